Context: an optimization exercise on an open-source flow, tuned for small area, a short achievable clock period and few clock cycles per item. The choices shown serve that exercise and are no tape-out recipe. Where RTL was checked, it was by simulation tests only, not by an equivalence proof against the original. Runs are listed by start time; runs that overlapped did not see each other's results, and the first one shown may already differ from the original design. The series may have gaps, and a smaller design here may also do less where the tests do not look. The RTL of runs 7, 9, 11, 12, 17 and 19 was laid out without a check of its function. Power and IR drop assume default switching activity.

[flow/run.sh]
#!/bin/bash
# synth_recipe.tcl (not shown) runs the flow's synth.tcl, then flattens the netlist and writes it again
# the make line also repeats each setting of config.mk as NAME=value (left out here)
make -C /OpenROAD-flow-scripts/flow DESIGN_CONFIG=/design/flow/config.mk WORK_HOME=/design/flow/orfs CLKGATE_MAP_FILE= SYNTH_SCRIPT=/design/flow/synth_recipe.tcl finish
[flow/config.mk]
export PLATFORM = sky130hd
export DESIGN_NAME = RFILE
export DESIGN_NICKNAME = RFILE
export VERILOG_FILES = /design/flow/design.v
export SDC_FILE = /design/flow/constraint.sdc
export NUM_CORES = 8
export LEC_CHECK = 0
export CAP_MARGIN = 20
export CORE_MARGIN = 2
export CORE_UTILIZATION = 40
export SLEW_MARGIN = 20
[flow/constraint.sdc]
create_clock -name core_clock -period 115.0 [get_ports {clk}]
set_input_delay 23.0000 -clock core_clock [delete_from_list [all_inputs] [get_ports {clk}]]
set_output_delay 23.0000 -clock core_clock [all_outputs]
set_load 0.01 [all_outputs]
[flow/design.v]
`timescale 1ns/10ps
module RFILE(clk, rst, A_x, A_y, B_x, B_y, C_x, C_y, rssiA, rssiB, rssiC, valueA, valueB, valueC, expA, expB, expC, busy, out_valid, xt, yt);
input           clk;
input           rst;
input  [7:0]    A_x;
input  [7:0]    A_y; 
input  [7:0]    B_x; 
input  [7:0]    B_y; 
input  [7:0]    C_x; 
input  [7:0]    C_y;
input  [19:0]   rssiA;
input  [19:0]   rssiB;
input  [19:0]   rssiC;
input  [15:0]   valueA;
input  [15:0]   valueB;
input  [15:0]   valueC;
output [11:0]   expA;
output [11:0]   expB;
output [11:0]   expC;
output          busy;
output          out_valid;
output [7:0]    xt;
output [7:0]    yt;
reg [1:0] cs,ns;
reg [3:0] cs_p,ns_p;  
reg done,busy;
reg out_valid;
reg pow_a,pow_b,pow_c;
reg [31:0] d_a,d_b,d_c;
reg signed [15:0] X_0,X_1,Y_0,Y_1,C_0,C_1;
reg signed [31:0] delt_x,delt_y,delt;
reg [7:0] xt,yt;
reg [7:0] d_ar,d_br,d_cr;
reg [7:0] cnt_pow_a,cnt_pow_b,cnt_pow_c;
reg [11:0] expA;
reg [11:0] expB;
reg [11:0] expC;
parameter IDLE = 2'd0;
parameter RECV = 2'd3;
parameter PROCESS = 2'd1;
parameter OUT = 2'd2;
parameter P_IDLE = 4'd0;
parameter P_RSSI_2S = 4'd1;
parameter P_DISTANCE_0 = 4'd2;
parameter P_DISTANCE_1 = 4'd3;
parameter P_DISTANCE_2 = 4'd4;
parameter P_DISTANCE_3 = 4'd5;
parameter P_DISTANCE_4 = 4'd6;
parameter P_COMPUTE_0 = 4'd7;
parameter P_COMPUTE_1 = 4'd8;
parameter P_COMPUTE_2 = 4'd9;
parameter P_COMPUTE_3 = 4'd10;
parameter P_COMPUTE_4 = 4'd11;
parameter P_POW = 4'd12;
parameter P_DONE = 4'd15;
always@(posedge clk or posedge rst) begin
    if(rst) begin
        cs <= IDLE;
        cs_p <= P_IDLE;
    end 
    else begin
        cs <= ns;
        cs_p <= ns_p;
    end
end
always@(*) begin
    case(cs)
    IDLE: ns = RECV;
    RECV: ns = PROCESS;
    PROCESS: begin
        if(done == 1'd1) ns = OUT;
        else ns = PROCESS;
    end
    OUT: ns = RECV;
    default: ns = IDLE; 
    endcase
end
always@(*) begin
    if(cs == PROCESS || cs == RECV) begin
        case(cs_p)
        P_IDLE: ns_p = P_RSSI_2S;
        P_RSSI_2S: ns_p = P_DISTANCE_0;
        P_DISTANCE_0: ns_p = P_DISTANCE_1;
        P_DISTANCE_1: begin
            ns_p = P_DISTANCE_2;
        end
        P_DISTANCE_2: begin
            ns_p = P_POW;
        end
        P_POW: begin
            if(pow_a == 1'd1 && pow_b == 1'd1 && pow_c == 1'd1) ns_p = P_DISTANCE_3;
            else ns_p = P_POW;
        end
        P_DISTANCE_3: begin
            ns_p = P_DISTANCE_4;
        end
        P_DISTANCE_4: begin
            ns_p = P_COMPUTE_0;
        end
        P_COMPUTE_0: begin
            ns_p = P_COMPUTE_1;
        end
        P_COMPUTE_1: begin
            ns_p = P_COMPUTE_2;
        end
        P_COMPUTE_2: begin
            ns_p = P_COMPUTE_3;
        end
        P_COMPUTE_3: begin
            ns_p = P_COMPUTE_4;
        end
        P_COMPUTE_4: begin
            ns_p = P_DONE;
        end
        P_DONE: begin
            ns_p = P_DONE;
        end
        default: ns_p = P_IDLE;
        endcase 
    end
    else ns_p = P_IDLE;
end
always@(posedge clk or posedge rst) begin
    if(rst) begin
        d_a <= 48'd0;
        d_b <= 48'd0;
        d_c <= 48'd0; 
        pow_a <= 1'd0;
        pow_b <= 1'd0;
        pow_c <= 1'd0;
        xt <= 8'd0;
        yt <= 8'd0;
        X_0 <= 17'd0;
        X_1 <= 17'd0;
        Y_0 <= 17'd0;
        Y_1 <= 17'd0;
        C_0 <= 17'd0;
        C_1 <= 17'd0;
        delt_x <= 33'd0;
        delt_y <= 33'd0;
        delt <= 33'd0;
        cnt_pow_a <= 8'd0;
        cnt_pow_b <= 8'd0;
        cnt_pow_c <= 8'd0;
        expA <= 12'd0;
        expB <= 12'd0;
        expC <= 12'd0;
    end
    else if(cs_p == IDLE) begin
        pow_a <= 1'd0;
        pow_b <= 1'd0;
        pow_c <= 1'd0;
    end
    else if(cs_p == P_RSSI_2S) begin
        d_a[19:0] <= ~(rssiA-20'h1);
        d_b[19:0] <= ~(rssiB-20'h1);
        d_c[19:0] <= ~(rssiC-20'h1);
    end
    else if(cs_p == P_DISTANCE_0) begin
        d_a <= ((d_a[19:0]-{8'd59,12'd0})>>1);
        d_b <= ((d_b[19:0]-{8'd59,12'd0})>>1);
        d_c <= ((d_c[19:0]-{8'd59,12'd0})>>1);
    end
    else if(cs_p == P_DISTANCE_1) begin
        d_a <= d_a / 4'd10;
        d_b <= d_b / 4'd10;
        d_c <= d_c / 4'd10;
    end
    else if(cs_p == P_DISTANCE_2) begin
        d_ar <= d_a[19:12];
        d_br <= d_b[19:12];
        d_cr <= d_c[19:12];
        d_a <= 32'd1;
        d_b <= 32'd1;
        d_c <= 32'd1;
        cnt_pow_a <= 8'd0;
        cnt_pow_b <= 8'd0;
        cnt_pow_c <= 8'd0;
        expA <= d_a[11:0];
        expB <= d_b[11:0];
        expC <= d_c[11:0];
    end
    else if(cs_p == P_POW) begin
        if(cnt_pow_a < d_ar) begin
            d_a <= d_a*4'd10;
            cnt_pow_a <= cnt_pow_a + 8'd1;
        end
        else pow_a <= 1'd1;
        if(cnt_pow_b < d_br) begin
            d_b <= d_b*4'd10;
            cnt_pow_b <= cnt_pow_b + 8'd1;
        end
        else pow_b <= 1'd1;
        if(cnt_pow_c < d_cr) begin
            d_c <= d_c*4'd10;
            cnt_pow_c <= cnt_pow_c + 8'd1;
        end
        else pow_c <= 1'd1;
    end
    else if(cs_p == P_DISTANCE_3) begin
        pow_a <= 1'd0;
        pow_b <= 1'd0;
        pow_c <= 1'd0;
        d_a <= (d_a * valueA)>>12;
        d_b <= (d_b * valueB)>>12;
        d_c <= (d_c * valueC)>>12;
    end
    else if(cs_p == P_DISTANCE_4) begin
        d_a <= d_a*d_a;
        d_b <= d_b*d_b;
        d_c <= d_c*d_c;
    end
    else if(cs_p == P_COMPUTE_0) begin
        C_0 <= (d_a - d_b) - A_x*A_x + B_x*B_x - A_y*A_y + B_y*B_y;
    end
    else if(cs_p == P_COMPUTE_1) begin
        C_1 <= (d_b - d_c) - B_x*B_x + C_x*C_x - B_y*B_y + C_y*C_y;
    end
    else if(cs_p == P_COMPUTE_2) begin
        X_0 <= (B_x - A_x)<<1;
        X_1 <= (C_x - B_x)<<1;
        Y_0 <= (B_y - A_y)<<1;
        Y_1 <= (C_y - B_y)<<1;
    end
    else if(cs_p == P_COMPUTE_3) begin
        delt <= X_0*Y_1 - X_1*Y_0;
        delt_x <= C_0*Y_1 - Y_0*C_1;
        delt_y <= X_0*C_1 - X_1*C_0;
    end
    else if(cs_p == P_COMPUTE_4) begin
    end
    else if(cs_p == P_DONE) begin
         xt <= delt_x / delt;
         yt <= delt_y / delt;
    end
end
always@(posedge clk or posedge rst) begin
    if(rst) busy <= 1'd0;
    else if(ns == RECV || ns == PROCESS) busy <= 1'd1;
    else if(ns == OUT) busy <= 1'd0;
end
always@(posedge clk or posedge rst) begin
    if(rst) out_valid <= 1'd0;
    else if(ns == OUT) out_valid <= 1'd1;
    else out_valid <= 1'd0;
end
always@(posedge clk or posedge rst) begin
    if(rst) done <= 1'd0;
    else if(ns_p == P_DONE) done <= 1'd1;
    else done <= 1'd0;
end
endmodule
==> results of run 1 <==
## routing by layer
layer | up-vias | global-route usage (%) | part of all wire, %
met2 | 4737 | 41.7 | 48
met4 | 10 | 9.78 | 4.8
met3 | 1070 | 2.67 | 5.6
met5 | - | 0 | 0.011
met1 | 83691 | 31.8 | 42
li1 | 77359 | - | -
## logic make-up (layout without fill, tap and decap cells)
family / count (synthesis) / in the layout / share of synthesized area (%)
simple gates: 6754 / 6755 / 15.4
fa+ha+maj: 6058 / 6058 / 49.8
buf+inv: 5367 / 5038 / 9.90
compound gates: 4020 / 4024 / 13.2
xor+xnor: 1003 / 1003 / 4.29
mux: 516 / 516 / 2.85
flops: 368 / 368 / 4.54
other cells: 0 / 18 / 0
## flip-flops by register name (all words and copies together), names as in the netlist, 16 cells and up
register	count
delt_y	31
delt_x	31
d_c	32
C_0	16
d_a	32
C_1	16
delt	30
d_b	32
## worst max-delay path by stage
stage             slack [ns]    end     from  cells past startpoint
floorplan               0.12  xt[6]  delt[2]                    565
global placement        3.78  yt[7]  delt[2]                    537
## per-stage QoR
stage	cells	hold WS [ns]	setup slack [ns]	instance area, um^2	util, %
final	30537	0.472	6.37	219000	42.7
after global placement	30340	0.460	3.78	215000	42.0
after floorplan	24086	0.428	0.117	206000	-
after global routing	30523	0.504	-0.173	219000	42.7
after CTS	30443	0.482	1.11	217000	42.4
after detailed placement	30340	0.464	1.65	215000	42.0
## layout by cell type, fill, tap and decap left out, types with 169 or more instances in the layout
cell and instances:
a21o_1 256, a21oi_1 754, and2_1 897, buf_4 407, clkdlybuf4s50_1 210, dfrtp_1 285, fa_1 3548, ha_1 2498
inv_1 4259, mux2_2 411, nand2_1 2651, nand2b_1 199, nand3_1 169, nor2_1 1186, nor3_1 964, o21a_1 833
o21ai_0 747, o31ai_1 389, xnor2_1 735, xor2_1 243
## layout make-up
type	count	area, um^2	area share (%)
clock buffer	69	1520	0.695
clock inverter	34	493	0.226
timing repair inverter	1	5.00	0.00229
antenna	18	45.0	0.0206
inverter	4291	16100	7.38
multi-input combinational	18356	177000	81.0
sequential	368	9400	4.30
timing repair buffer	643	5540	2.54
tap	6757	8450	3.87
## what timing repair did
item,4_1_cts,5_1_grt
setup buffers,0,68
hold buffers,0,0
endpoints found under the hold margin,0,0
gates resized for setup,0,130
endpoints found under the setup margin,0,16
==> results.sh, run 1 <==
export IMPL_status="complete, no violations"
export IMPL_async_flop_share_pct=93.5
export IMPL_synth_edf_count=24
export IMPL_final_fill_count=50828
export IMPL_grt_pass1_wl_um=996000
export IMPL_grt_total_usage_pct=24.5
export IMPL_critical_path_top_delay_family="compound AO/OA/AOI/OAI gates"
export IMPL_vias=166867
export IMPL_start_util_pct=40.1
export IMPL_synth_common_cells="inv_1, fa_1, nand2_1, ha_1, nor2_1"
export IMPL_netlist_area_leader_share_pct=34.6
export IMPL_fmax_ghz=0.00921
export IMPL_postRouteAntennaNets=0
export IMPL_crit_cells=532
export IMPL_syn_avg_cell_area_um2=8.53
export IMPL_yosysSeqAreaShare_pct=4.54
export IMPL_h_tree_depth=2
export IMPL_clockBufferDepth=3
export IMPL_first_pass_iters=8
export IMPL_crit_type="flop to flop"
export IMPL_hp_class="flop to flop"
export IMPL_worst_path_most_repeated_cell="o21a_1"
export IMPL_yosysMostFrequentCell="inv_1"
export IMPL_netlist_area_um2=206000
export IMPL_drc=0
export IMPL_clk_latency_ns=0.85
export IMPL_worstHoldPathCells=2
export IMPL_yosys_register_bits=368
export IMPL_ff2ff_setup_slack_ns=6.37
export IMPL_cts_root_buf="clkbuf_16"
export IMPL_timing_rr_end="xt[6]"
export IMPL_synth_area_leader_cell="fa_1"
export IMPL_grt_pass1_vias=171117
export IMPL_synth_main_ff_cell="dfrtp_1"
export IMPL_slew_violations=0
export IMPL_hold_start="yt[1]"
export IMPL_setup_viol=0
export IMPL_synthTopCellsByArea="fa_1, ha_1, inv_1"
export IMPL_worstMarginPinSlew_ns=1.32
export IMPL_min_to="yt[1]"
export IMPL_cts_sinks=368
export IMPL_cp_num_buf_inv=20
export IMPL_grt_max_degree=110
export IMPL_die_h_um=721
export IMPL_dieArea_um2=520000
export IMPL_fin_nets=29920
export IMPL_grt_ovfl_total=0
export IMPL_fin_skew_ns=0.153
export IMPL_clk_pin_slew_worst_paths_ns=0.06
export IMPL_vias_per_cell=5.46
export IMPL_postRouteWirelength_um=637000
export IMPL_slew_headroom_pct=11.1
export IMPL_r2r_start="delt[2]"
export IMPL_port_buffers=211
export IMPL_antenna_found_initial=30
export IMPL_reg2reg_depth=532
export IMPL_gp_congestion=0.945
export IMPL_drive_gt1_share_pct=5.74
export IMPL_yosys_warnings=1
export IMPL_fin_crit_ns=108.63
export IMPL_critPathCapture="xt[6]"
export IMPL_drt_iter0_drc=11410
export IMPL_cts_tree="done"
export IMPL_end_kind="flop"
export IMPL_final_setup_tns_ns=0
export IMPL_layout_area_overhead_vs_synth_pct=6.34
export IMPL_maxCapViolations=0
export IMPL_slowest_delay_ns=0.61
export IMPL_finalHoldViolations=0
export IMPL_cp_arrival_ns=109.33
export IMPL_rows=263
export IMPL_worst_path_max_fanout=37
export IMPL_hpwl_um=508000
export IMPL_die_w_um=721
export IMPL_synth_nets=30290
export IMPL_required_ns=115.70
export IMPL_core_area_um2=512000
export IMPL_cp_slowest_cell="or4_4"
export IMPL_startpoint="delt[2]"
export IMPL_io_pin_count=212
export IMPL_wl_per_cell_um=20.9
export IMPL_synth_cell_type_count=146
export IMPL_period_share_pct=94.5
export IMPL_syn_inst=24086
export IMPL_start_kind="flop"
export IMPL_cts_buffers=55
Testbench counts, summed over its fixed seeds: cycles 8,717, items 512.
Power of run 1 is not shown: the default activity estimate is doubtful for this run.
==> inputs of run 2 (changes only) <==
==> flow/design.v (replaced) <==
`timescale 1ns/10ps
module RFILE(clk, rst, A_x, A_y, B_x, B_y, C_x, C_y, rssiA, rssiB, rssiC,
             valueA, valueB, valueC, expA, expB, expC, busy, out_valid, xt, yt);
input           clk;
input           rst;
input  [7:0]    A_x, A_y, B_x, B_y, C_x, C_y;
input  [19:0]   rssiA, rssiB, rssiC;
input  [15:0]   valueA, valueB, valueC;
output reg [11:0] expA, expB, expC;
output          busy;
output reg      out_valid;
output reg [7:0] xt, yt;
reg  [4:0] t;           
reg  [2:0] k;           
wire       fin = (t >= 5'd13) && (t[2:0] - 3'd5 == k);
always @(posedge clk or posedge rst) begin
    if (rst) begin
        t <= 5'd0;
        out_valid <= 1'b0;
    end else begin
        t <= fin ? 5'd0 : t + 5'd1;
        out_valid <= fin;
    end
end
assign busy = ~out_valid;
function [13:0] f_exp(input [19:0] u);
    reg [19:0] z; reg [2:0] r; reg [3:0] s; reg [16:0] q; integer j;
    begin
        z = 20'd806912 - u;
        r = 3'd0;
        for (j = 18; j >= 2; j = j - 1) begin
            s = {r, z[j]};
            q[j-2] = (s >= 4'd5);
            r = q[j-2] ? s - 4'd5 : s[2:0];
        end
        f_exp = q[13:0];
    end
endfunction
reg  [19:0] rs;
reg  [1:0]  iA, iB, iC;
wire [13:0] e = f_exp(rs);
always @(posedge clk) begin
    rs <= (t == 5'd0) ? rssiA : (t == 5'd1) ? rssiB : rssiC;
    if (t == 5'd1) {iA, expA} <= e;
    if (t == 5'd2) {iB, expB} <= e;
    if (t == 5'd3) {iC, expC} <= e;
end
function [13:0] f_d(input [15:0] v, input [1:0] i);
    reg [25:0] a, b, c, p; reg ci;
    begin
        case (i)
            2'd0: begin a = v;            b = 26'd0;         c = 26'd0;        end
            2'd1: begin a = {v, 3'd0};    b = {v, 1'd0};     c = 26'd0;        end
            2'd2: begin a = {v, 6'd0};    b = {v, 5'd0};     c = {v, 2'd0};    end
            default: begin a = {v, 10'd0}; b = ~{5'd0, v, 5'd0}; c = {v, 3'd0}; end
        endcase
        ci = (i == 2'd3);
        p = a + b + c + ci;
        f_d = p[25:12];
    end
endfunction
reg  [15:0] vr;
reg  [7:0]  cx, cy;
wire [1:0]  isel = (t == 5'd4) ? iA : (t == 5'd5) ? iB : iC;
wire [13:0] dd = f_d(vr, isel);
wire [15:0] w = dd * dd - cx * cx - cy * cy;
always @(posedge clk) begin
    vr <= (t == 5'd3) ? valueA : (t == 5'd4) ? valueB : valueC;
    {cx, cy} <= (t == 5'd3) ? {A_x, A_y} : (t == 5'd4) ? {B_x, B_y} : {C_x, C_y};
end
wire signed [8:0] x0 = {1'b0, B_x} - {1'b0, A_x};
wire signed [8:0] x1 = {1'b0, C_x} - {1'b0, B_x};
wire signed [8:0] y0 = {1'b0, B_y} - {1'b0, A_y};
wire signed [8:0] y1 = {1'b0, C_y} - {1'b0, B_y};
reg  [15:0] c0, c1;
reg  [16:0] cd;
wire [15:0] c1n = c1 - ((t == 5'd6) ? w : 16'd0);
wire [16:0] cdn = {c0[15], c0} - {c1n[15], c1n};
always @(posedge clk) begin
    if (t == 5'd0) begin
        c0 <= {{7{x0[8]}}, x0};
        c1 <= {{7{x1[8]}}, x1};
    end else if (t == 5'd4) c0 <= w;
    else if (t == 5'd5) c0 <= c0 - w;
    if (t == 5'd5) c1 <= w;
    else if (t == 5'd6) c1 <= c1n;
    if (t == 5'd1 || t == 5'd6) cd <= cdn;
end
reg  [17:0] g;
reg         sgnd;
reg         negx, negy;
wire [18:0] rxq, ryq;
wire [17:0] fxq, fyq;
wire [17:0] dlt = {rxq[8:0], fxq[17:9]};      
wire [16:0] adl = dlt[17] ? 17'd0 - dlt[16:0] : dlt[16:0];
always @(posedge clk) begin
    if (t == 5'd5) begin
        sgnd <= dlt[17];
        g <= {adl, 1'b0};
        k <= 3'd0;
    end else if (t >= 5'd6 && t <= 5'd8) begin
        if (g[17:12] == 6'd0) begin g <= {g[11:0], 6'd0}; k <= k + 3'd2; end
        else if (g[17:15] == 3'd0) begin g <= {g[14:0], 3'd0}; k <= k + 3'd1; end
    end
    if (t == 5'd10) begin negx <= rxq[18]; negy <= ryq[18]; end
end
wire ldx  = (t == 5'd1) || (t == 5'd6);
wire mulx = (t >= 5'd2 && t <= 5'd4) || (t >= 5'd7 && t <= 5'd9);
wire ldy  = (t == 5'd6);
wire muly = (t >= 5'd7 && t <= 5'd9);
wire msb  = (t == 5'd4) || (t == 5'd9);
wire div  = (t >= 5'd10);
wire fe   = (t <= 5'd12);
wire ginv = sgnd & (t >= 5'd7);
lane lx(.clk(clk), .ld(ldx), .mul(mulx), .div(div), .msb(msb), .fe(fe), .ginv(ginv),
        .ldv({y1, y0}), .u(c0), .v(c1), .w(cd), .polw(1'b0), .g(g), .r(rxq), .f(fxq));
lane ly(.clk(clk), .ld(ldy), .mul(muly), .div(div), .msb(msb), .fe(fe), .ginv(ginv),
        .ldv({x0, x1}), .u(c1), .v(c0), .w(cd), .polw(1'b1), .g(g), .r(ryq), .f(fyq));
wire [18:0] ng = 19'd0 - {1'b0, g};
wire nzx = rxq[18] ? (rxq != ng) : (rxq != 19'd0);
wire nzy = ryq[18] ? (ryq != ng) : (ryq != 19'd0);
always @(posedge clk) begin
    xt <= fxq[7:0] + {7'd0, negx & nzx};
    yt <= fyq[7:0] + {7'd0, negy & nzy};
end
endmodule
module lane(clk, ld, mul, div, msb, fe, ginv, ldv, u, v, w, polw, g, r, f);
input clk, ld, mul, div, msb, fe, ginv, polw;
input [17:0] ldv;
input [15:0] u, v;
input [16:0] w;
input [17:0] g;
output reg [18:0] r;
output reg [17:0] f;
reg [18:0] rr [0:3];
reg [19:0] x, y, s;
reg        ci, ab, bb, inv;
reg [16:0] sel;
reg [2:0]  ob;
integer j;
always @* begin
    rr[0] = r;
    for (j = 0; j < 3; j = j + 1) begin
        if (mul) begin
            ab = f[9 + j];
            bb = f[j];
            sel = (ab & ~bb) ? {u[15], u} : (~ab & bb) ? {v[15], v} : (ab & bb) ? w : 17'd0;
            inv = ((~ab & bb) | (ab & bb & polw)) ^ (msb && j == 2) ^ ginv;
            x = {rr[j][18], rr[j]};
            y = {{3{sel[16]}}, sel} ^ {20{inv}};
            ci = inv;
        end else begin
            x = {rr[j], fe & f[17 - j]};
            inv = ~rr[j][18];
            y = {2'b00, g} ^ {20{inv}};
            ci = inv;
        end
        s = x + y + {19'd0, ci};
        if (mul) begin
            ob[j] = s[0];
            rr[j + 1] = s[19:1];
        end else begin
            ob[j] = ~s[19];
            rr[j + 1] = s[18:0];
        end
    end
end
always @(posedge clk) begin
    if (ld) begin
        r <= 19'd0;
        f <= ldv;
    end else if (mul) begin
        r <= rr[3];
        f <= {ob[2], ob[1], ob[0], f[17:12], 3'd0, f[8:3]};
    end else if (div) begin
        r <= rr[3];
        f <= {f[14:0], ob[0], ob[1], ob[2]};
    end
end
endmodule
==> run 2 against run 1 <==
Still clean. Sequential share of layout area grew 12 points. Non-clock buffer count down 377. Sequential cell count shrank 107. Global-route usage down 1.5 points. Routed wire length down 83%. Die area shrank 82%. Critical endpoint is now c0[15]. Largest cell class unchanged.
==> results.sh, run 2 <==
export IMPL_status="complete, no violations"
export IMPL_hold_buffers=0
export IMPL_period_share_pct=22.2
export IMPL_synth_area_leader_cell="edfxtp_1"
export IMPL_dieArea_um2=95400
export IMPL_cts_tree="done"
export IMPL_cts_root_buf="clkbuf_16"
export IMPL_wl_per_cell_um=18.1
export IMPL_final_setup_tns_ns=0
export IMPL_postRouteAntennaNets=0
export IMPL_layout_area_overhead_vs_synth_pct=12.0
export IMPL_syn_inst=4761
export IMPL_clk_latency_ns=0.59
export IMPL_finalHoldViolations=0
export IMPL_yosysMostFrequentCell="nand2_1"
export IMPL_fin_nets=5500
export IMPL_post_cts_buffers=0
export IMPL_netlist_area_leader_share_pct=11.9
export IMPL_hpwl_um=86600
export IMPL_place_inst=6006
export IMPL_fmax_ghz=0.0393
export IMPL_drt_iter0_drc=2455
export IMPL_start_kind="input pin"
export IMPL_yosysSeqAreaShare_pct=18.1
export IMPL_rows=111
export IMPL_first_pass_iters=5
export IMPL_start_util_pct=40.5
export IMPL_postRouteWirelength_um=110000
export IMPL_netlist_area_um2=37200
export IMPL_grt_total_usage_pct=23.0
export IMPL_reg_largest_list="lx.r: 19 flops, ly.r: 19 flops, rs: 19 flops"
export IMPL_clk_pin_slew_worst_paths_ns=0.06
export IMPL_synthTopCellsByArea="edfxtp_1, fa_1, ha_1"
export IMPL_core_area_um2=91900
export IMPL_design_area_um2=41600
export IMPL_die_h_um=309
export IMPL_grt_pass1_wl_um=174000
export IMPL_grt_pass1_vias=31482
export IMPL_layout_common_cells="nand2_1, inv_1, a21oi_1, ha_1"
export IMPL_drive_gt1_share_pct=3.91
export IMPL_worstHoldPathCells=1
export IMPL_synth_nets=5458
export IMPL_final_cells=6076
export IMPL_grt_ovfl_total=0
export IMPL_setup_viol=0
export IMPL_synth_cell_type_count=95
export IMPL_end_kind="flop"
export IMPL_required_ns=115.28
export IMPL_worstMarginPinSlew_ns=1.08
export IMPL_dpl_cell_area_um2=40400
export IMPL_async_flop_share_pct=2.30
export IMPL_clockBufferDepth=3
export IMPL_yosys_warnings=3
export IMPL_grt_max_degree=97
export IMPL_vias=32382
export IMPL_worst_path_max_fanout=8
export IMPL_rsz0062_at_grt="no"
export IMPL_slew_headroom_pct=28.1
export IMPL_cts_buffers=37
export IMPL_synth_edf_count=147
export IMPL_final_common_cell="nand2_1"
export IMPL_cts_resized=0
export IMPL_port_buffers=208
export IMPL_gp_congestion=0.906
export IMPL_hp_class="flop to flop"
export IMPL_cp_arrival_ns=25.76
export IMPL_synth_common_cells="nand2_1, inv_1, a21oi_1, nor2_1, ha_1"
export IMPL_antenna_found_initial=1
export IMPL_cts_sinks=261
export IMPL_vias_per_cell=5.33
export IMPL_synth_main_ff_cell="edfxtp_1"
export IMPL_yosys_register_bits=261
export IMPL_dp_worst_setup_slack_ns=88.91
export IMPL_drc=0
export IMPL_fin_skew_ns=0.0427
export IMPL_die_w_um=309
export IMPL_fin_crit_ns=25.48
export IMPL_syn_avg_cell_area_um2=7.81
export IMPL_maxCapViolations=0
export IMPL_h_tree_depth=2
export IMPL_setup_ws_ns=89.52
export IMPL_reg2reg_depth=73
export IMPL_slew_violations=0
export IMPL_io_pin_count=212
export IMPL_crit_type="input pin to flop"
run 2: cell families after synthesis:
logic type,count (synthesis),synth area share [%]
buf+inv,706,7.16
xor+xnor,530,12.5
flops,261,18.1
compound gates,1140,18.7
mux,154,4.26
simple gates,1430,17.0
fa+ha+maj,539,22.4
other cells,1,0.0101
run 2: path summary, 6_finish.rpt:
check                              from   endpoint  slack [ns]
worst max-delay path             B_x[0]     c0[15]       89.52
worst min-delay path            ly.f[7]      yt[7]        0.52
worst max register to register    rs[3]    expC[0]       97.37
worst min register to register  ly.f[7]      yt[7]        0.52
max in group asynchronous           rst  out_valid       92.16
min in group asynchronous           rst       t[0]       22.65
run 2: worst max-delay path, stage by stage:
cell,delay (ns)
clkdlybuf4s50_1,0.50
inv_1,0.06
ha_1,0.21
fa_1,0.41
nor2b_1,0.12
o21ai_0,0.08
nand2b_1,0.11
a21o_1,0.12
a21o_1,0.13
and2_1,0.12
o21ai_0,0.11
a21oi_1,0.68
a21oi_1,0.09
run 2: through the flow:
stage | hold WS [ns] | util [%]
final | 0.517 | 45.3
after global routing | 0.547 | 45.3
after CTS | 0.518 | 45.3
after detailed placement | 0.510 | 43.9
after global placement | 0.488 | 43.9
after floorplan | 0.406 | -
run 2: metal layers:
layer | wire length (um) | GRT usage (%) | vias to the layer above | part of all wire (%)
li1 | - | - | 16102 | -
met1 | 47800 | 29.8 | 15338 | 43
met2 | 53600 | 40.3 | 776 | 49
met3 | 5310 | 2.17 | 166 | 4.8
met4 | 3380 | 7.19 | 0 | 3.1
met5 | 0 | 0 | - | 0
run 2: cell type report:
class	instances	area [um^2]
diodes	1	2.50
clock buffers	52	1050
clock inverters	16	208
fillers	9272	50300
inverters	443	1660
multi-input cells	3794	27900
flip-flops and latches	261	6730
well taps	1243	1560
repair buffers	266	2530
Testbench counts for the RTL of run 2, summed over its fixed seeds: cycles 8,201, items 512.
Power of run 2 is not shown: default switching activity piles up to over one toggle a cycle in this logic, so the estimate is an artifact.
==> inputs of run 3 (changes only) <==
==> flow/design.v (replaced) <==
`timescale 1ns/10ps
module RFILE(clk, rst, A_x, A_y, B_x, B_y, C_x, C_y, rssiA, rssiB, rssiC,
             valueA, valueB, valueC, expA, expB, expC, busy, out_valid, xt, yt);
input           clk;
input           rst;
input  [7:0]    A_x, A_y, B_x, B_y, C_x, C_y;
input  [19:0]   rssiA, rssiB, rssiC;
input  [15:0]   valueA, valueB, valueC;
output reg [11:0] expA, expB, expC;
output          busy;
output reg      out_valid;
output reg [7:0] xt, yt;
reg  [4:0] t;
reg  [2:0] k;             
reg  [4:0] endx, endy;    
reg  [4:0] tfin;
wire       fx = (t == 5'd7);
wire       fy = (t == 5'd8);
wire [4:0] endxn = 5'd6 + {3'd0, fsx} + {2'd0, k};
wire [4:0] endyn = 5'd7 + {3'd0, fsy} + {2'd0, k};
wire [4:0] endxv = fx ? endxn : endx;
wire [4:0] finn = (endxv > endyn) ? endxv : endyn;
wire       lastx = fx ? (endxn == 5'd7) : (t == endx);
wire       lasty = (t == (fy ? endyn : endy));
wire       fin = fy ? (finn == 5'd8) : ((t > 5'd8) && (t == tfin));
wire       fex = (t <= endx - {2'd0, k});
wire       fey = (t <= endy - {2'd0, k});
always @(posedge clk or posedge rst) begin
    if (rst) begin
        t <= 5'd0;
        out_valid <= 1'b0;
    end else begin
        t <= fin ? 5'd0 : t + 5'd1;
        out_valid <= fin;
    end
end
assign busy = ~out_valid;
always @(posedge clk) begin
    if (fx) endx <= endxn;
    if (fy) begin endy <= endyn; tfin <= finn; end
end
function [13:0] f_exp(input [19:0] u);
    reg [19:0] z; reg [2:0] r, rn; reg [16:0] q; integer j; reg b;
    begin
        z = 20'd806912 - u;
        r = 3'd0;
        for (j = 18; j >= 2; j = j - 1) begin
            b = z[j];
            case (r)
                3'd0: begin q[j-2] = 1'b0; rn = {2'b00, b}; end
                3'd1: begin q[j-2] = 1'b0; rn = {2'b01, b}; end
                3'd2: begin q[j-2] = b;    rn = b ? 3'd0 : 3'd4; end
                3'd3: begin q[j-2] = 1'b1; rn = b ? 3'd2 : 3'd1; end
                default: begin q[j-2] = 1'b1; rn = b ? 3'd4 : 3'd3; end
            endcase
            r = rn;
        end
        f_exp = q[13:0];
    end
endfunction
reg  [19:0] rs;
reg  [1:0]  iA, iB, iC;
wire [13:0] e = f_exp(rs);
always @(posedge clk) begin
    rs <= (t == 5'd0) ? rssiA : (t == 5'd1) ? rssiB : rssiC;
    if (t == 5'd1) {iA, expA} <= e;
    if (t == 5'd2) {iB, expB} <= e;
    if (t == 5'd3) {iC, expC} <= e;
end
reg  [15:0] vr;
reg  [7:0]  cx, cy;
wire [1:0]  isel = (t == 5'd4) ? iA : (t == 5'd5) ? iB : iC;
wire du_i0 = (isel == 2'd0), du_i1 = (isel == 2'd1), du_i2 = (isel == 2'd2), du_i3 = (isel == 2'd3);
wire du_0 = (du_i0 & vr[0]);
wire du_1 = (du_i0 & vr[1]);
wire du_2 = (du_i1 & vr[0]);
wire du_3 = (du_i0 & vr[2]);
wire du_4 = (du_i1 & vr[1]);
wire du_5 = (du_i2 & vr[0]);
wire du_6 = (du_i0 & vr[3]) | (du_i1 & vr[0]);
wire du_7 = (du_i1 & vr[2]);
wire du_8 = (du_i2 & vr[1]) | (du_i3 & vr[0]);
wire du_9 = (du_i0 & vr[4]) | (du_i1 & vr[1]);
wire du_10 = (du_i1 & vr[3]);
wire du_11 = (du_i2 & vr[2]) | (du_i3 & vr[1]);
wire du_12 = (du_i0 & vr[5]) | (du_i1 & vr[2]);
wire du_13 = (du_i1 & vr[4]) | (du_i2 & vr[0]) | (du_i3 & ~vr[0]);
wire du_14 = (du_i2 & vr[3]) | (du_i3 & vr[2]);
wire du_15 = (du_i0 & vr[6]) | (du_i1 & vr[3]) | (du_i2 & vr[0]);
wire du_16 = (du_i1 & vr[5]) | (du_i2 & vr[1]) | (du_i3 & ~vr[1]);
wire du_17 = (du_i2 & vr[4]) | (du_i3 & vr[3]);
wire du_18 = (du_i0 & vr[7]) | (du_i1 & vr[4]) | (du_i2 & vr[1]);
wire du_19 = (du_i1 & vr[6]) | (du_i2 & vr[2]) | (du_i3 & ~vr[2]);
wire du_20 = (du_i2 & vr[5]) | (du_i3 & vr[4]);
wire du_21 = (du_i0 & vr[8]) | (du_i1 & vr[5]) | (du_i2 & vr[2]);
wire du_22 = (du_i1 & vr[7]) | (du_i2 & vr[3]) | (du_i3 & ~vr[3]);
wire du_23 = (du_i2 & vr[6]) | (du_i3 & vr[5]);
wire du_24 = (du_i0 & vr[9]) | (du_i1 & vr[6]) | (du_i2 & vr[3]);
wire du_25 = (du_i1 & vr[8]) | (du_i2 & vr[4]) | (du_i3 & ~vr[4]);
wire du_26 = (du_i2 & vr[7]) | (du_i3 & vr[6]);
wire du_27 = (du_i0 & vr[10]) | (du_i1 & vr[7]) | (du_i2 & vr[4]) | (du_i3 & vr[0]);
wire du_28 = (du_i1 & vr[9]) | (du_i2 & vr[5]) | (du_i3 & ~vr[5]);
wire du_29 = (du_i2 & vr[8]) | (du_i3 & vr[7]);
wire du_30 = (du_i0 & vr[11]) | (du_i1 & vr[8]) | (du_i2 & vr[5]) | (du_i3 & vr[1]);
wire du_31 = (du_i1 & vr[10]) | (du_i2 & vr[6]) | (du_i3 & ~vr[6]);
wire du_32 = (du_i2 & vr[9]) | (du_i3 & vr[8]);
wire du_33 = (du_i0 & vr[12]) | (du_i1 & vr[9]) | (du_i2 & vr[6]) | (du_i3 & vr[2]);
wire du_34 = (du_i1 & vr[11]) | (du_i2 & vr[7]) | (du_i3 & ~vr[7]);
wire du_35 = (du_i2 & vr[10]) | (du_i3 & vr[9]);
wire du_36 = (du_i0 & vr[13]) | (du_i1 & vr[10]) | (du_i2 & vr[7]) | (du_i3 & vr[3]);
wire du_37 = (du_i1 & vr[12]) | (du_i2 & vr[8]) | (du_i3 & ~vr[8]);
wire du_38 = (du_i2 & vr[11]) | (du_i3 & vr[10]);
wire du_39 = (du_i0 & vr[14]) | (du_i1 & vr[11]) | (du_i2 & vr[8]) | (du_i3 & vr[4]);
wire du_40 = (du_i1 & vr[13]) | (du_i2 & vr[9]) | (du_i3 & ~vr[9]);
wire du_41 = (du_i2 & vr[12]) | (du_i3 & vr[11]);
wire du_42 = (du_i0 & vr[15]) | (du_i1 & vr[12]) | (du_i2 & vr[9]) | (du_i3 & vr[5]);
wire du_43 = (du_i1 & vr[14]) | (du_i2 & vr[10]) | (du_i3 & ~vr[10]);
wire du_44 = (du_i2 & vr[13]) | (du_i3 & vr[12]);
wire du_45 = (du_i1 & vr[13]) | (du_i2 & vr[10]) | (du_i3 & vr[6]);
wire du_46 = (du_i1 & vr[15]) | (du_i2 & vr[11]) | (du_i3 & ~vr[11]);
wire du_47 = (du_i2 & vr[14]) | (du_i3 & vr[13]);
wire du_48 = (du_i1 & vr[14]) | (du_i2 & vr[11]) | (du_i3 & vr[7]);
wire du_49 = (du_i2 & vr[12]) | (du_i3 & ~vr[12]);
wire du_50 = (du_i2 & vr[15]) | (du_i3 & vr[14]);
wire du_51 = (du_i1 & vr[15]) | (du_i2 & vr[12]) | (du_i3 & vr[8]);
wire du_52 = (du_i2 & vr[13]) | (du_i3 & ~vr[13]);
wire du_53 = (du_i3 & vr[15]);
wire du_54 = (du_i2 & vr[13]) | (du_i3 & vr[9]);
wire du_55 = (du_i2 & vr[14]) | (du_i3 & ~vr[14]);
wire du_56 = (du_i2 & vr[14]) | (du_i3 & vr[10]);
wire du_57 = (du_i2 & vr[15]) | (du_i3 & ~vr[15]);
wire du_58 = (du_i2 & vr[15]) | (du_i3 & vr[11]);
wire du_59 = du_i3;
wire du_60 = (du_i3 & vr[12]);
wire du_61 = du_i3;
wire du_62 = (du_i3 & vr[13]);
wire du_63 = du_i3;
wire du_64 = (du_i3 & vr[14]);
wire du_65 = du_i3;
wire du_66 = (du_i3 & vr[15]);
wire du_67 = du_i3;
wire du_68 = du_i3;
wire du_69 = du_12 ^ du_13;
wire du_70 = du_12 & du_13;
wire du_71 = du_15 ^ du_16;
wire du_72 = du_15 & du_16;
wire du_73 = du_18 ^ du_19;
wire du_74 = du_18 & du_19;
wire du_75 = du_21 ^ du_22;
wire du_76 = du_21 & du_22;
wire du_77 = du_24 ^ du_25;
wire du_78 = du_24 & du_25;
wire du_79 = du_27 ^ du_28;
wire du_80 = du_27 & du_28;
wire du_81 = du_30 ^ du_31;
wire du_82 = du_30 & du_31;
wire du_83 = du_33 ^ du_34;
wire du_84 = du_33 & du_34;
wire du_85 = du_36 ^ du_37;
wire du_86 = du_36 & du_37;
wire du_87 = du_39 ^ du_40;
wire du_88 = du_39 & du_40;
wire du_89 = du_42 ^ du_43;
wire du_90 = du_42 & du_43;
wire du_91 = du_45 ^ du_46;
wire du_92 = du_45 & du_46;
wire du_93 = du_48 ^ du_49;
wire du_94 = du_48 & du_49;
wire du_95 = du_51 ^ du_52;
wire du_96 = du_51 & du_52;
wire du_97 = du_3 ^ du_4;
wire du_98 = du_3 & du_4;
wire du_99 = du_6 ^ du_7 ^ du_8;
wire du_100 = (du_6 & du_7) | (du_6 & du_8) | (du_7 & du_8);
wire du_101 = du_9 ^ du_10 ^ du_11;
wire du_102 = (du_9 & du_10) | (du_9 & du_11) | (du_10 & du_11);
wire du_103 = du_14 ^ du_68 ^ du_69;
wire du_104 = (du_14 & du_68) | (du_14 & du_69) | (du_68 & du_69);
wire du_105 = du_17 ^ du_70 ^ du_71;
wire du_106 = (du_17 & du_70) | (du_17 & du_71) | (du_70 & du_71);
wire du_107 = du_20 ^ du_72 ^ du_73;
wire du_108 = (du_20 & du_72) | (du_20 & du_73) | (du_72 & du_73);
wire du_109 = du_23 ^ du_74 ^ du_75;
wire du_110 = (du_23 & du_74) | (du_23 & du_75) | (du_74 & du_75);
wire du_111 = du_26 ^ du_76 ^ du_77;
wire du_112 = (du_26 & du_76) | (du_26 & du_77) | (du_76 & du_77);
wire du_113 = du_29 ^ du_78 ^ du_79;
wire du_114 = (du_29 & du_78) | (du_29 & du_79) | (du_78 & du_79);
wire du_115 = du_32 ^ du_80 ^ du_81;
wire du_116 = (du_32 & du_80) | (du_32 & du_81) | (du_80 & du_81);
wire du_117 = du_35 ^ du_82 ^ du_83;
wire du_118 = (du_35 & du_82) | (du_35 & du_83) | (du_82 & du_83);
wire du_119 = du_38 ^ du_84 ^ du_85;
wire du_120 = (du_38 & du_84) | (du_38 & du_85) | (du_84 & du_85);
wire du_121 = du_41 ^ du_86 ^ du_87;
wire du_122 = (du_41 & du_86) | (du_41 & du_87) | (du_86 & du_87);
wire du_123 = du_44 ^ du_88 ^ du_89;
wire du_124 = (du_44 & du_88) | (du_44 & du_89) | (du_88 & du_89);
wire du_125 = du_47 ^ du_90 ^ du_91;
wire du_126 = (du_47 & du_90) | (du_47 & du_91) | (du_90 & du_91);
wire du_127 = du_50 ^ du_92 ^ du_93;
wire du_128 = (du_50 & du_92) | (du_50 & du_93) | (du_92 & du_93);
wire du_129 = du_53 ^ du_94 ^ du_95;
wire du_130 = (du_53 & du_94) | (du_53 & du_95) | (du_94 & du_95);
wire du_131 = du_54 ^ du_55 ^ du_96;
wire du_132 = (du_54 & du_55) | (du_54 & du_96) | (du_55 & du_96);
wire du_133 = du_56 ^ du_57;
wire du_134 = du_56 & du_57;
wire du_135 = du_58 ^ du_59;
wire du_136 = du_58 & du_59;
wire du_137 = du_60 ^ du_61;
wire du_138 = du_60 & du_61;
wire du_139 = du_62 ^ du_63;
wire du_140 = du_62 & du_63;
wire du_141 = du_64 ^ du_65;
wire du_142 = du_64 & du_65;
wire du_143 = du_66 ^ du_67;
wire du_144 = du_66 & du_67;
wire du_145 = du_0;
wire du_146 = du_1 ^ du_2;
wire du_147 = du_1 & du_2;
wire du_148 = du_5 ^ du_97 ^ du_147;
wire du_149 = (du_5 & du_97) | (du_5 & du_147) | (du_97 & du_147);
wire du_150 = du_98 ^ du_99 ^ du_149;
wire du_151 = (du_98 & du_99) | (du_98 & du_149) | (du_99 & du_149);
wire du_152 = du_100 ^ du_101 ^ du_151;
wire du_153 = (du_100 & du_101) | (du_100 & du_151) | (du_101 & du_151);
wire du_154 = du_102 ^ du_103 ^ du_153;
wire du_155 = (du_102 & du_103) | (du_102 & du_153) | (du_103 & du_153);
wire du_156 = du_104 ^ du_105 ^ du_155;
wire du_157 = (du_104 & du_105) | (du_104 & du_155) | (du_105 & du_155);
wire du_158 = du_106 ^ du_107 ^ du_157;
wire du_159 = (du_106 & du_107) | (du_106 & du_157) | (du_107 & du_157);
wire du_160 = du_108 ^ du_109 ^ du_159;
wire du_161 = (du_108 & du_109) | (du_108 & du_159) | (du_109 & du_159);
wire du_162 = du_110 ^ du_111 ^ du_161;
wire du_163 = (du_110 & du_111) | (du_110 & du_161) | (du_111 & du_161);
wire du_164 = du_112 ^ du_113 ^ du_163;
wire du_165 = (du_112 & du_113) | (du_112 & du_163) | (du_113 & du_163);
wire du_166 = du_114 ^ du_115 ^ du_165;
wire du_167 = (du_114 & du_115) | (du_114 & du_165) | (du_115 & du_165);
wire du_168 = du_116 ^ du_117 ^ du_167;
wire du_169 = (du_116 & du_117) | (du_116 & du_167) | (du_117 & du_167);
wire du_170 = du_118 ^ du_119 ^ du_169;
wire du_171 = (du_118 & du_119) | (du_118 & du_169) | (du_119 & du_169);
wire du_172 = du_120 ^ du_121 ^ du_171;
wire du_173 = (du_120 & du_121) | (du_120 & du_171) | (du_121 & du_171);
wire du_174 = du_122 ^ du_123 ^ du_173;
wire du_175 = (du_122 & du_123) | (du_122 & du_173) | (du_123 & du_173);
wire du_176 = du_124 ^ du_125 ^ du_175;
wire du_177 = (du_124 & du_125) | (du_124 & du_175) | (du_125 & du_175);
wire du_178 = du_126 ^ du_127 ^ du_177;
wire du_179 = (du_126 & du_127) | (du_126 & du_177) | (du_127 & du_177);
wire du_180 = du_128 ^ du_129 ^ du_179;
wire du_181 = (du_128 & du_129) | (du_128 & du_179) | (du_129 & du_179);
wire du_182 = du_130 ^ du_131 ^ du_181;
wire du_183 = (du_130 & du_131) | (du_130 & du_181) | (du_131 & du_181);
wire du_184 = du_132 ^ du_133 ^ du_183;
wire du_185 = (du_132 & du_133) | (du_132 & du_183) | (du_133 & du_183);
wire du_186 = du_134 ^ du_135 ^ du_185;
wire du_187 = (du_134 & du_135) | (du_134 & du_185) | (du_135 & du_185);
wire du_188 = du_136 ^ du_137 ^ du_187;
wire du_189 = (du_136 & du_137) | (du_136 & du_187) | (du_137 & du_187);
wire du_190 = du_138 ^ du_139 ^ du_189;
wire du_191 = (du_138 & du_139) | (du_138 & du_189) | (du_139 & du_189);
wire du_192 = du_140 ^ du_141 ^ du_191;
wire du_193 = (du_140 & du_141) | (du_140 & du_191) | (du_141 & du_191);
wire du_194 = du_142 ^ du_143 ^ du_193;
wire du_195 = (du_142 & du_143) | (du_142 & du_193) | (du_143 & du_193);
wire [25:0] du_sum = {du_194, du_192, du_190, du_188, du_186, du_184, du_182, du_180, du_178, du_176, du_174, du_172, du_170, du_168, du_166, du_164, du_162, du_160, du_158, du_156, du_154, du_152, du_150, du_148, du_146, du_145};
wire [13:0] dd = du_sum[25:12];
wire sq_0 = dd[0];
wire sq_1 = dd[0] & dd[1];
wire sq_2 = dd[0] & dd[2];
wire sq_3 = dd[0] & dd[3];
wire sq_4 = dd[0] & dd[4];
wire sq_5 = dd[0] & dd[5];
wire sq_6 = dd[0] & dd[6];
wire sq_7 = dd[0] & dd[7];
wire sq_8 = dd[0] & dd[8];
wire sq_9 = dd[0] & dd[9];
wire sq_10 = dd[0] & dd[10];
wire sq_11 = dd[0] & dd[11];
wire sq_12 = dd[0] & dd[12];
wire sq_13 = dd[0] & dd[13];
wire sq_14 = dd[1];
wire sq_15 = dd[1] & dd[2];
wire sq_16 = dd[1] & dd[3];
wire sq_17 = dd[1] & dd[4];
wire sq_18 = dd[1] & dd[5];
wire sq_19 = dd[1] & dd[6];
wire sq_20 = dd[1] & dd[7];
wire sq_21 = dd[1] & dd[8];
wire sq_22 = dd[1] & dd[9];
wire sq_23 = dd[1] & dd[10];
wire sq_24 = dd[1] & dd[11];
wire sq_25 = dd[1] & dd[12];
wire sq_26 = dd[1] & dd[13];
wire sq_27 = dd[2];
wire sq_28 = dd[2] & dd[3];
wire sq_29 = dd[2] & dd[4];
wire sq_30 = dd[2] & dd[5];
wire sq_31 = dd[2] & dd[6];
wire sq_32 = dd[2] & dd[7];
wire sq_33 = dd[2] & dd[8];
wire sq_34 = dd[2] & dd[9];
wire sq_35 = dd[2] & dd[10];
wire sq_36 = dd[2] & dd[11];
wire sq_37 = dd[2] & dd[12];
wire sq_38 = dd[3];
wire sq_39 = dd[3] & dd[4];
wire sq_40 = dd[3] & dd[5];
wire sq_41 = dd[3] & dd[6];
wire sq_42 = dd[3] & dd[7];
wire sq_43 = dd[3] & dd[8];
wire sq_44 = dd[3] & dd[9];
wire sq_45 = dd[3] & dd[10];
wire sq_46 = dd[3] & dd[11];
wire sq_47 = dd[4];
wire sq_48 = dd[4] & dd[5];
wire sq_49 = dd[4] & dd[6];
wire sq_50 = dd[4] & dd[7];
wire sq_51 = dd[4] & dd[8];
wire sq_52 = dd[4] & dd[9];
wire sq_53 = dd[4] & dd[10];
wire sq_54 = dd[5];
wire sq_55 = dd[5] & dd[6];
wire sq_56 = dd[5] & dd[7];
wire sq_57 = dd[5] & dd[8];
wire sq_58 = dd[5] & dd[9];
wire sq_59 = dd[6];
wire sq_60 = dd[6] & dd[7];
wire sq_61 = dd[6] & dd[8];
wire sq_62 = dd[7];
wire sq_63 = ~cx[0];
wire sq_64 = ~(cx[0] & cx[1]);
wire sq_65 = ~(cx[0] & cx[2]);
wire sq_66 = ~(cx[0] & cx[3]);
wire sq_67 = ~(cx[0] & cx[4]);
wire sq_68 = ~(cx[0] & cx[5]);
wire sq_69 = ~(cx[0] & cx[6]);
wire sq_70 = ~(cx[0] & cx[7]);
wire sq_71 = ~cx[1];
wire sq_72 = ~(cx[1] & cx[2]);
wire sq_73 = ~(cx[1] & cx[3]);
wire sq_74 = ~(cx[1] & cx[4]);
wire sq_75 = ~(cx[1] & cx[5]);
wire sq_76 = ~(cx[1] & cx[6]);
wire sq_77 = ~(cx[1] & cx[7]);
wire sq_78 = ~cx[2];
wire sq_79 = ~(cx[2] & cx[3]);
wire sq_80 = ~(cx[2] & cx[4]);
wire sq_81 = ~(cx[2] & cx[5]);
wire sq_82 = ~(cx[2] & cx[6]);
wire sq_83 = ~(cx[2] & cx[7]);
wire sq_84 = ~cx[3];
wire sq_85 = ~(cx[3] & cx[4]);
wire sq_86 = ~(cx[3] & cx[5]);
wire sq_87 = ~(cx[3] & cx[6]);
wire sq_88 = ~(cx[3] & cx[7]);
wire sq_89 = ~cx[4];
wire sq_90 = ~(cx[4] & cx[5]);
wire sq_91 = ~(cx[4] & cx[6]);
wire sq_92 = ~(cx[4] & cx[7]);
wire sq_93 = ~cx[5];
wire sq_94 = ~(cx[5] & cx[6]);
wire sq_95 = ~(cx[5] & cx[7]);
wire sq_96 = ~cx[6];
wire sq_97 = ~(cx[6] & cx[7]);
wire sq_98 = ~cx[7];
wire sq_99 = ~cy[0];
wire sq_100 = ~(cy[0] & cy[1]);
wire sq_101 = ~(cy[0] & cy[2]);
wire sq_102 = ~(cy[0] & cy[3]);
wire sq_103 = ~(cy[0] & cy[4]);
wire sq_104 = ~(cy[0] & cy[5]);
wire sq_105 = ~(cy[0] & cy[6]);
wire sq_106 = ~(cy[0] & cy[7]);
wire sq_107 = ~cy[1];
wire sq_108 = ~(cy[1] & cy[2]);
wire sq_109 = ~(cy[1] & cy[3]);
wire sq_110 = ~(cy[1] & cy[4]);
wire sq_111 = ~(cy[1] & cy[5]);
wire sq_112 = ~(cy[1] & cy[6]);
wire sq_113 = ~(cy[1] & cy[7]);
wire sq_114 = ~cy[2];
wire sq_115 = ~(cy[2] & cy[3]);
wire sq_116 = ~(cy[2] & cy[4]);
wire sq_117 = ~(cy[2] & cy[5]);
wire sq_118 = ~(cy[2] & cy[6]);
wire sq_119 = ~(cy[2] & cy[7]);
wire sq_120 = ~cy[3];
wire sq_121 = ~(cy[3] & cy[4]);
wire sq_122 = ~(cy[3] & cy[5]);
wire sq_123 = ~(cy[3] & cy[6]);
wire sq_124 = ~(cy[3] & cy[7]);
wire sq_125 = ~cy[4];
wire sq_126 = ~(cy[4] & cy[5]);
wire sq_127 = ~(cy[4] & cy[6]);
wire sq_128 = ~(cy[4] & cy[7]);
wire sq_129 = ~cy[5];
wire sq_130 = ~(cy[5] & cy[6]);
wire sq_131 = ~(cy[5] & cy[7]);
wire sq_132 = ~cy[6];
wire sq_133 = ~(cy[6] & cy[7]);
wire sq_134 = ~cy[7];
wire sq_135 = sq_7 ^ sq_19 ^ sq_30;
wire sq_136 = (sq_7 & sq_19) | (sq_7 & sq_30) | (sq_19 & sq_30);
wire sq_137 = sq_39 ^ sq_47;
wire sq_138 = sq_39 & sq_47;
wire sq_139 = sq_9 ^ sq_21;
wire sq_140 = sq_9 & sq_21;
wire sq_141 = sq_3 ^ sq_15;
wire sq_142 = sq_3 & sq_15;
wire sq_143 = sq_5 ^ sq_17 ^ sq_28;
wire sq_144 = (sq_5 & sq_17) | (sq_5 & sq_28) | (sq_17 & sq_28);
wire sq_145 = sq_38 ^ sq_68 ^ sq_74;
wire sq_146 = (sq_38 & sq_68) | (sq_38 & sq_74) | (sq_68 & sq_74);
wire sq_147 = sq_6 ^ sq_18 ^ sq_29;
wire sq_148 = (sq_6 & sq_18) | (sq_6 & sq_29) | (sq_18 & sq_29);
wire sq_149 = sq_69 ^ sq_75;
wire sq_150 = sq_69 & sq_75;
wire sq_151 = sq_70 ^ sq_76 ^ sq_81;
wire sq_152 = (sq_70 & sq_76) | (sq_70 & sq_81) | (sq_76 & sq_81);
wire sq_153 = sq_85 ^ sq_89 ^ sq_106;
wire sq_154 = (sq_85 & sq_89) | (sq_85 & sq_106) | (sq_89 & sq_106);
wire sq_155 = sq_112 ^ sq_117 ^ sq_121;
wire sq_156 = (sq_112 & sq_117) | (sq_112 & sq_121) | (sq_117 & sq_121);
wire sq_157 = sq_8 ^ sq_20 ^ sq_31;
wire sq_158 = (sq_8 & sq_20) | (sq_8 & sq_31) | (sq_20 & sq_31);
wire sq_159 = sq_40 ^ sq_77 ^ sq_82;
wire sq_160 = (sq_40 & sq_77) | (sq_40 & sq_82) | (sq_77 & sq_82);
wire sq_161 = sq_86 ^ sq_113 ^ sq_118;
wire sq_162 = (sq_86 & sq_113) | (sq_86 & sq_118) | (sq_113 & sq_118);
wire sq_163 = sq_122 ^ 1'b1;
wire sq_164 = sq_122 & 1'b1;
wire sq_165 = sq_32 ^ sq_41 ^ sq_48;
wire sq_166 = (sq_32 & sq_41) | (sq_32 & sq_48) | (sq_41 & sq_48);
wire sq_167 = sq_54 ^ sq_83 ^ sq_87;
wire sq_168 = (sq_54 & sq_83) | (sq_54 & sq_87) | (sq_83 & sq_87);
wire sq_169 = sq_90 ^ sq_93 ^ sq_119;
wire sq_170 = (sq_90 & sq_93) | (sq_90 & sq_119) | (sq_93 & sq_119);
wire sq_171 = sq_123 ^ sq_126 ^ sq_129;
wire sq_172 = (sq_123 & sq_126) | (sq_123 & sq_129) | (sq_126 & sq_129);
wire sq_173 = sq_10 ^ sq_22 ^ sq_33;
wire sq_174 = (sq_10 & sq_22) | (sq_10 & sq_33) | (sq_22 & sq_33);
wire sq_175 = sq_42 ^ sq_49 ^ sq_88;
wire sq_176 = (sq_42 & sq_49) | (sq_42 & sq_88) | (sq_49 & sq_88);
wire sq_177 = sq_91 ^ sq_124;
wire sq_178 = sq_91 & sq_124;
wire sq_179 = sq_11 ^ sq_23 ^ sq_34;
wire sq_180 = (sq_11 & sq_23) | (sq_11 & sq_34) | (sq_23 & sq_34);
wire sq_181 = sq_43 ^ sq_50 ^ sq_55;
wire sq_182 = (sq_43 & sq_50) | (sq_43 & sq_55) | (sq_50 & sq_55);
wire sq_183 = sq_59 ^ sq_92 ^ sq_94;
wire sq_184 = (sq_59 & sq_92) | (sq_59 & sq_94) | (sq_92 & sq_94);
wire sq_185 = sq_96 ^ sq_128;
wire sq_186 = sq_96 & sq_128;
wire sq_187 = sq_12 ^ sq_24 ^ sq_35;
wire sq_188 = (sq_12 & sq_24) | (sq_12 & sq_35) | (sq_24 & sq_35);
wire sq_189 = sq_44 ^ sq_51;
wire sq_190 = sq_44 & sq_51;
wire sq_191 = sq_13 ^ sq_25 ^ sq_36;
wire sq_192 = (sq_13 & sq_25) | (sq_13 & sq_36) | (sq_25 & sq_36);
wire sq_193 = sq_45 ^ sq_52 ^ sq_57;
wire sq_194 = (sq_45 & sq_52) | (sq_45 & sq_57) | (sq_52 & sq_57);
wire sq_195 = sq_60 ^ sq_62;
wire sq_196 = sq_60 & sq_62;
wire sq_197 = sq_1 ^ sq_14;
wire sq_198 = sq_1 & sq_14;
wire sq_199 = sq_27 ^ sq_66 ^ sq_72;
wire sq_200 = (sq_27 & sq_66) | (sq_27 & sq_72) | (sq_66 & sq_72);
wire sq_201 = sq_78 ^ sq_102;
wire sq_202 = sq_78 & sq_102;
wire sq_203 = sq_4 ^ sq_16 ^ sq_67;
wire sq_204 = (sq_4 & sq_16) | (sq_4 & sq_67) | (sq_16 & sq_67);
wire sq_205 = sq_73 ^ sq_103 ^ sq_109;
wire sq_206 = (sq_73 & sq_103) | (sq_73 & sq_109) | (sq_103 & sq_109);
wire sq_207 = sq_79 ^ sq_84 ^ sq_104;
wire sq_208 = (sq_79 & sq_84) | (sq_79 & sq_104) | (sq_84 & sq_104);
wire sq_209 = sq_110 ^ sq_115 ^ sq_120;
wire sq_210 = (sq_110 & sq_115) | (sq_110 & sq_120) | (sq_115 & sq_120);
wire sq_211 = 1'b1 ^ sq_143;
wire sq_212 = 1'b1 & sq_143;
wire sq_213 = sq_80 ^ sq_105 ^ sq_111;
wire sq_214 = (sq_80 & sq_105) | (sq_80 & sq_111) | (sq_105 & sq_111);
wire sq_215 = sq_116 ^ 1'b1 ^ sq_144;
wire sq_216 = (sq_116 & 1'b1) | (sq_116 & sq_144) | (1'b1 & sq_144);
wire sq_217 = sq_146 ^ sq_147 ^ sq_149;
wire sq_218 = (sq_146 & sq_147) | (sq_146 & sq_149) | (sq_147 & sq_149);
wire sq_219 = sq_125 ^ 1'b1 ^ sq_135;
wire sq_220 = (sq_125 & 1'b1) | (sq_125 & sq_135) | (1'b1 & sq_135);
wire sq_221 = sq_137 ^ sq_148 ^ sq_150;
wire sq_222 = (sq_137 & sq_148) | (sq_137 & sq_150) | (sq_148 & sq_150);
wire sq_223 = sq_151 ^ sq_153 ^ sq_155;
wire sq_224 = (sq_151 & sq_153) | (sq_151 & sq_155) | (sq_153 & sq_155);
wire sq_225 = sq_136 ^ sq_138 ^ sq_152;
wire sq_226 = (sq_136 & sq_138) | (sq_136 & sq_152) | (sq_138 & sq_152);
wire sq_227 = sq_154 ^ sq_156 ^ sq_157;
wire sq_228 = (sq_154 & sq_156) | (sq_154 & sq_157) | (sq_156 & sq_157);
wire sq_229 = sq_159 ^ sq_161 ^ sq_163;
wire sq_230 = (sq_159 & sq_161) | (sq_159 & sq_163) | (sq_161 & sq_163);
wire sq_231 = sq_139 ^ sq_158 ^ sq_160;
wire sq_232 = (sq_139 & sq_158) | (sq_139 & sq_160) | (sq_158 & sq_160);
wire sq_233 = sq_162 ^ sq_164 ^ sq_165;
wire sq_234 = (sq_162 & sq_164) | (sq_162 & sq_165) | (sq_164 & sq_165);
wire sq_235 = sq_167 ^ sq_169 ^ sq_171;
wire sq_236 = (sq_167 & sq_169) | (sq_167 & sq_171) | (sq_169 & sq_171);
wire sq_237 = sq_127 ^ sq_140 ^ sq_166;
wire sq_238 = (sq_127 & sq_140) | (sq_127 & sq_166) | (sq_140 & sq_166);
wire sq_239 = sq_168 ^ sq_170 ^ sq_172;
wire sq_240 = (sq_168 & sq_170) | (sq_168 & sq_172) | (sq_170 & sq_172);
wire sq_241 = sq_173 ^ sq_175 ^ sq_177;
wire sq_242 = (sq_173 & sq_175) | (sq_173 & sq_177) | (sq_175 & sq_177);
wire sq_243 = sq_130 ^ sq_132 ^ sq_174;
wire sq_244 = (sq_130 & sq_132) | (sq_130 & sq_174) | (sq_132 & sq_174);
wire sq_245 = sq_176 ^ sq_178 ^ sq_179;
wire sq_246 = (sq_176 & sq_178) | (sq_176 & sq_179) | (sq_178 & sq_179);
wire sq_247 = sq_181 ^ sq_183 ^ sq_185;
wire sq_248 = (sq_181 & sq_183) | (sq_181 & sq_185) | (sq_183 & sq_185);
wire sq_249 = sq_56 ^ sq_95 ^ sq_131;
wire sq_250 = (sq_56 & sq_95) | (sq_56 & sq_131) | (sq_95 & sq_131);
wire sq_251 = sq_180 ^ sq_182 ^ sq_184;
wire sq_252 = (sq_180 & sq_182) | (sq_180 & sq_184) | (sq_182 & sq_184);
wire sq_253 = sq_186 ^ sq_187 ^ sq_189;
wire sq_254 = (sq_186 & sq_187) | (sq_186 & sq_189) | (sq_187 & sq_189);
wire sq_255 = sq_97 ^ sq_98 ^ sq_133;
wire sq_256 = (sq_97 & sq_98) | (sq_97 & sq_133) | (sq_98 & sq_133);
wire sq_257 = sq_134 ^ sq_188 ^ sq_190;
wire sq_258 = (sq_134 & sq_188) | (sq_134 & sq_190) | (sq_188 & sq_190);
wire sq_259 = sq_191 ^ sq_193 ^ sq_195;
wire sq_260 = (sq_191 & sq_193) | (sq_191 & sq_195) | (sq_193 & sq_195);
wire sq_261 = sq_26 ^ sq_37 ^ sq_46;
wire sq_262 = (sq_26 & sq_37) | (sq_26 & sq_46) | (sq_37 & sq_46);
wire sq_263 = sq_53 ^ sq_58 ^ sq_61;
wire sq_264 = (sq_53 & sq_58) | (sq_53 & sq_61) | (sq_58 & sq_61);
wire sq_265 = sq_192 ^ sq_194 ^ sq_196;
wire sq_266 = (sq_192 & sq_194) | (sq_192 & sq_196) | (sq_194 & sq_196);
wire sq_267 = sq_64 ^ sq_71 ^ sq_100;
wire sq_268 = (sq_64 & sq_71) | (sq_64 & sq_100) | (sq_71 & sq_100);
wire sq_269 = sq_2 ^ sq_65 ^ sq_101;
wire sq_270 = (sq_2 & sq_65) | (sq_2 & sq_101) | (sq_65 & sq_101);
wire sq_271 = sq_108 ^ sq_114 ^ 1'b1;
wire sq_272 = (sq_108 & sq_114) | (sq_108 & 1'b1) | (sq_114 & 1'b1);
wire sq_273 = sq_141 ^ sq_199;
wire sq_274 = sq_141 & sq_199;
wire sq_275 = 1'b1 ^ sq_142 ^ sq_200;
wire sq_276 = (1'b1 & sq_142) | (1'b1 & sq_200) | (sq_142 & sq_200);
wire sq_277 = sq_202 ^ sq_203 ^ sq_205;
wire sq_278 = (sq_202 & sq_203) | (sq_202 & sq_205) | (sq_203 & sq_205);
wire sq_279 = sq_145 ^ sq_204 ^ sq_206;
wire sq_280 = (sq_145 & sq_204) | (sq_145 & sq_206) | (sq_204 & sq_206);
wire sq_281 = sq_207 ^ sq_209 ^ sq_211;
wire sq_282 = (sq_207 & sq_209) | (sq_207 & sq_211) | (sq_209 & sq_211);
wire sq_283 = sq_208 ^ sq_210 ^ sq_212;
wire sq_284 = (sq_208 & sq_210) | (sq_208 & sq_212) | (sq_210 & sq_212);
wire sq_285 = sq_213 ^ sq_215 ^ sq_217;
wire sq_286 = (sq_213 & sq_215) | (sq_213 & sq_217) | (sq_215 & sq_217);
wire sq_287 = sq_214 ^ sq_216 ^ sq_218;
wire sq_288 = (sq_214 & sq_216) | (sq_214 & sq_218) | (sq_216 & sq_218);
wire sq_289 = sq_219 ^ sq_221 ^ sq_223;
wire sq_290 = (sq_219 & sq_221) | (sq_219 & sq_223) | (sq_221 & sq_223);
wire sq_291 = sq_220 ^ sq_222 ^ sq_224;
wire sq_292 = (sq_220 & sq_222) | (sq_220 & sq_224) | (sq_222 & sq_224);
wire sq_293 = sq_225 ^ sq_227 ^ sq_229;
wire sq_294 = (sq_225 & sq_227) | (sq_225 & sq_229) | (sq_227 & sq_229);
wire sq_295 = sq_226 ^ sq_228 ^ sq_230;
wire sq_296 = (sq_226 & sq_228) | (sq_226 & sq_230) | (sq_228 & sq_230);
wire sq_297 = sq_231 ^ sq_233 ^ sq_235;
wire sq_298 = (sq_231 & sq_233) | (sq_231 & sq_235) | (sq_233 & sq_235);
wire sq_299 = sq_232 ^ sq_234 ^ sq_236;
wire sq_300 = (sq_232 & sq_234) | (sq_232 & sq_236) | (sq_234 & sq_236);
wire sq_301 = sq_237 ^ sq_239 ^ sq_241;
wire sq_302 = (sq_237 & sq_239) | (sq_237 & sq_241) | (sq_239 & sq_241);
wire sq_303 = sq_238 ^ sq_240 ^ sq_242;
wire sq_304 = (sq_238 & sq_240) | (sq_238 & sq_242) | (sq_240 & sq_242);
wire sq_305 = sq_243 ^ sq_245 ^ sq_247;
wire sq_306 = (sq_243 & sq_245) | (sq_243 & sq_247) | (sq_245 & sq_247);
wire sq_307 = sq_244 ^ sq_246 ^ sq_248;
wire sq_308 = (sq_244 & sq_246) | (sq_244 & sq_248) | (sq_246 & sq_248);
wire sq_309 = sq_249 ^ sq_251 ^ sq_253;
wire sq_310 = (sq_249 & sq_251) | (sq_249 & sq_253) | (sq_251 & sq_253);
wire sq_311 = sq_250 ^ sq_252 ^ sq_254;
wire sq_312 = (sq_250 & sq_252) | (sq_250 & sq_254) | (sq_252 & sq_254);
wire sq_313 = sq_255 ^ sq_257 ^ sq_259;
wire sq_314 = (sq_255 & sq_257) | (sq_255 & sq_259) | (sq_257 & sq_259);
wire sq_315 = sq_256 ^ sq_258 ^ sq_260;
wire sq_316 = (sq_256 & sq_258) | (sq_256 & sq_260) | (sq_258 & sq_260);
wire sq_317 = sq_261 ^ sq_263 ^ sq_265;
wire sq_318 = (sq_261 & sq_263) | (sq_261 & sq_265) | (sq_263 & sq_265);
wire sq_319 = sq_107 ^ 1'b1;
wire sq_320 = sq_107 & 1'b1;
wire sq_321 = 1'b1 ^ sq_198 ^ sq_268;
wire sq_322 = (1'b1 & sq_198) | (1'b1 & sq_268) | (sq_198 & sq_268);
wire sq_323 = sq_201 ^ sq_270 ^ sq_271;
wire sq_324 = (sq_201 & sq_270) | (sq_201 & sq_271) | (sq_270 & sq_271);
wire sq_325 = sq_272 ^ sq_274 ^ sq_275;
wire sq_326 = (sq_272 & sq_274) | (sq_272 & sq_275) | (sq_274 & sq_275);
wire sq_327 = sq_276 ^ sq_278 ^ sq_279;
wire sq_328 = (sq_276 & sq_278) | (sq_276 & sq_279) | (sq_278 & sq_279);
wire sq_329 = sq_280 ^ sq_282 ^ sq_283;
wire sq_330 = (sq_280 & sq_282) | (sq_280 & sq_283) | (sq_282 & sq_283);
wire sq_331 = sq_284 ^ sq_286 ^ sq_287;
wire sq_332 = (sq_284 & sq_286) | (sq_284 & sq_287) | (sq_286 & sq_287);
wire sq_333 = sq_288 ^ sq_290 ^ sq_291;
wire sq_334 = (sq_288 & sq_290) | (sq_288 & sq_291) | (sq_290 & sq_291);
wire sq_335 = sq_292 ^ sq_294 ^ sq_295;
wire sq_336 = (sq_292 & sq_294) | (sq_292 & sq_295) | (sq_294 & sq_295);
wire sq_337 = sq_296 ^ sq_298 ^ sq_299;
wire sq_338 = (sq_296 & sq_298) | (sq_296 & sq_299) | (sq_298 & sq_299);
wire sq_339 = sq_300 ^ sq_302 ^ sq_303;
wire sq_340 = (sq_300 & sq_302) | (sq_300 & sq_303) | (sq_302 & sq_303);
wire sq_341 = sq_304 ^ sq_306 ^ sq_307;
wire sq_342 = (sq_304 & sq_306) | (sq_304 & sq_307) | (sq_306 & sq_307);
wire sq_343 = sq_308 ^ sq_310 ^ sq_311;
wire sq_344 = (sq_308 & sq_310) | (sq_308 & sq_311) | (sq_310 & sq_311);
wire sq_345 = sq_312 ^ sq_314 ^ sq_315;
wire sq_346 = (sq_312 & sq_314) | (sq_312 & sq_315) | (sq_314 & sq_315);
wire sq_347 = sq_0 ^ sq_63;
wire sq_348 = sq_0 & sq_63;
wire sq_349 = sq_197 ^ sq_267;
wire sq_350 = sq_197 & sq_267;
wire sq_351 = sq_269 ^ sq_320 ^ sq_321;
wire sq_352 = (sq_269 & sq_320) | (sq_269 & sq_321) | (sq_320 & sq_321);
wire sq_353 = sq_273 ^ sq_322 ^ sq_323;
wire sq_354 = (sq_273 & sq_322) | (sq_273 & sq_323) | (sq_322 & sq_323);
wire sq_355 = sq_277 ^ sq_324 ^ sq_325;
wire sq_356 = (sq_277 & sq_324) | (sq_277 & sq_325) | (sq_324 & sq_325);
wire sq_357 = sq_281 ^ sq_326 ^ sq_327;
wire sq_358 = (sq_281 & sq_326) | (sq_281 & sq_327) | (sq_326 & sq_327);
wire sq_359 = sq_285 ^ sq_328 ^ sq_329;
wire sq_360 = (sq_285 & sq_328) | (sq_285 & sq_329) | (sq_328 & sq_329);
wire sq_361 = sq_289 ^ sq_330 ^ sq_331;
wire sq_362 = (sq_289 & sq_330) | (sq_289 & sq_331) | (sq_330 & sq_331);
wire sq_363 = sq_293 ^ sq_332 ^ sq_333;
wire sq_364 = (sq_293 & sq_332) | (sq_293 & sq_333) | (sq_332 & sq_333);
wire sq_365 = sq_297 ^ sq_334 ^ sq_335;
wire sq_366 = (sq_297 & sq_334) | (sq_297 & sq_335) | (sq_334 & sq_335);
wire sq_367 = sq_301 ^ sq_336 ^ sq_337;
wire sq_368 = (sq_301 & sq_336) | (sq_301 & sq_337) | (sq_336 & sq_337);
wire sq_369 = sq_305 ^ sq_338 ^ sq_339;
wire sq_370 = (sq_305 & sq_338) | (sq_305 & sq_339) | (sq_338 & sq_339);
wire sq_371 = sq_309 ^ sq_340 ^ sq_341;
wire sq_372 = (sq_309 & sq_340) | (sq_309 & sq_341) | (sq_340 & sq_341);
wire sq_373 = sq_313 ^ sq_342 ^ sq_343;
wire sq_374 = (sq_313 & sq_342) | (sq_313 & sq_343) | (sq_342 & sq_343);
wire sq_375 = sq_317 ^ sq_344 ^ sq_345;
wire sq_376 = (sq_317 & sq_344) | (sq_317 & sq_345) | (sq_344 & sq_345);
wire sq_377 = sq_99 ^ sq_347;
wire sq_378 = sq_99 & sq_347;
wire sq_379 = 1'b1 ^ sq_348 ^ sq_378;
wire sq_380 = (1'b1 & sq_348) | (1'b1 & sq_378) | (sq_348 & sq_378);
wire sq_381 = sq_319 ^ sq_349 ^ sq_380;
wire sq_382 = (sq_319 & sq_349) | (sq_319 & sq_380) | (sq_349 & sq_380);
wire sq_383 = sq_350 ^ sq_351 ^ sq_382;
wire sq_384 = (sq_350 & sq_351) | (sq_350 & sq_382) | (sq_351 & sq_382);
wire sq_385 = sq_352 ^ sq_353 ^ sq_384;
wire sq_386 = (sq_352 & sq_353) | (sq_352 & sq_384) | (sq_353 & sq_384);
wire sq_387 = sq_354 ^ sq_355 ^ sq_386;
wire sq_388 = (sq_354 & sq_355) | (sq_354 & sq_386) | (sq_355 & sq_386);
wire sq_389 = sq_356 ^ sq_357 ^ sq_388;
wire sq_390 = (sq_356 & sq_357) | (sq_356 & sq_388) | (sq_357 & sq_388);
wire sq_391 = sq_358 ^ sq_359 ^ sq_390;
wire sq_392 = (sq_358 & sq_359) | (sq_358 & sq_390) | (sq_359 & sq_390);
wire sq_393 = sq_360 ^ sq_361 ^ sq_392;
wire sq_394 = (sq_360 & sq_361) | (sq_360 & sq_392) | (sq_361 & sq_392);
wire sq_395 = sq_362 ^ sq_363 ^ sq_394;
wire sq_396 = (sq_362 & sq_363) | (sq_362 & sq_394) | (sq_363 & sq_394);
wire sq_397 = sq_364 ^ sq_365 ^ sq_396;
wire sq_398 = (sq_364 & sq_365) | (sq_364 & sq_396) | (sq_365 & sq_396);
wire sq_399 = sq_366 ^ sq_367 ^ sq_398;
wire sq_400 = (sq_366 & sq_367) | (sq_366 & sq_398) | (sq_367 & sq_398);
wire sq_401 = sq_368 ^ sq_369 ^ sq_400;
wire sq_402 = (sq_368 & sq_369) | (sq_368 & sq_400) | (sq_369 & sq_400);
wire sq_403 = sq_370 ^ sq_371 ^ sq_402;
wire sq_404 = (sq_370 & sq_371) | (sq_370 & sq_402) | (sq_371 & sq_402);
wire sq_405 = sq_372 ^ sq_373 ^ sq_404;
wire sq_406 = (sq_372 & sq_373) | (sq_372 & sq_404) | (sq_373 & sq_404);
wire sq_407 = sq_374 ^ sq_375 ^ sq_406;
wire sq_408 = (sq_374 & sq_375) | (sq_374 & sq_406) | (sq_375 & sq_406);
wire [15:0] sq_sum = {sq_407, sq_405, sq_403, sq_401, sq_399, sq_397, sq_395, sq_393, sq_391, sq_389, sq_387, sq_385, sq_383, sq_381, sq_379, sq_377};
wire [15:0] w = sq_sum;
always @(posedge clk) begin
    vr <= (t == 5'd3) ? valueA : (t == 5'd4) ? valueB : valueC;
    {cx, cy} <= (t == 5'd3) ? {A_x, A_y} : (t == 5'd4) ? {B_x, B_y} : {C_x, C_y};
end
reg  [15:0] c0, c1;
always @(posedge clk) begin
    if (t == 5'd4) c0 <= w;
    else if (t == 5'd5) c0 <= c0 - w;
    if (t == 5'd5) c1 <= w;
    else if (t == 5'd6) c1 <= c1 - w;
end
wire signed [8:0] x0 = {1'b0, B_x} - {1'b0, A_x};
wire signed [8:0] x1 = {1'b0, C_x} - {1'b0, B_x};
wire signed [8:0] y0 = {1'b0, B_y} - {1'b0, A_y};
wire signed [8:0] y1 = {1'b0, C_y} - {1'b0, B_y};
wire [15:0] na = (t == 5'd7) ? c0 : (t == 5'd8) ? c1 : {{7{fxr[17]}}, fxr[17:9]};
wire [15:0] nb = (t == 5'd7) ? c1 : (t == 5'd8) ? c0 : {{7{fxr[8]}}, fxr[8:0]};
wire [8:0]  pp = fx ? fxr[17:9] : fyr[17:9];
wire [8:0]  qv = fx ? fxr[8:0] : fyr[8:0];
wire [9:0]  np = {pp[8], pp};
wire [9:0]  nq = 10'd0 - {qv[8], qv};
wire [9:0]  npq = {pp[8], pp} - {qv[8], qv};
wire nu_sp0 = (na[0] & ~nb[0]), nu_sq0 = (~na[0] & nb[0]), nu_sb0 = (na[0] & nb[0]);
wire nu_0 = ((nu_sp0 & np[0]) | (nu_sq0 & nq[0]) | (nu_sb0 & npq[0]));
wire nu_1 = ((nu_sp0 & np[1]) | (nu_sq0 & nq[1]) | (nu_sb0 & npq[1]));
wire nu_2 = ((nu_sp0 & np[2]) | (nu_sq0 & nq[2]) | (nu_sb0 & npq[2]));
wire nu_3 = ((nu_sp0 & np[3]) | (nu_sq0 & nq[3]) | (nu_sb0 & npq[3]));
wire nu_4 = ((nu_sp0 & np[4]) | (nu_sq0 & nq[4]) | (nu_sb0 & npq[4]));
wire nu_5 = ((nu_sp0 & np[5]) | (nu_sq0 & nq[5]) | (nu_sb0 & npq[5]));
wire nu_6 = ((nu_sp0 & np[6]) | (nu_sq0 & nq[6]) | (nu_sb0 & npq[6]));
wire nu_7 = ((nu_sp0 & np[7]) | (nu_sq0 & nq[7]) | (nu_sb0 & npq[7]));
wire nu_8 = ((nu_sp0 & np[8]) | (nu_sq0 & nq[8]) | (nu_sb0 & npq[8]));
wire nu_9 = ~((nu_sp0 & np[9]) | (nu_sq0 & nq[9]) | (nu_sb0 & npq[9]));
wire nu_sp1 = (na[1] & ~nb[1]), nu_sq1 = (~na[1] & nb[1]), nu_sb1 = (na[1] & nb[1]);
wire nu_10 = ((nu_sp1 & np[0]) | (nu_sq1 & nq[0]) | (nu_sb1 & npq[0]));
wire nu_11 = ((nu_sp1 & np[1]) | (nu_sq1 & nq[1]) | (nu_sb1 & npq[1]));
wire nu_12 = ((nu_sp1 & np[2]) | (nu_sq1 & nq[2]) | (nu_sb1 & npq[2]));
wire nu_13 = ((nu_sp1 & np[3]) | (nu_sq1 & nq[3]) | (nu_sb1 & npq[3]));
wire nu_14 = ((nu_sp1 & np[4]) | (nu_sq1 & nq[4]) | (nu_sb1 & npq[4]));
wire nu_15 = ((nu_sp1 & np[5]) | (nu_sq1 & nq[5]) | (nu_sb1 & npq[5]));
wire nu_16 = ((nu_sp1 & np[6]) | (nu_sq1 & nq[6]) | (nu_sb1 & npq[6]));
wire nu_17 = ((nu_sp1 & np[7]) | (nu_sq1 & nq[7]) | (nu_sb1 & npq[7]));
wire nu_18 = ((nu_sp1 & np[8]) | (nu_sq1 & nq[8]) | (nu_sb1 & npq[8]));
wire nu_19 = ~((nu_sp1 & np[9]) | (nu_sq1 & nq[9]) | (nu_sb1 & npq[9]));
wire nu_sp2 = (na[2] & ~nb[2]), nu_sq2 = (~na[2] & nb[2]), nu_sb2 = (na[2] & nb[2]);
wire nu_20 = ((nu_sp2 & np[0]) | (nu_sq2 & nq[0]) | (nu_sb2 & npq[0]));
wire nu_21 = ((nu_sp2 & np[1]) | (nu_sq2 & nq[1]) | (nu_sb2 & npq[1]));
wire nu_22 = ((nu_sp2 & np[2]) | (nu_sq2 & nq[2]) | (nu_sb2 & npq[2]));
wire nu_23 = ((nu_sp2 & np[3]) | (nu_sq2 & nq[3]) | (nu_sb2 & npq[3]));
wire nu_24 = ((nu_sp2 & np[4]) | (nu_sq2 & nq[4]) | (nu_sb2 & npq[4]));
wire nu_25 = ((nu_sp2 & np[5]) | (nu_sq2 & nq[5]) | (nu_sb2 & npq[5]));
wire nu_26 = ((nu_sp2 & np[6]) | (nu_sq2 & nq[6]) | (nu_sb2 & npq[6]));
wire nu_27 = ((nu_sp2 & np[7]) | (nu_sq2 & nq[7]) | (nu_sb2 & npq[7]));
wire nu_28 = ((nu_sp2 & np[8]) | (nu_sq2 & nq[8]) | (nu_sb2 & npq[8]));
wire nu_29 = ~((nu_sp2 & np[9]) | (nu_sq2 & nq[9]) | (nu_sb2 & npq[9]));
wire nu_sp3 = (na[3] & ~nb[3]), nu_sq3 = (~na[3] & nb[3]), nu_sb3 = (na[3] & nb[3]);
wire nu_30 = ((nu_sp3 & np[0]) | (nu_sq3 & nq[0]) | (nu_sb3 & npq[0]));
wire nu_31 = ((nu_sp3 & np[1]) | (nu_sq3 & nq[1]) | (nu_sb3 & npq[1]));
wire nu_32 = ((nu_sp3 & np[2]) | (nu_sq3 & nq[2]) | (nu_sb3 & npq[2]));
wire nu_33 = ((nu_sp3 & np[3]) | (nu_sq3 & nq[3]) | (nu_sb3 & npq[3]));
wire nu_34 = ((nu_sp3 & np[4]) | (nu_sq3 & nq[4]) | (nu_sb3 & npq[4]));
wire nu_35 = ((nu_sp3 & np[5]) | (nu_sq3 & nq[5]) | (nu_sb3 & npq[5]));
wire nu_36 = ((nu_sp3 & np[6]) | (nu_sq3 & nq[6]) | (nu_sb3 & npq[6]));
wire nu_37 = ((nu_sp3 & np[7]) | (nu_sq3 & nq[7]) | (nu_sb3 & npq[7]));
wire nu_38 = ((nu_sp3 & np[8]) | (nu_sq3 & nq[8]) | (nu_sb3 & npq[8]));
wire nu_39 = ~((nu_sp3 & np[9]) | (nu_sq3 & nq[9]) | (nu_sb3 & npq[9]));
wire nu_sp4 = (na[4] & ~nb[4]), nu_sq4 = (~na[4] & nb[4]), nu_sb4 = (na[4] & nb[4]);
wire nu_40 = ((nu_sp4 & np[0]) | (nu_sq4 & nq[0]) | (nu_sb4 & npq[0]));
wire nu_41 = ((nu_sp4 & np[1]) | (nu_sq4 & nq[1]) | (nu_sb4 & npq[1]));
wire nu_42 = ((nu_sp4 & np[2]) | (nu_sq4 & nq[2]) | (nu_sb4 & npq[2]));
wire nu_43 = ((nu_sp4 & np[3]) | (nu_sq4 & nq[3]) | (nu_sb4 & npq[3]));
wire nu_44 = ((nu_sp4 & np[4]) | (nu_sq4 & nq[4]) | (nu_sb4 & npq[4]));
wire nu_45 = ((nu_sp4 & np[5]) | (nu_sq4 & nq[5]) | (nu_sb4 & npq[5]));
wire nu_46 = ((nu_sp4 & np[6]) | (nu_sq4 & nq[6]) | (nu_sb4 & npq[6]));
wire nu_47 = ((nu_sp4 & np[7]) | (nu_sq4 & nq[7]) | (nu_sb4 & npq[7]));
wire nu_48 = ((nu_sp4 & np[8]) | (nu_sq4 & nq[8]) | (nu_sb4 & npq[8]));
wire nu_49 = ~((nu_sp4 & np[9]) | (nu_sq4 & nq[9]) | (nu_sb4 & npq[9]));
wire nu_sp5 = (na[5] & ~nb[5]), nu_sq5 = (~na[5] & nb[5]), nu_sb5 = (na[5] & nb[5]);
wire nu_50 = ((nu_sp5 & np[0]) | (nu_sq5 & nq[0]) | (nu_sb5 & npq[0]));
wire nu_51 = ((nu_sp5 & np[1]) | (nu_sq5 & nq[1]) | (nu_sb5 & npq[1]));
wire nu_52 = ((nu_sp5 & np[2]) | (nu_sq5 & nq[2]) | (nu_sb5 & npq[2]));
wire nu_53 = ((nu_sp5 & np[3]) | (nu_sq5 & nq[3]) | (nu_sb5 & npq[3]));
wire nu_54 = ((nu_sp5 & np[4]) | (nu_sq5 & nq[4]) | (nu_sb5 & npq[4]));
wire nu_55 = ((nu_sp5 & np[5]) | (nu_sq5 & nq[5]) | (nu_sb5 & npq[5]));
wire nu_56 = ((nu_sp5 & np[6]) | (nu_sq5 & nq[6]) | (nu_sb5 & npq[6]));
wire nu_57 = ((nu_sp5 & np[7]) | (nu_sq5 & nq[7]) | (nu_sb5 & npq[7]));
wire nu_58 = ((nu_sp5 & np[8]) | (nu_sq5 & nq[8]) | (nu_sb5 & npq[8]));
wire nu_59 = ~((nu_sp5 & np[9]) | (nu_sq5 & nq[9]) | (nu_sb5 & npq[9]));
wire nu_sp6 = (na[6] & ~nb[6]), nu_sq6 = (~na[6] & nb[6]), nu_sb6 = (na[6] & nb[6]);
wire nu_60 = ((nu_sp6 & np[0]) | (nu_sq6 & nq[0]) | (nu_sb6 & npq[0]));
wire nu_61 = ((nu_sp6 & np[1]) | (nu_sq6 & nq[1]) | (nu_sb6 & npq[1]));
wire nu_62 = ((nu_sp6 & np[2]) | (nu_sq6 & nq[2]) | (nu_sb6 & npq[2]));
wire nu_63 = ((nu_sp6 & np[3]) | (nu_sq6 & nq[3]) | (nu_sb6 & npq[3]));
wire nu_64 = ((nu_sp6 & np[4]) | (nu_sq6 & nq[4]) | (nu_sb6 & npq[4]));
wire nu_65 = ((nu_sp6 & np[5]) | (nu_sq6 & nq[5]) | (nu_sb6 & npq[5]));
wire nu_66 = ((nu_sp6 & np[6]) | (nu_sq6 & nq[6]) | (nu_sb6 & npq[6]));
wire nu_67 = ((nu_sp6 & np[7]) | (nu_sq6 & nq[7]) | (nu_sb6 & npq[7]));
wire nu_68 = ((nu_sp6 & np[8]) | (nu_sq6 & nq[8]) | (nu_sb6 & npq[8]));
wire nu_69 = ~((nu_sp6 & np[9]) | (nu_sq6 & nq[9]) | (nu_sb6 & npq[9]));
wire nu_sp7 = (na[7] & ~nb[7]), nu_sq7 = (~na[7] & nb[7]), nu_sb7 = (na[7] & nb[7]);
wire nu_70 = ((nu_sp7 & np[0]) | (nu_sq7 & nq[0]) | (nu_sb7 & npq[0]));
wire nu_71 = ((nu_sp7 & np[1]) | (nu_sq7 & nq[1]) | (nu_sb7 & npq[1]));
wire nu_72 = ((nu_sp7 & np[2]) | (nu_sq7 & nq[2]) | (nu_sb7 & npq[2]));
wire nu_73 = ((nu_sp7 & np[3]) | (nu_sq7 & nq[3]) | (nu_sb7 & npq[3]));
wire nu_74 = ((nu_sp7 & np[4]) | (nu_sq7 & nq[4]) | (nu_sb7 & npq[4]));
wire nu_75 = ((nu_sp7 & np[5]) | (nu_sq7 & nq[5]) | (nu_sb7 & npq[5]));
wire nu_76 = ((nu_sp7 & np[6]) | (nu_sq7 & nq[6]) | (nu_sb7 & npq[6]));
wire nu_77 = ((nu_sp7 & np[7]) | (nu_sq7 & nq[7]) | (nu_sb7 & npq[7]));
wire nu_78 = ((nu_sp7 & np[8]) | (nu_sq7 & nq[8]) | (nu_sb7 & npq[8]));
wire nu_79 = ~((nu_sp7 & np[9]) | (nu_sq7 & nq[9]) | (nu_sb7 & npq[9]));
wire nu_sp8 = (na[8] & ~nb[8]), nu_sq8 = (~na[8] & nb[8]), nu_sb8 = (na[8] & nb[8]);
wire nu_80 = ((nu_sp8 & np[0]) | (nu_sq8 & nq[0]) | (nu_sb8 & npq[0]));
wire nu_81 = ((nu_sp8 & np[1]) | (nu_sq8 & nq[1]) | (nu_sb8 & npq[1]));
wire nu_82 = ((nu_sp8 & np[2]) | (nu_sq8 & nq[2]) | (nu_sb8 & npq[2]));
wire nu_83 = ((nu_sp8 & np[3]) | (nu_sq8 & nq[3]) | (nu_sb8 & npq[3]));
wire nu_84 = ((nu_sp8 & np[4]) | (nu_sq8 & nq[4]) | (nu_sb8 & npq[4]));
wire nu_85 = ((nu_sp8 & np[5]) | (nu_sq8 & nq[5]) | (nu_sb8 & npq[5]));
wire nu_86 = ((nu_sp8 & np[6]) | (nu_sq8 & nq[6]) | (nu_sb8 & npq[6]));
wire nu_87 = ((nu_sp8 & np[7]) | (nu_sq8 & nq[7]) | (nu_sb8 & npq[7]));
wire nu_88 = ((nu_sp8 & np[8]) | (nu_sq8 & nq[8]) | (nu_sb8 & npq[8]));
wire nu_89 = ~((nu_sp8 & np[9]) | (nu_sq8 & nq[9]) | (nu_sb8 & npq[9]));
wire nu_sp9 = (na[9] & ~nb[9]), nu_sq9 = (~na[9] & nb[9]), nu_sb9 = (na[9] & nb[9]);
wire nu_90 = ((nu_sp9 & np[0]) | (nu_sq9 & nq[0]) | (nu_sb9 & npq[0]));
wire nu_91 = ((nu_sp9 & np[1]) | (nu_sq9 & nq[1]) | (nu_sb9 & npq[1]));
wire nu_92 = ((nu_sp9 & np[2]) | (nu_sq9 & nq[2]) | (nu_sb9 & npq[2]));
wire nu_93 = ((nu_sp9 & np[3]) | (nu_sq9 & nq[3]) | (nu_sb9 & npq[3]));
wire nu_94 = ((nu_sp9 & np[4]) | (nu_sq9 & nq[4]) | (nu_sb9 & npq[4]));
wire nu_95 = ((nu_sp9 & np[5]) | (nu_sq9 & nq[5]) | (nu_sb9 & npq[5]));
wire nu_96 = ((nu_sp9 & np[6]) | (nu_sq9 & nq[6]) | (nu_sb9 & npq[6]));
wire nu_97 = ((nu_sp9 & np[7]) | (nu_sq9 & nq[7]) | (nu_sb9 & npq[7]));
wire nu_98 = ((nu_sp9 & np[8]) | (nu_sq9 & nq[8]) | (nu_sb9 & npq[8]));
wire nu_99 = ~((nu_sp9 & np[9]) | (nu_sq9 & nq[9]) | (nu_sb9 & npq[9]));
wire nu_sp10 = (na[10] & ~nb[10]), nu_sq10 = (~na[10] & nb[10]), nu_sb10 = (na[10] & nb[10]);
wire nu_100 = ((nu_sp10 & np[0]) | (nu_sq10 & nq[0]) | (nu_sb10 & npq[0]));
wire nu_101 = ((nu_sp10 & np[1]) | (nu_sq10 & nq[1]) | (nu_sb10 & npq[1]));
wire nu_102 = ((nu_sp10 & np[2]) | (nu_sq10 & nq[2]) | (nu_sb10 & npq[2]));
wire nu_103 = ((nu_sp10 & np[3]) | (nu_sq10 & nq[3]) | (nu_sb10 & npq[3]));
wire nu_104 = ((nu_sp10 & np[4]) | (nu_sq10 & nq[4]) | (nu_sb10 & npq[4]));
wire nu_105 = ((nu_sp10 & np[5]) | (nu_sq10 & nq[5]) | (nu_sb10 & npq[5]));
wire nu_106 = ((nu_sp10 & np[6]) | (nu_sq10 & nq[6]) | (nu_sb10 & npq[6]));
wire nu_107 = ((nu_sp10 & np[7]) | (nu_sq10 & nq[7]) | (nu_sb10 & npq[7]));
wire nu_108 = ((nu_sp10 & np[8]) | (nu_sq10 & nq[8]) | (nu_sb10 & npq[8]));
wire nu_109 = ~((nu_sp10 & np[9]) | (nu_sq10 & nq[9]) | (nu_sb10 & npq[9]));
wire nu_sp11 = (na[11] & ~nb[11]), nu_sq11 = (~na[11] & nb[11]), nu_sb11 = (na[11] & nb[11]);
wire nu_110 = ((nu_sp11 & np[0]) | (nu_sq11 & nq[0]) | (nu_sb11 & npq[0]));
wire nu_111 = ((nu_sp11 & np[1]) | (nu_sq11 & nq[1]) | (nu_sb11 & npq[1]));
wire nu_112 = ((nu_sp11 & np[2]) | (nu_sq11 & nq[2]) | (nu_sb11 & npq[2]));
wire nu_113 = ((nu_sp11 & np[3]) | (nu_sq11 & nq[3]) | (nu_sb11 & npq[3]));
wire nu_114 = ((nu_sp11 & np[4]) | (nu_sq11 & nq[4]) | (nu_sb11 & npq[4]));
wire nu_115 = ((nu_sp11 & np[5]) | (nu_sq11 & nq[5]) | (nu_sb11 & npq[5]));
wire nu_116 = ((nu_sp11 & np[6]) | (nu_sq11 & nq[6]) | (nu_sb11 & npq[6]));
wire nu_117 = ((nu_sp11 & np[7]) | (nu_sq11 & nq[7]) | (nu_sb11 & npq[7]));
wire nu_118 = ((nu_sp11 & np[8]) | (nu_sq11 & nq[8]) | (nu_sb11 & npq[8]));
wire nu_119 = ~((nu_sp11 & np[9]) | (nu_sq11 & nq[9]) | (nu_sb11 & npq[9]));
wire nu_sp12 = (na[12] & ~nb[12]), nu_sq12 = (~na[12] & nb[12]), nu_sb12 = (na[12] & nb[12]);
wire nu_120 = ((nu_sp12 & np[0]) | (nu_sq12 & nq[0]) | (nu_sb12 & npq[0]));
wire nu_121 = ((nu_sp12 & np[1]) | (nu_sq12 & nq[1]) | (nu_sb12 & npq[1]));
wire nu_122 = ((nu_sp12 & np[2]) | (nu_sq12 & nq[2]) | (nu_sb12 & npq[2]));
wire nu_123 = ((nu_sp12 & np[3]) | (nu_sq12 & nq[3]) | (nu_sb12 & npq[3]));
wire nu_124 = ((nu_sp12 & np[4]) | (nu_sq12 & nq[4]) | (nu_sb12 & npq[4]));
wire nu_125 = ((nu_sp12 & np[5]) | (nu_sq12 & nq[5]) | (nu_sb12 & npq[5]));
wire nu_126 = ((nu_sp12 & np[6]) | (nu_sq12 & nq[6]) | (nu_sb12 & npq[6]));
wire nu_127 = ((nu_sp12 & np[7]) | (nu_sq12 & nq[7]) | (nu_sb12 & npq[7]));
wire nu_128 = ((nu_sp12 & np[8]) | (nu_sq12 & nq[8]) | (nu_sb12 & npq[8]));
wire nu_129 = ~((nu_sp12 & np[9]) | (nu_sq12 & nq[9]) | (nu_sb12 & npq[9]));
wire nu_sp13 = (na[13] & ~nb[13]), nu_sq13 = (~na[13] & nb[13]), nu_sb13 = (na[13] & nb[13]);
wire nu_130 = ((nu_sp13 & np[0]) | (nu_sq13 & nq[0]) | (nu_sb13 & npq[0]));
wire nu_131 = ((nu_sp13 & np[1]) | (nu_sq13 & nq[1]) | (nu_sb13 & npq[1]));
wire nu_132 = ((nu_sp13 & np[2]) | (nu_sq13 & nq[2]) | (nu_sb13 & npq[2]));
wire nu_133 = ((nu_sp13 & np[3]) | (nu_sq13 & nq[3]) | (nu_sb13 & npq[3]));
wire nu_134 = ((nu_sp13 & np[4]) | (nu_sq13 & nq[4]) | (nu_sb13 & npq[4]));
wire nu_135 = ((nu_sp13 & np[5]) | (nu_sq13 & nq[5]) | (nu_sb13 & npq[5]));
wire nu_136 = ((nu_sp13 & np[6]) | (nu_sq13 & nq[6]) | (nu_sb13 & npq[6]));
wire nu_137 = ((nu_sp13 & np[7]) | (nu_sq13 & nq[7]) | (nu_sb13 & npq[7]));
wire nu_138 = ((nu_sp13 & np[8]) | (nu_sq13 & nq[8]) | (nu_sb13 & npq[8]));
wire nu_139 = ~((nu_sp13 & np[9]) | (nu_sq13 & nq[9]) | (nu_sb13 & npq[9]));
wire nu_sp14 = (na[14] & ~nb[14]), nu_sq14 = (~na[14] & nb[14]), nu_sb14 = (na[14] & nb[14]);
wire nu_140 = ((nu_sp14 & np[0]) | (nu_sq14 & nq[0]) | (nu_sb14 & npq[0]));
wire nu_141 = ((nu_sp14 & np[1]) | (nu_sq14 & nq[1]) | (nu_sb14 & npq[1]));
wire nu_142 = ((nu_sp14 & np[2]) | (nu_sq14 & nq[2]) | (nu_sb14 & npq[2]));
wire nu_143 = ((nu_sp14 & np[3]) | (nu_sq14 & nq[3]) | (nu_sb14 & npq[3]));
wire nu_144 = ((nu_sp14 & np[4]) | (nu_sq14 & nq[4]) | (nu_sb14 & npq[4]));
wire nu_145 = ((nu_sp14 & np[5]) | (nu_sq14 & nq[5]) | (nu_sb14 & npq[5]));
wire nu_146 = ((nu_sp14 & np[6]) | (nu_sq14 & nq[6]) | (nu_sb14 & npq[6]));
wire nu_147 = ((nu_sp14 & np[7]) | (nu_sq14 & nq[7]) | (nu_sb14 & npq[7]));
wire nu_148 = ((nu_sp14 & np[8]) | (nu_sq14 & nq[8]) | (nu_sb14 & npq[8]));
wire nu_149 = ~((nu_sp14 & np[9]) | (nu_sq14 & nq[9]) | (nu_sb14 & npq[9]));
wire nu_sp15 = (na[15] & ~nb[15]), nu_sq15 = (~na[15] & nb[15]), nu_sb15 = (na[15] & nb[15]);
wire nu_150 = ~((nu_sp15 & np[0]) | (nu_sq15 & nq[0]) | (nu_sb15 & npq[0]));
wire nu_151 = ~((nu_sp15 & np[1]) | (nu_sq15 & nq[1]) | (nu_sb15 & npq[1]));
wire nu_152 = ~((nu_sp15 & np[2]) | (nu_sq15 & nq[2]) | (nu_sb15 & npq[2]));
wire nu_153 = ~((nu_sp15 & np[3]) | (nu_sq15 & nq[3]) | (nu_sb15 & npq[3]));
wire nu_154 = ~((nu_sp15 & np[4]) | (nu_sq15 & nq[4]) | (nu_sb15 & npq[4]));
wire nu_155 = ~((nu_sp15 & np[5]) | (nu_sq15 & nq[5]) | (nu_sb15 & npq[5]));
wire nu_156 = ~((nu_sp15 & np[6]) | (nu_sq15 & nq[6]) | (nu_sb15 & npq[6]));
wire nu_157 = ~((nu_sp15 & np[7]) | (nu_sq15 & nq[7]) | (nu_sb15 & npq[7]));
wire nu_158 = ~((nu_sp15 & np[8]) | (nu_sq15 & nq[8]) | (nu_sb15 & npq[8]));
wire nu_159 = ((nu_sp15 & np[9]) | (nu_sq15 & nq[9]) | (nu_sb15 & npq[9]));
wire nu_160 = nu_9 ^ nu_18 ^ nu_27;
wire nu_161 = (nu_9 & nu_18) | (nu_9 & nu_27) | (nu_18 & nu_27);
wire nu_162 = nu_19 ^ nu_28 ^ nu_37;
wire nu_163 = (nu_19 & nu_28) | (nu_19 & nu_37) | (nu_28 & nu_37);
wire nu_164 = nu_29 ^ nu_38 ^ nu_47;
wire nu_165 = (nu_29 & nu_38) | (nu_29 & nu_47) | (nu_38 & nu_47);
wire nu_166 = nu_39 ^ nu_48 ^ nu_57;
wire nu_167 = (nu_39 & nu_48) | (nu_39 & nu_57) | (nu_48 & nu_57);
wire nu_168 = nu_49 ^ nu_58 ^ nu_67;
wire nu_169 = (nu_49 & nu_58) | (nu_49 & nu_67) | (nu_58 & nu_67);
wire nu_170 = nu_59 ^ nu_68 ^ nu_77;
wire nu_171 = (nu_59 & nu_68) | (nu_59 & nu_77) | (nu_68 & nu_77);
wire nu_172 = nu_69 ^ nu_78 ^ nu_87;
wire nu_173 = (nu_69 & nu_78) | (nu_69 & nu_87) | (nu_78 & nu_87);
wire nu_174 = nu_96 ^ nu_105;
wire nu_175 = nu_96 & nu_105;
wire nu_176 = nu_79 ^ nu_88 ^ nu_97;
wire nu_177 = (nu_79 & nu_88) | (nu_79 & nu_97) | (nu_88 & nu_97);
wire nu_178 = nu_6 ^ nu_15;
wire nu_179 = nu_6 & nu_15;
wire nu_180 = nu_7 ^ nu_16 ^ nu_25;
wire nu_181 = (nu_7 & nu_16) | (nu_7 & nu_25) | (nu_16 & nu_25);
wire nu_182 = nu_34 ^ nu_43;
wire nu_183 = nu_34 & nu_43;
wire nu_184 = nu_8 ^ nu_17 ^ nu_26;
wire nu_185 = (nu_8 & nu_17) | (nu_8 & nu_26) | (nu_17 & nu_26);
wire nu_186 = nu_35 ^ nu_44 ^ nu_53;
wire nu_187 = (nu_35 & nu_44) | (nu_35 & nu_53) | (nu_44 & nu_53);
wire nu_188 = nu_62 ^ nu_71;
wire nu_189 = nu_62 & nu_71;
wire nu_190 = nu_36 ^ nu_45 ^ nu_54;
wire nu_191 = (nu_36 & nu_45) | (nu_36 & nu_54) | (nu_45 & nu_54);
wire nu_192 = nu_63 ^ nu_72 ^ nu_81;
wire nu_193 = (nu_63 & nu_72) | (nu_63 & nu_81) | (nu_72 & nu_81);
wire nu_194 = nu_90 ^ 1'b1 ^ nu_160;
wire nu_195 = (nu_90 & 1'b1) | (nu_90 & nu_160) | (1'b1 & nu_160);
wire nu_196 = nu_46 ^ nu_55 ^ nu_64;
wire nu_197 = (nu_46 & nu_55) | (nu_46 & nu_64) | (nu_55 & nu_64);
wire nu_198 = nu_73 ^ nu_82 ^ nu_91;
wire nu_199 = (nu_73 & nu_82) | (nu_73 & nu_91) | (nu_82 & nu_91);
wire nu_200 = nu_100 ^ nu_161 ^ nu_162;
wire nu_201 = (nu_100 & nu_161) | (nu_100 & nu_162) | (nu_161 & nu_162);
wire nu_202 = nu_56 ^ nu_65 ^ nu_74;
wire nu_203 = (nu_56 & nu_65) | (nu_56 & nu_74) | (nu_65 & nu_74);
wire nu_204 = nu_83 ^ nu_92 ^ nu_101;
wire nu_205 = (nu_83 & nu_92) | (nu_83 & nu_101) | (nu_92 & nu_101);
wire nu_206 = nu_110 ^ nu_163 ^ nu_164;
wire nu_207 = (nu_110 & nu_163) | (nu_110 & nu_164) | (nu_163 & nu_164);
wire nu_208 = nu_66 ^ nu_75 ^ nu_84;
wire nu_209 = (nu_66 & nu_75) | (nu_66 & nu_84) | (nu_75 & nu_84);
wire nu_210 = nu_93 ^ nu_102 ^ nu_111;
wire nu_211 = (nu_93 & nu_102) | (nu_93 & nu_111) | (nu_102 & nu_111);
wire nu_212 = nu_120 ^ nu_165 ^ nu_166;
wire nu_213 = (nu_120 & nu_165) | (nu_120 & nu_166) | (nu_165 & nu_166);
wire nu_214 = nu_76 ^ nu_85 ^ nu_94;
wire nu_215 = (nu_76 & nu_85) | (nu_76 & nu_94) | (nu_85 & nu_94);
wire nu_216 = nu_103 ^ nu_112 ^ nu_121;
wire nu_217 = (nu_103 & nu_112) | (nu_103 & nu_121) | (nu_112 & nu_121);
wire nu_218 = nu_130 ^ nu_167 ^ nu_168;
wire nu_219 = (nu_130 & nu_167) | (nu_130 & nu_168) | (nu_167 & nu_168);
wire nu_220 = nu_86 ^ nu_95 ^ nu_104;
wire nu_221 = (nu_86 & nu_95) | (nu_86 & nu_104) | (nu_95 & nu_104);
wire nu_222 = nu_113 ^ nu_122 ^ nu_131;
wire nu_223 = (nu_113 & nu_122) | (nu_113 & nu_131) | (nu_122 & nu_131);
wire nu_224 = nu_140 ^ nu_169 ^ nu_170;
wire nu_225 = (nu_140 & nu_169) | (nu_140 & nu_170) | (nu_169 & nu_170);
wire nu_226 = nu_114 ^ nu_123 ^ nu_132;
wire nu_227 = (nu_114 & nu_123) | (nu_114 & nu_132) | (nu_123 & nu_132);
wire nu_228 = nu_141 ^ nu_150 ^ 1'b1;
wire nu_229 = (nu_141 & nu_150) | (nu_141 & 1'b1) | (nu_150 & 1'b1);
wire nu_230 = nu_171 ^ nu_172 ^ nu_174;
wire nu_231 = (nu_171 & nu_172) | (nu_171 & nu_174) | (nu_172 & nu_174);
wire nu_232 = nu_106 ^ nu_115 ^ nu_124;
wire nu_233 = (nu_106 & nu_115) | (nu_106 & nu_124) | (nu_115 & nu_124);
wire nu_234 = nu_133 ^ nu_142 ^ nu_151;
wire nu_235 = (nu_133 & nu_142) | (nu_133 & nu_151) | (nu_142 & nu_151);
wire nu_236 = nu_173 ^ nu_175 ^ nu_176;
wire nu_237 = (nu_173 & nu_175) | (nu_173 & nu_176) | (nu_175 & nu_176);
wire nu_238 = nu_89 ^ nu_98 ^ nu_107;
wire nu_239 = (nu_89 & nu_98) | (nu_89 & nu_107) | (nu_98 & nu_107);
wire nu_240 = nu_116 ^ nu_125 ^ nu_134;
wire nu_241 = (nu_116 & nu_125) | (nu_116 & nu_134) | (nu_125 & nu_134);
wire nu_242 = nu_143 ^ nu_152 ^ nu_177;
wire nu_243 = (nu_143 & nu_152) | (nu_143 & nu_177) | (nu_152 & nu_177);
wire nu_244 = nu_99 ^ nu_108 ^ nu_117;
wire nu_245 = (nu_99 & nu_108) | (nu_99 & nu_117) | (nu_108 & nu_117);
wire nu_246 = nu_126 ^ nu_135 ^ nu_144;
wire nu_247 = (nu_126 & nu_135) | (nu_126 & nu_144) | (nu_135 & nu_144);
wire nu_248 = nu_109 ^ nu_118 ^ nu_127;
wire nu_249 = (nu_109 & nu_118) | (nu_109 & nu_127) | (nu_118 & nu_127);
wire nu_250 = nu_4 ^ nu_13;
wire nu_251 = nu_4 & nu_13;
wire nu_252 = nu_5 ^ nu_14 ^ nu_23;
wire nu_253 = (nu_5 & nu_14) | (nu_5 & nu_23) | (nu_14 & nu_23);
wire nu_254 = nu_32 ^ nu_41;
wire nu_255 = nu_32 & nu_41;
wire nu_256 = nu_24 ^ nu_33 ^ nu_42;
wire nu_257 = (nu_24 & nu_33) | (nu_24 & nu_42) | (nu_33 & nu_42);
wire nu_258 = nu_51 ^ nu_60 ^ nu_178;
wire nu_259 = (nu_51 & nu_60) | (nu_51 & nu_178) | (nu_60 & nu_178);
wire nu_260 = nu_52 ^ nu_61 ^ nu_70;
wire nu_261 = (nu_52 & nu_61) | (nu_52 & nu_70) | (nu_61 & nu_70);
wire nu_262 = nu_179 ^ nu_180 ^ nu_182;
wire nu_263 = (nu_179 & nu_180) | (nu_179 & nu_182) | (nu_180 & nu_182);
wire nu_264 = nu_80 ^ nu_181 ^ nu_183;
wire nu_265 = (nu_80 & nu_181) | (nu_80 & nu_183) | (nu_181 & nu_183);
wire nu_266 = nu_184 ^ nu_186 ^ nu_188;
wire nu_267 = (nu_184 & nu_186) | (nu_184 & nu_188) | (nu_186 & nu_188);
wire nu_268 = nu_185 ^ nu_187 ^ nu_189;
wire nu_269 = (nu_185 & nu_187) | (nu_185 & nu_189) | (nu_187 & nu_189);
wire nu_270 = nu_190 ^ nu_192 ^ nu_194;
wire nu_271 = (nu_190 & nu_192) | (nu_190 & nu_194) | (nu_192 & nu_194);
wire nu_272 = nu_191 ^ nu_193 ^ nu_195;
wire nu_273 = (nu_191 & nu_193) | (nu_191 & nu_195) | (nu_193 & nu_195);
wire nu_274 = nu_196 ^ nu_198 ^ nu_200;
wire nu_275 = (nu_196 & nu_198) | (nu_196 & nu_200) | (nu_198 & nu_200);
wire nu_276 = nu_197 ^ nu_199 ^ nu_201;
wire nu_277 = (nu_197 & nu_199) | (nu_197 & nu_201) | (nu_199 & nu_201);
wire nu_278 = nu_202 ^ nu_204 ^ nu_206;
wire nu_279 = (nu_202 & nu_204) | (nu_202 & nu_206) | (nu_204 & nu_206);
wire nu_280 = nu_203 ^ nu_205 ^ nu_207;
wire nu_281 = (nu_203 & nu_205) | (nu_203 & nu_207) | (nu_205 & nu_207);
wire nu_282 = nu_208 ^ nu_210 ^ nu_212;
wire nu_283 = (nu_208 & nu_210) | (nu_208 & nu_212) | (nu_210 & nu_212);
wire nu_284 = nu_209 ^ nu_211 ^ nu_213;
wire nu_285 = (nu_209 & nu_211) | (nu_209 & nu_213) | (nu_211 & nu_213);
wire nu_286 = nu_214 ^ nu_216 ^ nu_218;
wire nu_287 = (nu_214 & nu_216) | (nu_214 & nu_218) | (nu_216 & nu_218);
wire nu_288 = nu_215 ^ nu_217 ^ nu_219;
wire nu_289 = (nu_215 & nu_217) | (nu_215 & nu_219) | (nu_217 & nu_219);
wire nu_290 = nu_220 ^ nu_222 ^ nu_224;
wire nu_291 = (nu_220 & nu_222) | (nu_220 & nu_224) | (nu_222 & nu_224);
wire nu_292 = nu_221 ^ nu_223 ^ nu_225;
wire nu_293 = (nu_221 & nu_223) | (nu_221 & nu_225) | (nu_223 & nu_225);
wire nu_294 = nu_226 ^ nu_228 ^ nu_230;
wire nu_295 = (nu_226 & nu_228) | (nu_226 & nu_230) | (nu_228 & nu_230);
wire nu_296 = nu_227 ^ nu_229 ^ nu_231;
wire nu_297 = (nu_227 & nu_229) | (nu_227 & nu_231) | (nu_229 & nu_231);
wire nu_298 = nu_232 ^ nu_234 ^ nu_236;
wire nu_299 = (nu_232 & nu_234) | (nu_232 & nu_236) | (nu_234 & nu_236);
wire nu_300 = nu_233 ^ nu_235 ^ nu_237;
wire nu_301 = (nu_233 & nu_235) | (nu_233 & nu_237) | (nu_235 & nu_237);
wire nu_302 = nu_238 ^ nu_240 ^ nu_242;
wire nu_303 = (nu_238 & nu_240) | (nu_238 & nu_242) | (nu_240 & nu_242);
wire nu_304 = nu_153 ^ nu_239 ^ nu_241;
wire nu_305 = (nu_153 & nu_239) | (nu_153 & nu_241) | (nu_239 & nu_241);
wire nu_306 = nu_243 ^ nu_244 ^ nu_246;
wire nu_307 = (nu_243 & nu_244) | (nu_243 & nu_246) | (nu_244 & nu_246);
wire nu_308 = nu_136 ^ nu_145 ^ nu_154;
wire nu_309 = (nu_136 & nu_145) | (nu_136 & nu_154) | (nu_145 & nu_154);
wire nu_310 = nu_245 ^ nu_247 ^ nu_248;
wire nu_311 = (nu_245 & nu_247) | (nu_245 & nu_248) | (nu_247 & nu_248);
wire nu_312 = nu_119 ^ nu_128 ^ nu_137;
wire nu_313 = (nu_119 & nu_128) | (nu_119 & nu_137) | (nu_128 & nu_137);
wire nu_314 = nu_146 ^ nu_155 ^ nu_249;
wire nu_315 = (nu_146 & nu_155) | (nu_146 & nu_249) | (nu_155 & nu_249);
wire nu_316 = nu_129 ^ nu_138 ^ nu_147;
wire nu_317 = (nu_129 & nu_138) | (nu_129 & nu_147) | (nu_138 & nu_147);
wire nu_318 = nu_3 ^ nu_12;
wire nu_319 = nu_3 & nu_12;
wire nu_320 = nu_22 ^ nu_31 ^ nu_40;
wire nu_321 = (nu_22 & nu_31) | (nu_22 & nu_40) | (nu_31 & nu_40);
wire nu_322 = nu_50 ^ nu_251 ^ nu_252;
wire nu_323 = (nu_50 & nu_251) | (nu_50 & nu_252) | (nu_251 & nu_252);
wire nu_324 = nu_253 ^ nu_255 ^ nu_256;
wire nu_325 = (nu_253 & nu_255) | (nu_253 & nu_256) | (nu_255 & nu_256);
wire nu_326 = nu_257 ^ nu_259 ^ nu_260;
wire nu_327 = (nu_257 & nu_259) | (nu_257 & nu_260) | (nu_259 & nu_260);
wire nu_328 = nu_261 ^ nu_263 ^ nu_264;
wire nu_329 = (nu_261 & nu_263) | (nu_261 & nu_264) | (nu_263 & nu_264);
wire nu_330 = nu_265 ^ nu_267 ^ nu_268;
wire nu_331 = (nu_265 & nu_267) | (nu_265 & nu_268) | (nu_267 & nu_268);
wire nu_332 = nu_269 ^ nu_271 ^ nu_272;
wire nu_333 = (nu_269 & nu_271) | (nu_269 & nu_272) | (nu_271 & nu_272);
wire nu_334 = nu_273 ^ nu_275 ^ nu_276;
wire nu_335 = (nu_273 & nu_275) | (nu_273 & nu_276) | (nu_275 & nu_276);
wire nu_336 = nu_277 ^ nu_279 ^ nu_280;
wire nu_337 = (nu_277 & nu_279) | (nu_277 & nu_280) | (nu_279 & nu_280);
wire nu_338 = nu_281 ^ nu_283 ^ nu_284;
wire nu_339 = (nu_281 & nu_283) | (nu_281 & nu_284) | (nu_283 & nu_284);
wire nu_340 = nu_285 ^ nu_287 ^ nu_288;
wire nu_341 = (nu_285 & nu_287) | (nu_285 & nu_288) | (nu_287 & nu_288);
wire nu_342 = nu_289 ^ nu_291 ^ nu_292;
wire nu_343 = (nu_289 & nu_291) | (nu_289 & nu_292) | (nu_291 & nu_292);
wire nu_344 = nu_293 ^ nu_295 ^ nu_296;
wire nu_345 = (nu_293 & nu_295) | (nu_293 & nu_296) | (nu_295 & nu_296);
wire nu_346 = nu_297 ^ nu_299 ^ nu_300;
wire nu_347 = (nu_297 & nu_299) | (nu_297 & nu_300) | (nu_299 & nu_300);
wire nu_348 = nu_301 ^ nu_303 ^ nu_304;
wire nu_349 = (nu_301 & nu_303) | (nu_301 & nu_304) | (nu_303 & nu_304);
wire nu_350 = nu_305 ^ nu_307 ^ nu_308;
wire nu_351 = (nu_305 & nu_307) | (nu_305 & nu_308) | (nu_307 & nu_308);
wire nu_352 = nu_309 ^ nu_311 ^ nu_312;
wire nu_353 = (nu_309 & nu_311) | (nu_309 & nu_312) | (nu_311 & nu_312);
wire nu_354 = nu_156 ^ nu_313 ^ nu_315;
wire nu_355 = (nu_156 & nu_313) | (nu_156 & nu_315) | (nu_313 & nu_315);
wire nu_356 = nu_139 ^ nu_148 ^ nu_157;
wire nu_357 = (nu_139 & nu_148) | (nu_139 & nu_157) | (nu_148 & nu_157);
wire nu_358 = nu_2 ^ nu_11;
wire nu_359 = nu_2 & nu_11;
wire nu_360 = nu_21 ^ nu_30 ^ nu_318;
wire nu_361 = (nu_21 & nu_30) | (nu_21 & nu_318) | (nu_30 & nu_318);
wire nu_362 = nu_250 ^ nu_319 ^ nu_320;
wire nu_363 = (nu_250 & nu_319) | (nu_250 & nu_320) | (nu_319 & nu_320);
wire nu_364 = nu_254 ^ nu_321 ^ nu_322;
wire nu_365 = (nu_254 & nu_321) | (nu_254 & nu_322) | (nu_321 & nu_322);
wire nu_366 = nu_258 ^ nu_323 ^ nu_324;
wire nu_367 = (nu_258 & nu_323) | (nu_258 & nu_324) | (nu_323 & nu_324);
wire nu_368 = nu_262 ^ nu_325 ^ nu_326;
wire nu_369 = (nu_262 & nu_325) | (nu_262 & nu_326) | (nu_325 & nu_326);
wire nu_370 = nu_266 ^ nu_327 ^ nu_328;
wire nu_371 = (nu_266 & nu_327) | (nu_266 & nu_328) | (nu_327 & nu_328);
wire nu_372 = nu_270 ^ nu_329 ^ nu_330;
wire nu_373 = (nu_270 & nu_329) | (nu_270 & nu_330) | (nu_329 & nu_330);
wire nu_374 = nu_274 ^ nu_331 ^ nu_332;
wire nu_375 = (nu_274 & nu_331) | (nu_274 & nu_332) | (nu_331 & nu_332);
wire nu_376 = nu_278 ^ nu_333 ^ nu_334;
wire nu_377 = (nu_278 & nu_333) | (nu_278 & nu_334) | (nu_333 & nu_334);
wire nu_378 = nu_282 ^ nu_335 ^ nu_336;
wire nu_379 = (nu_282 & nu_335) | (nu_282 & nu_336) | (nu_335 & nu_336);
wire nu_380 = nu_286 ^ nu_337 ^ nu_338;
wire nu_381 = (nu_286 & nu_337) | (nu_286 & nu_338) | (nu_337 & nu_338);
wire nu_382 = nu_290 ^ nu_339 ^ nu_340;
wire nu_383 = (nu_290 & nu_339) | (nu_290 & nu_340) | (nu_339 & nu_340);
wire nu_384 = nu_294 ^ nu_341 ^ nu_342;
wire nu_385 = (nu_294 & nu_341) | (nu_294 & nu_342) | (nu_341 & nu_342);
wire nu_386 = nu_298 ^ nu_343 ^ nu_344;
wire nu_387 = (nu_298 & nu_343) | (nu_298 & nu_344) | (nu_343 & nu_344);
wire nu_388 = nu_302 ^ nu_345 ^ nu_346;
wire nu_389 = (nu_302 & nu_345) | (nu_302 & nu_346) | (nu_345 & nu_346);
wire nu_390 = nu_306 ^ nu_347 ^ nu_348;
wire nu_391 = (nu_306 & nu_347) | (nu_306 & nu_348) | (nu_347 & nu_348);
wire nu_392 = nu_310 ^ nu_349 ^ nu_350;
wire nu_393 = (nu_310 & nu_349) | (nu_310 & nu_350) | (nu_349 & nu_350);
wire nu_394 = nu_314 ^ nu_351 ^ nu_352;
wire nu_395 = (nu_314 & nu_351) | (nu_314 & nu_352) | (nu_351 & nu_352);
wire nu_396 = nu_316 ^ nu_353 ^ nu_354;
wire nu_397 = (nu_316 & nu_353) | (nu_316 & nu_354) | (nu_353 & nu_354);
wire nu_398 = nu_317 ^ nu_355 ^ nu_356;
wire nu_399 = (nu_317 & nu_355) | (nu_317 & nu_356) | (nu_355 & nu_356);
wire nu_400 = nu_149 ^ nu_158 ^ nu_357;
wire nu_401 = (nu_149 & nu_158) | (nu_149 & nu_357) | (nu_158 & nu_357);
wire [24:0] nu_sum = {nu_159, nu_399, nu_397, nu_395, nu_393, nu_391, nu_389, nu_387, nu_385, nu_383, nu_381, nu_379, nu_377, nu_375, nu_373, nu_371, nu_369, nu_367, nu_365, nu_363, nu_361, nu_359, nu_20, nu_1, nu_0} + {nu_401, nu_400, nu_398, nu_396, nu_394, nu_392, nu_390, nu_388, nu_386, nu_384, nu_382, nu_380, nu_378, nu_376, nu_374, nu_372, nu_370, nu_368, nu_366, nu_364, nu_362, nu_360, nu_358, nu_10, 1'b0};
reg  [17:0] g;
reg         sgnd;
wire [17:0] dl = nu_sum[17:0];
wire [16:0] adl = dl[17] ? 17'd0 - dl[16:0] : dl[16:0];
wire gb17 = g[17], gb16 = ~g[17] & g[16], gb15 = ~g[17] & ~g[16];
wire [18:0] negg = 19'd0 - {1'b0, g};
always @(posedge clk) begin
    if (t == 5'd1) begin
        sgnd <= dl[17];
        g <= {adl, 1'b0};
        k <= 3'd0;
    end else if (t >= 5'd2 && t <= 5'd6 && g[17:15] == 3'd0) begin
        g <= {g[14:0], 3'd0};
        k <= k + 3'd1;
    end
end
wire [24:0] nx = nu_sum;
wire f3x = (gb17 & (&nx[24:20] | ~|nx[24:20])) | (gb16 & (&nx[24:19] | ~|nx[24:19])) | (gb15 & (&nx[24:18] | ~|nx[24:18]));
wire f6x = (gb17 & (&nx[24:23] | ~|nx[24:23])) | (gb16 & (&nx[24:22] | ~|nx[24:22])) | (gb15 & (&nx[24:21] | ~|nx[24:21]));
wire [1:0] fsx = f3x ? 2'd1 : f6x ? 2'd2 : 2'd3;    
wire [18:0] rix = f3x ? {nx[24], nx[20:3]} : f6x ? {nx[24], nx[23:6]} : {{3{nx[24]}}, nx[24:9]};
wire [2:0] fix = f3x ? nx[2:0] : f6x ? nx[5:3] : nx[8:6];
wire [17:0] ffx = f3x ? {18{nx[24]}} : f6x ? {nx[2:0], {15{nx[24]}}} : {nx[5:0], {12{nx[24]}}};
reg  [18:0] rx;
reg  [17:0] fxr;
reg         negx;
reg  [18:0] rrx [0:3];
reg  [2:0]  qx;
reg  [19:0] xsx, ysx, ssx;
reg         fbx, ivx;
integer jx;
always @* begin
    rrx[0] = fx ? rix : rx;
    for (jx = 0; jx < 3; jx = jx + 1) begin
        fbx = fx ? fix[2 - jx] : (fex & fxr[17 - jx]);
        xsx = {rrx[jx], fbx};
        ivx = ~rrx[jx][18];
        ysx = {2'b00, g} ^ {20{ivx}};
        ssx = xsx + ysx + {19'd0, ivx};
        qx[2 - jx] = ~ssx[19];
        rrx[jx + 1] = ssx[18:0];
    end
end
wire        ngx = fx ? nx[24] : negx;
wire [7:0]  qqx = fx ? {{5{nx[24]}}, qx} : {fxr[4:0], qx};
wire        nzx = rrx[3][18] ? (rrx[3] != negg) : (rrx[3] != 19'd0);
wire [7:0]  resx = (qqx ^ {8{sgnd}}) + {7'd0, sgnd ^ (ngx & nzx)};
always @(posedge clk) begin
    rx <= rrx[3];
    if (fx) negx <= nx[24];
end
wire [24:0] ny = nu_sum;
wire f3y = (gb17 & (&ny[24:20] | ~|ny[24:20])) | (gb16 & (&ny[24:19] | ~|ny[24:19])) | (gb15 & (&ny[24:18] | ~|ny[24:18]));
wire f6y = (gb17 & (&ny[24:23] | ~|ny[24:23])) | (gb16 & (&ny[24:22] | ~|ny[24:22])) | (gb15 & (&ny[24:21] | ~|ny[24:21]));
wire [1:0] fsy = f3y ? 2'd1 : f6y ? 2'd2 : 2'd3;    
wire [18:0] riy = f3y ? {ny[24], ny[20:3]} : f6y ? {ny[24], ny[23:6]} : {{3{ny[24]}}, ny[24:9]};
wire [2:0] fiy = f3y ? ny[2:0] : f6y ? ny[5:3] : ny[8:6];
wire [17:0] ffy = f3y ? {18{ny[24]}} : f6y ? {ny[2:0], {15{ny[24]}}} : {ny[5:0], {12{ny[24]}}};
reg  [18:0] ry;
reg  [17:0] fyr;
reg         negy;
reg  [18:0] rry [0:3];
reg  [2:0]  qy;
reg  [19:0] xsy, ysy, ssy;
reg         fby, ivy;
integer jy;
always @* begin
    rry[0] = fy ? riy : ry;
    for (jy = 0; jy < 3; jy = jy + 1) begin
        fby = fy ? fiy[2 - jy] : (fey & fyr[17 - jy]);
        xsy = {rry[jy], fby};
        ivy = ~rry[jy][18];
        ysy = {2'b00, g} ^ {20{ivy}};
        ssy = xsy + ysy + {19'd0, ivy};
        qy[2 - jy] = ~ssy[19];
        rry[jy + 1] = ssy[18:0];
    end
end
wire        ngy = fy ? ny[24] : negy;
wire [7:0]  qqy = fy ? {{5{ny[24]}}, qy} : {fyr[4:0], qy};
wire        nzy = rry[3][18] ? (rry[3] != negg) : (rry[3] != 19'd0);
wire [7:0]  resy = (qqy ^ {8{sgnd}}) + {7'd0, sgnd ^ (ngy & nzy)};
always @(posedge clk) begin
    ry <= rry[3];
    if (fy) negy <= ny[24];
end
always @(posedge clk) begin
    if (t == 5'd0) begin
        fxr <= {y1, y0};
        fyr <= {x0, x1};
    end else begin
        if (fx) fxr <= {ffx[17:3], qx};
        else if (t > 5'd7) fxr <= {fxr[14:0], qx};
        if (fy) fyr <= {ffy[17:3], qy};
        else if (t > 5'd8) fyr <= {fyr[14:0], qy};
    end
    if (lastx) xt <= resx;
    if (lasty) yt <= resy;
end
endmodule
==> run 3 against run 2 <==
Clock skew grew 0.0010 ns. Maximum frequency shrank 1.2%. Count of clock-buffer cells in the layout decreased by 7. Sequential cell count decreased by 2. Global-route usage increased by 2.3 points. Utilization shrank 0.21 points. Sequential share of layout area shrank 0.77 points.
==> results.sh, run 3 <==
export IMPL_syn_inst=4841
export IMPL_period_share_pct=22.4
export IMPL_wl_per_cell_um=20.8
export IMPL_hp_class="flop to flop"
export IMPL_design_area_um2=43600
export IMPL_io_pin_count=212
export IMPL_final_common_cell="nand2_1"
export IMPL_slowest_delay_ns=0.84
export IMPL_cts_resized=0
export IMPL_busiest_layer="met2"
export IMPL_cp_arrival_ns=26.09
export IMPL_fin_nets=5597
export IMPL_cts_root_buf="clkbuf_16"
export IMPL_place_inst=6143
export IMPL_fin_skew_ns=0.0437
export IMPL_grt_max_degree=98
export IMPL_netlist_area_um2=39000
export IMPL_setup_viol=0
export IMPL_final_fill_count=9810
export IMPL_die_w_um=316
export IMPL_synthTopCellsByArea="fa_1, edfxtp_1, ha_1"
export IMPL_yosys_register_bits=259
export IMPL_postRouteAntennaNets=0
export IMPL_grt_pass1_vias=34392
export IMPL_h_tree_depth=2
export IMPL_synth_nets=5534
export IMPL_grt_total_usage_pct=25.3
export IMPL_finalHoldViolations=0
export IMPL_cts_sinks=259
export IMPL_synth_common_cells="nand2_1, inv_1, o21ai_0, nor2_1, ha_1"
export IMPL_slew_violations=0
export IMPL_hpwl_um=102000
export IMPL_layout_common_cells="nand2_1, inv_1, o21ai_0, nor2_1, ha_1"
export IMPL_required_ns=115.30
export IMPL_met1_usage_pct=34.6
export IMPL_drive_gt1_share_pct=5.07
export IMPL_dieArea_um2=100000
export IMPL_grt_ovfl_total=0
export IMPL_worst_path_max_fanout=80
export IMPL_synth_cell_type_count=118
export IMPL_reg_largest_list="rs: 19 flops, rx: 19 flops, ry: 19 flops"
export IMPL_rsz0062_at_grt="no"
export IMPL_fin_crit_ns=25.79
export IMPL_start_kind="flop"
export IMPL_rows=114
export IMPL_clk_latency_ns=0.58
export IMPL_antenna_found_initial=1
export IMPL_grt_pass1_wl_um=200000
export IMPL_drc=0
export IMPL_post_cts_buffers=0
export IMPL_grtUsageMet2_pct=41.6
export IMPL_yosysMostFrequentCell="nand2_1"
export IMPL_fmax_ghz=0.0388
export IMPL_port_buffers=208
export IMPL_synth_main_ff_cell="edfxtp_1"
export IMPL_first_pass_iters=13
export IMPL_core_area_um2=96700
export IMPL_clockBufferDepth=3
export IMPL_syn_avg_cell_area_um2=8.07
export IMPL_seq_area_um2=6710
export IMPL_crit_type="flop to flop"
export IMPL_cts_buffers=35
export IMPL_slew_headroom_pct=23.0
export IMPL_gp_congestion=0.958
export IMPL_cp_slowest_cell="xor2_2"
export IMPL_synth_area_leader_cell="fa_1"
export IMPL_clk_pin_slew_worst_paths_ns=0.06
export IMPL_vias_per_cell=5.84
export IMPL_dpl_cell_area_um2=42400
export IMPL_layout_area_overhead_vs_synth_pct=11.7
export IMPL_hold_buffers=0
export IMPL_start_util_pct=40.4
export IMPL_vias=36262
export IMPL_postRouteWirelength_um=129000
export IMPL_multi_input_area_um2=29900
export IMPL_grt_util_met3_pct=3.54
export IMPL_final_setup_tns_ns=0
export IMPL_end_kind="flop"
export IMPL_maxCapViolations=0
export IMPL_cts_tree="done"
export IMPL_async_flop_share_pct=2.32
export IMPL_yosysSeqAreaShare_pct=17.2
export IMPL_drt_iter0_drc=3453
export IMPL_yosys_warnings=3
export IMPL_netlist_area_leader_share_pct=13.0
export IMPL_status="complete, no violations"
export IMPL_worstMarginPinSlew_ns=1.15
export IMPL_synth_edf_count=149
export IMPL_final_cells=6207
export IMPL_die_h_um=316
==> run 3: layout make-up <==
cell class	instances	share of cell area (%)
diodes	1	0.00574
clock buffers	45	2.26
clock inverters	18	0.508
inverters	447	3.85
multi-input cells	3896	68.6
flip-flops and latches	259	15.4
well taps	1276	3.66
repair buffers	265	5.76
==> run 3: final timing paths <==
kind	from	slack (ns)	to	cells after the start
hold reg to reg	endy[2]	0.53	endy[2]	2
min in group asynchronous	rst	22.72	t[2]	2
max in group asynchronous	rst	92.09	t[1]	2
setup / recovery	t[1]	89.21	xt[6]	92
hold / removal	endy[2]	0.53	endy[2]	2
setup reg to reg	t[1]	89.21	xt[6]	92
==> run 3: critical path: cells and delay by family (launching register included) <==
kind	cells	cell delay [ns]
AND/OR/NAND/NOR	25	4.99
adder cells (fa/ha/maj)	15	6.10
XOR/XNOR	7	2.49
buffers and inverters	8	1.99
AO/OA/AOI/OAI	36	9.06
flip-flops	1	0.63
multiplexers	1	0.15
==> run 3: metrics by stage <==
| stage | util, % | worst slack (ns) | hold WS [ns] |
|---|---|---|---|
| floorplan | - | 90.19 | 0.455 |
| detailed placement | 43.8 | 89.18 | 0.519 |
| global placement | 43.8 | 89.21 | 0.502 |
| CTS | 45.1 | 89.57 | 0.528 |
| global route | 45.1 | 87.89 | 0.565 |
| finish | 45.1 | 89.21 | 0.529 |
==> run 3: cell families after synthesis <==
kind of cell             Yosys count  share of synthesized area (%)
buffers and inverters            686                           6.63
AND/OR/NAND/NOR                 1482                           18.4
adder cells (fa/ha/maj)          541                           22.2
flip-flops                       259                           17.2
AO/OA/AOI/OAI                   1343                           23.2
multiplexers                      85                           2.22
XOR/XNOR                         445                           10.3
==> run 3: metal layers <==
metal	up-vias	routed length, um
met3	228	9820
met2	1397	59500
met5	-	0
met1	17377	56100
met4	0	3890
li1	17260	-
Testbench counts for the RTL of run 3, summed over its fixed seeds: cycles 5,694, items 512.
Power of run 3 is left out for the same reason.
## Run 4: large edit since run 3, in outline
flow/design.v: 1223 -> 2230 lines; modules unchanged: 0
  RFILE: edited, 1222 -> 2229 lines, shown in part
==> module RFILE, changes in run 4, first 39 of 2046 lines <==
@@ -14,13 +14,11 @@
 reg  [4:0] endx, endy;    
 reg  [4:0] tfin;
-wire       fx = (t == 5'd7);
-wire       fy = (t == 5'd8);
+wire       first = (t == 5'd7);
 wire [4:0] endxn = 5'd6 + {3'd0, fsx} + {2'd0, k};
-wire [4:0] endyn = 5'd7 + {3'd0, fsy} + {2'd0, k};
-wire [4:0] endxv = fx ? endxn : endx;
-wire [4:0] finn = (endxv > endyn) ? endxv : endyn;
-wire       lastx = fx ? (endxn == 5'd7) : (t == endx);
-wire       lasty = (t == (fy ? endyn : endy));
-wire       fin = fy ? (finn == 5'd8) : ((t > 5'd8) && (t == tfin));
+wire [4:0] endyn = 5'd6 + {3'd0, fsy} + {2'd0, k};
+wire [4:0] finn = (endxn > endyn) ? endxn : endyn;
+wire       lastx = first ? (endxn == 5'd7) : (t == endx);
+wire       lasty = first ? (endyn == 5'd7) : (t == endy);
+wire       fin = first ? (finn == 5'd7) : ((t > 5'd7) && (t == tfin));
 wire       fex = (t <= endx - {2'd0, k});
 wire       fey = (t <= endy - {2'd0, k});
@@ -36,6 +34,5 @@
 assign busy = ~out_valid;
 always @(posedge clk) begin
-    if (fx) endx <= endxn;
-    if (fy) begin endy <= endyn; tfin <= finn; end
+    if (first) begin endx <= endxn; endy <= endyn; tfin <= finn; end
 end
 function [13:0] f_exp(input [19:0] u);
@@ -695,447 +692,886 @@
 wire signed [8:0] y0 = {1'b0, B_y} - {1'b0, A_y};
 wire signed [8:0] y1 = {1'b0, C_y} - {1'b0, B_y};
-wire [15:0] na = (t == 5'd7) ? c0 : (t == 5'd8) ? c1 : {{7{fxr[17]}}, fxr[17:9]};
-wire [15:0] nb = (t == 5'd7) ? c1 : (t == 5'd8) ? c0 : {{7{fxr[8]}}, fxr[8:0]};
-wire [8:0]  pp = fx ? fxr[17:9] : fyr[17:9];
-wire [8:0]  qv = fx ? fxr[8:0] : fyr[8:0];
-wire [9:0]  np = {pp[8], pp};
-wire [9:0]  nq = 10'd0 - {qv[8], qv};
-wire [9:0]  npq = {pp[8], pp} - {qv[8], qv};
-wire nu_sp0 = (na[0] & ~nb[0]), nu_sq0 = (~na[0] & nb[0]), nu_sb0 = (na[0] & nb[0]);
--- a/flow/config.mk
+++ b/flow/config.mk
@@ -6,4 +6,5 @@
 export NUM_CORES = 8
 export LEC_CHECK = 0
+export ABC_AREA = 1
 export CAP_MARGIN = 20
 export CORE_MARGIN = 2
==> run 4 against run 3 <==
Register-to-register slack better by 1.4 ns. Maximum frequency up 1.3%. First-iteration DRC count down 6.6%. Die area up 3.9%. Routed wire length up 2.0%. Via count up 2.4%. Critical path type is now input pin to flop. Largest cell class unchanged.
==> results.sh, run 4 <==
export IMPL_status="complete, no violations"
export IMPL_reg2reg_depth=122
export IMPL_hold_buffers=0
export IMPL_netlist_area_um2=40600
export IMPL_synthTopCellsByArea="fa_1, edfxtp_1, inv_1"
export IMPL_fin_nets=6594
export IMPL_io_pin_count=212
export IMPL_fin_crit_ns=25.45
export IMPL_dieArea_um2=104000
export IMPL_timing_rr_end="xt[7]"
export IMPL_cts_root_buf="clkbuf_16"
export IMPL_maxCapViolations=0
export IMPL_r2r_start="t[4]"
export IMPL_cp_slowest_cell="clkdlybuf4s50_1"
export IMPL_final_fill_count=10341
export IMPL_ff2ff_setup_slack_ns=90.61
export IMPL_fmax_ghz=0.0393
export IMPL_hp_class="flop to flop"
export IMPL_yosys_register_bits=259
export IMPL_synth_area_leader_cell="fa_1"
export IMPL_postRouteAntennaNets=0
export IMPL_clk_latency_ns=0.58
export IMPL_final_common_cell="inv_1"
export IMPL_cts_tree="done"
export IMPL_yosysMostFrequentCell="inv_1"
export IMPL_cp_num_buf_inv=2
export IMPL_synth_cell_type_count=71
export IMPL_gp_congestion=0.960
export IMPL_vias_per_cell=5.21
export IMPL_worstMarginPinSlew_ns=1.11
export IMPL_hold_start="negy"
export IMPL_grt_pass1_wl_um=204000
export IMPL_async_flop_share_pct=2.32
export IMPL_synth_main_ff_cell="edfxtp_1"
export IMPL_clk_pin_slew_worst_paths_ns=0.06
export IMPL_yosys_warnings=1
export IMPL_h_tree_depth=2
export IMPL_min_to="negy"
export IMPL_final_setup_tns_ns=0
export IMPL_worst_path_most_repeated_cell="nor2_1"
export IMPL_slew_headroom_pct=25.4
export IMPL_finalHoldViolations=0
export IMPL_drive_gt1_share_pct=5.17
export IMPL_reg_largest_list="rs: 19 flops, rx: 19 flops, ry: 19 flops"
export IMPL_rows=116
export IMPL_hpwl_um=106000
export IMPL_slew_violations=0
export IMPL_vias=37118
export IMPL_drc=0
export IMPL_post_cts_buffers=0
export IMPL_layout_common_cells="inv_1, nand2_1, nor2_1, fa_1, ha_1"
export IMPL_start_kind="input pin"
export IMPL_port_buffers=208
export IMPL_cp_arrival_ns=25.73
export IMPL_worst_path_max_fanout=3
export IMPL_grt_max_degree=80
export IMPL_cts_buffers=36
export IMPL_synth_nets=6468
export IMPL_critical_path_top_delay_family="simple AND/OR/NAND/NOR gates"
export IMPL_grt_total_usage_pct=25.3
export IMPL_fin_skew_ns=0.0279
export IMPL_syn_avg_cell_area_um2=7.24
export IMPL_first_pass_iters=8
export IMPL_drt_iter0_drc=3225
export IMPL_postRouteWirelength_um=132000
export IMPL_layout_area_overhead_vs_synth_pct=11.9
export IMPL_synth_edf_count=159
export IMPL_clockBufferDepth=3
export IMPL_end_kind="flop"
export IMPL_period_share_pct=22.1
export IMPL_wl_per_cell_um=18.5
export IMPL_crit_type="input pin to flop"
export IMPL_slowest_delay_ns=0.63
export IMPL_die_w_um=323
export IMPL_required_ns=115.28
export IMPL_cts_resized=0
export IMPL_worstHoldPathCells=2
export IMPL_die_h_um=323
export IMPL_grt_pass1_vias=35868
export IMPL_grt_ovfl_total=0
export IMPL_netlist_area_leader_share_pct=18.8
export IMPL_yosysSeqAreaShare_pct=16.8
export IMPL_cts_sinks=259
export IMPL_start_util_pct=40.5
export IMPL_core_area_um2=100000
export IMPL_syn_inst=5607
export IMPL_setup_viol=0
export IMPL_rsz0062_at_grt="no"
export IMPL_synth_common_cells="inv_1, nand2_1, nor2_1, fa_1, ha_1"
export IMPL_antenna_found_initial=3
export IMPL_cp_cell_sequence="clkdlybuf4s50_1 > inv_1 > ha_1 > nand3b_1 > and2_1 > or2_2 > nand2_1 > a21oi_1 > nor2_1 > nor2_1 > nor2_1 > nor2_1 > xnor2_1 > nand2_1 > o221ai_1"
-- run 4: cell types whose count changed after synthesis, sizes merged, moves of 65 or more --
cell | previous run | this run
a21o | 121 | 16
and2 | 85 | 8
fa | 254 | 381
inv | 442 | 1129
mux2i | 75 | 2
nand2 | 528 | 1164
nand2b | 80 | 0
nand3 | 85 | 207
nor2 | 314 | 543
nor2b | 89 | 0
o22ai | 17 | 82
xnor2 | 269 | 78
xor2 | 172 | 239
-- run 4: logic make-up after synthesis --
kind of cell / share of synthesized area, %
AOI/OAI and AO/OA: 13.7
xor gates and xnor gates: 6.93
adders and majority gates: 28.7
buffers and inverters: 12.4
muxes: 0.0493
DFF: 16.8
and+or+nand+nor: 21.5
-- run 4: area by class of cell --
| cell class | count | area [um^2] | area share, % |
|---|---|---|---|
| Inverter | 1146 | 4300 | 9.48 |
| Antenna cell | 1 | 2.50 | 0.00551 |
| Multi-Input combinational cell | 4023 | 28800 | 63.5 |
| Timing Repair Buffer | 267 | 2530 | 5.58 |
| Clock inverter | 23 | 253 | 0.557 |
| Clock buffer | 43 | 968 | 2.13 |
| Sequential cell | 259 | 6810 | 15.0 |
| Tap cell | 1357 | 1700 | 3.74 |
-- run 4: per-stage QoR --
stage          cell area, um^2  util, %  std cells  setup WS [ns]  hold slack, ns
6_report                 45400     45.3       7119          89.55           0.509
5_1_grt                  45400     45.3       7118          88.54           0.524
4_1_cts                  45400     45.3       7118          89.66           0.501
3_5_place_dp             44200     44.0       7052          89.07           0.483
3_3_place_gp             44200     44.0       7051          89.09           0.478
2_1_floorplan            40600        -       5607          90.13           0.443
-- run 4: per-layer routing --
layer / global-route usage (%) / vias to the layer above / part of all wire (%)
met4: 7.85 / 4 / 3.2
met3: 3.18 / 194 / 6.6
met2: 41.9 / 1249 / 46
li1: - / 18029 / -
met5: 0 / - / 0.020
met1: 34.4 / 17642 / 44
-- run 4: worst max-delay path by stage --
stage / end / slack, ns / cells after the start / from
after global routing: xt[7] / 88.54 / 119 / t[4]
after detailed placement: fx[16] / 89.07 / 15 / B_y[1]
after CTS: fx[16] / 89.66 / 15 / B_y[1]
final: fx[16] / 89.55 / 15 / B_y[1]
after global placement: fx[16] / 89.09 / 15 / B_y[1]
after floorplan: fx[8] / 90.13 / 10 / B_y[0]
-- run 4: worst min-delay path: stages, from the launching register on --
cell,delay (ns)
dfxtp_1,0.31
nand2_1,0.05
nand2_1,0.11
Testbench counts for the RTL of run 4, summed over its fixed seeds: cycles 5,198, items 512.
Power of run 4 is left out for the same reason.
==> inputs of run 5 (changes only) <==
--- a/flow/design.v
+++ b/flow/design.v
@@ -12,22 +12,27 @@
 output reg [7:0] xt, yt;
 reg  [4:0] t;
+reg  [8:0] ph;            
 reg  [2:0] k;             
-reg  [4:0] endx, endy;    
-reg  [4:0] tfin;
-wire       first = (t == 5'd7);
-wire [4:0] endxn = 5'd6 + {3'd0, fsx} + {2'd0, k};
-wire [4:0] endyn = 5'd6 + {3'd0, fsy} + {2'd0, k};
-wire [4:0] finn = (endxn > endyn) ? endxn : endyn;
-wire       lastx = first ? (endxn == 5'd7) : (t == endx);
-wire       lasty = first ? (endyn == 5'd7) : (t == endy);
-wire       fin = first ? (finn == 5'd7) : ((t > 5'd7) && (t == tfin));
-wire       fex = (t <= endx - {2'd0, k});
-wire       fey = (t <= endy - {2'd0, k});
+reg        knz;           
+reg  [2:0] cx_, cy_;      
+wire       first = ph[7];
+wire [2:0] nxn = {1'b0, fsx} + k;      
+wire [2:0] nyn = {1'b0, fsy} + k;
+wire [2:0] cxn = first ? nxn : (cx_ == 3'd0) ? 3'd0 : cx_ - 3'd1;
+wire [2:0] cyn = first ? nyn : (cy_ == 3'd0) ? 3'd0 : cy_ - 3'd1;
+wire       lastx = (cxn == 3'd1);
+wire       lasty = (cyn == 3'd1);
+wire       fin = ph[8] && (cxn <= 3'd1) && (cyn <= 3'd1);
+reg  [1:0] fcx, fcy;      
+wire       fex = (fcx != 2'd0);
+wire       fey = (fcy != 2'd0);
 always @(posedge clk or posedge rst) begin
     if (rst) begin
         t <= 5'd0;
+        ph <= 9'd1;
         out_valid <= 1'b0;
     end else begin
-        t <= fin ? 5'd0 : t + 5'd1;
+        t <= fin ? 5'd0 : (t == 5'd8) ? t : t + 5'd1;
+        ph <= fin ? 9'd1 : {ph[8] | ph[7], ph[6:0], 1'b0};
         out_valid <= fin;
     end
@@ -35,5 +40,11 @@
 assign busy = ~out_valid;
 always @(posedge clk) begin
-    if (first) begin endx <= endxn; endy <= endyn; tfin <= finn; end
+    cx_ <= cxn;
+    cy_ <= cyn;
+    if (first) begin fcx <= fsx - 2'd1; fcy <= fsy - 2'd1; end
+    else begin
+        if (fcx != 2'd0) fcx <= fcx - 2'd1;
+        if (fcy != 2'd0) fcy <= fcy - 2'd1;
+    end
 end
 function [13:0] f_exp(input [19:0] u);
@@ -60,12 +71,12 @@
 wire [13:0] e = f_exp(rs);
 always @(posedge clk) begin
-    rs <= (t == 5'd0) ? rssiA : (t == 5'd1) ? rssiB : rssiC;
-    if (t == 5'd1) {iA, expA} <= e;
-    if (t == 5'd2) {iB, expB} <= e;
-    if (t == 5'd3) {iC, expC} <= e;
+    rs <= ph[0] ? rssiA : ph[1] ? rssiB : rssiC;
+    if (ph[1]) {iA, expA} <= e;
+    if (ph[2]) {iB, expB} <= e;
+    if (ph[3]) {iC, expC} <= e;
 end
 reg  [15:0] vr;
 reg  [7:0]  cx, cy;
-wire [1:0]  isel = (t == 5'd4) ? iA : (t == 5'd5) ? iB : iC;
+wire [1:0]  isel = ph[4] ? iA : ph[5] ? iB : iC;
 wire du_i0 = (isel == 2'd0), du_i1 = (isel == 2'd1), du_i2 = (isel == 2'd2), du_i3 = (isel == 2'd3);
 wire du_0 = (du_i0 & vr[0]);
@@ -679,25 +690,27 @@
 wire [15:0] w = sq_sum;
 always @(posedge clk) begin
-    vr <= (t == 5'd3) ? valueA : (t == 5'd4) ? valueB : valueC;
-    {cx, cy} <= (t == 5'd3) ? {A_x, A_y} : (t == 5'd4) ? {B_x, B_y} : {C_x, C_y};
+    vr <= ph[3] ? valueA : ph[4] ? valueB : valueC;
+    {cx, cy} <= ph[3] ? {A_x, A_y} : ph[4] ? {B_x, B_y} : {C_x, C_y};
 end
 reg  [15:0] c0, c1;
 always @(posedge clk) begin
-    if (t == 5'd4) c0 <= w;
-    else if (t == 5'd5) c0 <= c0 - w;
-    if (t == 5'd5) c1 <= w;
-    else if (t == 5'd6) c1 <= c1 - w;
+    if (ph[0]) c0 <= {A_x, B_x};
+    else if (ph[4]) c0 <= w;
+    else if (ph[5]) c0 <= c0 - w;
+    if (ph[0]) c1 <= {C_x, A_y};
+    else if (ph[5]) c1 <= w;
+    else if (ph[6]) c1 <= c1 - w;
 end
-wire signed [8:0] x0 = {1'b0, B_x} - {1'b0, A_x};
-wire signed [8:0] x1 = {1'b0, C_x} - {1'b0, B_x};
-wire signed [8:0] y0 = {1'b0, B_y} - {1'b0, A_y};
-wire signed [8:0] y1 = {1'b0, C_y} - {1'b0, B_y};
-wire [15:0] ma = (t == 5'd6) ? c0 : (t == 5'd7) ? c1 : (t == 5'd1) ? {{7{fx[17]}}, fx[17:9]} : {{7{fx[8]}}, fx[8:0]};
-wire [8:0]  mpx0 = (t == 5'd1) ? fy[17:9] : (t == 5'd2) ? fy[8:0] : (t == 5'd6) ? fx[17:9] : fx[8:0];
-wire        mnx = (t == 5'd2) || (t == 5'd7);
+wire signed [8:0] x0 = {1'b0, c0[7:0]} - {1'b0, c0[15:8]};
+wire signed [8:0] x1 = {1'b0, c1[15:8]} - {1'b0, c0[7:0]};
+wire signed [8:0] y0 = {1'b0, g[15:8]} - {1'b0, c1[7:0]};
+wire signed [8:0] y1 = {1'b0, g[7:0]} - {1'b0, g[15:8]};
+wire [15:0] ma = ph[6] ? c0 : first ? c1 : ph[2] ? {{7{fx[17]}}, fx[17:9]} : {{7{fx[8]}}, fx[8:0]};
+wire [8:0]  mpx0 = ph[2] ? fy[17:9] : ph[3] ? fy[8:0] : ph[6] ? fx[17:9] : fx[8:0];
+wire        mnx = ph[3] || first;
 wire [8:0]  mpx = mnx ? 9'd0 - mpx0 : mpx0;
-wire [8:0]  mpy = (t == 5'd6) ? 9'd0 - fy[8:0] : fy[17:9];
-wire [24:0] madx = (t == 5'd2) ? {{6{rx[18]}}, rx} : (t == 5'd7) ? {rx[18], rx, fx[17:13]} : 25'd0;
-wire [24:0] mady = (t == 5'd7) ? {ry[18], ry, fy[4:0]} : 25'd0;
+wire [8:0]  mpy = ph[6] ? 9'd0 - fy[8:0] : fy[17:9];
+wire [24:0] madx = ph[3] ? {{6{rx[18]}}, rx} : first ? {rx[18], rx, fx[17:13]} : 25'd0;
+wire [24:0] mady = first ? {ry[18], ry, fy[4:0]} : 25'd0;
 wire mx_0 = (ma[0] & mpx[0]);
 wire mx_1 = (ma[0] & mpx[1]);
@@ -1562,28 +1575,30 @@
 wire [17:0] dl = mxo[17:0];
 wire [16:0] adl = dl[17] ? 17'd0 - dl[16:0] : dl[16:0];
-wire gb17 = g[17], gb16 = ~g[17] & g[16], gb15 = ~g[17] & ~g[16];
+wire gb17 = g[17], gb16 = ~g[17] & g[16], gb15 = ~g[17] & ~g[16] & g[15], gb14 = ~g[17] & ~g[16] & ~g[15];
 wire [18:0] negg = 19'd0 - {1'b0, g};
 always @(posedge clk) begin
-    if (t == 5'd2) begin
+    if (ph[0]) g <= {2'b00, B_y, C_y};
+    else if (ph[3]) begin
         sgnd <= dl[17];
         g <= {adl, 1'b0};
         k <= 3'd0;
-    end else if (t >= 5'd3 && t <= 5'd6) begin
-        if (g[17:12] == 6'd0) begin g <= {g[11:0], 6'd0}; k <= k + 3'd2; end
-        else if (g[17:15] == 3'd0) begin g <= {g[14:0], 3'd0}; k <= k + 3'd1; end
+        knz <= 1'b0;
+    end else if (ph[4] | ph[5] | ph[6]) begin
+        if (g[17:10] == 8'd0) begin g <= {g[9:0], 8'd0}; k <= k + 3'd2; knz <= 1'b1; end
+        else if (g[17:14] == 4'd0) begin g <= {g[13:0], 4'd0}; k <= k + 3'd1; knz <= 1'b1; end
     end
 end
 wire [24:0] nx = mxo;
-wire f3x = (gb17 & (&nx[24:20] | ~|nx[24:20])) | (gb16 & (&nx[24:19] | ~|nx[24:19])) | (gb15 & (&nx[24:18] | ~|nx[24:18]));
-wire f6x = (gb17 & (&nx[24:23] | ~|nx[24:23])) | (gb16 & (&nx[24:22] | ~|nx[24:22])) | (gb15 & (&nx[24:21] | ~|nx[24:21]));
-wire [1:0] fsx = f3x ? 2'd1 : f6x ? 2'd2 : 2'd3;    
-wire [18:0] rix = f3x ? {nx[24], nx[20:3]} : f6x ? {nx[24], nx[23:6]} : {{3{nx[24]}}, nx[24:9]};
-wire [2:0] fix = f3x ? nx[2:0] : f6x ? nx[5:3] : nx[8:6];
-wire [17:0] ffx = f3x ? {18{nx[24]}} : f6x ? {nx[2:0], {15{nx[24]}}} : {nx[5:0], {12{nx[24]}}};
+wire f4x = knz & ((gb17 & (&nx[24:21] | ~|nx[24:21])) | (gb16 & (&nx[24:20] | ~|nx[24:20])) | (gb15 & (&nx[24:19] | ~|nx[24:19])) | (gb14 & (&nx[24:18] | ~|nx[24:18])));
+wire f8x = (gb17) | (gb16 & (&nx[24] | ~|nx[24])) | (gb15 & (&nx[24:23] | ~|nx[24:23])) | (gb14 & (&nx[24:22] | ~|nx[24:22]));
+wire [1:0] fsx = f4x ? 2'd1 : f8x ? 2'd2 : 2'd3;    
+wire [18:0] rix = f4x ? {nx[24], nx[21:4]} : f8x ? {{2{nx[24]}}, nx[24:8]} : {{6{nx[24]}}, nx[24:12]};
+wire [3:0] fix = f4x ? nx[3:0] : f8x ? nx[7:4] : nx[11:8];
+wire [17:0] ffx = f4x ? 18'd0 : f8x ? {nx[3:0], 14'd0} : {nx[7:0], 10'd0};
 reg  [18:0] rx;
 reg  [17:0] fx;
 reg         negx;
 wire [18:0] rrx0 = first ? rix : rx;
-wire fbx0 = first ? fix[2] : (fex & fx[17]);
+wire fbx0 = first ? fix[3] : (fex & fx[17]);
 wire ivx0 = ~rrx0[18];
 wire [19:0] xax0 = {rrx0, fbx0};
@@ -1684,5 +1699,5 @@
 wire [18:0] rrx1 = {ax0_s18, ax0_s17, ax0_s16, ax0_s15, ax0_s14, ax0_s13, ax0_s12, ax0_s11, ax0_s10, ax0_s9, ax0_s8, ax0_s7, ax0_s6, ax0_s5, ax0_s4, ax0_s3, ax0_s2, ax0_s1, ax0_s0};
 wire qx0 = ~ax0_s19;
-wire fbx1 = first ? fix[1] : (fex & fx[16]);
+wire fbx1 = first ? fix[2] : (fex & fx[16]);
 wire ivx1 = ~rrx1[18];
 wire [19:0] xax1 = {rrx1, fbx1};
@@ -1783,5 +1798,5 @@
 wire [18:0] rrx2 = {ax1_s18, ax1_s17, ax1_s16, ax1_s15, ax1_s14, ax1_s13, ax1_s12, ax1_s11, ax1_s10, ax1_s9, ax1_s8, ax1_s7, ax1_s6, ax1_s5, ax1_s4, ax1_s3, ax1_s2, ax1_s1, ax1_s0};
 wire qx1 = ~ax1_s19;
-wire fbx2 = first ? fix[0] : (fex & fx[15]);
+wire fbx2 = first ? fix[1] : (fex & fx[15]);
 wire ivx2 = ~rrx2[18];
 wire [19:0] xax2 = {rrx2, fbx2};
@@ -1882,24 +1897,122 @@
 wire [18:0] rrx3 = {ax2_s18, ax2_s17, ax2_s16, ax2_s15, ax2_s14, ax2_s13, ax2_s12, ax2_s11, ax2_s10, ax2_s9, ax2_s8, ax2_s7, ax2_s6, ax2_s5, ax2_s4, ax2_s3, ax2_s2, ax2_s1, ax2_s0};
 wire qx2 = ~ax2_s19;
-wire [2:0] qx = {qx0, qx1, qx2};
-wire        ngx = first ? nx[24] : negx;
-wire [7:0]  qqx = first ? {{5{nx[24]}}, qx} : {fx[4:0], qx};
-wire        nzx = rrx3[18] ? (rrx3 != negg) : (rrx3 != 19'd0);
-wire [7:0]  resx = (qqx ^ {8{sgnd}}) + {7'd0, sgnd ^ (ngx & nzx)};
+wire fbx3 = first ? fix[0] : (fex & fx[14]);
+wire ivx3 = ~rrx3[18];
+wire [19:0] xax3 = {rrx3, fbx3};
+wire [19:0] yax3 = {2'b00, g} ^ {20{ivx3}};
+wire ax3_g0 = xax3[0] & yax3[0]; wire ax3_p0 = xax3[0] ^ yax3[0];
+wire ax3_g1 = xax3[1] & yax3[1]; wire ax3_p1 = xax3[1] ^ yax3[1];
+wire ax3_g2 = xax3[2] & yax3[2]; wire ax3_p2 = xax3[2] ^ yax3[2];
+wire ax3_g3 = xax3[3] & yax3[3]; wire ax3_p3 = xax3[3] ^ yax3[3];
+wire ax3_g4 = xax3[4] & yax3[4]; wire ax3_p4 = xax3[4] ^ yax3[4];
+wire ax3_g5 = xax3[5] & yax3[5]; wire ax3_p5 = xax3[5] ^ yax3[5];
+wire ax3_g6 = xax3[6] & yax3[6]; wire ax3_p6 = xax3[6] ^ yax3[6];
+wire ax3_g7 = xax3[7] & yax3[7]; wire ax3_p7 = xax3[7] ^ yax3[7];
+wire ax3_g8 = xax3[8] & yax3[8]; wire ax3_p8 = xax3[8] ^ yax3[8];
+wire ax3_g9 = xax3[9] & yax3[9]; wire ax3_p9 = xax3[9] ^ yax3[9];
+wire ax3_g10 = xax3[10] & yax3[10]; wire ax3_p10 = xax3[10] ^ yax3[10];
+wire ax3_g11 = xax3[11] & yax3[11]; wire ax3_p11 = xax3[11] ^ yax3[11];
+wire ax3_g12 = xax3[12] & yax3[12]; wire ax3_p12 = xax3[12] ^ yax3[12];
+wire ax3_g13 = xax3[13] & yax3[13]; wire ax3_p13 = xax3[13] ^ yax3[13];
+wire ax3_g14 = xax3[14] & yax3[14]; wire ax3_p14 = xax3[14] ^ yax3[14];
+wire ax3_g15 = xax3[15] & yax3[15]; wire ax3_p15 = xax3[15] ^ yax3[15];
+wire ax3_g16 = xax3[16] & yax3[16]; wire ax3_p16 = xax3[16] ^ yax3[16];
+wire ax3_g17 = xax3[17] & yax3[17]; wire ax3_p17 = xax3[17] ^ yax3[17];
+wire ax3_g18 = xax3[18] & yax3[18]; wire ax3_p18 = xax3[18] ^ yax3[18];
+wire ax3_g19 = xax3[19] & yax3[19]; wire ax3_p19 = xax3[19] ^ yax3[19];
+wire ax3_G0 = ax3_g1 | (ax3_p1 & ax3_g0); wire ax3_P0 = ax3_p1 & ax3_p0;
+wire ax3_G1 = ax3_g3 | (ax3_p3 & ax3_g2); wire ax3_P1 = ax3_p3 & ax3_p2;
+wire ax3_G2 = ax3_g5 | (ax3_p5 & ax3_g4); wire ax3_P2 = ax3_p5 & ax3_p4;
+wire ax3_G3 = ax3_g7 | (ax3_p7 & ax3_g6); wire ax3_P3 = ax3_p7 & ax3_p6;
+wire ax3_G4 = ax3_g9 | (ax3_p9 & ax3_g8); wire ax3_P4 = ax3_p9 & ax3_p8;
+wire ax3_G5 = ax3_g11 | (ax3_p11 & ax3_g10); wire ax3_P5 = ax3_p11 & ax3_p10;
+wire ax3_G6 = ax3_g13 | (ax3_p13 & ax3_g12); wire ax3_P6 = ax3_p13 & ax3_p12;
+wire ax3_G7 = ax3_g15 | (ax3_p15 & ax3_g14); wire ax3_P7 = ax3_p15 & ax3_p14;
+wire ax3_G8 = ax3_g17 | (ax3_p17 & ax3_g16); wire ax3_P8 = ax3_p17 & ax3_p16;
+wire ax3_G9 = ax3_g19 | (ax3_p19 & ax3_g18); wire ax3_P9 = ax3_p19 & ax3_p18;
+wire ax3_G10 = ax3_G1 | (ax3_P1 & ax3_G0); wire ax3_P10 = ax3_P1 & ax3_P0;
+wire ax3_G11 = ax3_G3 | (ax3_P3 & ax3_G2); wire ax3_P11 = ax3_P3 & ax3_P2;
+wire ax3_G12 = ax3_G5 | (ax3_P5 & ax3_G4); wire ax3_P12 = ax3_P5 & ax3_P4;
+wire ax3_G13 = ax3_G7 | (ax3_P7 & ax3_G6); wire ax3_P13 = ax3_P7 & ax3_P6;
+wire ax3_G14 = ax3_G9 | (ax3_P9 & ax3_G8); wire ax3_P14 = ax3_P9 & ax3_P8;
+wire ax3_G15 = ax3_G11 | (ax3_P11 & ax3_G10); wire ax3_P15 = ax3_P11 & ax3_P10;
+wire ax3_G16 = ax3_G13 | (ax3_P13 & ax3_G12); wire ax3_P16 = ax3_P13 & ax3_P12;
+wire ax3_G17 = ax3_G16 | (ax3_P16 & ax3_G15); wire ax3_P17 = ax3_P16 & ax3_P15;
+wire ax3_G18 = ax3_g2 | (ax3_p2 & ax3_G0); wire ax3_P18 = ax3_p2 & ax3_P0;
+wire ax3_G19 = ax3_g4 | (ax3_p4 & ax3_G10); wire ax3_P19 = ax3_p4 & ax3_P10;
+wire ax3_G20 = ax3_G2 | (ax3_P2 & ax3_G10); wire ax3_P20 = ax3_P2 & ax3_P10;
+wire ax3_G21 = ax3_g6 | (ax3_p6 & ax3_G20); wire ax3_P21 = ax3_p6 & ax3_P20;
+wire ax3_G22 = ax3_g8 | (ax3_p8 & ax3_G15); wire ax3_P22 = ax3_p8 & ax3_P15;
+wire ax3_G23 = ax3_G4 | (ax3_P4 & ax3_G15); wire ax3_P23 = ax3_P4 & ax3_P15;
+wire ax3_G24 = ax3_g10 | (ax3_p10 & ax3_G23); wire ax3_P24 = ax3_p10 & ax3_P23;
+wire ax3_G25 = ax3_G12 | (ax3_P12 & ax3_G15); wire ax3_P25 = ax3_P12 & ax3_P15;
+wire ax3_G26 = ax3_g12 | (ax3_p12 & ax3_G25); wire ax3_P26 = ax3_p12 & ax3_P25;
+wire ax3_G27 = ax3_G6 | (ax3_P6 & ax3_G25); wire ax3_P27 = ax3_P6 & ax3_P25;
+wire ax3_G28 = ax3_g14 | (ax3_p14 & ax3_G27); wire ax3_P28 = ax3_p14 & ax3_P27;
+wire ax3_G29 = ax3_g16 | (ax3_p16 & ax3_G17); wire ax3_P29 = ax3_p16 & ax3_P17;
+wire ax3_G30 = ax3_G8 | (ax3_P8 & ax3_G17); wire ax3_P30 = ax3_P8 & ax3_P17;
+wire ax3_G31 = ax3_g18 | (ax3_p18 & ax3_G30); wire ax3_P31 = ax3_p18 & ax3_P30;
+wire ax3_G32 = ax3_G14 | (ax3_P14 & ax3_G17); wire ax3_P32 = ax3_P14 & ax3_P17;
+wire ax3_c1 = ax3_g0 | (ax3_p0 & ivx3);
+wire ax3_c2 = ax3_G0 | (ax3_P0 & ivx3);
+wire ax3_c3 = ax3_G18 | (ax3_P18 & ivx3);
+wire ax3_c4 = ax3_G10 | (ax3_P10 & ivx3);
+wire ax3_c5 = ax3_G19 | (ax3_P19 & ivx3);
+wire ax3_c6 = ax3_G20 | (ax3_P20 & ivx3);
+wire ax3_c7 = ax3_G21 | (ax3_P21 & ivx3);
+wire ax3_c8 = ax3_G15 | (ax3_P15 & ivx3);
+wire ax3_c9 = ax3_G22 | (ax3_P22 & ivx3);
+wire ax3_c10 = ax3_G23 | (ax3_P23 & ivx3);
+wire ax3_c11 = ax3_G24 | (ax3_P24 & ivx3);
+wire ax3_c12 = ax3_G25 | (ax3_P25 & ivx3);
+wire ax3_c13 = ax3_G26 | (ax3_P26 & ivx3);
+wire ax3_c14 = ax3_G27 | (ax3_P27 & ivx3);
+wire ax3_c15 = ax3_G28 | (ax3_P28 & ivx3);
+wire ax3_c16 = ax3_G17 | (ax3_P17 & ivx3);
+wire ax3_c17 = ax3_G29 | (ax3_P29 & ivx3);
+wire ax3_c18 = ax3_G30 | (ax3_P30 & ivx3);
+wire ax3_c19 = ax3_G31 | (ax3_P31 & ivx3);
+wire ax3_c20 = ax3_G32 | (ax3_P32 & ivx3);
+wire ax3_s0 = ax3_p0 ^ ivx3;
+wire ax3_s1 = ax3_p1 ^ ax3_c1;
+wire ax3_s2 = ax3_p2 ^ ax3_c2;
+wire ax3_s3 = ax3_p3 ^ ax3_c3;
+wire ax3_s4 = ax3_p4 ^ ax3_c4;
+wire ax3_s5 = ax3_p5 ^ ax3_c5;
+wire ax3_s6 = ax3_p6 ^ ax3_c6;
+wire ax3_s7 = ax3_p7 ^ ax3_c7;
+wire ax3_s8 = ax3_p8 ^ ax3_c8;
+wire ax3_s9 = ax3_p9 ^ ax3_c9;
+wire ax3_s10 = ax3_p10 ^ ax3_c10;
+wire ax3_s11 = ax3_p11 ^ ax3_c11;
+wire ax3_s12 = ax3_p12 ^ ax3_c12;
+wire ax3_s13 = ax3_p13 ^ ax3_c13;
+wire ax3_s14 = ax3_p14 ^ ax3_c14;
+wire ax3_s15 = ax3_p15 ^ ax3_c15;
+wire ax3_s16 = ax3_p16 ^ ax3_c16;
+wire ax3_s17 = ax3_p17 ^ ax3_c17;
+wire ax3_s18 = ax3_p18 ^ ax3_c18;
+wire ax3_s19 = ax3_p19 ^ ax3_c19;
+wire [18:0] rrx4 = {ax3_s18, ax3_s17, ax3_s16, ax3_s15, ax3_s14, ax3_s13, ax3_s12, ax3_s11, ax3_s10, ax3_s9, ax3_s8, ax3_s7, ax3_s6, ax3_s5, ax3_s4, ax3_s3, ax3_s2, ax3_s1, ax3_s0};
+wire qx3 = ~ax3_s19;
+wire [3:0] qx = {qx0, qx1, qx2, qx3};
+wire [7:0]  qqx = {fx[3:0], qx};
+wire        nzx = rrx4[18] ? (rrx4 != negg) : (rrx4 != 19'd0);
+wire [7:0]  resx = (qqx ^ {8{sgnd}}) + {7'd0, sgnd ^ (negx & nzx)};
 always @(posedge clk) begin
     if (first) negx <= nx[24];
 end
 wire [24:0] ny = myo;
-wire f3y = (gb17 & (&ny[24:20] | ~|ny[24:20])) | (gb16 & (&ny[24:19] | ~|ny[24:19])) | (gb15 & (&ny[24:18] | ~|ny[24:18]));
-wire f6y = (gb17 & (&ny[24:23] | ~|ny[24:23])) | (gb16 & (&ny[24:22] | ~|ny[24:22])) | (gb15 & (&ny[24:21] | ~|ny[24:21]));
-wire [1:0] fsy = f3y ? 2'd1 : f6y ? 2'd2 : 2'd3;    
-wire [18:0] riy = f3y ? {ny[24], ny[20:3]} : f6y ? {ny[24], ny[23:6]} : {{3{ny[24]}}, ny[24:9]};
-wire [2:0] fiy = f3y ? ny[2:0] : f6y ? ny[5:3] : ny[8:6];
-wire [17:0] ffy = f3y ? {18{ny[24]}} : f6y ? {ny[2:0], {15{ny[24]}}} : {ny[5:0], {12{ny[24]}}};
+wire f4y = knz & ((gb17 & (&ny[24:21] | ~|ny[24:21])) | (gb16 & (&ny[24:20] | ~|ny[24:20])) | (gb15 & (&ny[24:19] | ~|ny[24:19])) | (gb14 & (&ny[24:18] | ~|ny[24:18])));
+wire f8y = (gb17) | (gb16 & (&ny[24] | ~|ny[24])) | (gb15 & (&ny[24:23] | ~|ny[24:23])) | (gb14 & (&ny[24:22] | ~|ny[24:22]));
+wire [1:0] fsy = f4y ? 2'd1 : f8y ? 2'd2 : 2'd3;    
+wire [18:0] riy = f4y ? {ny[24], ny[21:4]} : f8y ? {{2{ny[24]}}, ny[24:8]} : {{6{ny[24]}}, ny[24:12]};
+wire [3:0] fiy = f4y ? ny[3:0] : f8y ? ny[7:4] : ny[11:8];
+wire [17:0] ffy = f4y ? 18'd0 : f8y ? {ny[3:0], 14'd0} : {ny[7:0], 10'd0};
 reg  [18:0] ry;
 reg  [17:0] fy;
 reg         negy;
 wire [18:0] rry0 = first ? riy : ry;
-wire fby0 = first ? fiy[2] : (fey & fy[17]);
+wire fby0 = first ? fiy[3] : (fey & fy[17]);
 wire ivy0 = ~rry0[18];
 wire [19:0] xay0 = {rry0, fby0};
@@ -2000,5 +2113,5 @@
 wire [18:0] rry1 = {ay0_s18, ay0_s17, ay0_s16, ay0_s15, ay0_s14, ay0_s13, ay0_s12, ay0_s11, ay0_s10, ay0_s9, ay0_s8, ay0_s7, ay0_s6, ay0_s5, ay0_s4, ay0_s3, ay0_s2, ay0_s1, ay0_s0};
 wire qy0 = ~ay0_s19;
-wire fby1 = first ? fiy[1] : (fey & fy[16]);
+wire fby1 = first ? fiy[2] : (fey & fy[16]);
 wire ivy1 = ~rry1[18];
 wire [19:0] xay1 = {rry1, fby1};
@@ -2099,5 +2212,5 @@
 wire [18:0] rry2 = {ay1_s18, ay1_s17, ay1_s16, ay1_s15, ay1_s14, ay1_s13, ay1_s12, ay1_s11, ay1_s10, ay1_s9, ay1_s8, ay1_s7, ay1_s6, ay1_s5, ay1_s4, ay1_s3, ay1_s2, ay1_s1, ay1_s0};
 wire qy1 = ~ay1_s19;
-wire fby2 = first ? fiy[0] : (fey & fy[15]);
+wire fby2 = first ? fiy[1] : (fey & fy[15]);
 wire ivy2 = ~rry2[18];
 wire [19:0] xay2 = {rry2, fby2};
@@ -2198,33 +2311,131 @@
 wire [18:0] rry3 = {ay2_s18, ay2_s17, ay2_s16, ay2_s15, ay2_s14, ay2_s13, ay2_s12, ay2_s11, ay2_s10, ay2_s9, ay2_s8, ay2_s7, ay2_s6, ay2_s5, ay2_s4, ay2_s3, ay2_s2, ay2_s1, ay2_s0};
 wire qy2 = ~ay2_s19;
-wire [2:0] qy = {qy0, qy1, qy2};
-wire        ngy = first ? ny[24] : negy;
-wire [7:0]  qqy = first ? {{5{ny[24]}}, qy} : {fy[4:0], qy};
-wire        nzy = rry3[18] ? (rry3 != negg) : (rry3 != 19'd0);
-wire [7:0]  resy = (qqy ^ {8{sgnd}}) + {7'd0, sgnd ^ (ngy & nzy)};
+wire fby3 = first ? fiy[0] : (fey & fy[14]);
+wire ivy3 = ~rry3[18];
+wire [19:0] xay3 = {rry3, fby3};
+wire [19:0] yay3 = {2'b00, g} ^ {20{ivy3}};
+wire ay3_g0 = xay3[0] & yay3[0]; wire ay3_p0 = xay3[0] ^ yay3[0];
+wire ay3_g1 = xay3[1] & yay3[1]; wire ay3_p1 = xay3[1] ^ yay3[1];
+wire ay3_g2 = xay3[2] & yay3[2]; wire ay3_p2 = xay3[2] ^ yay3[2];
+wire ay3_g3 = xay3[3] & yay3[3]; wire ay3_p3 = xay3[3] ^ yay3[3];
+wire ay3_g4 = xay3[4] & yay3[4]; wire ay3_p4 = xay3[4] ^ yay3[4];
+wire ay3_g5 = xay3[5] & yay3[5]; wire ay3_p5 = xay3[5] ^ yay3[5];
+wire ay3_g6 = xay3[6] & yay3[6]; wire ay3_p6 = xay3[6] ^ yay3[6];
+wire ay3_g7 = xay3[7] & yay3[7]; wire ay3_p7 = xay3[7] ^ yay3[7];
+wire ay3_g8 = xay3[8] & yay3[8]; wire ay3_p8 = xay3[8] ^ yay3[8];
+wire ay3_g9 = xay3[9] & yay3[9]; wire ay3_p9 = xay3[9] ^ yay3[9];
+wire ay3_g10 = xay3[10] & yay3[10]; wire ay3_p10 = xay3[10] ^ yay3[10];
+wire ay3_g11 = xay3[11] & yay3[11]; wire ay3_p11 = xay3[11] ^ yay3[11];
+wire ay3_g12 = xay3[12] & yay3[12]; wire ay3_p12 = xay3[12] ^ yay3[12];
+wire ay3_g13 = xay3[13] & yay3[13]; wire ay3_p13 = xay3[13] ^ yay3[13];
+wire ay3_g14 = xay3[14] & yay3[14]; wire ay3_p14 = xay3[14] ^ yay3[14];
+wire ay3_g15 = xay3[15] & yay3[15]; wire ay3_p15 = xay3[15] ^ yay3[15];
+wire ay3_g16 = xay3[16] & yay3[16]; wire ay3_p16 = xay3[16] ^ yay3[16];
+wire ay3_g17 = xay3[17] & yay3[17]; wire ay3_p17 = xay3[17] ^ yay3[17];
+wire ay3_g18 = xay3[18] & yay3[18]; wire ay3_p18 = xay3[18] ^ yay3[18];
+wire ay3_g19 = xay3[19] & yay3[19]; wire ay3_p19 = xay3[19] ^ yay3[19];
+wire ay3_G0 = ay3_g1 | (ay3_p1 & ay3_g0); wire ay3_P0 = ay3_p1 & ay3_p0;
+wire ay3_G1 = ay3_g3 | (ay3_p3 & ay3_g2); wire ay3_P1 = ay3_p3 & ay3_p2;
+wire ay3_G2 = ay3_g5 | (ay3_p5 & ay3_g4); wire ay3_P2 = ay3_p5 & ay3_p4;
+wire ay3_G3 = ay3_g7 | (ay3_p7 & ay3_g6); wire ay3_P3 = ay3_p7 & ay3_p6;
+wire ay3_G4 = ay3_g9 | (ay3_p9 & ay3_g8); wire ay3_P4 = ay3_p9 & ay3_p8;
+wire ay3_G5 = ay3_g11 | (ay3_p11 & ay3_g10); wire ay3_P5 = ay3_p11 & ay3_p10;
+wire ay3_G6 = ay3_g13 | (ay3_p13 & ay3_g12); wire ay3_P6 = ay3_p13 & ay3_p12;
+wire ay3_G7 = ay3_g15 | (ay3_p15 & ay3_g14); wire ay3_P7 = ay3_p15 & ay3_p14;
+wire ay3_G8 = ay3_g17 | (ay3_p17 & ay3_g16); wire ay3_P8 = ay3_p17 & ay3_p16;
+wire ay3_G9 = ay3_g19 | (ay3_p19 & ay3_g18); wire ay3_P9 = ay3_p19 & ay3_p18;
+wire ay3_G10 = ay3_G1 | (ay3_P1 & ay3_G0); wire ay3_P10 = ay3_P1 & ay3_P0;
+wire ay3_G11 = ay3_G3 | (ay3_P3 & ay3_G2); wire ay3_P11 = ay3_P3 & ay3_P2;
+wire ay3_G12 = ay3_G5 | (ay3_P5 & ay3_G4); wire ay3_P12 = ay3_P5 & ay3_P4;
+wire ay3_G13 = ay3_G7 | (ay3_P7 & ay3_G6); wire ay3_P13 = ay3_P7 & ay3_P6;
+wire ay3_G14 = ay3_G9 | (ay3_P9 & ay3_G8); wire ay3_P14 = ay3_P9 & ay3_P8;
+wire ay3_G15 = ay3_G11 | (ay3_P11 & ay3_G10); wire ay3_P15 = ay3_P11 & ay3_P10;
+wire ay3_G16 = ay3_G13 | (ay3_P13 & ay3_G12); wire ay3_P16 = ay3_P13 & ay3_P12;
+wire ay3_G17 = ay3_G16 | (ay3_P16 & ay3_G15); wire ay3_P17 = ay3_P16 & ay3_P15;
+wire ay3_G18 = ay3_g2 | (ay3_p2 & ay3_G0); wire ay3_P18 = ay3_p2 & ay3_P0;
+wire ay3_G19 = ay3_g4 | (ay3_p4 & ay3_G10); wire ay3_P19 = ay3_p4 & ay3_P10;
+wire ay3_G20 = ay3_G2 | (ay3_P2 & ay3_G10); wire ay3_P20 = ay3_P2 & ay3_P10;
+wire ay3_G21 = ay3_g6 | (ay3_p6 & ay3_G20); wire ay3_P21 = ay3_p6 & ay3_P20;
+wire ay3_G22 = ay3_g8 | (ay3_p8 & ay3_G15); wire ay3_P22 = ay3_p8 & ay3_P15;
+wire ay3_G23 = ay3_G4 | (ay3_P4 & ay3_G15); wire ay3_P23 = ay3_P4 & ay3_P15;
+wire ay3_G24 = ay3_g10 | (ay3_p10 & ay3_G23); wire ay3_P24 = ay3_p10 & ay3_P23;
+wire ay3_G25 = ay3_G12 | (ay3_P12 & ay3_G15); wire ay3_P25 = ay3_P12 & ay3_P15;
+wire ay3_G26 = ay3_g12 | (ay3_p12 & ay3_G25); wire ay3_P26 = ay3_p12 & ay3_P25;
+wire ay3_G27 = ay3_G6 | (ay3_P6 & ay3_G25); wire ay3_P27 = ay3_P6 & ay3_P25;
+wire ay3_G28 = ay3_g14 | (ay3_p14 & ay3_G27); wire ay3_P28 = ay3_p14 & ay3_P27;
+wire ay3_G29 = ay3_g16 | (ay3_p16 & ay3_G17); wire ay3_P29 = ay3_p16 & ay3_P17;
+wire ay3_G30 = ay3_G8 | (ay3_P8 & ay3_G17); wire ay3_P30 = ay3_P8 & ay3_P17;
+wire ay3_G31 = ay3_g18 | (ay3_p18 & ay3_G30); wire ay3_P31 = ay3_p18 & ay3_P30;
+wire ay3_G32 = ay3_G14 | (ay3_P14 & ay3_G17); wire ay3_P32 = ay3_P14 & ay3_P17;
+wire ay3_c1 = ay3_g0 | (ay3_p0 & ivy3);
+wire ay3_c2 = ay3_G0 | (ay3_P0 & ivy3);
+wire ay3_c3 = ay3_G18 | (ay3_P18 & ivy3);
+wire ay3_c4 = ay3_G10 | (ay3_P10 & ivy3);
+wire ay3_c5 = ay3_G19 | (ay3_P19 & ivy3);
+wire ay3_c6 = ay3_G20 | (ay3_P20 & ivy3);
+wire ay3_c7 = ay3_G21 | (ay3_P21 & ivy3);
+wire ay3_c8 = ay3_G15 | (ay3_P15 & ivy3);
+wire ay3_c9 = ay3_G22 | (ay3_P22 & ivy3);
+wire ay3_c10 = ay3_G23 | (ay3_P23 & ivy3);
+wire ay3_c11 = ay3_G24 | (ay3_P24 & ivy3);
+wire ay3_c12 = ay3_G25 | (ay3_P25 & ivy3);
+wire ay3_c13 = ay3_G26 | (ay3_P26 & ivy3);
+wire ay3_c14 = ay3_G27 | (ay3_P27 & ivy3);
+wire ay3_c15 = ay3_G28 | (ay3_P28 & ivy3);
+wire ay3_c16 = ay3_G17 | (ay3_P17 & ivy3);
+wire ay3_c17 = ay3_G29 | (ay3_P29 & ivy3);
+wire ay3_c18 = ay3_G30 | (ay3_P30 & ivy3);
+wire ay3_c19 = ay3_G31 | (ay3_P31 & ivy3);
+wire ay3_c20 = ay3_G32 | (ay3_P32 & ivy3);
+wire ay3_s0 = ay3_p0 ^ ivy3;
+wire ay3_s1 = ay3_p1 ^ ay3_c1;
+wire ay3_s2 = ay3_p2 ^ ay3_c2;
+wire ay3_s3 = ay3_p3 ^ ay3_c3;
+wire ay3_s4 = ay3_p4 ^ ay3_c4;
+wire ay3_s5 = ay3_p5 ^ ay3_c5;
+wire ay3_s6 = ay3_p6 ^ ay3_c6;
+wire ay3_s7 = ay3_p7 ^ ay3_c7;
+wire ay3_s8 = ay3_p8 ^ ay3_c8;
+wire ay3_s9 = ay3_p9 ^ ay3_c9;
+wire ay3_s10 = ay3_p10 ^ ay3_c10;
+wire ay3_s11 = ay3_p11 ^ ay3_c11;
+wire ay3_s12 = ay3_p12 ^ ay3_c12;
+wire ay3_s13 = ay3_p13 ^ ay3_c13;
+wire ay3_s14 = ay3_p14 ^ ay3_c14;
+wire ay3_s15 = ay3_p15 ^ ay3_c15;
+wire ay3_s16 = ay3_p16 ^ ay3_c16;
+wire ay3_s17 = ay3_p17 ^ ay3_c17;
+wire ay3_s18 = ay3_p18 ^ ay3_c18;
+wire ay3_s19 = ay3_p19 ^ ay3_c19;
+wire [18:0] rry4 = {ay3_s18, ay3_s17, ay3_s16, ay3_s15, ay3_s14, ay3_s13, ay3_s12, ay3_s11, ay3_s10, ay3_s9, ay3_s8, ay3_s7, ay3_s6, ay3_s5, ay3_s4, ay3_s3, ay3_s2, ay3_s1, ay3_s0};
+wire qy3 = ~ay3_s19;
+wire [3:0] qy = {qy0, qy1, qy2, qy3};
+wire [7:0]  qqy = {fy[3:0], qy};
+wire        nzy = rry4[18] ? (rry4 != negg) : (rry4 != 19'd0);
+wire [7:0]  resy = (qqy ^ {8{sgnd}}) + {7'd0, sgnd ^ (negy & nzy)};
 always @(posedge clk) begin
     if (first) negy <= ny[24];
 end
 always @(posedge clk) begin
-    if (t == 5'd1) rx <= mxo[18:0];
-    else if (t == 5'd6) rx <= mxo[23:5];
-    else rx <= rrx3;
-    if (t == 5'd6) ry <= myo[23:5];
-    else ry <= rry3;
-    if (t == 5'd0) begin
+    if (ph[2]) rx <= mxo[18:0];
+    else if (ph[6]) rx <= mxo[23:5];
+    else rx <= rrx4;
+    if (ph[6]) ry <= myo[23:5];
+    else ry <= rry4;
+    if (ph[1]) begin
         fx <= {y1, y0};
         fy <= {x0, x1};
-    end else if (t == 5'd6) begin
+    end else if (ph[6]) begin
         fx <= {mxo[4:0], fx[12:0]};
         fy <= {fy[17:5], myo[4:0]};
     end else if (first) begin
-        fx <= {ffx[17:3], qx};
-        fy <= {ffy[17:3], qy};
-    end else if (t > 5'd7) begin
-        fx <= {fx[14:0], qx};
-        fy <= {fy[14:0], qy};
+        fx <= {ffx[17:4], qx};
+        fy <= {ffy[17:4], qy};
+    end else if (ph[8]) begin
+        fx <= {fx[13:0], qx};
+        fy <= {fy[13:0], qy};
     end
-    if (lastx) xt <= resx;
-    if (lasty) yt <= resy;
+    if (ph[8] & lastx) xt <= resx;
+    if (ph[8] & lasty) yt <= resy;
 end
 endmodule
==> run 5 against run 4 <==
Still clean. Via count up 7.4%. Area after synthesis up 4.0%. Clock skew is 0.010 ns higher. Largest cell class unchanged.
==> results.sh, run 5 <==
export IMPL_start_util_pct=40.2
export IMPL_hp_class="flop to flop"
export IMPL_die_w_um=329
export IMPL_period_share_pct=21.3
export IMPL_power_per_cell_area_nw_per_um2=25.8
export IMPL_worst_path_max_fanout=2
export IMPL_worstMarginPinSlew_ns=1.19
export IMPL_cp_cell_sequence="inv_1 > clkdlybuf4s50_1"
export IMPL_yosys_warnings=1
export IMPL_grt_ovfl_total=0
export IMPL_first_pass_iters=6
export IMPL_postRouteWirelength_um=147000
export IMPL_finalHoldViolations=0
export IMPL_vias_per_cell=5.34
export IMPL_grt_pass1_vias=37811
export IMPL_synth_edf_count=153
export IMPL_syn_avg_cell_area_um2=7.13
export IMPL_p_leak_nw=23.6
export IMPL_vdd_ir_drop_max_mv=0.0888
export IMPL_synth_common_cells="nand2_1, inv_1, nor2_1, a21oi_1, fa_1"
export IMPL_dieArea_um2=108000
export IMPL_yosysSeqAreaShare_pct=16.1
export IMPL_hpwl_um=117000
export IMPL_die_h_um=329
export IMPL_final_common_cell="nand2_1"
export IMPL_seq_area_um2=6800
export IMPL_async_flop_share_pct=3.85
export IMPL_fin_skew_ns=0.0382
export IMPL_p_comb_share_pct=77.0
export IMPL_synth_main_ff_cell="edfxtp_1"
export IMPL_io_pin_count=212
export IMPL_layout_area_overhead_vs_synth_pct=11.5
export IMPL_drc=0
export IMPL_clockBufferDepth=3
export IMPL_maxCapViolations=0
export IMPL_cp_arrival_ns=1.51
export IMPL_clk_pin_slew_worst_paths_ns=0.06
export IMPL_rows=119
export IMPL_utilization_pct=44.8
export IMPL_swShare_pct=49.9
export IMPL_m1WireLength_um=64900
export IMPL_yosysMostFrequentCell="nand2_1"
export IMPL_cts_buffers=36
export IMPL_reg_largest_list="rs: 19 flops, rx: 19 flops, ry: 19 flops"
export IMPL_end_kind="output port"
export IMPL_fmax_ghz=0.0408
export IMPL_slew_violations=0
export IMPL_power_net_switching_w=0.000606
export IMPL_highest_layer="met5"
export IMPL_netlist_area_leader_share_pct=18.0
export IMPL_port_buffers=208
export IMPL_crit_type="flop to output port"
export IMPL_core_area_um2=105000
export IMPL_cp_num_buf_inv=2
export IMPL_slew_headroom_pct=20.0
export IMPL_grt_pass1_wl_um=222000
export IMPL_status="complete, no violations"
export IMPL_cts_root_buf="clkbuf_16"
export IMPL_wl_per_cell_um=19.7
export IMPL_netlist_area_um2=42200
export IMPL_final_setup_tns_ns=0
export IMPL_layout_common_cells="nand2_1, inv_1, nor2_1, a21oi_1, fa_1"
export IMPL_start_kind="flop"
export IMPL_rsz0062_at_grt="no"
export IMPL_gp_congestion=0.998
export IMPL_drt_iter0_drc=3715
export IMPL_yosys_register_bits=260
export IMPL_synth_area_leader_cell="fa_1"
export IMPL_grt_max_degree=86
export IMPL_cts_resized=0
export IMPL_met3_length_um=14000
export IMPL_h_tree_depth=2
export IMPL_critical_path_top_delay_family="buffers and inverters"
export IMPL_cts_sinks=260
export IMPL_antenna_found_initial=11
export IMPL_dp_worst_setup_slack_ns=90.89
export IMPL_cp_slowest_cell="clkdlybuf4s50_1"
export IMPL_post_cts_buffers=0
export IMPL_setup_viol=0
export IMPL_p_int_w=0.000609
export IMPL_fin_nets=6911
export IMPL_synth_nets=6787
export IMPL_grt_total_usage_pct=26.8
export IMPL_postRouteAntennaNets=0
export IMPL_power_frac_seq_pct=13.6
export IMPL_synth_cell_type_count=63
export IMPL_required_ns=92.00
export IMPL_synthTopCellsByArea="fa_1, edfxtp_1, nand2_1"
export IMPL_cts_tree="done"
export IMPL_multi_input_area_um2=30300
export IMPL_setup_ws_ns=90.49
export IMPL_drive_gt1_share_pct=4.37
export IMPL_fin_crit_ns=24.51
export IMPL_clk_latency_ns=0.58
export IMPL_hold_buffers=0
export IMPL_dr_wl_met2_um=63400
export IMPL_syn_inst=5919
export IMPL_clkPwrFrac_pct=9.4
export IMPL_vias=39860
export IMPL_slowest_delay_ns=0.52
export IMPL_final_fill_count=10842
## run 5: cell types whose count changed after synthesis, sizes merged, moves of 13 or more
cell / delta
xnor2: +13
o211ai: +37
inv: +33
nand3: +17
a31oi: -22
a21oi: +118
nor2: -19
buf: +14
o221ai: -19
xor2: +70
nand2: +30
a22oi: +24
o21ai: +30
o22ai: -36
## run 5: worst reg2reg max path, delay by kind of cell (launching register included)
| family | cells | cell delay (ns) |
|---|---|---|
| buffers and inverters | 16 | 2.87 |
| DFF | 1 | 0.49 |
| AOI/OAI and AO/OA | 31 | 6.46 |
| and+or+nand+nor | 54 | 7.20 |
| xor gates and xnor gates | 5 | 2.19 |
| adders and majority gates | 13 | 4.84 |
## run 5: path summary, 6_finish.rpt
check | depth (start not counted) | slack [ns] | endpoint | startpoint
max in group asynchronous | 2 | 91.88 | ph[7] | rst
hold reg to reg | 2 | 0.51 | cy_[1] | cy_[2]
min in group asynchronous | 2 | 22.75 | ph[3] | rst
hold / removal | 2 | 0.51 | cy_[1] | cy_[2]
setup reg to reg | 119 | 90.70 | xt[7] | ph[6]
setup / recovery | 2 | 90.49 | busy | out_valid
## run 5: cells by family after synthesis
| kind of cell | share of synthesized area, % |
|---|---|
| and+or+nand+nor | 20.8 |
| buffers and inverters | 12.3 |
| AOI/OAI and AO/OA | 14.6 |
| adders and majority gates | 27.8 |
| xor gates and xnor gates | 8.44 |
| DFF | 16.1 |
## run 5: through the flow
| step | cells | total power, W | cell area (um^2) | hold WS (ns) |
|---|---|---|---|---|
| floorplan | 5919 | 0.000887 | 42200 | 0.469 |
| global placement | 7395 | 0.00107 | 45900 | 0.488 |
| finish | 7463 | 0.00122 | 47100 | 0.512 |
| CTS | 7460 | 0.00121 | 47000 | 0.510 |
| global route | 7463 | 0.00135 | 47100 | 0.541 |
| detailed placement | 7395 | 0.00109 | 45900 | 0.500 |
## run 5: area by class of cell
cell class              instances  share of cell area, %
multi-input cells            4278                   64.3
inverters                    1184                   9.45
flip-flops and latches        260                   14.5
well taps                    1391                   3.70
clock buffers                  47                   2.07
clock inverters                18                  0.378
diodes                          2                 0.0106
repair buffers                283                   5.64
## run 5: power by group through the flow
stage / Clock, W / Combinational [W] / Sequential [W]
after floorplan: 0 / 0.000722 / 0.000166
after global placement: 0 / 0.000906 / 0.000167
after detailed placement: 0 / 0.000922 / 0.000167
after CTS: 0.000116 / 0.000930 / 0.000165
after global routing: 0.000119 / 0.00107 / 0.000165
final: 0.000114 / 0.000936 / 0.000165
## run 5: metal layers
metal	vias to the layer above	GRT usage, %
met5	-	0
met4	16	8.05
met3	300	4.79
met2	1654	41.0
met1	18871	38.2
li1	19019	-
Testbench counts for the RTL of run 5, summed over its fixed seeds: cycles 4,791, items 512.
==> inputs of run 6 (changes only) <==
==> flow/flow/run.sh (new file) <==
#!/bin/bash
# Standard layout (standard.sh) with two changes:
#  - synthesis script flow/syn.tcl (the standard flow's script, Yosys synth -noabc),
#  - port buffers are sky130_fd_sc_hd__buf_1 (every port still gets one).
set -euo pipefail
HERE=$(pwd)
sed -e "s#SYNTH_SCRIPT=[^ ]*#SYNTH_SCRIPT=$HERE/flow/syn.tcl#" \
    -e "s#make -C #make BUFFER_PORTS_ARGS='-buffer_cell sky130_fd_sc_hd__buf_1' -C #" \
    standard.sh > flow_standard.sh
grep -q "flow/syn.tcl" flow_standard.sh
grep -q "BUFFER_PORTS_ARGS" flow_standard.sh
bash flow_standard.sh finish > make.log 2>&1
==> flow/flow/syn.tcl (new file) <==
# The standard flow's synthesis script (synth_recipe.tcl) with one change: Yosys's generic
# synth runs without its early "abc -fast" pass (-noabc). That pass rewrites
# the XOR/majority logic so that extract_fa builds full adders with inverted
# pins and leaves inverters between them. Registers are unchanged.
proc synth {args} { yosys synth -nofsm -noshare -noabc {*}$args }
source $::env(SCRIPTS_DIR)/synth.tcl
# left out here: clear keep_hierarchy, flatten, clean up, hide names made inside functions, write 1_2_yosys.v
==> flow/standard.sh (new file) <==
#!/bin/bash
# synth_recipe.tcl (not shown) runs the flow's synth.tcl, then flattens the netlist and writes it again
# the make line also repeats each setting of config.mk as NAME=value (left out here)
make -C /OpenROAD-flow-scripts/flow DESIGN_CONFIG=/design/flow/config.mk WORK_HOME=/design/flow/orfs CLKGATE_MAP_FILE= SYNTH_SCRIPT=/design/flow/synth_recipe.tcl "${@:-finish}"
removed: flow/run.sh
==> run 6 against run 5 <==
Area after synthesis down 3.0%. Combinational power grew 4.6%. Clock power is 11% lower. Highest routed layer unchanged. Power grew 2.6%. Setup slack worse by 0.45 ns. Maximum frequency fell by 1.8%. Synthesized cell count down 6.7%. Via count is 4.3% lower. First-iteration DRC count is 6.3% lower. Utilization fell by 1.2 points. Routed wire length decreased by 1.6%.
==> results.sh, run 6 <==
export IMPL_drt_iter0_drc=3480
export IMPL_core_area_um2=102000
export IMPL_syn_avg_cell_area_um2=7.42
export IMPL_synth_cell_type_count=69
export IMPL_grt_max_degree=86
export IMPL_io_pin_count=212
export IMPL_cts_resized=0
export IMPL_dp_worst_setup_slack_ns=90.45
export IMPL_synth_main_ff_cell="edfxtp_1"
export IMPL_power_per_cell_area_nw_per_um2=28.1
export IMPL_postRouteAntennaNets=0
export IMPL_cts_sinks=260
export IMPL_fin_nets=6532
export IMPL_final_common_cell="nand2_1"
export IMPL_cts_tree="done"
export IMPL_netlist_area_um2=41000
export IMPL_antenna_cells=0
export IMPL_post_cts_buffers=0
export IMPL_clk_latency_ns=0.65
export IMPL_setup_viol=0
export IMPL_clk_pin_slew_worst_paths_ns=0.06
export IMPL_p_leak_nw=21.8
export IMPL_netlist_area_leader_share_pct=19.2
export IMPL_start_util_pct=40.3
export IMPL_drive_gt1_share_pct=4.70
export IMPL_gp_congestion=0.995
export IMPL_fin_skew_ns=0.0577
export IMPL_cp_slowest_cell="dfrtp_4"
export IMPL_vdd_ir_drop_max_mv=0.0701
export IMPL_cts_root_buf="clkbuf_16"
export IMPL_layout_area_overhead_vs_synth_pct=8.19
export IMPL_grt_ovfl_total=0
export IMPL_design_area_um2=44300
export IMPL_die_w_um=324
export IMPL_fmax_ghz=0.0401
export IMPL_worst_path_most_repeated_cell="nand2_1"
export IMPL_yosys_area_share_simple_pct=21.1
export IMPL_fin_crit_ns=24.96
export IMPL_final_fill_count=10606
export IMPL_slew_headroom_pct=24.8
export IMPL_die_h_um=324
export IMPL_critical_path_top_delay_family="compound AO/OA/AOI/OAI gates"
export IMPL_grt_total_usage_pct=27.3
export IMPL_vias=38145
export IMPL_grt_pass1_vias=36935
export IMPL_finalHoldViolations=0
export IMPL_reg_largest_list="rs: 19 flops, rx: 19 flops, ry: 19 flops"
export IMPL_drc=0
export IMPL_total_power_w=0.00125
export IMPL_status="complete, no violations"
export IMPL_synth_area_leader_cell="fa_1"
export IMPL_clockBufferDepth=3
export IMPL_hold_buffers=0
export IMPL_cp_num_buf_inv=13
export IMPL_synthTopCellsByArea="fa_1, edfxtp_1, ha_1"
export IMPL_hp_class="flop to flop"
export IMPL_worst_path_max_fanout=50
export IMPL_setup_ws_ns=90.04
export IMPL_rsz0062_at_grt="no"
export IMPL_yosys_register_bits=260
export IMPL_vias_per_cell=5.42
export IMPL_start_kind="flop"
export IMPL_wl_per_cell_um=20.6
export IMPL_ff2ff_setup_slack_ns=90.04
export IMPL_yosysSeqAreaShare_pct=16.6
export IMPL_yosys_warnings=1
export IMPL_maxCapViolations=0
export IMPL_grt_pass1_wl_um=219000
export IMPL_hpwl_um=117000
export IMPL_port_buffers=208
export IMPL_synthMuxAreaShare_pct=0.0244
export IMPL_synth_common_cells="nand2_1, inv_1, nor2_1, fa_1, a21oi_1"
export IMPL_synth_top_family_by_area="adder cells"
export IMPL_yosys_area_share_adder_pct=29.7
export IMPL_cp_arrival_ns=25.34
export IMPL_h_tree_depth=1
export IMPL_yosysMostFrequentCell="nand2_1"
export IMPL_slowest_delay_ns=0.80
export IMPL_synth_compound_area_share_pct=14.8
export IMPL_multi_input_area_um2=30400
export IMPL_syn_inst=5523
export IMPL_async_flop_share_pct=3.85
export IMPL_required_ns=115.37
export IMPL_dieArea_um2=105000
export IMPL_crit_type="flop to flop"
export IMPL_synth_edf_count=153
export IMPL_postRouteWirelength_um=145000
export IMPL_period_share_pct=21.7
export IMPL_antenna_found_initial=5
export IMPL_end_kind="flop"
export IMPL_cts_buffers=31
export IMPL_seq_area_um2=6800
export IMPL_slew_violations=0
export IMPL_final_setup_tns_ns=0
export IMPL_worstMarginPinSlew_ns=1.13
export IMPL_layout_common_cells="nand2_1, inv_1, nor2_1, fa_1, a21oi_1"
export IMPL_dpl_cell_area_um2=43300
export IMPL_synth_nets=6416
export IMPL_rows=117
export IMPL_first_pass_iters=7
export IMPL_synth_xor_area_share_pct=8.55
==> run 6: changes by cell type after synthesis, sizes merged, moves of 18 or more <==
cell and change:
xor2 +45, o21ai -23, a21oi -22, nand2 -63
inv -364, nor3 -21, nor2 +91, xnor2 -51
clkbuf +18
==> run 6: per-layer routing <==
layer / track usage (%) / wire, um / part of all wire, % / vias up
met5: 0 / 8 / 0.0055 / -
met4: 9.59 / 5580 / 3.9 / 2
met3: 4.08 / 10400 / 7.2 / 309
met1: 35.6 / 60600 / 42 / 18311
li1: - / - / - / 18134
met2: 46.0 / 68300 / 47 / 1389
==> run 6: cells by family after synthesis <==
group	Yosys count
buf+inv	1008
fa+ha+maj	735
xor+xnor	395
mux	1
compound gates	1032
simple gates	2092
flops	260
==> run 6: final cells by class <==
cell class / count / area share [%]
multi-input combinational: 4255 / 68.6
clock buffer: 40 / 1.94
timing repair buffer: 284 / 3.05
clock inverter: 18 / 0.339
tap: 1368 / 3.86
sequential: 260 / 15.3
inverter: 807 / 6.84
==> run 6: worst paths after layout <==
kind / endpoint / cells after the start / start
hold reg to reg: cx_[1] / 4 / cx_[2]
max in group asynchronous: ph[3] / 2 / rst
setup reg to reg: xt[6] / 112 / ph[3]
setup / recovery: xt[6] / 112 / ph[3]
hold / removal: cx_[1] / 4 / cx_[2]
min in group asynchronous: ph[6] / 2 / rst
==> run 6: stage by stage <==
stage | instances | hold WS, ns | utilization [%]
2_1_floorplan | 5523 | 0.520 | -
3_3_place_gp | 6974 | 0.555 | 42.6
3_5_place_dp | 6974 | 0.568 | 42.6
4_1_cts | 7032 | 0.583 | 43.6
5_1_grt | 7032 | 0.647 | 43.6
6_report | 7032 | 0.589 | 43.6
==> run 6: tightest hold or removal path, cell delays in order, from the launching register on <==
cell and delay, ns:
dfxtp_1 0.31, inv_1 0.05, nand2_1 0.07, a31oi_1 0.09, inv_1 0.04
==> run 6: power by group <==
group          total [W]  internal [W]  leakage (nW)  switching (W)
Combinational   0.000979      0.000392          18.9       0.000587
Clock           0.000101     0.0000556         0.503      0.0000451
Sequential      0.000167      0.000165          2.33     0.00000190
Total            0.00125      0.000613          21.8       0.000634
==> inputs of run 7 (changes only) <==
--- a/flow/design.v
+++ b/flow/design.v
@@ -15,16 +15,10 @@
 reg  [2:0] k;             
 reg        knz;           
-reg  [2:0] cx_, cy_;      
+reg  [2:0] cnt;           
 wire       first = ph[7];
-wire [2:0] nxn = {1'b0, fsx} + k;      
-wire [2:0] nyn = {1'b0, fsy} + k;
-wire [2:0] cxn = first ? nxn : (cx_ == 3'd0) ? 3'd0 : cx_ - 3'd1;
-wire [2:0] cyn = first ? nyn : (cy_ == 3'd0) ? 3'd0 : cy_ - 3'd1;
-wire       lastx = (cxn == 3'd1);
-wire       lasty = (cyn == 3'd1);
-wire       fin = ph[8] && (cxn <= 3'd1) && (cyn <= 3'd1);
-reg  [1:0] fcx, fcy;      
-wire       fex = (fcx != 2'd0);
-wire       fey = (fcy != 2'd0);
+wire [2:0] cn = first ? ({1'b0, fs} + k) : cnt - 3'd1;
+wire       fin = ph[8] && (cn == 3'd1);
+reg  [1:0] fc;            
+wire       fe = (fc != 2'd0);
 always @(posedge clk or posedge rst) begin
     if (rst) begin
@@ -40,11 +34,7 @@
 assign busy = ~out_valid;
 always @(posedge clk) begin
-    cx_ <= cxn;
-    cy_ <= cyn;
-    if (first) begin fcx <= fsx - 2'd1; fcy <= fsy - 2'd1; end
-    else begin
-        if (fcx != 2'd0) fcx <= fcx - 2'd1;
-        if (fcy != 2'd0) fcy <= fcy - 2'd1;
-    end
+    cnt <= cn;
+    if (first) fc <= fs - 2'd1;
+    else if (fc != 2'd0) fc <= fc - 2'd1;
 end
 function [13:0] f_exp(input [19:0] u);
@@ -703,13 +693,12 @@
 end
 wire signed [8:0] x0 = {1'b0, c0[7:0]} - {1'b0, c0[15:8]};
-wire signed [8:0] x1 = {1'b0, c1[15:8]} - {1'b0, c0[7:0]};
-wire signed [8:0] y0 = {1'b0, g[15:8]} - {1'b0, c1[7:0]};
+wire signed [8:0] nx1 = {1'b0, c0[7:0]} - {1'b0, c1[15:8]};    
+wire signed [8:0] ny0 = {1'b0, c1[7:0]} - {1'b0, g[15:8]};     
 wire signed [8:0] y1 = {1'b0, g[7:0]} - {1'b0, g[15:8]};
 wire [15:0] ma = ph[6] ? c0 : first ? c1 : ph[2] ? {{7{fx[17]}}, fx[17:9]} : {{7{fx[8]}}, fx[8:0]};
-wire [8:0]  mpx0 = ph[2] ? fy[17:9] : ph[3] ? fy[8:0] : ph[6] ? fx[17:9] : fx[8:0];
-wire        mnx = ph[3] || first;
-wire [8:0]  mpx = mnx ? 9'd0 - mpx0 : mpx0;
-wire [8:0]  mpy = ph[6] ? 9'd0 - fy[8:0] : fy[17:9];
-wire [24:0] madx = ph[3] ? {{6{rx[18]}}, rx} : first ? {rx[18], rx, fx[17:13]} : 25'd0;
+wire [8:0]  mpx = ph[2] ? fy[17:9] : ph[3] ? fy[8:0] : ph[6] ? fx[17:9] : fx[8:0];
+wire [8:0]  mpy = ph[6] ? fy[8:0] : fy[17:9];
+wire        mcx = ph[3];
+wire [24:0] madx = ph[3] ? ~{{6{rx[18]}}, rx} : first ? {rx[18], rx, fx[17:13]} : 25'd0;
 wire [24:0] mady = first ? {ry[18], ry, fy[4:0]} : 25'd0;
 wire mx_0 = (ma[0] & mpx[0]);
@@ -882,263 +871,266 @@
 wire mx_167 = madx[23];
 wire mx_168 = ~madx[24];
-wire mx_169 = mx_8 ^ mx_16 ^ mx_24;
-wire mx_170 = (mx_8 & mx_16) | (mx_8 & mx_24) | (mx_16 & mx_24);
-wire mx_171 = mx_17 ^ mx_25 ^ mx_33;
-wire mx_172 = (mx_17 & mx_25) | (mx_17 & mx_33) | (mx_25 & mx_33);
-wire mx_173 = mx_26 ^ mx_34 ^ mx_42;
-wire mx_174 = (mx_26 & mx_34) | (mx_26 & mx_42) | (mx_34 & mx_42);
-wire mx_175 = mx_35 ^ mx_43 ^ mx_51;
-wire mx_176 = (mx_35 & mx_43) | (mx_35 & mx_51) | (mx_43 & mx_51);
-wire mx_177 = mx_44 ^ mx_52 ^ mx_60;
-wire mx_178 = (mx_44 & mx_52) | (mx_44 & mx_60) | (mx_52 & mx_60);
-wire mx_179 = mx_53 ^ mx_61 ^ mx_69;
-wire mx_180 = (mx_53 & mx_61) | (mx_53 & mx_69) | (mx_61 & mx_69);
-wire mx_181 = mx_62 ^ mx_70 ^ mx_78;
-wire mx_182 = (mx_62 & mx_70) | (mx_62 & mx_78) | (mx_70 & mx_78);
-wire mx_183 = mx_71 ^ mx_79 ^ mx_87;
-wire mx_184 = (mx_71 & mx_79) | (mx_71 & mx_87) | (mx_79 & mx_87);
-wire mx_185 = mx_95 ^ mx_103;
-wire mx_186 = mx_95 & mx_103;
-wire mx_187 = mx_80 ^ mx_88 ^ mx_96;
-wire mx_188 = (mx_80 & mx_88) | (mx_80 & mx_96) | (mx_88 & mx_96);
-wire mx_189 = mx_5 ^ mx_13;
-wire mx_190 = mx_5 & mx_13;
-wire mx_191 = mx_6 ^ mx_14 ^ mx_22;
-wire mx_192 = (mx_6 & mx_14) | (mx_6 & mx_22) | (mx_14 & mx_22);
-wire mx_193 = mx_30 ^ mx_38;
-wire mx_194 = mx_30 & mx_38;
-wire mx_195 = mx_7 ^ mx_15 ^ mx_23;
-wire mx_196 = (mx_7 & mx_15) | (mx_7 & mx_23) | (mx_15 & mx_23);
-wire mx_197 = mx_31 ^ mx_39 ^ mx_47;
-wire mx_198 = (mx_31 & mx_39) | (mx_31 & mx_47) | (mx_39 & mx_47);
-wire mx_199 = mx_55 ^ mx_63;
-wire mx_200 = mx_55 & mx_63;
-wire mx_201 = mx_32 ^ mx_40 ^ mx_48;
-wire mx_202 = (mx_32 & mx_40) | (mx_32 & mx_48) | (mx_40 & mx_48);
-wire mx_203 = mx_56 ^ mx_64 ^ mx_72;
-wire mx_204 = (mx_56 & mx_64) | (mx_56 & mx_72) | (mx_64 & mx_72);
-wire mx_205 = mx_152 ^ 1'b1 ^ mx_169;
-wire mx_206 = (mx_152 & 1'b1) | (mx_152 & mx_169) | (1'b1 & mx_169);
-wire mx_207 = mx_41 ^ mx_49 ^ mx_57;
-wire mx_208 = (mx_41 & mx_49) | (mx_41 & mx_57) | (mx_49 & mx_57);
-wire mx_209 = mx_65 ^ mx_73 ^ mx_81;
-wire mx_210 = (mx_65 & mx_73) | (mx_65 & mx_81) | (mx_73 & mx_81);
-wire mx_211 = mx_153 ^ mx_170 ^ mx_171;
-wire mx_212 = (mx_153 & mx_170) | (mx_153 & mx_171) | (mx_170 & mx_171);
-wire mx_213 = mx_50 ^ mx_58 ^ mx_66;
-wire mx_214 = (mx_50 & mx_58) | (mx_50 & mx_66) | (mx_58 & mx_66);
-wire mx_215 = mx_74 ^ mx_82 ^ mx_90;
-wire mx_216 = (mx_74 & mx_82) | (mx_74 & mx_90) | (mx_82 & mx_90);
-wire mx_217 = mx_154 ^ mx_172 ^ mx_173;
-wire mx_218 = (mx_154 & mx_172) | (mx_154 & mx_173) | (mx_172 & mx_173);
-wire mx_219 = mx_59 ^ mx_67 ^ mx_75;
-wire mx_220 = (mx_59 & mx_67) | (mx_59 & mx_75) | (mx_67 & mx_75);
-wire mx_221 = mx_83 ^ mx_91 ^ mx_99;
-wire mx_222 = (mx_83 & mx_91) | (mx_83 & mx_99) | (mx_91 & mx_99);
-wire mx_223 = mx_155 ^ mx_174 ^ mx_175;
-wire mx_224 = (mx_155 & mx_174) | (mx_155 & mx_175) | (mx_174 & mx_175);
-wire mx_225 = mx_68 ^ mx_76 ^ mx_84;
-wire mx_226 = (mx_68 & mx_76) | (mx_68 & mx_84) | (mx_76 & mx_84);
-wire mx_227 = mx_92 ^ mx_100 ^ mx_108;
-wire mx_228 = (mx_92 & mx_100) | (mx_92 & mx_108) | (mx_100 & mx_108);
-wire mx_229 = mx_156 ^ mx_176 ^ mx_177;
-wire mx_230 = (mx_156 & mx_176) | (mx_156 & mx_177) | (mx_176 & mx_177);
-wire mx_231 = mx_77 ^ mx_85 ^ mx_93;
-wire mx_232 = (mx_77 & mx_85) | (mx_77 & mx_93) | (mx_85 & mx_93);
-wire mx_233 = mx_101 ^ mx_109 ^ mx_117;
-wire mx_234 = (mx_101 & mx_109) | (mx_101 & mx_117) | (mx_109 & mx_117);
-wire mx_235 = mx_157 ^ mx_178 ^ mx_179;
-wire mx_236 = (mx_157 & mx_178) | (mx_157 & mx_179) | (mx_178 & mx_179);
-wire mx_237 = mx_86 ^ mx_94 ^ mx_102;
-wire mx_238 = (mx_86 & mx_94) | (mx_86 & mx_102) | (mx_94 & mx_102);
-wire mx_239 = mx_110 ^ mx_118 ^ mx_126;
-wire mx_240 = (mx_110 & mx_118) | (mx_110 & mx_126) | (mx_118 & mx_126);
-wire mx_241 = mx_158 ^ mx_180 ^ mx_181;
-wire mx_242 = (mx_158 & mx_180) | (mx_158 & mx_181) | (mx_180 & mx_181);
-wire mx_243 = mx_111 ^ mx_119 ^ mx_127;
-wire mx_244 = (mx_111 & mx_119) | (mx_111 & mx_127) | (mx_119 & mx_127);
-wire mx_245 = mx_135 ^ mx_159 ^ 1'b1;
-wire mx_246 = (mx_135 & mx_159) | (mx_135 & 1'b1) | (mx_159 & 1'b1);
-wire mx_247 = mx_182 ^ mx_183 ^ mx_185;
-wire mx_248 = (mx_182 & mx_183) | (mx_182 & mx_185) | (mx_183 & mx_185);
-wire mx_249 = mx_104 ^ mx_112 ^ mx_120;
-wire mx_250 = (mx_104 & mx_112) | (mx_104 & mx_120) | (mx_112 & mx_120);
-wire mx_251 = mx_128 ^ mx_136 ^ mx_160;
-wire mx_252 = (mx_128 & mx_136) | (mx_128 & mx_160) | (mx_136 & mx_160);
-wire mx_253 = mx_184 ^ mx_186 ^ mx_187;
-wire mx_254 = (mx_184 & mx_186) | (mx_184 & mx_187) | (mx_186 & mx_187);
-wire mx_255 = mx_89 ^ mx_97 ^ mx_105;
-wire mx_256 = (mx_89 & mx_97) | (mx_89 & mx_105) | (mx_97 & mx_105);
-wire mx_257 = mx_113 ^ mx_121 ^ mx_129;
-wire mx_258 = (mx_113 & mx_121) | (mx_113 & mx_129) | (mx_121 & mx_129);
-wire mx_259 = mx_137 ^ mx_161 ^ mx_188;
-wire mx_260 = (mx_137 & mx_161) | (mx_137 & mx_188) | (mx_161 & mx_188);
-wire mx_261 = mx_98 ^ mx_106 ^ mx_114;
-wire mx_262 = (mx_98 & mx_106) | (mx_98 & mx_114) | (mx_106 & mx_114);
-wire mx_263 = mx_122 ^ mx_130 ^ mx_138;
-wire mx_264 = (mx_122 & mx_130) | (mx_122 & mx_138) | (mx_130 & mx_138);
-wire mx_265 = mx_107 ^ mx_115 ^ mx_123;
-wire mx_266 = (mx_107 & mx_115) | (mx_107 & mx_123) | (mx_115 & mx_123);
-wire mx_267 = mx_3 ^ mx_11;
-wire mx_268 = mx_3 & mx_11;
-wire mx_269 = mx_4 ^ mx_12 ^ mx_20;
-wire mx_270 = (mx_4 & mx_12) | (mx_4 & mx_20) | (mx_12 & mx_20);
-wire mx_271 = mx_28 ^ mx_36;
-wire mx_272 = mx_28 & mx_36;
-wire mx_273 = mx_21 ^ mx_29 ^ mx_37;
-wire mx_274 = (mx_21 & mx_29) | (mx_21 & mx_37) | (mx_29 & mx_37);
-wire mx_275 = mx_45 ^ mx_149 ^ mx_189;
-wire mx_276 = (mx_45 & mx_149) | (mx_45 & mx_189) | (mx_149 & mx_189);
-wire mx_277 = mx_46 ^ mx_54 ^ mx_150;
-wire mx_278 = (mx_46 & mx_54) | (mx_46 & mx_150) | (mx_54 & mx_150);
-wire mx_279 = mx_190 ^ mx_191 ^ mx_193;
-wire mx_280 = (mx_190 & mx_191) | (mx_190 & mx_193) | (mx_191 & mx_193);
-wire mx_281 = mx_151 ^ mx_192 ^ mx_194;
-wire mx_282 = (mx_151 & mx_192) | (mx_151 & mx_194) | (mx_192 & mx_194);
-wire mx_283 = mx_195 ^ mx_197 ^ mx_199;
-wire mx_284 = (mx_195 & mx_197) | (mx_195 & mx_199) | (mx_197 & mx_199);
-wire mx_285 = mx_196 ^ mx_198 ^ mx_200;
-wire mx_286 = (mx_196 & mx_198) | (mx_196 & mx_200) | (mx_198 & mx_200);
-wire mx_287 = mx_201 ^ mx_203 ^ mx_205;
-wire mx_288 = (mx_201 & mx_203) | (mx_201 & mx_205) | (mx_203 & mx_205);
-wire mx_289 = mx_202 ^ mx_204 ^ mx_206;
-wire mx_290 = (mx_202 & mx_204) | (mx_202 & mx_206) | (mx_204 & mx_206);
-wire mx_291 = mx_207 ^ mx_209 ^ mx_211;
-wire mx_292 = (mx_207 & mx_209) | (mx_207 & mx_211) | (mx_209 & mx_211);
-wire mx_293 = mx_208 ^ mx_210 ^ mx_212;
-wire mx_294 = (mx_208 & mx_210) | (mx_208 & mx_212) | (mx_210 & mx_212);
-wire mx_295 = mx_213 ^ mx_215 ^ mx_217;
-wire mx_296 = (mx_213 & mx_215) | (mx_213 & mx_217) | (mx_215 & mx_217);
-wire mx_297 = mx_214 ^ mx_216 ^ mx_218;
-wire mx_298 = (mx_214 & mx_216) | (mx_214 & mx_218) | (mx_216 & mx_218);
-wire mx_299 = mx_219 ^ mx_221 ^ mx_223;
-wire mx_300 = (mx_219 & mx_221) | (mx_219 & mx_223) | (mx_221 & mx_223);
-wire mx_301 = mx_220 ^ mx_222 ^ mx_224;
-wire mx_302 = (mx_220 & mx_222) | (mx_220 & mx_224) | (mx_222 & mx_224);
-wire mx_303 = mx_225 ^ mx_227 ^ mx_229;
-wire mx_304 = (mx_225 & mx_227) | (mx_225 & mx_229) | (mx_227 & mx_229);
-wire mx_305 = mx_226 ^ mx_228 ^ mx_230;
-wire mx_306 = (mx_226 & mx_228) | (mx_226 & mx_230) | (mx_228 & mx_230);
-wire mx_307 = mx_231 ^ mx_233 ^ mx_235;
-wire mx_308 = (mx_231 & mx_233) | (mx_231 & mx_235) | (mx_233 & mx_235);
-wire mx_309 = mx_232 ^ mx_234 ^ mx_236;
-wire mx_310 = (mx_232 & mx_234) | (mx_232 & mx_236) | (mx_234 & mx_236);
-wire mx_311 = mx_237 ^ mx_239 ^ mx_241;
-wire mx_312 = (mx_237 & mx_239) | (mx_237 & mx_241) | (mx_239 & mx_241);
-wire mx_313 = mx_238 ^ mx_240 ^ mx_242;
-wire mx_314 = (mx_238 & mx_240) | (mx_238 & mx_242) | (mx_240 & mx_242);
-wire mx_315 = mx_243 ^ mx_245 ^ mx_247;
-wire mx_316 = (mx_243 & mx_245) | (mx_243 & mx_247) | (mx_245 & mx_247);
-wire mx_317 = mx_244 ^ mx_246 ^ mx_248;
-wire mx_318 = (mx_244 & mx_246) | (mx_244 & mx_248) | (mx_246 & mx_248);
-wire mx_319 = mx_249 ^ mx_251 ^ mx_253;
-wire mx_320 = (mx_249 & mx_251) | (mx_249 & mx_253) | (mx_251 & mx_253);
-wire mx_321 = mx_250 ^ mx_252 ^ mx_254;
-wire mx_322 = (mx_250 & mx_252) | (mx_250 & mx_254) | (mx_252 & mx_254);
-wire mx_323 = mx_255 ^ mx_257 ^ mx_259;
-wire mx_324 = (mx_255 & mx_257) | (mx_255 & mx_259) | (mx_257 & mx_259);
-wire mx_325 = mx_162 ^ mx_256 ^ mx_258;
-wire mx_326 = (mx_162 & mx_256) | (mx_162 & mx_258) | (mx_256 & mx_258);
-wire mx_327 = mx_260 ^ mx_261 ^ mx_263;
-wire mx_328 = (mx_260 & mx_261) | (mx_260 & mx_263) | (mx_261 & mx_263);
-wire mx_329 = mx_131 ^ mx_139 ^ mx_163;
-wire mx_330 = (mx_131 & mx_139) | (mx_131 & mx_163) | (mx_139 & mx_163);
-wire mx_331 = mx_262 ^ mx_264 ^ mx_265;
-wire mx_332 = (mx_262 & mx_264) | (mx_262 & mx_265) | (mx_264 & mx_265);
-wire mx_333 = mx_116 ^ mx_124 ^ mx_132;
-wire mx_334 = (mx_116 & mx_124) | (mx_116 & mx_132) | (mx_124 & mx_132);
-wire mx_335 = mx_140 ^ mx_164 ^ mx_266;
-wire mx_336 = (mx_140 & mx_164) | (mx_140 & mx_266) | (mx_164 & mx_266);
-wire mx_337 = mx_125 ^ mx_133 ^ mx_141;
-wire mx_338 = (mx_125 & mx_133) | (mx_125 & mx_141) | (mx_133 & mx_141);
-wire mx_339 = mx_2 ^ mx_10;
-wire mx_340 = mx_2 & mx_10;
-wire mx_341 = mx_19 ^ mx_27 ^ mx_147;
-wire mx_342 = (mx_19 & mx_27) | (mx_19 & mx_147) | (mx_27 & mx_147);
-wire mx_343 = mx_148 ^ mx_268 ^ mx_269;
-wire mx_344 = (mx_148 & mx_268) | (mx_148 & mx_269) | (mx_268 & mx_269);
-wire mx_345 = mx_270 ^ mx_272 ^ mx_273;
-wire mx_346 = (mx_270 & mx_272) | (mx_270 & mx_273) | (mx_272 & mx_273);
-wire mx_347 = mx_274 ^ mx_276 ^ mx_277;
-wire mx_348 = (mx_274 & mx_276) | (mx_274 & mx_277) | (mx_276 & mx_277);
-wire mx_349 = mx_278 ^ mx_280 ^ mx_281;
-wire mx_350 = (mx_278 & mx_280) | (mx_278 & mx_281) | (mx_280 & mx_281);
-wire mx_351 = mx_282 ^ mx_284 ^ mx_285;
-wire mx_352 = (mx_282 & mx_284) | (mx_282 & mx_285) | (mx_284 & mx_285);
-wire mx_353 = mx_286 ^ mx_288 ^ mx_289;
-wire mx_354 = (mx_286 & mx_288) | (mx_286 & mx_289) | (mx_288 & mx_289);
-wire mx_355 = mx_290 ^ mx_292 ^ mx_293;
-wire mx_356 = (mx_290 & mx_292) | (mx_290 & mx_293) | (mx_292 & mx_293);
-wire mx_357 = mx_294 ^ mx_296 ^ mx_297;
-wire mx_358 = (mx_294 & mx_296) | (mx_294 & mx_297) | (mx_296 & mx_297);
-wire mx_359 = mx_298 ^ mx_300 ^ mx_301;
-wire mx_360 = (mx_298 & mx_300) | (mx_298 & mx_301) | (mx_300 & mx_301);
-wire mx_361 = mx_302 ^ mx_304 ^ mx_305;
-wire mx_362 = (mx_302 & mx_304) | (mx_302 & mx_305) | (mx_304 & mx_305);
-wire mx_363 = mx_306 ^ mx_308 ^ mx_309;
-wire mx_364 = (mx_306 & mx_308) | (mx_306 & mx_309) | (mx_308 & mx_309);
-wire mx_365 = mx_310 ^ mx_312 ^ mx_313;
-wire mx_366 = (mx_310 & mx_312) | (mx_310 & mx_313) | (mx_312 & mx_313);
-wire mx_367 = mx_314 ^ mx_316 ^ mx_317;
-wire mx_368 = (mx_314 & mx_316) | (mx_314 & mx_317) | (mx_316 & mx_317);
-wire mx_369 = mx_318 ^ mx_320 ^ mx_321;
-wire mx_370 = (mx_318 & mx_320) | (mx_318 & mx_321) | (mx_320 & mx_321);
-wire mx_371 = mx_322 ^ mx_324 ^ mx_325;
-wire mx_372 = (mx_322 & mx_324) | (mx_322 & mx_325) | (mx_324 & mx_325);
-wire mx_373 = mx_326 ^ mx_328 ^ mx_329;
-wire mx_374 = (mx_326 & mx_328) | (mx_326 & mx_329) | (mx_328 & mx_329);
-wire mx_375 = mx_330 ^ mx_332 ^ mx_333;
-wire mx_376 = (mx_330 & mx_332) | (mx_330 & mx_333) | (mx_332 & mx_333);
-wire mx_377 = mx_165 ^ mx_334 ^ mx_336;
-wire mx_378 = (mx_165 & mx_334) | (mx_165 & mx_336) | (mx_334 & mx_336);
-wire mx_379 = mx_134 ^ mx_142 ^ mx_166;
-wire mx_380 = (mx_134 & mx_142) | (mx_134 & mx_166) | (mx_142 & mx_166);
-wire mx_381 = mx_1 ^ mx_9;
-wire mx_382 = mx_1 & mx_9;
-wire mx_383 = mx_18 ^ mx_146 ^ mx_339;
-wire mx_384 = (mx_18 & mx_146) | (mx_18 & mx_339) | (mx_146 & mx_339);
-wire mx_385 = mx_267 ^ mx_340 ^ mx_341;
-wire mx_386 = (mx_267 & mx_340) | (mx_267 & mx_341) | (mx_340 & mx_341);
-wire mx_387 = mx_271 ^ mx_342 ^ mx_343;
-wire mx_388 = (mx_271 & mx_342) | (mx_271 & mx_343) | (mx_342 & mx_343);
-wire mx_389 = mx_275 ^ mx_344 ^ mx_345;
-wire mx_390 = (mx_275 & mx_344) | (mx_275 & mx_345) | (mx_344 & mx_345);
-wire mx_391 = mx_279 ^ mx_346 ^ mx_347;
-wire mx_392 = (mx_279 & mx_346) | (mx_279 & mx_347) | (mx_346 & mx_347);
-wire mx_393 = mx_283 ^ mx_348 ^ mx_349;
-wire mx_394 = (mx_283 & mx_348) | (mx_283 & mx_349) | (mx_348 & mx_349);
-wire mx_395 = mx_287 ^ mx_350 ^ mx_351;
-wire mx_396 = (mx_287 & mx_350) | (mx_287 & mx_351) | (mx_350 & mx_351);
-wire mx_397 = mx_291 ^ mx_352 ^ mx_353;
-wire mx_398 = (mx_291 & mx_352) | (mx_291 & mx_353) | (mx_352 & mx_353);
-wire mx_399 = mx_295 ^ mx_354 ^ mx_355;
-wire mx_400 = (mx_295 & mx_354) | (mx_295 & mx_355) | (mx_354 & mx_355);
-wire mx_401 = mx_299 ^ mx_356 ^ mx_357;
-wire mx_402 = (mx_299 & mx_356) | (mx_299 & mx_357) | (mx_356 & mx_357);
-wire mx_403 = mx_303 ^ mx_358 ^ mx_359;
-wire mx_404 = (mx_303 & mx_358) | (mx_303 & mx_359) | (mx_358 & mx_359);
-wire mx_405 = mx_307 ^ mx_360 ^ mx_361;
-wire mx_406 = (mx_307 & mx_360) | (mx_307 & mx_361) | (mx_360 & mx_361);
-wire mx_407 = mx_311 ^ mx_362 ^ mx_363;
-wire mx_408 = (mx_311 & mx_362) | (mx_311 & mx_363) | (mx_362 & mx_363);
-wire mx_409 = mx_315 ^ mx_364 ^ mx_365;
-wire mx_410 = (mx_315 & mx_364) | (mx_315 & mx_365) | (mx_364 & mx_365);
-wire mx_411 = mx_319 ^ mx_366 ^ mx_367;
-wire mx_412 = (mx_319 & mx_366) | (mx_319 & mx_367) | (mx_366 & mx_367);
-wire mx_413 = mx_323 ^ mx_368 ^ mx_369;
-wire mx_414 = (mx_323 & mx_368) | (mx_323 & mx_369) | (mx_368 & mx_369);
-wire mx_415 = mx_327 ^ mx_370 ^ mx_371;
-wire mx_416 = (mx_327 & mx_370) | (mx_327 & mx_371) | (mx_370 & mx_371);
-wire mx_417 = mx_331 ^ mx_372 ^ mx_373;
-wire mx_418 = (mx_331 & mx_372) | (mx_331 & mx_373) | (mx_372 & mx_373);
-wire mx_419 = mx_335 ^ mx_374 ^ mx_375;
-wire mx_420 = (mx_335 & mx_374) | (mx_335 & mx_375) | (mx_374 & mx_375);
-wire mx_421 = mx_337 ^ mx_376 ^ mx_377;
-wire mx_422 = (mx_337 & mx_376) | (mx_337 & mx_377) | (mx_376 & mx_377);
-wire mx_423 = mx_338 ^ mx_378 ^ mx_379;
-wire mx_424 = (mx_338 & mx_378) | (mx_338 & mx_379) | (mx_378 & mx_379);
-wire mx_425 = mx_143 ^ mx_167 ^ mx_380;
-wire mx_426 = (mx_143 & mx_167) | (mx_143 & mx_380) | (mx_167 & mx_380);
-wire [24:0] mx_sum = {mx_168, mx_424, mx_422, mx_420, mx_418, mx_416, mx_414, mx_412, mx_410, mx_408, mx_406, mx_404, mx_402, mx_400, mx_398, mx_396, mx_394, mx_392, mx_390, mx_388, mx_386, mx_384, mx_382, mx_145, mx_0} + {mx_426, mx_425, mx_423, mx_421, mx_419, mx_417, mx_415, mx_413, mx_411, mx_409, mx_407, mx_405, mx_403, mx_401, mx_399, mx_397, mx_395, mx_393, mx_391, mx_389, mx_387, mx_385, mx_383, mx_381, mx_144};
+wire mx_169 = mcx;
+wire mx_170 = mx_8 ^ mx_16 ^ mx_24;
+wire mx_171 = (mx_8 & mx_16) | (mx_8 & mx_24) | (mx_16 & mx_24);
+wire mx_172 = mx_17 ^ mx_25 ^ mx_33;
+wire mx_173 = (mx_17 & mx_25) | (mx_17 & mx_33) | (mx_25 & mx_33);
+wire mx_174 = mx_26 ^ mx_34 ^ mx_42;
+wire mx_175 = (mx_26 & mx_34) | (mx_26 & mx_42) | (mx_34 & mx_42);
+wire mx_176 = mx_35 ^ mx_43 ^ mx_51;
+wire mx_177 = (mx_35 & mx_43) | (mx_35 & mx_51) | (mx_43 & mx_51);
+wire mx_178 = mx_44 ^ mx_52 ^ mx_60;
+wire mx_179 = (mx_44 & mx_52) | (mx_44 & mx_60) | (mx_52 & mx_60);
+wire mx_180 = mx_53 ^ mx_61 ^ mx_69;
+wire mx_181 = (mx_53 & mx_61) | (mx_53 & mx_69) | (mx_61 & mx_69);
+wire mx_182 = mx_62 ^ mx_70 ^ mx_78;
+wire mx_183 = (mx_62 & mx_70) | (mx_62 & mx_78) | (mx_70 & mx_78);
+wire mx_184 = mx_71 ^ mx_79 ^ mx_87;
+wire mx_185 = (mx_71 & mx_79) | (mx_71 & mx_87) | (mx_79 & mx_87);
+wire mx_186 = mx_95 ^ mx_103;
+wire mx_187 = mx_95 & mx_103;
+wire mx_188 = mx_80 ^ mx_88 ^ mx_96;
+wire mx_189 = (mx_80 & mx_88) | (mx_80 & mx_96) | (mx_88 & mx_96);
+wire mx_190 = mx_5 ^ mx_13;
+wire mx_191 = mx_5 & mx_13;
+wire mx_192 = mx_6 ^ mx_14 ^ mx_22;
+wire mx_193 = (mx_6 & mx_14) | (mx_6 & mx_22) | (mx_14 & mx_22);
+wire mx_194 = mx_30 ^ mx_38;
+wire mx_195 = mx_30 & mx_38;
+wire mx_196 = mx_7 ^ mx_15 ^ mx_23;
+wire mx_197 = (mx_7 & mx_15) | (mx_7 & mx_23) | (mx_15 & mx_23);
+wire mx_198 = mx_31 ^ mx_39 ^ mx_47;
+wire mx_199 = (mx_31 & mx_39) | (mx_31 & mx_47) | (mx_39 & mx_47);
+wire mx_200 = mx_55 ^ mx_63;
+wire mx_201 = mx_55 & mx_63;
+wire mx_202 = mx_32 ^ mx_40 ^ mx_48;
+wire mx_203 = (mx_32 & mx_40) | (mx_32 & mx_48) | (mx_40 & mx_48);
+wire mx_204 = mx_56 ^ mx_64 ^ mx_72;
+wire mx_205 = (mx_56 & mx_64) | (mx_56 & mx_72) | (mx_64 & mx_72);
+wire mx_206 = mx_152 ^ 1'b1 ^ mx_170;
+wire mx_207 = (mx_152 & 1'b1) | (mx_152 & mx_170) | (1'b1 & mx_170);
+wire mx_208 = mx_41 ^ mx_49 ^ mx_57;
+wire mx_209 = (mx_41 & mx_49) | (mx_41 & mx_57) | (mx_49 & mx_57);
+wire mx_210 = mx_65 ^ mx_73 ^ mx_81;
+wire mx_211 = (mx_65 & mx_73) | (mx_65 & mx_81) | (mx_73 & mx_81);
+wire mx_212 = mx_153 ^ mx_171 ^ mx_172;
+wire mx_213 = (mx_153 & mx_171) | (mx_153 & mx_172) | (mx_171 & mx_172);
+wire mx_214 = mx_50 ^ mx_58 ^ mx_66;
+wire mx_215 = (mx_50 & mx_58) | (mx_50 & mx_66) | (mx_58 & mx_66);
+wire mx_216 = mx_74 ^ mx_82 ^ mx_90;
+wire mx_217 = (mx_74 & mx_82) | (mx_74 & mx_90) | (mx_82 & mx_90);
+wire mx_218 = mx_154 ^ mx_173 ^ mx_174;
+wire mx_219 = (mx_154 & mx_173) | (mx_154 & mx_174) | (mx_173 & mx_174);
+wire mx_220 = mx_59 ^ mx_67 ^ mx_75;
+wire mx_221 = (mx_59 & mx_67) | (mx_59 & mx_75) | (mx_67 & mx_75);
+wire mx_222 = mx_83 ^ mx_91 ^ mx_99;
+wire mx_223 = (mx_83 & mx_91) | (mx_83 & mx_99) | (mx_91 & mx_99);
+wire mx_224 = mx_155 ^ mx_175 ^ mx_176;
+wire mx_225 = (mx_155 & mx_175) | (mx_155 & mx_176) | (mx_175 & mx_176);
+wire mx_226 = mx_68 ^ mx_76 ^ mx_84;
+wire mx_227 = (mx_68 & mx_76) | (mx_68 & mx_84) | (mx_76 & mx_84);
+wire mx_228 = mx_92 ^ mx_100 ^ mx_108;
+wire mx_229 = (mx_92 & mx_100) | (mx_92 & mx_108) | (mx_100 & mx_108);
+wire mx_230 = mx_156 ^ mx_177 ^ mx_178;
+wire mx_231 = (mx_156 & mx_177) | (mx_156 & mx_178) | (mx_177 & mx_178);
+wire mx_232 = mx_77 ^ mx_85 ^ mx_93;
+wire mx_233 = (mx_77 & mx_85) | (mx_77 & mx_93) | (mx_85 & mx_93);
+wire mx_234 = mx_101 ^ mx_109 ^ mx_117;
+wire mx_235 = (mx_101 & mx_109) | (mx_101 & mx_117) | (mx_109 & mx_117);
+wire mx_236 = mx_157 ^ mx_179 ^ mx_180;
+wire mx_237 = (mx_157 & mx_179) | (mx_157 & mx_180) | (mx_179 & mx_180);
+wire mx_238 = mx_86 ^ mx_94 ^ mx_102;
+wire mx_239 = (mx_86 & mx_94) | (mx_86 & mx_102) | (mx_94 & mx_102);
+wire mx_240 = mx_110 ^ mx_118 ^ mx_126;
+wire mx_241 = (mx_110 & mx_118) | (mx_110 & mx_126) | (mx_118 & mx_126);
+wire mx_242 = mx_158 ^ mx_181 ^ mx_182;
+wire mx_243 = (mx_158 & mx_181) | (mx_158 & mx_182) | (mx_181 & mx_182);
+wire mx_244 = mx_111 ^ mx_119 ^ mx_127;
+wire mx_245 = (mx_111 & mx_119) | (mx_111 & mx_127) | (mx_119 & mx_127);
+wire mx_246 = mx_135 ^ mx_159 ^ 1'b1;
+wire mx_247 = (mx_135 & mx_159) | (mx_135 & 1'b1) | (mx_159 & 1'b1);
+wire mx_248 = mx_183 ^ mx_184 ^ mx_186;
+wire mx_249 = (mx_183 & mx_184) | (mx_183 & mx_186) | (mx_184 & mx_186);
+wire mx_250 = mx_104 ^ mx_112 ^ mx_120;
+wire mx_251 = (mx_104 & mx_112) | (mx_104 & mx_120) | (mx_112 & mx_120);
+wire mx_252 = mx_128 ^ mx_136 ^ mx_160;
+wire mx_253 = (mx_128 & mx_136) | (mx_128 & mx_160) | (mx_136 & mx_160);
+wire mx_254 = mx_185 ^ mx_187 ^ mx_188;
+wire mx_255 = (mx_185 & mx_187) | (mx_185 & mx_188) | (mx_187 & mx_188);
+wire mx_256 = mx_89 ^ mx_97 ^ mx_105;
+wire mx_257 = (mx_89 & mx_97) | (mx_89 & mx_105) | (mx_97 & mx_105);
+wire mx_258 = mx_113 ^ mx_121 ^ mx_129;
+wire mx_259 = (mx_113 & mx_121) | (mx_113 & mx_129) | (mx_121 & mx_129);
+wire mx_260 = mx_137 ^ mx_161 ^ mx_189;
+wire mx_261 = (mx_137 & mx_161) | (mx_137 & mx_189) | (mx_161 & mx_189);
+wire mx_262 = mx_98 ^ mx_106 ^ mx_114;
+wire mx_263 = (mx_98 & mx_106) | (mx_98 & mx_114) | (mx_106 & mx_114);
+wire mx_264 = mx_122 ^ mx_130 ^ mx_138;
+wire mx_265 = (mx_122 & mx_130) | (mx_122 & mx_138) | (mx_130 & mx_138);
+wire mx_266 = mx_107 ^ mx_115 ^ mx_123;
+wire mx_267 = (mx_107 & mx_115) | (mx_107 & mx_123) | (mx_115 & mx_123);
+wire mx_268 = mx_3 ^ mx_11;
+wire mx_269 = mx_3 & mx_11;
+wire mx_270 = mx_4 ^ mx_12 ^ mx_20;
+wire mx_271 = (mx_4 & mx_12) | (mx_4 & mx_20) | (mx_12 & mx_20);
+wire mx_272 = mx_28 ^ mx_36;
+wire mx_273 = mx_28 & mx_36;
+wire mx_274 = mx_21 ^ mx_29 ^ mx_37;
+wire mx_275 = (mx_21 & mx_29) | (mx_21 & mx_37) | (mx_29 & mx_37);
+wire mx_276 = mx_45 ^ mx_149 ^ mx_190;
+wire mx_277 = (mx_45 & mx_149) | (mx_45 & mx_190) | (mx_149 & mx_190);
+wire mx_278 = mx_46 ^ mx_54 ^ mx_150;
+wire mx_279 = (mx_46 & mx_54) | (mx_46 & mx_150) | (mx_54 & mx_150);
+wire mx_280 = mx_191 ^ mx_192 ^ mx_194;
+wire mx_281 = (mx_191 & mx_192) | (mx_191 & mx_194) | (mx_192 & mx_194);
+wire mx_282 = mx_151 ^ mx_193 ^ mx_195;
+wire mx_283 = (mx_151 & mx_193) | (mx_151 & mx_195) | (mx_193 & mx_195);
+wire mx_284 = mx_196 ^ mx_198 ^ mx_200;
+wire mx_285 = (mx_196 & mx_198) | (mx_196 & mx_200) | (mx_198 & mx_200);
+wire mx_286 = mx_197 ^ mx_199 ^ mx_201;
+wire mx_287 = (mx_197 & mx_199) | (mx_197 & mx_201) | (mx_199 & mx_201);
+wire mx_288 = mx_202 ^ mx_204 ^ mx_206;
+wire mx_289 = (mx_202 & mx_204) | (mx_202 & mx_206) | (mx_204 & mx_206);
+wire mx_290 = mx_203 ^ mx_205 ^ mx_207;
+wire mx_291 = (mx_203 & mx_205) | (mx_203 & mx_207) | (mx_205 & mx_207);
+wire mx_292 = mx_208 ^ mx_210 ^ mx_212;
+wire mx_293 = (mx_208 & mx_210) | (mx_208 & mx_212) | (mx_210 & mx_212);
+wire mx_294 = mx_209 ^ mx_211 ^ mx_213;
+wire mx_295 = (mx_209 & mx_211) | (mx_209 & mx_213) | (mx_211 & mx_213);
+wire mx_296 = mx_214 ^ mx_216 ^ mx_218;
+wire mx_297 = (mx_214 & mx_216) | (mx_214 & mx_218) | (mx_216 & mx_218);
+wire mx_298 = mx_215 ^ mx_217 ^ mx_219;
+wire mx_299 = (mx_215 & mx_217) | (mx_215 & mx_219) | (mx_217 & mx_219);
+wire mx_300 = mx_220 ^ mx_222 ^ mx_224;
+wire mx_301 = (mx_220 & mx_222) | (mx_220 & mx_224) | (mx_222 & mx_224);
+wire mx_302 = mx_221 ^ mx_223 ^ mx_225;
+wire mx_303 = (mx_221 & mx_223) | (mx_221 & mx_225) | (mx_223 & mx_225);
+wire mx_304 = mx_226 ^ mx_228 ^ mx_230;
+wire mx_305 = (mx_226 & mx_228) | (mx_226 & mx_230) | (mx_228 & mx_230);
+wire mx_306 = mx_227 ^ mx_229 ^ mx_231;
+wire mx_307 = (mx_227 & mx_229) | (mx_227 & mx_231) | (mx_229 & mx_231);
+wire mx_308 = mx_232 ^ mx_234 ^ mx_236;
+wire mx_309 = (mx_232 & mx_234) | (mx_232 & mx_236) | (mx_234 & mx_236);
+wire mx_310 = mx_233 ^ mx_235 ^ mx_237;
+wire mx_311 = (mx_233 & mx_235) | (mx_233 & mx_237) | (mx_235 & mx_237);
+wire mx_312 = mx_238 ^ mx_240 ^ mx_242;
+wire mx_313 = (mx_238 & mx_240) | (mx_238 & mx_242) | (mx_240 & mx_242);
+wire mx_314 = mx_239 ^ mx_241 ^ mx_243;
+wire mx_315 = (mx_239 & mx_241) | (mx_239 & mx_243) | (mx_241 & mx_243);
+wire mx_316 = mx_244 ^ mx_246 ^ mx_248;
+wire mx_317 = (mx_244 & mx_246) | (mx_244 & mx_248) | (mx_246 & mx_248);
+wire mx_318 = mx_245 ^ mx_247 ^ mx_249;
+wire mx_319 = (mx_245 & mx_247) | (mx_245 & mx_249) | (mx_247 & mx_249);
+wire mx_320 = mx_250 ^ mx_252 ^ mx_254;
+wire mx_321 = (mx_250 & mx_252) | (mx_250 & mx_254) | (mx_252 & mx_254);
+wire mx_322 = mx_251 ^ mx_253 ^ mx_255;
+wire mx_323 = (mx_251 & mx_253) | (mx_251 & mx_255) | (mx_253 & mx_255);
+wire mx_324 = mx_256 ^ mx_258 ^ mx_260;
+wire mx_325 = (mx_256 & mx_258) | (mx_256 & mx_260) | (mx_258 & mx_260);
+wire mx_326 = mx_162 ^ mx_257 ^ mx_259;
+wire mx_327 = (mx_162 & mx_257) | (mx_162 & mx_259) | (mx_257 & mx_259);
+wire mx_328 = mx_261 ^ mx_262 ^ mx_264;
+wire mx_329 = (mx_261 & mx_262) | (mx_261 & mx_264) | (mx_262 & mx_264);
+wire mx_330 = mx_131 ^ mx_139 ^ mx_163;
+wire mx_331 = (mx_131 & mx_139) | (mx_131 & mx_163) | (mx_139 & mx_163);
+wire mx_332 = mx_263 ^ mx_265 ^ mx_266;
+wire mx_333 = (mx_263 & mx_265) | (mx_263 & mx_266) | (mx_265 & mx_266);
+wire mx_334 = mx_116 ^ mx_124 ^ mx_132;
+wire mx_335 = (mx_116 & mx_124) | (mx_116 & mx_132) | (mx_124 & mx_132);
+wire mx_336 = mx_140 ^ mx_164 ^ mx_267;
+wire mx_337 = (mx_140 & mx_164) | (mx_140 & mx_267) | (mx_164 & mx_267);
+wire mx_338 = mx_125 ^ mx_133 ^ mx_141;
+wire mx_339 = (mx_125 & mx_133) | (mx_125 & mx_141) | (mx_133 & mx_141);
+wire mx_340 = mx_2 ^ mx_10;
+wire mx_341 = mx_2 & mx_10;
+wire mx_342 = mx_19 ^ mx_27 ^ mx_147;
+wire mx_343 = (mx_19 & mx_27) | (mx_19 & mx_147) | (mx_27 & mx_147);
+wire mx_344 = mx_148 ^ mx_269 ^ mx_270;
+wire mx_345 = (mx_148 & mx_269) | (mx_148 & mx_270) | (mx_269 & mx_270);
+wire mx_346 = mx_271 ^ mx_273 ^ mx_274;
+wire mx_347 = (mx_271 & mx_273) | (mx_271 & mx_274) | (mx_273 & mx_274);
+wire mx_348 = mx_275 ^ mx_277 ^ mx_278;
+wire mx_349 = (mx_275 & mx_277) | (mx_275 & mx_278) | (mx_277 & mx_278);
+wire mx_350 = mx_279 ^ mx_281 ^ mx_282;
+wire mx_351 = (mx_279 & mx_281) | (mx_279 & mx_282) | (mx_281 & mx_282);
+wire mx_352 = mx_283 ^ mx_285 ^ mx_286;
+wire mx_353 = (mx_283 & mx_285) | (mx_283 & mx_286) | (mx_285 & mx_286);
+wire mx_354 = mx_287 ^ mx_289 ^ mx_290;
+wire mx_355 = (mx_287 & mx_289) | (mx_287 & mx_290) | (mx_289 & mx_290);
+wire mx_356 = mx_291 ^ mx_293 ^ mx_294;
+wire mx_357 = (mx_291 & mx_293) | (mx_291 & mx_294) | (mx_293 & mx_294);
+wire mx_358 = mx_295 ^ mx_297 ^ mx_298;
+wire mx_359 = (mx_295 & mx_297) | (mx_295 & mx_298) | (mx_297 & mx_298);
+wire mx_360 = mx_299 ^ mx_301 ^ mx_302;
+wire mx_361 = (mx_299 & mx_301) | (mx_299 & mx_302) | (mx_301 & mx_302);
+wire mx_362 = mx_303 ^ mx_305 ^ mx_306;
+wire mx_363 = (mx_303 & mx_305) | (mx_303 & mx_306) | (mx_305 & mx_306);
+wire mx_364 = mx_307 ^ mx_309 ^ mx_310;
+wire mx_365 = (mx_307 & mx_309) | (mx_307 & mx_310) | (mx_309 & mx_310);
+wire mx_366 = mx_311 ^ mx_313 ^ mx_314;
+wire mx_367 = (mx_311 & mx_313) | (mx_311 & mx_314) | (mx_313 & mx_314);
+wire mx_368 = mx_315 ^ mx_317 ^ mx_318;
+wire mx_369 = (mx_315 & mx_317) | (mx_315 & mx_318) | (mx_317 & mx_318);
+wire mx_370 = mx_319 ^ mx_321 ^ mx_322;
+wire mx_371 = (mx_319 & mx_321) | (mx_319 & mx_322) | (mx_321 & mx_322);
+wire mx_372 = mx_323 ^ mx_325 ^ mx_326;
+wire mx_373 = (mx_323 & mx_325) | (mx_323 & mx_326) | (mx_325 & mx_326);
+wire mx_374 = mx_327 ^ mx_329 ^ mx_330;
+wire mx_375 = (mx_327 & mx_329) | (mx_327 & mx_330) | (mx_329 & mx_330);
+wire mx_376 = mx_331 ^ mx_333 ^ mx_334;
+wire mx_377 = (mx_331 & mx_333) | (mx_331 & mx_334) | (mx_333 & mx_334);
+wire mx_378 = mx_165 ^ mx_335 ^ mx_337;
+wire mx_379 = (mx_165 & mx_335) | (mx_165 & mx_337) | (mx_335 & mx_337);
+wire mx_380 = mx_134 ^ mx_142 ^ mx_166;
+wire mx_381 = (mx_134 & mx_142) | (mx_134 & mx_166) | (mx_142 & mx_166);
+wire mx_382 = mx_0 ^ mx_144;
+wire mx_383 = mx_0 & mx_144;
+wire mx_384 = mx_1 ^ mx_9 ^ mx_145;
+wire mx_385 = (mx_1 & mx_9) | (mx_1 & mx_145) | (mx_9 & mx_145);
+wire mx_386 = mx_18 ^ mx_146 ^ mx_340;
+wire mx_387 = (mx_18 & mx_146) | (mx_18 & mx_340) | (mx_146 & mx_340);
+wire mx_388 = mx_268 ^ mx_341 ^ mx_342;
+wire mx_389 = (mx_268 & mx_341) | (mx_268 & mx_342) | (mx_341 & mx_342);
+wire mx_390 = mx_272 ^ mx_343 ^ mx_344;
+wire mx_391 = (mx_272 & mx_343) | (mx_272 & mx_344) | (mx_343 & mx_344);
+wire mx_392 = mx_276 ^ mx_345 ^ mx_346;
+wire mx_393 = (mx_276 & mx_345) | (mx_276 & mx_346) | (mx_345 & mx_346);
+wire mx_394 = mx_280 ^ mx_347 ^ mx_348;
+wire mx_395 = (mx_280 & mx_347) | (mx_280 & mx_348) | (mx_347 & mx_348);
+wire mx_396 = mx_284 ^ mx_349 ^ mx_350;
+wire mx_397 = (mx_284 & mx_349) | (mx_284 & mx_350) | (mx_349 & mx_350);
+wire mx_398 = mx_288 ^ mx_351 ^ mx_352;
+wire mx_399 = (mx_288 & mx_351) | (mx_288 & mx_352) | (mx_351 & mx_352);
+wire mx_400 = mx_292 ^ mx_353 ^ mx_354;
+wire mx_401 = (mx_292 & mx_353) | (mx_292 & mx_354) | (mx_353 & mx_354);
+wire mx_402 = mx_296 ^ mx_355 ^ mx_356;
+wire mx_403 = (mx_296 & mx_355) | (mx_296 & mx_356) | (mx_355 & mx_356);
+wire mx_404 = mx_300 ^ mx_357 ^ mx_358;
+wire mx_405 = (mx_300 & mx_357) | (mx_300 & mx_358) | (mx_357 & mx_358);
+wire mx_406 = mx_304 ^ mx_359 ^ mx_360;
+wire mx_407 = (mx_304 & mx_359) | (mx_304 & mx_360) | (mx_359 & mx_360);
+wire mx_408 = mx_308 ^ mx_361 ^ mx_362;
+wire mx_409 = (mx_308 & mx_361) | (mx_308 & mx_362) | (mx_361 & mx_362);
+wire mx_410 = mx_312 ^ mx_363 ^ mx_364;
+wire mx_411 = (mx_312 & mx_363) | (mx_312 & mx_364) | (mx_363 & mx_364);
+wire mx_412 = mx_316 ^ mx_365 ^ mx_366;
+wire mx_413 = (mx_316 & mx_365) | (mx_316 & mx_366) | (mx_365 & mx_366);
+wire mx_414 = mx_320 ^ mx_367 ^ mx_368;
+wire mx_415 = (mx_320 & mx_367) | (mx_320 & mx_368) | (mx_367 & mx_368);
+wire mx_416 = mx_324 ^ mx_369 ^ mx_370;
+wire mx_417 = (mx_324 & mx_369) | (mx_324 & mx_370) | (mx_369 & mx_370);
+wire mx_418 = mx_328 ^ mx_371 ^ mx_372;
+wire mx_419 = (mx_328 & mx_371) | (mx_328 & mx_372) | (mx_371 & mx_372);
+wire mx_420 = mx_332 ^ mx_373 ^ mx_374;
+wire mx_421 = (mx_332 & mx_373) | (mx_332 & mx_374) | (mx_373 & mx_374);
+wire mx_422 = mx_336 ^ mx_375 ^ mx_376;
+wire mx_423 = (mx_336 & mx_375) | (mx_336 & mx_376) | (mx_375 & mx_376);
+wire mx_424 = mx_338 ^ mx_377 ^ mx_378;
+wire mx_425 = (mx_338 & mx_377) | (mx_338 & mx_378) | (mx_377 & mx_378);
+wire mx_426 = mx_339 ^ mx_379 ^ mx_380;
+wire mx_427 = (mx_339 & mx_379) | (mx_339 & mx_380) | (mx_379 & mx_380);
+wire mx_428 = mx_143 ^ mx_167 ^ mx_381;
+wire mx_429 = (mx_143 & mx_167) | (mx_143 & mx_381) | (mx_167 & mx_381);
+wire [24:0] mx_sum = {mx_168, mx_427, mx_425, mx_423, mx_421, mx_419, mx_417, mx_415, mx_413, mx_411, mx_409, mx_407, mx_405, mx_403, mx_401, mx_399, mx_397, mx_395, mx_393, mx_391, mx_389, mx_387, mx_385, mx_383, mx_169} + {mx_429, mx_428, mx_426, mx_424, mx_422, mx_420, mx_418, mx_416, mx_414, mx_412, mx_410, mx_408, mx_406, mx_404, mx_402, mx_400, mx_398, mx_396, mx_394, mx_392, mx_390, mx_388, mx_386, mx_384, mx_382};
 wire my_0 = (ma[0] & mpy[0]);
 wire my_1 = (ma[0] & mpy[1]);
@@ -1573,5 +1565,5 @@
 reg  [17:0] g;
 reg         sgnd;
-wire [17:0] dl = mxo[17:0];
+wire [17:0] dl = mxo[17:0];        
 wire [16:0] adl = dl[17] ? 17'd0 - dl[16:0] : dl[16:0];
 wire gb17 = g[17], gb16 = ~g[17] & g[16], gb15 = ~g[17] & ~g[16] & g[15], gb14 = ~g[17] & ~g[16] & ~g[15];
@@ -1580,5 +1572,5 @@
     if (ph[0]) g <= {2'b00, B_y, C_y};
     else if (ph[3]) begin
-        sgnd <= dl[17];
+        sgnd <= ~dl[17];
         g <= {adl, 1'b0};
         k <= 3'd0;
@@ -1591,14 +1583,19 @@
 wire [24:0] nx = mxo;
 wire f4x = knz & ((gb17 & (&nx[24:21] | ~|nx[24:21])) | (gb16 & (&nx[24:20] | ~|nx[24:20])) | (gb15 & (&nx[24:19] | ~|nx[24:19])) | (gb14 & (&nx[24:18] | ~|nx[24:18])));
-wire f8x = (gb17) | (gb16 & (&nx[24] | ~|nx[24])) | (gb15 & (&nx[24:23] | ~|nx[24:23])) | (gb14 & (&nx[24:22] | ~|nx[24:22]));
-wire [1:0] fsx = f4x ? 2'd1 : f8x ? 2'd2 : 2'd3;    
-wire [18:0] rix = f4x ? {nx[24], nx[21:4]} : f8x ? {{2{nx[24]}}, nx[24:8]} : {{6{nx[24]}}, nx[24:12]};
-wire [3:0] fix = f4x ? nx[3:0] : f8x ? nx[7:4] : nx[11:8];
-wire [17:0] ffx = f4x ? 18'd0 : f8x ? {nx[3:0], 14'd0} : {nx[7:0], 10'd0};
+wire f8x = (gb17) | (gb16) | (gb15 & (&nx[24:23] | ~|nx[24:23])) | (gb14 & (&nx[24:22] | ~|nx[24:22]));
+wire [24:0] ny = myo;
+wire f4y = knz & ((gb17 & (&ny[24:21] | ~|ny[24:21])) | (gb16 & (&ny[24:20] | ~|ny[24:20])) | (gb15 & (&ny[24:19] | ~|ny[24:19])) | (gb14 & (&ny[24:18] | ~|ny[24:18])));
+wire f8y = (gb17) | (gb16) | (gb15 & (&ny[24:23] | ~|ny[24:23])) | (gb14 & (&ny[24:22] | ~|ny[24:22]));
+wire f4 = f4x & f4y;
+wire f8 = f8x & f8y;
+wire [1:0] fs = f4 ? 2'd1 : f8 ? 2'd2 : 2'd3;    
+wire [18:0] rix = f4 ? {nx[24], nx[21:4]} : f8 ? {{2{nx[24]}}, nx[24:8]} : {{6{nx[24]}}, nx[24:12]};
+wire [3:0] fix = f4 ? nx[3:0] : f8 ? nx[7:4] : nx[11:8];
+wire [17:0] ffx = f4 ? 18'd0 : f8 ? {nx[3:0], 14'd0} : {nx[7:0], 10'd0};
 reg  [18:0] rx;
 reg  [17:0] fx;
 reg         negx;
 wire [18:0] rrx0 = first ? rix : rx;
-wire fbx0 = first ? fix[3] : (fex & fx[17]);
+wire fbx0 = first ? fix[3] : (fe & fx[17]);
 wire ivx0 = ~rrx0[18];
 wire [19:0] xax0 = {rrx0, fbx0};
@@ -1699,5 +1696,5 @@
 wire [18:0] rrx1 = {ax0_s18, ax0_s17, ax0_s16, ax0_s15, ax0_s14, ax0_s13, ax0_s12, ax0_s11, ax0_s10, ax0_s9, ax0_s8, ax0_s7, ax0_s6, ax0_s5, ax0_s4, ax0_s3, ax0_s2, ax0_s1, ax0_s0};
 wire qx0 = ~ax0_s19;
-wire fbx1 = first ? fix[2] : (fex & fx[16]);
+wire fbx1 = first ? fix[2] : (fe & fx[16]);
 wire ivx1 = ~rrx1[18];
 wire [19:0] xax1 = {rrx1, fbx1};
@@ -1798,5 +1795,5 @@
 wire [18:0] rrx2 = {ax1_s18, ax1_s17, ax1_s16, ax1_s15, ax1_s14, ax1_s13, ax1_s12, ax1_s11, ax1_s10, ax1_s9, ax1_s8, ax1_s7, ax1_s6, ax1_s5, ax1_s4, ax1_s3, ax1_s2, ax1_s1, ax1_s0};
 wire qx1 = ~ax1_s19;
-wire fbx2 = first ? fix[1] : (fex & fx[15]);
+wire fbx2 = first ? fix[1] : (fe & fx[15]);
 wire ivx2 = ~rrx2[18];
 wire [19:0] xax2 = {rrx2, fbx2};
@@ -1897,5 +1894,5 @@
 wire [18:0] rrx3 = {ax2_s18, ax2_s17, ax2_s16, ax2_s15, ax2_s14, ax2_s13, ax2_s12, ax2_s11, ax2_s10, ax2_s9, ax2_s8, ax2_s7, ax2_s6, ax2_s5, ax2_s4, ax2_s3, ax2_s2, ax2_s1, ax2_s0};
 wire qx2 = ~ax2_s19;
-wire fbx3 = first ? fix[0] : (fex & fx[14]);
+wire fbx3 = first ? fix[0] : (fe & fx[14]);
 wire ivx3 = ~rrx3[18];
 wire [19:0] xax3 = {rrx3, fbx3};
@@ -1999,20 +1996,18 @@
 wire [7:0]  qqx = {fx[3:0], qx};
 wire        nzx = rrx4[18] ? (rrx4 != negg) : (rrx4 != 19'd0);
-wire [7:0]  resx = (qqx ^ {8{sgnd}}) + {7'd0, sgnd ^ (negx & nzx)};
+wire [7:0]  bqx = qqx ^ {8{sgnd}};
+wire [7:0]  bix = bqx + 8'd1;
+wire [7:0]  resx = (sgnd ^ (negx & nzx)) ? bix : bqx;
 always @(posedge clk) begin
     if (first) negx <= nx[24];
 end
-wire [24:0] ny = myo;
-wire f4y = knz & ((gb17 & (&ny[24:21] | ~|ny[24:21])) | (gb16 & (&ny[24:20] | ~|ny[24:20])) | (gb15 & (&ny[24:19] | ~|ny[24:19])) | (gb14 & (&ny[24:18] | ~|ny[24:18])));
-wire f8y = (gb17) | (gb16 & (&ny[24] | ~|ny[24])) | (gb15 & (&ny[24:23] | ~|ny[24:23])) | (gb14 & (&ny[24:22] | ~|ny[24:22]));
-wire [1:0] fsy = f4y ? 2'd1 : f8y ? 2'd2 : 2'd3;    
-wire [18:0] riy = f4y ? {ny[24], ny[21:4]} : f8y ? {{2{ny[24]}}, ny[24:8]} : {{6{ny[24]}}, ny[24:12]};
-wire [3:0] fiy = f4y ? ny[3:0] : f8y ? ny[7:4] : ny[11:8];
-wire [17:0] ffy = f4y ? 18'd0 : f8y ? {ny[3:0], 14'd0} : {ny[7:0], 10'd0};
+wire [18:0] riy = f4 ? {ny[24], ny[21:4]} : f8 ? {{2{ny[24]}}, ny[24:8]} : {{6{ny[24]}}, ny[24:12]};
+wire [3:0] fiy = f4 ? ny[3:0] : f8 ? ny[7:4] : ny[11:8];
+wire [17:0] ffy = f4 ? 18'd0 : f8 ? {ny[3:0], 14'd0} : {ny[7:0], 10'd0};
 reg  [18:0] ry;
 reg  [17:0] fy;
 reg         negy;
 wire [18:0] rry0 = first ? riy : ry;
-wire fby0 = first ? fiy[3] : (fey & fy[17]);
+wire fby0 = first ? fiy[3] : (fe & fy[17]);
 wire ivy0 = ~rry0[18];
 wire [19:0] xay0 = {rry0, fby0};
@@ -2113,5 +2108,5 @@
 wire [18:0] rry1 = {ay0_s18, ay0_s17, ay0_s16, ay0_s15, ay0_s14, ay0_s13, ay0_s12, ay0_s11, ay0_s10, ay0_s9, ay0_s8, ay0_s7, ay0_s6, ay0_s5, ay0_s4, ay0_s3, ay0_s2, ay0_s1, ay0_s0};
 wire qy0 = ~ay0_s19;
-wire fby1 = first ? fiy[2] : (fey & fy[16]);
+wire fby1 = first ? fiy[2] : (fe & fy[16]);
 wire ivy1 = ~rry1[18];
 wire [19:0] xay1 = {rry1, fby1};
@@ -2212,5 +2207,5 @@
 wire [18:0] rry2 = {ay1_s18, ay1_s17, ay1_s16, ay1_s15, ay1_s14, ay1_s13, ay1_s12, ay1_s11, ay1_s10, ay1_s9, ay1_s8, ay1_s7, ay1_s6, ay1_s5, ay1_s4, ay1_s3, ay1_s2, ay1_s1, ay1_s0};
 wire qy1 = ~ay1_s19;
-wire fby2 = first ? fiy[1] : (fey & fy[15]);
+wire fby2 = first ? fiy[1] : (fe & fy[15]);
 wire ivy2 = ~rry2[18];
 wire [19:0] xay2 = {rry2, fby2};
@@ -2311,5 +2306,5 @@
 wire [18:0] rry3 = {ay2_s18, ay2_s17, ay2_s16, ay2_s15, ay2_s14, ay2_s13, ay2_s12, ay2_s11, ay2_s10, ay2_s9, ay2_s8, ay2_s7, ay2_s6, ay2_s5, ay2_s4, ay2_s3, ay2_s2, ay2_s1, ay2_s0};
 wire qy2 = ~ay2_s19;
-wire fby3 = first ? fiy[0] : (fey & fy[14]);
+wire fby3 = first ? fiy[0] : (fe & fy[14]);
 wire ivy3 = ~rry3[18];
 wire [19:0] xay3 = {rry3, fby3};
@@ -2413,5 +2408,7 @@
 wire [7:0]  qqy = {fy[3:0], qy};
 wire        nzy = rry4[18] ? (rry4 != negg) : (rry4 != 19'd0);
-wire [7:0]  resy = (qqy ^ {8{sgnd}}) + {7'd0, sgnd ^ (negy & nzy)};
+wire [7:0]  bqy = qqy ^ {8{sgnd}};
+wire [7:0]  biy = bqy + 8'd1;
+wire [7:0]  resy = (sgnd ^ (negy & nzy)) ? biy : bqy;
 always @(posedge clk) begin
     if (first) negy <= ny[24];
@@ -2424,6 +2421,6 @@
     else ry <= rry4;
     if (ph[1]) begin
-        fx <= {y1, y0};
-        fy <= {x0, x1};
+        fx <= {y1, ny0};
+        fy <= {x0, nx1};
     end else if (ph[6]) begin
         fx <= {mxo[4:0], fx[12:0]};
@@ -2436,6 +2433,6 @@
         fy <= {fy[13:0], qy};
     end
-    if (ph[8] & lastx) xt <= resx;
-    if (ph[8] & lasty) yt <= resy;
+    xt <= resx;
+    yt <= resy;
 end
 endmodule
==> run 7 against run 6 <==
Power up 0.53%. Non-clock buffer count is 2 lower. Die area down 0.47%. Area after synthesis shrank 0.47%. Final cell count shrank 0.31%. Global-route usage fell by 0.39 points. Sequential share of layout area shrank 0.61 points. First-iteration DRC count grew 4.2%. Worst hold slack got worse by 0.049 ns. Still clean. Largest power group unchanged. Combinational power barely moved. Routed wire length is 2.0% lower. Highest routed layer is now met4.
==> results.sh, run 7 <==
export IMPL_gp_congestion=0.982
export IMPL_grt_max_degree=79
export IMPL_finalHoldViolations=0
export IMPL_start_kind="flop"
export IMPL_final_fill_count=10385
export IMPL_r2r_start="ph[6]"
export IMPL_rsz0062_at_grt="no"
export IMPL_reg_largest_list="rs: 19 flops, rx: 19 flops, ry: 19 flops"
export IMPL_post_cts_buffers=0
export IMPL_hold_start="cnt[0]"
export IMPL_hold_buffers=0
export IMPL_h_tree_depth=2
export IMPL_multi_input_area_um2=30400
export IMPL_cts_resized=0
export IMPL_layout_area_overhead_vs_synth_pct=8.55
export IMPL_worstMarginPinSlew_ns=0.990
export IMPL_fmax_ghz=0.0414
export IMPL_postRouteWirelength_um=142000
export IMPL_hp_class="flop to flop"
export IMPL_synth_edf_count=135
export IMPL_clk_pin_slew_worst_paths_ns=0.06
export IMPL_netlist_area_um2=40800
export IMPL_dieArea_um2=104000
export IMPL_crit_type="flop to output port"
export IMPL_drive_gt1_share_pct=6.31
export IMPL_cts_root_buf="clkbuf_16"
export IMPL_syn_avg_cell_area_um2=7.42
export IMPL_hpwl_um=113000
export IMPL_layout_common_cells="nand2_1, inv_1, nor2_1, fa_1"
export IMPL_port_buffers=208
export IMPL_vias=38011
export IMPL_grt_pass1_wl_um=216000
export IMPL_clockBufferDepth=3
export IMPL_netlist_area_leader_share_pct=19.3
export IMPL_drt_iter0_drc=3625
export IMPL_grt_pass1_vias=36136
export IMPL_worst_path_max_fanout=2
export IMPL_cts_tree="done"
export IMPL_maxCapViolations=0
export IMPL_vias_per_cell=5.42
export IMPL_final_setup_tns_ns=0
export IMPL_yosysSeqAreaShare_pct=16.0
export IMPL_fin_nets=6499
export IMPL_io_pin_count=212
export IMPL_clk_latency_ns=0.58
export IMPL_final_common_cell="nand2_1"
export IMPL_drc=0
export IMPL_die_h_um=323
export IMPL_syn_inst=5492
export IMPL_startpoint="out_valid"
export IMPL_vdd_ir_drop_max_mv=0.0714
export IMPL_fin_skew_ns=0.0339
export IMPL_synth_nets=6378
export IMPL_required_ns=92.00
export IMPL_die_w_um=323
export IMPL_slew_violations=0
export IMPL_grt_ovfl_total=0
export IMPL_yosys_register_bits=255
export IMPL_first_pass_iters=9
export IMPL_cp_arrival_ns=1.18
export IMPL_synth_main_ff_cell="edfxtp_1"
export IMPL_synthTopCellsByArea="fa_1, ha_1, edfxtp_1"
export IMPL_synth_area_leader_cell="fa_1"
export IMPL_power_per_cell_area_nw_per_um2=28.3
export IMPL_async_flop_share_pct=3.92
export IMPL_cts_sinks=255
export IMPL_end_kind="output port"
export IMPL_period_share_pct=21.0
export IMPL_p_leak_nw=21.9
export IMPL_start_util_pct=40.2
export IMPL_design_area_um2=44200
export IMPL_fin_crit_ns=24.18
export IMPL_dpl_cell_area_um2=43100
export IMPL_rows=117
export IMPL_core_area_um2=101000
export IMPL_synth_cell_type_count=77
export IMPL_postRouteAntennaNets=0
export IMPL_seq_area_um2=6520
export IMPL_slew_headroom_pct=33.3
export IMPL_yosysMostFrequentCell="nand2_1"
export IMPL_antenna_found_initial=1
export IMPL_synth_common_cells="nand2_1, inv_1, nor2_1, fa_1"
export IMPL_wl_per_cell_um=20.2
export IMPL_setup_viol=0
export IMPL_grt_total_usage_pct=26.9
export IMPL_yosys_warnings=1
export IMPL_cts_buffers=35
export IMPL_status="complete, no violations"
-- run 7: cell types whose count changed after synthesis, sizes merged, moves of 10 or more --
cell,previous run,this run
nor2,615,599
dfxtp,97,110
nand3,221,245
a21oi,357,339
o211ai,78,88
o22ai,44,59
edfxtp,153,135
a21o,33,23
nand4,27,45
xor2,354,336
-- run 7: cells by family (layout without fill, tap and decap cells) --
logic type	Yosys count	in the layout	share of synthesized area, %
buffers and inverters	1009	1157	9.39
adder cells (fa/ha/maj)	728	728	29.6
multiplexers	5	5	0.123
XOR/XNOR	374	374	8.10
other	0	2	0
AO/OA/AOI/OAI	1022	1022	14.8
AND/OR/NAND/NOR	2099	2099	22.0
flip-flops	255	255	16.0
-- run 7: layout make-up --
cell class	instances	share of cell area (%)
diodes	2	0.0113
clock buffers	43	2.14
clock inverters	21	0.512
inverters	811	6.91
multi-input cells	4228	68.8
flip-flops and latches	255	14.7
well taps	1368	3.87
repair buffers	282	3.02
-- run 7: path summary, 6_finish.rpt --
path,endpoint,slack [ns],depth (start not counted)
max reg2reg,yt[5],91.40,112
min in group asynchronous,ph[4],22.44,2
min,cnt[0],0.54,3
max,busy,90.82,2
max in group asynchronous,ph[7],92.12,2
min reg2reg,cnt[0],0.54,3
-- run 7: per-layer routing --
metal | share of wire (%) | wire length, um | track usage, %
met4 | 4.2 | 6030 | 10.3
met1 | 42 | 58900 | 35.9
met2 | 46 | 65400 | 43.8
met3 | 8.2 | 11600 | 4.18
met5 | 0 | 0 | 0
-- run 7: critical path: stages, from the launching register on --
cell and delay (ns):
dfrtp_1 0.40, inv_1 0.06, buf_1 0.15
-- run 7: through the flow --
step / util (%) / worst slack (ns) / power [W] / cells / hold slack, ns
3_5_place_dp: 42.5 / 91.27 / 0.00113 / 6944 / 0.527
4_1_cts: 43.6 / 90.78 / 0.00125 / 7008 / 0.542
2_1_floorplan: - / 91.51 / 0.000900 / 5492 / 0.476
5_1_grt: 43.6 / 89.26 / 0.00139 / 7008 / 0.566
3_3_place_gp: 42.5 / 91.29 / 0.00110 / 6944 / 0.525
6_report: 43.6 / 90.82 / 0.00125 / 7010 / 0.540
-- run 7: power breakdown --
part / total (W) / switching, W / internal (W)
Sequential: 0.000160 / 0.00000183 / 0.000158
Clock: 0.000113 / 0.0000470 / 0.0000664
Combinational: 0.000980 / 0.000587 / 0.000393
Total: 0.00125 / 0.000636 / 0.000617
==> inputs of run 8 (changes only) <==
--- a/flow/design.v
+++ b/flow/design.v
@@ -11,5 +11,4 @@
 output reg      out_valid;
 output reg [7:0] xt, yt;
-reg  [4:0] t;
 reg  [8:0] ph;            
 reg  [2:0] k;             
@@ -23,9 +22,7 @@
 always @(posedge clk or posedge rst) begin
     if (rst) begin
-        t <= 5'd0;
         ph <= 9'd1;
         out_valid <= 1'b0;
     end else begin
-        t <= fin ? 5'd0 : (t == 5'd8) ? t : t + 5'd1;
         ph <= fin ? 9'd1 : {ph[8] | ph[7], ph[6:0], 1'b0};
         out_valid <= fin;
@@ -687,8 +684,8 @@
     if (ph[0]) c0 <= {A_x, B_x};
     else if (ph[4]) c0 <= w;
-    else if (ph[5]) c0 <= c0 - w;
+    else c0 <= c0 - w;
     if (ph[0]) c1 <= {C_x, A_y};
     else if (ph[5]) c1 <= w;
-    else if (ph[6]) c1 <= c1 - w;
+    else c1 <= c1 - w;
 end
 wire signed [8:0] x0 = {1'b0, c0[7:0]} - {1'b0, c0[15:8]};
==> run 8 against run 7 <==
Still clean. Register-to-register slack lost 1.2 ns. Combinational power is essentially flat. First-iteration DRC count shrank 1.5%. Clock skew shrank 0.011 ns. Synthesized cell count shrank 0.11%. Largest power group unchanged.
==> results.sh, run 8 <==
export IMPL_status="complete, no violations"
export IMPL_synth_edf_count=103
export IMPL_drive_gt1_share_pct=4.59
export IMPL_grt_max_degree=78
export IMPL_yosysSeqAreaShare_pct=15.5
export IMPL_async_flop_share_pct=3.92
export IMPL_p_leak_nw=21.5
export IMPL_total_power_w=0.00126
export IMPL_final_fill_count=10149
export IMPL_vias=37611
export IMPL_post_cts_buffers=0
export IMPL_maxCapViolations=0
export IMPL_worstMarginPinSlew_ns=1.11
export IMPL_hp_class="flop to flop"
export IMPL_syn_avg_cell_area_um2=7.29
export IMPL_final_common_cell="nand2_1"
export IMPL_wl_per_cell_um=20.0
export IMPL_cts_resized=0
export IMPL_slew_violations=0
export IMPL_crit_type="flop to flop"
export IMPL_power_per_cell_area_nw_per_um2=29.1
export IMPL_met3_length_um=10300
export IMPL_start_util_pct=40.5
export IMPL_highest_layer="met4"
export IMPL_cp_arrival_ns=25.27
export IMPL_synth_cell_type_count=68
export IMPL_io_pin_count=212
export IMPL_p_comb_share_pct=80.3
export IMPL_first_pass_iters=6
export IMPL_layout_common_cells="nand2_1, inv_1, nor2_1, fa_1, a21oi_1"
export IMPL_die_w_um=320
export IMPL_fin_skew_ns=0.0226
export IMPL_m1WireLength_um=59100
export IMPL_clk_pin_slew_worst_paths_ns=0.06
export IMPL_rows=115
export IMPL_synth_common_cells="nand2_1, inv_1, nor2_1, fa_1, a21oi_1"
export IMPL_drc=0
export IMPL_hold_buffers=0
export IMPL_clk_latency_ns=0.55
export IMPL_reg_largest_list="rs: 19 flops, rx: 19 flops, ry: 19 flops"
export IMPL_gp_congestion=0.978
export IMPL_cts_root_buf="clkbuf_16"
export IMPL_worst_path_max_fanout=73
export IMPL_cts_sinks=255
export IMPL_cts_buffers=34
export IMPL_antenna_found_initial=1
export IMPL_period_share_pct=21.6
export IMPL_layout_area_overhead_vs_synth_pct=8.24
export IMPL_p_int_w=0.000621
export IMPL_postRouteAntennaNets=0
export IMPL_yosysMostFrequentCell="nand2_1"
export IMPL_clkPwrFrac_pct=9.0
export IMPL_power_frac_seq_pct=10.6
export IMPL_dr_wl_met2_um=62500
export IMPL_yosys_warnings=1
export IMPL_netlist_area_leader_share_pct=19.7
export IMPL_grt_ovfl_total=0
export IMPL_rsz0062_at_grt="no"
export IMPL_slew_headroom_pct=25.2
export IMPL_dpl_cell_area_um2=42100
export IMPL_synth_main_ff_cell="dfxtp_1"
export IMPL_dieArea_um2=103000
export IMPL_grt_total_usage_pct=26.5
export IMPL_swShare_pct=50.8
export IMPL_utilization_pct=43.9
export IMPL_h_tree_depth=2
export IMPL_fin_nets=6480
export IMPL_start_kind="flop"
export IMPL_slowest_delay_ns=0.70
export IMPL_finalHoldViolations=0
export IMPL_worst_path_most_repeated_cell="nor2_1"
export IMPL_dp_worst_setup_slack_ns=90.83
export IMPL_postRouteWirelength_um=138000
export IMPL_cp_slowest_cell="buf_4"
export IMPL_netlist_area_um2=40000
export IMPL_design_area_um2=43300
export IMPL_vdd_ir_drop_max_mv=0.0887
export IMPL_fin_crit_ns=24.85
export IMPL_synth_nets=6372
export IMPL_port_buffers=208
export IMPL_syn_inst=5486
export IMPL_setup_ws_ns=90.15
export IMPL_clockBufferDepth=3
export IMPL_synth_area_leader_cell="fa_1"
export IMPL_synthTopCellsByArea="fa_1, ha_1, nand2_1"
export IMPL_setup_viol=0
export IMPL_die_h_um=320
export IMPL_drt_iter0_drc=3572
export IMPL_power_net_switching_w=0.000640
export IMPL_end_kind="flop"
export IMPL_final_setup_tns_ns=0
export IMPL_cts_tree="done"
export IMPL_grt_pass1_wl_um=211000
export IMPL_fmax_ghz=0.0402
export IMPL_required_ns=115.42
export IMPL_vias_per_cell=5.44
export IMPL_core_area_um2=98700
export IMPL_yosys_register_bits=255
export IMPL_hpwl_um=111000
export IMPL_grt_pass1_vias=35792
run 8: cell types whose count changed after synthesis, sizes merged, moves of 6 or more:
cell    before  now
a211oi      16   24
edfxtp     135  103
o21ai      340  365
a21oi      339  346
inv        805  792
xnor2       38   44
nand4       45   36
o221ai      17   26
nor2       599  626
dfxtp      110  142
o211ai      88   31
run 8: area by class of cell:
| cell class | count | area, um^2 | share of cell area, % |
|---|---|---|---|
| diodes | 1 | 2.50 | 0.00578 |
| clock buffers | 50 | 1000 | 2.32 |
| clock inverters | 12 | 184 | 0.425 |
| inverters | 796 | 2990 | 6.91 |
| multi-input cells | 4234 | 30000 | 69.4 |
| flip-flops and latches | 255 | 6200 | 14.3 |
| well taps | 1287 | 1610 | 3.72 |
| repair buffers | 273 | 1270 | 2.93 |
run 8: layer usage:
metal / track usage [%] / vias up
met5: 0 / -
met2: 42.3 / 1477
li1: - / 17974
met1: 36.3 / 17910
met3: 3.45 / 250
met4: 10.4 / 0
run 8: cells by family after synthesis:
logic type	Yosys count	synth area share, %
AOI/OAI and AO/OA	1017	14.8
xor gates and xnor gates	381	8.39
adders and majority gates	728	30.2
buffers and inverters	997	9.51
DFF	255	15.5
and+or+nand+nor	2108	21.7
run 8: through the flow:
stage / hold slack, ns / instances
floorplan: 0.443 / 5486
global placement: 0.483 / 6845
detailed placement: 0.485 / 6845
CTS: 0.493 / 6907
global route: 0.510 / 6908
finish: 0.491 / 6908
run 8: power groups by stage:
| stage | clock, W | combinational (W) | sequential, W |
|---|---|---|---|
| after CTS | 0.000116 | 0.00101 | 0.000134 |
| after detailed placement | 0 | 0.00101 | 0.000136 |
| final | 0.000114 | 0.00101 | 0.000134 |
| after floorplan | 0 | 0.000809 | 0.000130 |
| after global placement | 0 | 0.000983 | 0.000136 |
| after global routing | 0.000119 | 0.00118 | 0.000135 |
run 8: worst paths after layout:
check	depth (start not counted)	start	to	slack, ns
max	108	ph[6]	xt[2]	90.15
min	1	cnt[0]	cnt[0]	0.49
max reg2reg	108	ph[6]	xt[2]	90.15
min reg2reg	1	cnt[0]	cnt[0]	0.49
max in group asynchronous	2	rst	ph[3]	92.22
min in group asynchronous	2	rst	out_valid	22.42
run 8: critical path: cells and delay by family (launching register included):
kind / cells / cell delay [ns]
buffers and inverters: 8 / 2.48
AOI/OAI and AO/OA: 43 / 8.84
DFF: 1 / 0.66
and+or+nand+nor: 42 / 6.91
adders and majority gates: 10 / 3.98
xor gates and xnor gates: 5 / 1.76
Testbench counts for the RTL of run 8, summed over its fixed seeds: cycles 4,791, items 512.
==> inputs of run 9 (changes only) <==
--- a/flow/design.v
+++ b/flow/design.v
@@ -8,5 +8,5 @@
 input  [15:0]   valueA, valueB, valueC;
 output reg [11:0] expA, expB, expC;
-output          busy;
+output reg      busy;
 output reg      out_valid;
 output reg [7:0] xt, yt;
@@ -24,10 +24,11 @@
         ph <= 9'd1;
         out_valid <= 1'b0;
+        busy <= 1'b1;
     end else begin
         ph <= fin ? 9'd1 : {ph[8] | ph[7], ph[6:0], 1'b0};
         out_valid <= fin;
+        busy <= ~fin;
     end
 end
-assign busy = ~out_valid;
 always @(posedge clk) begin
     cnt <= cn;
@@ -54,14 +55,14 @@
     end
 endfunction
-reg  [19:0] rs;
+reg  [19:0] rs;            
 reg  [1:0]  iA, iB, iC;
 wire [13:0] e = f_exp(rs);
 always @(posedge clk) begin
-    rs <= ph[0] ? rssiA : ph[1] ? rssiB : rssiC;
+    rs <= ph[0] ? rssiA : ph[1] ? rssiB : ph[2] ? rssiC : ph[3] ? {4'd0, valueA} : ph[4] ? {4'd0, valueB} : {4'd0, valueC};
     if (ph[1]) {iA, expA} <= e;
     if (ph[2]) {iB, expB} <= e;
     if (ph[3]) {iC, expC} <= e;
 end
-reg  [15:0] vr;
+wire [15:0] vr = rs[15:0];
 reg  [7:0]  cx, cy;
 wire [1:0]  isel = ph[4] ? iA : ph[5] ? iB : iC;
@@ -677,5 +678,4 @@
 wire [15:0] w = sq_sum;
 always @(posedge clk) begin
-    vr <= ph[3] ? valueA : ph[4] ? valueB : valueC;
     {cx, cy} <= ph[3] ? {A_x, A_y} : ph[4] ? {B_x, B_y} : {C_x, C_y};
 end
--- a/flow/flow/run.sh
+++ b/flow/flow/run.sh
@@ -1,8 +1,10 @@
 #!/bin/bash
 # Standard layout (standard.sh) with two changes:
-#  - synthesis script flow/syn.tcl (the standard flow's script, Yosys synth -noabc),
+#  - synthesis script flow/syn.tcl (the standard flow's script with Yosys synth -noabc and
+#    the final ABC mapping done by flow/abc_map.script),
 #  - port buffers are sky130_fd_sc_hd__buf_1 (every port still gets one).
 set -euo pipefail
 HERE=$(pwd)
+export FLOW_ABC_SCRIPT=$HERE/flow/abc_map.script
 sed -e "s#SYNTH_SCRIPT=[^ ]*#SYNTH_SCRIPT=$HERE/flow/syn.tcl#" \
     -e "s#make -C #make BUFFER_PORTS_ARGS='-buffer_cell sky130_fd_sc_hd__buf_1' -C #" \
==> flow/flow/abc_map.script (new file) <==
strash
dch -f
map -D 18000
topo
stime -c
buffer -c
upsize -c
dnsize -c
==> flow/flow/syn.tcl (replaced) <==
# The standard flow's synthesis script (synth_recipe.tcl) with two changes to the
# combinational mapping only; registers are unchanged:
#  - Yosys's generic synth runs without its early "abc -fast" pass (-noabc).
#    That pass rewrites XOR/majority logic so that extract_fa builds full
#    adders with inverted pins and leaves inverters between them.
#  - The final ABC mapping uses flow/abc_map.script (delay-targeted mapping
#    with area recovery, then the usual buffering and sizing) in place of the
#    ORFS script, whose delay target of 115 ps makes it map for speed only.
proc synth {args} { yosys synth -nofsm -noshare -noabc {*}$args }
proc abc {args} {
  set i [lsearch -exact $args -script]
  if {$i >= 0 && [info exists ::env(FLOW_ABC_SCRIPT)]} {
    lset args [expr {$i + 1}] $::env(FLOW_ABC_SCRIPT)
  }
  puts "abc mapping script: [lindex $args [expr {$i + 1}]]"
  yosys abc {*}$args
}
source $::env(SCRIPTS_DIR)/synth.tcl
# left out here: clear keep_hierarchy, flatten, clean up, hide names made inside functions, write 1_2_yosys.v
==> run 9 against run 8 <==
Clock skew increased by 0.017 ns. Sequential cell count decreased by 15. Power decreased by 6.1%. Via count decreased by 6.5%. Utilization decreased by 0.29 points. Critical endpoint is now busy.
==> results.sh, run 9 <==
export IMPL_status="complete, no violations"
export IMPL_min_to="cnt[0]"
export IMPL_final_common_cell="nor2_1"
export IMPL_netlist_area_leader_share_pct=20.7
export IMPL_post_cts_buffers=0
export IMPL_yosysMostFrequentCell="nor2_1"
export IMPL_synth_cell_type_count=73
export IMPL_postRouteWirelength_um=135000
export IMPL_layout_area_overhead_vs_synth_pct=8.37
export IMPL_fin_nets=5975
export IMPL_synthTopCellsByArea="fa_1, ha_1, xor2_1"
export IMPL_critical_path_top_delay_family="flip-flops"
export IMPL_cts_buffers=31
export IMPL_grt_total_usage_pct=27.4
export IMPL_period_share_pct=21.1
export IMPL_io_pin_count=212
export IMPL_timing_rr_end="yt[6]"
export IMPL_maxCapViolations=0
export IMPL_rows=113
export IMPL_cp_num_buf_inv=1
export IMPL_p_leak_nw=19.4
export IMPL_vdd_ir_drop_max_mv=0.0904
export IMPL_ff2ff_setup_slack_ns=91.26
export IMPL_vias_per_cell=5.51
export IMPL_rsz0062_at_grt="no"
export IMPL_synth_common_cells="nor2_1, inv_1, nand2_1, fa_1, xor2_1"
export IMPL_cp_cell_sequence="buf_1"
export IMPL_worstHoldPathCells=1
export IMPL_hpwl_um=108000
export IMPL_hp_class="flop to flop"
export IMPL_finalHoldViolations=0
export IMPL_port_buffers=208
export IMPL_worst_hold_slack_ns=0.485
export IMPL_cts_resized=0
export IMPL_synth_edf_count=103
export IMPL_yosys_register_bits=240
export IMPL_slew_headroom_pct=25.3
export IMPL_netlist_area_um2=38000
export IMPL_cp_arrival_ns=1.29
export IMPL_reg2reg_depth=112
export IMPL_grt_ovfl_total=0
export IMPL_cp_slowest_cell="dfstp_2"
export IMPL_synth_main_ff_cell="dfxtp_1"
export IMPL_slowest_delay_ns=0.51
export IMPL_setup_viol=0
export IMPL_clk_latency_ns=0.64
export IMPL_drt_iter0_drc=3087
export IMPL_p_int_w=0.000578
export IMPL_slew_violations=0
export IMPL_fmax_ghz=0.0412
export IMPL_cts_sinks=240
export IMPL_die_w_um=312
export IMPL_vias=35154
export IMPL_syn_avg_cell_area_um2=7.63
export IMPL_r2r_start="ph[6]"
export IMPL_reg_largest_list="rs: 19 flops, rx: 19 flops, ry: 19 flops"
export IMPL_synth_nets=5867
export IMPL_final_setup_tns_ns=0
export IMPL_syn_inst=4981
export IMPL_first_pass_iters=6
export IMPL_worstMarginPinSlew_ns=1.11
export IMPL_clockBufferDepth=3
export IMPL_gp_congestion=0.984
export IMPL_start_kind="flop"
export IMPL_core_area_um2=94600
export IMPL_cts_root_buf="clkbuf_16"
export IMPL_antenna_found_initial=2
export IMPL_h_tree_depth=1
export IMPL_synth_area_leader_cell="fa_1"
export IMPL_layout_common_cells="nor2_1, inv_1, nand2_1, fa_1, xor2_1"
export IMPL_postRouteAntennaNets=0
export IMPL_end_kind="output port"
export IMPL_fin_crit_ns=24.29
export IMPL_swShare_pct=51.2
export IMPL_crit_type="flop to output port"
export IMPL_worst_path_max_fanout=1
export IMPL_wl_per_cell_um=21.2
export IMPL_power_net_switching_w=0.000606
export IMPL_p_comb_share_pct=80.7
export IMPL_yosys_warnings=1
export IMPL_drc=0
export IMPL_start_util_pct=40.2
export IMPL_async_flop_share_pct=4.58
export IMPL_clkPwrFrac_pct=8.6
export IMPL_dieArea_um2=97500
export IMPL_grt_max_degree=70
export IMPL_grt_pass1_vias=34532
export IMPL_hold_start="cnt[0]"
export IMPL_power_per_cell_area_nw_per_um2=28.7
export IMPL_grt_pass1_wl_um=206000
export IMPL_die_h_um=312
export IMPL_yosysSeqAreaShare_pct=15.5
export IMPL_clk_pin_slew_worst_paths_ns=0.07
export IMPL_required_ns=92.00
export IMPL_power_frac_seq_pct=10.7
export IMPL_cts_tree="done"
export IMPL_antenna_cells=0
export IMPL_fin_skew_ns=0.0400
export IMPL_drive_gt1_share_pct=4.50
export IMPL_hold_buffers=0
==> run 9: worst max-delay path by stage <==
stage                     depth (start not counted)      start  slack, ns     to
after detailed placement                        111      ph[6]      90.60  yt[6]
after global placement                          111      ph[6]      90.83  yt[6]
after CTS                                       111      ph[6]      90.48  yt[6]
after floorplan                                   4  valueB[0]      91.42  rs[0]
after global routing                            114      ph[6]      89.36  yt[6]
final                                             1       busy      90.71   busy
==> run 9: stage by stage <==
stage	std cells	util (%)	cell area [um^2]	power [W]	setup slack, ns
4_1_cts	6378	43.5	41200	0.00118	90.48
5_1_grt	6379	43.6	41200	0.00134	89.36
6_report	6379	43.6	41200	0.00118	90.71
3_5_place_dp	6320	42.5	40200	0.00107	90.60
2_1_floorplan	4981	-	38000	0.000861	91.42
3_3_place_gp	6320	42.5	40200	0.00104	90.83
==> run 9: power groups by stage <==
stage               Clock (W)  Combinational, W  Sequential (W)
floorplan                   0          0.000738        0.000123
global route         0.000106           0.00111        0.000127
finish               0.000102          0.000955        0.000127
global placement            0          0.000915        0.000128
CTS                  0.000103          0.000951        0.000127
detailed placement          0          0.000942        0.000128
==> run 9: area by class of cell <==
type	instances	area, um^2
fillers	9708	53400
multi-input cells	3817	28700
flip-flops and latches	240	5910
inverters	733	2760
well taps	1265	1580
repair buffers	266	1220
clock buffers	43	862
clock inverters	15	160
==> run 9: logic make-up after synthesis <==
group	count (synthesis)	share of synthesized area [%]
multiplexers	1	0.0263
flip-flops	240	15.5
AND/OR/NAND/NOR	1607	17.2
XOR/XNOR	414	9.54
AO/OA/AOI/OAI	1067	16.9
buffers and inverters	924	9.14
adder cells (fa/ha/maj)	728	31.7
==> run 9: routing by layer <==
| metal | track usage (%) | vias to the layer above | wire [um] |
|---|---|---|---|
| li1 | - | 16590 | - |
| met1 | 34.7 | 16823 | 54400 |
| met2 | 46.7 | 1429 | 64200 |
| met3 | 4.53 | 308 | 10500 |
| met4 | 10.7 | 4 | 6210 |
| met5 | 0 | - | 24 |
==> inputs of run 10 (changes only) <==
--- a/flow/design.v
+++ b/flow/design.v
@@ -1579,15 +1579,15 @@
 end
 wire [24:0] nx = mxo;
-wire f4x = knz & ((gb17 & (&nx[24:21] | ~|nx[24:21])) | (gb16 & (&nx[24:20] | ~|nx[24:20])) | (gb15 & (&nx[24:19] | ~|nx[24:19])) | (gb14 & (&nx[24:18] | ~|nx[24:18])));
-wire f8x = (gb17) | (gb16) | (gb15 & (&nx[24:23] | ~|nx[24:23])) | (gb14 & (&nx[24:22] | ~|nx[24:22]));
+wire f4x = knz & ((gb17 & (&nx[24:20] | ~|nx[24:20])) | (gb16 & (&nx[24:19] | ~|nx[24:19])) | (gb15 & (&nx[24:18] | ~|nx[24:18])) | (gb14 & (&nx[24:17] | ~|nx[24:17])));
+wire f8x = (gb17) | (gb16 & (&nx[24:23] | ~|nx[24:23])) | (gb15 & (&nx[24:22] | ~|nx[24:22])) | (gb14 & (&nx[24:21] | ~|nx[24:21]));
 wire [24:0] ny = myo;
-wire f4y = knz & ((gb17 & (&ny[24:21] | ~|ny[24:21])) | (gb16 & (&ny[24:20] | ~|ny[24:20])) | (gb15 & (&ny[24:19] | ~|ny[24:19])) | (gb14 & (&ny[24:18] | ~|ny[24:18])));
-wire f8y = (gb17) | (gb16) | (gb15 & (&ny[24:23] | ~|ny[24:23])) | (gb14 & (&ny[24:22] | ~|ny[24:22]));
+wire f4y = knz & ((gb17 & (&ny[24:20] | ~|ny[24:20])) | (gb16 & (&ny[24:19] | ~|ny[24:19])) | (gb15 & (&ny[24:18] | ~|ny[24:18])) | (gb14 & (&ny[24:17] | ~|ny[24:17])));
+wire f8y = (gb17) | (gb16 & (&ny[24:23] | ~|ny[24:23])) | (gb15 & (&ny[24:22] | ~|ny[24:22])) | (gb14 & (&ny[24:21] | ~|ny[24:21]));
 wire f4 = f4x & f4y;
 wire f8 = f8x & f8y;
 wire [1:0] fs = f4 ? 2'd1 : f8 ? 2'd2 : 2'd3;    
-wire [18:0] rix = f4 ? {nx[24], nx[21:4]} : f8 ? {{2{nx[24]}}, nx[24:8]} : {{6{nx[24]}}, nx[24:12]};
-wire [3:0] fix = f4 ? nx[3:0] : f8 ? nx[7:4] : nx[11:8];
-wire [17:0] ffx = f4 ? 18'd0 : f8 ? {nx[3:0], 14'd0} : {nx[7:0], 10'd0};
+wire [18:0] rix = f4 ? {nx[24], nx[20:3]} : f8 ? {nx[24], nx[24:7]} : {{5{nx[24]}}, nx[24:11]};
+wire [3:0] fix = f4 ? {nx[2:0], 1'b0} : f8 ? nx[6:3] : nx[10:7];
+wire [17:0] ffx = f4 ? {18{nx[24]}} : f8 ? {nx[2:0], 1'b0, {14{nx[24]}}} : {nx[6:0], 1'b0, {10{nx[24]}}};
 reg  [18:0] rx;
 reg  [17:0] fx;
@@ -1991,6 +1991,6 @@
 wire qx3 = ~ax3_s19;
 wire [3:0] qx = {qx0, qx1, qx2, qx3};
-wire [7:0]  qqx = {fx[3:0], qx};
-wire        nzx = rrx4[18] ? (rrx4 != negg) : (rrx4 != 19'd0);
+wire [7:0]  qqx = {fx[4:0], qx[3:1]};
+wire        nzx = rrx3[18] ? (rrx3 != negg) : (rrx3 != 19'd0);
 wire [7:0]  bqx = qqx ^ {8{sgnd}};
 wire [7:0]  bix = bqx + 8'd1;
@@ -1999,7 +1999,7 @@
     if (first) negx <= nx[24];
 end
-wire [18:0] riy = f4 ? {ny[24], ny[21:4]} : f8 ? {{2{ny[24]}}, ny[24:8]} : {{6{ny[24]}}, ny[24:12]};
-wire [3:0] fiy = f4 ? ny[3:0] : f8 ? ny[7:4] : ny[11:8];
-wire [17:0] ffy = f4 ? 18'd0 : f8 ? {ny[3:0], 14'd0} : {ny[7:0], 10'd0};
+wire [18:0] riy = f4 ? {ny[24], ny[20:3]} : f8 ? {ny[24], ny[24:7]} : {{5{ny[24]}}, ny[24:11]};
+wire [3:0] fiy = f4 ? {ny[2:0], 1'b0} : f8 ? ny[6:3] : ny[10:7];
+wire [17:0] ffy = f4 ? {18{ny[24]}} : f8 ? {ny[2:0], 1'b0, {14{ny[24]}}} : {ny[6:0], 1'b0, {10{ny[24]}}};
 reg  [18:0] ry;
 reg  [17:0] fy;
@@ -2403,6 +2403,6 @@
 wire qy3 = ~ay3_s19;
 wire [3:0] qy = {qy0, qy1, qy2, qy3};
-wire [7:0]  qqy = {fy[3:0], qy};
-wire        nzy = rry4[18] ? (rry4 != negg) : (rry4 != 19'd0);
+wire [7:0]  qqy = {fy[4:0], qy[3:1]};
+wire        nzy = rry3[18] ? (rry3 != negg) : (rry3 != 19'd0);
 wire [7:0]  bqy = qqy ^ {8{sgnd}};
 wire [7:0]  biy = bqy + 8'd1;
==> run 10 against run 9 <==
Routed wire length is 0.78% higher. Global-route usage is 0.20 points higher. Highest routed layer unchanged. Critical path type unchanged. Power is 1.1% lower. Final cell count is 0.91% higher. Maximum frequency is 0.26% lower. Die area is 0.29% higher.
==> results.sh, run 10 <==
export IMPL_busiest_layer="met2"
export IMPL_core_area_um2=94700
export IMPL_grt_pass1_vias=34863
export IMPL_yosys_warnings=1
export IMPL_yosysMostFrequentCell="nor2_1"
export IMPL_reg_largest_list="rs: 19 flops, rx: 19 flops, ry: 19 flops"
export IMPL_rows=113
export IMPL_final_setup_tns_ns=0
export IMPL_netlist_area_um2=38100
export IMPL_vias_per_cell=5.54
export IMPL_critical_path_top_delay_family="flip-flops"
export IMPL_postRouteWirelength_um=136000
export IMPL_hpwl_um=109000
export IMPL_yosysSeqAreaShare_pct=15.5
export IMPL_grt_ovfl_total=0
export IMPL_finalHoldViolations=0
export IMPL_worstMarginPinSlew_ns=1.11
export IMPL_met1_usage_pct=34.5
export IMPL_synth_nets=5916
export IMPL_gp_congestion=1.00
export IMPL_syn_inst=5030
export IMPL_cts_sinks=240
export IMPL_post_cts_buffers=0
export IMPL_die_w_um=313
export IMPL_clk_pin_slew_worst_paths_ns=0.06
export IMPL_dpl_cell_area_um2=40300
export IMPL_dieArea_um2=97800
export IMPL_synth_main_ff_cell="dfxtp_1"
export IMPL_antenna_found_initial=3
export IMPL_grtUsageMet2_pct=45.8
export IMPL_vias=35645
export IMPL_fin_nets=6031
export IMPL_slew_headroom_pct=26.0
export IMPL_grt_max_degree=74
export IMPL_fmax_ghz=0.0411
export IMPL_grt_pass1_wl_um=208000
export IMPL_setup_viol=0
export IMPL_layout_area_overhead_vs_synth_pct=8.78
export IMPL_port_buffers=208
export IMPL_drive_gt1_share_pct=4.74
export IMPL_synthTopCellsByArea="fa_1, ha_1, xor2_1"
export IMPL_layout_common_cells="nor2_1, inv_1, nand2_1, fa_1, xor2_1"
export IMPL_die_h_um=313
export IMPL_final_fill_count=9876
export IMPL_synth_edf_count=103
export IMPL_yosys_register_bits=240
export IMPL_grt_util_met3_pct=5.03
export IMPL_vdd_ir_drop_max_mv=0.0873
export IMPL_postRouteAntennaNets=0
export IMPL_rsz0062_at_grt="no"
export IMPL_cts_resized=0
export IMPL_worst_path_max_fanout=1
export IMPL_start_util_pct=40.3
export IMPL_async_flop_share_pct=4.58
export IMPL_cp_num_buf_inv=1
export IMPL_hp_class="flop to flop"
export IMPL_power_per_cell_area_nw_per_um2=28.2
export IMPL_maxCapViolations=0
export IMPL_reg2reg_depth=98
export IMPL_syn_avg_cell_area_um2=7.58
export IMPL_clk_latency_ns=0.61
export IMPL_final_common_cell="nor2_1"
export IMPL_cp_slowest_cell="dfstp_2"
export IMPL_end_kind="output port"
export IMPL_io_pin_count=212
export IMPL_synth_cell_type_count=63
export IMPL_cts_tree="done"
export IMPL_required_ns=92.00
export IMPL_drc=0
export IMPL_fin_skew_ns=0.0357
export IMPL_slowest_delay_ns=0.52
export IMPL_worstHoldPathCells=1
export IMPL_h_tree_depth=2
export IMPL_period_share_pct=21.2
export IMPL_fin_crit_ns=24.36
export IMPL_slew_violations=0
export IMPL_cts_buffers=34
export IMPL_netlist_area_leader_share_pct=20.6
export IMPL_cts_root_buf="clkbuf_16"
export IMPL_status="complete, no violations"
export IMPL_cp_cell_sequence="buf_1"
export IMPL_first_pass_iters=6
export IMPL_grt_total_usage_pct=27.6
export IMPL_crit_type="flop to output port"
export IMPL_cp_arrival_ns=1.36
export IMPL_p_leak_nw=19.5
export IMPL_hold_buffers=0
export IMPL_crit_cells=1
export IMPL_wl_per_cell_um=21.2
export IMPL_start_kind="flop"
export IMPL_synth_common_cells="nor2_1, inv_1, nand2_1, fa_1, xor2_1"
export IMPL_clockBufferDepth=3
export IMPL_drt_iter0_drc=3198
export IMPL_synth_area_leader_cell="fa_1"
export IMPL_design_area_um2=41500
==> run 10: cell type report <==
class / count / area (um^2) / area share [%]
multi-input cells: 3841 / 28700 / 69.2
diodes: 1 / 2.50 / 0.00603
repair buffers: 269 / 1240 / 2.99
inverters: 759 / 2850 / 6.87
well taps: 1265 / 1580 / 3.82
clock inverters: 22 / 307 / 0.739
flip-flops and latches: 240 / 5910 / 14.2
clock buffers: 40 / 895 / 2.16
==> run 10: power breakdown <==
group / internal, W / total, W / switching, W / leakage, nW
sequential: 0.000115 / 0.000126 / 0.0000109 / 2.11
clock: 0.0000667 / 0.000116 / 0.0000488 / 0.588
combinational: 0.000384 / 0.000930 / 0.000545 / 16.8
total: 0.000566 / 0.00117 / 0.000605 / 19.5
==> run 10: metal layers <==
layer	wire length [um]	up-vias
met2	63200	1588
li1	-	16721
met5	27	-
met1	53800	17012
met4	7680	4
met3	11600	320
==> run 10: logic make-up after synthesis <==
group,count (synthesis),share of synthesized area (%)
simple gates,1619,17.4
compound gates,1090,16.9
buf+inv,949,9.34
fa+ha+maj,728,31.6
xor+xnor,403,9.28
flops,240,15.5
mux,1,0.0263
==> run 10: final timing paths <==
kind / startpoint / endpoint / slack, ns
min in group asynchronous: rst / out_valid / 22.39
max in group asynchronous: rst / ph[6] / 92.28
min reg2reg: cnt[0] / cnt[0] / 0.51
max: busy / busy / 90.64
max reg2reg: ph[2] / fy[0] / 91.78
min: cnt[0] / cnt[0] / 0.51
==> run 10: per-stage QoR <==
stage | total power, W | setup slack, ns | hold slack (ns) | cells | utilization (%)
after global routing | 0.00132 | 89.89 | 0.544 | 6436 | 43.8
after floorplan | 0.000839 | 91.41 | 0.441 | 5030 | -
after detailed placement | 0.00105 | 90.74 | 0.491 | 6374 | 42.5
after CTS | 0.00117 | 90.63 | 0.501 | 6436 | 43.8
after global placement | 0.00102 | 90.71 | 0.472 | 6374 | 42.5
final | 0.00117 | 90.64 | 0.512 | 6437 | 43.8
Testbench counts for the RTL of run 10, summed over its fixed seeds: cycles 4,835, items 512.
==> inputs of run 11 (changes only) <==
--- a/flow/design.v
+++ b/flow/design.v
@@ -24,11 +24,10 @@
         ph <= 9'd1;
         out_valid <= 1'b0;
-        busy <= 1'b1;
     end else begin
         ph <= fin ? 9'd1 : {ph[8] | ph[7], ph[6:0], 1'b0};
         out_valid <= fin;
-        busy <= ~fin;
     end
 end
+always @(posedge clk) busy <= ~fin;
 always @(posedge clk) begin
     cnt <= cn;
==> run 11 against run 10 <==
Still clean. Final cell count fell by 0.19%. Count of clock-buffer cells in the layout increased by 7. Register-to-register slack better by 0.65 ns. Worst hold slack worse by 0.017 ns. First-iteration DRC count grew 2.3%. Clock skew is 0.0055 ns higher. Clock power is 18% lower. Setup slack gained 0.13 ns. Synthesized cell count decreased by 0.32%. Non-clock buffer count is 6 higher.
==> results.sh, run 11 <==
export IMPL_vdd_ir_drop_max_mv=0.0562
export IMPL_drc=0
export IMPL_io_pin_count=212
export IMPL_grt_ovfl_total=0
export IMPL_fmax_ghz=0.0413
export IMPL_hpwl_um=111000
export IMPL_cp_slowest_cell="dfrtp_1"
export IMPL_cp_num_buf_inv=1
export IMPL_die_h_um=313
export IMPL_synthTopCellsByArea="fa_1, ha_1, xor2_1"
export IMPL_yosys_warnings=1
export IMPL_core_area_um2=94700
export IMPL_p_leak_nw=19.4
export IMPL_crit_type="flop to output port"
export IMPL_maxCapViolations=0
export IMPL_cts_tree="done"
export IMPL_end_kind="output port"
export IMPL_yosys_register_bits=240
export IMPL_async_flop_share_pct=4.17
export IMPL_clk_pin_slew_worst_paths_ns=0.07
export IMPL_synth_main_ff_cell="dfxtp_1"
export IMPL_period_share_pct=21.1
export IMPL_setup_ws_ns=90.78
export IMPL_final_fill_count=9795
export IMPL_clockBufferDepth=3
export IMPL_grt_pass1_vias=34899
export IMPL_synth_nets=5900
export IMPL_post_cts_buffers=0
export IMPL_utilization_pct=43.6
export IMPL_layout_area_overhead_vs_synth_pct=8.32
export IMPL_worst_path_max_fanout=1
export IMPL_slew_violations=0
export IMPL_postRouteAntennaNets=0
export IMPL_final_cells=6425
export IMPL_fin_crit_ns=24.22
export IMPL_cp_cell_sequence="buf_1"
export IMPL_place_inst=6367
export IMPL_syn_inst=5014
export IMPL_rsz0062_at_grt="no"
export IMPL_power_per_cell_area_nw_per_um2=27.9
export IMPL_cp_arrival_ns=1.22
export IMPL_gp_congestion=1.01
export IMPL_vias_per_cell=5.56
export IMPL_grt_pass1_wl_um=210000
export IMPL_synth_common_cells="nor2_1, inv_1, nand2_1, fa_1, xor2_1"
export IMPL_required_ns=92.00
export IMPL_r2r_start="ph[6]"
export IMPL_worstMarginPinSlew_ns=1.33
export IMPL_synth_edf_count=103
export IMPL_hold_start="cnt[0]"
export IMPL_dieArea_um2=97700
export IMPL_port_buffers=208
export IMPL_dpl_cell_area_um2=40300
export IMPL_hold_buffers=0
export IMPL_status="complete, no violations"
export IMPL_yosysMostFrequentCell="nor2_1"
export IMPL_startpoint="out_valid"
export IMPL_final_setup_tns_ns=0
export IMPL_setup_viol=0
export IMPL_cts_resized=0
export IMPL_start_util_pct=40.2
export IMPL_slew_headroom_pct=9.85
export IMPL_clk_latency_ns=0.63
export IMPL_synth_cell_type_count=64
export IMPL_finalHoldViolations=0
export IMPL_cts_sinks=240
export IMPL_ff2ff_setup_slack_ns=92.43
export IMPL_design_area_um2=41300
export IMPL_final_common_cell="nor2_1"
export IMPL_crit_cells=1
export IMPL_reg2reg_depth=109
export IMPL_grt_total_usage_pct=27.9
export IMPL_netlist_area_leader_share_pct=20.7
export IMPL_min_to="cnt[0]"
export IMPL_rows=113
export IMPL_die_w_um=313
export IMPL_multi_input_area_um2=28600
export IMPL_vias=35754
export IMPL_syn_avg_cell_area_um2=7.60
export IMPL_fin_nets=6020
export IMPL_first_pass_iters=6
export IMPL_start_kind="flop"
export IMPL_fin_skew_ns=0.0412
export IMPL_seq_area_um2=5900
export IMPL_drt_iter0_drc=3271
export IMPL_synth_area_leader_cell="fa_1"
export IMPL_antenna_found_initial=3
export IMPL_worstHoldPathCells=1
export IMPL_reg_largest_list="rs: 19 flops, rx: 19 flops, ry: 19 flops"
export IMPL_drive_gt1_share_pct=4.58
export IMPL_critical_path_top_delay_family="flip-flops"
export IMPL_wl_per_cell_um=21.6
export IMPL_layout_common_cells="nor2_1, inv_1, nand2_1, fa_1, xor2_1"
export IMPL_yosysSeqAreaShare_pct=15.5
export IMPL_netlist_area_um2=38100
export IMPL_timing_rr_end="fy[0]"
export IMPL_cts_root_buf="clkbuf_16"
export IMPL_dp_worst_setup_slack_ns=90.92
export IMPL_cts_buffers=30
export IMPL_hp_class="flop to flop"
export IMPL_h_tree_depth=1
export IMPL_postRouteWirelength_um=139000
export IMPL_grt_max_degree=70
export IMPL_slowest_delay_ns=0.36
run 11: cells by family (layout without fill, tap and decap cells):
family	Yosys count	in the layout	synth area share (%)
flops	240	240	15.5
xor+xnor	399	399	9.20
compound gates	1092	1092	17.1
other cells	0	2	0
buf+inv	952	1096	9.40
mux	2	2	0.0526
simple gates	1601	1601	17.2
fa+ha+maj	728	728	31.7
run 11: report_power, final:
| group | total, W | switching, W | internal, W |
|---|---|---|---|
| clock network | 0.0000950 | 0.0000423 | 0.0000527 |
| registers | 0.000123 | 0.00000868 | 0.000115 |
| logic | 0.000931 | 0.000545 | 0.000386 |
| total | 0.00115 | 0.000596 | 0.000554 |
run 11: cell type report:
class,instances,share of cell area (%)
Tap cell,1265,3.84
Multi-Input combinational cell,3822,69.4
Clock inverter,9,0.212
Clock buffer,47,2.12
Timing Repair Buffer,275,3.11
Sequential cell,240,14.3
Inverter,765,6.96
Antenna cell,2,0.0121
run 11: worst max-delay path by stage:
| stage | endpoint | slack [ns] |
|---|---|---|
| finish | out_valid | 90.78 |
| CTS | out_valid | 90.73 |
| global route | fy[0] | 90.45 |
| global placement | rs[12] | 90.81 |
| detailed placement | rs[12] | 90.92 |
| floorplan | rs[0] | 91.41 |
run 11: through the flow:
| step | hold WS (ns) | power [W] |
|---|---|---|
| 2_1_floorplan | 0.441 | 0.000838 |
| 3_3_place_gp | 0.464 | 0.00102 |
| 3_5_place_dp | 0.469 | 0.00104 |
| 4_1_cts | 0.478 | 0.00115 |
| 5_1_grt | 0.550 | 0.00128 |
| 6_report | 0.495 | 0.00115 |
run 11: per-layer routing:
metal	routed length [um]	part of all wire [%]	GRT usage [%]	vias to the layer above
li1	-	-	-	16703
met1	57900	42	37.2	17340
met2	63000	45	44.8	1481
met3	13100	9.5	6.42	230
met4	4680	3.4	8.76	0
met5	0	0	0	-
==> inputs of run 12 (changes only) <==
--- a/flow/design.v
+++ b/flow/design.v
@@ -23,11 +23,12 @@
     if (rst) begin
         ph <= 9'd1;
-        out_valid <= 1'b0;
     end else begin
         ph <= fin ? 9'd1 : {ph[8] | ph[7], ph[6:0], 1'b0};
-        out_valid <= fin;
     end
 end
-always @(posedge clk) busy <= ~fin;
+always @(posedge clk) begin
+    out_valid <= fin;
+    busy <= ~fin;
+end
 always @(posedge clk) begin
     cnt <= cn;
--- a/flow/config.mk
+++ b/flow/config.mk
@@ -10,3 +10,6 @@
 export CORE_MARGIN = 2
 export CORE_UTILIZATION = 40
+export CTS_BUF_LIST = sky130_fd_sc_hd__clkbuf_8 sky130_fd_sc_hd__clkbuf_16
+export CTS_CLUSTER_DIAMETER = 100
+export CTS_CLUSTER_SIZE = 40
 export SLEW_MARGIN = 20
==> run 12 against run 11 <==
Maximum frequency increased by 0.23%. Global-route usage decreased by 0.19 points. Critical path depth did not move. Sequential power barely moved. Critical endpoint unchanged. Synthesized cell count up 0.32%. Largest cell class unchanged. Area after synthesis about the same. Routed wire length fell by 1.5%. Power shrank 1.8%. Clock power shrank 13%.
==> results.sh, run 12 <==
export IMPL_layout_area_overhead_vs_synth_pct=7.67
export IMPL_dieArea_um2=97800
export IMPL_vias_per_cell=5.51
export IMPL_slowest_delay_ns=0.33
export IMPL_port_buffers=208
export IMPL_power_frac_seq_pct=11.1
export IMPL_netlist_area_um2=38100
export IMPL_fin_skew_ns=0.0450
export IMPL_start_util_pct=40.2
export IMPL_h_tree_depth=1
export IMPL_cp_slowest_cell="dfxtp_1"
export IMPL_rows=113
export IMPL_reg2reg_depth=107
export IMPL_grt_pass1_vias=35162
export IMPL_syn_inst=5030
export IMPL_p_leak_nw=19.3
export IMPL_gp_congestion=0.976
export IMPL_synth_edf_count=103
export IMPL_netlist_area_leader_share_pct=20.6
export IMPL_end_kind="output port"
export IMPL_p_comb_share_pct=81.6
export IMPL_async_flop_share_pct=3.75
export IMPL_finalHoldViolations=0
export IMPL_yosysMostFrequentCell="nor2_1"
export IMPL_fmax_ghz=0.0414
export IMPL_maxCapViolations=0
export IMPL_final_fill_count=9899
export IMPL_start_kind="flop"
export IMPL_synth_area_leader_cell="fa_1"
export IMPL_status="complete, no violations"
export IMPL_fin_nets=6015
export IMPL_period_share_pct=21.0
export IMPL_multi_input_area_um2=28700
export IMPL_synth_common_cells="nor2_1, inv_1, nand2_1, fa_1, xor2_1"
export IMPL_cts_resized=0
export IMPL_fin_crit_ns=24.17
export IMPL_final_cells=6407
export IMPL_antenna_found_initial=1
export IMPL_drt_iter0_drc=3393
export IMPL_post_cts_buffers=0
export IMPL_slew_headroom_pct=27.6
export IMPL_synthTopCellsByArea="fa_1, ha_1, xor2_1"
export IMPL_grt_max_degree=74
export IMPL_grt_ovfl_total=0
export IMPL_yosys_warnings=1
export IMPL_synth_main_ff_cell="dfxtp_1"
export IMPL_cts_tree="done"
export IMPL_cp_cell_sequence="buf_1"
export IMPL_grt_total_usage_pct=27.7
export IMPL_required_ns=92.00
export IMPL_yosysSeqAreaShare_pct=15.4
export IMPL_clkPwrFrac_pct=7.3
export IMPL_synth_cell_type_count=63
export IMPL_clk_pin_slew_worst_paths_ns=0.12
export IMPL_hold_start="cnt[0]"
export IMPL_synth_nets=5916
export IMPL_reg_largest_list="rs: 19 flops, rx: 19 flops, ry: 19 flops"
export IMPL_cp_arrival_ns=1.17
export IMPL_syn_avg_cell_area_um2=7.58
export IMPL_cp_num_buf_inv=1
export IMPL_min_to="cnt[0]"
export IMPL_worstMarginPinSlew_ns=1.08
export IMPL_vias=35319
export IMPL_slew_violations=0
export IMPL_hpwl_um=110000
export IMPL_die_w_um=313
export IMPL_postRouteWirelength_um=137000
export IMPL_drc=0
export IMPL_first_pass_iters=8
export IMPL_layout_common_cells="nor2_1, inv_1, nand2_1, fa_1, xor2_1"
export IMPL_antenna_cells=0
export IMPL_ff2ff_setup_slack_ns=92.45
export IMPL_cts_root_buf="clkbuf_16"
export IMPL_crit_cells=1
export IMPL_core_area_um2=94700
export IMPL_hold_buffers=0
export IMPL_power_per_cell_area_nw_per_um2=27.5
export IMPL_rsz0062_at_grt="no"
export IMPL_swShare_pct=52.7
export IMPL_yosys_register_bits=240
export IMPL_critical_path_top_delay_family="flip-flops"
export IMPL_seq_area_um2=5890
export IMPL_r2r_start="ph[6]"
export IMPL_place_inst=6372
export IMPL_p_int_w=0.000534
export IMPL_power_net_switching_w=0.000594
export IMPL_crit_type="flop to output port"
export IMPL_hp_class="flop to flop"
export IMPL_postRouteAntennaNets=0
export IMPL_cts_buffers=19
export IMPL_timing_rr_end="fy[0]"
export IMPL_drive_gt1_share_pct=4.34
export IMPL_setup_viol=0
export IMPL_io_pin_count=212
export IMPL_die_h_um=313
export IMPL_vdd_ir_drop_max_mv=0.0914
export IMPL_final_setup_tns_ns=0
export IMPL_final_common_cell="nor2_1"
export IMPL_clockBufferDepth=3
export IMPL_clk_latency_ns=0.59
export IMPL_worst_path_max_fanout=1
export IMPL_worstHoldPathCells=1
export IMPL_grt_pass1_wl_um=209000
export IMPL_wl_per_cell_um=21.3
export IMPL_cts_sinks=240
[run 12: cell count changes in the layout (fill, tap and decap cells not counted), moves of 6 or more]
cell	previous run	this run
nand2_1	619	634
clkbuf_16	31	19
buf_4	67	59
a31oi_1	31	39
inv_1	702	696
a22oi_1	39	33
clkbuf_1	12	0
o21ai_0	348	355
[run 12: area by class of cell]
type / count / area share, %
inverters: 759 / 6.94
clock buffers: 19 / 1.16
well taps: 1265 / 3.86
clock inverters: 15 / 0.738
repair buffers: 268 / 3.02
flip-flops and latches: 240 / 14.4
multi-input cells: 3841 / 69.9
[run 12: power groups by stage]
stage          registers, W  clock network (W)  logic, W
2_1_floorplan      0.000121                  0  0.000718
3_3_place_gp       0.000127                  0  0.000896
3_5_place_dp       0.000127                  0  0.000916
4_1_cts            0.000125          0.0000840  0.000921
5_1_grt            0.000126          0.0000871   0.00107
6_report           0.000125          0.0000830  0.000920
[run 12: layer usage]
metal  share of wire, %  vias up  track usage, %  wire length, um
li1                   -    16682               -                -
met1                 40    16853            35.7            54700
met2                 47     1485            46.1            63600
met3                7.9      297            3.88            10800
met4                5.5        2            12.8             7460
met5             0.0095        -               0               13
[run 12: worst max path at each step]
stage                     from         to  slack (ns)
global route         out_valid  out_valid       90.80
detailed placement  valueB[14]     rs[14]       90.87
global placement    valueB[14]     rs[14]       90.88
finish               out_valid  out_valid       90.83
CTS                  out_valid  out_valid       90.81
floorplan            valueB[0]      rs[0]       91.41
[run 12: cells by family (layout without fill, tap and decap cells)]
kind of cell             Yosys count  after routing  share of synthesized area, %
multiplexers                       1              1                        0.0263
AO/OA/AOI/OAI                   1090           1090                          16.9
XOR/XNOR                         403            403                          9.28
buffers and inverters            949           1061                          9.34
adder cells (fa/ha/maj)          728            728                          31.6
flip-flops                       240            240                          15.4
AND/OR/NAND/NOR                 1619           1619                          17.4
[run 12: stage by stage]
step	setup WS, ns	util, %	hold WS [ns]	instance area, um^2	total power, W
6_report	90.83	43.3	0.489	41000	0.00113
5_1_grt	90.80	43.3	0.539	41000	0.00129
4_1_cts	90.81	43.3	0.496	41000	0.00113
3_5_place_dp	90.87	42.5	0.480	40300	0.00104
3_3_place_gp	90.88	42.5	0.478	40300	0.00102
2_1_floorplan	91.41	-	0.441	38100	0.000839
[run 12: worst reg2reg max path, delay by kind of cell (launching register included)]
family	cells	cell delay (ns)
flip-flops	1	0.74
adder cells (fa/ha/maj)	10	3.98
AND/OR/NAND/NOR	41	5.77
XOR/XNOR	4	1.05
AO/OA/AOI/OAI	30	6.16
buffers and inverters	22	4.56
==> run 13: too many edits to list; what changed since run 12 <==
flow/design.v: 2435 -> 2413 lines; modules unchanged: 0
  RFILE: edited, 2434 -> 2412 lines, shown in part
==> module RFILE, changes in run 13, first 53 of 1701 lines <==
@@ -698,863 +698,841 @@
 wire [24:0] madx = ph[3] ? ~{{6{rx[18]}}, rx} : first ? {rx[18], rx, fx[17:13]} : 25'd0;
 wire [24:0] mady = first ? {ry[18], ry, fy[4:0]} : 25'd0;
-wire mx_0 = (ma[0] & mpx[0]);
-wire mx_1 = (ma[0] & mpx[1]);
-wire mx_2 = (ma[0] & mpx[2]);
-wire mx_3 = (ma[0] & mpx[3]);
-wire mx_4 = (ma[0] & mpx[4]);
-wire mx_5 = (ma[0] & mpx[5]);
-wire mx_6 = (ma[0] & mpx[6]);
-wire mx_7 = (ma[0] & mpx[7]);
-wire mx_8 = ~(ma[0] & mpx[8]);
-wire mx_9 = (ma[1] & mpx[0]);
-wire mx_10 = (ma[1] & mpx[1]);
-wire mx_11 = (ma[1] & mpx[2]);
-wire mx_12 = (ma[1] & mpx[3]);
-wire mx_13 = (ma[1] & mpx[4]);
-wire mx_14 = (ma[1] & mpx[5]);
-wire mx_15 = (ma[1] & mpx[6]);
-wire mx_16 = (ma[1] & mpx[7]);
-wire mx_17 = ~(ma[1] & mpx[8]);
-wire mx_18 = (ma[2] & mpx[0]);
-wire mx_19 = (ma[2] & mpx[1]);
-wire mx_20 = (ma[2] & mpx[2]);
-wire mx_21 = (ma[2] & mpx[3]);
-wire mx_22 = (ma[2] & mpx[4]);
-wire mx_23 = (ma[2] & mpx[5]);
-wire mx_24 = (ma[2] & mpx[6]);
-wire mx_25 = (ma[2] & mpx[7]);
-wire mx_26 = ~(ma[2] & mpx[8]);
-wire mx_27 = (ma[3] & mpx[0]);
-wire mx_28 = (ma[3] & mpx[1]);
-wire mx_29 = (ma[3] & mpx[2]);
-wire mx_30 = (ma[3] & mpx[3]);
-wire mx_31 = (ma[3] & mpx[4]);
-wire mx_32 = (ma[3] & mpx[5]);
-wire mx_33 = (ma[3] & mpx[6]);
-wire mx_34 = (ma[3] & mpx[7]);
-wire mx_35 = ~(ma[3] & mpx[8]);
-wire mx_36 = (ma[4] & mpx[0]);
-wire mx_37 = (ma[4] & mpx[1]);
-wire mx_38 = (ma[4] & mpx[2]);
-wire mx_39 = (ma[4] & mpx[3]);
-wire mx_40 = (ma[4] & mpx[4]);
-wire mx_41 = (ma[4] & mpx[5]);
-wire mx_42 = (ma[4] & mpx[6]);
-wire mx_43 = (ma[4] & mpx[7]);
-wire mx_44 = ~(ma[4] & mpx[8]);
-wire mx_45 = (ma[5] & mpx[0]);
-wire mx_46 = (ma[5] & mpx[1]);
-wire mx_47 = (ma[5] & mpx[2]);
-wire mx_48 = (ma[5] & mpx[3]);
-wire mx_49 = (ma[5] & mpx[4]);
--- a/flow/config.mk
+++ b/flow/config.mk
@@ -10,6 +10,3 @@
 export CORE_MARGIN = 2
 export CORE_UTILIZATION = 40
-export CTS_BUF_LIST = sky130_fd_sc_hd__clkbuf_8 sky130_fd_sc_hd__clkbuf_16
-export CTS_CLUSTER_DIAMETER = 100
-export CTS_CLUSTER_SIZE = 40
 export SLEW_MARGIN = 20
==> run 13 against run 12 <==
Sequential cell count is the same. Non-clock buffer count up 3. Maximum frequency up 0.35%. Count of clock-buffer cells in the layout up 28. Critical path type unchanged. Clock skew decreased by 0.021 ns. Clock power rose by 36%. Sequential share of layout area barely moved. First-iteration DRC count is 0.80% lower. Power grew 5.1%. Final cell count down 0.81%. Still clean.
==> results.sh, run 13 <==
export IMPL_synth_xor_area_share_pct=12.3
export IMPL_drt_iter0_drc=3366
export IMPL_cts_resized=0
export IMPL_netlist_area_leader_share_pct=16.2
export IMPL_gp_congestion=0.954
export IMPL_yosys_area_share_adder_pct=28.4
export IMPL_postRouteAntennaNets=0
export IMPL_vdd_ir_drop_max_mv=0.0856
export IMPL_fin_crit_ns=24.08
export IMPL_status="complete, no violations"
export IMPL_synth_common_cells="inv_1, nand2_1, nor2_1, xor2_1, ha_1"
export IMPL_antenna_found_initial=0
export IMPL_required_ns=92.00
export IMPL_drive_gt1_share_pct=5.02
export IMPL_utilization_pct=44.0
export IMPL_reg_largest_list="rs: 19 flops, rx: 19 flops, ry: 19 flops"
export IMPL_cp_num_buf_inv=1
export IMPL_final_fill_count=9600
export IMPL_dieArea_um2=96800
export IMPL_cts_sinks=240
export IMPL_cp_slowest_cell="edfxtp_1"
export IMPL_maxCapViolations=0
export IMPL_power_per_cell_area_nw_per_um2=28.9
export IMPL_slew_violations=0
export IMPL_cp_arrival_ns=1.08
export IMPL_synth_nets=5803
export IMPL_start_util_pct=40.4
export IMPL_first_pass_iters=5
export IMPL_yosys_register_bits=240
export IMPL_critical_path_top_delay_family="flip-flops"
export IMPL_yosys_warnings=1
export IMPL_vias_per_cell=5.56
export IMPL_grt_max_degree=82
export IMPL_multi_input_area_um2=28200
export IMPL_wl_per_cell_um=21.0
export IMPL_async_flop_share_pct=3.75
export IMPL_clockBufferDepth=3
export IMPL_grt_ovfl_total=0
export IMPL_syn_inst=4971
export IMPL_synth_cell_type_count=66
export IMPL_vias=35304
export IMPL_antenna_cells=0
export IMPL_cts_root_buf="clkbuf_16"
export IMPL_h_tree_depth=2
export IMPL_layout_area_overhead_vs_synth_pct=8.77
export IMPL_setup_viol=0
export IMPL_yosysSeqAreaShare_pct=15.6
export IMPL_postRouteWirelength_um=134000
export IMPL_cts_buffers=35
export IMPL_hold_buffers=0
export IMPL_slew_headroom_pct=16.0
export IMPL_worstMarginPinSlew_ns=1.26
export IMPL_synth_top_family_by_area="adder cells"
export IMPL_yosysMostFrequentCell="inv_1"
export IMPL_final_setup_tns_ns=0
export IMPL_yosys_area_share_simple_pct=14.5
export IMPL_layout_common_cells="inv_1, nand2_1, nor2_1, xor2_1, ha_1"
export IMPL_synth_compound_area_share_pct=19.5
export IMPL_synth_area_leader_cell="fa_1"
export IMPL_synth_edf_count=103
export IMPL_clk_latency_ns=0.56
export IMPL_rsz0062_at_grt="no"
export IMPL_synth_main_ff_cell="dfxtp_1"
export IMPL_io_pin_count=212
export IMPL_period_share_pct=20.9
export IMPL_netlist_area_um2=37700
export IMPL_clk_pin_slew_worst_paths_ns=0.06
export IMPL_grt_pass1_vias=34240
export IMPL_rows=112
export IMPL_port_buffers=208
export IMPL_die_h_um=311
export IMPL_hpwl_um=106000
export IMPL_grt_pass1_wl_um=204000
export IMPL_end_kind="output port"
export IMPL_post_cts_buffers=0
export IMPL_cp_cell_sequence="buf_1"
export IMPL_final_common_cell="inv_1"
export IMPL_fin_nets=5907
export IMPL_syn_avg_cell_area_um2=7.59
export IMPL_worst_path_max_fanout=1
export IMPL_start_kind="flop"
export IMPL_core_area_um2=93300
export IMPL_finalHoldViolations=0
export IMPL_slowest_delay_ns=0.39
export IMPL_p_leak_nw=19.0
export IMPL_cts_tree="done"
export IMPL_hp_class="flop to flop"
export IMPL_crit_type="flop to output port"
export IMPL_drc=0
export IMPL_die_w_um=311
export IMPL_fin_skew_ns=0.0236
export IMPL_seq_area_um2=5890
export IMPL_synthTopCellsByArea="fa_1, ha_1, xor2_1"
export IMPL_fmax_ghz=0.0415
export IMPL_synthMuxAreaShare_pct=0.0265
export IMPL_grt_total_usage_pct=27.1
## run 13: path summary, 6_finish.rpt
check                      startpoint  endpoint  slack, ns  depth (start not counted)
setup / recovery              expA[6]   expA[6]      90.92                          1
hold / removal                 cnt[0]    cnt[0]       0.50                          1
setup reg to reg                ph[7]     fx[0]      91.71                        103
hold reg to reg                cnt[0]    cnt[0]       0.50                          1
max in group asynchronous         rst     ph[0]      92.26                          2
min in group asynchronous         rst     ph[3]      22.45                          2
## run 13: logic make-up (layout without fill, tap and decap cells)
group / Yosys count / in the layout
simple gates: 1333 / 1333
compound gates: 1225 / 1225
buf+inv: 969 / 1099
fa+ha+maj: 674 / 674
xor+xnor: 529 / 529
flops: 240 / 240
mux: 1 / 1
## run 13: layout make-up
type / instances / share of cell area [%]
well taps: 1254 / 3.82
multi-input cells: 3762 / 68.8
flip-flops and latches: 240 / 14.4
clock buffers: 47 / 2.37
clock inverters: 16 / 0.491
repair buffers: 271 / 3.10
inverters: 765 / 7.00
## run 13: report_power, final
group | total [W] | internal, W | switching [W]
registers | 0.000127 | 0.000117 | 0.00000952
clock network | 0.000113 | 0.0000688 | 0.0000447
logic | 0.000946 | 0.000392 | 0.000554
## run 13: metrics by stage
stage | std cells | worst slack [ns] | hold WS, ns | power (W) | area (um^2)
3_3_place_gp | 6290 | 90.85 | 0.477 | 0.00104 | 39800
2_1_floorplan | 4971 | 91.42 | 0.441 | 0.000854 | 37700
3_5_place_dp | 6291 | 90.86 | 0.482 | 0.00106 | 39800
5_1_grt | 6355 | 89.90 | 0.516 | 0.00133 | 41000
6_report | 6355 | 90.92 | 0.495 | 0.00119 | 41000
4_1_cts | 6354 | 90.87 | 0.489 | 0.00118 | 41000
## run 13: per-layer routing
layer  track usage (%)  vias up  part of all wire (%)
met2              45.8     1440                    47
li1                  -    16790                     -
met5                 0        -                     0
met4              10.8        0                   4.5
met1              34.6    16818                    41
met3              4.04      256                   7.4
Testbench counts for the RTL of run 13, summed over its fixed seeds: cycles 4,835, items 512.
==> inputs of run 14 (changes only) <==
--- a/flow/design.v
+++ b/flow/design.v
@@ -681,11 +681,12 @@
 end
 reg  [15:0] c0, c1;
+wire [15:0] cw = (ph[5] ? c0 : c1) - w;    
 always @(posedge clk) begin
     if (ph[0]) c0 <= {A_x, B_x};
     else if (ph[4]) c0 <= w;
-    else c0 <= c0 - w;
+    else c0 <= cw;
     if (ph[0]) c1 <= {C_x, A_y};
     else if (ph[5]) c1 <= w;
-    else c1 <= c1 - w;
+    else c1 <= cw;
 end
 wire signed [8:0] x0 = {1'b0, c0[7:0]} - {1'b0, c0[15:8]};
==> run 14 against run 13 <==
Sequential share of layout area rose by 0.20 points. Critical endpoint is now xt[7]. Combinational power fell by 28%. Die area fell by 0.75%.
==> results.sh, run 14 <==
export IMPL_antenna_found_initial=7
export IMPL_slew_violations=0
export IMPL_synthMuxAreaShare_pct=0.0267
export IMPL_die_h_um=310
export IMPL_fmax_ghz=0.0414
export IMPL_synth_nets=5778
export IMPL_gp_congestion=0.964
export IMPL_dieArea_um2=96000
export IMPL_reg2reg_depth=103
export IMPL_worstMarginPinSlew_ns=1.21
export IMPL_drive_gt1_share_pct=5.53
export IMPL_grt_total_usage_pct=27.2
export IMPL_hpwl_um=105000
export IMPL_cts_root_buf="clkbuf_16"
export IMPL_final_setup_tns_ns=0
export IMPL_status="complete, no violations"
export IMPL_clockBufferDepth=3
export IMPL_drc=0
export IMPL_reg_largest_list="rs: 19 flops, rx: 19 flops, ry: 19 flops"
export IMPL_critical_path_top_delay_family="flip-flops"
export IMPL_finalHoldViolations=0
export IMPL_synth_main_ff_cell="dfxtp_1"
export IMPL_hold_start="cnt[0]"
export IMPL_synth_cell_type_count=73
export IMPL_netlist_area_leader_share_pct=16.3
export IMPL_maxCapViolations=0
export IMPL_ff2ff_setup_slack_ns=92.59
export IMPL_worst_path_max_fanout=1
export IMPL_clk_latency_ns=0.62
export IMPL_hp_class="flop to flop"
export IMPL_yosysMostFrequentCell="inv_1"
export IMPL_power_per_cell_area_nw_per_um2=22.4
export IMPL_wl_per_cell_um=20.9
export IMPL_postRouteAntennaNets=0
export IMPL_min_to="cnt[0]"
export IMPL_async_flop_share_pct=3.75
export IMPL_seq_area_um2=5890
export IMPL_grt_max_degree=75
export IMPL_cts_tree="done"
export IMPL_port_buffers=208
export IMPL_start_util_pct=40.2
export IMPL_synth_compound_area_share_pct=19.5
export IMPL_syn_inst=4963
export IMPL_start_kind="flop"
export IMPL_vdd_ir_drop_max_mv=0.0918
export IMPL_io_pin_count=212
export IMPL_worst_hold_slack_ns=0.481
export IMPL_fin_nets=5856
export IMPL_die_w_um=310
export IMPL_p_leak_nw=18.7
export IMPL_final_cells=6321
export IMPL_final_common_cell="inv_1"
export IMPL_yosysSeqAreaShare_pct=15.7
export IMPL_cp_arrival_ns=1.16
export IMPL_drt_iter0_drc=3485
export IMPL_setup_viol=0
export IMPL_core_area_um2=93000
export IMPL_cp_slowest_cell="dfxtp_1"
export IMPL_vias_per_cell=5.58
export IMPL_synth_xor_area_share_pct=12.1
export IMPL_end_kind="output port"
export IMPL_cp_cell_sequence="buf_1"
export IMPL_cts_resized=0
export IMPL_hold_buffers=0
export IMPL_cp_num_buf_inv=1
export IMPL_multi_input_area_um2=27900
export IMPL_first_pass_iters=6
export IMPL_final_fill_count=9670
export IMPL_synth_common_cells="inv_1, nand2_1, nor2_1, xor2_1, ha_1"
export IMPL_period_share_pct=21.0
export IMPL_postRouteWirelength_um=132000
export IMPL_synthTopCellsByArea="fa_1, ha_1, xor2_1"
export IMPL_fin_crit_ns=24.16
export IMPL_synth_top_family_by_area="adder cells"
export IMPL_layout_area_overhead_vs_synth_pct=8.13
export IMPL_yosys_area_share_simple_pct=14.9
export IMPL_grt_ovfl_total=0
export IMPL_timing_rr_end="fx[0]"
export IMPL_required_ns=92.00
export IMPL_crit_type="flop to output port"
export IMPL_cts_buffers=31
export IMPL_total_power_w=0.000905
export IMPL_worstHoldPathCells=1
export IMPL_utilization_pct=43.5
export IMPL_post_cts_buffers=0
export IMPL_yosys_warnings=1
export IMPL_yosys_register_bits=240
export IMPL_vias=35259
export IMPL_layout_common_cells="inv_1, nand2_1, nor2_1, xor2_1, ha_1"
export IMPL_synth_area_leader_cell="fa_1"
export IMPL_syn_avg_cell_area_um2=7.54
export IMPL_clk_pin_slew_worst_paths_ns=0.06
export IMPL_r2r_start="ph[2]"
export IMPL_fin_skew_ns=0.0262
export IMPL_place_inst=6262
export IMPL_grt_pass1_wl_um=200000
export IMPL_rsz0062_at_grt="no"
export IMPL_rows=112
export IMPL_synth_edf_count=103
export IMPL_netlist_area_um2=37400
export IMPL_slowest_delay_ns=0.38
export IMPL_h_tree_depth=1
export IMPL_slew_headroom_pct=18.1
export IMPL_yosys_area_share_adder_pct=28.1
export IMPL_grt_pass1_vias=33957
export IMPL_cts_sinks=240
==> run 14: worst max-delay path by stage <==
stage	start	depth (start not counted)	end
finish	xt[7]	1	xt[7]
global placement	valueB[15]	5	rs[15]
CTS	xt[7]	1	xt[7]
floorplan	valueB[10]	4	rs[10]
global route	xt[7]	1	xt[7]
detailed placement	valueC[15]	5	rs[15]
==> run 14: cell type report <==
class	instances	area share [%]
Multi-Input combinational cell	3754	69.0
Sequential cell	240	14.6
Inverter	751	6.97
Tap cell	1254	3.88
Timing Repair Buffer	263	2.95
Clock buffer	35	2.03
Clock inverter	23	0.560
Antenna cell	1	0.00618
==> run 14: metrics by stage <==
stage / cell area, um^2 / setup WS, ns
CTS: 40500 / 90.82
floorplan: 37400 / 91.42
detailed placement: 39400 / 90.61
global placement: 39400 / 90.63
finish: 40500 / 90.84
global route: 40500 / 90.80
==> run 14: cells by family (layout without fill, tap and decap cells) <==
group                    Yosys count  after routing
multiplexers                       1              1
AO/OA/AOI/OAI                   1222           1222
AND/OR/NAND/NOR                 1359           1359
adder cells (fa/ha/maj)          657            657
buffers and inverters            969           1072
XOR/XNOR                         515            515
flip-flops                       240            240
other                              0              1
==> run 14: metal layers <==
metal	up-vias	share of wire [%]	global-route usage (%)
met5	-	0.052	0
met4	10	5.0	11.4
met3	298	7.9	3.68
met2	1588	47	45.7
met1	16688	41	34.9
li1	16675	-	-
==> run 14: power by group <==
part           total (W)  internal [W]  switching (W)
clock network   0.000103     0.0000600      0.0000427
registers       0.000125      0.000117     0.00000782
logic           0.000677      0.000269       0.000408
Testbench counts for the RTL of run 14, summed over its fixed seeds: cycles 4,835, items 512.
==> inputs of run 15 (changes only) <==
--- a/flow/config.mk
+++ b/flow/config.mk
@@ -9,4 +9,4 @@
 export CAP_MARGIN = 20
 export CORE_MARGIN = 2
-export CORE_UTILIZATION = 40
+export CORE_UTILIZATION = 55
 export SLEW_MARGIN = 20
==> run 15 against run 14 <==
Still clean on timing, DRC and antenna. Setup slack worse by 0.037 ns. Clock skew up 0.014 ns. Area after synthesis unchanged. Sequential share of layout area up 0.20 points. Sequential power about the same. Combinational power up 1%. Cell area down 1.4%. Worst hold slack better by 0.012 ns. Synthesized cell count unchanged. Power up 0.59%. Non-clock buffer count down 7. Die area down 27%. Critical endpoint is now out_valid. Largest cell class unchanged.
==> results.sh, run 15 <==
export IMPL_grt_pass1_vias=33723
export IMPL_drive_gt1_share_pct=5.44
export IMPL_first_pass_iters=6
export IMPL_status="complete, no violations"
export IMPL_finalHoldViolations=0
export IMPL_setup_viol=0
export IMPL_worstHoldPathCells=1
export IMPL_die_w_um=265
export IMPL_clk_pin_slew_worst_paths_ns=0.06
export IMPL_wl_per_cell_um=22.1
export IMPL_h_tree_depth=1
export IMPL_netlist_area_um2=37400
export IMPL_synthTopCellsByArea="fa_1, ha_1, xor2_1"
export IMPL_final_fill_count=6493
export IMPL_vias=34980
export IMPL_grt_total_usage_pct=36.8
export IMPL_rows=95
export IMPL_reg_largest_list="rs: 19 flops, rx: 19 flops, ry: 19 flops"
export IMPL_core_area_um2=67300
export IMPL_fmax_ghz=0.0413
export IMPL_slew_headroom_pct=23.2
export IMPL_required_ns=92.00
export IMPL_cts_tree="done"
export IMPL_synth_cell_type_count=73
export IMPL_antenna_found_initial=1
export IMPL_postRouteWirelength_um=131000
export IMPL_cp_arrival_ns=1.20
export IMPL_cts_sinks=240
export IMPL_clk_latency_ns=0.63
export IMPL_async_flop_share_pct=3.75
export IMPL_antenna_cells=0
export IMPL_gp_congestion=0.995
export IMPL_netlist_area_leader_share_pct=16.3
export IMPL_synth_area_leader_cell="fa_1"
export IMPL_port_buffers=208
export IMPL_min_to="cnt[0]"
export IMPL_power_net_switching_w=0.000468
export IMPL_yosysMostFrequentCell="inv_1"
export IMPL_worst_path_max_fanout=1
export IMPL_clkPwrFrac_pct=10.8
export IMPL_layout_area_overhead_vs_synth_pct=6.64
export IMPL_synth_nets=5778
export IMPL_cts_resized=0
export IMPL_cp_num_buf_inv=1
export IMPL_die_h_um=265
export IMPL_slew_violations=0
export IMPL_syn_avg_cell_area_um2=7.54
export IMPL_critical_path_top_delay_family="flip-flops"
export IMPL_hp_class="flop to flop"
export IMPL_drt_iter0_drc=3230
export IMPL_cts_root_buf="clkbuf_16"
export IMPL_fin_skew_ns=0.0401
export IMPL_hpwl_um=103000
export IMPL_reg2reg_depth=105
export IMPL_cts_buffers=31
export IMPL_cp_slowest_cell="dfxtp_1"
export IMPL_multi_input_area_um2=27900
export IMPL_ff2ff_setup_slack_ns=93.15
export IMPL_maxCapViolations=0
export IMPL_fin_crit_ns=24.20
export IMPL_postRouteAntennaNets=0
export IMPL_p_comb_share_pct=75.5
export IMPL_place_inst=5873
export IMPL_startpoint="out_valid"
export IMPL_dieArea_um2=70200
export IMPL_yosys_warnings=1
export IMPL_io_pin_count=212
export IMPL_grt_pass1_wl_um=198000
export IMPL_grt_ovfl_total=0
export IMPL_synth_main_ff_cell="dfxtp_1"
export IMPL_yosysSeqAreaShare_pct=15.7
export IMPL_hold_start="cnt[0]"
export IMPL_rsz0062_at_grt="no"
export IMPL_period_share_pct=21.0
export IMPL_p_leak_nw=18.6
export IMPL_setup_ws_ns=90.80
export IMPL_post_cts_buffers=0
export IMPL_power_per_cell_area_nw_per_um2=22.8
export IMPL_end_kind="output port"
export IMPL_utilization_pct=59.3
export IMPL_dpl_cell_area_um2=38900
export IMPL_cp_cell_sequence="buf_1"
export IMPL_p_int_w=0.000442
export IMPL_timing_rr_end="fx[0]"
export IMPL_clockBufferDepth=3
export IMPL_synth_common_cells="inv_1, nand2_1, nor2_1, xor2_1, ha_1"
export IMPL_worstMarginPinSlew_ns=1.15
export IMPL_fin_nets=5849
export IMPL_start_util_pct=55.6
export IMPL_yosys_register_bits=240
export IMPL_start_kind="flop"
export IMPL_final_common_cell="inv_1"
export IMPL_syn_inst=4963
export IMPL_drc=0
export IMPL_power_frac_seq_pct=13.7
export IMPL_hold_buffers=0
export IMPL_crit_type="flop to output port"
export IMPL_seq_area_um2=5890
export IMPL_design_area_um2=39900
export IMPL_swShare_pct=51.5
export IMPL_vdd_ir_drop_max_mv=0.170
export IMPL_dp_worst_setup_slack_ns=90.78
export IMPL_grt_max_degree=85
export IMPL_slowest_delay_ns=0.35
export IMPL_vias_per_cell=5.90
export IMPL_final_cells=5932
export IMPL_layout_common_cells="inv_1, nand2_1, nor2_1, xor2_1, ha_1"
export IMPL_final_setup_tns_ns=0
export IMPL_synth_edf_count=103
export IMPL_r2r_start="ph[2]"
==> run 15: cell counts after synthesis <==
Identical to the previous run, type by type.
==> run 15: layout make-up <==
cell class              count  area share [%]
clock inverters            21           0.433
clock buffers              37            2.10
flip-flops and latches    240            14.8
multi-input cells        3754            70.0
well taps                 873            2.74
inverters                 751            7.07
repair buffers            256            2.88
==> run 15: kinds of logic after synthesis <==
group | Yosys count | synth area share (%)
fa+ha+maj | 657 | 28.1
simple gates | 1359 | 14.9
mux | 1 | 0.0267
compound gates | 1222 | 19.5
xor+xnor | 515 | 12.1
flops | 240 | 15.7
buf+inv | 969 | 9.74
==> run 15: stage by stage <==
step | hold WS [ns] | total power, W
2_1_floorplan | 0.443 | 0.000638
3_3_place_gp | 0.483 | 0.000792
3_5_place_dp | 0.497 | 0.000804
4_1_cts | 0.505 | 0.000905
5_1_grt | 0.530 | 0.00102
6_report | 0.492 | 0.000910
==> run 15: layer usage <==
layer	GRT usage, %	part of all wire (%)	vias up
li1	-	-	16658
met1	47.3	40	16596
met2	62.2	47	1433
met3	4.38	7.5	293
met4	16.9	5.4	0
met5	0	0	-
==> run 15: worst max path at each step <==
stage | end | slack [ns] | cells after the start
2_1_floorplan | rs[10] | 91.42 | 4
3_5_place_dp | rs[6] | 90.78 | 5
4_1_cts | out_valid | 90.76 | 1
3_3_place_gp | rs[6] | 90.78 | 5
6_report | out_valid | 90.80 | 1
5_1_grt | out_valid | 90.76 | 1
==> run 15: power by group through the flow <==
stage          Sequential (W)   Clock, W  Combinational (W)
4_1_cts              0.000124  0.0000996           0.000681
3_5_place_dp         0.000126          0           0.000678
3_3_place_gp         0.000126          0           0.000665
2_1_floorplan        0.000122          0           0.000515
5_1_grt              0.000125   0.000103           0.000794
6_report             0.000124  0.0000984           0.000687
==> inputs of run 16 (changes only) <==
--- a/flow/design.v
+++ b/flow/design.v
@@ -686,12 +686,12 @@
     else if (ph[4]) c0 <= w;
     else c0 <= cw;
-    if (ph[0]) c1 <= {C_x, A_y};
+    if (ph[0]) c1 <= {A_y, B_y};
     else if (ph[5]) c1 <= w;
     else c1 <= cw;
 end
 wire signed [8:0] x0 = {1'b0, c0[7:0]} - {1'b0, c0[15:8]};
-wire signed [8:0] nx1 = {1'b0, c0[7:0]} - {1'b0, c1[15:8]};    
-wire signed [8:0] ny0 = {1'b0, c1[7:0]} - {1'b0, g[15:8]};     
-wire signed [8:0] y1 = {1'b0, g[7:0]} - {1'b0, g[15:8]};
+wire signed [8:0] nx1 = {1'b0, c0[7:0]} - {1'b0, cx};          
+wire signed [8:0] ny0 = {1'b0, c1[15:8]} - {1'b0, c1[7:0]};    
+wire signed [8:0] y1 = {1'b0, cy} - {1'b0, c1[7:0]};
 wire [15:0] ma = ph[6] ? c0 : first ? c1 : ph[2] ? {{7{fx[17]}}, fx[17:9]} : {{7{fx[8]}}, fx[8:0]};
 wire [8:0]  mpx = ph[2] ? fy[17:9] : ph[3] ? fy[8:0] : ph[6] ? fx[17:9] : fx[8:0];
@@ -1546,6 +1546,5 @@
 wire [18:0] negg = 19'd0 - {1'b0, g};
 always @(posedge clk) begin
-    if (ph[0]) g <= {2'b00, B_y, C_y};
-    else if (ph[3]) begin
+    if (ph[3]) begin
         sgnd <= ~dl[17];
         g <= {adl, 1'b0};
--- a/flow/config.mk
+++ b/flow/config.mk
@@ -9,4 +9,4 @@
 export CAP_MARGIN = 20
 export CORE_MARGIN = 2
-export CORE_UTILIZATION = 55
+export CORE_UTILIZATION = 40
 export SLEW_MARGIN = 20
==> run 16 against run 15 <==
Final cell count grew 4.1%. Critical path depth is the same. Area after synthesis shrank 1.2%. Synthesized cell count shrank 1.7%. Die area grew 35%. Largest cell class unchanged. Power grew 10%. Setup slack gained 0.00070 ns. Combinational power grew 13%. Via count shrank 1.9%. Routed wire length shrank 3.0%.
==> results.sh, run 16 <==
export IMPL_status="complete, no violations"
export IMPL_p_int_w=0.000485
export IMPL_synth_cell_type_count=67
export IMPL_wl_per_cell_um=20.5
export IMPL_power_frac_seq_pct=12.5
export IMPL_netlist_area_leader_share_pct=16.0
export IMPL_grt_pass1_vias=33448
export IMPL_antenna_found_initial=1
export IMPL_fin_nets=5791
export IMPL_syn_avg_cell_area_um2=7.58
export IMPL_grt_pass1_wl_um=195000
export IMPL_syn_inst=4879
export IMPL_synth_main_ff_cell="dfxtp_1"
export IMPL_post_cts_buffers=0
export IMPL_io_pin_count=212
export IMPL_setup_ws_ns=90.80
export IMPL_fmax_ghz=0.0413
export IMPL_cts_buffers=31
export IMPL_yosys_register_bits=239
export IMPL_first_pass_iters=8
export IMPL_cp_arrival_ns=1.20
export IMPL_grt_max_degree=74
export IMPL_async_flop_share_pct=3.77
export IMPL_crit_type="flop to output port"
export IMPL_start_util_pct=40.4
export IMPL_maxCapViolations=0
export IMPL_dieArea_um2=94900
export IMPL_synth_area_leader_cell="fa_1"
export IMPL_gp_congestion=0.931
export IMPL_grt_ovfl_total=0
export IMPL_p_leak_nw=18.6
export IMPL_period_share_pct=21.0
export IMPL_vdd_ir_drop_max_mv=0.0650
export IMPL_postRouteAntennaNets=0
export IMPL_yosysMostFrequentCell="inv_1"
export IMPL_fin_skew_ns=0.0152
export IMPL_synth_common_cells="inv_1, nand2_1, nor2_1, xor2_1, ha_1"
export IMPL_worstMarginPinSlew_ns=1.14
export IMPL_setup_viol=0
export IMPL_synth_edf_count=100
export IMPL_port_buffers=208
export IMPL_yosysSeqAreaShare_pct=15.8
export IMPL_postRouteWirelength_um=127000
export IMPL_swShare_pct=51.8
export IMPL_required_ns=92.00
export IMPL_drc=0
export IMPL_slew_headroom_pct=23.8
export IMPL_end_kind="output port"
export IMPL_cts_resized=0
export IMPL_layout_area_overhead_vs_synth_pct=8.02
export IMPL_final_common_cell="inv_1"
export IMPL_reg_largest_list="rs: 19 flops, rx: 19 flops, ry: 19 flops"
export IMPL_dp_worst_setup_slack_ns=90.96
export IMPL_yosys_warnings=1
export IMPL_die_h_um=308
export IMPL_power_per_cell_area_nw_per_um2=25.2
export IMPL_netlist_area_um2=37000
export IMPL_clk_pin_slew_worst_paths_ns=0.06
export IMPL_vias_per_cell=5.55
export IMPL_rows=111
export IMPL_grt_total_usage_pct=26.5
export IMPL_drive_gt1_share_pct=4.69
export IMPL_p_comb_share_pct=77.4
export IMPL_cts_sinks=239
export IMPL_layout_common_cells="inv_1, nand2_1, nor2_1, xor2_1, ha_1"
export IMPL_power_net_switching_w=0.000521
export IMPL_hold_buffers=0
export IMPL_synthTopCellsByArea="fa_1, ha_1, xor2_1"
export IMPL_worst_path_max_fanout=1
export IMPL_fin_crit_ns=24.20
export IMPL_rsz0062_at_grt="no"
export IMPL_cts_root_buf="clkbuf_16"
export IMPL_h_tree_depth=1
export IMPL_cp_num_buf_inv=1
export IMPL_synth_nets=5704
export IMPL_critical_path_top_delay_family="flip-flops"
export IMPL_hp_class="flop to flop"
export IMPL_cts_tree="done"
export IMPL_vias=34308
export IMPL_cp_cell_sequence="buf_1"
export IMPL_die_w_um=308
export IMPL_clockBufferDepth=3
export IMPL_slowest_delay_ns=0.39
export IMPL_cp_slowest_cell="dfxtp_1"
export IMPL_drt_iter0_drc=3188
export IMPL_core_area_um2=91700
export IMPL_clk_latency_ns=0.61
export IMPL_start_kind="flop"
export IMPL_finalHoldViolations=0
export IMPL_dpl_cell_area_um2=38900
export IMPL_design_area_um2=40000
export IMPL_hpwl_um=102000
export IMPL_slew_violations=0
export IMPL_final_setup_tns_ns=0
export IMPL_clkPwrFrac_pct=10.1
==> run 16: cell types whose count changed after synthesis, moves of 8 or more <==
| cell | previous run | this run |
|---|---|---|
| o21ai_0 | 290 | 309 |
| fa_1 | 304 | 296 |
| xnor2_1 | 63 | 84 |
| inv_2 | 81 | 50 |
| clkbuf_1 | 178 | 164 |
| nor3_1 | 71 | 59 |
| a21oi_1 | 351 | 318 |
| nand2_1 | 581 | 589 |
| o21ai_1 | 70 | 21 |
| o21a_1 | 4 | 14 |
| ha_1 | 353 | 371 |
| xor2_1 | 451 | 421 |
==> run 16: power by group through the flow <==
stage               combinational, W  sequential (W)  clock, W
floorplan                   0.000558        0.000122         0
global placement            0.000758        0.000127         0
detailed placement          0.000768        0.000127         0
CTS                         0.000772        0.000125  0.000103
global route                0.000876        0.000126  0.000106
finish                      0.000778        0.000125  0.000102
==> run 16: routing by layer <==
layer | up-vias | share of wire [%] | GRT usage, %
li1 | 16426 | - | -
met1 | 16346 | 42 | 34.4
met2 | 1328 | 47 | 45.3
met3 | 208 | 6.8 | 3.24
met4 | 0 | 3.9 | 9.23
met5 | - | 0 | 0
==> run 16: through the flow <==
step           cells  power, W  hold slack (ns)  util (%)
6_report        6177   0.00101            0.490      43.6
5_1_grt         6176   0.00111            0.531      43.6
4_1_cts         6176   0.00100            0.488      43.6
3_5_place_dp    6119  0.000895            0.459      42.4
3_3_place_gp    6119  0.000886            0.451      42.4
2_1_floorplan   4879  0.000680            0.431         -
==> run 16: area by class of cell <==
| cell class | count | area, um^2 |
|---|---|---|
| inverters | 727 | 2730 |
| repair buffers | 257 | 1150 |
| well taps | 1186 | 1480 |
| fillers | 9423 | 51700 |
| diodes | 1 | 2.50 |
| multi-input cells | 3710 | 27700 |
| flip-flops and latches | 239 | 5850 |
| clock buffers | 38 | 863 |
| clock inverters | 19 | 189 |
==> run 16: cell families after synthesis <==
family / synth area share [%]
AND/OR/NAND/NOR: 14.9
AO/OA/AOI/OAI: 19.4
buffers and inverters: 9.44
adder cells (fa/ha/maj): 28.6
XOR/XNOR: 12.0
flip-flops: 15.8
==> run 16: final timing paths <==
check	from	to	slack, ns	cells past startpoint
min in group asynchronous	rst	ph[8]	22.41	2
worst min-delay path	cnt[0]	cnt[0]	0.49	1
worst min register to register	cnt[0]	cnt[0]	0.49	1
worst max register to register	ph[7]	fy[0]	91.81	111
max in group asynchronous	rst	ph[0]	92.28	2
worst max-delay path	xt[6]	xt[6]	90.80	1
Testbench counts for the RTL of run 16, summed over its fixed seeds: cycles 4,835, items 512.
==> inputs of run 17 (changes only) <==
--- a/flow/design.v
+++ b/flow/design.v
@@ -14,7 +14,9 @@
 reg  [2:0] k;             
 reg        knz;           
+reg        k2;            
+reg        s4r;           
 reg  [2:0] cnt;           
 wire       first = ph[7];
-wire [2:0] cn = first ? ({1'b0, fs} + k) : cnt - 3'd1;
+wire [2:0] cn = first ? ({1'b0, fs} + k - {2'd0, s4}) : cnt - 3'd1;
 wire       fin = ph[8] && (cn == 3'd1);
 reg  [1:0] fc;            
@@ -1544,5 +1546,5 @@
 wire [16:0] adl = dl[17] ? 17'd0 - dl[16:0] : dl[16:0];
 wire gb17 = g[17], gb16 = ~g[17] & g[16], gb15 = ~g[17] & ~g[16] & g[15], gb14 = ~g[17] & ~g[16] & ~g[15];
-wire [18:0] negg = 19'd0 - {1'b0, g};
+wire [18:0] negg = 19'd0 - {1'b0, geff};
 always @(posedge clk) begin
     if (ph[3]) begin
@@ -1551,15 +1553,22 @@
         k <= 3'd0;
         knz <= 1'b0;
+        k2 <= 1'b0;
     end else if (ph[4] | ph[5] | ph[6]) begin
-        if (g[17:10] == 8'd0) begin g <= {g[9:0], 8'd0}; k <= k + 3'd2; knz <= 1'b1; end
-        else if (g[17:14] == 4'd0) begin g <= {g[13:0], 4'd0}; k <= k + 3'd1; knz <= 1'b1; end
+        if (g[17:10] == 8'd0) begin g <= {g[9:0], 8'd0}; k <= k + 3'd2; knz <= 1'b1; k2 <= 1'b1; end
+        else if (g[17:14] == 4'd0) begin g <= {g[13:0], 4'd0}; k <= k + 3'd1; knz <= 1'b1; k2 <= k2 | knz; end
     end
 end
 wire [24:0] nx = mxo;
+wire s4x = (gb17 & (&nx[24:16] | ~|nx[24:16])) | (gb16 & (&nx[24:15] | ~|nx[24:15])) | (gb15 & (&nx[24:14] | ~|nx[24:14])) | (gb14 & (&nx[24:13] | ~|nx[24:13]));
 wire f4x = knz & ((gb17 & (&nx[24:20] | ~|nx[24:20])) | (gb16 & (&nx[24:19] | ~|nx[24:19])) | (gb15 & (&nx[24:18] | ~|nx[24:18])) | (gb14 & (&nx[24:17] | ~|nx[24:17])));
 wire f8x = (gb17) | (gb16 & (&nx[24:23] | ~|nx[24:23])) | (gb15 & (&nx[24:22] | ~|nx[24:22])) | (gb14 & (&nx[24:21] | ~|nx[24:21]));
 wire [24:0] ny = myo;
+wire s4y = (gb17 & (&ny[24:16] | ~|ny[24:16])) | (gb16 & (&ny[24:15] | ~|ny[24:15])) | (gb15 & (&ny[24:14] | ~|ny[24:14])) | (gb14 & (&ny[24:13] | ~|ny[24:13]));
 wire f4y = knz & ((gb17 & (&ny[24:20] | ~|ny[24:20])) | (gb16 & (&ny[24:19] | ~|ny[24:19])) | (gb15 & (&ny[24:18] | ~|ny[24:18])) | (gb14 & (&ny[24:17] | ~|ny[24:17])));
 wire f8y = (gb17) | (gb16 & (&ny[24:23] | ~|ny[24:23])) | (gb15 & (&ny[24:22] | ~|ny[24:22])) | (gb14 & (&ny[24:21] | ~|ny[24:21]));
+wire s4 = k2 & s4x & s4y;
+wire s4e = first ? s4 : s4r;
+wire [17:0] geff = s4e ? {4'd0, g[17:4]} : g;
+always @(posedge clk) if (first) s4r <= s4;
 wire f4 = f4x & f4y;
 wire f8 = f8x & f8y;
@@ -1575,5 +1584,5 @@
 wire ivx0 = ~rrx0[18];
 wire [19:0] xax0 = {rrx0, fbx0};
-wire [19:0] yax0 = {2'b00, g} ^ {20{ivx0}};
+wire [19:0] yax0 = {2'b00, geff} ^ {20{ivx0}};
 wire ax0_g0 = xax0[0] & yax0[0]; wire ax0_p0 = xax0[0] ^ yax0[0];
 wire ax0_g1 = xax0[1] & yax0[1]; wire ax0_p1 = xax0[1] ^ yax0[1];
@@ -1674,5 +1683,5 @@
 wire ivx1 = ~rrx1[18];
 wire [19:0] xax1 = {rrx1, fbx1};
-wire [19:0] yax1 = {2'b00, g} ^ {20{ivx1}};
+wire [19:0] yax1 = {2'b00, geff} ^ {20{ivx1}};
 wire ax1_g0 = xax1[0] & yax1[0]; wire ax1_p0 = xax1[0] ^ yax1[0];
 wire ax1_g1 = xax1[1] & yax1[1]; wire ax1_p1 = xax1[1] ^ yax1[1];
@@ -1773,5 +1782,5 @@
 wire ivx2 = ~rrx2[18];
 wire [19:0] xax2 = {rrx2, fbx2};
-wire [19:0] yax2 = {2'b00, g} ^ {20{ivx2}};
+wire [19:0] yax2 = {2'b00, geff} ^ {20{ivx2}};
 wire ax2_g0 = xax2[0] & yax2[0]; wire ax2_p0 = xax2[0] ^ yax2[0];
 wire ax2_g1 = xax2[1] & yax2[1]; wire ax2_p1 = xax2[1] ^ yax2[1];
@@ -1872,5 +1881,5 @@
 wire ivx3 = ~rrx3[18];
 wire [19:0] xax3 = {rrx3, fbx3};
-wire [19:0] yax3 = {2'b00, g} ^ {20{ivx3}};
+wire [19:0] yax3 = {2'b00, geff} ^ {20{ivx3}};
 wire ax3_g0 = xax3[0] & yax3[0]; wire ax3_p0 = xax3[0] ^ yax3[0];
 wire ax3_g1 = xax3[1] & yax3[1]; wire ax3_p1 = xax3[1] ^ yax3[1];
@@ -1987,5 +1996,5 @@
 wire ivy0 = ~rry0[18];
 wire [19:0] xay0 = {rry0, fby0};
-wire [19:0] yay0 = {2'b00, g} ^ {20{ivy0}};
+wire [19:0] yay0 = {2'b00, geff} ^ {20{ivy0}};
 wire ay0_g0 = xay0[0] & yay0[0]; wire ay0_p0 = xay0[0] ^ yay0[0];
 wire ay0_g1 = xay0[1] & yay0[1]; wire ay0_p1 = xay0[1] ^ yay0[1];
@@ -2086,5 +2095,5 @@
 wire ivy1 = ~rry1[18];
 wire [19:0] xay1 = {rry1, fby1};
-wire [19:0] yay1 = {2'b00, g} ^ {20{ivy1}};
+wire [19:0] yay1 = {2'b00, geff} ^ {20{ivy1}};
 wire ay1_g0 = xay1[0] & yay1[0]; wire ay1_p0 = xay1[0] ^ yay1[0];
 wire ay1_g1 = xay1[1] & yay1[1]; wire ay1_p1 = xay1[1] ^ yay1[1];
@@ -2185,5 +2194,5 @@
 wire ivy2 = ~rry2[18];
 wire [19:0] xay2 = {rry2, fby2};
-wire [19:0] yay2 = {2'b00, g} ^ {20{ivy2}};
+wire [19:0] yay2 = {2'b00, geff} ^ {20{ivy2}};
 wire ay2_g0 = xay2[0] & yay2[0]; wire ay2_p0 = xay2[0] ^ yay2[0];
 wire ay2_g1 = xay2[1] & yay2[1]; wire ay2_p1 = xay2[1] ^ yay2[1];
@@ -2284,5 +2293,5 @@
 wire ivy3 = ~rry3[18];
 wire [19:0] xay3 = {rry3, fby3};
-wire [19:0] yay3 = {2'b00, g} ^ {20{ivy3}};
+wire [19:0] yay3 = {2'b00, geff} ^ {20{ivy3}};
 wire ay3_g0 = xay3[0] & yay3[0]; wire ay3_p0 = xay3[0] ^ yay3[0];
 wire ay3_g1 = xay3[1] & yay3[1]; wire ay3_p1 = xay3[1] ^ yay3[1];
==> run 17 against run 16 <==
Die area increased by 1.0%. Maximum frequency decreased by 1.9%. Utilization increased by 0.18 points.
==> results.sh, run 17 <==
export IMPL_place_inst=6230
export IMPL_hp_class="flop to flop"
export IMPL_maxCapViolations=0
export IMPL_synth_xor_area_share_pct=12.6
export IMPL_antenna_found_initial=0
export IMPL_grt_util_met3_pct=3.10
export IMPL_layout_area_overhead_vs_synth_pct=8.80
export IMPL_clk_latency_ns=0.56
export IMPL_drive_gt1_share_pct=5.36
export IMPL_worst_hold_slack_ns=0.484
export IMPL_slowest_delay_ns=0.88
export IMPL_ff2ff_setup_slack_ns=90.33
export IMPL_period_share_pct=21.5
export IMPL_final_common_cell="inv_1"
export IMPL_start_util_pct=40.2
export IMPL_async_flop_share_pct=3.73
export IMPL_layout_common_cells="inv_1, nand2_1, nor2_1, xor2_1, ha_1"
export IMPL_cts_root_buf="clkbuf_16"
export IMPL_cp_num_buf_inv=19
export IMPL_postRouteAntennaNets=0
export IMPL_grt_total_usage_pct=27.0
export IMPL_postRouteWirelength_um=130000
export IMPL_worstMarginPinSlew_ns=1.11
export IMPL_critPathCapture="fy[0]"
export IMPL_grtUsageMet2_pct=46.1
export IMPL_fin_nets=5831
export IMPL_rsz0062_at_grt="no"
export IMPL_timing_rr_end="fy[0]"
export IMPL_startpoint="ph[7]"
export IMPL_hpwl_um=103000
export IMPL_die_w_um=310
export IMPL_critical_path_top_delay_family="compound AO/OA/AOI/OAI gates"
export IMPL_dieArea_um2=95900
export IMPL_yosys_area_share_simple_pct=15.3
export IMPL_synthMuxAreaShare_pct=0.0536
export IMPL_setup_viol=0
export IMPL_cts_sinks=241
export IMPL_gp_congestion=0.951
export IMPL_post_cts_buffers=0
export IMPL_yosysSeqAreaShare_pct=15.7
export IMPL_drt_iter0_drc=2998
export IMPL_worst_path_most_repeated_cell="inv_1"
export IMPL_vias_per_cell=5.55
export IMPL_cp_slowest_cell="dfrtp_2"
export IMPL_synth_edf_count=100
export IMPL_utilization_pct=43.8
export IMPL_drc=0
export IMPL_syn_avg_cell_area_um2=7.62
export IMPL_syn_inst=4903
export IMPL_synth_area_leader_cell="fa_1"
export IMPL_fin_crit_ns=24.67
export IMPL_synthTopCellsByArea="fa_1, ha_1, xor2_1"
export IMPL_antenna_cells=0
export IMPL_cts_resized=0
export IMPL_clockBufferDepth=3
export IMPL_power_per_cell_area_nw_per_um2=23.7
export IMPL_port_buffers=208
export IMPL_yosys_area_share_adder_pct=28.2
export IMPL_final_cells=6292
export IMPL_dp_worst_setup_slack_ns=90.55
export IMPL_worst_path_max_fanout=32
export IMPL_status="complete, no violations"
export IMPL_required_ns=115.27
export IMPL_synth_main_ff_cell="dfxtp_1"
export IMPL_netlist_area_um2=37400
export IMPL_slew_headroom_pct=26.3
export IMPL_first_pass_iters=6
export IMPL_grt_max_degree=68
export IMPL_hold_buffers=0
export IMPL_setup_ws_ns=90.33
export IMPL_synth_cell_type_count=68
export IMPL_vdd_ir_drop_max_mv=0.114
export IMPL_cts_buffers=34
export IMPL_busiest_layer="met2"
export IMPL_crit_cells=107
export IMPL_cp_arrival_ns=24.94
export IMPL_slew_violations=0
export IMPL_synth_top_family_by_area="adder cells"
export IMPL_fmax_ghz=0.0405
export IMPL_p_leak_nw=19.1
export IMPL_core_area_um2=92900
export IMPL_rows=112
export IMPL_reg_largest_list="rs: 19 flops, rx: 19 flops, ry: 19 flops"
export IMPL_die_h_um=310
export IMPL_h_tree_depth=2
export IMPL_reg2reg_depth=107
export IMPL_yosysMostFrequentCell="inv_1"
export IMPL_start_kind="flop"
export IMPL_synth_nets=5722
export IMPL_synth_common_cells="inv_1, nand2_1, nor2_1, xor2_1, ha_1"
export IMPL_grt_ovfl_total=0
export IMPL_netlist_area_leader_share_pct=16.3
export IMPL_end_kind="flop"
export IMPL_final_fill_count=9593
export IMPL_synth_compound_area_share_pct=18.9
export IMPL_io_pin_count=212
export IMPL_final_setup_tns_ns=0
export IMPL_crit_type="flop to flop"
export IMPL_r2r_start="ph[7]"
export IMPL_vias=34890
export IMPL_grt_pass1_wl_um=200000
export IMPL_cts_tree="done"
export IMPL_fin_skew_ns=0.0192
export IMPL_grt_pass1_vias=34468
export IMPL_finalHoldViolations=0
export IMPL_met1_usage_pct=34.4
export IMPL_clk_pin_slew_worst_paths_ns=0.06
export IMPL_yosys_register_bits=241
export IMPL_wl_per_cell_um=20.6
export IMPL_yosys_warnings=1
==> run 17: cell types whose count changed in the layout (fill, tap and decap cells not counted), moves of 10 or more <==
cell	before	now
a21oi_1	316	306
buf_4	49	70
ha_1	371	357
inv_1	655	629
nand2_1	589	563
nor2_1	551	533
nor2_2	14	24
nor3_1	59	81
o21ai_1	21	36
xor2_1	421	448
==> run 17: worst min path at each step <==
| stage | from | endpoint | cells past startpoint | slack (ns) |
|---|---|---|---|---|
| floorplan | k2 | k2 | 2 | 0.43 |
| global placement | k[2] | k[2] | 1 | 0.47 |
| detailed placement | k[2] | k[2] | 1 | 0.48 |
| CTS | k[2] | k[2] | 1 | 0.49 |
| global route | k2 | k2 | 2 | 0.52 |
| finish | cnt[0] | cnt[0] | 1 | 0.48 |
==> run 17: per-layer routing <==
| layer | part of all wire (%) | vias up |
|---|---|---|
| met5 | 0 | - |
| met4 | 4.7 | 0 |
| met3 | 6.3 | 252 |
| met2 | 48 | 1319 |
| met1 | 41 | 16708 |
| li1 | - | 16611 |
==> run 17: cell type report <==
cell class | count | area (um^2) | share of cell area (%)
clock buffers | 52 | 1010 | 2.48
flip-flops and latches | 241 | 5880 | 14.5
repair buffers | 278 | 1310 | 3.21
multi-input cells | 3750 | 28100 | 69.2
inverters | 707 | 2660 | 6.53
well taps | 1254 | 1570 | 3.86
clock inverters | 10 | 123 | 0.302
==> run 17: through the flow <==
stage / area, um^2 / total power [W]
4_1_cts: 40700 / 0.000957
3_5_place_dp: 39500 / 0.000844
3_3_place_gp: 39500 / 0.000828
5_1_grt: 40700 / 0.00107
2_1_floorplan: 37400 / 0.000672
6_report: 40700 / 0.000964
==> run 17: power breakdown <==
| part | internal [W] | switching (W) | leakage (nW) |
|---|---|---|---|
| logic | 0.000296 | 0.000433 | 16.5 |
| clock network | 0.0000654 | 0.0000437 | 0.550 |
| registers | 0.000118 | 0.00000802 | 2.08 |
| total | 0.000479 | 0.000485 | 19.1 |
==> run 17: cells by family (layout without fill, tap and decap cells) <==
group | count (synthesis) | in the layout
compound gates | 1175 | 1175
buf+inv | 912 | 1047
mux | 2 | 2
xor+xnor | 539 | 539
simple gates | 1373 | 1373
flops | 241 | 241
fa+ha+maj | 661 | 661
==> inputs of run 18 (changes only) <==
--- a/flow/design.v
+++ b/flow/design.v
@@ -15,8 +15,7 @@
 reg        knz;           
 reg        k2;            
-reg        s4r;           
 reg  [2:0] cnt;           
 wire       first = ph[7];
-wire [2:0] cn = first ? ({1'b0, fs} + k - {2'd0, s4}) : cnt - 3'd1;
+wire [2:0] cn = first ? (s4 ? k : {1'b0, fs} + k) : cnt - 3'd1;
 wire       fin = ph[8] && (cn == 3'd1);
 reg  [1:0] fc;            
@@ -35,5 +34,5 @@
 always @(posedge clk) begin
     cnt <= cn;
-    if (first) fc <= fs - 2'd1;
+    if (first) fc <= s4 ? 2'd0 : fs - 2'd1;
     else if (fc != 2'd0) fc <= fc - 2'd1;
 end
@@ -1546,5 +1545,5 @@
 wire [16:0] adl = dl[17] ? 17'd0 - dl[16:0] : dl[16:0];
 wire gb17 = g[17], gb16 = ~g[17] & g[16], gb15 = ~g[17] & ~g[16] & g[15], gb14 = ~g[17] & ~g[16] & ~g[15];
-wire [18:0] negg = 19'd0 - {1'b0, geff};
+wire [18:0] negg = 19'd0 - {1'b0, g};
 always @(posedge clk) begin
     if (ph[3]) begin
@@ -1568,12 +1567,9 @@
 wire f8y = (gb17) | (gb16 & (&ny[24:23] | ~|ny[24:23])) | (gb15 & (&ny[24:22] | ~|ny[24:22])) | (gb14 & (&ny[24:21] | ~|ny[24:21]));
 wire s4 = k2 & s4x & s4y;
-wire s4e = first ? s4 : s4r;
-wire [17:0] geff = s4e ? {4'd0, g[17:4]} : g;
-always @(posedge clk) if (first) s4r <= s4;
 wire f4 = f4x & f4y;
 wire f8 = f8x & f8y;
 wire [1:0] fs = f4 ? 2'd1 : f8 ? 2'd2 : 2'd3;    
-wire [18:0] rix = f4 ? {nx[24], nx[20:3]} : f8 ? {nx[24], nx[24:7]} : {{5{nx[24]}}, nx[24:11]};
-wire [3:0] fix = f4 ? {nx[2:0], 1'b0} : f8 ? nx[6:3] : nx[10:7];
+wire [18:0] rix = s4 ? {nx[17:0], 1'b0} : f4 ? {nx[24], nx[20:3]} : f8 ? {nx[24], nx[24:7]} : {{5{nx[24]}}, nx[24:11]};
+wire [3:0] fix = s4 ? 4'd0 : f4 ? {nx[2:0], 1'b0} : f8 ? nx[6:3] : nx[10:7];
 wire [17:0] ffx = f4 ? {18{nx[24]}} : f8 ? {nx[2:0], 1'b0, {14{nx[24]}}} : {nx[6:0], 1'b0, {10{nx[24]}}};
 reg  [18:0] rx;
@@ -1584,5 +1580,5 @@
 wire ivx0 = ~rrx0[18];
 wire [19:0] xax0 = {rrx0, fbx0};
-wire [19:0] yax0 = {2'b00, geff} ^ {20{ivx0}};
+wire [19:0] yax0 = {2'b00, g} ^ {20{ivx0}};
 wire ax0_g0 = xax0[0] & yax0[0]; wire ax0_p0 = xax0[0] ^ yax0[0];
 wire ax0_g1 = xax0[1] & yax0[1]; wire ax0_p1 = xax0[1] ^ yax0[1];
@@ -1683,5 +1679,5 @@
 wire ivx1 = ~rrx1[18];
 wire [19:0] xax1 = {rrx1, fbx1};
-wire [19:0] yax1 = {2'b00, geff} ^ {20{ivx1}};
+wire [19:0] yax1 = {2'b00, g} ^ {20{ivx1}};
 wire ax1_g0 = xax1[0] & yax1[0]; wire ax1_p0 = xax1[0] ^ yax1[0];
 wire ax1_g1 = xax1[1] & yax1[1]; wire ax1_p1 = xax1[1] ^ yax1[1];
@@ -1782,5 +1778,5 @@
 wire ivx2 = ~rrx2[18];
 wire [19:0] xax2 = {rrx2, fbx2};
-wire [19:0] yax2 = {2'b00, geff} ^ {20{ivx2}};
+wire [19:0] yax2 = {2'b00, g} ^ {20{ivx2}};
 wire ax2_g0 = xax2[0] & yax2[0]; wire ax2_p0 = xax2[0] ^ yax2[0];
 wire ax2_g1 = xax2[1] & yax2[1]; wire ax2_p1 = xax2[1] ^ yax2[1];
@@ -1881,5 +1877,5 @@
 wire ivx3 = ~rrx3[18];
 wire [19:0] xax3 = {rrx3, fbx3};
-wire [19:0] yax3 = {2'b00, geff} ^ {20{ivx3}};
+wire [19:0] yax3 = {2'b00, g} ^ {20{ivx3}};
 wire ax3_g0 = xax3[0] & yax3[0]; wire ax3_p0 = xax3[0] ^ yax3[0];
 wire ax3_g1 = xax3[1] & yax3[1]; wire ax3_p1 = xax3[1] ^ yax3[1];
@@ -1986,6 +1982,6 @@
     if (first) negx <= nx[24];
 end
-wire [18:0] riy = f4 ? {ny[24], ny[20:3]} : f8 ? {ny[24], ny[24:7]} : {{5{ny[24]}}, ny[24:11]};
-wire [3:0] fiy = f4 ? {ny[2:0], 1'b0} : f8 ? ny[6:3] : ny[10:7];
+wire [18:0] riy = s4 ? {ny[17:0], 1'b0} : f4 ? {ny[24], ny[20:3]} : f8 ? {ny[24], ny[24:7]} : {{5{ny[24]}}, ny[24:11]};
+wire [3:0] fiy = s4 ? 4'd0 : f4 ? {ny[2:0], 1'b0} : f8 ? ny[6:3] : ny[10:7];
 wire [17:0] ffy = f4 ? {18{ny[24]}} : f8 ? {ny[2:0], 1'b0, {14{ny[24]}}} : {ny[6:0], 1'b0, {10{ny[24]}}};
 reg  [18:0] ry;
@@ -1996,5 +1992,5 @@
 wire ivy0 = ~rry0[18];
 wire [19:0] xay0 = {rry0, fby0};
-wire [19:0] yay0 = {2'b00, geff} ^ {20{ivy0}};
+wire [19:0] yay0 = {2'b00, g} ^ {20{ivy0}};
 wire ay0_g0 = xay0[0] & yay0[0]; wire ay0_p0 = xay0[0] ^ yay0[0];
 wire ay0_g1 = xay0[1] & yay0[1]; wire ay0_p1 = xay0[1] ^ yay0[1];
@@ -2095,5 +2091,5 @@
 wire ivy1 = ~rry1[18];
 wire [19:0] xay1 = {rry1, fby1};
-wire [19:0] yay1 = {2'b00, geff} ^ {20{ivy1}};
+wire [19:0] yay1 = {2'b00, g} ^ {20{ivy1}};
 wire ay1_g0 = xay1[0] & yay1[0]; wire ay1_p0 = xay1[0] ^ yay1[0];
 wire ay1_g1 = xay1[1] & yay1[1]; wire ay1_p1 = xay1[1] ^ yay1[1];
@@ -2194,5 +2190,5 @@
 wire ivy2 = ~rry2[18];
 wire [19:0] xay2 = {rry2, fby2};
-wire [19:0] yay2 = {2'b00, geff} ^ {20{ivy2}};
+wire [19:0] yay2 = {2'b00, g} ^ {20{ivy2}};
 wire ay2_g0 = xay2[0] & yay2[0]; wire ay2_p0 = xay2[0] ^ yay2[0];
 wire ay2_g1 = xay2[1] & yay2[1]; wire ay2_p1 = xay2[1] ^ yay2[1];
@@ -2293,5 +2289,5 @@
 wire ivy3 = ~rry3[18];
 wire [19:0] xay3 = {rry3, fby3};
-wire [19:0] yay3 = {2'b00, geff} ^ {20{ivy3}};
+wire [19:0] yay3 = {2'b00, g} ^ {20{ivy3}};
 wire ay3_g0 = xay3[0] & yay3[0]; wire ay3_p0 = xay3[0] ^ yay3[0];
 wire ay3_g1 = xay3[1] & yay3[1]; wire ay3_p1 = xay3[1] ^ yay3[1];
==> run 18 against run 17 <==
Register-to-register slack better by 1.1 ns. Still clean on timing, DRC and antenna. Via count increased by 1.7%. Clock skew is 0.027 ns higher. Maximum frequency rose by 1.9%. Die area rose by 1.4%. Worst hold slack barely moved. Cell area is 0.59% higher. Combinational power grew 5.8%. Global-route usage shrank 0.61 points. Largest power group unchanged. Clock power decreased by 11%.
==> results.sh, run 18 <==
export IMPL_final_setup_tns_ns=0
export IMPL_layout_common_cells="inv_1, nand2_1, nor2_1, xor2_1, ha_1"
export IMPL_core_area_um2=93600
export IMPL_port_buffers=208
export IMPL_grt_total_usage_pct=26.4
export IMPL_fin_skew_ns=0.0462
export IMPL_synth_common_cells="inv_1, nand2_1, nor2_1, xor2_1, ha_1"
export IMPL_cp_arrival_ns=1.21
export IMPL_yosysMostFrequentCell="inv_1"
export IMPL_yosys_register_bits=240
export IMPL_fmax_ghz=0.0413
export IMPL_dieArea_um2=97200
export IMPL_post_cts_buffers=0
export IMPL_wl_per_cell_um=20.6
export IMPL_final_fill_count=9715
export IMPL_status="complete, no violations"
export IMPL_die_h_um=312
export IMPL_fin_nets=5905
export IMPL_finalHoldViolations=0
export IMPL_setup_viol=0
export IMPL_antenna_found_initial=4
export IMPL_worst_hold_slack_ns=0.484
export IMPL_seq_area_um2=5860
export IMPL_async_flop_share_pct=3.75
export IMPL_hpwl_um=104000
export IMPL_drc=0
export IMPL_synthTopCellsByArea="fa_1, ha_1, xor2_1"
export IMPL_syn_avg_cell_area_um2=7.59
export IMPL_cts_root_buf="clkbuf_16"
export IMPL_reg_largest_list="rs: 19 flops, rx: 19 flops, ry: 19 flops"
export IMPL_netlist_area_um2=37900
export IMPL_critical_path_top_delay_family="flip-flops"
export IMPL_grt_ovfl_total=0
export IMPL_postRouteWirelength_um=131000
export IMPL_slowest_delay_ns=0.40
export IMPL_period_share_pct=21.0
export IMPL_first_pass_iters=6
export IMPL_cp_slowest_cell="dfxtp_1"
export IMPL_gp_congestion=0.962
export IMPL_hold_buffers=0
export IMPL_crit_type="flop to output port"
export IMPL_cts_resized=0
export IMPL_postRouteAntennaNets=0
export IMPL_cts_tree="done"
export IMPL_start_util_pct=40.5
export IMPL_yosys_warnings=1
export IMPL_h_tree_depth=1
export IMPL_netlist_area_leader_share_pct=15.6
export IMPL_synth_area_leader_cell="fa_1"
export IMPL_cp_cell_sequence="buf_1"
export IMPL_grt_pass1_wl_um=201000
export IMPL_end_kind="output port"
export IMPL_cts_sinks=240
export IMPL_total_power_w=0.000995
export IMPL_worst_path_max_fanout=1
export IMPL_start_kind="flop"
export IMPL_layout_area_overhead_vs_synth_pct=7.92
export IMPL_drive_gt1_share_pct=6.06
export IMPL_p_leak_nw=19.4
export IMPL_synth_main_ff_cell="dfxtp_1"
export IMPL_die_w_um=312
export IMPL_syn_inst=4997
export IMPL_maxCapViolations=0
export IMPL_clk_latency_ns=0.63
export IMPL_rows=112
export IMPL_drt_iter0_drc=3266
export IMPL_grt_pass1_vias=34550
export IMPL_grt_max_degree=91
export IMPL_rsz0062_at_grt="no"
export IMPL_slew_violations=0
export IMPL_synth_cell_type_count=81
export IMPL_fin_crit_ns=24.21
export IMPL_multi_input_area_um2=28300
export IMPL_clockBufferDepth=3
export IMPL_final_common_cell="inv_1"
export IMPL_clk_pin_slew_worst_paths_ns=0.06
export IMPL_slew_headroom_pct=25.1
export IMPL_yosysSeqAreaShare_pct=15.4
export IMPL_synth_edf_count=100
export IMPL_cp_num_buf_inv=1
export IMPL_worstMarginPinSlew_ns=1.12
export IMPL_required_ns=92.00
export IMPL_hp_class="flop to flop"
export IMPL_vdd_ir_drop_max_mv=0.0909
export IMPL_vias=35482
export IMPL_synth_nets=5823
export IMPL_io_pin_count=212
export IMPL_power_per_cell_area_nw_per_um2=24.3
export IMPL_cts_buffers=30
export IMPL_vias_per_cell=5.58
-- run 18: metrics by stage --
step	setup WS, ns	cells	utilization, %	cell area (um^2)
floorplan	91.42	4997	-	37900
global placement	90.94	6301	42.6	39900
detailed placement	90.91	6301	42.6	39900
CTS	90.77	6355	43.7	40900
global route	89.50	6356	43.7	40900
finish	90.79	6356	43.7	40900
-- run 18: power by group --
part	leakage [nW]	internal [W]	switching, W
Sequential	2.09	0.000118	0.00000861
Combinational	16.8	0.000305	0.000466
Clock	0.479	0.0000540	0.0000433
Total	19.4	0.000477	0.000517
-- run 18: worst paths after layout --
path                            startpoint  endpoint  slack, ns  cells past startpoint
min in group asynchronous              rst     ph[7]      22.36                      2
worst max register to register       ph[6]     fx[0]      91.44                    116
worst max-delay path                 xt[6]     xt[6]      90.79                      1
worst min register to register      cnt[0]    cnt[0]       0.48                      1
worst min-delay path                cnt[0]    cnt[0]       0.48                      1
max in group asynchronous              rst     ph[0]      92.29                      2
-- run 18: per-layer routing --
metal	wire length, um	vias to the layer above	GRT usage [%]
met5	36	-	0
met4	6030	6	10.9
met2	61600	1482	44.4
li1	-	16844	-
met1	53300	16870	33.7
met3	10100	280	4.03
-- run 18: cells by family (layout without fill, tap and decap cells) --
kind of cell | Yosys count | count (layout) | share of synthesized area [%]
buffers and inverters | 997 | 1101 | 9.95
other | 0 | 1 | 0
xor gates and xnor gates | 501 | 501 | 11.7
DFF | 240 | 240 | 15.4
and+or+nand+nor | 1338 | 1338 | 14.9
adders and majority gates | 668 | 668 | 27.9
AOI/OAI and AO/OA | 1253 | 1253 | 20.1
-- run 18: cell type report --
cell class | count | share of cell area (%)
Multi-Input combinational cell | 3760 | 69.2
Sequential cell | 240 | 14.3
Inverter | 784 | 7.20
Tap cell | 1254 | 3.84
Timing Repair Buffer | 263 | 2.95
Clock buffer | 34 | 1.91
Clock inverter | 20 | 0.529
Antenna cell | 1 | 0.00612
Testbench counts for the RTL of run 18, summed over its fixed seeds: cycles 4,728, items 512.
==> inputs of run 19 (changes only) <==
--- a/flow/design.v
+++ b/flow/design.v
@@ -14,8 +14,16 @@
 reg  [2:0] k;             
 reg        knz;           
-reg        k2;            
 reg  [2:0] cnt;           
 wire       first = ph[7];
-wire [2:0] cn = first ? (s4 ? k : {1'b0, fs} + k) : cnt - 3'd1;
+reg        mq2, mq3, mq6, mq7, lfx, lfy;
+always @(posedge clk) begin
+    mq2 <= ph[1];
+    mq3 <= ph[2];
+    mq6 <= ph[5];
+    mq7 <= ph[6];
+    lfx <= ph[6];
+    lfy <= ph[6];
+end
+wire [2:0] cn = first ? ({1'b0, fs} + k) : cnt - 3'd1;
 wire       fin = ph[8] && (cn == 3'd1);
 reg  [1:0] fc;            
@@ -34,5 +42,5 @@
 always @(posedge clk) begin
     cnt <= cn;
-    if (first) fc <= s4 ? 2'd0 : fs - 2'd1;
+    if (first) fc <= fs - 2'd1;
     else if (fc != 2'd0) fc <= fc - 2'd1;
 end
@@ -695,10 +703,10 @@
 wire signed [8:0] ny0 = {1'b0, c1[15:8]} - {1'b0, c1[7:0]};    
 wire signed [8:0] y1 = {1'b0, cy} - {1'b0, c1[7:0]};
-wire [15:0] ma = ph[6] ? c0 : first ? c1 : ph[2] ? {{7{fx[17]}}, fx[17:9]} : {{7{fx[8]}}, fx[8:0]};
-wire [8:0]  mpx = ph[2] ? fy[17:9] : ph[3] ? fy[8:0] : ph[6] ? fx[17:9] : fx[8:0];
-wire [8:0]  mpy = ph[6] ? fy[8:0] : fy[17:9];
-wire        mcx = ph[3];
-wire [24:0] madx = ph[3] ? ~{{6{rx[18]}}, rx} : first ? {rx[18], rx, fx[17:13]} : 25'd0;
-wire [24:0] mady = first ? {ry[18], ry, fy[4:0]} : 25'd0;
+wire [15:0] ma = mq6 ? c0 : mq7 ? c1 : mq2 ? {{7{fx[17]}}, fx[17:9]} : {{7{fx[8]}}, fx[8:0]};
+wire [8:0]  mpx = mq2 ? fy[17:9] : mq3 ? fy[8:0] : mq6 ? fx[17:9] : fx[8:0];
+wire [8:0]  mpy = mq6 ? fy[8:0] : fy[17:9];
+wire        mcx = mq3;
+wire [24:0] madx = mq3 ? ~{{6{rx[18]}}, rx} : mq7 ? {rx[18], rx, fx[17:13]} : 25'd0;
+wire [24:0] mady = mq7 ? {ry[18], ry, fy[4:0]} : 25'd0;
 wire be_one0 = ma[0] ^ 1'b0;
 wire be_two0 = (ma[1] & ~ma[0] & ~1'b0) | (~ma[1] & ma[0] & 1'b0);
@@ -1552,30 +1560,26 @@
         k <= 3'd0;
         knz <= 1'b0;
-        k2 <= 1'b0;
     end else if (ph[4] | ph[5] | ph[6]) begin
-        if (g[17:10] == 8'd0) begin g <= {g[9:0], 8'd0}; k <= k + 3'd2; knz <= 1'b1; k2 <= 1'b1; end
-        else if (g[17:14] == 4'd0) begin g <= {g[13:0], 4'd0}; k <= k + 3'd1; knz <= 1'b1; k2 <= k2 | knz; end
+        if (g[17:10] == 8'd0) begin g <= {g[9:0], 8'd0}; k <= k + 3'd2; knz <= 1'b1; end
+        else if (g[17:14] == 4'd0) begin g <= {g[13:0], 4'd0}; k <= k + 3'd1; knz <= 1'b1; end
     end
 end
 wire [24:0] nx = mxo;
-wire s4x = (gb17 & (&nx[24:16] | ~|nx[24:16])) | (gb16 & (&nx[24:15] | ~|nx[24:15])) | (gb15 & (&nx[24:14] | ~|nx[24:14])) | (gb14 & (&nx[24:13] | ~|nx[24:13]));
 wire f4x = knz & ((gb17 & (&nx[24:20] | ~|nx[24:20])) | (gb16 & (&nx[24:19] | ~|nx[24:19])) | (gb15 & (&nx[24:18] | ~|nx[24:18])) | (gb14 & (&nx[24:17] | ~|nx[24:17])));
 wire f8x = (gb17) | (gb16 & (&nx[24:23] | ~|nx[24:23])) | (gb15 & (&nx[24:22] | ~|nx[24:22])) | (gb14 & (&nx[24:21] | ~|nx[24:21]));
 wire [24:0] ny = myo;
-wire s4y = (gb17 & (&ny[24:16] | ~|ny[24:16])) | (gb16 & (&ny[24:15] | ~|ny[24:15])) | (gb15 & (&ny[24:14] | ~|ny[24:14])) | (gb14 & (&ny[24:13] | ~|ny[24:13]));
 wire f4y = knz & ((gb17 & (&ny[24:20] | ~|ny[24:20])) | (gb16 & (&ny[24:19] | ~|ny[24:19])) | (gb15 & (&ny[24:18] | ~|ny[24:18])) | (gb14 & (&ny[24:17] | ~|ny[24:17])));
 wire f8y = (gb17) | (gb16 & (&ny[24:23] | ~|ny[24:23])) | (gb15 & (&ny[24:22] | ~|ny[24:22])) | (gb14 & (&ny[24:21] | ~|ny[24:21]));
-wire s4 = k2 & s4x & s4y;
 wire f4 = f4x & f4y;
 wire f8 = f8x & f8y;
 wire [1:0] fs = f4 ? 2'd1 : f8 ? 2'd2 : 2'd3;    
-wire [18:0] rix = s4 ? {nx[17:0], 1'b0} : f4 ? {nx[24], nx[20:3]} : f8 ? {nx[24], nx[24:7]} : {{5{nx[24]}}, nx[24:11]};
-wire [3:0] fix = s4 ? 4'd0 : f4 ? {nx[2:0], 1'b0} : f8 ? nx[6:3] : nx[10:7];
+wire [18:0] rix = f4 ? {nx[24], nx[20:3]} : f8 ? {nx[24], nx[24:7]} : {{5{nx[24]}}, nx[24:11]};
+wire [3:0] fix = f4 ? {nx[2:0], 1'b0} : f8 ? nx[6:3] : nx[10:7];
 wire [17:0] ffx = f4 ? {18{nx[24]}} : f8 ? {nx[2:0], 1'b0, {14{nx[24]}}} : {nx[6:0], 1'b0, {10{nx[24]}}};
 reg  [18:0] rx;
 reg  [17:0] fx;
 reg         negx;
-wire [18:0] rrx0 = first ? rix : rx;
-wire fbx0 = first ? fix[3] : (fe & fx[17]);
+wire [18:0] rrx0 = lfx ? rix : rx;
+wire fbx0 = lfx ? fix[3] : (fe & fx[17]);
 wire ivx0 = ~rrx0[18];
 wire [19:0] xax0 = {rrx0, fbx0};
@@ -1676,5 +1680,5 @@
 wire [18:0] rrx1 = {ax0_s18, ax0_s17, ax0_s16, ax0_s15, ax0_s14, ax0_s13, ax0_s12, ax0_s11, ax0_s10, ax0_s9, ax0_s8, ax0_s7, ax0_s6, ax0_s5, ax0_s4, ax0_s3, ax0_s2, ax0_s1, ax0_s0};
 wire qx0 = ~ax0_s19;
-wire fbx1 = first ? fix[2] : (fe & fx[16]);
+wire fbx1 = lfx ? fix[2] : (fe & fx[16]);
 wire ivx1 = ~rrx1[18];
 wire [19:0] xax1 = {rrx1, fbx1};
@@ -1775,5 +1779,5 @@
 wire [18:0] rrx2 = {ax1_s18, ax1_s17, ax1_s16, ax1_s15, ax1_s14, ax1_s13, ax1_s12, ax1_s11, ax1_s10, ax1_s9, ax1_s8, ax1_s7, ax1_s6, ax1_s5, ax1_s4, ax1_s3, ax1_s2, ax1_s1, ax1_s0};
 wire qx1 = ~ax1_s19;
-wire fbx2 = first ? fix[1] : (fe & fx[15]);
+wire fbx2 = lfx ? fix[1] : (fe & fx[15]);
 wire ivx2 = ~rrx2[18];
 wire [19:0] xax2 = {rrx2, fbx2};
@@ -1874,5 +1878,5 @@
 wire [18:0] rrx3 = {ax2_s18, ax2_s17, ax2_s16, ax2_s15, ax2_s14, ax2_s13, ax2_s12, ax2_s11, ax2_s10, ax2_s9, ax2_s8, ax2_s7, ax2_s6, ax2_s5, ax2_s4, ax2_s3, ax2_s2, ax2_s1, ax2_s0};
 wire qx2 = ~ax2_s19;
-wire fbx3 = first ? fix[0] : (fe & fx[14]);
+wire fbx3 = lfx ? fix[0] : (fe & fx[14]);
 wire ivx3 = ~rrx3[18];
 wire [19:0] xax3 = {rrx3, fbx3};
@@ -1982,12 +1986,12 @@
     if (first) negx <= nx[24];
 end
-wire [18:0] riy = s4 ? {ny[17:0], 1'b0} : f4 ? {ny[24], ny[20:3]} : f8 ? {ny[24], ny[24:7]} : {{5{ny[24]}}, ny[24:11]};
-wire [3:0] fiy = s4 ? 4'd0 : f4 ? {ny[2:0], 1'b0} : f8 ? ny[6:3] : ny[10:7];
+wire [18:0] riy = f4 ? {ny[24], ny[20:3]} : f8 ? {ny[24], ny[24:7]} : {{5{ny[24]}}, ny[24:11]};
+wire [3:0] fiy = f4 ? {ny[2:0], 1'b0} : f8 ? ny[6:3] : ny[10:7];
 wire [17:0] ffy = f4 ? {18{ny[24]}} : f8 ? {ny[2:0], 1'b0, {14{ny[24]}}} : {ny[6:0], 1'b0, {10{ny[24]}}};
 reg  [18:0] ry;
 reg  [17:0] fy;
 reg         negy;
-wire [18:0] rry0 = first ? riy : ry;
-wire fby0 = first ? fiy[3] : (fe & fy[17]);
+wire [18:0] rry0 = lfy ? riy : ry;
+wire fby0 = lfy ? fiy[3] : (fe & fy[17]);
 wire ivy0 = ~rry0[18];
 wire [19:0] xay0 = {rry0, fby0};
@@ -2088,5 +2092,5 @@
 wire [18:0] rry1 = {ay0_s18, ay0_s17, ay0_s16, ay0_s15, ay0_s14, ay0_s13, ay0_s12, ay0_s11, ay0_s10, ay0_s9, ay0_s8, ay0_s7, ay0_s6, ay0_s5, ay0_s4, ay0_s3, ay0_s2, ay0_s1, ay0_s0};
 wire qy0 = ~ay0_s19;
-wire fby1 = first ? fiy[2] : (fe & fy[16]);
+wire fby1 = lfy ? fiy[2] : (fe & fy[16]);
 wire ivy1 = ~rry1[18];
 wire [19:0] xay1 = {rry1, fby1};
@@ -2187,5 +2191,5 @@
 wire [18:0] rry2 = {ay1_s18, ay1_s17, ay1_s16, ay1_s15, ay1_s14, ay1_s13, ay1_s12, ay1_s11, ay1_s10, ay1_s9, ay1_s8, ay1_s7, ay1_s6, ay1_s5, ay1_s4, ay1_s3, ay1_s2, ay1_s1, ay1_s0};
 wire qy1 = ~ay1_s19;
-wire fby2 = first ? fiy[1] : (fe & fy[15]);
+wire fby2 = lfy ? fiy[1] : (fe & fy[15]);
 wire ivy2 = ~rry2[18];
 wire [19:0] xay2 = {rry2, fby2};
@@ -2286,5 +2290,5 @@
 wire [18:0] rry3 = {ay2_s18, ay2_s17, ay2_s16, ay2_s15, ay2_s14, ay2_s13, ay2_s12, ay2_s11, ay2_s10, ay2_s9, ay2_s8, ay2_s7, ay2_s6, ay2_s5, ay2_s4, ay2_s3, ay2_s2, ay2_s1, ay2_s0};
 wire qy2 = ~ay2_s19;
-wire fby3 = first ? fiy[0] : (fe & fy[14]);
+wire fby3 = lfy ? fiy[0] : (fe & fy[14]);
 wire ivy3 = ~rry3[18];
 wire [19:0] xay3 = {rry3, fby3};
==> run 19 against run 18 <==
Largest cell class unchanged. Combinational power is 5.1% lower. Setup slack improved by 0.026 ns. Worst hold slack got worse by 0.015 ns. Via count is 2.6% lower. Final cell count shrank 1.7%. Largest power group unchanged. Sequential cell count rose by 3. Die area is 2.1% lower. Synthesized cell count is 2.2% lower. Maximum frequency up 0.11%. Sequential power is essentially flat.
==> results.sh, run 19 <==
export IMPL_vdd_ir_drop_max_mv=0.0903
export IMPL_cp_slowest_cell="dfxtp_1"
export IMPL_hpwl_um=101000
export IMPL_grt_total_usage_pct=26.2
export IMPL_end_kind="output port"
export IMPL_layout_common_cells="inv_1, nand2_1, nor2_1, xor2_1, ha_1"
export IMPL_netlist_area_leader_share_pct=16.0
export IMPL_synth_nets=5713
export IMPL_cp_arrival_ns=1.18
export IMPL_cts_root_buf="clkbuf_16"
export IMPL_die_w_um=309
export IMPL_yosys_warnings=1
export IMPL_cts_sinks=243
export IMPL_syn_avg_cell_area_um2=7.59
export IMPL_synthTopCellsByArea="fa_1, ha_1, xor2_1"
export IMPL_hold_buffers=0
export IMPL_drive_gt1_share_pct=4.72
export IMPL_syn_inst=4888
export IMPL_first_pass_iters=5
export IMPL_die_h_um=309
export IMPL_wl_per_cell_um=20.3
export IMPL_postRouteAntennaNets=0
export IMPL_yosys_register_bits=243
export IMPL_drt_iter0_drc=3245
export IMPL_critical_path_top_delay_family="flip-flops"
export IMPL_clk_latency_ns=0.58
export IMPL_slowest_delay_ns=0.42
export IMPL_worstMarginPinSlew_ns=1.12
export IMPL_clockBufferDepth=3
export IMPL_io_pin_count=212
export IMPL_period_share_pct=21.0
export IMPL_antenna_found_initial=1
export IMPL_vias=34544
export IMPL_cts_resized=0
export IMPL_multi_input_area_um2=27700
export IMPL_synth_area_leader_cell="fa_1"
export IMPL_port_buffers=208
export IMPL_h_tree_depth=2
export IMPL_fin_crit_ns=24.18
export IMPL_crit_type="flop to output port"
export IMPL_grt_ovfl_total=0
export IMPL_grt_max_degree=80
export IMPL_total_power_w=0.000973
export IMPL_worst_path_max_fanout=1
export IMPL_maxCapViolations=0
export IMPL_synth_cell_type_count=64
export IMPL_yosysMostFrequentCell="inv_1"
export IMPL_clk_pin_slew_worst_paths_ns=0.06
export IMPL_dieArea_um2=95200
export IMPL_grt_pass1_vias=33522
export IMPL_async_flop_share_pct=3.70
export IMPL_place_inst=6186
export IMPL_gp_congestion=0.961
export IMPL_synth_common_cells="inv_1, nand2_1, nor2_1, xor2_1, ha_1"
export IMPL_synth_edf_count=100
export IMPL_slew_headroom_pct=23.4
export IMPL_required_ns=92.00
export IMPL_final_common_cell="inv_1"
export IMPL_rsz0062_at_grt="no"
export IMPL_cp_cell_sequence="buf_1"
export IMPL_fin_skew_ns=0.0234
export IMPL_core_area_um2=91800
export IMPL_postRouteWirelength_um=127000
export IMPL_reg_largest_list="rs: 19 flops, rx: 19 flops, ry: 19 flops"
export IMPL_cts_tree="done"
export IMPL_slew_violations=0
export IMPL_setup_viol=0
export IMPL_vias_per_cell=5.53
export IMPL_final_fill_count=9377
export IMPL_power_per_cell_area_nw_per_um2=24.1
export IMPL_p_leak_nw=18.9
export IMPL_final_setup_tns_ns=0
export IMPL_layout_area_overhead_vs_synth_pct=8.55
export IMPL_hp_class="flop to flop"
export IMPL_antenna_cells=0
export IMPL_seq_area_um2=5920
export IMPL_netlist_area_um2=37100
export IMPL_start_util_pct=40.4
export IMPL_cts_buffers=34
export IMPL_fmax_ghz=0.0414
export IMPL_rows=111
export IMPL_finalHoldViolations=0
export IMPL_yosysSeqAreaShare_pct=15.9
export IMPL_drc=0
export IMPL_grt_pass1_wl_um=193000
export IMPL_cp_num_buf_inv=1
export IMPL_start_kind="flop"
export IMPL_fin_nets=5804
export IMPL_synth_main_ff_cell="dfxtp_1"
export IMPL_status="complete, no violations"
export IMPL_final_cells=6248
export IMPL_post_cts_buffers=0
-- run 19: changes by cell type in the layout (fill, tap and decap cells not counted), moves of 9 or more --
cell / change
o21ai_0: -53
nand2_1: +29
o21ai_2: -9
inv_1: -39
o22ai_1: -49
nor2_1: +30
xnor2_1: +11
a22oi_1: +49
inv_2: -11
-- run 19: cells by family (layout without fill, tap and decap cells) --
| family | count (synthesis) | after routing | synth area share, % |
|---|---|---|---|
| AND/OR/NAND/NOR | 1356 | 1356 | 14.9 |
| AO/OA/AOI/OAI | 1177 | 1177 | 19.3 |
| buffers and inverters | 939 | 1056 | 9.50 |
| adder cells (fa/ha/maj) | 667 | 667 | 28.5 |
| XOR/XNOR | 506 | 506 | 11.9 |
| flip-flops | 243 | 243 | 15.9 |
-- run 19: per-stage QoR --
step           hold WS, ns  setup slack [ns]  util (%)  area, um^2
2_1_floorplan        0.345             91.41         -       37100
3_3_place_gp         0.461             90.70      42.6       39100
3_5_place_dp         0.462             90.73      42.6       39100
4_1_cts              0.473             90.81      43.9       40300
5_1_grt              0.511             90.69      43.9       40300
6_report             0.469             90.82      43.9       40300
-- run 19: path summary, 6_finish.rpt --
kind,startpoint,end,slack [ns],depth (start not counted)
min in group asynchronous,rst,ph[7],22.42,2
worst min register to register,cnt[0],cnt[0],0.47,1
worst max-delay path,xt[7],xt[7],90.82,1
max in group asynchronous,rst,ph[0],92.28,2
worst max register to register,mq2,fy[0],92.80,108
worst min-delay path,cnt[0],cnt[0],0.47,1
-- run 19: final cells by class --
type                       count  area share [%]
clock inverter                19           0.565
sequential                   243            14.7
multi-input combinational   3706            68.8
clock buffer                  43            2.38
inverter                     737            6.87
timing repair buffer         257            2.87
tap                         1243            3.86
-- run 19: where the power goes --
part           internal [W]  switching, W  leakage, nW
registers          0.000119    0.00000853         2.13
logic              0.000292      0.000440         16.1
clock network     0.0000650     0.0000476        0.577
-- run 19: per-layer routing --
metal,global-route usage [%],vias up,wire length (um)
met3,3.48,230,9280
li1,-,16486,-
met2,45.4,1394,60600
met5,0,-,0
met4,8.43,0,4430
met1,33.8,16434,52300
==> inputs of run 20 (changes only) <==
--- a/flow/design.v
+++ b/flow/design.v
@@ -14,4 +14,5 @@
 reg  [2:0] k;             
 reg        knz;           
+reg        k2;            
 reg  [2:0] cnt;           
 wire       first = ph[7];
@@ -25,5 +26,5 @@
     lfy <= ph[6];
 end
-wire [2:0] cn = first ? ({1'b0, fs} + k) : cnt - 3'd1;
+wire [2:0] cn = first ? (s4 ? k : {1'b0, fs} + k) : cnt - 3'd1;
 wire       fin = ph[8] && (cn == 3'd1);
 reg  [1:0] fc;            
@@ -42,5 +43,5 @@
 always @(posedge clk) begin
     cnt <= cn;
-    if (first) fc <= fs - 2'd1;
+    if (first) fc <= s4 ? 2'd0 : fs - 2'd1;
     else if (fc != 2'd0) fc <= fc - 2'd1;
 end
@@ -1560,20 +1561,24 @@
         k <= 3'd0;
         knz <= 1'b0;
+        k2 <= 1'b0;
     end else if (ph[4] | ph[5] | ph[6]) begin
-        if (g[17:10] == 8'd0) begin g <= {g[9:0], 8'd0}; k <= k + 3'd2; knz <= 1'b1; end
-        else if (g[17:14] == 4'd0) begin g <= {g[13:0], 4'd0}; k <= k + 3'd1; knz <= 1'b1; end
+        if (g[17:10] == 8'd0) begin g <= {g[9:0], 8'd0}; k <= k + 3'd2; knz <= 1'b1; k2 <= 1'b1; end
+        else if (g[17:14] == 4'd0) begin g <= {g[13:0], 4'd0}; k <= k + 3'd1; knz <= 1'b1; k2 <= k2 | knz; end
     end
 end
 wire [24:0] nx = mxo;
+wire s4x = (gb17 & (&nx[24:16] | ~|nx[24:16])) | (gb16 & (&nx[24:15] | ~|nx[24:15])) | (gb15 & (&nx[24:14] | ~|nx[24:14])) | (gb14 & (&nx[24:13] | ~|nx[24:13]));
 wire f4x = knz & ((gb17 & (&nx[24:20] | ~|nx[24:20])) | (gb16 & (&nx[24:19] | ~|nx[24:19])) | (gb15 & (&nx[24:18] | ~|nx[24:18])) | (gb14 & (&nx[24:17] | ~|nx[24:17])));
 wire f8x = (gb17) | (gb16 & (&nx[24:23] | ~|nx[24:23])) | (gb15 & (&nx[24:22] | ~|nx[24:22])) | (gb14 & (&nx[24:21] | ~|nx[24:21]));
 wire [24:0] ny = myo;
+wire s4y = (gb17 & (&ny[24:16] | ~|ny[24:16])) | (gb16 & (&ny[24:15] | ~|ny[24:15])) | (gb15 & (&ny[24:14] | ~|ny[24:14])) | (gb14 & (&ny[24:13] | ~|ny[24:13]));
 wire f4y = knz & ((gb17 & (&ny[24:20] | ~|ny[24:20])) | (gb16 & (&ny[24:19] | ~|ny[24:19])) | (gb15 & (&ny[24:18] | ~|ny[24:18])) | (gb14 & (&ny[24:17] | ~|ny[24:17])));
 wire f8y = (gb17) | (gb16 & (&ny[24:23] | ~|ny[24:23])) | (gb15 & (&ny[24:22] | ~|ny[24:22])) | (gb14 & (&ny[24:21] | ~|ny[24:21]));
+wire s4 = k2 & s4x & s4y;
 wire f4 = f4x & f4y;
 wire f8 = f8x & f8y;
 wire [1:0] fs = f4 ? 2'd1 : f8 ? 2'd2 : 2'd3;    
-wire [18:0] rix = f4 ? {nx[24], nx[20:3]} : f8 ? {nx[24], nx[24:7]} : {{5{nx[24]}}, nx[24:11]};
-wire [3:0] fix = f4 ? {nx[2:0], 1'b0} : f8 ? nx[6:3] : nx[10:7];
+wire [18:0] rix = s4 ? {nx[17:0], 1'b0} : f4 ? {nx[24], nx[20:3]} : f8 ? {nx[24], nx[24:7]} : {{5{nx[24]}}, nx[24:11]};
+wire [3:0] fix = s4 ? 4'd0 : f4 ? {nx[2:0], 1'b0} : f8 ? nx[6:3] : nx[10:7];
 wire [17:0] ffx = f4 ? {18{nx[24]}} : f8 ? {nx[2:0], 1'b0, {14{nx[24]}}} : {nx[6:0], 1'b0, {10{nx[24]}}};
 reg  [18:0] rx;
@@ -1986,6 +1991,6 @@
     if (first) negx <= nx[24];
 end
-wire [18:0] riy = f4 ? {ny[24], ny[20:3]} : f8 ? {ny[24], ny[24:7]} : {{5{ny[24]}}, ny[24:11]};
-wire [3:0] fiy = f4 ? {ny[2:0], 1'b0} : f8 ? ny[6:3] : ny[10:7];
+wire [18:0] riy = s4 ? {ny[17:0], 1'b0} : f4 ? {ny[24], ny[20:3]} : f8 ? {ny[24], ny[24:7]} : {{5{ny[24]}}, ny[24:11]};
+wire [3:0] fiy = s4 ? 4'd0 : f4 ? {ny[2:0], 1'b0} : f8 ? ny[6:3] : ny[10:7];
 wire [17:0] ffy = f4 ? {18{ny[24]}} : f8 ? {ny[2:0], 1'b0, {14{ny[24]}}} : {ny[6:0], 1'b0, {10{ny[24]}}};
 reg  [18:0] ry;
==> flow/flow/abc_map.script (replaced) <==
strash
dc2
strash
dch -f
map -D 18000
topo
stime -c
buffer -c
upsize -c
dnsize -c
--- a/flow/flow/syn.tcl
+++ b/flow/flow/syn.tcl
@@ -4,6 +4,7 @@
 #    That pass rewrites XOR/majority logic so that extract_fa builds full
 #    adders with inverted pins and leaves inverters between them.
-#  - The final ABC mapping uses flow/abc_map.script (delay-targeted mapping
-#    with area recovery, then the usual buffering and sizing) in place of the
+#  - The final ABC mapping uses flow/abc_map.script (a dc2 rewrite, then
+#    delay-targeted mapping with area recovery, then the usual buffering and
+#    sizing) in place of the
 #    ORFS script, whose delay target of 115 ps makes it map for speed only.
 proc synth {args} { yosys synth -nofsm -noshare -noabc {*}$args }
==> run 20 against run 19 <==
First-iteration DRC count is 5.6% lower. Setup slack worse by 1.3 ns. Sequential share of layout area is 0.18 points lower. Combinational power is 1% lower. Via count is 1.3% higher. Clock skew is 0.023 ns higher. Cell area is 1.5% higher. Synthesized cell count is 0.12% lower. Count of clock-buffer cells in the layout is 2 lower. Largest power group unchanged. Area after synthesis is 1.7% higher. Critical endpoint is now fx[0]. Register-to-register slack worse by 3.3 ns. Critical path depth is 129 higher. Largest cell class unchanged.
==> results.sh, run 20 <==
export IMPL_status="complete, no violations"
export IMPL_cts_sinks=244
export IMPL_final_setup_tns_ns=0
export IMPL_synth_cell_type_count=97
export IMPL_vias=35002
export IMPL_vias_per_cell=5.57
export IMPL_start_util_pct=40.4
export IMPL_grt_total_usage_pct=26.5
export IMPL_hp_class="flop to flop"
export IMPL_cts_resized=0
export IMPL_drive_gt1_share_pct=7.42
export IMPL_end_kind="flop"
export IMPL_worst_path_max_fanout=55
export IMPL_yosys_register_bits=244
export IMPL_setup_viol=0
export IMPL_netlist_area_um2=37700
export IMPL_reg_largest_list="rs: 19 flops, rx: 19 flops, ry: 19 flops"
export IMPL_vdd_ir_drop_max_mv=0.0757
export IMPL_clkPwrFrac_pct=11.8
export IMPL_crit_type="flop to flop"
export IMPL_swShare_pct=49.5
export IMPL_seq_area_um2=5940
export IMPL_gp_congestion=0.965
export IMPL_clk_pin_slew_worst_paths_ns=0.06
export IMPL_antenna_found_initial=0
export IMPL_syn_avg_cell_area_um2=7.73
export IMPL_fin_nets=5826
export IMPL_die_w_um=311
export IMPL_p_int_w=0.000487
export IMPL_yosys_warnings=1
export IMPL_postRouteAntennaNets=0
export IMPL_drt_iter0_drc=3064
export IMPL_grt_pass1_wl_um=200000
export IMPL_busiest_layer="met2"
export IMPL_h_tree_depth=2
export IMPL_layout_common_cells="inv_1, nor2_1, nand2_1, ha_1, xor2_1"
export IMPL_start_kind="flop"
export IMPL_rows=112
export IMPL_slew_violations=0
export IMPL_slowest_delay_ns=0.98
export IMPL_hold_start="cnt[0]"
export IMPL_fin_crit_ns=25.46
export IMPL_yosysSeqAreaShare_pct=15.7
export IMPL_async_flop_share_pct=3.69
export IMPL_maxCapViolations=0
export IMPL_yosysMostFrequentCell="inv_1"
export IMPL_port_buffers=208
export IMPL_required_ns=115.25
export IMPL_dieArea_um2=96800
export IMPL_netlist_area_leader_share_pct=15.7
export IMPL_fmax_ghz=0.0393
export IMPL_final_common_cell="inv_1"
export IMPL_wl_per_cell_um=20.9
export IMPL_p_leak_nw=19.2
export IMPL_final_fill_count=9612
export IMPL_die_h_um=311
export IMPL_cp_slowest_cell="dfxtp_2"
export IMPL_power_frac_seq_pct=13.3
export IMPL_fin_skew_ns=0.0465
export IMPL_multi_input_area_um2=28200
export IMPL_io_pin_count=212
export IMPL_drc=0
export IMPL_reg2reg_depth=130
export IMPL_rsz0062_at_grt="no"
export IMPL_timing_rr_end="fx[0]"
export IMPL_met1_usage_pct=33.5
export IMPL_core_area_um2=93500
export IMPL_p_comb_share_pct=74.9
export IMPL_worst_path_most_repeated_cell="nand2_2"
export IMPL_postRouteWirelength_um=131000
export IMPL_grtUsageMet2_pct=46.0
export IMPL_hpwl_um=104000
export IMPL_grt_max_degree=65
export IMPL_power_net_switching_w=0.000477
export IMPL_worstMarginPinSlew_ns=1.00
export IMPL_crit_cells=130
export IMPL_synthTopCellsByArea="fa_1, ha_1, xor2_1"
export IMPL_r2r_start="mq6"
export IMPL_total_power_w=0.000963
export IMPL_synth_edf_count=100
export IMPL_cts_tree="done"
export IMPL_cts_buffers=35
export IMPL_synth_area_leader_cell="fa_1"
export IMPL_layout_area_overhead_vs_synth_pct=8.38
export IMPL_critPathCapture="fx[0]"
export IMPL_synth_main_ff_cell="dfxtp_1"
export IMPL_grt_pass1_vias=33948
export IMPL_synth_common_cells="inv_1, nor2_1, nand2_1, ha_1, xor2_1"
export IMPL_clockBufferDepth=3
export IMPL_finalHoldViolations=0
export IMPL_startpoint="mq6"
export IMPL_critical_path_top_delay_family="compound AO/OA/AOI/OAI gates"
export IMPL_post_cts_buffers=0
export IMPL_first_pass_iters=8
export IMPL_grt_util_met3_pct=3.03
export IMPL_clk_latency_ns=0.59
export IMPL_slew_headroom_pct=32.9
export IMPL_cp_arrival_ns=25.72
export IMPL_period_share_pct=22.1
export IMPL_ff2ff_setup_slack_ns=89.54
export IMPL_syn_inst=4882
export IMPL_cp_num_buf_inv=24
export IMPL_grt_ovfl_total=0
export IMPL_synth_nets=5708
export IMPL_power_per_cell_area_nw_per_um2=23.5
export IMPL_hold_buffers=0
export IMPL_cts_root_buf="clkbuf_16"
run 20: worst min path at each step:
stage / end / depth (start not counted)
global route: cnt[0] / 1
CTS: cnt[0] / 1
floorplan: lfx / 0
finish: cnt[0] / 1
detailed placement: cnt[0] / 1
global placement: cnt[0] / 1
run 20: cells by family after synthesis:
kind of cell | share of synthesized area, %
AO/OA/AOI/OAI | 20.0
multiplexers | 0.0796
XOR/XNOR | 10.3
buffers and inverters | 9.80
adder cells (fa/ha/maj) | 28.0
AND/OR/NAND/NOR | 16.1
flip-flops | 15.7
run 20: routing by layer:
metal  wire [um]  vias up
met1       53300    16710
met4        5510        0
li1            -    16592
met3        8880      263
met2       63300     1437
met5           0        -
run 20: worst register-to-register path, delay by kind of cell, from the launching register on:
family          cells  cell delay [ns]
compound gates     35             8.18
xor+xnor            8             2.72
flops               1             0.98
fa+ha+maj          12             4.65
simple gates       51             4.81
buf+inv            24             3.76
run 20: through the flow:
step                hold slack [ns]  cell area, um^2  cells  worst slack [ns]  utilization, %
floorplan                     0.362            37700   4882             91.33               -
global placement              0.482            39700   6217             90.31            42.5
detailed placement            0.487            39700   6217             90.02            42.5
CTS                           0.501            40900   6281             89.94            43.8
global route                  0.521            40900   6281             87.68            43.8
finish                        0.497            40900   6282             89.54            43.8
run 20: layout make-up:
cell class                      count  area share (%)
Tap cell                         1254            3.84
Clock buffer                       41            2.22
Inverter                          727            6.71
Antenna cell                        1         0.00612
Multi-Input combinational cell   3714            68.8
Timing Repair Buffer              278            3.19
Sequential cell                   244            14.5
Clock inverter                     23           0.685
run 20: power groups by stage:
stage / clock network [W] / registers [W] / logic (W)
floorplan: 0 / 0.000125 / 0.000558
global placement: 0 / 0.000130 / 0.000705
detailed placement: 0 / 0.000130 / 0.000712
CTS: 0.000115 / 0.000128 / 0.000718
global route: 0.000118 / 0.000129 / 0.000837
finish: 0.000113 / 0.000128 / 0.000722
Testbench counts for the RTL of run 20, summed over its fixed seeds: cycles 4,728, items 512.
==> inputs of run 21 (changes only) <==
==> flow/flow/abc_map.script (replaced) <==
strash
dch -f
map -D 18000
topo
stime -c
buffer -c
upsize -c
dnsize -c
--- a/flow/flow/syn.tcl
+++ b/flow/flow/syn.tcl
@@ -4,7 +4,6 @@
 #    That pass rewrites XOR/majority logic so that extract_fa builds full
 #    adders with inverted pins and leaves inverters between them.
-#  - The final ABC mapping uses flow/abc_map.script (a dc2 rewrite, then
-#    delay-targeted mapping with area recovery, then the usual buffering and
-#    sizing) in place of the
+#  - The final ABC mapping uses flow/abc_map.script (delay-targeted mapping
+#    with area recovery, then the usual buffering and sizing) in place of the
 #    ORFS script, whose delay target of 115 ps makes it map for speed only.
 proc synth {args} { yosys synth -nofsm -noshare -noabc {*}$args }
==> run 21 against run 20 <==
Setup slack improved by 1.3 ns. Sequential share of layout area about the same. Global-route usage grew 0.27 points. Sequential power about the same. Die area is 0.38% higher. Maximum frequency up 5.3%. Clock skew rose by 0.011 ns. Still clean on timing, DRC and antenna. Worst hold slack got worse by 0.011 ns.
==> results.sh, run 21 <==
export IMPL_cp_cell_sequence="buf_1"
export IMPL_grt_pass1_vias=34888
export IMPL_grt_total_usage_pct=26.7
export IMPL_power_per_cell_area_nw_per_um2=25.0
export IMPL_hp_class="flop to flop"
export IMPL_critical_path_top_delay_family="flip-flops"
export IMPL_postRouteAntennaNets=0
export IMPL_start_util_pct=40.5
export IMPL_dp_worst_setup_slack_ns=90.88
export IMPL_cts_buffers=31
export IMPL_final_setup_tns_ns=0
export IMPL_crit_type="flop to output port"
export IMPL_final_common_cell="inv_1"
export IMPL_cts_root_buf="clkbuf_16"
export IMPL_rows=112
export IMPL_vias_per_cell=5.60
export IMPL_layout_common_cells="inv_1, nand2_1, nor2_1, xor2_1, ha_1"
export IMPL_grt_ovfl_total=0
export IMPL_synth_cell_type_count=78
export IMPL_fmax_ghz=0.0414
export IMPL_fin_skew_ns=0.0572
export IMPL_post_cts_buffers=0
export IMPL_setup_ws_ns=90.82
export IMPL_synth_nets=5811
export IMPL_clk_pin_slew_worst_paths_ns=0.06
export IMPL_period_share_pct=21.0
export IMPL_cp_num_buf_inv=1
export IMPL_antenna_found_initial=2
export IMPL_clk_latency_ns=0.63
export IMPL_ff2ff_setup_slack_ns=92.75
export IMPL_port_buffers=208
export IMPL_p_leak_nw=19.8
export IMPL_async_flop_share_pct=3.69
export IMPL_place_inst=6301
export IMPL_r2r_start="mq6"
export IMPL_critPathCapture="out_valid"
export IMPL_core_area_um2=93600
export IMPL_drc=0
export IMPL_die_h_um=312
export IMPL_final_cells=6359
export IMPL_hold_buffers=0
export IMPL_gp_congestion=0.965
export IMPL_drt_iter0_drc=3358
export IMPL_syn_inst=4985
export IMPL_synth_common_cells="inv_1, nand2_1, nor2_1, xor2_1, ha_1"
export IMPL_worst_path_max_fanout=1
export IMPL_hpwl_um=106000
export IMPL_synth_main_ff_cell="dfxtp_1"
export IMPL_startpoint="out_valid"
export IMPL_vdd_ir_drop_max_mv=0.0723
export IMPL_reg2reg_depth=104
export IMPL_clockBufferDepth=3
export IMPL_die_w_um=312
export IMPL_grt_max_degree=78
export IMPL_maxCapViolations=0
export IMPL_yosys_register_bits=244
export IMPL_multi_input_area_um2=28300
export IMPL_io_pin_count=212
export IMPL_worstMarginPinSlew_ns=1.08
export IMPL_netlist_area_leader_share_pct=15.6
export IMPL_timing_rr_end="fx[0]"
export IMPL_reg_largest_list="rs: 19 flops, rx: 19 flops, ry: 19 flops"
export IMPL_fin_nets=5906
export IMPL_fin_crit_ns=24.18
export IMPL_required_ns=92.00
export IMPL_slowest_delay_ns=0.38
export IMPL_cp_slowest_cell="dfxtp_1"
export IMPL_slew_violations=0
export IMPL_dpl_cell_area_um2=39900
export IMPL_cts_tree="done"
export IMPL_wl_per_cell_um=20.9
export IMPL_cp_arrival_ns=1.18
export IMPL_drive_gt1_share_pct=5.68
export IMPL_setup_viol=0
export IMPL_grt_pass1_wl_um=203000
export IMPL_seq_area_um2=5940
export IMPL_first_pass_iters=9
export IMPL_design_area_um2=41000
export IMPL_dieArea_um2=97200
export IMPL_layout_area_overhead_vs_synth_pct=8.22
export IMPL_worstHoldPathCells=1
export IMPL_cts_resized=0
export IMPL_start_kind="flop"
export IMPL_yosys_warnings=1
export IMPL_postRouteWirelength_um=133000
export IMPL_yosysSeqAreaShare_pct=15.7
export IMPL_finalHoldViolations=0
export IMPL_slew_headroom_pct=27.7
export IMPL_syn_avg_cell_area_um2=7.60
export IMPL_vias=35623
export IMPL_status="complete, no violations"
export IMPL_yosysMostFrequentCell="inv_1"
export IMPL_end_kind="output port"
export IMPL_final_fill_count=9825
export IMPL_h_tree_depth=1
export IMPL_synth_edf_count=100
export IMPL_total_power_w=0.00102
export IMPL_synthTopCellsByArea="fa_1, ha_1, xor2_1"
export IMPL_synth_area_leader_cell="fa_1"
export IMPL_netlist_area_um2=37900
export IMPL_rsz0062_at_grt="no"
export IMPL_cts_sinks=244
export IMPL_crit_cells=1
[run 21: cell types whose count changed after synthesis, moves of 25 or more]
cell / delta
nand2_1: +78
a21oi_1: +25
nor2_1: -115
inv_1: +43
xor2_1: +61
o22ai_1: +30
o21ai_0: +29
[run 21: worst min path at each step]
stage,startpoint,to,slack (ns)
after detailed placement,cnt[0],cnt[0],0.47
after CTS,cnt[0],cnt[0],0.48
after floorplan,ph[6],lfx,0.35
after global placement,k[2],k[2],0.46
after global routing,cnt[0],cnt[0],0.52
final,cnt[0],cnt[0],0.49
[run 21: final cells by class]
class	count	area share, %
clock inverter	23	0.665
multi-input combinational	3758	69.0
tap	1254	3.83
antenna	1	0.00610
timing repair buffer	268	3.00
clock buffer	34	1.92
sequential	244	14.5
inverter	777	7.12
[run 21: power breakdown]
part           total, W  switching [W]  internal, W
Sequential     0.000129     0.00000960     0.000119
Clock          0.000105      0.0000440    0.0000608
Combinational  0.000791       0.000479     0.000312
Total           0.00102       0.000533     0.000492
[run 21: logic make-up (layout without fill, tap and decap cells)]
group,Yosys count,count (layout),synth area share [%]
AO/OA/AOI/OAI,1256,1256,20.2
XOR/XNOR,502,502,11.6
adder cells (fa/ha/maj),668,668,27.9
buffers and inverters,983,1102,9.79
flip-flops,244,244,15.7
other,0,1,0
AND/OR/NAND/NOR,1332,1332,14.8
[run 21: stage by stage]
step | hold WS, ns | util [%]
3_5_place_dp | 0.471 | 42.7
2_1_floorplan | 0.345 | -
5_1_grt | 0.521 | 43.8
6_report | 0.486 | 43.8
3_3_place_gp | 0.461 | 42.7
4_1_cts | 0.479 | 43.8
[run 21: layer usage]
layer  vias up  GRT usage (%)  wire length [um]  part of all wire (%)
met4         2           9.97              5850                   4.4
met5         -              0                13                0.0098
met3       259           4.31             10600                   8.0
met1     17009           33.8             53700                    40
met2      1485           45.6             62600                    47
li1      16868              -                 -                     -
==> inputs of run 22 (changes only) <==
--- a/flow/config.mk
+++ b/flow/config.mk
@@ -10,3 +10,4 @@
 export CORE_MARGIN = 2
 export CORE_UTILIZATION = 40
+export CTS_BUF_LIST = sky130_fd_sc_hd__clkbuf_16
 export SLEW_MARGIN = 20
==> run 22 against run 21 <==
Count of clock-buffer cells in the layout shrank 3. First-iteration DRC count is the same. Synthesized cell count is the same. Largest power group unchanged. Sequential cell count is the same. Area after synthesis is the same. Final cell count is essentially flat. Worst hold slack is essentially flat. Die area is the same. Global-route usage is the same. Still clean. Critical endpoint unchanged. Sequential share of layout area is essentially flat. Largest cell class unchanged. Clock power is essentially flat. Setup slack gained 0.0032 ns.
==> results.sh, run 22 <==
export IMPL_dp_worst_setup_slack_ns=90.88
export IMPL_synth_top_family_by_area="adder cells"
export IMPL_cp_num_buf_inv=1
export IMPL_grt_ovfl_total=0
export IMPL_grt_util_met3_pct=4.31
export IMPL_io_pin_count=212
export IMPL_netlist_area_leader_share_pct=15.6
export IMPL_grt_max_degree=78
export IMPL_grt_pass1_vias=34888
export IMPL_wl_per_cell_um=20.9
export IMPL_synth_edf_count=100
export IMPL_clockBufferDepth=3
export IMPL_yosys_register_bits=244
export IMPL_die_w_um=312
export IMPL_finalHoldViolations=0
export IMPL_vdd_ir_drop_max_mv=0.0725
export IMPL_port_buffers=208
export IMPL_start_kind="flop"
export IMPL_p_leak_nw=19.8
export IMPL_setup_viol=0
export IMPL_syn_inst=4985
export IMPL_busiest_layer="met2"
export IMPL_fin_crit_ns=24.18
export IMPL_reg_largest_list="rs: 19 flops, rx: 19 flops, ry: 19 flops"
export IMPL_clk_pin_slew_worst_paths_ns=0.06
export IMPL_cts_root_buf="clkbuf_16"
export IMPL_postRouteAntennaNets=0
export IMPL_drive_gt1_share_pct=5.68
export IMPL_yosys_area_share_adder_pct=27.9
export IMPL_cts_buffers=31
export IMPL_p_comb_share_pct=77.2
export IMPL_final_common_cell="inv_1"
export IMPL_dieArea_um2=97200
export IMPL_fmax_ghz=0.0414
export IMPL_post_cts_buffers=0
export IMPL_grtUsageMet2_pct=45.6
export IMPL_die_h_um=312
export IMPL_async_flop_share_pct=3.69
export IMPL_cp_cell_sequence="buf_1"
export IMPL_synth_main_ff_cell="dfxtp_1"
export IMPL_gp_congestion=0.965
export IMPL_crit_type="flop to output port"
export IMPL_drc=0
export IMPL_status="complete, no violations"
export IMPL_rsz0062_at_grt="no"
export IMPL_p_int_w=0.000491
export IMPL_worstMarginPinSlew_ns=1.09
export IMPL_maxCapViolations=0
export IMPL_final_fill_count=9825
export IMPL_synth_nets=5811
export IMPL_clkPwrFrac_pct=10.2
export IMPL_cp_slowest_cell="dfxtp_1"
export IMPL_netlist_area_um2=37900
export IMPL_yosys_warnings=1
export IMPL_antenna_found_initial=2
export IMPL_start_util_pct=40.5
export IMPL_core_area_um2=93600
export IMPL_layout_common_cells="inv_1, nand2_1, nor2_1, xor2_1, ha_1"
export IMPL_yosysSeqAreaShare_pct=15.7
export IMPL_hp_class="flop to flop"
export IMPL_worst_hold_slack_ns=0.486
export IMPL_cp_arrival_ns=1.18
export IMPL_yosys_area_share_simple_pct=14.8
export IMPL_hpwl_um=106000
export IMPL_synth_xor_area_share_pct=11.6
export IMPL_end_kind="output port"
export IMPL_synth_area_leader_cell="fa_1"
export IMPL_drt_iter0_drc=3358
export IMPL_required_ns=92.00
export IMPL_cts_resized=0
export IMPL_postRouteWirelength_um=133000
export IMPL_worst_path_max_fanout=1
export IMPL_grt_total_usage_pct=26.7
export IMPL_synth_cell_type_count=78
export IMPL_cts_tree="done"
export IMPL_power_frac_seq_pct=12.6
export IMPL_utilization_pct=43.8
export IMPL_yosysMostFrequentCell="inv_1"
export IMPL_synthTopCellsByArea="fa_1, ha_1, xor2_1"
export IMPL_cts_sinks=244
export IMPL_fin_skew_ns=0.0542
export IMPL_final_setup_tns_ns=0
export IMPL_rows=112
export IMPL_total_power_w=0.00102
export IMPL_clk_latency_ns=0.63
export IMPL_slew_headroom_pct=27.4
export IMPL_h_tree_depth=1
export IMPL_power_per_cell_area_nw_per_um2=25.0
export IMPL_synth_common_cells="inv_1, nand2_1, nor2_1, xor2_1, ha_1"
export IMPL_critical_path_top_delay_family="flip-flops"
export IMPL_grt_pass1_wl_um=203000
export IMPL_first_pass_iters=9
export IMPL_swShare_pct=52.0
export IMPL_slew_violations=0
export IMPL_hold_buffers=0
export IMPL_period_share_pct=21.0
export IMPL_vias_per_cell=5.61
export IMPL_vias=35676
export IMPL_synthMuxAreaShare_pct=0
export IMPL_slowest_delay_ns=0.38
export IMPL_syn_avg_cell_area_um2=7.60
export IMPL_setup_ws_ns=90.82
export IMPL_synth_compound_area_share_pct=20.2
export IMPL_layout_area_overhead_vs_synth_pct=8.22
export IMPL_fin_nets=5906
export IMPL_met1_usage_pct=33.8
export IMPL_power_net_switching_w=0.000533
[run 22: cell count changes in the layout (fill, tap and decap cells not counted), sizes merged]
| cell | change |
|---|---|
| diode | +1 |
| inv | +3 |
| clkbuf | -3 |
[run 22: power groups by stage]
stage	sequential [W]	combinational, W	clock [W]
floorplan	0.000125	0.000563	0
global placement	0.000131	0.000769	0
detailed placement	0.000131	0.000774	0
CTS	0.000129	0.000784	0.000106
global route	0.000129	0.000890	0.000109
finish	0.000129	0.000792	0.000104
[run 22: cells by family (layout without fill, tap and decap cells)]
logic type	Yosys count	after routing
compound gates	1256	1256
xor+xnor	502	502
other cells	0	2
simple gates	1332	1332
buf+inv	983	1102
flops	244	244
fa+ha+maj	668	668
[run 22: worst paths after layout]
kind                            slack, ns      start  cells past startpoint        end
worst max-delay path                90.82  out_valid                      1  out_valid
worst min-delay path                 0.49     cnt[0]                      1     cnt[0]
worst max register to register      92.71        mq6                    104      fx[0]
worst min register to register       0.49     cnt[0]                      1     cnt[0]
max in group asynchronous           92.27        rst                      2      ph[4]
min in group asynchronous           22.36        rst                      2      ph[8]
[run 22: metrics by stage]
step / instance area, um^2 / std cells
floorplan: 37900 / 4985
global placement: 39900 / 6301
detailed placement: 39900 / 6301
CTS: 41000 / 6358
global route: 41000 / 6358
finish: 41000 / 6360
[run 22: final cells by class]
cell class / instances / area (um^2) / share of cell area, %
multi-input cells: 3758 / 28300 / 69.0
flip-flops and latches: 244 / 5940 / 14.5
inverters: 777 / 2920 / 7.12
well taps: 1254 / 1570 / 3.83
repair buffers: 268 / 1230 / 3.00
clock buffers: 31 / 776 / 1.89
clock inverters: 26 / 284 / 0.693
diodes: 2 / 5.00 / 0.0122
[run 22: layer usage]
| metal | wire length, um | part of all wire (%) | vias to the layer above |
|---|---|---|---|
| li1 | - | - | 16869 |
| met1 | 53900 | 41 | 17058 |
| met2 | 62600 | 47 | 1490 |
| met3 | 10400 | 7.9 | 257 |
| met4 | 5790 | 4.4 | 2 |
| met5 | 13 | 0.0098 | - |
==> inputs of run 23 (changes only) <==
--- a/flow/config.mk
+++ b/flow/config.mk
@@ -10,4 +10,5 @@
 export CORE_MARGIN = 2
 export CORE_UTILIZATION = 40
-export CTS_BUF_LIST = sky130_fd_sc_hd__clkbuf_16
+export CTS_CLUSTER_DIAMETER = 50
+export CTS_CLUSTER_SIZE = 20
 export SLEW_MARGIN = 20
==> run 23 against run 22 <==
Clock power is 34% higher. Area after synthesis did not move. Worst hold slack improved by 0.0022 ns. Power rose by 2.7%. Sequential power is essentially flat. Highest routed layer unchanged. Routed wire length is essentially flat. Global-route usage up 0.14 points. Utilization increased by 0.52 points. First-iteration DRC count is 3.4% higher. Critical path type unchanged. Maximum frequency about the same.
==> results.sh, run 23 <==
export IMPL_synth_edf_count=100
export IMPL_drc=0
export IMPL_power_per_cell_area_nw_per_um2=25.4
export IMPL_synth_cell_type_count=78
export IMPL_layout_common_cells="inv_1, nand2_1, nor2_1, xor2_1, ha_1"
export IMPL_dieArea_um2=97200
export IMPL_status="complete, no violations"
export IMPL_worst_path_max_fanout=1
export IMPL_port_buffers=208
export IMPL_hold_buffers=0
export IMPL_hpwl_um=106000
export IMPL_drt_iter0_drc=3471
export IMPL_start_kind="flop"
export IMPL_cts_tree="done"
export IMPL_final_fill_count=9795
export IMPL_fin_nets=5917
export IMPL_io_pin_count=212
export IMPL_clk_latency_ns=0.62
export IMPL_clk_pin_slew_worst_paths_ns=0.06
export IMPL_final_setup_tns_ns=0
export IMPL_h_tree_depth=2
export IMPL_wl_per_cell_um=20.8
export IMPL_yosysSeqAreaShare_pct=15.7
export IMPL_synth_common_cells="inv_1, nand2_1, nor2_1, xor2_1, ha_1"
export IMPL_setup_viol=0
export IMPL_start_util_pct=40.5
export IMPL_ff2ff_setup_slack_ns=92.72
export IMPL_cp_arrival_ns=1.19
export IMPL_netlist_area_um2=37900
export IMPL_final_common_cell="inv_1"
export IMPL_fmax_ghz=0.0413
export IMPL_yosysMostFrequentCell="inv_1"
export IMPL_grt_pass1_wl_um=204000
export IMPL_cp_cell_sequence="buf_1"
export IMPL_cp_slowest_cell="dfxtp_1"
export IMPL_first_pass_iters=7
export IMPL_rsz0062_at_grt="no"
export IMPL_post_cts_buffers=0
export IMPL_dpl_cell_area_um2=39900
export IMPL_synth_area_leader_cell="fa_1"
export IMPL_postRouteAntennaNets=0
export IMPL_die_h_um=312
export IMPL_grt_max_degree=78
export IMPL_period_share_pct=21.0
export IMPL_yosys_register_bits=244
export IMPL_grt_ovfl_total=0
export IMPL_async_flop_share_pct=3.69
export IMPL_grt_pass1_vias=35089
export IMPL_slowest_delay_ns=0.41
export IMPL_netlist_area_leader_share_pct=15.6
export IMPL_die_w_um=312
export IMPL_postRouteWirelength_um=133000
export IMPL_p_leak_nw=20.0
export IMPL_core_area_um2=93600
export IMPL_drive_gt1_share_pct=6.07
export IMPL_vdd_ir_drop_max_mv=0.0708
export IMPL_worstMarginPinSlew_ns=1.09
export IMPL_synthTopCellsByArea="fa_1, ha_1, xor2_1"
export IMPL_yosys_warnings=1
export IMPL_hp_class="flop to flop"
export IMPL_reg_largest_list="rs: 19 flops, rx: 19 flops, ry: 19 flops"
export IMPL_cts_sinks=244
export IMPL_required_ns=92.00
export IMPL_synth_nets=5811
export IMPL_layout_area_overhead_vs_synth_pct=9.50
export IMPL_utilization_pct=44.3
export IMPL_end_kind="output port"
export IMPL_syn_inst=4985
export IMPL_cts_resized=0
export IMPL_vias=35671
export IMPL_synth_main_ff_cell="dfxtp_1"
export IMPL_cts_buffers=42
export IMPL_fin_crit_ns=24.19
export IMPL_slew_violations=0
export IMPL_grt_total_usage_pct=26.9
export IMPL_design_area_um2=41500
export IMPL_slew_headroom_pct=27.5
export IMPL_antenna_found_initial=3
export IMPL_rows=112
export IMPL_finalHoldViolations=0
export IMPL_cp_num_buf_inv=1
export IMPL_gp_congestion=0.965
export IMPL_clockBufferDepth=3
export IMPL_critical_path_top_delay_family="flip-flops"
export IMPL_crit_type="flop to output port"
export IMPL_fin_skew_ns=0.0481
export IMPL_vias_per_cell=5.59
export IMPL_maxCapViolations=0
export IMPL_cts_root_buf="clkbuf_16"
export IMPL_syn_avg_cell_area_um2=7.60
==> run 23: power breakdown <==
group / internal, W / total, W / switching [W]
clock: 0.0000861 / 0.000139 / 0.0000526
combinational: 0.000311 / 0.000784 / 0.000473
sequential: 0.000119 / 0.000129 / 0.00000963
==> run 23: worst paths after layout <==
path / from / cells after the start / endpoint
setup / recovery: yt[6] / 1 / yt[6]
hold / removal: cnt[0] / 1 / cnt[0]
setup reg to reg: mq6 / 104 / fx[0]
hold reg to reg: cnt[0] / 1 / cnt[0]
max in group asynchronous: rst / 2 / ph[4]
min in group asynchronous: rst / 2 / ph[2]
==> run 23: cell type report <==
cell class	instances	area, um^2	share of cell area [%]
tap	1254	1570	3.78
clock inverter	32	458	1.10
inverter	777	2920	7.04
antenna	1	2.50	0.00603
clock buffer	46	1090	2.62
timing repair buffer	268	1230	2.97
multi-input combinational	3758	28300	68.2
sequential	244	5940	14.3
==> run 23: per-layer routing <==
| layer | GRT usage (%) | vias to the layer above | share of wire (%) |
|---|---|---|---|
| met4 | 11.5 | 4 | 4.8 |
| met5 | 0 | - | 0.022 |
| met3 | 4.49 | 297 | 7.6 |
| met1 | 33.8 | 16945 | 41 |
| li1 | - | 16906 | - |
| met2 | 45.4 | 1519 | 47 |
==> run 23: metrics by stage <==
| step | worst slack (ns) | power, W | cells | hold slack [ns] |
|---|---|---|---|---|
| finish | 90.81 | 0.00105 | 6380 | 0.488 |
| global route | 90.78 | 0.00116 | 6379 | 0.521 |
| CTS | 90.80 | 0.00105 | 6379 | 0.479 |
| detailed placement | 90.88 | 0.000905 | 6301 | 0.471 |
| global placement | 90.86 | 0.000900 | 6301 | 0.461 |
| floorplan | 91.41 | 0.000687 | 4985 | 0.345 |
==> run 23: cell families (layout without fill, tap and decap cells) <==
family | after synthesis | in the layout | synth area share (%)
xor+xnor | 502 | 502 | 11.6
fa+ha+maj | 668 | 668 | 27.9
other cells | 0 | 1 | 0
simple gates | 1332 | 1332 | 14.8
compound gates | 1256 | 1256 | 20.2
buf+inv | 983 | 1123 | 9.79
flops | 244 | 244 | 15.7

[port drivers added, routing unchanged]
Ports are ideal in the flow. The routed layouts listed here were re-timed in OpenROAD. Step 1 (the two cells are an assumption about what drives the block):
set clk [get_ports {clk}]
set_driving_cell -lib_cell sky130_fd_sc_hd__clkbuf_16 $clk
set_driving_cell -lib_cell sky130_fd_sc_hd__buf_2 [delete_from_list [all_inputs] $clk]
Step 2, shift: input delay + t, output delay - t, t = (earliest + latest rising clock arrival at the registers) / 2. This alone moves slack from input paths to output paths. Three values: ideal, step 1, step 2; two values: the first two.
run	shift t [ns]	setup slack, ns	clock arrival spread, ns
run 1	0.890	6.367 / 6.367 / 6.367	0.156 / 0.156
run 2	0.623	89.523 / 89.517 / 88.893	0.043 / 0.043
run 3	0.618	89.208 / 89.208 / 89.163	0.044 / 0.044
run 4	0.637	89.549 / 89.590 / 88.953	0.028 / 0.028
run 5	0.633	90.485 / 90.417 / 90.704	0.039 / 0.038
run 6	0.684	90.038 / 90.038 / 90.038	0.057 / 0.058
run 7	0.624	90.820 / 90.757 / 91.256	0.034 / 0.034
run 8	0.603	90.150 / 90.150 / 90.150	0.023 / 0.023
run 9	0.693	90.707 / 90.637 / 90.952	0.041 / 0.040
run 10	0.661	90.644 / 90.573 / 90.745	0.036 / 0.036
run 11	0.675	90.777 / 90.712 / 90.858	0.044 / 0.044
run 12	0.647	90.832 / 90.758 / 90.910	0.045 / 0.045
run 13	0.613	90.916 / 90.848 / 90.821	0.023 / 0.024
run 14	0.673	90.838 / 90.772 / 90.627	0.027 / 0.026
run 15	0.679	90.800 / 90.731 / 90.777	0.047 / 0.047
run 16	0.667	90.801 / 90.738 / 90.997	0.015 / 0.015
run 17	0.619	90.330 / 90.330 / 90.330	0.019 / 0.019
run 18	0.677	90.794 / 90.727 / 90.974	0.046 / 0.047
run 19	0.635	90.820 / 90.758 / 90.612	0.024 / 0.024
run 20	0.633	89.536 / 89.536 / 89.536	0.046 / 0.046
run 21	0.669	90.817 / 90.752 / 90.868	0.057 / 0.057
run 22	0.667	90.820 / 90.755 / 90.870	0.055 / 0.055
run 23	0.673	90.809 / 90.734 / 90.866	0.048 / 0.048
After both steps setup and hold are still met in every run listed. The setup slack of run 2, which loses most, moves by -0.006 ns with the drivers and by -0.630 ns with both steps.
